Source: an optimization exercise on an open RTL-to-GDS flow (aim: small area, a short achievable clock period and few clock cycles per item). Production flows keep margins and buffers that such runs may drop. RTL that was checked went through simulation tests only; none was proved equivalent to the original. Runs are listed by start time; runs that overlapped did not see each other's results, and the first one shown may already differ from the original design. The series may have gaps, and a smaller design here may also do less where the tests do not look. Function not checked in runs 5, 10, 12 to 15, 20, 34 and 37: the RTL went through the layout flow alone. Power and IR drop assume default switching activity.

==> design.v <==
module pow_5_seq
(
    input         clock,
    input         reset_n,
    input         run,
    input  [17:0] n,
    output        ready,
    output [17:0] n_pow_5
);
    reg [4:0] shift;
    always @(posedge clock or negedge reset_n)
        if (! reset_n)
            shift <= 0;
        else if (run)
            shift <= 5'b10000;
        else
            shift <= shift >> 1;
    assign ready = shift [0];
    reg [17:0] r_n, mul;
    always @(posedge clock)
        if (run)
        begin
            r_n <= n;
            mul <= n;
        end
        else
        begin
            mul <= mul * r_n;
        end
    assign n_pow_5 = mul;
endmodule
==> run.sh <==
#!/bin/bash
# synth_recipe.tcl (not shown) runs the flow's synth.tcl, then flattens the netlist and writes it again
# the make line also repeats each setting of config.mk as NAME=value (left out here)
make -C /OpenROAD-flow-scripts/flow DESIGN_CONFIG=/design/flow/config.mk WORK_HOME=/design/flow/orfs CLKGATE_MAP_FILE= SYNTH_SCRIPT=/design/flow/synth_recipe.tcl finish
==> config.mk <==
export PLATFORM = sky130hd
export DESIGN_NAME = pow_5_seq
export DESIGN_NICKNAME = pow_5_seq
export VERILOG_FILES = /design/flow/design.v
export SDC_FILE = /design/flow/constraint.sdc
export NUM_CORES = 4
export LEC_CHECK = 0
export CAP_MARGIN = 20
export CORE_MARGIN = 2
export CORE_UTILIZATION = 40
export SLEW_MARGIN = 20
==> constraint.sdc <==
create_clock -name core_clock -period 5.8 [get_ports {clock}]
set_input_delay 1.1600 -clock core_clock [delete_from_list [all_inputs] [get_ports {clock}]]
set_output_delay 1.1600 -clock core_clock [all_outputs]
set_load 0.01 [all_outputs]
==> flow_summary.ini, run 1 <==
[run_status]
run_status = timing/DRC/antenna clean

[floorplan]
floorplan.die_area_um2 = 16900
initial_core_utilization_pct = 40.5
rows = 46
design.portCount = 40
floorplan.core_area_um2 = 15700
fp.dieW_um = 130
die-height_um = 130

[clock_network]
clk_root_buffer_cell = clkbuf_16
clock_tree.htree_level_count = 2
holdBufCountCts = 0
tritoncts.num_buffers = 5
clk_pin_slew_ps = 60
worst_skew_pair.late_latency_ps = 280
tritoncts = yes
numClockSinks = 41
cts_max_path_buffers = 2

[setup_path]
cp_num_buf_inv = 4
startpoint_type = flop
number_of_cells_on_the_worst_reg_to_reg_path = 18
worstPathCellList = and2_2, fa_1, inv_1, fa_1, inv_1, fa_1, inv_1, fa_1, fa_1, inv_1, ha_1, a21o_1, nor3_1, a211oi_2, o21ai_1, nand2b_1, xnor2_1, o21ai_1
timing.critical_path.slowest_stage_cell = edfxtp_1
critical_path_required_ps = 5930
worst_path_dominant_cell_family = adder cells
critical_path_arrival_ps = 5660
path_max_fanout = 15
critPathMostFrequentCell = fa_1
crit_path_max_incr_delay_ps = 700
setup.worst_path.class = reg -> reg
timing.critical_path.to_type = flop
path_depth = 18

[synth]
cells_after_synthesis = 674
synth_sequential_area_ratio_pct = 16.1
yosys_register_bits = 41
postSynth.topFlopCell = edfxtp_1
edff_count_synth = 18
ys_async_sr_fraction_pct = 12.2
post-synth-top-area-cell = fa_1
ys_types = 40
yosysTopAreaCellShare_pct = 34.3
yosysWarningCount = 1
netlist_top_cells_area = fa_1, ha_1, and2_1
synth.avg_cell_area_um2 = 9.45
syn_nets = 857
synthesis.area_um2 = 6370

[layout]
area_growth_syn_to_layout_pct = 13.4
layout_commonest_cell = inv_1
antenna_diode_count = 0
design_area_um2 = 7220
ratio_of_cells_with_drive_above_1_in_the_final_layout_pct = 5.87
final_cell_mix = inv_1, fa_1, and2_1
fin_cells = 932
fin_nets = 898
fill_count = 1480

[placed_design]
place_hpwl_mm = 12.8
port-buffer-count = 39
placed_cells_incl_taps = 919
placed_area_um2 = 7010
globalplace.congestion = 0.864
dp_slack_ps = 184

[global_route]
vias_in_the_first_global_route = 4993
grt_antenna_before_repair = 0
grt_start_max_net_pins = 57
grt_pass1_wl_mm = 26.6
track_usage_pct = 20.7
overflow = 0

[timing]
setup_viol_count_final = 0
remaining_max_slew_budget_at_the_tightest_pin_pct = 31.2
final-max-slew-violation-count = 0
peak_freq_mhz = 181
final.setup_skew_ps = 4.89
layout_worst_path_cycle_share_pct = 95.3
rsz_0062_raised_after_global_routing = false
accumulated_negative_setup_slack_ps = 0
worst-slew-pin-transition_ps = 1030
timing.final.hold_violations = 0
final_setup_margin_ps = 271
timing.final.crit_period_ps = 5530

[drt]
vias = 4496
postRouteAntennaNets = 0
drt-initial-drc-count = 257
wire_per_inst_um = 17.2
detail_route.first_pass.iterations = 4
avgViaCountPerCell = 4.82
finalWirelength_mm = 16.0
drcViolationCount = 0

[flow_run]
max_cap_violations = 0

[worst_hold_path]
hp-class = reg -> reg
hold_path_depth = 1
-- logic make-up after synthesis --
logic type               share of synthesized area, %
adder cells (fa/ha/maj)                          44.7
multiplexers                                     1.04
buffers and inverters                            11.4
XOR/XNOR                                         5.92
AND/OR/NAND/NOR                                  17.4
AO/OA/AOI/OAI                                    3.48
flip-flops                                       16.1
-- sequential cells by signal, summed over array words and instances (netlist names) --
register	count
r_n	18
mul	18
shift	5
-- through the flow --
stage | util, % | hold WS [ps]
2_1_floorplan | - | 439
3_3_place_gp | 44.6 | 447
3_5_place_dp | 44.6 | 458
4_1_cts | 45.7 | 471
5_1_grt | 45.9 | 481
6_report | 45.9 | 466
-- what timing repair did --
item,CTS,global route
setup endpoints to repair,0,2
gates resized for setup,0,1
buffers inserted,0,5
-- layout make-up --
type / instances / area [um2] / area share, %
Clock buffer: 6 / 129 / 1.79
Clock inverter: 2 / 38.8 / 0.537
Inverter: 167 / 627 / 8.69
Multi-Input combinational cell: 445 / 4620 / 64.0
Sequential cell: 41 / 1030 / 14.2
Tap cell: 216 / 270 / 3.74
Timing Repair Buffer: 55 / 505 / 7.00
-- synth_stat cells, drive strengths merged (9+ instances only) --
library cell,number
o21ai,15
inv,167
dfxtp,18
and2,113
nand2,70
xnor2,28
fa,109
ha,53
xor2,9
clkbuf,18
edfxtp,18
-- path summary, 6_finish.rpt --
path / start / to / slack, ps
max in group asynchronous: reset_n / shift[4]$_DFF_PN0_ / 4530
min: shift[3]$_DFF_PN0_ / shift[2]$_DFF_PN0_ / 470
max: r_n[2]$_DFFE_PP_ / mul[15]$_DFF_P_ / 270
min in group asynchronous: reset_n / shift[2]$_DFF_PN0_ / 1090
min reg2reg: shift[3]$_DFF_PN0_ / shift[2]$_DFF_PN0_ / 470
max reg2reg: r_n[2]$_DFFE_PP_ / mul[15]$_DFF_P_ / 270
-- layer usage --
metal	share of wire [%]	track usage [%]	vias up
li1	-	-	2056
met1	43	29.6	2275
met2	47	33.3	140
met3	7.5	2.42	25
met4	2.1	5.88	0
met5	0	0	-
Testbench counts, summed over its fixed seeds: cycles 120,000, items 24,000.
Power of run 1 is left out: the tool's default activity adds up to more than one toggle a clock period on the data nets, which glitch-free logic cannot reach.
==> inputs of run 2 (changes only) <==
==> design.v (replaced) <==
module pow_5_seq
(
    input         clock,
    input         reset_n,
    input         run,
    input  [17:0] n,
    output        ready,
    output [17:0] n_pow_5
);
    reg rdy;
    always @(posedge clock or negedge reset_n)
        if (!reset_n) rdy <= 1'b0;
        else          rdy <= run;
    assign ready = rdy;
    wire w1;
    wire w2;
    wire w3;
    wire w4;
    wire w5;
    wire w6;
    wire w7;
    wire w8;
    wire w9;
    wire w10;
    wire w11;
    wire w12;
    wire w13;
    wire w14;
    wire w15;
    wire w16;
    wire w17;
    wire w18;
    wire w19;
    wire w20;
    wire w21;
    wire w22;
    wire w23;
    wire w24;
    wire w25;
    wire w26;
    wire w27;
    wire w28;
    wire w29;
    wire w30;
    wire w31;
    wire w32;
    wire w33;
    wire w34;
    wire w35;
    wire w36;
    wire w37;
    wire w38;
    wire w39;
    wire w40;
    wire w41;
    wire w42;
    wire w43;
    wire w44;
    wire w45;
    wire w46;
    wire w47;
    wire w48;
    wire w49;
    wire w50;
    wire w51;
    wire w52;
    wire w53;
    wire w54;
    wire w55;
    wire w56;
    wire w57;
    wire w58;
    wire w59;
    wire w60;
    wire w61;
    wire w62;
    wire w63;
    wire w64;
    wire w65;
    wire w66;
    wire w67;
    wire w68;
    wire w69;
    wire w70;
    wire w71;
    wire w72;
    wire w73;
    wire w74;
    wire w75;
    wire w76;
    wire w77;
    wire w78;
    wire w79;
    wire w80;
    wire w81;
    wire w82;
    wire w83;
    wire w84;
    wire w85;
    wire w86;
    wire w87;
    wire w88;
    wire w89;
    wire w90;
    wire w91;
    wire w92;
    wire w93;
    wire w94;
    wire w95;
    wire w96;
    wire w97;
    wire w98;
    wire w99;
    wire w100;
    wire w101;
    wire w102;
    wire w103;
    wire w104;
    wire w105;
    wire w106;
    wire w107;
    wire w108;
    wire w109;
    wire w110;
    wire w111;
    wire w112;
    wire w113;
    wire w114;
    wire w115;
    wire w116;
    wire w117;
    wire w118;
    wire w119;
    wire w120;
    wire w121;
    wire w122;
    wire w123;
    wire w124;
    wire w125;
    wire w126;
    wire w127;
    wire w128;
    wire w129;
    wire w130;
    wire w131;
    wire w132;
    wire w133;
    wire w134;
    wire w135;
    wire w136;
    wire w137;
    wire w138;
    wire w139;
    wire w140;
    wire w141;
    wire w142;
    wire w143;
    wire w144;
    wire w145;
    wire w146;
    wire w147;
    wire w148;
    wire w149;
    wire w150;
    wire w151;
    wire w152;
    wire w153;
    wire w154;
    wire w155;
    wire w156;
    wire w157;
    wire w158;
    wire w159;
    wire w160;
    wire w161;
    wire w162;
    wire w163;
    wire w164;
    wire w165;
    wire w166;
    wire w167;
    wire w168;
    wire w169;
    wire w170;
    wire w171;
    wire w172;
    wire w173;
    wire w174;
    wire w175;
    wire w176;
    wire w177;
    wire w178;
    wire w179;
    wire w180;
    wire w181;
    wire w182;
    wire w183;
    wire w184;
    wire w185;
    wire w186;
    wire w187;
    wire w188;
    wire w189;
    wire w190;
    wire w191;
    wire w192;
    wire w193;
    wire w194;
    wire w195;
    wire w196;
    wire w197;
    wire w198;
    wire w199;
    wire w200;
    wire w201;
    wire w202;
    wire w203;
    wire w204;
    wire w205;
    wire w206;
    wire w207;
    wire w208;
    wire w209;
    wire w210;
    wire w211;
    wire w212;
    wire w213;
    wire w214;
    wire w215;
    wire w216;
    wire w217;
    wire w218;
    wire w219;
    wire w220;
    wire w221;
    wire w222;
    wire w223;
    wire w224;
    wire w225;
    wire w226;
    wire w227;
    wire w228;
    wire w229;
    wire w230;
    wire w231;
    wire w232;
    wire w233;
    wire w234;
    wire w235;
    wire w236;
    wire w237;
    wire w238;
    wire w239;
    wire w240;
    wire w241;
    wire w242;
    wire w243;
    wire w244;
    wire w245;
    wire w246;
    wire w247;
    wire w248;
    wire w249;
    wire w250;
    wire w251;
    wire w252;
    wire w253;
    wire w254;
    wire w255;
    wire w256;
    wire w257;
    wire w258;
    wire w259;
    wire w260;
    wire w261;
    wire w262;
    wire w263;
    wire w264;
    wire w265;
    wire w266;
    wire w267;
    wire w268;
    wire w269;
    wire w270;
    wire w271;
    wire w272;
    wire w273;
    wire w274;
    wire w275;
    wire w276;
    wire w277;
    wire w278;
    wire w279;
    wire w280;
    wire w281;
    wire w282;
    wire w283;
    wire w284;
    wire w285;
    reg r_w99;
    reg r_w104;
    reg r_w101;
    reg r_w106;
    reg r_w103;
    reg r_w105;
    reg r_w107;
    reg r_w114;
    reg r_w116;
    reg r_w61;
    reg r_w83;
    reg r_w115;
    reg r_w117;
    reg r_w124;
    reg r_w126;
    reg r_w134;
    reg r_w125;
    reg r_w127;
    reg r_w136;
    reg r_w138;
    reg r_w140;
    reg r_w88;
    reg r_w135;
    reg r_w150;
    reg r_w137;
    reg r_w139;
    reg r_w141;
    reg r_w152;
    reg r_w154;
    reg r_w156;
    reg r_w157;
    reg r_w178;
    reg r_w179;
    reg r_w180;
    reg r_w181;
    reg r_w182;
    reg r_w100;
    reg r_w102;
    reg r_w197;
    reg r_w209;
    reg r_w221;
    reg r_w222;
    reg r_w207;
    reg r_w246;
    reg r_w219;
    reg r_w208;
    reg r_w255;
    reg r_w257;
    reg r_n_0;
    reg r_w1;
    reg r_w2;
    reg r_w3;
    reg r_w4;
    reg r_w5;
    reg r_w205;
    reg r_w275;
    reg r_w276;
    reg [16:0] lut_a5;
    always @(*)
        case ({n[5], n[4], n[3], n[2], n[1], n[0]})
            6'd0: lut_a5 = 17'b00000000000000000;
            6'd1: lut_a5 = 17'b00000000000000000;
            6'd2: lut_a5 = 17'b00000000000010000;
            6'd3: lut_a5 = 17'b00000000001111001;
            6'd4: lut_a5 = 17'b00000001000000000;
            6'd5: lut_a5 = 17'b00000011000011010;
            6'd6: lut_a5 = 17'b00000111100110000;
            6'd7: lut_a5 = 17'b00010000011010011;
            6'd8: lut_a5 = 17'b00100000000000000;
            6'd9: lut_a5 = 17'b00111001101010100;
            6'd10: lut_a5 = 17'b01100001101010000;
            6'd11: lut_a5 = 17'b10011101010001101;
            6'd12: lut_a5 = 17'b11110011000000000;
            6'd13: lut_a5 = 17'b01101010100101110;
            6'd14: lut_a5 = 17'b00001101001110000;
            6'd15: lut_a5 = 17'b11100101100100111;
            6'd16: lut_a5 = 17'b00000000000000000;
            6'd17: lut_a5 = 17'b01101010100101000;
            6'd18: lut_a5 = 17'b00110101010010000;
            6'd19: lut_a5 = 17'b01110010000100001;
            6'd20: lut_a5 = 17'b00110101000000000;
            6'd21: lut_a5 = 17'b10010100011000010;
            6'd22: lut_a5 = 17'b10101000110110000;
            6'd23: lut_a5 = 17'b10001101011111011;
            6'd24: lut_a5 = 17'b01100000000000000;
            6'd25: lut_a5 = 17'b01000000101111100;
            6'd26: lut_a5 = 17'b01010010111010000;
            6'd27: lut_a5 = 17'b10111100100110101;
            6'd28: lut_a5 = 17'b10100111000000000;
            6'd29: lut_a5 = 17'b00111110011010110;
            6'd30: lut_a5 = 17'b10110010011110000;
            6'd31: lut_a5 = 17'b00110110001001111;
            6'd32: lut_a5 = 17'b00000000000000000;
            6'd33: lut_a5 = 17'b01001010001010000;
            6'd34: lut_a5 = 17'b01010010100010000;
            6'd35: lut_a5 = 17'b01011010111001001;
            6'd36: lut_a5 = 17'b10101001000000000;
            6'd37: lut_a5 = 17'b10000110101101010;
            6'd38: lut_a5 = 17'b01000010000110000;
            6'd39: lut_a5 = 17'b00101101100100011;
            6'd40: lut_a5 = 17'b10100000000000000;
            6'd41: lut_a5 = 17'b11110100110100100;
            6'd42: lut_a5 = 17'b10001100001010000;
            6'd43: lut_a5 = 17'b11001010111011101;
            6'd44: lut_a5 = 17'b00011011000000000;
            6'd45: lut_a5 = 17'b11101011001111110;
            6'd46: lut_a5 = 17'b10101111101110000;
            6'd47: lut_a5 = 17'b11100001101110111;
            6'd48: lut_a5 = 17'b00000000000000000;
            6'd49: lut_a5 = 17'b10001110101111000;
            6'd50: lut_a5 = 17'b00010111110010000;
            6'd51: lut_a5 = 17'b00101010101110001;
            6'd52: lut_a5 = 17'b01011101000000000;
            6'd53: lut_a5 = 17'b01001010000010010;
            6'd54: lut_a5 = 17'b10010011010110000;
            6'd55: lut_a5 = 17'b11100000101001011;
            6'd56: lut_a5 = 17'b11100000000000000;
            6'd57: lut_a5 = 17'b01000101111001100;
            6'd58: lut_a5 = 17'b11001101011010000;
            6'd59: lut_a5 = 17'b00111000010000101;
            6'd60: lut_a5 = 17'b01001111000000000;
            6'd61: lut_a5 = 17'b11100001000100110;
            6'd62: lut_a5 = 17'b11000100111110000;
            6'd63: lut_a5 = 17'b11011000010011111;
        endcase
    assign w1 = lut_a5[0];
    assign w2 = lut_a5[1];
    assign w3 = lut_a5[2];
    assign w4 = lut_a5[3];
    assign w5 = lut_a5[4];
    assign w6 = lut_a5[5];
    assign w7 = lut_a5[6];
    assign w8 = lut_a5[7];
    assign w9 = lut_a5[8];
    assign w10 = lut_a5[9];
    assign w11 = lut_a5[10];
    assign w12 = lut_a5[11];
    assign w13 = lut_a5[12];
    assign w14 = lut_a5[13];
    assign w15 = lut_a5[14];
    assign w16 = lut_a5[15];
    assign w17 = lut_a5[16];
    reg [7:0] lut_p;
    always @(*)
        case ({n[5], n[4], n[3], n[2], n[1], n[0]})
            6'd0: lut_p = 8'b00000000;
            6'd1: lut_p = 8'b00000000;
            6'd2: lut_p = 8'b00000101;
            6'd3: lut_p = 8'b00011001;
            6'd4: lut_p = 8'b01010000;
            6'd5: lut_p = 8'b11000011;
            6'd6: lut_p = 8'b10010101;
            6'd7: lut_p = 8'b11101110;
            6'd8: lut_p = 8'b00000000;
            6'd9: lut_p = 8'b00000010;
            6'd10: lut_p = 8'b00110101;
            6'd11: lut_p = 8'b11011111;
            6'd12: lut_p = 8'b01010000;
            6'd13: lut_p = 8'b11011101;
            6'd14: lut_p = 8'b11100101;
            6'd15: lut_p = 8'b11001100;
            6'd16: lut_p = 8'b00000000;
            6'd17: lut_p = 8'b11110100;
            6'd18: lut_p = 8'b00100101;
            6'd19: lut_p = 8'b00010101;
            6'd20: lut_p = 8'b01010000;
            6'd21: lut_p = 8'b01100111;
            6'd22: lut_p = 8'b11110101;
            6'd23: lut_p = 8'b10011010;
            6'd24: lut_p = 8'b00000000;
            6'd25: lut_p = 8'b11010110;
            6'd26: lut_p = 8'b11010101;
            6'd27: lut_p = 8'b10111011;
            6'd28: lut_p = 8'b01010000;
            6'd29: lut_p = 8'b01100001;
            6'd30: lut_p = 8'b11000101;
            6'd31: lut_p = 8'b01011000;
            6'd32: lut_p = 8'b00000000;
            6'd33: lut_p = 8'b10101000;
            6'd34: lut_p = 8'b01000101;
            6'd35: lut_p = 8'b11010001;
            6'd36: lut_p = 8'b01010000;
            6'd37: lut_p = 8'b11001011;
            6'd38: lut_p = 8'b01010101;
            6'd39: lut_p = 8'b00000110;
            6'd40: lut_p = 8'b00000000;
            6'd41: lut_p = 8'b01101010;
            6'd42: lut_p = 8'b01110101;
            6'd43: lut_p = 8'b01010111;
            6'd44: lut_p = 8'b01010000;
            6'd45: lut_p = 8'b10100101;
            6'd46: lut_p = 8'b10100101;
            6'd47: lut_p = 8'b10100100;
            6'd48: lut_p = 8'b00000000;
            6'd49: lut_p = 8'b00011100;
            6'd50: lut_p = 8'b01100101;
            6'd51: lut_p = 8'b01001101;
            6'd52: lut_p = 8'b01010000;
            6'd53: lut_p = 8'b11101111;
            6'd54: lut_p = 8'b10110101;
            6'd55: lut_p = 8'b00110010;
            6'd56: lut_p = 8'b00000000;
            6'd57: lut_p = 8'b10111110;
            6'd58: lut_p = 8'b00010101;
            6'd59: lut_p = 8'b10110011;
            6'd60: lut_p = 8'b01010000;
            6'd61: lut_p = 8'b10101001;
            6'd62: lut_p = 8'b10000101;
            6'd63: lut_p = 8'b10110000;
        endcase
    assign w18 = lut_p[0];
    assign w19 = lut_p[1];
    assign w20 = lut_p[2];
    assign w21 = lut_p[3];
    assign w22 = lut_p[4];
    assign w23 = lut_p[5];
    assign w24 = lut_p[6];
    assign w25 = lut_p[7];
    reg [2:0] lut_q;
    always @(*)
        case ({n[5], n[4], n[3], n[2], n[1], n[0]})
            6'd0: lut_q = 3'b000;
            6'd1: lut_q = 3'b001;
            6'd2: lut_q = 3'b010;
            6'd3: lut_q = 3'b001;
            6'd4: lut_q = 3'b000;
            6'd5: lut_q = 3'b100;
            6'd6: lut_q = 3'b110;
            6'd7: lut_q = 3'b100;
            6'd8: lut_q = 3'b000;
            6'd9: lut_q = 3'b111;
            6'd10: lut_q = 3'b010;
            6'd11: lut_q = 3'b111;
            6'd12: lut_q = 3'b000;
            6'd13: lut_q = 3'b010;
            6'd14: lut_q = 3'b110;
            6'd15: lut_q = 3'b010;
            6'd16: lut_q = 3'b000;
            6'd17: lut_q = 3'b101;
            6'd18: lut_q = 3'b010;
            6'd19: lut_q = 3'b101;
            6'd20: lut_q = 3'b000;
            6'd21: lut_q = 3'b000;
            6'd22: lut_q = 3'b110;
            6'd23: lut_q = 3'b000;
            6'd24: lut_q = 3'b000;
            6'd25: lut_q = 3'b011;
            6'd26: lut_q = 3'b010;
            6'd27: lut_q = 3'b011;
            6'd28: lut_q = 3'b000;
            6'd29: lut_q = 3'b110;
            6'd30: lut_q = 3'b110;
            6'd31: lut_q = 3'b110;
            6'd32: lut_q = 3'b000;
            6'd33: lut_q = 3'b001;
            6'd34: lut_q = 3'b010;
            6'd35: lut_q = 3'b001;
            6'd36: lut_q = 3'b000;
            6'd37: lut_q = 3'b100;
            6'd38: lut_q = 3'b110;
            6'd39: lut_q = 3'b100;
            6'd40: lut_q = 3'b000;
            6'd41: lut_q = 3'b111;
            6'd42: lut_q = 3'b010;
            6'd43: lut_q = 3'b111;
            6'd44: lut_q = 3'b000;
            6'd45: lut_q = 3'b010;
            6'd46: lut_q = 3'b110;
            6'd47: lut_q = 3'b010;
            6'd48: lut_q = 3'b000;
            6'd49: lut_q = 3'b101;
            6'd50: lut_q = 3'b010;
            6'd51: lut_q = 3'b101;
            6'd52: lut_q = 3'b000;
            6'd53: lut_q = 3'b000;
            6'd54: lut_q = 3'b110;
            6'd55: lut_q = 3'b000;
            6'd56: lut_q = 3'b000;
            6'd57: lut_q = 3'b011;
            6'd58: lut_q = 3'b010;
            6'd59: lut_q = 3'b011;
            6'd60: lut_q = 3'b000;
            6'd61: lut_q = 3'b110;
            6'd62: lut_q = 3'b110;
            6'd63: lut_q = 3'b110;
        endcase
    assign w26 = lut_q[0];
    assign w27 = lut_q[1];
    assign w28 = lut_q[2];
    reg [2:0] lut_r;
    always @(*)
        case ({n[10], n[9], n[8], n[7], n[6]})
            5'd0: lut_r = 3'b000;
            5'd1: lut_r = 3'b000;
            5'd2: lut_r = 3'b001;
            5'd3: lut_r = 3'b010;
            5'd4: lut_r = 3'b100;
            5'd5: lut_r = 3'b110;
            5'd6: lut_r = 3'b001;
            5'd7: lut_r = 3'b100;
            5'd8: lut_r = 3'b000;
            5'd9: lut_r = 3'b100;
            5'd10: lut_r = 3'b001;
            5'd11: lut_r = 3'b110;
            5'd12: lut_r = 3'b100;
            5'd13: lut_r = 3'b010;
            5'd14: lut_r = 3'b001;
            5'd15: lut_r = 3'b000;
            5'd16: lut_r = 3'b000;
            5'd17: lut_r = 3'b000;
            5'd18: lut_r = 3'b001;
            5'd19: lut_r = 3'b010;
            5'd20: lut_r = 3'b100;
            5'd21: lut_r = 3'b110;
            5'd22: lut_r = 3'b001;
            5'd23: lut_r = 3'b100;
            5'd24: lut_r = 3'b000;
            5'd25: lut_r = 3'b100;
            5'd26: lut_r = 3'b001;
            5'd27: lut_r = 3'b110;
            5'd28: lut_r = 3'b100;
            5'd29: lut_r = 3'b010;
            5'd30: lut_r = 3'b001;
            5'd31: lut_r = 3'b000;
        endcase
    assign w29 = lut_r[0];
    assign w30 = lut_r[1];
    assign w31 = lut_r[2];
    assign w32 = n[0] & n[6];
    assign w33 = n[0] & n[7];
    assign w34 = n[0] & n[8];
    assign w35 = n[0] & n[9];
    assign w36 = n[0] & n[10];
    assign w37 = n[0] & n[11];
    assign w38 = w18 & n[6];
    assign w39 = w18 & n[7];
    assign w40 = w18 & n[8];
    assign w41 = w18 & n[9];
    assign w42 = w18 & n[10];
    assign w43 = w18 & n[11];
    assign w44 = w19 & n[6];
    assign w45 = w19 & n[7];
    assign w46 = w19 & n[8];
    assign w47 = w19 & n[9];
    assign w48 = w19 & n[10];
    assign w49 = w19 & n[11];
    assign w50 = w20 & n[6];
    assign w51 = w20 & n[7];
    assign w52 = w20 & n[8];
    assign w53 = w20 & n[9];
    assign w54 = w20 & n[10];
    assign w55 = w20 & n[11];
    assign w56 = w21 & n[6];
    assign w57 = w21 & n[7];
    assign w58 = w21 & n[8];
    assign w59 = w21 & n[9];
    assign w60 = w21 & n[10];
    assign w61 = w22 & n[6];
    assign w62 = w22 & n[7];
    assign w63 = w22 & n[8];
    assign w64 = w22 & n[9];
    assign w65 = w23 & n[6];
    assign w66 = w23 & n[7];
    assign w67 = w23 & n[8];
    assign w68 = w24 & n[6];
    assign w69 = w24 & n[7];
    assign w70 = w25 & n[6];
    assign w71 = n[0] & n[12];
    assign w72 = n[0] & n[13];
    assign w73 = n[0] & n[14];
    assign w74 = n[0] & n[15];
    assign w75 = n[0] & n[16];
    assign w76 = n[0] & n[17];
    assign w77 = w18 & n[12];
    assign w78 = w18 & n[13];
    assign w79 = w19 & n[12];
    assign w80 = n[0] & w29;
    assign w81 = n[0] & w30;
    assign w82 = n[0] & w31;
    assign w83 = w1 & n[6];
    assign w84 = w1 & w29;
    assign w85 = w1 & w30;
    assign w86 = w26 & n[6];
    assign w87 = w26 & w29;
    assign w88 = w27 & n[6];
    assign w89 = w28 & n[6];
    assign w90 = w34 ^ w32;
    assign w91 = w34 & w32;
    assign w92 = w35 ^ w33 ^ w91;
    assign w93 = (w35 & w33) | (w35 & w91) | (w33 & w91);
    assign w94 = w36 ^ w34 ^ w93;
    assign w95 = (w36 & w34) | (w36 & w93) | (w34 & w93);
    assign w96 = w10 ^ w38;
    assign w97 = w10 & w38;
    assign w98 = w37 ^ w35 ^ w11;
    assign w99 = (w37 & w35) | (w37 & w11) | (w35 & w11);
    assign w100 = w95 ^ w39 ^ w44;
    assign w101 = (w95 & w39) | (w95 & w44) | (w39 & w44);
    assign w102 = w97 ^ w98;
    assign w103 = w97 & w98;
    assign w104 = w36 ^ w71 ^ w12;
    assign w105 = (w36 & w71) | (w36 & w12) | (w71 & w12);
    assign w106 = w40 ^ w45 ^ w50;
    assign w107 = (w40 & w45) | (w40 & w50) | (w45 & w50);
    assign w108 = r_w99 ^ r_w104 ^ r_w101;
    assign w109 = (r_w99 & r_w104) | (r_w99 & r_w101) | (r_w104 & r_w101);
    assign w110 = r_w106 ^ r_w103;
    assign w111 = r_w106 & r_w103;
    assign w112 = w37 ^ w72 ^ w32;
    assign w113 = (w37 & w72) | (w37 & w32) | (w72 & w32);
    assign w114 = w112 ^ w13 ^ w41;
    assign w115 = (w112 & w13) | (w112 & w41) | (w13 & w41);
    assign w116 = w46 ^ w51 ^ w56;
    assign w117 = (w46 & w51) | (w46 & w56) | (w51 & w56);
    assign w118 = r_w105 ^ r_w107 ^ r_w114;
    assign w119 = (r_w105 & r_w107) | (r_w105 & r_w114) | (r_w107 & r_w114);
    assign w120 = r_w116 ^ w111 ^ w109;
    assign w121 = (r_w116 & w111) | (r_w116 & w109) | (w111 & w109);
    assign w122 = w73 ^ w71 ^ w113;
    assign w123 = (w73 & w71) | (w73 & w113) | (w71 & w113);
    assign w124 = w14 ^ w122 ^ w42;
    assign w125 = (w14 & w122) | (w14 & w42) | (w122 & w42);
    assign w126 = w47 ^ w52 ^ w57;
    assign w127 = (w47 & w52) | (w47 & w57) | (w52 & w57);
    assign w128 = r_w61 ^ r_w83 ^ r_w115;
    assign w129 = (r_w61 & r_w83) | (r_w61 & r_w115) | (r_w83 & r_w115);
    assign w130 = r_w117 ^ r_w124 ^ r_w126;
    assign w131 = (r_w117 & r_w124) | (r_w117 & r_w126) | (r_w124 & r_w126);
    assign w132 = w119 ^ w128 ^ w130;
    assign w133 = (w119 & w128) | (w119 & w130) | (w128 & w130);
    assign w134 = w74 ^ w72 ^ w123;
    assign w135 = (w74 & w72) | (w74 & w123) | (w72 & w123);
    assign w136 = w15 ^ w43 ^ w48;
    assign w137 = (w15 & w43) | (w15 & w48) | (w43 & w48);
    assign w138 = w53 ^ w58 ^ w62;
    assign w139 = (w53 & w58) | (w53 & w62) | (w58 & w62);
    assign w140 = w65 ^ w80 ^ w86;
    assign w141 = (w65 & w80) | (w65 & w86) | (w80 & w86);
    assign w142 = r_w134 ^ r_w125 ^ r_w127;
    assign w143 = (r_w134 & r_w125) | (r_w134 & r_w127) | (r_w125 & r_w127);
    assign w144 = r_w136 ^ r_w138 ^ r_w140;
    assign w145 = (r_w136 & r_w138) | (r_w136 & r_w140) | (r_w138 & r_w140);
    assign w146 = w129 ^ w131 ^ w142;
    assign w147 = (w129 & w131) | (w129 & w142) | (w131 & w142);
    assign w148 = w144 ^ w133;
    assign w149 = w144 & w133;
    assign w150 = w75 ^ w73 ^ w16;
    assign w151 = (w75 & w73) | (w75 & w16) | (w73 & w16);
    assign w152 = w49 ^ w54 ^ w59;
    assign w153 = (w49 & w54) | (w49 & w59) | (w54 & w59);
    assign w154 = w63 ^ w66 ^ w68;
    assign w155 = (w63 & w66) | (w63 & w68) | (w66 & w68);
    assign w156 = w77 ^ w81 ^ w84;
    assign w157 = (w77 & w81) | (w77 & w84) | (w81 & w84);
    assign w158 = r_w88 ^ r_w135 ^ r_w150;
    assign w159 = (r_w88 & r_w135) | (r_w88 & r_w150) | (r_w135 & r_w150);
    assign w160 = r_w137 ^ r_w139 ^ r_w141;
    assign w161 = (r_w137 & r_w139) | (r_w137 & r_w141) | (r_w139 & r_w141);
    assign w162 = r_w152 ^ r_w154 ^ r_w156;
    assign w163 = (r_w152 & r_w154) | (r_w152 & r_w156) | (r_w154 & r_w156);
    assign w164 = w143 ^ w158 ^ w145;
    assign w165 = (w143 & w158) | (w143 & w145) | (w158 & w145);
    assign w166 = w160 ^ w162 ^ w147;
    assign w167 = (w160 & w162) | (w160 & w147) | (w162 & w147);
    assign w168 = w164 ^ w149;
    assign w169 = w164 & w149;
    assign w170 = w76 ^ w74;
    assign w171 = w170 ^ w17;
    assign w172 = w55 ^ w60;
    assign w173 = w64 ^ w67;
    assign w174 = w69 ^ w70;
    assign w175 = w78 ^ w79;
    assign w176 = w82 ^ w85;
    assign w177 = w87 ^ w89;
    assign w178 = w171 ^ w172;
    assign w179 = w173 ^ w174;
    assign w180 = w175 ^ w176;
    assign w181 = w177 ^ w151;
    assign w182 = w153 ^ w155;
    assign w183 = r_w157 ^ r_w178;
    assign w184 = r_w179 ^ r_w180;
    assign w185 = r_w181 ^ r_w182;
    assign w186 = w183 ^ w184;
    assign w187 = w159 ^ w161;
    assign w188 = w185 ^ w163;
    assign w189 = w186 ^ w187;
    assign w190 = w188 ^ w189;
    assign w191 = w165 ^ w190;
    assign w192 = w167 ^ w191;
    assign w193 = w6 & w32;
    assign w194 = w7 & w33;
    assign w195 = w8 & w90;
    assign w196 = w9 & w92;
    assign w197 = w94 & w96;
    assign w198 = r_w100 & r_w102;
    assign w199 = w108 & w110;
    assign w200 = w118 & w120;
    assign w201 = w121 & w132;
    assign w202 = w146 & w148;
    assign w203 = w166 & w168;
    assign w204 = w169 & w192;
    assign w205 = w6 ^ w32;
    assign w206 = w7 ^ w33;
    assign w207 = w8 ^ w90;
    assign w208 = w9 ^ w92;
    assign w209 = w94 ^ w96;
    assign w210 = r_w100 ^ r_w102;
    assign w211 = w108 ^ w110;
    assign w212 = w118 ^ w120;
    assign w213 = w121 ^ w132;
    assign w214 = w146 ^ w148;
    assign w215 = w166 ^ w168;
    assign w216 = w169 ^ w192;
    assign w217 = w3 & w2;
    assign w218 = w5 & w4;
    assign w219 = w194 | (w206 & w193);
    assign w220 = w206 & w205;
    assign w221 = w196 | (w208 & w195);
    assign w222 = w208 & w207;
    assign w223 = w198 | (w210 & r_w197);
    assign w224 = w210 & r_w209;
    assign w225 = w200 | (w212 & w199);
    assign w226 = w212 & w211;
    assign w227 = w202 | (w214 & w201);
    assign w228 = w214 & w213;
    assign w229 = w204 | (w216 & w203);
    assign w230 = w216 & w215;
    assign w231 = w2 & w1;
    assign w232 = w217 & w1;
    assign w233 = w205 & w218;
    assign w234 = w220 & w218;
    assign w235 = r_w197 | (r_w209 & r_w221);
    assign w236 = r_w209 & r_w222;
    assign w237 = w223 | (w224 & r_w221);
    assign w238 = w224 & r_w222;
    assign w239 = w201 | (w213 & w225);
    assign w240 = w213 & w226;
    assign w241 = w227 | (w228 & w225);
    assign w242 = w228 & w226;
    assign w243 = w4 & w232;
    assign w244 = w218 & w232;
    assign w245 = w233 & w232;
    assign w246 = w234 & w232;
    assign w247 = w199 | (w211 & w237);
    assign w248 = w211 & w238;
    assign w249 = w225 | (w226 & w237);
    assign w250 = w226 & w238;
    assign w251 = w239 | (w240 & w237);
    assign w252 = w240 & w238;
    assign w253 = w241 | (w242 & w237);
    assign w254 = w242 & w238;
    assign w255 = w195 | (w207 & w219);
    assign w256 = r_w207 & r_w246;
    assign w257 = w221 | (w222 & w219);
    assign w258 = r_w222 & r_w246;
    assign w259 = w235 | (w236 & r_w219);
    assign w260 = w236 & r_w246;
    assign w261 = w237 | (w238 & r_w219);
    assign w262 = w238 & r_w246;
    assign w263 = w247 | (w248 & r_w219);
    assign w264 = w248 & r_w246;
    assign w265 = w249 | (w250 & r_w219);
    assign w266 = w250 & r_w246;
    assign w267 = w251 | (w252 & r_w219);
    assign w268 = w252 & r_w246;
    assign w269 = w253 | (w254 & r_w219);
    assign w270 = w254 & r_w246;
    assign w271 = w203 | (w215 & w269);
    assign w272 = w215 & w270;
    assign w273 = w229 | (w230 & w269);
    assign w274 = w230 & w270;
    assign w275 = w206 ^ w193;
    assign w276 = w207 ^ w219;
    assign w277 = r_w208 ^ r_w255;
    assign w278 = r_w209 ^ r_w257;
    assign w279 = w210 ^ w259;
    assign w280 = w211 ^ w261;
    assign w281 = w212 ^ w263;
    assign w282 = w213 ^ w265;
    assign w283 = w214 ^ w267;
    assign w284 = w215 ^ w269;
    assign w285 = w216 ^ w271;
    always @(posedge clock) begin
        r_w99 <= w99;
        r_w104 <= w104;
        r_w101 <= w101;
        r_w106 <= w106;
        r_w103 <= w103;
        r_w105 <= w105;
        r_w107 <= w107;
        r_w114 <= w114;
        r_w116 <= w116;
        r_w61 <= w61;
        r_w83 <= w83;
        r_w115 <= w115;
        r_w117 <= w117;
        r_w124 <= w124;
        r_w126 <= w126;
        r_w134 <= w134;
        r_w125 <= w125;
        r_w127 <= w127;
        r_w136 <= w136;
        r_w138 <= w138;
        r_w140 <= w140;
        r_w88 <= w88;
        r_w135 <= w135;
        r_w150 <= w150;
        r_w137 <= w137;
        r_w139 <= w139;
        r_w141 <= w141;
        r_w152 <= w152;
        r_w154 <= w154;
        r_w156 <= w156;
        r_w157 <= w157;
        r_w178 <= w178;
        r_w179 <= w179;
        r_w180 <= w180;
        r_w181 <= w181;
        r_w182 <= w182;
        r_w100 <= w100;
        r_w102 <= w102;
        r_w197 <= w197;
        r_w209 <= w209;
        r_w221 <= w221;
        r_w222 <= w222;
        r_w207 <= w207;
        r_w246 <= w246;
        r_w219 <= w219;
        r_w208 <= w208;
        r_w255 <= w255;
        r_w257 <= w257;
        r_n_0 <= n[0];
        r_w1 <= w1;
        r_w2 <= w2;
        r_w3 <= w3;
        r_w4 <= w4;
        r_w5 <= w5;
        r_w205 <= w205;
        r_w275 <= w275;
        r_w276 <= w276;
    end
    assign n_pow_5 = {w285, w284, w283, w282, w281, w280, w279, w278, w277, r_w276, r_w275, r_w205, r_w5, r_w4, r_w3, r_w2, r_w1, r_n_0};
endmodule
==> flow_summary.ini, run 2 <==
[run_status]
run_status = timing/DRC/antenna clean

[placed_design]
globalplace.congestion = 0.927
place_hpwl_mm = 9.66
placed_cells_incl_taps = 709
port-buffer-count = 39

[layout]
multi_input_area_um2 = 3190
ratio_of_cells_with_drive_above_1_in_the_final_layout_pct = 5.96
final-seq-area_um2 = 1130
antenna_diode_count = 0
fin_cells = 717
fin_nets = 654
layout_commonest_cell = nand2_1
area_growth_syn_to_layout_pct = 10.1
fill_count = 1165
final_cell_mix = nand2_1, inv_1, dfxtp_1

[synth]
post_synth_and_or_nand_nor_area_fraction_pct = 17.3
yosysWarningCount = 1
synth_sequential_area_ratio_pct = 23.2
ys_async_sr_fraction_pct = 1.79
adder_cell_share_of_the_synthesized_area_pct = 22.2
syn_nets = 654
edff_count_synth = 0
synth_top_family_by_area = adder cells
post-synth-top-area-cell = dfxtp_1
cells_after_synthesis = 569
synth_compound_area_share_pct = 17.3
yosysTopAreaCellShare_pct = 22.7
synth.avg_cell_area_um2 = 8.54
post_synth_mux_area_share_pct = 2.21
yosys_register_bits = 56
post_synth_xor_area_fraction_pct = 6.57
synthTopCellsByCount = nand2_1, inv_1, dfxtp_1, fa_1, a21oi_1
netlist_top_cells_area = dfxtp_1, fa_1, ha_1
synth_most_common_cell = nand2_1
postSynth.topFlopCell = dfxtp_1
synthesis.area_um2 = 4860
ys_types = 70

[drt]
finalWirelength_mm = 12.6
vias = 3943
avgViaCountPerCell = 5.50
drt-initial-drc-count = 401
drcViolationCount = 0
wire_per_inst_um = 17.6
postRouteAntennaNets = 0
detail_route.first_pass.iterations = 5

[timing]
rsz_0062_raised_after_global_routing = false
worst-slew-pin-transition_ps = 931
setup_viol_count_final = 0
remaining_max_slew_budget_at_the_tightest_pin_pct = 37.8
accumulated_negative_setup_slack_ps = 0
peak_freq_mhz = 194
final-max-slew-violation-count = 0
timing.final.crit_period_ps = 5160
timing.final.hold_violations = 0
layout_worst_path_cycle_share_pct = 89.0

[clock_network]
clk_pin_slew_ps = 70
cts.repair.resized = 0
clk_root_buffer_cell = clkbuf_16
post-cts-setup-buffer-count = 0
clock_tree.htree_level_count = 2
holdBufCountCts = 0
numClockSinks = 56
tritoncts.num_buffers = 5
cts_max_path_buffers = 2
tritoncts = yes

[pwr]
portion_of_total_power_attributed_to_sequential_cells_pct = 26.3
p_int_mw = 1.17
power_frac_clock_pct = 18.3
combPwrFrac_pct = 55.5
pwr_density_cell_nw_per_um2 = 337
power.switching_fraction_pct = 35.0
power.static_leakage_nw = 2.40
ir_drop_mv = 0.160
power.net_switching_uw = 632

[setup_path]
setup.worst_path.class = reg -> out
timing.critical_path.to_type = output port
critical_path_required_ps = 4640
critical_path_arrival_ps = 4000
startpoint_type = flop
path_max_fanout = 2

[global_route]
overflow = 0
grt_pass1_wl_mm = 20.6
grt_start_max_net_pins = 39
grt_antenna_before_repair = 0
track_usage_pct = 20.4
vias_in_the_first_global_route = 3990

[worst_hold_path]
hp-class = in -> async

[floorplan]
floorplan.core_area_um2 = 11900
fp.dieW_um = 114
die-height_um = 114
floorplan.die_area_um2 = 13000
initial_core_utilization_pct = 40.8
design.portCount = 40
rows = 40

[flow_run]
max_cap_violations = 0
==> run 2: changes by cell type in the layout (fill, tap and decap cells not counted), moves of 20 or more <==
cell / change
dfxtp_1: +37
and2_1: -93
a21oi_1: +22
ha_1: -26
fa_1: -72
nor2_1: +20
inv_1: -108
==> run 2: cell type report <==
type                       instances  share of cell area (%)
clock buffer                       6                    2.41
tap                              147                    3.44
clock inverter                     2                   0.655
sequential                        56                    21.0
timing repair buffer              49                    8.60
inverter                          61                    4.28
multi-input combinational        396                    59.6
==> run 2: metrics by stage <==
step / util (%) / total power [mW] / hold slack, ps / worst slack [ps] / cell area (um2)
finish: 44.9 / 1.81 / 1010 / 637 / 5350
floorplan: - / 1.26 / 864 / 1560 / 4860
global placement: 43.6 / 1.48 / 1310 / 942 / 5190
global route: 44.9 / 1.94 / 1000 / 455 / 5350
CTS: 44.9 / 1.83 / 998 / 600 / 5350
detailed placement: 43.6 / 1.49 / 1310 / 940 / 5190
==> run 2: worst max-delay path: stages (launching register included) <==
cell,delay [ps]
dfxtp_1,320
fa_1,400
inv_1,70
fa_1,400
inv_1,60
ha_1,240
or2_2,300
a21oi_1,150
a21oi_1,80
a21o_1,220
fa_1,380
xnor2_1,230
xnor2_1,160
xnor2_1,140
clkdlybuf4s50_1,560
==> run 2: kinds of logic after synthesis <==
kind of cell | Yosys count
buf+inv | 117
fa+ha+maj | 64
flops | 56
compound gates | 121
xor+xnor | 34
mux | 7
simple gates | 170
==> run 2: power by group through the flow <==
stage	Clock, mW	Sequential, mW	Combinational [mW]
final	0.330	0.474	1.00
after global routing	0.354	0.481	1.10
after CTS	0.338	0.475	1.02
after detailed placement	0	0.484	1.01
after global placement	0	0.482	0.993
after floorplan	0	0.478	0.777
==> run 2: final timing paths <==
| path | start | end | cells past startpoint |
|---|---|---|---|
| hold / removal | reset_n | rdy$_DFF_PN0_ | 1 |
| min in group core_clock | run | rdy$_DFF_PN0_ | 1 |
| setup / recovery | r_w99$_DFF_P_ | n_pow_5[17] | 14 |
| max in group asynchronous | reset_n | rdy$_DFF_PN0_ | 1 |
==> run 2: routing by layer <==
layer / vias to the layer above / share of wire [%] / global-route usage (%)
met1: 1881 / 43 / 26.9
met4: 0 / 4.4 / 10.8
met3: 34 / 5.9 / 2.91
li1: 1881 / - / -
met2: 147 / 47 / 32.3
met5: - / 0 / 0
Testbench counts for the RTL of run 2, summed over its fixed seeds: cycles 24,000, items 24,000.
==> inputs of run 3 (changes only) <==
--- a/config.mk
+++ b/config.mk
@@ -9,3 +9,4 @@
 export CORE_MARGIN = 2
 export CORE_UTILIZATION = 40
+export SETUP_SLACK_MARGIN = 1.0
 export SLEW_MARGIN = 20
==> flow_summary.ini, run 3 <==
[run_status]
run_status = timing/DRC/antenna clean

[pwr]
power.static_leakage_nw = 2.41
pwr_density_cell_nw_per_um2 = 333
post-layout-total-power_mw = 1.78
ir_drop_mv = 0.137

[drt]
detail_route.first_pass.iterations = 6
postRouteAntennaNets = 0
drcViolationCount = 0
vias = 3908
finalWirelength_mm = 12.6
drt-initial-drc-count = 406
avgViaCountPerCell = 5.45
wire_per_inst_um = 17.5

[setup_path]
timing.critical_path.slowest_stage_cell = fa_1
setup.worst_path.class = reg -> out
worstPathCellList = fa_1, inv_1, fa_1, inv_1, ha_1, or2_2, a21oi_1, a21oi_1, a21o_1, fa_2, xnor2_2, xnor2_1, xnor2_1, buf_2
crit_path_max_incr_delay_ps = 400
timing.critical_path.to_type = output port
worst_path_dominant_cell_family = adder cells
startpoint_type = flop
path_max_fanout = 2
critical_path_required_ps = 4640
cp_num_buf_inv = 3
critical_path_arrival_ps = 3510

[timing]
layout_worst_path_cycle_share_pct = 80.5
worst-slew-pin-transition_ps = 911
accumulated_negative_setup_slack_ps = 0
final-max-slew-violation-count = 0
rsz_0062_raised_after_global_routing = true
timing.final.crit_period_ps = 4670
setup_viol_count_final = 0
timing.final.hold_violations = 0
final_setup_margin_ps = 1130
peak_freq_mhz = 214
remaining_max_slew_budget_at_the_tightest_pin_pct = 39.1

[flow_run]
max_cap_violations = 0

[placed_design]
dp_slack_ps = 940
port-buffer-count = 39
place_hpwl_mm = 9.66
globalplace.congestion = 0.927

[synth]
synthTopCellsByCount = nand2_1, inv_1, dfxtp_1, fa_1, a21oi_1
syn_nets = 654
post_synth_xor_area_fraction_pct = 6.57
ys_async_sr_fraction_pct = 1.79
ys_types = 70
edff_count_synth = 0
cells_after_synthesis = 569
post-synth-top-area-cell = dfxtp_1
synth.avg_cell_area_um2 = 8.54
netlist_top_cells_area = dfxtp_1, fa_1, ha_1
synth_top_family_by_area = adder cells
synthesis.area_um2 = 4860
synth_most_common_cell = nand2_1
yosysTopAreaCellShare_pct = 22.7
adder_cell_share_of_the_synthesized_area_pct = 22.2
post_synth_mux_area_share_pct = 2.21
synth_sequential_area_ratio_pct = 23.2
post_synth_and_or_nand_nor_area_fraction_pct = 17.3
postSynth.topFlopCell = dfxtp_1
yosysWarningCount = 1
synth_compound_area_share_pct = 17.3
yosys_register_bits = 56

[layout]
fill_count = 1165
final_util_pct = 45.0
final_cell_mix = nand2_1, inv_1, dfxtp_1
area_growth_syn_to_layout_pct = 10.3
ratio_of_cells_with_drive_above_1_in_the_final_layout_pct = 6.49
fin_nets = 654
antenna_diode_count = 0
layout_commonest_cell = nand2_1

[clock_network]
numClockSinks = 56
tritoncts.num_buffers = 5
holdBufCountCts = 0
clock_tree.htree_level_count = 2
clk_pin_slew_ps = 70
cts_max_path_buffers = 2
tritoncts = yes
post-cts-setup-buffer-count = 0
clk_root_buffer_cell = clkbuf_16

[global_route]
vias_in_the_first_global_route = 3990
overflow = 0
track_usage_pct = 20.4
grt_start_max_net_pins = 39
grt_antenna_before_repair = 0
grt_pass1_wl_mm = 20.6

[floorplan]
fp.dieW_um = 114
design.portCount = 40
floorplan.core_area_um2 = 11900
die-height_um = 114
rows = 40
floorplan.die_area_um2 = 13000
initial_core_utilization_pct = 40.8

[worst_hold_path]
hp-class = in -> async
-- run 3: final timing paths --
path                          startpoint       endpoint  slack (ps)  depth (start not counted)
worst max-delay path       r_w99$_DFF_P_    n_pow_5[17]        1130                         14
worst min-delay path             reset_n  rdy$_DFF_PN0_        1010                          1
max in group asynchronous        reset_n  rdy$_DFF_PN0_        4700                          1
min in group core_clock              run  rdy$_DFF_PN0_        1310                          1
-- run 3: timing repair --
action                                  4_1_cts  5_1_grt
endpoints found under the setup margin        1        2
pin swaps                                     1        2
resized for setup                             5        2
-- run 3: power breakdown --
group | switching [mW] | leakage (nW) | internal [mW] | total, mW
clock | 0.127 | 0.0808 | 0.203 | 0.331
sequential | 0.0252 | 0.470 | 0.449 | 0.474
combinational | 0.483 | 1.86 | 0.496 | 0.979
-- run 3: cells by family (layout without fill, tap and decap cells) --
kind of cell / count (synthesis) / count (layout)
fa+ha+maj: 64 / 64
compound gates: 121 / 121
mux: 7 / 7
xor+xnor: 34 / 34
simple gates: 170 / 170
buf+inv: 117 / 118
flops: 56 / 56
-- run 3: cell type report --
type                       count  area, um2  area share (%)
multi-input combinational    396       3200            59.7
sequential                    56       1130            21.0
timing repair buffer          49        458            8.55
inverter                      61        229            4.27
tap                          147        184            3.43
clock buffer                   6        129            2.40
clock inverter                 2       35.0           0.654
-- run 3: layer usage --
metal | GRT usage, % | up-vias | routed length (um)
li1 | - | 1880 | -
met1 | 26.9 | 1843 | 5410
met2 | 32.3 | 147 | 5840
met3 | 2.91 | 38 | 772
met4 | 10.8 | 0 | 553
met5 | 0 | - | 0
-- run 3: stage by stage --
step	std cells	hold slack [ps]	instance area, um2
after CTS	717	998	5360
after floorplan	569	864	4860
after detailed placement	709	1310	5190
final	717	1010	5360
after global routing	717	1000	5360
after global placement	709	1310	5190
==> inputs of run 4 (changes only) <==
--- a/config.mk
+++ b/config.mk
@@ -9,4 +9,4 @@
 export CORE_MARGIN = 2
 export CORE_UTILIZATION = 40
-export SETUP_SLACK_MARGIN = 1.0
+export SETUP_SLACK_MARGIN = 2.0
 export SLEW_MARGIN = 20
==> flow_summary.ini, run 4 <==
[timing]
final_setup_margin_ps = 1330
timing.final.crit_period_ps = 4470
layout_worst_path_cycle_share_pct = 77.1
remaining_max_slew_budget_at_the_tightest_pin_pct = 50.7
accumulated_negative_setup_slack_ps = 0
timing.final.hold_violations = 0
rsz_0062_raised_after_global_routing = true
worst-slew-pin-transition_ps = 740
final-max-slew-violation-count = 0
setup_viol_count_final = 0
peak_freq_mhz = 224

[pwr]
pwr_density_cell_nw_per_um2 = 335
power.switching_fraction_pct = 36.4
power_frac_clock_pct = 17.7
power.static_leakage_nw = 2.61
combPwrFrac_pct = 58.2
power.net_switching_uw = 717
portion_of_total_power_attributed_to_sequential_cells_pct = 24.1
p_int_mw = 1.25
ir_drop_mv = 0.152

[placed_design]
placed_cells_incl_taps = 711
globalplace.congestion = 0.960
port-buffer-count = 39
dp_slack_ps = 1080
place_hpwl_mm = 10.4

[drt]
detail_route.first_pass.iterations = 5
wire_per_inst_um = 19.0
postRouteAntennaNets = 0
vias = 4151
drcViolationCount = 0
avgViaCountPerCell = 5.56
drt-initial-drc-count = 351
finalWirelength_mm = 14.2

[setup_path]
critical_path_arrival_ps = 3310
path_max_fanout = 2
setup.worst_path.class = reg -> out
timing.critical_path.to_type = output port
worstPathCellList = fa_1, inv_1, fa_1, inv_1, ha_4, a21oi_4, a21oi_2, a21o_1, fa_2, xnor2_2, xnor2_1, xnor2_1, buf_2
timing.critical_path.slowest_stage_cell = fa_1
critical_path_required_ps = 4640
cp_num_buf_inv = 3
worst_path_dominant_cell_family = adder cells
startpoint_type = flop
crit_path_max_incr_delay_ps = 520

[layout]
fin_nets = 684
fin_cells = 747
ratio_of_cells_with_drive_above_1_in_the_final_layout_pct = 18.2
area_growth_syn_to_layout_pct = 20.9
layout_commonest_cell = nand2_1
final_cell_mix = nand2_1, inv_1, dfxtp_1
antenna_diode_count = 0

[global_route]
grt_start_max_net_pins = 38
overflow = 0
grt_antenna_before_repair = 0
vias_in_the_first_global_route = 4133
track_usage_pct = 22.3
grt_pass1_wl_mm = 22.3

[synth]
synthesis.area_um2 = 4860
ys_async_sr_fraction_pct = 1.79
netlist_top_cells_area = dfxtp_1, fa_1, ha_1
yosysTopAreaCellShare_pct = 22.7
syn_nets = 654
synthTopCellsByCount = nand2_1, inv_1, dfxtp_1, fa_1, a21oi_1
post-synth-top-area-cell = dfxtp_1
postSynth.topFlopCell = dfxtp_1
edff_count_synth = 0
synth_most_common_cell = nand2_1
cells_after_synthesis = 569
synth.avg_cell_area_um2 = 8.54
ys_types = 70
synth_sequential_area_ratio_pct = 23.2
yosysWarningCount = 1
yosys_register_bits = 56

[clock_network]
clk_pin_slew_ps = 70
tritoncts.num_buffers = 5
clk_root_buffer_cell = clkbuf_16
tritoncts = yes
cts_max_path_buffers = 2
clock_tree.htree_level_count = 2
numClockSinks = 56

[worst_hold_path]
hp-class = in -> async

[floorplan]
rows = 40
floorplan.die_area_um2 = 13000
fp.dieW_um = 114
design.portCount = 40
floorplan.core_area_um2 = 11900
die-height_um = 114
initial_core_utilization_pct = 40.8

[run_status]
run_status = timing/DRC/antenna clean

[flow_run]
max_cap_violations = 0
[run 4: power groups by stage]
stage / sequential [mW] / clock [mW] / combinational, mW
global placement: 0.482 / 0 / 1.04
CTS: 0.475 / 0.355 / 1.08
finish: 0.475 / 0.348 / 1.15
global route: 0.481 / 0.375 / 1.27
floorplan: 0.478 / 0 / 0.810
detailed placement: 0.484 / 0 / 1.04
[run 4: cell type report]
class	count	area, um2
clock inverters	3	47.5
fillers	1173	6040
repair buffers	79	709
clock buffers	5	125
well taps	147	184
flip-flops and latches	56	1130
multi-input cells	396	3440
inverters	61	239
[run 4: layer usage]
metal  part of all wire [%]  vias up  global-route usage, %
met5                      0        -                      0
met1                     42     1987                   28.9
met4                    4.6        0                   11.3
li1                       -     1950                      -
met2                     47      175                   36.1
met3                    6.6       39                   3.34
[run 4: metrics by stage]
step | util (%) | instance area, um2 | hold WS, ps | power [mW]
after floorplan | - | 4910 | 864 | 1.29
after global placement | 44.1 | 5250 | 1310 | 1.52
after detailed placement | 44.1 | 5250 | 1310 | 1.53
after CTS | 47.6 | 5670 | 999 | 1.91
after global routing | 49.3 | 5870 | 990 | 2.12
final | 49.3 | 5870 | 1000 | 1.97
[run 4: path summary, 6_finish.rpt]
check	startpoint	end	cells after the start
max in group asynchronous	reset_n	rdy$_DFF_PN0_	1
max	r_w61$_DFF_P_	n_pow_5[17]	13
min	reset_n	rdy$_DFF_PN0_	1
min in group core_clock	run	rdy$_DFF_PN0_	1
[run 4: repair_timing]
action,in CTS,in global routing
pin swaps,8,11
hold buffers,0,0
setup endpoints to repair,32,9
setup buffers,16,12
resized for setup,51,30
[run 4: kinds of logic after synthesis]
group | count (synthesis) | synth area share [%]
AND/OR/NAND/NOR | 170 | 17.3
AO/OA/AOI/OAI | 121 | 17.3
buffers and inverters | 117 | 11.2
adder cells (fa/ha/maj) | 64 | 22.2
flip-flops | 56 | 23.2
XOR/XNOR | 34 | 6.57
multiplexers | 7 | 2.21
==> inputs of run 5 (changes only) <==
--- a/design.v
+++ b/design.v
@@ -298,52 +298,44 @@
     wire w284;
     wire w285;
-    reg r_w99;
-    reg r_w104;
-    reg r_w101;
-    reg r_w106;
-    reg r_w103;
     reg r_w105;
     reg r_w107;
     reg r_w114;
     reg r_w116;
-    reg r_w61;
-    reg r_w83;
-    reg r_w115;
+    reg r_w111;
+    reg r_w109;
     reg r_w117;
     reg r_w124;
     reg r_w126;
-    reg r_w134;
-    reg r_w125;
-    reg r_w127;
+    reg r_w119;
+    reg r_w128;
     reg r_w136;
     reg r_w138;
     reg r_w140;
-    reg r_w88;
-    reg r_w135;
-    reg r_w150;
-    reg r_w137;
-    reg r_w139;
-    reg r_w141;
+    reg r_w129;
+    reg r_w131;
+    reg r_w142;
     reg r_w152;
     reg r_w154;
     reg r_w156;
-    reg r_w157;
-    reg r_w178;
-    reg r_w179;
-    reg r_w180;
-    reg r_w181;
-    reg r_w182;
-    reg r_w100;
-    reg r_w102;
+    reg r_w143;
+    reg r_w158;
+    reg r_w145;
+    reg r_w160;
+    reg r_w159;
+    reg r_w161;
+    reg r_w185;
+    reg r_w163;
+    reg r_w186;
+    reg r_w108;
+    reg r_w110;
+    reg r_w198;
+    reg r_w210;
     reg r_w197;
     reg r_w209;
     reg r_w221;
     reg r_w222;
-    reg r_w207;
-    reg r_w246;
     reg r_w219;
-    reg r_w208;
-    reg r_w255;
-    reg r_w257;
+    reg r_w246;
+    reg r_w259;
     reg r_n_0;
     reg r_w1;
@@ -355,4 +347,6 @@
     reg r_w275;
     reg r_w276;
+    reg r_w277;
+    reg r_w278;
     reg [16:0] lut_a5;
     always @(*)
@@ -702,8 +696,8 @@
     assign w106 = w40 ^ w45 ^ w50;
     assign w107 = (w40 & w45) | (w40 & w50) | (w45 & w50);
-    assign w108 = r_w99 ^ r_w104 ^ r_w101;
-    assign w109 = (r_w99 & r_w104) | (r_w99 & r_w101) | (r_w104 & r_w101);
-    assign w110 = r_w106 ^ r_w103;
-    assign w111 = r_w106 & r_w103;
+    assign w108 = w99 ^ w104 ^ w101;
+    assign w109 = (w99 & w104) | (w99 & w101) | (w104 & w101);
+    assign w110 = w106 ^ w103;
+    assign w111 = w106 & w103;
     assign w112 = w37 ^ w72 ^ w32;
     assign w113 = (w37 & w72) | (w37 & w32) | (w72 & w32);
@@ -713,7 +707,7 @@
     assign w117 = (w46 & w51) | (w46 & w56) | (w51 & w56);
     assign w118 = r_w105 ^ r_w107 ^ r_w114;
-    assign w119 = (r_w105 & r_w107) | (r_w105 & r_w114) | (r_w107 & r_w114);
-    assign w120 = r_w116 ^ w111 ^ w109;
-    assign w121 = (r_w116 & w111) | (r_w116 & w109) | (w111 & w109);
+    assign w119 = (w105 & w107) | (w105 & w114) | (w107 & w114);
+    assign w120 = r_w116 ^ r_w111 ^ r_w109;
+    assign w121 = (r_w116 & r_w111) | (r_w116 & r_w109) | (r_w111 & r_w109);
     assign w122 = w73 ^ w71 ^ w113;
     assign w123 = (w73 & w71) | (w73 & w113) | (w71 & w113);
@@ -722,10 +716,10 @@
     assign w126 = w47 ^ w52 ^ w57;
     assign w127 = (w47 & w52) | (w47 & w57) | (w52 & w57);
-    assign w128 = r_w61 ^ r_w83 ^ r_w115;
-    assign w129 = (r_w61 & r_w83) | (r_w61 & r_w115) | (r_w83 & r_w115);
+    assign w128 = w61 ^ w83 ^ w115;
+    assign w129 = (w61 & w83) | (w61 & w115) | (w83 & w115);
     assign w130 = r_w117 ^ r_w124 ^ r_w126;
-    assign w131 = (r_w117 & r_w124) | (r_w117 & r_w126) | (r_w124 & r_w126);
-    assign w132 = w119 ^ w128 ^ w130;
-    assign w133 = (w119 & w128) | (w119 & w130) | (w128 & w130);
+    assign w131 = (w117 & w124) | (w117 & w126) | (w124 & w126);
+    assign w132 = r_w119 ^ r_w128 ^ w130;
+    assign w133 = (r_w119 & r_w128) | (r_w119 & w130) | (r_w128 & w130);
     assign w134 = w74 ^ w72 ^ w123;
     assign w135 = (w74 & w72) | (w74 & w123) | (w72 & w123);
@@ -736,10 +730,10 @@
     assign w140 = w65 ^ w80 ^ w86;
     assign w141 = (w65 & w80) | (w65 & w86) | (w80 & w86);
-    assign w142 = r_w134 ^ r_w125 ^ r_w127;
-    assign w143 = (r_w134 & r_w125) | (r_w134 & r_w127) | (r_w125 & r_w127);
+    assign w142 = w134 ^ w125 ^ w127;
+    assign w143 = (w134 & w125) | (w134 & w127) | (w125 & w127);
     assign w144 = r_w136 ^ r_w138 ^ r_w140;
-    assign w145 = (r_w136 & r_w138) | (r_w136 & r_w140) | (r_w138 & r_w140);
-    assign w146 = w129 ^ w131 ^ w142;
-    assign w147 = (w129 & w131) | (w129 & w142) | (w131 & w142);
+    assign w145 = (w136 & w138) | (w136 & w140) | (w138 & w140);
+    assign w146 = r_w129 ^ r_w131 ^ r_w142;
+    assign w147 = (r_w129 & r_w131) | (r_w129 & r_w142) | (r_w131 & r_w142);
     assign w148 = w144 ^ w133;
     assign w149 = w144 & w133;
@@ -752,14 +746,14 @@
     assign w156 = w77 ^ w81 ^ w84;
     assign w157 = (w77 & w81) | (w77 & w84) | (w81 & w84);
-    assign w158 = r_w88 ^ r_w135 ^ r_w150;
-    assign w159 = (r_w88 & r_w135) | (r_w88 & r_w150) | (r_w135 & r_w150);
-    assign w160 = r_w137 ^ r_w139 ^ r_w141;
-    assign w161 = (r_w137 & r_w139) | (r_w137 & r_w141) | (r_w139 & r_w141);
+    assign w158 = w88 ^ w135 ^ w150;
+    assign w159 = (w88 & w135) | (w88 & w150) | (w135 & w150);
+    assign w160 = w137 ^ w139 ^ w141;
+    assign w161 = (w137 & w139) | (w137 & w141) | (w139 & w141);
     assign w162 = r_w152 ^ r_w154 ^ r_w156;
-    assign w163 = (r_w152 & r_w154) | (r_w152 & r_w156) | (r_w154 & r_w156);
-    assign w164 = w143 ^ w158 ^ w145;
-    assign w165 = (w143 & w158) | (w143 & w145) | (w158 & w145);
-    assign w166 = w160 ^ w162 ^ w147;
-    assign w167 = (w160 & w162) | (w160 & w147) | (w162 & w147);
+    assign w163 = (w152 & w154) | (w152 & w156) | (w154 & w156);
+    assign w164 = r_w143 ^ r_w158 ^ r_w145;
+    assign w165 = (r_w143 & r_w158) | (r_w143 & r_w145) | (r_w158 & r_w145);
+    assign w166 = r_w160 ^ w162 ^ w147;
+    assign w167 = (r_w160 & w162) | (r_w160 & w147) | (w162 & w147);
     assign w168 = w164 ^ w149;
     assign w169 = w164 & w149;
@@ -777,11 +771,11 @@
     assign w181 = w177 ^ w151;
     assign w182 = w153 ^ w155;
-    assign w183 = r_w157 ^ r_w178;
-    assign w184 = r_w179 ^ r_w180;
-    assign w185 = r_w181 ^ r_w182;
+    assign w183 = w157 ^ w178;
+    assign w184 = w179 ^ w180;
+    assign w185 = w181 ^ w182;
     assign w186 = w183 ^ w184;
-    assign w187 = w159 ^ w161;
-    assign w188 = w185 ^ w163;
-    assign w189 = w186 ^ w187;
+    assign w187 = r_w159 ^ r_w161;
+    assign w188 = r_w185 ^ r_w163;
+    assign w189 = r_w186 ^ w187;
     assign w190 = w188 ^ w189;
     assign w191 = w165 ^ w190;
@@ -792,6 +786,6 @@
     assign w196 = w9 & w92;
     assign w197 = w94 & w96;
-    assign w198 = r_w100 & r_w102;
-    assign w199 = w108 & w110;
+    assign w198 = w100 & w102;
+    assign w199 = r_w108 & r_w110;
     assign w200 = w118 & w120;
     assign w201 = w121 & w132;
@@ -804,6 +798,6 @@
     assign w208 = w9 ^ w92;
     assign w209 = w94 ^ w96;
-    assign w210 = r_w100 ^ r_w102;
-    assign w211 = w108 ^ w110;
+    assign w210 = w100 ^ w102;
+    assign w211 = r_w108 ^ r_w110;
     assign w212 = w118 ^ w120;
     assign w213 = w121 ^ w132;
@@ -817,6 +811,6 @@
     assign w221 = w196 | (w208 & w195);
     assign w222 = w208 & w207;
-    assign w223 = w198 | (w210 & r_w197);
-    assign w224 = w210 & r_w209;
+    assign w223 = r_w198 | (r_w210 & r_w197);
+    assign w224 = r_w210 & r_w209;
     assign w225 = w200 | (w212 & w199);
     assign w226 = w212 & w211;
@@ -829,6 +823,6 @@
     assign w233 = w205 & w218;
     assign w234 = w220 & w218;
-    assign w235 = r_w197 | (r_w209 & r_w221);
-    assign w236 = r_w209 & r_w222;
+    assign w235 = w197 | (w209 & w221);
+    assign w236 = w209 & w222;
     assign w237 = w223 | (w224 & r_w221);
     assign w238 = w224 & r_w222;
@@ -850,9 +844,9 @@
     assign w254 = w242 & w238;
     assign w255 = w195 | (w207 & w219);
-    assign w256 = r_w207 & r_w246;
+    assign w256 = w207 & w246;
     assign w257 = w221 | (w222 & w219);
-    assign w258 = r_w222 & r_w246;
-    assign w259 = w235 | (w236 & r_w219);
-    assign w260 = w236 & r_w246;
+    assign w258 = w222 & w246;
+    assign w259 = w235 | (w236 & w219);
+    assign w260 = w236 & w246;
     assign w261 = w237 | (w238 & r_w219);
     assign w262 = w238 & r_w246;
@@ -871,7 +865,7 @@
     assign w275 = w206 ^ w193;
     assign w276 = w207 ^ w219;
-    assign w277 = r_w208 ^ r_w255;
-    assign w278 = r_w209 ^ r_w257;
-    assign w279 = w210 ^ w259;
+    assign w277 = w208 ^ w255;
+    assign w278 = w209 ^ w257;
+    assign w279 = r_w210 ^ r_w259;
     assign w280 = w211 ^ w261;
     assign w281 = w212 ^ w263;
@@ -881,52 +875,44 @@
     assign w285 = w216 ^ w271;
     always @(posedge clock) begin
-        r_w99 <= w99;
-        r_w104 <= w104;
-        r_w101 <= w101;
-        r_w106 <= w106;
-        r_w103 <= w103;
         r_w105 <= w105;
         r_w107 <= w107;
         r_w114 <= w114;
         r_w116 <= w116;
-        r_w61 <= w61;
-        r_w83 <= w83;
-        r_w115 <= w115;
+        r_w111 <= w111;
+        r_w109 <= w109;
         r_w117 <= w117;
         r_w124 <= w124;
         r_w126 <= w126;
-        r_w134 <= w134;
-        r_w125 <= w125;
-        r_w127 <= w127;
+        r_w119 <= w119;
+        r_w128 <= w128;
         r_w136 <= w136;
         r_w138 <= w138;
         r_w140 <= w140;
-        r_w88 <= w88;
-        r_w135 <= w135;
-        r_w150 <= w150;
-        r_w137 <= w137;
-        r_w139 <= w139;
-        r_w141 <= w141;
+        r_w129 <= w129;
+        r_w131 <= w131;
+        r_w142 <= w142;
         r_w152 <= w152;
         r_w154 <= w154;
         r_w156 <= w156;
-        r_w157 <= w157;
-        r_w178 <= w178;
-        r_w179 <= w179;
-        r_w180 <= w180;
-        r_w181 <= w181;
-        r_w182 <= w182;
-        r_w100 <= w100;
-        r_w102 <= w102;
+        r_w143 <= w143;
+        r_w158 <= w158;
+        r_w145 <= w145;
+        r_w160 <= w160;
+        r_w159 <= w159;
+        r_w161 <= w161;
+        r_w185 <= w185;
+        r_w163 <= w163;
+        r_w186 <= w186;
+        r_w108 <= w108;
+        r_w110 <= w110;
+        r_w198 <= w198;
+        r_w210 <= w210;
         r_w197 <= w197;
         r_w209 <= w209;
         r_w221 <= w221;
         r_w222 <= w222;
-        r_w207 <= w207;
-        r_w246 <= w246;
         r_w219 <= w219;
-        r_w208 <= w208;
-        r_w255 <= w255;
-        r_w257 <= w257;
+        r_w246 <= w246;
+        r_w259 <= w259;
         r_n_0 <= n[0];
         r_w1 <= w1;
@@ -938,5 +924,7 @@
         r_w275 <= w275;
         r_w276 <= w276;
+        r_w277 <= w277;
+        r_w278 <= w278;
     end
-    assign n_pow_5 = {w285, w284, w283, w282, w281, w280, w279, w278, w277, r_w276, r_w275, r_w205, r_w5, r_w4, r_w3, r_w2, r_w1, r_n_0};
+    assign n_pow_5 = {w285, w284, w283, w282, w281, w280, w279, r_w278, r_w277, r_w276, r_w275, r_w205, r_w5, r_w4, r_w3, r_w2, r_w1, r_n_0};
 endmodule
--- a/config.mk
+++ b/config.mk
@@ -9,4 +9,4 @@
 export CORE_MARGIN = 2
 export CORE_UTILIZATION = 40
-export SETUP_SLACK_MARGIN = 2.0
+export SETUP_SLACK_MARGIN = 1.0
 export SLEW_MARGIN = 20
==> flow_summary.ini, run 5 <==
[clock_network]
numClockSinks = 51
tritoncts.num_buffers = 5
clk_pin_slew_ps = 70
clk_root_buffer_cell = clkbuf_16
clock_tree.htree_level_count = 2
cts_max_path_buffers = 2
tritoncts = yes
holdBufCountCts = 0

[timing]
whs_ps = 1000
final-max-slew-violation-count = 0
timing.final.crit_period_ps = 4550
final_setup_margin_ps = 1250
worst-slew-pin-transition_ps = 771
rsz_0062_raised_after_global_routing = false
peak_freq_mhz = 220
remaining_max_slew_budget_at_the_tightest_pin_pct = 48.6
accumulated_negative_setup_slack_ps = 0
timing.final.hold_violations = 0
layout_worst_path_cycle_share_pct = 78.4
setup_viol_count_final = 0

[layout]
antenna_diode_count = 0
final-seq-area_um2 = 1030
final_cell_mix = nand2_1, inv_1, dfxtp_1
layout_commonest_cell = nand2_1
area_growth_syn_to_layout_pct = 10.6
final_util_pct = 45.8
multi_input_area_um2 = 3230
fin_nets = 660
ratio_of_cells_with_drive_above_1_in_the_final_layout_pct = 6.86
fill_count = 1134

[setup_path]
worstPathCellList = clkdlybuf4s50_1, buf_4, ha_1, buf_4, o32ai_1, nor3_1, o21ai_0, fa_1, inv_1, maj3_1
setup.worst_path.class = in -> reg
timing.critical_path.slowest_stage_cell = nor3_1
critical_path_required_ps = 5980
startpoint_type = input pin
path_max_fanout = 32
critPathMostFrequentCell = buf_4
critical_path_arrival_ps = 4730
crit_path_max_incr_delay_ps = 590
timing.critical_path.to_type = flop

[floorplan]
rows = 39
design.portCount = 40
die-height_um = 113
floorplan.die_area_um2 = 12800
initial_core_utilization_pct = 41.5
fp.dieW_um = 113
floorplan.core_area_um2 = 11500

[drt]
drcViolationCount = 0
drt-initial-drc-count = 643
wire_per_inst_um = 17.6
vias = 4075
finalWirelength_mm = 12.8
avgViaCountPerCell = 5.61
detail_route.first_pass.iterations = 17
postRouteAntennaNets = 0

[synth]
yosysWarningCount = 1
yosysTopAreaCellShare_pct = 21.0
synthTopCellsByCount = nand2_1, inv_1, dfxtp_1, o21ai_0
ys_types = 64
ys_async_sr_fraction_pct = 1.96
synth_sequential_area_ratio_pct = 21.5
netlist_top_cells_area = dfxtp_1, fa_1, ha_1
synthesis.area_um2 = 4780
synth_most_common_cell = nand2_1
syn_nets = 663
post-synth-top-area-cell = dfxtp_1
cells_after_synthesis = 585
postSynth.topFlopCell = dfxtp_1
edff_count_synth = 0
synth.avg_cell_area_um2 = 8.16
yosys_register_bits = 51

[pwr]
power_frac_clock_pct = 18.9
power.static_leakage_nw = 2.35
power.net_switching_uw = 637
combPwrFrac_pct = 55.6
power.switching_fraction_pct = 35.7
post-layout-total-power_mw = 1.78
p_int_mw = 1.15
ir_drop_mv = 0.158
portion_of_total_power_attributed_to_sequential_cells_pct = 25.5
pwr_density_cell_nw_per_um2 = 338

[worst_hold_path]
hp-class = in -> async

[flow_run]
max_cap_violations = 0

[global_route]
vias_in_the_first_global_route = 3925
grt_antenna_before_repair = 0
overflow = 0
grt_pass1_wl_mm = 20.8
grt_start_max_net_pins = 47
track_usage_pct = 20.7

[placed_design]
port-buffer-count = 39
globalplace.congestion = 0.963
dp_slack_ps = 788
place_hpwl_mm = 9.65

[run_status]
run_status = timing/DRC/antenna clean
==> run 5: cell count changes after synthesis, moves of 7 or more <==
cell,change
nand2_1,+12
xnor2_1,+7
o211ai_1,-7
buf_2,-14
clkbuf_1,+10
nor2_1,+8
o21ai_0,+16
==> run 5: final cells by class <==
cell class,instances,area share (%)
multi-input combinational,416,61.1
clock inverter,3,0.900
timing repair buffer,48,8.51
tap,143,3.39
inverter,60,4.27
sequential,51,19.4
clock buffer,5,2.37
==> run 5: cells by family (layout without fill, tap and decap cells) <==
group / Yosys count / count (layout) / share of synthesized area, %
simple gates: 171 / 171 / 16.5
compound gates: 133 / 133 / 17.9
buf+inv: 118 / 116 / 11.2
fa+ha+maj: 61 / 61 / 21.0
flops: 51 / 51 / 21.5
xor+xnor: 40 / 40 / 8.25
mux: 11 / 11 / 3.64
==> run 5: repair_timing <==
action                                 4_1_cts  5_1_grt
setup buffers                                0        0
resized for setup                            3        2
endpoints found under the hold margin        0        0
gates cloned                                 0        0
setup endpoints to repair                    1        6
==> run 5: through the flow <==
step / instance area [um2] / std cells
finish: 5280 / 726
global route: 5280 / 726
global placement: 5090 / 718
CTS: 5280 / 726
detailed placement: 5090 / 718
floorplan: 4780 / 585
==> run 5: path summary, 6_finish.rpt <==
check                      startpoint        endpoint  depth (start not counted)
max                              n[0]  r_w163$_DFF_P_                         10
min                           reset_n   rdy$_DFF_PN0_                          1
max in group asynchronous     reset_n   rdy$_DFF_PN0_                          1
min in group core_clock           run   rdy$_DFF_PN0_                          1
==> run 5: power by group through the flow <==
stage	registers [mW]	logic, mW	clock network [mW]
2_1_floorplan	0.458	0.782	0
6_report	0.456	0.991	0.336
3_5_place_dp	0.465	1.00	0
3_3_place_gp	0.464	0.981	0
5_1_grt	0.463	1.10	0.359
4_1_cts	0.457	1.00	0.347
==> run 5: critical path: cells and delay by family <==
kind                     cells  cell delay, ps
AO/OA/AOI/OAI                2             370
AND/OR/NAND/NOR              1             590
adder cells (fa/ha/maj)      3            1440
buffers and inverters        4            1150
==> run 5: layer usage <==
metal  up-vias  global-route usage, %  share of wire, %
met2       225                   32.6                46
met5         -                      0                 0
met3        39                   2.36               8.5
met4         0                   8.05               3.6
li1       1925                      -                 -
met1      1886                   29.2                42
==> inputs of run 6 (changes only) <==
--- a/design.v
+++ b/design.v
@@ -298,43 +298,34 @@
     wire w284;
     wire w285;
-    reg r_w105;
-    reg r_w107;
-    reg r_w114;
     reg r_w116;
     reg r_w111;
     reg r_w109;
-    reg r_w117;
-    reg r_w124;
-    reg r_w126;
     reg r_w119;
     reg r_w128;
-    reg r_w136;
-    reg r_w138;
-    reg r_w140;
+    reg r_w130;
     reg r_w129;
     reg r_w131;
     reg r_w142;
-    reg r_w152;
-    reg r_w154;
-    reg r_w156;
+    reg r_w144;
     reg r_w143;
     reg r_w158;
     reg r_w145;
     reg r_w160;
-    reg r_w159;
-    reg r_w161;
+    reg r_w162;
     reg r_w185;
     reg r_w163;
     reg r_w186;
+    reg r_w187;
+    reg r_w118;
     reg r_w108;
     reg r_w110;
-    reg r_w198;
-    reg r_w210;
-    reg r_w197;
-    reg r_w209;
+    reg r_w199;
+    reg r_w223;
+    reg r_w224;
     reg r_w221;
     reg r_w222;
     reg r_w219;
     reg r_w246;
+    reg r_w210;
     reg r_w259;
     reg r_n_0;
@@ -706,5 +697,5 @@
     assign w116 = w46 ^ w51 ^ w56;
     assign w117 = (w46 & w51) | (w46 & w56) | (w51 & w56);
-    assign w118 = r_w105 ^ r_w107 ^ r_w114;
+    assign w118 = w105 ^ w107 ^ w114;
     assign w119 = (w105 & w107) | (w105 & w114) | (w107 & w114);
     assign w120 = r_w116 ^ r_w111 ^ r_w109;
@@ -718,8 +709,8 @@
     assign w128 = w61 ^ w83 ^ w115;
     assign w129 = (w61 & w83) | (w61 & w115) | (w83 & w115);
-    assign w130 = r_w117 ^ r_w124 ^ r_w126;
+    assign w130 = w117 ^ w124 ^ w126;
     assign w131 = (w117 & w124) | (w117 & w126) | (w124 & w126);
-    assign w132 = r_w119 ^ r_w128 ^ w130;
-    assign w133 = (r_w119 & r_w128) | (r_w119 & w130) | (r_w128 & w130);
+    assign w132 = r_w119 ^ r_w128 ^ r_w130;
+    assign w133 = (r_w119 & r_w128) | (r_w119 & r_w130) | (r_w128 & r_w130);
     assign w134 = w74 ^ w72 ^ w123;
     assign w135 = (w74 & w72) | (w74 & w123) | (w72 & w123);
@@ -732,10 +723,10 @@
     assign w142 = w134 ^ w125 ^ w127;
     assign w143 = (w134 & w125) | (w134 & w127) | (w125 & w127);
-    assign w144 = r_w136 ^ r_w138 ^ r_w140;
+    assign w144 = w136 ^ w138 ^ w140;
     assign w145 = (w136 & w138) | (w136 & w140) | (w138 & w140);
     assign w146 = r_w129 ^ r_w131 ^ r_w142;
     assign w147 = (r_w129 & r_w131) | (r_w129 & r_w142) | (r_w131 & r_w142);
-    assign w148 = w144 ^ w133;
-    assign w149 = w144 & w133;
+    assign w148 = r_w144 ^ w133;
+    assign w149 = r_w144 & w133;
     assign w150 = w75 ^ w73 ^ w16;
     assign w151 = (w75 & w73) | (w75 & w16) | (w73 & w16);
@@ -750,10 +741,10 @@
     assign w160 = w137 ^ w139 ^ w141;
     assign w161 = (w137 & w139) | (w137 & w141) | (w139 & w141);
-    assign w162 = r_w152 ^ r_w154 ^ r_w156;
+    assign w162 = w152 ^ w154 ^ w156;
     assign w163 = (w152 & w154) | (w152 & w156) | (w154 & w156);
     assign w164 = r_w143 ^ r_w158 ^ r_w145;
     assign w165 = (r_w143 & r_w158) | (r_w143 & r_w145) | (r_w158 & r_w145);
-    assign w166 = r_w160 ^ w162 ^ w147;
-    assign w167 = (r_w160 & w162) | (r_w160 & w147) | (w162 & w147);
+    assign w166 = r_w160 ^ r_w162 ^ w147;
+    assign w167 = (r_w160 & r_w162) | (r_w160 & w147) | (r_w162 & w147);
     assign w168 = w164 ^ w149;
     assign w169 = w164 & w149;
@@ -775,7 +766,7 @@
     assign w185 = w181 ^ w182;
     assign w186 = w183 ^ w184;
-    assign w187 = r_w159 ^ r_w161;
+    assign w187 = w159 ^ w161;
     assign w188 = r_w185 ^ r_w163;
-    assign w189 = r_w186 ^ w187;
+    assign w189 = r_w186 ^ r_w187;
     assign w190 = w188 ^ w189;
     assign w191 = w165 ^ w190;
@@ -787,6 +778,6 @@
     assign w197 = w94 & w96;
     assign w198 = w100 & w102;
-    assign w199 = r_w108 & r_w110;
-    assign w200 = w118 & w120;
+    assign w199 = w108 & w110;
+    assign w200 = r_w118 & w120;
     assign w201 = w121 & w132;
     assign w202 = w146 & w148;
@@ -800,5 +791,5 @@
     assign w210 = w100 ^ w102;
     assign w211 = r_w108 ^ r_w110;
-    assign w212 = w118 ^ w120;
+    assign w212 = r_w118 ^ w120;
     assign w213 = w121 ^ w132;
     assign w214 = w146 ^ w148;
@@ -811,7 +802,7 @@
     assign w221 = w196 | (w208 & w195);
     assign w222 = w208 & w207;
-    assign w223 = r_w198 | (r_w210 & r_w197);
-    assign w224 = r_w210 & r_w209;
-    assign w225 = w200 | (w212 & w199);
+    assign w223 = w198 | (w210 & w197);
+    assign w224 = w210 & w209;
+    assign w225 = w200 | (w212 & r_w199);
     assign w226 = w212 & w211;
     assign w227 = w202 | (w214 & w201);
@@ -825,6 +816,6 @@
     assign w235 = w197 | (w209 & w221);
     assign w236 = w209 & w222;
-    assign w237 = w223 | (w224 & r_w221);
-    assign w238 = w224 & r_w222;
+    assign w237 = r_w223 | (r_w224 & r_w221);
+    assign w238 = r_w224 & r_w222;
     assign w239 = w201 | (w213 & w225);
     assign w240 = w213 & w226;
@@ -835,5 +826,5 @@
     assign w245 = w233 & w232;
     assign w246 = w234 & w232;
-    assign w247 = w199 | (w211 & w237);
+    assign w247 = r_w199 | (w211 & w237);
     assign w248 = w211 & w238;
     assign w249 = w225 | (w226 & w237);
@@ -875,43 +866,34 @@
     assign w285 = w216 ^ w271;
     always @(posedge clock) begin
-        r_w105 <= w105;
-        r_w107 <= w107;
-        r_w114 <= w114;
         r_w116 <= w116;
         r_w111 <= w111;
         r_w109 <= w109;
-        r_w117 <= w117;
-        r_w124 <= w124;
-        r_w126 <= w126;
         r_w119 <= w119;
         r_w128 <= w128;
-        r_w136 <= w136;
-        r_w138 <= w138;
-        r_w140 <= w140;
+        r_w130 <= w130;
         r_w129 <= w129;
         r_w131 <= w131;
         r_w142 <= w142;
-        r_w152 <= w152;
-        r_w154 <= w154;
-        r_w156 <= w156;
+        r_w144 <= w144;
         r_w143 <= w143;
         r_w158 <= w158;
         r_w145 <= w145;
         r_w160 <= w160;
-        r_w159 <= w159;
-        r_w161 <= w161;
+        r_w162 <= w162;
         r_w185 <= w185;
         r_w163 <= w163;
         r_w186 <= w186;
+        r_w187 <= w187;
+        r_w118 <= w118;
         r_w108 <= w108;
         r_w110 <= w110;
-        r_w198 <= w198;
-        r_w210 <= w210;
-        r_w197 <= w197;
-        r_w209 <= w209;
+        r_w199 <= w199;
+        r_w223 <= w223;
+        r_w224 <= w224;
         r_w221 <= w221;
         r_w222 <= w222;
         r_w219 <= w219;
         r_w246 <= w246;
+        r_w210 <= w210;
         r_w259 <= w259;
         r_n_0 <= n[0];
==> flow_summary.ini, run 6 <==
[flow_run]
max_cap_violations = 0

[layout]
final_cell_mix = nand2_1, nor2_1, dfxtp_1
fill_count = 1080
multi_input_area_um2 = 3160
final_util_pct = 45.1
antenna_diode_count = 0
fin_nets = 630
area_growth_syn_to_layout_pct = 9.79
ratio_of_cells_with_drive_above_1_in_the_final_layout_pct = 7.47
layout_commonest_cell = nand2_1
final-seq-area_um2 = 846
fin_cells = 689

[placed_design]
globalplace.congestion = 0.965
placed_cells_incl_taps = 679
dp_slack_ps = 825
place_hpwl_mm = 9.01
port-buffer-count = 39

[setup_path]
worstPathCellList = clkdlybuf4s50_1, buf_4, nand2b_1, nand2_1, nor2_1, a21oi_1, a21oi_1, a21oi_1, ha_1, fa_1, fa_1, xor2_1
critical_path_required_ps = 6010
path_max_fanout = 14
crit_path_max_incr_delay_ps = 800
crit_start = n[2]
worst_setup_path_endpoint = r_w277$_DFF_P_
startpoint_type = input pin
setup.worst_path.class = in -> reg
timing.critical_path.to_type = flop
critPathMostFrequentCell = a21oi_1
timing.critical_path.slowest_stage_cell = clkdlybuf4s50_1
critical_path_arrival_ps = 4650

[global_route]
grt_pass1_wl_mm = 18.9
grt_start_max_net_pins = 56
gr-usage-met2_pct = 31.0
grt_antenna_before_repair = 0
top_usage_layer = met2
overflow = 0
gr-usage-met3_pct = 3.97
vias_in_the_first_global_route = 3612
met1_usage_pct = 29.4
track_usage_pct = 20.8

[drt]
vias = 3843
avgViaCountPerCell = 5.58
wire_per_inst_um = 17.4
detail_route.first_pass.iterations = 5
drt-initial-drc-count = 445
finalWirelength_mm = 12.0
postRouteAntennaNets = 0
drcViolationCount = 0

[clock_network]
cts_max_path_buffers = 2
clk_pin_slew_ps = 100
clk_root_buffer_cell = clkbuf_8
tritoncts.num_buffers = 5
tritoncts = yes
numClockSinks = 42
clock_tree.htree_level_count = 2

[timing]
rsz_0062_raised_after_global_routing = false
setup_viol_count_final = 0
timing.final.crit_period_ps = 4440
final_setup_margin_ps = 1360
accumulated_negative_setup_slack_ps = 0
timing.final.hold_violations = 0
layout_worst_path_cycle_share_pct = 76.6
worst-slew-pin-transition_ps = 950
remaining_max_slew_budget_at_the_tightest_pin_pct = 36.7
peak_freq_mhz = 225
final-max-slew-violation-count = 0

[synth]
yosysWarningCount = 1
synth_most_common_cell = nand2_1
ys_types = 55
synthesis.area_um2 = 4470
post-synth-top-area-cell = dfxtp_1
yosysTopAreaCellShare_pct = 18.3
synthTopCellsByCount = nand2_1, nor2_1, dfxtp_1, inv_1, fa_1
ys_async_sr_fraction_pct = 2.38
edff_count_synth = 0
syn_nets = 630
netlist_top_cells_area = dfxtp_1, fa_1, nand2_1
postSynth.topFlopCell = dfxtp_1
yosys_register_bits = 42
synth_sequential_area_ratio_pct = 18.9
cells_after_synthesis = 548
synth.avg_cell_area_um2 = 8.16

[pwr]
pwr_density_cell_nw_per_um2 = 313
ir_drop_mv = 0.247
power.static_leakage_nw = 2.18

[floorplan]
fp.dieW_um = 110
floorplan.core_area_um2 = 10900
design.portCount = 40
die-height_um = 110
rows = 38
initial_core_utilization_pct = 41.1
floorplan.die_area_um2 = 12000

[worst_hold_path]
hp-class = in -> async

[run_status]
run_status = timing/DRC/antenna clean
-- run 6: cell count changes in the layout (fill, tap and decap cells not counted), sizes merged, moves of 7 or more --
cell	delta
dfxtp	-9
o211ai	+12
xnor2	-7
inv	-19
nor2	+10
o21ai	-9
-- run 6: layout make-up --
class                      count  share of cell area, %
multi-input combinational    407                   64.3
sequential                    42                   17.2
timing repair buffer          52                   9.89
tap                          140                   3.57
inverter                      40                   3.13
clock buffer                   5                   1.40
clock inverter                 3                  0.484
-- run 6: critical path: cells and delay by family --
family	cells	cell delay (ps)
AO/OA/AOI/OAI	3	320
buffers and inverters	2	1110
AND/OR/NAND/NOR	3	730
XOR/XNOR	1	150
adder cells (fa/ha/maj)	3	1170
-- run 6: logic make-up (layout without fill, tap and decap cells) --
family / Yosys count / count (layout) / share of synthesized area [%]
and+or+nand+nor: 180 / 180 / 18.3
DFF: 42 / 42 / 18.9
xor gates and xnor gates: 30 / 30 / 6.80
muxes: 10 / 10 / 4.00
AOI/OAI and AO/OA: 126 / 126 / 18.1
buffers and inverters: 99 / 100 / 10.7
adders and majority gates: 61 / 61 / 23.3
-- run 6: through the flow --
stage / power (mW) / instance area [um2] / hold slack [ps]
global placement: 1.32 / 4780 / 1310
finish: 1.54 / 4910 / 984
CTS: 1.55 / 4880 / 966
global route: 1.67 / 4910 / 972
detailed placement: 1.34 / 4780 / 1310
floorplan: 1.13 / 4470 / 864
-- run 6: repair_timing --
| item | 4_1_cts | 5_1_grt |
|---|---|---|
| endpoints found under the setup margin | 0 | 5 |
| buffers inserted | 0 | 2 |
| resized for setup | 0 | 5 |
| hold buffers | 0 | 0 |
-- run 6: worst min-delay path by stage --
stage	startpoint	end	slack, ps	cells past startpoint
after floorplan	reset_n	rdy$_DFF_PN0_	860	0
after global placement	reset_n	rdy$_DFF_PN0_	1310	1
after detailed placement	reset_n	rdy$_DFF_PN0_	1310	1
after CTS	reset_n	rdy$_DFF_PN0_	970	1
after global routing	reset_n	rdy$_DFF_PN0_	970	1
final	reset_n	rdy$_DFF_PN0_	980	1
-- run 6: power by group --
group	internal, mW	total [mW]	switching (mW)
logic	0.496	0.934	0.439
registers	0.368	0.398	0.0300
clock network	0.0862	0.204	0.118
-- run 6: layer usage --
layer	share of wire (%)	vias up
met2	45	190
met5	0	-
met3	7.5	26
li1	-	1811
met1	45	1816
met4	3.0	0
Testbench counts for the RTL of run 6, summed over its fixed seeds: cycles 24,000, items 24,000.
==> inputs of run 7 (changes only) <==
--- a/config.mk
+++ b/config.mk
@@ -8,5 +8,5 @@
 export CAP_MARGIN = 20
 export CORE_MARGIN = 2
-export CORE_UTILIZATION = 40
+export CORE_UTILIZATION = 70
 export SETUP_SLACK_MARGIN = 1.0
 export SLEW_MARGIN = 20
==> flow_summary.ini, run 7 <==
[placed_design]
globalplace.congestion = 1.02
placed_area_um2 = 4740
place_hpwl_mm = 8.69
port-buffer-count = 39

[setup_path]
crit_start = n[0]
crit_path_max_incr_delay_ps = 510
worst_setup_path_endpoint = r_w186$_DFF_P_
setup.worst_path.class = in -> reg
worstPathCellList = clkdlybuf4s50_1, inv_1, ha_1, mux2_2, and2_1, fa_1, xnor2_1, xnor2_1, xnor2_1, xnor3_1, xnor3_1
critical_path_arrival_ps = 4630
timing.critical_path.to_type = flop
critical_path_required_ps = 6000
path_max_fanout = 10
startpoint_type = input pin
critPathMostFrequentCell = xnor2_1
timing.critical_path.slowest_stage_cell = clkdlybuf4s50_1

[synth]
synthTopCellsByCount = nand2_1, nor2_1, dfxtp_1, inv_1, fa_1
netlist_top_cells_area = dfxtp_1, fa_1, nand2_1
yosysWarningCount = 1
synth_most_common_cell = nand2_1
yosysTopAreaCellShare_pct = 18.3
syn_nets = 630
edff_count_synth = 0
postSynth.topFlopCell = dfxtp_1
ys_async_sr_fraction_pct = 2.38
synth.avg_cell_area_um2 = 8.16
yosys_register_bits = 42
synthesis.area_um2 = 4470
cells_after_synthesis = 548
ys_types = 55
synth_sequential_area_ratio_pct = 18.9
post-synth-top-area-cell = dfxtp_1

[timing]
layout_worst_path_cycle_share_pct = 76.4
peak_freq_mhz = 226
remaining_max_slew_budget_at_the_tightest_pin_pct = 32.3
whs_ps = 999
worst-slew-pin-transition_ps = 1020
rsz_0062_raised_after_global_routing = false
timing.final.hold_violations = 0
accumulated_negative_setup_slack_ps = 0
final-max-slew-violation-count = 0
setup_viol_count_final = 0
timing.final.crit_period_ps = 4430

[clock_network]
tritoncts.num_buffers = 5
tritoncts = yes
holdBufCountCts = 0
cts_max_path_buffers = 2
numClockSinks = 42
cts.repair.resized = 0
clk_pin_slew_ps = 100
clk_root_buffer_cell = clkbuf_8
clock_tree.htree_level_count = 2
post-cts-setup-buffer-count = 0

[drt]
finalWirelength_mm = 11.4
avgViaCountPerCell = 6.23
drcViolationCount = 0
vias = 3910
detail_route.first_pass.iterations = 6
postRouteAntennaNets = 0
wire_per_inst_um = 18.1
drt-initial-drc-count = 528

[floorplan]
rows = 29
floorplan.core_area_um2 = 6280
fp.dieW_um = 83.9
floorplan.die_area_um2 = 7050
design.portCount = 40
die-height_um = 83.9
initial_core_utilization_pct = 71.3

[pwr]
power.static_leakage_nw = 2.17
pwr_density_cell_nw_per_um2 = 320
ir_drop_mv = 0.433

[worst_hold_path]
hp-class = in -> async

[layout]
ratio_of_cells_with_drive_above_1_in_the_final_layout_pct = 7.08
design_area_um2 = 4830
layout_commonest_cell = nand2_1
fin_nets = 632
final_util_pct = 76.9
area_growth_syn_to_layout_pct = 7.97
antenna_diode_count = 0
final_cell_mix = nand2_1, nor2_1, dfxtp_1
fill_count = 460

[global_route]
grt_start_max_net_pins = 64
grt_pass1_wl_mm = 18.9
grt_antenna_before_repair = 0
track_usage_pct = 33.8
overflow = 0
vias_in_the_first_global_route = 3796

[run_status]
run_status = timing/DRC/antenna clean

[flow_run]
max_cap_violations = 0
==> run 7: worst max-delay path: cells and delay by family <==
family,cells,cell delay [ps]
xor gates and xnor gates,5,1220
adders and majority gates,2,910
buffers and inverters,2,720
muxes,1,400
and+or+nand+nor,1,210
==> run 7: cell type report <==
| class | count | area (um2) | share of cell area, % |
|---|---|---|---|
| multi-input cells | 407 | 3150 | 65.2 |
| flip-flops and latches | 42 | 846 | 17.5 |
| repair buffers | 54 | 500 | 10.4 |
| inverters | 40 | 150 | 3.11 |
| well taps | 77 | 96.3 | 1.99 |
| clock buffers | 6 | 72.6 | 1.50 |
| clock inverters | 2 | 13.8 | 0.285 |
==> run 7: kinds of logic (layout without fill, tap and decap cells) <==
logic type / Yosys count / count (layout) / share of synthesized area, %
buffers and inverters: 99 / 102 / 10.7
and+or+nand+nor: 180 / 180 / 18.3
DFF: 42 / 42 / 18.9
AOI/OAI and AO/OA: 126 / 126 / 18.1
adders and majority gates: 61 / 61 / 23.3
muxes: 10 / 10 / 4.00
xor gates and xnor gates: 30 / 30 / 6.80
==> run 7: power by group <==
part           total [mW]  switching, mW  internal (mW)
clock               0.194          0.109         0.0852
combinational       0.954          0.465          0.489
sequential          0.399         0.0312          0.368
total                1.55          0.605          0.943
==> run 7: metal layers <==
metal	share of wire, %	track usage [%]	up-vias
li1	-	-	1812
met1	41	48.2	1818
met2	46	53.1	240
met3	9.7	5.74	40
met4	3.1	10.6	0
met5	0	0	-
==> run 7: worst min path at each step <==
stage	slack (ps)	depth (start not counted)	to
6_report	1000	1	rdy$_DFF_PN0_
2_1_floorplan	860	0	rdy$_DFF_PN0_
3_5_place_dp	1310	1	rdy$_DFF_PN0_
4_1_cts	1000	1	rdy$_DFF_PN0_
3_3_place_gp	1310	1	rdy$_DFF_PN0_
5_1_grt	990	1	rdy$_DFF_PN0_
==> run 7: through the flow <==
stage | total power [mW] | setup WS (ps) | cells
6_report | 1.55 | 1370 | 628
5_1_grt | 1.66 | 1170 | 628
4_1_cts | 1.56 | 1050 | 628
3_5_place_dp | 1.36 | 1080 | 620
3_3_place_gp | 1.30 | 1140 | 620
2_1_floorplan | 1.13 | 1700 | 548
==> inputs of run 8 (changes only) <==
--- a/config.mk
+++ b/config.mk
@@ -6,7 +6,8 @@
 export NUM_CORES = 4
 export LEC_CHECK = 0
+export ABC_AREA = 1
 export CAP_MARGIN = 20
 export CORE_MARGIN = 2
-export CORE_UTILIZATION = 70
+export CORE_UTILIZATION = 40
 export SETUP_SLACK_MARGIN = 1.0
 export SLEW_MARGIN = 20
==> flow_summary.ini, run 8 <==
[pwr]
pwr_density_cell_nw_per_um2 = 333
power.static_leakage_nw = 2.61
post-layout-total-power_mw = 1.68
ir_drop_mv = 0.368

[synth]
synthesis.area_um2 = 4580
syn_nets = 753
synth_most_common_cell = nand2_1
yosysWarningCount = 1
ys_types = 43
cells_after_synthesis = 671
postSynth.topFlopCell = dfxtp_1
synthTopCellsByCount = nand2_1, inv_1, nor2_1, nand3_1, dfxtp_1
synth.avg_cell_area_um2 = 6.82
edff_count_synth = 0
ys_async_sr_fraction_pct = 2.38
post-synth-top-area-cell = dfxtp_1
synth_sequential_area_ratio_pct = 18.5
netlist_top_cells_area = dfxtp_1, fa_1, nand2_1
yosys_register_bits = 42
yosysTopAreaCellShare_pct = 17.9

[floorplan]
floorplan.die_area_um2 = 12300
die-height_um = 111
fp.dieW_um = 111
rows = 39
design.portCount = 40
initial_core_utilization_pct = 40.6
floorplan.core_area_um2 = 11300

[setup_path]
critical_path_arrival_ps = 4790
setup.worst_path.class = in -> reg
critical_path_required_ps = 5960
timing.critical_path.to_type = flop
startpoint_type = input pin
path_max_fanout = 11

[drt]
drcViolationCount = 0
drt-initial-drc-count = 445
avgViaCountPerCell = 5.45
postRouteAntennaNets = 0
detail_route.first_pass.iterations = 6
wire_per_inst_um = 18.8
vias = 4470
finalWirelength_mm = 15.4

[timing]
setup_viol_count_final = 0
remaining_max_slew_budget_at_the_tightest_pin_pct = 55.3
timing.final.crit_period_ps = 4620
peak_freq_mhz = 216
rsz_0062_raised_after_global_routing = false
layout_worst_path_cycle_share_pct = 79.7
timing.final.hold_violations = 0
final-max-slew-violation-count = 0
accumulated_negative_setup_slack_ps = 0
worst-slew-pin-transition_ps = 666

[layout]
layout_commonest_cell = nand2_1
final_cell_mix = nand2_1, inv_1, nor2_1
antenna_diode_count = 0
fin_nets = 758
fill_count = 1181
area_growth_syn_to_layout_pct = 10.1
multi_input_area_um2 = 3060
final-seq-area_um2 = 846
ratio_of_cells_with_drive_above_1_in_the_final_layout_pct = 5.32

[clock_network]
cts.repair.resized = 0
clock_tree.htree_level_count = 2
tritoncts.num_buffers = 5
numClockSinks = 42
tritoncts = yes
clk_root_buffer_cell = clkbuf_16
clk_pin_slew_ps = 70
holdBufCountCts = 0
cts_max_path_buffers = 2
post-cts-setup-buffer-count = 0

[global_route]
vias_in_the_first_global_route = 4367
grt_antenna_before_repair = 0
overflow = 0
track_usage_pct = 25.7
grt_pass1_wl_mm = 24.4
grt_start_max_net_pins = 37

[placed_design]
port-buffer-count = 39
globalplace.congestion = 0.971
place_hpwl_mm = 12.1

[run_status]
run_status = timing/DRC/antenna clean

[flow_run]
max_cap_violations = 0

[worst_hold_path]
hp-class = in -> async
run 8: cell types whose count changed after synthesis, sizes merged, moves of 6 or more:
cell	before	now
nand3	7	53
clkbuf	22	9
xor2	7	13
a21oi	32	25
o211ai	14	4
inv	40	95
and2	14	0
nand2b	17	0
mux4	6	0
nand2	81	188
nor2	43	58
nor2b	7	0
xnor2	20	6
run 8: layer usage:
layer  GRT usage [%]  up-vias  wire length [um]
met2            39.1      230              6720
met1            36.7     2102              7030
met4            9.67        0               410
li1                -     2109                 -
met5               0        -                 0
met3            3.94       29              1240
run 8: report_power, final:
group	switching [mW]	internal, mW	leakage (nW)
registers	0.0318	0.370	0.355
clock network	0.125	0.160	0.0708
logic	0.503	0.488	2.19
total	0.660	1.02	2.61
run 8: area by class of cell:
cell class              count  area share, %
flip-flops and latches     42           16.8
repair buffers             47           8.99
inverters                  96           7.15
clock buffers               6           2.56
multi-input cells         484           60.7
well taps                 143           3.55
clock inverters             2          0.273
run 8: path summary, 6_finish.rpt:
kind,from,endpoint,cells past startpoint
max,n[0],r_w130$_DFF_P_,14
min,reset_n,rdy$_DFF_PN0_,1
max in group asynchronous,reset_n,rdy$_DFF_PN0_,1
min in group core_clock,run,rdy$_DFF_PN0_,1
run 8: cells by family after synthesis:
kind of cell / synth area share, %
compound gates: 12.2
buf+inv: 14.8
flops: 18.5
xor+xnor: 3.64
fa+ha+maj: 22.7
simple gates: 28.2
run 8: critical path: stages:
cell and delay, ps:
clkdlybuf4s50_1 590, inv_1 300, ha_1 250, inv_1 80, nand2_1 210, nand2_1 160, nor2_1 170, inv_1 60
a21oi_1 330, nor3_1 120, o22ai_1 360, fa_1 480, inv_1 80, fa_1 420
run 8: through the flow:
stage / utilization (%) / cell area (um2) / hold WS [ps] / worst slack [ps] / std cells
2_1_floorplan: - / 4580 / 864 / 2030 / 671
4_1_cts: 44.7 / 5030 / 997 / 1200 / 820
3_5_place_dp: 43.4 / 4890 / 1310 / 903 / 812
6_report: 44.7 / 5040 / 1000 / 1180 / 820
3_3_place_gp: 43.4 / 4890 / 1310 / 798 / 812
5_1_grt: 44.7 / 5040 / 999 / 1010 / 820
==> inputs of run 9 (changes only) <==
--- a/config.mk
+++ b/config.mk
@@ -6,8 +6,7 @@
 export NUM_CORES = 4
 export LEC_CHECK = 0
-export ABC_AREA = 1
 export CAP_MARGIN = 20
 export CORE_MARGIN = 2
 export CORE_UTILIZATION = 40
-export SETUP_SLACK_MARGIN = 1.0
+export SETUP_SLACK_MARGIN = 2.0
 export SLEW_MARGIN = 20
==> flow_summary.ini, run 9 <==
[synth]
synth.avg_cell_area_um2 = 8.16
postSynth.topFlopCell = dfxtp_1
yosys_register_bits = 42
netlist_top_cells_area = dfxtp_1, fa_1, nand2_1
ys_types = 55
synth_most_common_cell = nand2_1
cells_after_synthesis = 548
syn_nets = 630
synthTopCellsByCount = nand2_1, nor2_1, dfxtp_1, inv_1, fa_1
synthesis.area_um2 = 4470
edff_count_synth = 0
post-synth-top-area-cell = dfxtp_1
synth_sequential_area_ratio_pct = 18.9
yosysWarningCount = 1
ys_async_sr_fraction_pct = 2.38
yosysTopAreaCellShare_pct = 18.3

[timing]
worst-slew-pin-transition_ps = 629
timing.final.hold_violations = 0
layout_worst_path_cycle_share_pct = 70.0
remaining_max_slew_budget_at_the_tightest_pin_pct = 57.8
accumulated_negative_setup_slack_ps = 0
final-max-slew-violation-count = 0
rsz_0062_raised_after_global_routing = true
peak_freq_mhz = 246
timing.final.crit_period_ps = 4060
setup_viol_count_final = 0
whs_ps = 980

[layout]
fin_cells = 697
layout_commonest_cell = nand2_1
ratio_of_cells_with_drive_above_1_in_the_final_layout_pct = 13.8
antenna_diode_count = 0
area_growth_syn_to_layout_pct = 14.9
fill_count = 1079
fin_nets = 638
final_util_pct = 47.2
final_cell_mix = nand2_1, nor2_1, dfxtp_1

[setup_path]
crit_path_max_incr_delay_ps = 580
critical_path_arrival_ps = 2900
path_max_fanout = 2
timing.critical_path.slowest_stage_cell = fa_1
worstPathCellList = fa_1, ha_4, o21a_1, o21a_1, o21ai_1, nand2b_1, fa_2, xnor2_2, xnor2_1, xnor2_1, buf_2
setup.worst_path.class = reg -> out
timing.critical_path.to_type = output port
critical_path_required_ps = 4640
startpoint_type = flop

[clock_network]
tritoncts = yes
clk_pin_slew_ps = 100
cts_max_path_buffers = 2
tritoncts.num_buffers = 5
numClockSinks = 42
clock_tree.htree_level_count = 2
clk_root_buffer_cell = clkbuf_8

[pwr]
post-layout-total-power_mw = 1.61
pwr_density_cell_nw_per_um2 = 313
power.static_leakage_nw = 2.27
ir_drop_mv = 0.292

[floorplan]
fp.dieW_um = 110
floorplan.core_area_um2 = 10900
initial_core_utilization_pct = 41.1
die-height_um = 110
design.portCount = 40
floorplan.die_area_um2 = 12000
rows = 38

[worst_hold_path]
hp-class = in -> async

[global_route]
grt_pass1_wl_mm = 19.6
grt_antenna_before_repair = 0
vias_in_the_first_global_route = 3615
track_usage_pct = 21.4
overflow = 0
grt_start_max_net_pins = 55

[drt]
vias = 3863
drt-initial-drc-count = 308
detail_route.first_pass.iterations = 5
avgViaCountPerCell = 5.54
postRouteAntennaNets = 0
finalWirelength_mm = 12.4
wire_per_inst_um = 17.8
drcViolationCount = 0

[placed_design]
port-buffer-count = 39
placed_cells_incl_taps = 674
globalplace.congestion = 0.923
place_hpwl_mm = 9.06

[run_status]
run_status = timing/DRC/antenna clean

[flow_run]
max_cap_violations = 0
run 9: cell count changes after synthesis, sizes merged, moves of 5 or more:
| cell | change |
|---|---|
| nand4 | -5 |
| nand3 | -46 |
| clkbuf | +13 |
| nor2b | +7 |
| and2 | +14 |
| a21oi | +7 |
| inv | -55 |
| nor2 | -15 |
| mux4 | +6 |
| xnor2 | +14 |
| nand2 | -107 |
| xor2 | -6 |
| nand2b | +17 |
| o211ai | +10 |
run 9: worst max-delay path: cells and delay by family, from the launching register on:
kind / cells / cell delay [ps]
fa+ha+maj: 3 / 1150
simple gates: 1 / 110
xor+xnor: 3 / 430
flops: 1 / 330
buf+inv: 1 / 140
compound gates: 3 / 440
run 9: logic make-up after synthesis:
kind of cell,after synthesis,share of synthesized area [%]
AND/OR/NAND/NOR,180,18.3
AO/OA/AOI/OAI,126,18.1
buffers and inverters,99,10.7
XOR/XNOR,30,6.80
adder cells (fa/ha/maj),61,23.3
multiplexers,10,4.00
flip-flops,42,18.9
run 9: how the worst max path moves through the flow:
stage	endpoint	from	cells after the start
finish	n_pow_5[17]	r_w116$_DFF_P_	11
global route	n_pow_5[17]	r_w116$_DFF_P_	11
CTS	n_pow_5[17]	r_w109$_DFF_P_	11
detailed placement	r_w223$_DFF_P_	n[1]	11
global placement	r_w223$_DFF_P_	n[1]	11
floorplan	r_w130$_DFF_P_	n[0]	9
run 9: cell type report:
class                           instances  area (um2)  area share [%]
Tap cell                              140         175            3.41
Multi-Input combinational cell        407        3270            63.6
Clock buffer                            6        72.6            1.41
Sequential cell                        42         847            16.5
Inverter                               40         158            3.07
Timing Repair Buffer                   60         579            11.3
Clock inverter                          2        37.5           0.730
run 9: layer usage:
metal | vias to the layer above | global-route usage (%) | share of wire [%]
li1 | 1837 | - | -
met3 | 23 | 3.68 | 7.5
met1 | 1834 | 29.2 | 43
met2 | 169 | 34.4 | 46
met5 | - | 0 | 0
met4 | 0 | 6.96 | 2.7
run 9: what timing repair did:
item / in CTS / in global routing
buffers inserted: 7 / 7
endpoints found under the setup margin: 35 / 24
cloned: 0 / 1
hold buffers: 0 / 0
pin swaps: 3 / 2
gates resized for setup: 42 / 24
run 9: report_power, final:
group          switching [mW]  internal [mW]
Sequential             0.0326          0.368
Clock                   0.118          0.129
Combinational           0.455          0.508
run 9: stage by stage:
| step | cell area [um2] | worst slack, ps |
|---|---|---|
| global route | 5140 | 1600 |
| floorplan | 4520 | 2000 |
| detailed placement | 4780 | 882 |
| finish | 5140 | 1740 |
| CTS | 5020 | 1700 |
| global placement | 4780 | 991 |
==> inputs of run 10 (changes only) <==
--- a/design.v
+++ b/design.v
@@ -298,6 +298,11 @@
     wire w284;
     wire w285;
+    reg r_w34;
+    reg r_w32;
+    reg r_w10;
+    reg r_w38;
+    reg r_w98;
+    reg r_w106;
     reg r_w116;
-    reg r_w111;
     reg r_w109;
     reg r_w119;
@@ -317,112 +322,170 @@
     reg r_w186;
     reg r_w187;
-    reg r_w118;
+    reg r_w33;
+    reg r_w92;
+    reg r_w94;
+    reg r_w100;
     reg r_w108;
-    reg r_w110;
-    reg r_w199;
-    reg r_w223;
-    reg r_w224;
-    reg r_w221;
-    reg r_w222;
-    reg r_w219;
-    reg r_w246;
-    reg r_w210;
-    reg r_w259;
-    reg r_n_0;
+    reg r_w118;
     reg r_w1;
-    reg r_w2;
-    reg r_w3;
-    reg r_w4;
-    reg r_w5;
-    reg r_w205;
-    reg r_w275;
-    reg r_w276;
-    reg r_w277;
-    reg r_w278;
-    reg [16:0] lut_a5;
+    reg r_n_0;
+    reg r_n_1;
+    reg r_n_2;
+    reg r_n_3;
+    reg r_n_4;
+    reg r_n_5;
+    reg [8:0] lut_a5;
     always @(*)
         case ({n[5], n[4], n[3], n[2], n[1], n[0]})
-            6'd0: lut_a5 = 17'b00000000000000000;
-            6'd1: lut_a5 = 17'b00000000000000000;
-            6'd2: lut_a5 = 17'b00000000000010000;
-            6'd3: lut_a5 = 17'b00000000001111001;
-            6'd4: lut_a5 = 17'b00000001000000000;
-            6'd5: lut_a5 = 17'b00000011000011010;
-            6'd6: lut_a5 = 17'b00000111100110000;
-            6'd7: lut_a5 = 17'b00010000011010011;
-            6'd8: lut_a5 = 17'b00100000000000000;
-            6'd9: lut_a5 = 17'b00111001101010100;
-            6'd10: lut_a5 = 17'b01100001101010000;
-            6'd11: lut_a5 = 17'b10011101010001101;
-            6'd12: lut_a5 = 17'b11110011000000000;
-            6'd13: lut_a5 = 17'b01101010100101110;
-            6'd14: lut_a5 = 17'b00001101001110000;
-            6'd15: lut_a5 = 17'b11100101100100111;
-            6'd16: lut_a5 = 17'b00000000000000000;
-            6'd17: lut_a5 = 17'b01101010100101000;
-            6'd18: lut_a5 = 17'b00110101010010000;
-            6'd19: lut_a5 = 17'b01110010000100001;
-            6'd20: lut_a5 = 17'b00110101000000000;
-            6'd21: lut_a5 = 17'b10010100011000010;
-            6'd22: lut_a5 = 17'b10101000110110000;
-            6'd23: lut_a5 = 17'b10001101011111011;
-            6'd24: lut_a5 = 17'b01100000000000000;
-            6'd25: lut_a5 = 17'b01000000101111100;
-            6'd26: lut_a5 = 17'b01010010111010000;
-            6'd27: lut_a5 = 17'b10111100100110101;
-            6'd28: lut_a5 = 17'b10100111000000000;
-            6'd29: lut_a5 = 17'b00111110011010110;
-            6'd30: lut_a5 = 17'b10110010011110000;
-            6'd31: lut_a5 = 17'b00110110001001111;
-            6'd32: lut_a5 = 17'b00000000000000000;
-            6'd33: lut_a5 = 17'b01001010001010000;
-            6'd34: lut_a5 = 17'b01010010100010000;
-            6'd35: lut_a5 = 17'b01011010111001001;
-            6'd36: lut_a5 = 17'b10101001000000000;
-            6'd37: lut_a5 = 17'b10000110101101010;
-            6'd38: lut_a5 = 17'b01000010000110000;
-            6'd39: lut_a5 = 17'b00101101100100011;
-            6'd40: lut_a5 = 17'b10100000000000000;
-            6'd41: lut_a5 = 17'b11110100110100100;
-            6'd42: lut_a5 = 17'b10001100001010000;
-            6'd43: lut_a5 = 17'b11001010111011101;
-            6'd44: lut_a5 = 17'b00011011000000000;
-            6'd45: lut_a5 = 17'b11101011001111110;
-            6'd46: lut_a5 = 17'b10101111101110000;
-            6'd47: lut_a5 = 17'b11100001101110111;
-            6'd48: lut_a5 = 17'b00000000000000000;
-            6'd49: lut_a5 = 17'b10001110101111000;
-            6'd50: lut_a5 = 17'b00010111110010000;
-            6'd51: lut_a5 = 17'b00101010101110001;
-            6'd52: lut_a5 = 17'b01011101000000000;
-            6'd53: lut_a5 = 17'b01001010000010010;
-            6'd54: lut_a5 = 17'b10010011010110000;
-            6'd55: lut_a5 = 17'b11100000101001011;
-            6'd56: lut_a5 = 17'b11100000000000000;
-            6'd57: lut_a5 = 17'b01000101111001100;
-            6'd58: lut_a5 = 17'b11001101011010000;
-            6'd59: lut_a5 = 17'b00111000010000101;
-            6'd60: lut_a5 = 17'b01001111000000000;
-            6'd61: lut_a5 = 17'b11100001000100110;
-            6'd62: lut_a5 = 17'b11000100111110000;
-            6'd63: lut_a5 = 17'b11011000010011111;
+            6'd0: lut_a5 = 9'b000000000;
+            6'd1: lut_a5 = 9'b000000000;
+            6'd2: lut_a5 = 9'b000000000;
+            6'd3: lut_a5 = 9'b000000001;
+            6'd4: lut_a5 = 9'b000000010;
+            6'd5: lut_a5 = 9'b000000110;
+            6'd6: lut_a5 = 9'b000001110;
+            6'd7: lut_a5 = 9'b000100001;
+            6'd8: lut_a5 = 9'b001000000;
+            6'd9: lut_a5 = 9'b001110010;
+            6'd10: lut_a5 = 9'b011000010;
+            6'd11: lut_a5 = 9'b100111011;
+            6'd12: lut_a5 = 9'b111100110;
+            6'd13: lut_a5 = 9'b011010100;
+            6'd14: lut_a5 = 9'b000011010;
+            6'd15: lut_a5 = 9'b111001011;
+            6'd16: lut_a5 = 9'b000000000;
+            6'd17: lut_a5 = 9'b011010100;
+            6'd18: lut_a5 = 9'b001101010;
+            6'd19: lut_a5 = 9'b011100101;
+            6'd20: lut_a5 = 9'b001101010;
+            6'd21: lut_a5 = 9'b100101000;
+            6'd22: lut_a5 = 9'b101010000;
+            6'd23: lut_a5 = 9'b100011011;
+            6'd24: lut_a5 = 9'b011000000;
+            6'd25: lut_a5 = 9'b010000000;
+            6'd26: lut_a5 = 9'b010100100;
+            6'd27: lut_a5 = 9'b101111001;
+            6'd28: lut_a5 = 9'b101001110;
+            6'd29: lut_a5 = 9'b001111100;
+            6'd30: lut_a5 = 9'b101100100;
+            6'd31: lut_a5 = 9'b001101101;
+            6'd32: lut_a5 = 9'b000000000;
+            6'd33: lut_a5 = 9'b010010100;
+            6'd34: lut_a5 = 9'b010100100;
+            6'd35: lut_a5 = 9'b010110101;
+            6'd36: lut_a5 = 9'b101010010;
+            6'd37: lut_a5 = 9'b100001100;
+            6'd38: lut_a5 = 9'b010000100;
+            6'd39: lut_a5 = 9'b001011011;
+            6'd40: lut_a5 = 9'b101000000;
+            6'd41: lut_a5 = 9'b111101000;
+            6'd42: lut_a5 = 9'b100011000;
+            6'd43: lut_a5 = 9'b110010101;
+            6'd44: lut_a5 = 9'b000110110;
+            6'd45: lut_a5 = 9'b111010110;
+            6'd46: lut_a5 = 9'b101011110;
+            6'd47: lut_a5 = 9'b111000011;
+            6'd48: lut_a5 = 9'b000000000;
+            6'd49: lut_a5 = 9'b100011100;
+            6'd50: lut_a5 = 9'b000101110;
+            6'd51: lut_a5 = 9'b001010101;
+            6'd52: lut_a5 = 9'b010111010;
+            6'd53: lut_a5 = 9'b010010100;
+            6'd54: lut_a5 = 9'b100100110;
+            6'd55: lut_a5 = 9'b111000001;
+            6'd56: lut_a5 = 9'b111000000;
+            6'd57: lut_a5 = 9'b010001010;
+            6'd58: lut_a5 = 9'b110011010;
+            6'd59: lut_a5 = 9'b001110001;
+            6'd60: lut_a5 = 9'b010011110;
+            6'd61: lut_a5 = 9'b111000010;
+            6'd62: lut_a5 = 9'b110001000;
+            6'd63: lut_a5 = 9'b110110001;
         endcase
     assign w1 = lut_a5[0];
-    assign w2 = lut_a5[1];
-    assign w3 = lut_a5[2];
-    assign w4 = lut_a5[3];
-    assign w5 = lut_a5[4];
-    assign w6 = lut_a5[5];
-    assign w7 = lut_a5[6];
-    assign w8 = lut_a5[7];
-    assign w9 = lut_a5[8];
-    assign w10 = lut_a5[9];
-    assign w11 = lut_a5[10];
-    assign w12 = lut_a5[11];
-    assign w13 = lut_a5[12];
-    assign w14 = lut_a5[13];
-    assign w15 = lut_a5[14];
-    assign w16 = lut_a5[15];
-    assign w17 = lut_a5[16];
+    assign w10 = lut_a5[1];
+    assign w11 = lut_a5[2];
+    assign w12 = lut_a5[3];
+    assign w13 = lut_a5[4];
+    assign w14 = lut_a5[5];
+    assign w15 = lut_a5[6];
+    assign w16 = lut_a5[7];
+    assign w17 = lut_a5[8];
+    reg [7:0] lut_a5_2;
+    always @(*)
+        case ({r_n_5, r_n_4, r_n_3, r_n_2, r_n_1, r_n_0})
+            6'd0: lut_a5_2 = 8'b00000000;
+            6'd1: lut_a5_2 = 8'b00000000;
+            6'd2: lut_a5_2 = 8'b00001000;
+            6'd3: lut_a5_2 = 8'b00111100;
+            6'd4: lut_a5_2 = 8'b00000000;
+            6'd5: lut_a5_2 = 8'b00001101;
+            6'd6: lut_a5_2 = 8'b10011000;
+            6'd7: lut_a5_2 = 8'b01101001;
+            6'd8: lut_a5_2 = 8'b00000000;
+            6'd9: lut_a5_2 = 8'b10101010;
+            6'd10: lut_a5_2 = 8'b10101000;
+            6'd11: lut_a5_2 = 8'b01000110;
+            6'd12: lut_a5_2 = 8'b00000000;
+            6'd13: lut_a5_2 = 8'b10010111;
+            6'd14: lut_a5_2 = 8'b00111000;
+            6'd15: lut_a5_2 = 8'b10010011;
+            6'd16: lut_a5_2 = 8'b00000000;
+            6'd17: lut_a5_2 = 8'b10010100;
+            6'd18: lut_a5_2 = 8'b01001000;
+            6'd19: lut_a5_2 = 8'b00010000;
+            6'd20: lut_a5_2 = 8'b00000000;
+            6'd21: lut_a5_2 = 8'b01100001;
+            6'd22: lut_a5_2 = 8'b11011000;
+            6'd23: lut_a5_2 = 8'b01111101;
+            6'd24: lut_a5_2 = 8'b00000000;
+            6'd25: lut_a5_2 = 8'b10111110;
+            6'd26: lut_a5_2 = 8'b11101000;
+            6'd27: lut_a5_2 = 8'b10011010;
+            6'd28: lut_a5_2 = 8'b00000000;
+            6'd29: lut_a5_2 = 8'b01101011;
+            6'd30: lut_a5_2 = 8'b01111000;
+            6'd31: lut_a5_2 = 8'b00100111;
+            6'd32: lut_a5_2 = 8'b00000000;
+            6'd33: lut_a5_2 = 8'b00101000;
+            6'd34: lut_a5_2 = 8'b10001000;
+            6'd35: lut_a5_2 = 8'b11100100;
+            6'd36: lut_a5_2 = 8'b00000000;
+            6'd37: lut_a5_2 = 8'b10110101;
+            6'd38: lut_a5_2 = 8'b00011000;
+            6'd39: lut_a5_2 = 8'b10010001;
+            6'd40: lut_a5_2 = 8'b00000000;
+            6'd41: lut_a5_2 = 8'b11010010;
+            6'd42: lut_a5_2 = 8'b00101000;
+            6'd43: lut_a5_2 = 8'b11101110;
+            6'd44: lut_a5_2 = 8'b00000000;
+            6'd45: lut_a5_2 = 8'b00111111;
+            6'd46: lut_a5_2 = 8'b10111000;
+            6'd47: lut_a5_2 = 8'b10111011;
+            6'd48: lut_a5_2 = 8'b00000000;
+            6'd49: lut_a5_2 = 8'b10111100;
+            6'd50: lut_a5_2 = 8'b11001000;
+            6'd51: lut_a5_2 = 8'b10111000;
+            6'd52: lut_a5_2 = 8'b00000000;
+            6'd53: lut_a5_2 = 8'b00001001;
+            6'd54: lut_a5_2 = 8'b01011000;
+            6'd55: lut_a5_2 = 8'b10100101;
+            6'd56: lut_a5_2 = 8'b00000000;
+            6'd57: lut_a5_2 = 8'b11100110;
+            6'd58: lut_a5_2 = 8'b01101000;
+            6'd59: lut_a5_2 = 8'b01000010;
+            6'd60: lut_a5_2 = 8'b00000000;
+            6'd61: lut_a5_2 = 8'b00010011;
+            6'd62: lut_a5_2 = 8'b11111000;
+            6'd63: lut_a5_2 = 8'b01001111;
+        endcase
+    assign w2 = lut_a5_2[0];
+    assign w3 = lut_a5_2[1];
+    assign w4 = lut_a5_2[2];
+    assign w5 = lut_a5_2[3];
+    assign w6 = lut_a5_2[4];
+    assign w7 = lut_a5_2[5];
+    assign w8 = lut_a5_2[6];
+    assign w9 = lut_a5_2[7];
     reg [7:0] lut_p;
     always @(*)
@@ -669,5 +732,5 @@
     assign w88 = w27 & n[6];
     assign w89 = w28 & n[6];
-    assign w90 = w34 ^ w32;
+    assign w90 = r_w34 ^ r_w32;
     assign w91 = w34 & w32;
     assign w92 = w35 ^ w33 ^ w91;
@@ -675,12 +738,12 @@
     assign w94 = w36 ^ w34 ^ w93;
     assign w95 = (w36 & w34) | (w36 & w93) | (w34 & w93);
-    assign w96 = w10 ^ w38;
-    assign w97 = w10 & w38;
+    assign w96 = r_w10 ^ r_w38;
+    assign w97 = r_w10 & r_w38;
     assign w98 = w37 ^ w35 ^ w11;
     assign w99 = (w37 & w35) | (w37 & w11) | (w35 & w11);
     assign w100 = w95 ^ w39 ^ w44;
     assign w101 = (w95 & w39) | (w95 & w44) | (w39 & w44);
-    assign w102 = w97 ^ w98;
-    assign w103 = w97 & w98;
+    assign w102 = w97 ^ r_w98;
+    assign w103 = w97 & r_w98;
     assign w104 = w36 ^ w71 ^ w12;
     assign w105 = (w36 & w71) | (w36 & w12) | (w71 & w12);
@@ -689,6 +752,6 @@
     assign w108 = w99 ^ w104 ^ w101;
     assign w109 = (w99 & w104) | (w99 & w101) | (w104 & w101);
-    assign w110 = w106 ^ w103;
-    assign w111 = w106 & w103;
+    assign w110 = r_w106 ^ w103;
+    assign w111 = r_w106 & w103;
     assign w112 = w37 ^ w72 ^ w32;
     assign w113 = (w37 & w72) | (w37 & w32) | (w72 & w32);
@@ -699,6 +762,6 @@
     assign w118 = w105 ^ w107 ^ w114;
     assign w119 = (w105 & w107) | (w105 & w114) | (w107 & w114);
-    assign w120 = r_w116 ^ r_w111 ^ r_w109;
-    assign w121 = (r_w116 & r_w111) | (r_w116 & r_w109) | (r_w111 & r_w109);
+    assign w120 = r_w116 ^ w111 ^ r_w109;
+    assign w121 = (r_w116 & w111) | (r_w116 & r_w109) | (w111 & r_w109);
     assign w122 = w73 ^ w71 ^ w113;
     assign w123 = (w73 & w71) | (w73 & w113) | (w71 & w113);
@@ -772,11 +835,11 @@
     assign w191 = w165 ^ w190;
     assign w192 = w167 ^ w191;
-    assign w193 = w6 & w32;
-    assign w194 = w7 & w33;
+    assign w193 = w6 & r_w32;
+    assign w194 = w7 & r_w33;
     assign w195 = w8 & w90;
-    assign w196 = w9 & w92;
-    assign w197 = w94 & w96;
-    assign w198 = w100 & w102;
-    assign w199 = w108 & w110;
+    assign w196 = w9 & r_w92;
+    assign w197 = r_w94 & w96;
+    assign w198 = r_w100 & w102;
+    assign w199 = r_w108 & w110;
     assign w200 = r_w118 & w120;
     assign w201 = w121 & w132;
@@ -784,11 +847,11 @@
     assign w203 = w166 & w168;
     assign w204 = w169 & w192;
-    assign w205 = w6 ^ w32;
-    assign w206 = w7 ^ w33;
+    assign w205 = w6 ^ r_w32;
+    assign w206 = w7 ^ r_w33;
     assign w207 = w8 ^ w90;
-    assign w208 = w9 ^ w92;
-    assign w209 = w94 ^ w96;
-    assign w210 = w100 ^ w102;
-    assign w211 = r_w108 ^ r_w110;
+    assign w208 = w9 ^ r_w92;
+    assign w209 = r_w94 ^ w96;
+    assign w210 = r_w100 ^ w102;
+    assign w211 = r_w108 ^ w110;
     assign w212 = r_w118 ^ w120;
     assign w213 = w121 ^ w132;
@@ -804,5 +867,5 @@
     assign w223 = w198 | (w210 & w197);
     assign w224 = w210 & w209;
-    assign w225 = w200 | (w212 & r_w199);
+    assign w225 = w200 | (w212 & w199);
     assign w226 = w212 & w211;
     assign w227 = w202 | (w214 & w201);
@@ -810,12 +873,12 @@
     assign w229 = w204 | (w216 & w203);
     assign w230 = w216 & w215;
-    assign w231 = w2 & w1;
-    assign w232 = w217 & w1;
+    assign w231 = w2 & r_w1;
+    assign w232 = w217 & r_w1;
     assign w233 = w205 & w218;
     assign w234 = w220 & w218;
     assign w235 = w197 | (w209 & w221);
     assign w236 = w209 & w222;
-    assign w237 = r_w223 | (r_w224 & r_w221);
-    assign w238 = r_w224 & r_w222;
+    assign w237 = w223 | (w224 & w221);
+    assign w238 = w224 & w222;
     assign w239 = w201 | (w213 & w225);
     assign w240 = w213 & w226;
@@ -826,5 +889,5 @@
     assign w245 = w233 & w232;
     assign w246 = w234 & w232;
-    assign w247 = r_w199 | (w211 & w237);
+    assign w247 = w199 | (w211 & w237);
     assign w248 = w211 & w238;
     assign w249 = w225 | (w226 & w237);
@@ -840,14 +903,14 @@
     assign w259 = w235 | (w236 & w219);
     assign w260 = w236 & w246;
-    assign w261 = w237 | (w238 & r_w219);
-    assign w262 = w238 & r_w246;
-    assign w263 = w247 | (w248 & r_w219);
-    assign w264 = w248 & r_w246;
-    assign w265 = w249 | (w250 & r_w219);
-    assign w266 = w250 & r_w246;
-    assign w267 = w251 | (w252 & r_w219);
-    assign w268 = w252 & r_w246;
-    assign w269 = w253 | (w254 & r_w219);
-    assign w270 = w254 & r_w246;
+    assign w261 = w237 | (w238 & w219);
+    assign w262 = w238 & w246;
+    assign w263 = w247 | (w248 & w219);
+    assign w264 = w248 & w246;
+    assign w265 = w249 | (w250 & w219);
+    assign w266 = w250 & w246;
+    assign w267 = w251 | (w252 & w219);
+    assign w268 = w252 & w246;
+    assign w269 = w253 | (w254 & w219);
+    assign w270 = w254 & w246;
     assign w271 = w203 | (w215 & w269);
     assign w272 = w215 & w270;
@@ -858,5 +921,5 @@
     assign w277 = w208 ^ w255;
     assign w278 = w209 ^ w257;
-    assign w279 = r_w210 ^ r_w259;
+    assign w279 = w210 ^ w259;
     assign w280 = w211 ^ w261;
     assign w281 = w212 ^ w263;
@@ -866,6 +929,11 @@
     assign w285 = w216 ^ w271;
     always @(posedge clock) begin
+        r_w34 <= w34;
+        r_w32 <= w32;
+        r_w10 <= w10;
+        r_w38 <= w38;
+        r_w98 <= w98;
+        r_w106 <= w106;
         r_w116 <= w116;
-        r_w111 <= w111;
         r_w109 <= w109;
         r_w119 <= w119;
@@ -885,28 +953,18 @@
         r_w186 <= w186;
         r_w187 <= w187;
-        r_w118 <= w118;
+        r_w33 <= w33;
+        r_w92 <= w92;
+        r_w94 <= w94;
+        r_w100 <= w100;
         r_w108 <= w108;
-        r_w110 <= w110;
-        r_w199 <= w199;
-        r_w223 <= w223;
-        r_w224 <= w224;
-        r_w221 <= w221;
-        r_w222 <= w222;
-        r_w219 <= w219;
-        r_w246 <= w246;
-        r_w210 <= w210;
-        r_w259 <= w259;
-        r_n_0 <= n[0];
+        r_w118 <= w118;
         r_w1 <= w1;
-        r_w2 <= w2;
-        r_w3 <= w3;
-        r_w4 <= w4;
-        r_w5 <= w5;
-        r_w205 <= w205;
-        r_w275 <= w275;
-        r_w276 <= w276;
-        r_w277 <= w277;
-        r_w278 <= w278;
+        r_n_0 <= n[0];
+        r_n_1 <= n[1];
+        r_n_2 <= n[2];
+        r_n_3 <= n[3];
+        r_n_4 <= n[4];
+        r_n_5 <= n[5];
     end
-    assign n_pow_5 = {w285, w284, w283, w282, w281, w280, w279, r_w278, r_w277, r_w276, r_w275, r_w205, r_w5, r_w4, r_w3, r_w2, r_w1, r_n_0};
+    assign n_pow_5 = {w285, w284, w283, w282, w281, w280, w279, w278, w277, w276, w275, w205, w5, w4, w3, w2, r_w1, r_n_0};
 endmodule
--- a/config.mk
+++ b/config.mk
@@ -9,4 +9,4 @@
 export CORE_MARGIN = 2
 export CORE_UTILIZATION = 40
-export SETUP_SLACK_MARGIN = 2.0
+export SETUP_SLACK_MARGIN = 1.5
 export SLEW_MARGIN = 20
==> flow_summary.ini, run 10 <==
[run_status]
run_status = timing/DRC/antenna clean

[floorplan]
die-height_um = 111
rows = 39
initial_core_utilization_pct = 40.6
design.portCount = 40
floorplan.core_area_um2 = 11300
fp.dieW_um = 111
floorplan.die_area_um2 = 12300

[pwr]
portion_of_total_power_attributed_to_sequential_cells_pct = 21.4
power.switching_fraction_pct = 36.1
combPwrFrac_pct = 57.9
power.net_switching_uw = 633
post-layout-total-power_mw = 1.75
p_int_mw = 1.12
ir_drop_mv = 0.217
power.static_leakage_nw = 2.22
power_frac_clock_pct = 20.8
pwr_density_cell_nw_per_um2 = 332

[global_route]
grt_antenna_before_repair = 0
grt_start_max_net_pins = 58
overflow = 0
grt_pass1_wl_mm = 21.2
track_usage_pct = 21.6
vias_in_the_first_global_route = 4078

[layout]
final_cell_mix = nand2_1, inv_1, nor2_1
antenna_diode_count = 0
final_util_pct = 46.8
ratio_of_cells_with_drive_above_1_in_the_final_layout_pct = 14.0
area_growth_syn_to_layout_pct = 15.4
multi_input_area_um2 = 3320
final-seq-area_um2 = 830
layout_commonest_cell = nand2_1
fill_count = 1128
fin_nets = 655
largest_register_ffs = 8

[timing]
peak_freq_mhz = 220
timing.final.hold_violations = 0
remaining_max_slew_budget_at_the_tightest_pin_pct = 62.3
worst-slew-pin-transition_ps = 566
setup_viol_count_final = 0
rsz_0062_raised_after_global_routing = true
final_setup_margin_ps = 1250
layout_worst_path_cycle_share_pct = 78.5
accumulated_negative_setup_slack_ps = 0
final-max-slew-violation-count = 0
whs_ps = 1000
timing.final.crit_period_ps = 4550

[setup_path]
critical_path_arrival_ps = 3390
setup.worst_path.class = reg -> out
timing.critical_path.slowest_stage_cell = fa_1
worstPathCellList = ha_4, ha_4, ha_4, inv_2, fa_1, inv_2, ha_4, o21a_1, o31a_1, or2_4, fa_2, xnor2_2, xnor2_1, xnor2_1, buf_2
crit_path_max_incr_delay_ps = 420
cp_num_buf_inv = 3
critical_path_required_ps = 4640
path_max_fanout = 2
worst_path_dominant_cell_family = adder cells
timing.critical_path.to_type = output port
critPathMostFrequentCell = ha_4
startpoint_type = flop

[clock_network]
clock_tree.htree_level_count = 2
numClockSinks = 41
holdBufCountCts = 0
clk_pin_slew_ps = 70
tritoncts.num_buffers = 5
clk_root_buffer_cell = clkbuf_16
tritoncts = yes
cts_max_path_buffers = 2

[synth]
postSynth.topFlopCell = dfxtp_1
synth_most_common_cell = nand2_1
cells_after_synthesis = 564
ys_async_sr_fraction_pct = 2.44
ys_types = 69
yosysWarningCount = 1
edff_count_synth = 0
yosysTopAreaCellShare_pct = 17.5
synth_sequential_area_ratio_pct = 18.1
post-synth-top-area-cell = dfxtp_1
syn_nets = 648
synthesis.area_um2 = 4570
synthTopCellsByCount = nand2_1, inv_1, dfxtp_1, nor2_1, fa_1
netlist_top_cells_area = dfxtp_1, fa_1, ha_1
synth.avg_cell_area_um2 = 8.11
yosys_register_bits = 41

[drt]
detail_route.first_pass.iterations = 6
drt-initial-drc-count = 558
wire_per_inst_um = 18.2
finalWirelength_mm = 13.0
vias = 4084
drcViolationCount = 0
postRouteAntennaNets = 0
avgViaCountPerCell = 5.71

[placed_design]
globalplace.congestion = 0.974
dp_slack_ps = 848
port-buffer-count = 39
place_hpwl_mm = 9.40

[worst_hold_path]
hp-class = in -> async

[flow_run]
max_cap_violations = 0
run 10: timing repair:
action / 4_1_cts / 5_1_grt
buffers inserted: 4 / 2
setup endpoints to repair: 15 / 16
gates resized for setup: 34 / 13
pin swaps: 14 / 12
run 10: worst max path at each step:
stage / start / endpoint / slack [ps] / depth (start not counted)
floorplan: r_w10$_DFF_P_ / n_pow_5[17] / 1570 / 15
global placement: r_w32$_DFF_P_ / n_pow_5[17] / 910 / 15
detailed placement: r_w32$_DFF_P_ / n_pow_5[17] / 850 / 15
CTS: r_w38$_DFF_P_ / n_pow_5[17] / 1130 / 15
global route: r_w38$_DFF_P_ / n_pow_5[17] / 1130 / 15
finish: r_w38$_DFF_P_ / n_pow_5[17] / 1250 / 15
run 10: cells by family after synthesis:
group	Yosys count	share of synthesized area, %
AND/OR/NAND/NOR	172	17.4
AO/OA/AOI/OAI	132	19.2
buffers and inverters	116	12.3
adder cells (fa/ha/maj)	64	23.6
flip-flops	41	18.1
XOR/XNOR	31	6.57
multiplexers	8	2.85
run 10: final cells by class:
cell class | instances | share of cell area (%)
well taps | 143 | 3.39
inverters | 59 | 4.20
clock inverters | 3 | 1.30
multi-input cells | 407 | 62.8
repair buffers | 57 | 10.2
clock buffers | 5 | 2.37
flip-flops and latches | 41 | 15.7
run 10: power groups by stage:
stage / clock network (mW) / registers, mW / logic [mW]
after floorplan: 0 / 0.369 / 0.749
after global placement: 0 / 0.375 / 0.948
after detailed placement: 0 / 0.375 / 0.961
after CTS: 0.371 / 0.374 / 1.01
after global routing: 0.380 / 0.380 / 1.11
final: 0.364 / 0.374 / 1.01
run 10: metal layers:
| layer | global-route usage [%] | vias to the layer above | wire (um) |
|---|---|---|---|
| met2 | 33.6 | 213 | 5800 |
| met3 | 3.23 | 44 | 941 |
| met5 | 0.833 | - | 0 |
| met4 | 10.9 | 0 | 628 |
| met1 | 29.2 | 1944 | 5620 |
| li1 | - | 1883 | - |
run 10: stage by stage:
stage	cells	instance area (um2)
final	715	5280
after global routing	715	5280
after CTS	713	5200
after detailed placement	701	4880
after global placement	701	4880
after floorplan	564	4570
==> inputs of run 11 (changes only) <==
==> design.v: back to that of run 6 <==
--- a/config.mk
+++ b/config.mk
@@ -8,5 +8,5 @@
 export CAP_MARGIN = 20
 export CORE_MARGIN = 2
-export CORE_UTILIZATION = 40
+export CORE_UTILIZATION = 70
 export SETUP_SLACK_MARGIN = 1.5
 export SLEW_MARGIN = 20
==> flow_summary.ini, run 11 <==
[run_status]
run_status = timing/DRC/antenna clean

[layout]
ratio_of_cells_with_drive_above_1_in_the_final_layout_pct = 10.4
fill_count = 443
area_growth_syn_to_layout_pct = 9.76
design_area_um2 = 4910
fin_cells = 634
layout_commonest_cell = nand2_1
fin_nets = 638
final_cell_mix = nand2_1, nor2_1, dfxtp_1
antenna_diode_count = 0

[global_route]
vias_in_the_first_global_route = 3810
grt_antenna_before_repair = 0
met1_usage_pct = 47.8
grt_start_max_net_pins = 64
gr-usage-met3_pct = 5.14
gr-usage-met2_pct = 54.3
top_usage_layer = met2
grt_pass1_wl_mm = 18.9
overflow = 0
track_usage_pct = 33.9

[setup_path]
critical_path_required_ps = 4640
timing.critical_path.to_type = output port
worstPathCellList = fa_1, ha_1, o21a_1, o21a_1, o21ai_2, nand2b_1, fa_2, clkdlybuf4s50_1
timing.critical_path.slowest_stage_cell = fa_2
crit_path_max_incr_delay_ps = 530
critPathMostFrequentCell = o21a_1
setup.worst_path.class = reg -> out
worst_path_dominant_cell_family = adder cells
startpoint_type = flop
cp_num_buf_inv = 1
path_max_fanout = 3
critical_path_arrival_ps = 3030

[pwr]
power.net_switching_uw = 633
power_frac_clock_pct = 12.1
power.static_leakage_nw = 2.22
combPwrFrac_pct = 62.9
power.switching_fraction_pct = 39.5
pwr_density_cell_nw_per_um2 = 326
p_int_uw = 970
ir_drop_mv = 0.478
portion_of_total_power_attributed_to_sequential_cells_pct = 25.0

[synth]
synth_most_common_cell = nand2_1
synthTopCellsByCount = nand2_1, nor2_1, dfxtp_1, inv_1, fa_1
syn_nets = 630
synth_sequential_area_ratio_pct = 18.9
yosysWarningCount = 1
cells_after_synthesis = 548
post-synth-top-area-cell = dfxtp_1
yosys_register_bits = 42
synthesis.area_um2 = 4470
synth.avg_cell_area_um2 = 8.16
yosysTopAreaCellShare_pct = 18.3
postSynth.topFlopCell = dfxtp_1
edff_count_synth = 0
netlist_top_cells_area = dfxtp_1, fa_1, nand2_1
ys_types = 55
ys_async_sr_fraction_pct = 2.38

[drt]
postRouteAntennaNets = 0
avgViaCountPerCell = 6.28
drcViolationCount = 0
drt-initial-drc-count = 492
detail_route.first_pass.iterations = 5
finalWirelength_mm = 11.6
wire_per_inst_um = 18.4
vias = 3982

[timing]
accumulated_negative_setup_slack_ps = 0
worst-slew-pin-transition_ps = 1030
peak_freq_mhz = 238
layout_worst_path_cycle_share_pct = 72.3
final_setup_margin_ps = 1610
remaining_max_slew_budget_at_the_tightest_pin_pct = 31.5
final-max-slew-violation-count = 0
rsz_0062_raised_after_global_routing = true
timing.final.hold_violations = 0
whs_ps = 998
setup_viol_count_final = 0
timing.final.crit_period_ps = 4190

[clock_network]
clk_pin_slew_ps = 80
numClockSinks = 42
clock_tree.htree_level_count = 2
clk_root_buffer_cell = clkbuf_8
tritoncts.num_buffers = 5
cts_max_path_buffers = 2
tritoncts = yes

[floorplan]
floorplan.die_area_um2 = 7050
initial_core_utilization_pct = 71.3
design.portCount = 40
floorplan.core_area_um2 = 6280
rows = 29
fp.dieW_um = 83.9
die-height_um = 83.9

[placed_design]
placed_area_um2 = 4740
dp_slack_ps = 1080
placed_cells_incl_taps = 620
port-buffer-count = 39
place_hpwl_mm = 8.69
globalplace.congestion = 1.02

[flow_run]
max_cap_violations = 0

[worst_hold_path]
hp-class = in -> async
-- run 11: cell type report --
type | instances | area (um2) | area share, %
clock inverters | 2 | 13.8 | 0.280
clock buffers | 6 | 72.6 | 1.48
flip-flops and latches | 42 | 847 | 17.3
well taps | 77 | 96.3 | 1.96
multi-input cells | 407 | 3180 | 64.8
repair buffers | 60 | 542 | 11.0
inverters | 40 | 156 | 3.19
-- run 11: logic make-up (layout without fill, tap and decap cells) --
group | count (synthesis) | count (layout) | share of synthesized area [%]
fa+ha+maj | 61 | 61 | 23.3
flops | 42 | 42 | 18.9
buf+inv | 99 | 108 | 10.7
mux | 10 | 10 | 4.00
simple gates | 180 | 180 | 18.3
compound gates | 126 | 126 | 18.1
xor+xnor | 30 | 30 | 6.80
-- run 11: path summary, 6_finish.rpt --
path / from / end / slack (ps) / cells past startpoint
min in group core_clock: n[0] / r_n_0$_DFF_P_ / 1110 / 1
worst min-delay path: reset_n / rdy$_DFF_PN0_ / 1000 / 1
worst max-delay path: r_w116$_DFF_P_ / n_pow_5[16] / 1610 / 8
max in group asynchronous: reset_n / rdy$_DFF_PN0_ / 4710 / 1
-- run 11: per-layer routing --
layer / wire (um) / up-vias
met3: 1200 / 34
li1: - / 1832
met5: 0 / -
met2: 5470 / 255
met1: 4670 / 1861
met4: 305 / 0
-- run 11: repair_timing --
item,CTS,global route
setup buffers,3,3
hold buffers,0,0
pin swaps,1,1
resized for setup,8,15
setup endpoints to repair,8,21
-- run 11: power groups by stage --
stage | Combinational, mW | Clock [mW] | Sequential [mW]
final | 1.01 | 0.194 | 0.400
after CTS | 0.952 | 0.196 | 0.401
after detailed placement | 0.955 | 0 | 0.408
after floorplan | 0.729 | 0 | 0.398
after global placement | 0.899 | 0 | 0.404
after global routing | 1.10 | 0.206 | 0.407
-- run 11: per-stage QoR --
stage	power, mW	utilization, %
CTS	1.55	77.4
global placement	1.30	75.5
floorplan	1.13	-
detailed placement	1.36	75.5
global route	1.72	78.2
finish	1.60	78.2
Testbench counts for the RTL of run 11, summed over its fixed seeds: cycles 24,000, items 24,000.
## Run 12: large edit since run 11, in outline
design.v: 912 -> 996 lines; modules unchanged: 0
  pow_5_seq: edited, 912 -> 996 lines, shown in part
==> module pow_5_seq, changes in run 12, first 79 of 585 lines <==
@@ -298,6 +298,21 @@
     wire w284;
     wire w285;
+    wire w286;
+    wire w287;
+    wire w288;
+    wire w289;
+    wire w290;
+    wire w291;
+    wire w292;
+    wire w293;
+    wire w294;
+    wire w295;
+    reg r_w34;
+    reg r_w32;
+    reg r_w10;
+    reg r_w38;
+    reg r_w98;
+    reg r_w106;
     reg r_w116;
-    reg r_w111;
     reg r_w109;
     reg r_w119;
@@ -317,112 +332,173 @@
     reg r_w186;
     reg r_w187;
-    reg r_w118;
+    reg r_w7;
+    reg r_w33;
+    reg r_w8;
+    reg r_w9;
+    reg r_w92;
+    reg r_w94;
+    reg r_w100;
     reg r_w108;
-    reg r_w110;
-    reg r_w199;
-    reg r_w223;
-    reg r_w224;
-    reg r_w221;
-    reg r_w222;
-    reg r_w219;
-    reg r_w246;
-    reg r_w210;
-    reg r_w259;
-    reg r_n_0;
+    reg r_w118;
     reg r_w1;
-    reg r_w2;
-    reg r_w3;
-    reg r_w4;
-    reg r_w5;
-    reg r_w205;
-    reg r_w275;
-    reg r_w276;
-    reg r_w277;
-    reg r_w278;
-    reg [16:0] lut_a5;
+    reg r_n_0;
+    reg r_n_1;
+    reg r_n_2;
+    reg r_n_3;
+    reg r_n_4;
+    reg r_n_5;
+    reg [11:0] lut_a5;
     always @(*)
         case ({n[5], n[4], n[3], n[2], n[1], n[0]})
-            6'd0: lut_a5 = 17'b00000000000000000;
-            6'd1: lut_a5 = 17'b00000000000000000;
-            6'd2: lut_a5 = 17'b00000000000010000;
-            6'd3: lut_a5 = 17'b00000000001111001;
-            6'd4: lut_a5 = 17'b00000001000000000;
-            6'd5: lut_a5 = 17'b00000011000011010;
-            6'd6: lut_a5 = 17'b00000111100110000;
-            6'd7: lut_a5 = 17'b00010000011010011;
-            6'd8: lut_a5 = 17'b00100000000000000;
-            6'd9: lut_a5 = 17'b00111001101010100;
-            6'd10: lut_a5 = 17'b01100001101010000;
-            6'd11: lut_a5 = 17'b10011101010001101;
--- a/config.mk
+++ b/config.mk
@@ -8,5 +8,5 @@
 export CAP_MARGIN = 20
 export CORE_MARGIN = 2
-export CORE_UTILIZATION = 70
+export CORE_UTILIZATION = 40
 export SETUP_SLACK_MARGIN = 1.5
 export SLEW_MARGIN = 20
==> flow_summary.ini, run 12 <==
[synth]
cells_after_synthesis = 556
ys_async_sr_fraction_pct = 2.44
edff_count_synth = 0
synthTopCellsByCount = nand2_1, inv_1, nor2_1, dfxtp_1
synth.avg_cell_area_um2 = 8.40
yosys_register_bits = 41
syn_nets = 653
yosysWarningCount = 1
synth_most_common_cell = nand2_1
synthesis.area_um2 = 4670
ys_types = 63
post-synth-top-area-cell = dfxtp_1
synth_sequential_area_ratio_pct = 17.7
netlist_top_cells_area = dfxtp_1, fa_1, ha_1
postSynth.topFlopCell = dfxtp_1
yosysTopAreaCellShare_pct = 17.1

[global_route]
vias_in_the_first_global_route = 3781
track_usage_pct = 21.5
overflow = 0
grt_start_max_net_pins = 48
grt_antenna_before_repair = 0
grt_pass1_wl_mm = 21.1

[pwr]
pwr_density_cell_nw_per_um2 = 306
power.static_leakage_nw = 2.36
ir_drop_mv = 0.340

[layout]
fin_nets = 665
fill_count = 1133
antenna_diode_count = 0
final_cell_mix = inv_1, nand2_1, nor2_1
area_growth_syn_to_layout_pct = 13.5
final_util_pct = 46.4
largest_register_ffs = 5
ratio_of_cells_with_drive_above_1_in_the_final_layout_pct = 10.7

[drt]
postRouteAntennaNets = 0
avgViaCountPerCell = 5.61
vias = 3995
detail_route.first_pass.iterations = 5
finalWirelength_mm = 13.5
drt-initial-drc-count = 521
wire_per_inst_um = 18.9
drcViolationCount = 0

[timing]
setup_viol_count_final = 0
peak_freq_mhz = 238
rsz_0062_raised_after_global_routing = true
worst-slew-pin-transition_ps = 766
timing.final.hold_violations = 0
remaining_max_slew_budget_at_the_tightest_pin_pct = 48.7
final-max-slew-violation-count = 0
layout_worst_path_cycle_share_pct = 72.4
accumulated_negative_setup_slack_ps = 0
timing.final.crit_period_ps = 4200
whs_ps = 1010

[floorplan]
initial_core_utilization_pct = 40.9
rows = 39
fp.dieW_um = 112
design.portCount = 40
floorplan.core_area_um2 = 11400
die-height_um = 112
floorplan.die_area_um2 = 12600

[clock_network]
clk_root_buffer_cell = clkbuf_16
tritoncts.num_buffers = 5
tritoncts = yes
cts_max_path_buffers = 2
clk_pin_slew_ps = 60
clock_tree.htree_level_count = 2
numClockSinks = 41

[setup_path]
critical_path_arrival_ps = 3040
critical_path_required_ps = 4640
crit_start = r_w10$_DFF_P_
timing.critical_path.to_type = output port
setup.worst_path.class = reg -> out
startpoint_type = flop
path_max_fanout = 3

[run_status]
run_status = timing/DRC/antenna clean

[placed_design]
port-buffer-count = 39
globalplace.congestion = 0.977
place_hpwl_mm = 10.2

[flow_run]
max_cap_violations = 0

[worst_hold_path]
hp-class = in -> async
==> run 12: area by class of cell <==
cell class              instances  area (um2)  share of cell area, %
multi-input cells             408        3450                   65.0
clock inverters                 2        13.8                  0.260
flip-flops and latches         41         826                   15.6
well taps                     143         179                   3.37
clock buffers                   6         139                   2.62
inverters                      58         218                   4.11
repair buffers                 54         479                   9.04
==> run 12: how the worst max path moves through the flow <==
stage                endpoint  slack [ps]  depth (start not counted)
3_3_place_gp   r_w162$_DFF_P_         650                         10
5_1_grt           n_pow_5[17]        1450                         12
3_5_place_dp   r_w144$_DFF_P_         650                         10
2_1_floorplan  r_w162$_DFF_P_        1940                         11
6_report          n_pow_5[17]        1600                         12
4_1_cts           n_pow_5[17]        1400                         12
==> run 12: logic make-up (layout without fill, tap and decap cells) <==
family	count (synthesis)	in the layout	synth area share, %
flops	41	41	17.7
simple gates	170	170	17.4
xor+xnor	29	29	6.48
fa+ha+maj	77	77	26.7
mux	11	11	3.99
buf+inv	107	120	11.0
compound gates	121	121	16.7
==> run 12: repair_timing <==
| item | in CTS | in global routing |
|---|---|---|
| endpoints found under the setup margin | 25 | 21 |
| pin swaps | 2 | 5 |
| buffers inserted | 4 | 2 |
| hold buffers | 0 | 0 |
| gates resized for setup | 27 | 19 |
| cloned | 0 | 0 |
==> run 12: power breakdown <==
group,total [mW],internal (mW),switching [mW]
logic,0.960,0.468,0.492
clock network,0.286,0.171,0.115
registers,0.379,0.345,0.0341
==> run 12: worst max-delay path: stages, from the launching register on <==
cell	delay, ps
dfxtp_1	320
ha_1	200
ha_1	180
ha_1	200
fa_1	500
ha_4	300
nand4_1	90
or2_4	260
nor2_4	160
o41ai_4	90
o21bai_1	180
xnor2_1	120
buf_2	140
==> run 12: per-layer routing <==
metal  vias up  share of wire, %  global-route usage (%)
li1       1871                 -                       -
met1      1887                43                    30.0
met2       204                46                    33.8
met3        33               7.2                    2.16
met4         0               4.1                    10.2
met5         -                 0                       0
==> run 12: through the flow <==
| step | instance area (um2) | setup slack, ps | std cells | total power, mW |
|---|---|---|---|---|
| 2_1_floorplan | 4670 | 1940 | 556 | 1.16 |
| 3_3_place_gp | 5000 | 645 | 698 | 1.37 |
| 3_5_place_dp | 5000 | 655 | 698 | 1.38 |
| 4_1_cts | 5270 | 1400 | 710 | 1.64 |
| 5_1_grt | 5300 | 1450 | 712 | 1.76 |
| 6_report | 5300 | 1600 | 712 | 1.62 |
==> inputs of run 13 (changes only) <==
--- a/design.v
+++ b/design.v
@@ -308,10 +308,6 @@
     wire w294;
     wire w295;
-    reg r_w34;
-    reg r_w32;
-    reg r_w10;
-    reg r_w38;
-    reg r_w98;
     reg r_w106;
+    reg r_w103;
     reg r_w116;
     reg r_w109;
@@ -332,173 +328,109 @@
     reg r_w186;
     reg r_w187;
+    reg r_w6;
+    reg r_w32;
     reg r_w7;
     reg r_w33;
     reg r_w8;
-    reg r_w9;
-    reg r_w92;
+    reg r_w90;
     reg r_w94;
+    reg r_w96;
     reg r_w100;
+    reg r_w102;
     reg r_w108;
     reg r_w118;
+    reg r_w2;
     reg r_w1;
+    reg r_w3;
+    reg r_w4;
+    reg r_w5;
+    reg r_w208;
+    reg r_w196;
     reg r_n_0;
-    reg r_n_1;
-    reg r_n_2;
-    reg r_n_3;
-    reg r_n_4;
-    reg r_n_5;
-    reg [11:0] lut_a5;
+    reg [16:0] lut_a5;
     always @(*)
         case ({n[5], n[4], n[3], n[2], n[1], n[0]})
-            6'd0: lut_a5 = 12'b000000000000;
-            6'd1: lut_a5 = 12'b000000000000;
-            6'd2: lut_a5 = 12'b000000000000;
-            6'd3: lut_a5 = 12'b000000000011;
-            6'd4: lut_a5 = 12'b000000010000;
-            6'd5: lut_a5 = 12'b000000110000;
-            6'd6: lut_a5 = 12'b000001111000;
-            6'd7: lut_a5 = 12'b000100000111;
-            6'd8: lut_a5 = 12'b001000000000;
-            6'd9: lut_a5 = 12'b001110011010;
-            6'd10: lut_a5 = 12'b011000011010;
-            6'd11: lut_a5 = 12'b100111010101;
-            6'd12: lut_a5 = 12'b111100110000;
-            6'd13: lut_a5 = 12'b011010101000;
-            6'd14: lut_a5 = 12'b000011010010;
-            6'd15: lut_a5 = 12'b111001011001;
-            6'd16: lut_a5 = 12'b000000000000;
-            6'd17: lut_a5 = 12'b011010101000;
-            6'd18: lut_a5 = 12'b001101010100;
-            6'd19: lut_a5 = 12'b011100100001;
-            6'd20: lut_a5 = 12'b001101010000;
-            6'd21: lut_a5 = 12'b100101000110;
-            6'd22: lut_a5 = 12'b101010001100;
-            6'd23: lut_a5 = 12'b100011010111;
-            6'd24: lut_a5 = 12'b011000000000;
-            6'd25: lut_a5 = 12'b010000001010;
-            6'd26: lut_a5 = 12'b010100101110;
-            6'd27: lut_a5 = 12'b101111001001;
-            6'd28: lut_a5 = 12'b101001110000;
-            6'd29: lut_a5 = 12'b001111100110;
-            6'd30: lut_a5 = 12'b101100100110;
-            6'd31: lut_a5 = 12'b001101100011;
-            6'd32: lut_a5 = 12'b000000000000;
-            6'd33: lut_a5 = 12'b010010100010;
-            6'd34: lut_a5 = 12'b010100101000;
-            6'd35: lut_a5 = 12'b010110101111;
-            6'd36: lut_a5 = 12'b101010010000;
-            6'd37: lut_a5 = 12'b100001101010;
-            6'd38: lut_a5 = 12'b010000100000;
-            6'd39: lut_a5 = 12'b001011011001;
-            6'd40: lut_a5 = 12'b101000000000;
-            6'd41: lut_a5 = 12'b111101001100;
-            6'd42: lut_a5 = 12'b100011000010;
-            6'd43: lut_a5 = 12'b110010101111;
-            6'd44: lut_a5 = 12'b000110110000;
-            6'd45: lut_a5 = 12'b111010110010;
-            6'd46: lut_a5 = 12'b101011111010;
-            6'd47: lut_a5 = 12'b111000011011;
-            6'd48: lut_a5 = 12'b000000000000;
-            6'd49: lut_a5 = 12'b100011101010;
-            6'd50: lut_a5 = 12'b000101111100;
-            6'd51: lut_a5 = 12'b001010101011;
-            6'd52: lut_a5 = 12'b010111010000;
-            6'd53: lut_a5 = 12'b010010100000;
-            6'd54: lut_a5 = 12'b100100110100;
-            6'd55: lut_a5 = 12'b111000001011;
-            6'd56: lut_a5 = 12'b111000000000;
-            6'd57: lut_a5 = 12'b010001011110;
-            6'd58: lut_a5 = 12'b110011010110;
-            6'd59: lut_a5 = 12'b001110000101;
-            6'd60: lut_a5 = 12'b010011110000;
-            6'd61: lut_a5 = 12'b111000010000;
-            6'd62: lut_a5 = 12'b110001001110;
-            6'd63: lut_a5 = 12'b110110000101;
+            6'd0: lut_a5 = 17'b00000000000000000;
+            6'd1: lut_a5 = 17'b00000000000000000;
+            6'd2: lut_a5 = 17'b00000000000010000;
+            6'd3: lut_a5 = 17'b00000000001111001;
+            6'd4: lut_a5 = 17'b00000001000000000;
+            6'd5: lut_a5 = 17'b00000011000011010;
+            6'd6: lut_a5 = 17'b00000111100110000;
+            6'd7: lut_a5 = 17'b00010000011010011;
+            6'd8: lut_a5 = 17'b00100000000000000;
+            6'd9: lut_a5 = 17'b00111001101010100;
+            6'd10: lut_a5 = 17'b01100001101010000;
+            6'd11: lut_a5 = 17'b10011101010001101;
+            6'd12: lut_a5 = 17'b11110011000000000;
+            6'd13: lut_a5 = 17'b01101010100101110;
+            6'd14: lut_a5 = 17'b00001101001110000;
+            6'd15: lut_a5 = 17'b11100101100100111;
+            6'd16: lut_a5 = 17'b00000000000000000;
+            6'd17: lut_a5 = 17'b01101010100101000;
+            6'd18: lut_a5 = 17'b00110101010010000;
+            6'd19: lut_a5 = 17'b01110010000100001;
+            6'd20: lut_a5 = 17'b00110101000000000;
+            6'd21: lut_a5 = 17'b10010100011000010;
+            6'd22: lut_a5 = 17'b10101000110110000;
+            6'd23: lut_a5 = 17'b10001101011111011;
+            6'd24: lut_a5 = 17'b01100000000000000;
+            6'd25: lut_a5 = 17'b01000000101111100;
+            6'd26: lut_a5 = 17'b01010010111010000;
+            6'd27: lut_a5 = 17'b10111100100110101;
+            6'd28: lut_a5 = 17'b10100111000000000;
+            6'd29: lut_a5 = 17'b00111110011010110;
+            6'd30: lut_a5 = 17'b10110010011110000;
+            6'd31: lut_a5 = 17'b00110110001001111;
+            6'd32: lut_a5 = 17'b00000000000000000;
+            6'd33: lut_a5 = 17'b01001010001010000;
+            6'd34: lut_a5 = 17'b01010010100010000;
+            6'd35: lut_a5 = 17'b01011010111001001;
+            6'd36: lut_a5 = 17'b10101001000000000;
+            6'd37: lut_a5 = 17'b10000110101101010;
+            6'd38: lut_a5 = 17'b01000010000110000;
+            6'd39: lut_a5 = 17'b00101101100100011;
+            6'd40: lut_a5 = 17'b10100000000000000;
+            6'd41: lut_a5 = 17'b11110100110100100;
+            6'd42: lut_a5 = 17'b10001100001010000;
+            6'd43: lut_a5 = 17'b11001010111011101;
+            6'd44: lut_a5 = 17'b00011011000000000;
+            6'd45: lut_a5 = 17'b11101011001111110;
+            6'd46: lut_a5 = 17'b10101111101110000;
+            6'd47: lut_a5 = 17'b11100001101110111;
+            6'd48: lut_a5 = 17'b00000000000000000;
+            6'd49: lut_a5 = 17'b10001110101111000;
+            6'd50: lut_a5 = 17'b00010111110010000;
+            6'd51: lut_a5 = 17'b00101010101110001;
+            6'd52: lut_a5 = 17'b01011101000000000;
+            6'd53: lut_a5 = 17'b01001010000010010;
+            6'd54: lut_a5 = 17'b10010011010110000;
+            6'd55: lut_a5 = 17'b11100000101001011;
+            6'd56: lut_a5 = 17'b11100000000000000;
+            6'd57: lut_a5 = 17'b01000101111001100;
+            6'd58: lut_a5 = 17'b11001101011010000;
+            6'd59: lut_a5 = 17'b00111000010000101;
+            6'd60: lut_a5 = 17'b01001111000000000;
+            6'd61: lut_a5 = 17'b11100001000100110;
+            6'd62: lut_a5 = 17'b11000100111110000;
+            6'd63: lut_a5 = 17'b11011000010011111;
         endcase
     assign w1 = lut_a5[0];
-    assign w7 = lut_a5[1];
-    assign w8 = lut_a5[2];
-    assign w9 = lut_a5[3];
-    assign w10 = lut_a5[4];
-    assign w11 = lut_a5[5];
-    assign w12 = lut_a5[6];
-    assign w13 = lut_a5[7];
-    assign w14 = lut_a5[8];
-    assign w15 = lut_a5[9];
-    assign w16 = lut_a5[10];
-    assign w17 = lut_a5[11];
-    reg [4:0] lut_a5_2;
-    always @(*)
-        case ({r_n_5, r_n_4, r_n_3, r_n_2, r_n_1, r_n_0})
-            6'd0: lut_a5_2 = 5'b00000;
-            6'd1: lut_a5_2 = 5'b00000;
-            6'd2: lut_a5_2 = 5'b01000;
-            6'd3: lut_a5_2 = 5'b11100;
-            6'd4: lut_a5_2 = 5'b00000;
-            6'd5: lut_a5_2 = 5'b01101;
-            6'd6: lut_a5_2 = 5'b11000;
-            6'd7: lut_a5_2 = 5'b01001;
-            6'd8: lut_a5_2 = 5'b00000;
-            6'd9: lut_a5_2 = 5'b01010;
-            6'd10: lut_a5_2 = 5'b01000;
-            6'd11: lut_a5_2 = 5'b00110;
-            6'd12: lut_a5_2 = 5'b00000;
-            6'd13: lut_a5_2 = 5'b10111;
-            6'd14: lut_a5_2 = 5'b11000;
-            6'd15: lut_a5_2 = 5'b10011;
-            6'd16: lut_a5_2 = 5'b00000;
-            6'd17: lut_a5_2 = 5'b10100;
-            6'd18: lut_a5_2 = 5'b01000;
-            6'd19: lut_a5_2 = 5'b10000;
-            6'd20: lut_a5_2 = 5'b00000;
-            6'd21: lut_a5_2 = 5'b00001;
-            6'd22: lut_a5_2 = 5'b11000;
-            6'd23: lut_a5_2 = 5'b11101;
-            6'd24: lut_a5_2 = 5'b00000;
-            6'd25: lut_a5_2 = 5'b11110;
-            6'd26: lut_a5_2 = 5'b01000;
-            6'd27: lut_a5_2 = 5'b11010;
-            6'd28: lut_a5_2 = 5'b00000;
-            6'd29: lut_a5_2 = 5'b01011;
-            6'd30: lut_a5_2 = 5'b11000;
-            6'd31: lut_a5_2 = 5'b00111;
-            6'd32: lut_a5_2 = 5'b00000;
-            6'd33: lut_a5_2 = 5'b01000;
-            6'd34: lut_a5_2 = 5'b01000;
-            6'd35: lut_a5_2 = 5'b00100;
-            6'd36: lut_a5_2 = 5'b00000;
-            6'd37: lut_a5_2 = 5'b10101;
-            6'd38: lut_a5_2 = 5'b11000;
-            6'd39: lut_a5_2 = 5'b10001;
-            6'd40: lut_a5_2 = 5'b00000;
-            6'd41: lut_a5_2 = 5'b10010;
-            6'd42: lut_a5_2 = 5'b01000;
-            6'd43: lut_a5_2 = 5'b01110;
-            6'd44: lut_a5_2 = 5'b00000;
-            6'd45: lut_a5_2 = 5'b11111;
-            6'd46: lut_a5_2 = 5'b11000;
-            6'd47: lut_a5_2 = 5'b11011;
-            6'd48: lut_a5_2 = 5'b00000;
-            6'd49: lut_a5_2 = 5'b11100;
-            6'd50: lut_a5_2 = 5'b01000;
-            6'd51: lut_a5_2 = 5'b11000;
-            6'd52: lut_a5_2 = 5'b00000;
-            6'd53: lut_a5_2 = 5'b01001;
-            6'd54: lut_a5_2 = 5'b11000;
-            6'd55: lut_a5_2 = 5'b00101;
-            6'd56: lut_a5_2 = 5'b00000;
-            6'd57: lut_a5_2 = 5'b00110;
-            6'd58: lut_a5_2 = 5'b01000;
-            6'd59: lut_a5_2 = 5'b00010;
-            6'd60: lut_a5_2 = 5'b00000;
-            6'd61: lut_a5_2 = 5'b10011;
-            6'd62: lut_a5_2 = 5'b11000;
-            6'd63: lut_a5_2 = 5'b01111;
-        endcase
-    assign w2 = lut_a5_2[0];
-    assign w3 = lut_a5_2[1];
-    assign w4 = lut_a5_2[2];
-    assign w5 = lut_a5_2[3];
-    assign w6 = lut_a5_2[4];
+    assign w2 = lut_a5[1];
+    assign w3 = lut_a5[2];
+    assign w4 = lut_a5[3];
+    assign w5 = lut_a5[4];
+    assign w6 = lut_a5[5];
+    assign w7 = lut_a5[6];
+    assign w8 = lut_a5[7];
+    assign w9 = lut_a5[8];
+    assign w10 = lut_a5[9];
+    assign w11 = lut_a5[10];
+    assign w12 = lut_a5[11];
+    assign w13 = lut_a5[12];
+    assign w14 = lut_a5[13];
+    assign w15 = lut_a5[14];
+    assign w16 = lut_a5[15];
+    assign w17 = lut_a5[16];
     reg [7:0] lut_p;
     always @(*)
@@ -745,5 +677,5 @@
     assign w88 = w27 & n[6];
     assign w89 = w28 & n[6];
-    assign w90 = r_w34 ^ r_w32;
+    assign w90 = w34 ^ w32;
     assign w91 = w34 & w32;
     assign w92 = w35 ^ w33 ^ w91;
@@ -751,12 +683,12 @@
     assign w94 = w36 ^ w34 ^ w93;
     assign w95 = (w36 & w34) | (w36 & w93) | (w34 & w93);
-    assign w96 = r_w10 ^ r_w38;
-    assign w97 = r_w10 & r_w38;
+    assign w96 = w10 ^ w38;
+    assign w97 = w10 & w38;
     assign w98 = w37 ^ w35 ^ w11;
     assign w99 = (w37 & w35) | (w37 & w11) | (w35 & w11);
     assign w100 = w95 ^ w39 ^ w44;
     assign w101 = (w95 & w39) | (w95 & w44) | (w39 & w44);
-    assign w102 = w97 ^ r_w98;
-    assign w103 = w97 & r_w98;
+    assign w102 = w97 ^ w98;
+    assign w103 = w97 & w98;
     assign w104 = w36 ^ w71 ^ w12;
     assign w105 = (w36 & w71) | (w36 & w12) | (w71 & w12);
@@ -765,6 +697,6 @@
     assign w108 = w99 ^ w104 ^ w101;
     assign w109 = (w99 & w104) | (w99 & w101) | (w104 & w101);
-    assign w110 = r_w106 ^ w103;
-    assign w111 = r_w106 & w103;
+    assign w110 = r_w106 ^ r_w103;
+    assign w111 = r_w106 & r_w103;
     assign w112 = w37 ^ w72 ^ w32;
     assign w113 = (w37 & w72) | (w37 & w32) | (w72 & w32);
@@ -848,10 +780,10 @@
     assign w191 = w165 ^ w190;
     assign w192 = w167 ^ w191;
-    assign w193 = w6 & r_w32;
+    assign w193 = r_w6 & r_w32;
     assign w194 = r_w7 & r_w33;
-    assign w195 = r_w8 & w90;
-    assign w196 = r_w9 & r_w92;
-    assign w197 = r_w94 & w96;
-    assign w198 = r_w100 & w102;
+    assign w195 = r_w8 & r_w90;
+    assign w196 = w9 & w92;
+    assign w197 = r_w94 & r_w96;
+    assign w198 = r_w100 & r_w102;
     assign w199 = r_w108 & w110;
     assign w200 = r_w118 & w120;
@@ -860,10 +792,10 @@
     assign w203 = w166 & w168;
     assign w204 = w169 & w192;
-    assign w205 = w6 ^ r_w32;
+    assign w205 = r_w6 ^ r_w32;
     assign w206 = r_w7 ^ r_w33;
-    assign w207 = r_w8 ^ w90;
-    assign w208 = r_w9 ^ r_w92;
-    assign w209 = r_w94 ^ w96;
-    assign w210 = r_w100 ^ w102;
+    assign w207 = r_w8 ^ r_w90;
+    assign w208 = w9 ^ w92;
+    assign w209 = r_w94 ^ r_w96;
+    assign w210 = r_w100 ^ r_w102;
     assign w211 = r_w108 ^ w110;
     assign w212 = r_w118 ^ w120;
@@ -872,12 +804,12 @@
     assign w215 = w166 ^ w168;
     assign w216 = w169 ^ w192;
-    assign w217 = w2 & r_w1;
-    assign w218 = w3 & w2;
+    assign w217 = r_w2 & r_w1;
+    assign w218 = r_w3 & r_w2;
     assign w219 = w218 & r_w1;
-    assign w220 = w4 & w3;
-    assign w221 = w220 & w2;
+    assign w220 = r_w4 & r_w3;
+    assign w221 = w220 & r_w2;
     assign w222 = w221 & r_w1;
-    assign w223 = w5 & w4;
-    assign w224 = w223 & w3;
+    assign w223 = r_w5 & r_w4;
+    assign w224 = w223 & r_w3;
     assign w225 = w224 & w217;
     assign w226 = w205 & w223;
@@ -894,7 +826,7 @@
     assign w237 = w235 & w226;
     assign w238 = w237 & w219;
-    assign w239 = w208 ^ w236;
-    assign w240 = w196 | (w208 & w195);
-    assign w241 = w208 & w207;
+    assign w239 = r_w208 ^ w236;
+    assign w240 = r_w196 | (r_w208 & w195);
+    assign w241 = r_w208 & w207;
     assign w242 = w240 | (w241 & w229);
     assign w243 = w241 & w230;
@@ -952,10 +884,6 @@
     assign w295 = w216 ^ w293;
     always @(posedge clock) begin
-        r_w34 <= w34;
-        r_w32 <= w32;
-        r_w10 <= w10;
-        r_w38 <= w38;
-        r_w98 <= w98;
         r_w106 <= w106;
+        r_w103 <= w103;
         r_w116 <= w116;
         r_w109 <= w109;
@@ -976,21 +904,25 @@
         r_w186 <= w186;
         r_w187 <= w187;
+        r_w6 <= w6;
+        r_w32 <= w32;
         r_w7 <= w7;
         r_w33 <= w33;
         r_w8 <= w8;
-        r_w9 <= w9;
-        r_w92 <= w92;
+        r_w90 <= w90;
         r_w94 <= w94;
+        r_w96 <= w96;
         r_w100 <= w100;
+        r_w102 <= w102;
         r_w108 <= w108;
         r_w118 <= w118;
+        r_w2 <= w2;
         r_w1 <= w1;
+        r_w3 <= w3;
+        r_w4 <= w4;
+        r_w5 <= w5;
+        r_w208 <= w208;
+        r_w196 <= w196;
         r_n_0 <= n[0];
-        r_n_1 <= n[1];
-        r_n_2 <= n[2];
-        r_n_3 <= n[3];
-        r_n_4 <= n[4];
-        r_n_5 <= n[5];
     end
-    assign n_pow_5 = {w295, w290, w275, w270, w257, w253, w249, w245, w239, w233, w228, w205, w5, w4, w3, w2, r_w1, r_n_0};
+    assign n_pow_5 = {w295, w290, w275, w270, w257, w253, w249, w245, w239, w233, w228, w205, r_w5, r_w4, r_w3, r_w2, r_w1, r_n_0};
 endmodule
==> flow_summary.ini, run 13 <==
[run_status]
run_status = timing/DRC/antenna clean

[clock_network]
numClockSinks = 41
tritoncts.num_buffers = 5
clk_root_buffer_cell = clkbuf_16
clk_pin_slew_ps = 70
holdBufCountCts = 0
clock_tree.htree_level_count = 2
cts_max_path_buffers = 2
tritoncts = yes

[worst_hold_path]
hp-class = in -> async

[layout]
area_growth_syn_to_layout_pct = 12.0
fill_count = 1137
ratio_of_cells_with_drive_above_1_in_the_final_layout_pct = 9.59
design_area_um2 = 5320
final_cell_mix = nand2_1, inv_1, nor2_1
antenna_diode_count = 0
layout_commonest_cell = nand2_1
fin_nets = 674

[setup_path]
critical_path_arrival_ps = 4380
crit_start = n[0]
critical_path_required_ps = 5970
path_max_fanout = 14
timing.critical_path.to_type = flop
setup.worst_path.class = in -> reg
startpoint_type = input pin

[synth]
synthesis.area_um2 = 4750
edff_count_synth = 0
yosys_register_bits = 41
post_synth_mux_area_share_pct = 4.16
ys_types = 67
synth_sequential_area_ratio_pct = 17.4
ys_async_sr_fraction_pct = 2.44
yosysTopAreaCellShare_pct = 16.9
post-synth-top-area-cell = dfxtp_1
yosysWarningCount = 1
synth_top_family_by_area = adder cells
synth.avg_cell_area_um2 = 8.16
synth_most_common_cell = nand2_1
synth_compound_area_share_pct = 18.9
syn_nets = 673
netlist_top_cells_area = dfxtp_1, fa_1, ha_1
synthTopCellsByCount = nand2_1, inv_1, nor2_1, a21oi_1, dfxtp_1
post_synth_xor_area_fraction_pct = 5.93
post_synth_and_or_nand_nor_area_fraction_pct = 17.4
cells_after_synthesis = 582
postSynth.topFlopCell = dfxtp_1
adder_cell_share_of_the_synthesized_area_pct = 24.7

[global_route]
overflow = 0
grt_start_max_net_pins = 52
vias_in_the_first_global_route = 4067
grt_pass1_wl_mm = 22.5
grt_antenna_before_repair = 0
track_usage_pct = 22.6

[floorplan]
initial_core_utilization_pct = 41.2
floorplan.die_area_um2 = 12800
fp.dieW_um = 113
design.portCount = 40
die-height_um = 113
floorplan.core_area_um2 = 11500
rows = 39

[flow_run]
max_cap_violations = 0

[pwr]
portion_of_total_power_attributed_to_sequential_cells_pct = 22.6
power.net_switching_uw = 650
pwr_density_cell_nw_per_um2 = 320
combPwrFrac_pct = 60.5
ir_drop_mv = 0.215
power.switching_fraction_pct = 38.2
power_frac_clock_pct = 16.9
p_int_mw = 1.05
power.static_leakage_nw = 2.32

[timing]
rsz_0062_raised_after_global_routing = false
remaining_max_slew_budget_at_the_tightest_pin_pct = 63.1
peak_freq_mhz = 238
final_setup_margin_ps = 1600
timing.final.crit_period_ps = 4200
setup_viol_count_final = 0
layout_worst_path_cycle_share_pct = 72.4
worst-slew-pin-transition_ps = 554
timing.final.hold_violations = 0
accumulated_negative_setup_slack_ps = 0
final-max-slew-violation-count = 0

[drt]
drcViolationCount = 0
drt-initial-drc-count = 459
finalWirelength_mm = 14.0
vias = 4182
detail_route.first_pass.iterations = 16
postRouteAntennaNets = 0
wire_per_inst_um = 19.3
avgViaCountPerCell = 5.75

[placed_design]
place_hpwl_mm = 10.6
placed_area_um2 = 5050
port-buffer-count = 39
globalplace.congestion = 0.985
dp_slack_ps = 1050
==> run 13: cell type report <==
| type | instances | area, um2 | share of cell area (%) |
|---|---|---|---|
| multi-input combinational | 428 | 3460 | 65.1 |
| sequential | 41 | 826 | 15.5 |
| timing repair buffer | 53 | 495 | 9.31 |
| inverter | 54 | 206 | 3.88 |
| tap | 143 | 179 | 3.36 |
| clock buffer | 6 | 139 | 2.61 |
| clock inverter | 2 | 13.8 | 0.259 |
==> run 13: kinds of logic after synthesis <==
| logic type | after synthesis |
|---|---|
| AOI/OAI and AO/OA | 141 |
| muxes | 14 |
| adders and majority gates | 71 |
| xor gates and xnor gates | 29 |
| and+or+nand+nor | 173 |
| DFF | 41 |
| buffers and inverters | 113 |
==> run 13: through the flow <==
step                instances  hold slack [ps]  total power [mW]  util [%]
finish                    727             1010              1.70      46.2
detailed placement        717             1310              1.39      43.9
global route              727             1010              1.84      46.2
floorplan                 582              864              1.16         -
global placement          717             1310              1.39      43.9
CTS                       726             1000              1.68      45.4
==> run 13: repair_timing <==
item / 4_1_cts / 5_1_grt
pin swaps: 1 / 0
resized for setup: 7 / 20
endpoints found under the hold margin: 0 / 0
setup buffers: 1 / 1
endpoints found under the setup margin: 10 / 17
==> run 13: power groups by stage <==
stage          registers [mW]  logic, mW  clock network, mW
2_1_floorplan           0.377      0.780                  0
3_3_place_gp            0.389      0.998                  0
3_5_place_dp            0.389       1.00                  0
4_1_cts                 0.383       1.01              0.294
5_1_grt                 0.392       1.14              0.309
6_report                0.384       1.03              0.287
==> run 13: routing by layer <==
metal,up-vias,track usage (%),wire [um]
met4,0,7.48,392
met5,-,0,0
li1,1945,-,-
met3,35,4.39,1030
met2,214,34.2,6260
met1,1988,32.4,6360
==> run 13: worst paths after layout <==
path                       slack [ps]  cells after the start        endpoint
setup / recovery                 1600                     12  r_w144$_DFF_P_
min in group core_clock          1310                      1   rdy$_DFF_PN0_
hold / removal                   1010                      1   rdy$_DFF_PN0_
max in group asynchronous        4700                      1   rdy$_DFF_PN0_
==> run 13: worst max-delay path, stage by stage <==
cell,delay [ps]
clkdlybuf4s50_1,440
buf_6,180
inv_1,120
buf_4,240
ha_4,260
inv_1,100
mux4_2,510
mux2i_2,240
nand2_1,110
fa_1,500
inv_1,60
fa_1,470
==> inputs of run 14 (changes only) <==
==> design.v: back to that of run 12 <==
--- a/config.mk
+++ b/config.mk
@@ -9,4 +9,4 @@
 export CORE_MARGIN = 2
 export CORE_UTILIZATION = 40
-export SETUP_SLACK_MARGIN = 1.5
+export SETUP_SLACK_MARGIN = 1.0
 export SLEW_MARGIN = 20
==> flow_summary.ini, run 14 <==
[synth]
ys_types = 63
synth.avg_cell_area_um2 = 8.40
yosysWarningCount = 1
synth_most_common_cell = nand2_1
yosys_register_bits = 41
edff_count_synth = 0
synth_sequential_area_ratio_pct = 17.7
yosysTopAreaCellShare_pct = 17.1
ys_async_sr_fraction_pct = 2.44
cells_after_synthesis = 556
syn_nets = 653
post-synth-top-area-cell = dfxtp_1
synthTopCellsByCount = nand2_1, inv_1, nor2_1, dfxtp_1
postSynth.topFlopCell = dfxtp_1
netlist_top_cells_area = dfxtp_1, fa_1, ha_1
synthesis.area_um2 = 4670

[clock_network]
clock_tree.htree_level_count = 2
cts_max_path_buffers = 2
tritoncts.num_buffers = 5
clk_root_buffer_cell = clkbuf_16
clk_pin_slew_ps = 60
tritoncts = yes
numClockSinks = 41
post-cts-setup-buffer-count = 0

[layout]
antenna_diode_count = 0
final_cell_mix = nand2_1, inv_1, nor2_1
final-seq-area_um2 = 826
layout_commonest_cell = nand2_1
largest_register_ffs = 5
fill_count = 1149
area_growth_syn_to_layout_pct = 10.7
ratio_of_cells_with_drive_above_1_in_the_final_layout_pct = 6.22
multi_input_area_um2 = 3340
design_area_um2 = 5170
fin_nets = 659

[setup_path]
timing.critical_path.to_type = output port
critical_path_required_ps = 4640
setup.worst_path.class = reg -> out
startpoint_type = flop
worstPathCellList = ha_1, ha_1, ha_1, fa_1, ha_1, nand4_1, or2_2, nor2b_1, o21a_1, nor2_1, xnor2_1, clkdlybuf4s50_1
crit_start = r_w10$_DFF_P_
critPathMostFrequentCell = ha_1
worst_setup_path_endpoint = n_pow_5[15]
crit_path_max_incr_delay_ps = 540
path_max_fanout = 3
timing.critical_path.slowest_stage_cell = clkdlybuf4s50_1
critical_path_arrival_ps = 3500

[floorplan]
initial_core_utilization_pct = 40.9
design.portCount = 40
floorplan.core_area_um2 = 11400
die-height_um = 112
floorplan.die_area_um2 = 12600
rows = 39
fp.dieW_um = 112

[pwr]
ir_drop_mv = 0.496
power.static_leakage_nw = 2.32
pwr_density_cell_nw_per_um2 = 322
post-layout-total-power_mw = 1.67

[timing]
remaining_max_slew_budget_at_the_tightest_pin_pct = 48.9
accumulated_negative_setup_slack_ps = 0
whs_ps = 1010
setup_viol_count_final = 0
timing.final.crit_period_ps = 4660
worst-slew-pin-transition_ps = 764
layout_worst_path_cycle_share_pct = 80.4
peak_freq_mhz = 215
rsz_0062_raised_after_global_routing = true
final-max-slew-violation-count = 0
timing.final.hold_violations = 0

[global_route]
overflow = 0
vias_in_the_first_global_route = 3737
grt_pass1_wl_mm = 20.8
grt_antenna_before_repair = 0
grt_start_max_net_pins = 48
track_usage_pct = 21.2

[drt]
avgViaCountPerCell = 5.63
drt-initial-drc-count = 420
wire_per_inst_um = 18.8
detail_route.first_pass.iterations = 8
vias = 3976
finalWirelength_mm = 13.2
postRouteAntennaNets = 0
drcViolationCount = 0

[flow_run]
max_cap_violations = 0

[worst_hold_path]
hp-class = in -> async

[placed_design]
port-buffer-count = 39
place_hpwl_mm = 10.2
globalplace.congestion = 0.977
placed_area_um2 = 5000

[run_status]
run_status = timing/DRC/antenna clean
[run 14: changes by cell type in the layout (fill, tap and decap cells not counted), moves of 4 or more]
cell | previous run | this run
buf_4 | 13 | 9
ha_1 | 25 | 37
ha_4 | 5 | 0
a311oi_1 | 9 | 4
nand2b_1 | 15 | 7
inv_1 | 49 | 57
a31oi_1 | 6 | 12
and2_1 | 10 | 26
a211oi_1 | 8 | 14
o21ai_0 | 32 | 19
[run 14: worst min path at each step]
stage	slack, ps	cells past startpoint	to
2_1_floorplan	860	0	rdy$_DFF_PN0_
3_3_place_gp	1310	1	rdy$_DFF_PN0_
3_5_place_dp	1310	1	rdy$_DFF_PN0_
4_1_cts	1000	1	rdy$_DFF_PN0_
5_1_grt	1000	1	rdy$_DFF_PN0_
6_report	1010	1	rdy$_DFF_PN0_
[run 14: what timing repair did]
item / CTS / global route
gates resized for setup: 1 / 3
hold buffers: 0 / 0
setup endpoints to repair: 4 / 5
[run 14: cell type report]
type,instances,share of cell area (%)
multi-input cells,408,64.6
flip-flops and latches,41,16.0
repair buffers,48,8.81
inverters,58,4.21
well taps,143,3.46
clock buffers,6,2.69
clock inverters,2,0.266
[run 14: per-layer routing]
| layer | up-vias | GRT usage [%] | wire [um] |
|---|---|---|---|
| met5 | - | 0 | 0 |
| met4 | 0 | 10.0 | 551 |
| met3 | 35 | 2.11 | 831 |
| met2 | 172 | 32.9 | 5970 |
| met1 | 1909 | 30.0 | 5890 |
| li1 | 1860 | - | - |
[run 14: where the power goes]
part | switching [mW] | leakage (nW) | internal (mW)
combinational | 0.475 | 1.89 | 0.528
sequential | 0.0328 | 0.347 | 0.345
clock | 0.114 | 0.0768 | 0.171
total | 0.621 | 2.32 | 1.04
[run 14: kinds of logic (layout without fill, tap and decap cells)]
group                      after synthesis  in the layout  share of synthesized area (%)
and+or+nand+nor                        170            170                           17.4
AOI/OAI and AO/OA                      121            121                           16.7
buffers and inverters                  107            114                           11.0
adders and majority gates               77             77                           26.7
DFF                                     41             41                           17.7
muxes                                   11             11                           3.99
xor gates and xnor gates                29             29                           6.48
[run 14: critical path, delay by kind of cell, from the launching register on]
family | cells | cell delay [ps]
xor+xnor | 1 | 130
buf+inv | 1 | 540
flops | 1 | 320
simple gates | 4 | 670
fa+ha+maj | 5 | 1360
compound gates | 1 | 180
[run 14: per-stage QoR]
stage          cells  utilization [%]  worst slack, ps
2_1_floorplan    556                -             1940
3_3_place_gp     698             43.8              645
3_5_place_dp     698             43.8              655
4_1_cts          706             45.2             1010
5_1_grt          706             45.3              984
6_report         706             45.3             1140
==> inputs of run 15 (changes only) <==
==> design.v: back to that of run 13 <==
==> flow_summary.ini, run 15 <==
[run_status]
run_status = timing/DRC/antenna clean

[clock_network]
cts_max_path_buffers = 2
tritoncts.num_buffers = 5
tritoncts = yes
post-cts-setup-buffer-count = 0
clk_root_buffer_cell = clkbuf_16
numClockSinks = 41
clock_tree.htree_level_count = 2
cts.repair.resized = 0
holdBufCountCts = 0
clk_pin_slew_ps = 70

[pwr]
power.switching_fraction_pct = 37.8
p_int_mw = 1.04
combPwrFrac_pct = 59.9
ir_drop_mv = 0.198
power.net_switching_uw = 630
portion_of_total_power_attributed_to_sequential_cells_pct = 22.9
power_frac_clock_pct = 17.2
pwr_density_cell_nw_per_um2 = 321
power.static_leakage_nw = 2.31

[layout]
fill_count = 1148
final_util_pct = 45.2
final-seq-area_um2 = 826
multi_input_area_um2 = 3380
area_growth_syn_to_layout_pct = 9.62
ratio_of_cells_with_drive_above_1_in_the_final_layout_pct = 6.70
fin_nets = 672
final_cell_mix = nand2_1, inv_1, nor2_1
fin_cells = 725
antenna_diode_count = 0
layout_commonest_cell = nand2_1

[synth]
yosysTopAreaCellShare_pct = 16.9
edff_count_synth = 0
synth.avg_cell_area_um2 = 8.16
postSynth.topFlopCell = dfxtp_1
synthTopCellsByCount = nand2_1, inv_1, nor2_1, a21oi_1, dfxtp_1
post-synth-top-area-cell = dfxtp_1
synth_sequential_area_ratio_pct = 17.4
yosysWarningCount = 1
syn_nets = 673
cells_after_synthesis = 582
ys_types = 67
synthesis.area_um2 = 4750
synth_most_common_cell = nand2_1
yosys_register_bits = 41
ys_async_sr_fraction_pct = 2.44
netlist_top_cells_area = dfxtp_1, fa_1, ha_1

[global_route]
top_usage_layer = met2
overflow = 0
track_usage_pct = 22.5
grt_start_max_net_pins = 52
gr-usage-met2_pct = 34.0
grt_pass1_wl_mm = 22.5
grt_antenna_before_repair = 0
met1_usage_pct = 32.5
gr-usage-met3_pct = 4.23
vias_in_the_first_global_route = 4040

[worst_hold_path]
hp-class = in -> async

[drt]
postRouteAntennaNets = 0
drcViolationCount = 0
detail_route.first_pass.iterations = 16
vias = 4168
drt-initial-drc-count = 520
finalWirelength_mm = 13.9
avgViaCountPerCell = 5.75
wire_per_inst_um = 19.1

[setup_path]
timing.critical_path.slowest_stage_cell = mux4_2
path_max_fanout = 14
timing.critical_path.to_type = flop
critPathMostFrequentCell = inv_1
setup.worst_path.class = in -> reg
worstPathCellList = clkdlybuf4s50_1, buf_4, inv_1, buf_4, ha_1, inv_1, mux4_2, mux2i_1, nand2_1, fa_1, inv_1, fa_1
cp_num_buf_inv = 6
critical_path_arrival_ps = 4680
startpoint_type = input pin
crit_path_max_incr_delay_ps = 520
worst_path_dominant_cell_family = adder cells
critical_path_required_ps = 5970

[timing]
timing.final.crit_period_ps = 4510
rsz_0062_raised_after_global_routing = false
timing.final.hold_violations = 0
worst-slew-pin-transition_ps = 865
setup_viol_count_final = 0
whs_ps = 1010
peak_freq_mhz = 222
layout_worst_path_cycle_share_pct = 77.8
accumulated_negative_setup_slack_ps = 0
remaining_max_slew_budget_at_the_tightest_pin_pct = 42.4
final-max-slew-violation-count = 0

[floorplan]
rows = 39
design.portCount = 40
fp.dieW_um = 113
floorplan.core_area_um2 = 11500
initial_core_utilization_pct = 41.2
floorplan.die_area_um2 = 12800
die-height_um = 113

[placed_design]
globalplace.congestion = 0.985
place_hpwl_mm = 10.6
port-buffer-count = 39
placed_cells_incl_taps = 717

[flow_run]
max_cap_violations = 0
run 15: cell types whose count changed after synthesis, sizes merged, moves of 3 or more:
cell / change
ha: -6
and2: -16
nand2b: +7
o211ai: +3
and3: +3
nand2: +3
a311oi: +5
a31oi: -6
mux2i: +3
buf: +9
a211oi: -7
a21oi: +4
o21ai: +14
inv: -5
run 15: stage by stage:
stage                     area [um2]  setup WS (ps)  power (mW)
final                           5210           1290        1.67
after global routing            5210           1140        1.81
after CTS                       5210           1360        1.69
after detailed placement        5050           1050        1.39
after global placement          5050           1070        1.39
after floorplan                 4750           1660        1.16
run 15: power by group through the flow:
| stage | Sequential, mW | Clock [mW] | Combinational [mW] |
|---|---|---|---|
| 3_3_place_gp | 0.389 | 0 | 0.998 |
| 6_report | 0.382 | 0.287 | 1.00 |
| 4_1_cts | 0.383 | 0.294 | 1.01 |
| 3_5_place_dp | 0.389 | 0 | 1.00 |
| 2_1_floorplan | 0.377 | 0 | 0.780 |
| 5_1_grt | 0.389 | 0.309 | 1.11 |
run 15: path summary, 6_finish.rpt:
path,startpoint,cells past startpoint,slack [ps],end
max,n[0],12,1290,r_w144$_DFF_P_
min,reset_n,1,1010,rdy$_DFF_PN0_
max in group asynchronous,reset_n,1,4700,rdy$_DFF_PN0_
min in group core_clock,run,1,1310,rdy$_DFF_PN0_
run 15: cell type report:
cell class,instances,area share [%]
tap,143,3.44
multi-input combinational,428,64.8
clock buffer,6,2.67
sequential,41,15.9
timing repair buffer,51,9.04
inverter,54,3.89
clock inverter,2,0.264
run 15: kinds of logic (layout without fill, tap and decap cells):
group	Yosys count	in the layout	synth area share [%]
AOI/OAI and AO/OA	141	141	18.9
and+or+nand+nor	173	173	17.4
muxes	14	14	4.16
adders and majority gates	71	71	24.7
DFF	41	41	17.4
xor gates and xnor gates	29	29	5.93
buffers and inverters	113	113	11.5
run 15: per-layer routing:
metal	up-vias	wire length (um)
li1	1937	-
met1	1982	6300
met2	212	6120
met3	37	1040
met4	0	412
met5	-	0
==> inputs of run 16 (changes only) <==
==> design.v: back to that of run 6 <==
--- a/config.mk
+++ b/config.mk
@@ -9,4 +9,4 @@
 export CORE_MARGIN = 2
 export CORE_UTILIZATION = 40
-export SETUP_SLACK_MARGIN = 1.0
+export SETUP_SLACK_MARGIN = 1.5
 export SLEW_MARGIN = 20
==> flow_summary.ini, run 16 <==
[run_status]
run_status = timing/DRC/antenna clean

[floorplan]
fp.dieW_um = 110
floorplan.core_area_um2 = 10900
floorplan.die_area_um2 = 12000
design.portCount = 40
initial_core_utilization_pct = 41.1
die-height_um = 110
rows = 38

[drt]
avgViaCountPerCell = 5.58
vias = 3831
detail_route.first_pass.iterations = 5
drcViolationCount = 0
finalWirelength_mm = 11.9
postRouteAntennaNets = 0
drt-initial-drc-count = 457
wire_per_inst_um = 17.3

[synth]
yosysWarningCount = 1
edff_count_synth = 0
syn_nets = 630
postSynth.topFlopCell = dfxtp_1
yosysTopAreaCellShare_pct = 18.3
ys_types = 55
synth_most_common_cell = nand2_1
synthesis.area_um2 = 4470
synth_sequential_area_ratio_pct = 18.9
synth.avg_cell_area_um2 = 8.16
post-synth-top-area-cell = dfxtp_1
cells_after_synthesis = 548
synthTopCellsByCount = nand2_1, nor2_1, dfxtp_1, inv_1, fa_1
yosys_register_bits = 42
netlist_top_cells_area = dfxtp_1, fa_1, nand2_1
ys_async_sr_fraction_pct = 2.38

[clock_network]
clk_pin_slew_ps = 90
cts_max_path_buffers = 2
clk_root_buffer_cell = clkbuf_8
numClockSinks = 42
clock_tree.htree_level_count = 2
tritoncts.num_buffers = 5
tritoncts = yes
post-cts-setup-buffer-count = 0

[global_route]
overflow = 0
grt_start_max_net_pins = 56
vias_in_the_first_global_route = 3608
track_usage_pct = 20.8
grt_pass1_wl_mm = 18.9
grt_antenna_before_repair = 0

[layout]
area_growth_syn_to_layout_pct = 9.01
multi_input_area_um2 = 3160
layout_commonest_cell = nand2_1
fin_nets = 628
final_cell_mix = nand2_1, nor2_1, dfxtp_1
design_area_um2 = 4880
antenna_diode_count = 0
final_util_pct = 44.8
ratio_of_cells_with_drive_above_1_in_the_final_layout_pct = 8.04
fill_count = 1079
final-seq-area_um2 = 846

[setup_path]
timing.critical_path.to_type = flop
startpoint_type = input pin
path_max_fanout = 19
setup.worst_path.class = in -> reg
critical_path_required_ps = 6010
worstPathCellList = dlygate4sd2_1, buf_4, ha_1, a221o_1, a221oi_2, nand2_1, fa_1, fa_1, xor2_1
crit_path_max_incr_delay_ps = 530
cp_num_buf_inv = 2
worst_path_dominant_cell_family = adder cells
timing.critical_path.slowest_stage_cell = dlygate4sd2_1
critical_path_arrival_ps = 4350
critPathMostFrequentCell = fa_1

[timing]
layout_worst_path_cycle_share_pct = 71.4
timing.final.crit_period_ps = 4140
peak_freq_mhz = 242
remaining_max_slew_budget_at_the_tightest_pin_pct = 35.4
final_setup_margin_ps = 1660
timing.final.hold_violations = 0
accumulated_negative_setup_slack_ps = 0
rsz_0062_raised_after_global_routing = false
final-max-slew-violation-count = 0
setup_viol_count_final = 0
worst-slew-pin-transition_ps = 969

[pwr]
power.net_switching_uw = 587
pwr_density_cell_nw_per_um2 = 310
power_frac_clock_pct = 13.5
portion_of_total_power_attributed_to_sequential_cells_pct = 26.3
ir_drop_mv = 0.216
combPwrFrac_pct = 60.1
power.switching_fraction_pct = 38.8
power.static_leakage_nw = 2.16
p_int_uw = 924

[placed_design]
dp_slack_ps = 825
globalplace.congestion = 0.965
port-buffer-count = 39
place_hpwl_mm = 9.01
placed_area_um2 = 4780

[flow_run]
max_cap_violations = 0

[worst_hold_path]
hp-class = in -> async
[run 16: cell types whose count changed after synthesis, sizes merged, moves of 5 or more]
cell,delta
a211oi,-5
a21oi,-9
a311oi,-7
buf,-6
clkbuf,+6
ha,-8
inv,-13
mux2i,-6
nand2,+20
nor3,-5
o211ai,+8
[run 16: cell type report]
cell class,instances,area share [%]
clock inverter,3,0.488
tap,140,3.59
timing repair buffer,50,9.21
clock buffer,5,1.41
multi-input combinational,407,64.9
sequential,42,17.3
inverter,40,3.08
[run 16: logic make-up after synthesis]
| group | synth area share, % |
|---|---|
| simple gates | 18.3 |
| xor+xnor | 6.80 |
| flops | 18.9 |
| compound gates | 18.1 |
| buf+inv | 10.7 |
| fa+ha+maj | 23.3 |
| mux | 4.00 |
[run 16: what timing repair did]
action / in CTS / in global routing
resized for setup: 8 / 9
setup endpoints to repair: 23 / 18
cloned: 0 / 0
pin swaps: 1 / 2
hold buffers: 0 / 0
[run 16: path summary, 6_finish.rpt]
kind | startpoint | endpoint | slack, ps | cells past startpoint
worst max-delay path | n[2] | r_w187$_DFF_P_ | 1660 | 9
worst min-delay path | reset_n | rdy$_DFF_PN0_ | 980 | 1
max in group asynchronous | reset_n | rdy$_DFF_PN0_ | 4720 | 1
min in group core_clock | n[0] | r_n_0$_DFF_P_ | 1130 | 1
[run 16: layer usage]
layer	vias to the layer above	global-route usage [%]	share of wire, %
met4	0	8.68	2.8
met5	-	0	0
met3	21	3.97	7.4
li1	1807	-	-
met1	1813	29.4	45
met2	190	30.9	45
[run 16: power by group through the flow]
stage	clock network, mW	logic [mW]	registers (mW)
6_report	0.204	0.909	0.398
5_1_grt	0.224	1.02	0.405
4_1_cts	0.215	0.928	0.400
3_5_place_dp	0	0.930	0.407
3_3_place_gp	0	0.918	0.405
2_1_floorplan	0	0.729	0.398
[run 16: metrics by stage]
step	total power, mW	hold WS (ps)	instances
after floorplan	1.13	864	548
after global routing	1.65	974	687
after global placement	1.32	1310	679
final	1.51	984	687
after detailed placement	1.34	1310	679
after CTS	1.54	966	687
Testbench counts for the RTL of run 16, summed over its fixed seeds: cycles 24,000, items 24,000.
==> inputs of run 17 (changes only) <==
--- a/config.mk
+++ b/config.mk
@@ -9,4 +9,4 @@
 export CORE_MARGIN = 2
 export CORE_UTILIZATION = 40
-export SETUP_SLACK_MARGIN = 1.5
+export SETUP_SLACK_MARGIN = 1.7
 export SLEW_MARGIN = 20
==> flow_summary.ini, run 17 <==
[run_status]
run_status = timing/DRC/antenna clean

[synth]
synthesis.area_um2 = 4470
edff_count_synth = 0
yosysWarningCount = 1
post_synth_mux_area_share_pct = 4.00
synth_top_family_by_area = adder cells
post_synth_and_or_nand_nor_area_fraction_pct = 18.3
adder_cell_share_of_the_synthesized_area_pct = 23.3
synthTopCellsByCount = nand2_1, nor2_1, dfxtp_1, inv_1, fa_1
ys_async_sr_fraction_pct = 2.38
synth_most_common_cell = nand2_1
synth_sequential_area_ratio_pct = 18.9
yosysTopAreaCellShare_pct = 18.3
post-synth-top-area-cell = dfxtp_1
synth.avg_cell_area_um2 = 8.16
yosys_register_bits = 42
postSynth.topFlopCell = dfxtp_1
ys_types = 55
netlist_top_cells_area = dfxtp_1, fa_1, nand2_1
post_synth_xor_area_fraction_pct = 6.80
syn_nets = 630
synth_compound_area_share_pct = 18.1
cells_after_synthesis = 548

[timing]
timing.final.hold_violations = 0
setup_viol_count_final = 0
timing.final.crit_period_ps = 4140
final-max-slew-violation-count = 0
accumulated_negative_setup_slack_ps = 0
worst-slew-pin-transition_ps = 983
peak_freq_mhz = 242
rsz_0062_raised_after_global_routing = true
layout_worst_path_cycle_share_pct = 71.4
remaining_max_slew_budget_at_the_tightest_pin_pct = 34.5

[layout]
ratio_of_cells_with_drive_above_1_in_the_final_layout_pct = 10.2
multi_input_area_um2 = 3190
antenna_diode_count = 0
fill_count = 1080
final-seq-area_um2 = 846
area_growth_syn_to_layout_pct = 10.4
fin_nets = 632
final_cell_mix = nand2_1, nor2_1, dfxtp_1
layout_commonest_cell = nand2_1

[pwr]
post-layout-total-power_mw = 1.52
power_frac_clock_pct = 13.5
p_int_uw = 927
ir_drop_mv = 0.207
power.static_leakage_nw = 2.16
combPwrFrac_pct = 60.3
pwr_density_cell_nw_per_um2 = 308
portion_of_total_power_attributed_to_sequential_cells_pct = 26.3
power.switching_fraction_pct = 39.1
power.net_switching_uw = 595

[setup_path]
critical_path_required_ps = 4640
critical_path_arrival_ps = 2980
setup.worst_path.class = reg -> out
startpoint_type = flop
path_max_fanout = 3
timing.critical_path.to_type = output port

[clock_network]
tritoncts = yes
tritoncts.num_buffers = 5
clk_root_buffer_cell = clkbuf_8
numClockSinks = 42
cts_max_path_buffers = 2
clock_tree.htree_level_count = 2
clk_pin_slew_ps = 90

[placed_design]
globalplace.congestion = 0.965
place_hpwl_mm = 9.01
port-buffer-count = 39

[drt]
detail_route.first_pass.iterations = 5
avgViaCountPerCell = 5.62
drt-initial-drc-count = 510
finalWirelength_mm = 12.0
drcViolationCount = 0
vias = 3882
wire_per_inst_um = 17.4
postRouteAntennaNets = 0

[worst_hold_path]
hp-class = in -> async

[global_route]
grt_start_max_net_pins = 56
overflow = 0
grt_pass1_wl_mm = 18.9
grt_antenna_before_repair = 0
vias_in_the_first_global_route = 3612
track_usage_pct = 20.8

[floorplan]
rows = 38
die-height_um = 110
fp.dieW_um = 110
floorplan.core_area_um2 = 10900
floorplan.die_area_um2 = 12000
design.portCount = 40
initial_core_utilization_pct = 41.1

[flow_run]
max_cap_violations = 0
run 17: cell counts after synthesis:
Identical to the previous run, type by type.
run 17: per-stage QoR:
stage	std cells	hold WS, ps	area, um2	worst slack [ps]	util (%)
floorplan	548	864	4470	1700	-
finish	691	984	4940	1660	45.3
global placement	679	1310	4780	896	43.9
global route	691	974	4940	1500	45.3
detailed placement	679	1310	4780	825	43.9
CTS	688	966	4890	1600	44.9
run 17: kinds of logic after synthesis:
group	Yosys count
AND/OR/NAND/NOR	180
XOR/XNOR	30
multiplexers	10
AO/OA/AOI/OAI	126
adder cells (fa/ha/maj)	61
buffers and inverters	99
flip-flops	42
run 17: power by group through the flow:
stage	combinational (mW)	clock, mW	sequential, mW
3_3_place_gp	0.918	0	0.405
6_report	0.917	0.205	0.400
3_5_place_dp	0.930	0	0.407
4_1_cts	0.912	0.215	0.400
2_1_floorplan	0.729	0	0.398
5_1_grt	1.03	0.224	0.408
run 17: repair_timing:
item | CTS | global route
cloned | 0 | 0
setup endpoints to repair | 30 | 17
resized for setup | 18 | 16
pin swaps | 3 | 4
setup buffers | 1 | 3
hold buffers | 0 | 0
run 17: per-layer routing:
metal / track usage (%) / vias up / share of wire, %
met4: 9.31 / 0 / 3.5
met3: 3.79 / 31 / 7.8
li1: - / 1816 / -
met2: 30.6 / 209 / 44
met1: 29.5 / 1826 / 44
met5: 0 / - / 0
run 17: area by class of cell:
cell class | count | share of cell area (%)
inverter | 40 | 3.22
timing repair buffer | 54 | 9.66
multi-input combinational | 407 | 64.6
clock inverter | 3 | 0.481
tap | 140 | 3.55
clock buffer | 5 | 1.39
sequential | 42 | 17.1
run 17: worst paths after layout:
check,start,end,depth (start not counted)
min,reset_n,rdy$_DFF_PN0_,1
min in group core_clock,n[0],r_n_0$_DFF_P_,1
max in group asynchronous,reset_n,rdy$_DFF_PN0_,1
max,r_w109$_DFF_P_,n_pow_5[17],11
run 17: worst max-delay path, stage by stage (launching register included):
cell      delay, ps
dfxtp_1         320
fa_1            580
ha_4            210
o21a_1          120
o21a_1          200
o21ai_1         130
nand2b_1        120
fa_2            380
xnor2_2         150
xnor2_1         180
xnor2_1         130
buf_2           150
==> inputs of run 18 (changes only) <==
--- a/config.mk
+++ b/config.mk
@@ -9,4 +9,4 @@
 export CORE_MARGIN = 2
 export CORE_UTILIZATION = 40
-export SETUP_SLACK_MARGIN = 1.7
+export SETUP_SLACK_MARGIN = 1.6
 export SLEW_MARGIN = 20
==> flow_summary.ini, run 18 <==
[global_route]
grt_antenna_before_repair = 0
grt_pass1_wl_mm = 18.9
track_usage_pct = 20.8
met1_usage_pct = 29.4
overflow = 0
gr-usage-met2_pct = 30.9
gr-usage-met3_pct = 3.79
grt_start_max_net_pins = 56
top_usage_layer = met2
vias_in_the_first_global_route = 3607

[layout]
final_util_pct = 45.2
area_growth_syn_to_layout_pct = 10.0
final_cell_mix = nand2_1, nor2_1, dfxtp_1
fin_nets = 631
layout_commonest_cell = nand2_1
design_area_um2 = 4920
antenna_diode_count = 0
ratio_of_cells_with_drive_above_1_in_the_final_layout_pct = 9.45

[pwr]
power.static_leakage_nw = 2.16
pwr_density_cell_nw_per_um2 = 308
post-layout-total-power_mw = 1.52
ir_drop_mv = 0.207

[clock_network]
clk_root_buffer_cell = clkbuf_8
tritoncts = yes
tritoncts.num_buffers = 5
holdBufCountCts = 0
cts_max_path_buffers = 2
numClockSinks = 42
clk_pin_slew_ps = 90
clock_tree.htree_level_count = 2

[synth]
edff_count_synth = 0
ys_types = 55
synth_compound_area_share_pct = 18.1
yosysWarningCount = 1
post_synth_xor_area_fraction_pct = 6.80
synthesis.area_um2 = 4470
post_synth_mux_area_share_pct = 4.00
netlist_top_cells_area = dfxtp_1, fa_1, nand2_1
adder_cell_share_of_the_synthesized_area_pct = 23.3
synth.avg_cell_area_um2 = 8.16
yosys_register_bits = 42
ys_async_sr_fraction_pct = 2.38
post-synth-top-area-cell = dfxtp_1
synth_top_family_by_area = adder cells
post_synth_and_or_nand_nor_area_fraction_pct = 18.3
synthTopCellsByCount = nand2_1, nor2_1, dfxtp_1, inv_1, fa_1
synth_sequential_area_ratio_pct = 18.9
postSynth.topFlopCell = dfxtp_1
cells_after_synthesis = 548
yosysTopAreaCellShare_pct = 18.3
synth_most_common_cell = nand2_1
syn_nets = 630

[drt]
vias = 3833
postRouteAntennaNets = 0
avgViaCountPerCell = 5.56
drcViolationCount = 0
drt-initial-drc-count = 506
finalWirelength_mm = 11.9
detail_route.first_pass.iterations = 5
wire_per_inst_um = 17.3

[setup_path]
worstPathCellList = fa_1, ha_4, o21a_1, o21a_1, o21ai_1, nand2b_1, fa_2, xnor2_2, xnor2_1, xnor2_1, buf_2
crit_path_max_incr_delay_ps = 580
critical_path_required_ps = 4640
path_max_fanout = 3
critical_path_arrival_ps = 2980
worst_path_dominant_cell_family = adder cells
setup.worst_path.class = reg -> out
timing.critical_path.to_type = output port
cp_num_buf_inv = 1
startpoint_type = flop
timing.critical_path.slowest_stage_cell = fa_1

[floorplan]
rows = 38
initial_core_utilization_pct = 41.1
design.portCount = 40
fp.dieW_um = 110
die-height_um = 110
floorplan.die_area_um2 = 12000
floorplan.core_area_um2 = 10900

[timing]
rsz_0062_raised_after_global_routing = true
worst-slew-pin-transition_ps = 990
timing.final.crit_period_ps = 4140
remaining_max_slew_budget_at_the_tightest_pin_pct = 34.0
timing.final.hold_violations = 0
setup_viol_count_final = 0
peak_freq_mhz = 242
final-max-slew-violation-count = 0
accumulated_negative_setup_slack_ps = 0
layout_worst_path_cycle_share_pct = 71.4

[placed_design]
port-buffer-count = 39
placed_area_um2 = 4780
place_hpwl_mm = 9.01
globalplace.congestion = 0.965

[run_status]
run_status = timing/DRC/antenna clean

[flow_run]
max_cap_violations = 0

[worst_hold_path]
hp-class = in -> async
-- run 18: cell counts after synthesis --
Identical to the previous run, type by type.
-- run 18: path summary, 6_finish.rpt --
check | slack (ps) | depth (start not counted) | startpoint | to
setup / recovery | 1660 | 11 | r_w109$_DFF_P_ | n_pow_5[17]
hold / removal | 990 | 1 | reset_n | rdy$_DFF_PN0_
max in group asynchronous | 4720 | 1 | reset_n | rdy$_DFF_PN0_
min in group core_clock | 1250 | 1 | n[0] | r_n_0$_DFF_P_
-- run 18: timing repair --
item	in CTS	in global routing
cloned	0	0
pin swaps	2	4
endpoints found under the setup margin	27	14
resized for setup	16	10
buffers inserted	0	3
endpoints found under the hold margin	0	0
-- run 18: logic make-up (layout without fill, tap and decap cells) --
kind of cell,count (synthesis),count (layout)
AO/OA/AOI/OAI,126,126
adder cells (fa/ha/maj),61,61
flip-flops,42,42
multiplexers,10,10
buffers and inverters,99,101
AND/OR/NAND/NOR,180,180
XOR/XNOR,30,30
-- run 18: power by group --
part / internal, mW / switching, mW
clock: 0.0862 / 0.117
sequential: 0.368 / 0.0318
combinational: 0.471 / 0.442
total: 0.925 / 0.591
-- run 18: per-layer routing --
metal  routed length, um  vias to the layer above
met3                 917                       19
met1                5310                     1805
met4                 327                        0
met2                5380                      193
met5                   0                        -
li1                    -                     1816
-- run 18: final cells by class --
cell class | instances | area [um2]
repair buffers | 53 | 470
clock buffers | 5 | 68.8
flip-flops and latches | 42 | 846
clock inverters | 3 | 23.8
fillers | 1078 | 5970
well taps | 140 | 175
multi-input cells | 407 | 3180
inverters | 40 | 156
-- run 18: through the flow --
step           worst slack, ps  std cells  hold WS (ps)
6_report                  1660        690           985
5_1_grt                   1500        690           974
4_1_cts                   1600        687           966
3_5_place_dp               825        679          1310
3_3_place_gp               896        679          1310
2_1_floorplan             1700        548           864
==> inputs of run 19 (changes only) <==
--- a/design.v
+++ b/design.v
@@ -313,20 +313,16 @@
     reg r_w160;
     reg r_w162;
-    reg r_w185;
-    reg r_w163;
     reg r_w186;
     reg r_w187;
+    reg r_w188;
     reg r_w118;
-    reg r_w108;
-    reg r_w110;
     reg r_w199;
+    reg r_w211;
     reg r_w223;
     reg r_w224;
     reg r_w221;
-    reg r_w222;
+    reg r_w238;
     reg r_w219;
     reg r_w246;
-    reg r_w210;
-    reg r_w259;
     reg r_n_0;
     reg r_w1;
@@ -340,4 +336,5 @@
     reg r_w277;
     reg r_w278;
+    reg r_w279;
     reg [16:0] lut_a5;
     always @(*)
@@ -767,7 +764,7 @@
     assign w186 = w183 ^ w184;
     assign w187 = w159 ^ w161;
-    assign w188 = r_w185 ^ r_w163;
+    assign w188 = w185 ^ w163;
     assign w189 = r_w186 ^ r_w187;
-    assign w190 = w188 ^ w189;
+    assign w190 = r_w188 ^ w189;
     assign w191 = w165 ^ w190;
     assign w192 = w167 ^ w191;
@@ -790,5 +787,5 @@
     assign w209 = w94 ^ w96;
     assign w210 = w100 ^ w102;
-    assign w211 = r_w108 ^ r_w110;
+    assign w211 = w108 ^ w110;
     assign w212 = r_w118 ^ w120;
     assign w213 = w121 ^ w132;
@@ -805,5 +802,5 @@
     assign w224 = w210 & w209;
     assign w225 = w200 | (w212 & r_w199);
-    assign w226 = w212 & w211;
+    assign w226 = w212 & r_w211;
     assign w227 = w202 | (w214 & w201);
     assign w228 = w214 & w213;
@@ -817,5 +814,5 @@
     assign w236 = w209 & w222;
     assign w237 = r_w223 | (r_w224 & r_w221);
-    assign w238 = r_w224 & r_w222;
+    assign w238 = w224 & w222;
     assign w239 = w201 | (w213 & w225);
     assign w240 = w213 & w226;
@@ -826,12 +823,12 @@
     assign w245 = w233 & w232;
     assign w246 = w234 & w232;
-    assign w247 = r_w199 | (w211 & w237);
-    assign w248 = w211 & w238;
+    assign w247 = r_w199 | (r_w211 & w237);
+    assign w248 = r_w211 & r_w238;
     assign w249 = w225 | (w226 & w237);
-    assign w250 = w226 & w238;
+    assign w250 = w226 & r_w238;
     assign w251 = w239 | (w240 & w237);
-    assign w252 = w240 & w238;
+    assign w252 = w240 & r_w238;
     assign w253 = w241 | (w242 & w237);
-    assign w254 = w242 & w238;
+    assign w254 = w242 & r_w238;
     assign w255 = w195 | (w207 & w219);
     assign w256 = w207 & w246;
@@ -840,6 +837,6 @@
     assign w259 = w235 | (w236 & w219);
     assign w260 = w236 & w246;
-    assign w261 = w237 | (w238 & r_w219);
-    assign w262 = w238 & r_w246;
+    assign w261 = w237 | (r_w238 & r_w219);
+    assign w262 = r_w238 & r_w246;
     assign w263 = w247 | (w248 & r_w219);
     assign w264 = w248 & r_w246;
@@ -858,6 +855,6 @@
     assign w277 = w208 ^ w255;
     assign w278 = w209 ^ w257;
-    assign w279 = r_w210 ^ r_w259;
-    assign w280 = w211 ^ w261;
+    assign w279 = w210 ^ w259;
+    assign w280 = r_w211 ^ w261;
     assign w281 = w212 ^ w263;
     assign w282 = w213 ^ w265;
@@ -881,20 +878,16 @@
         r_w160 <= w160;
         r_w162 <= w162;
-        r_w185 <= w185;
-        r_w163 <= w163;
         r_w186 <= w186;
         r_w187 <= w187;
+        r_w188 <= w188;
         r_w118 <= w118;
-        r_w108 <= w108;
-        r_w110 <= w110;
         r_w199 <= w199;
+        r_w211 <= w211;
         r_w223 <= w223;
         r_w224 <= w224;
         r_w221 <= w221;
-        r_w222 <= w222;
+        r_w238 <= w238;
         r_w219 <= w219;
         r_w246 <= w246;
-        r_w210 <= w210;
-        r_w259 <= w259;
         r_n_0 <= n[0];
         r_w1 <= w1;
@@ -908,5 +901,6 @@
         r_w277 <= w277;
         r_w278 <= w278;
+        r_w279 <= w279;
     end
-    assign n_pow_5 = {w285, w284, w283, w282, w281, w280, w279, r_w278, r_w277, r_w276, r_w275, r_w205, r_w5, r_w4, r_w3, r_w2, r_w1, r_n_0};
+    assign n_pow_5 = {w285, w284, w283, w282, w281, w280, r_w279, r_w278, r_w277, r_w276, r_w275, r_w205, r_w5, r_w4, r_w3, r_w2, r_w1, r_n_0};
 endmodule
--- a/config.mk
+++ b/config.mk
@@ -9,4 +9,4 @@
 export CORE_MARGIN = 2
 export CORE_UTILIZATION = 40
-export SETUP_SLACK_MARGIN = 1.6
+export SETUP_SLACK_MARGIN = 1.9
 export SLEW_MARGIN = 20
==> flow_summary.ini, run 19 <==
[synth]
edff_count_synth = 0
post-synth-top-area-cell = dfxtp_1
yosys_register_bits = 39
synthesis.area_um2 = 4450
cells_after_synthesis = 543
synth_sequential_area_ratio_pct = 17.7
synth.avg_cell_area_um2 = 8.20
ys_types = 68
postSynth.topFlopCell = dfxtp_1
ys_async_sr_fraction_pct = 2.56
synthTopCellsByCount = nand2_1, inv_1, a21oi_1, dfxtp_1, fa_1
yosysWarningCount = 1
yosysTopAreaCellShare_pct = 17.1
netlist_top_cells_area = dfxtp_1, fa_1, ha_1
syn_nets = 626
synth_most_common_cell = nand2_1

[timing]
worst-slew-pin-transition_ps = 554
peak_freq_mhz = 259
rsz_0062_raised_after_global_routing = true
timing.final.crit_period_ps = 3870
timing.final.hold_violations = 0
final_setup_margin_ps = 1930
remaining_max_slew_budget_at_the_tightest_pin_pct = 63.1
layout_worst_path_cycle_share_pct = 66.7
setup_viol_count_final = 0
final-max-slew-violation-count = 0
accumulated_negative_setup_slack_ps = 0

[layout]
fin_nets = 634
final_cell_mix = nand2_1, inv_1, a21oi_1
antenna_diode_count = 0
design_area_um2 = 5210
area_growth_syn_to_layout_pct = 17.1
layout_commonest_cell = nand2_1
fill_count = 1060
ratio_of_cells_with_drive_above_1_in_the_final_layout_pct = 15.8

[clock_network]
holdBufCountCts = 0
numClockSinks = 39
tritoncts.num_buffers = 5
clk_root_buffer_cell = clkbuf_8
clk_pin_slew_ps = 80
cts_max_path_buffers = 2
clock_tree.htree_level_count = 2
tritoncts = yes

[placed_design]
dp_slack_ps = 635
globalplace.congestion = 0.977
port-buffer-count = 39
placed_area_um2 = 4790
place_hpwl_mm = 9.11

[setup_path]
setup.worst_path.class = reg -> out
critical_path_required_ps = 4640
startpoint_type = flop
path_max_fanout = 2
critical_path_arrival_ps = 2710
timing.critical_path.to_type = output port

[floorplan]
floorplan.die_area_um2 = 12000
rows = 38
design.portCount = 40
initial_core_utilization_pct = 41.1
floorplan.core_area_um2 = 10800
fp.dieW_um = 109
die-height_um = 109

[drt]
finalWirelength_mm = 12.5
vias = 3917
drt-initial-drc-count = 471
avgViaCountPerCell = 5.66
wire_per_inst_um = 18.1
postRouteAntennaNets = 0
drcViolationCount = 0
detail_route.first_pass.iterations = 5

[global_route]
overflow = 0
track_usage_pct = 21.7
grt_pass1_wl_mm = 20.1
grt_antenna_before_repair = 0
vias_in_the_first_global_route = 3833
grt_start_max_net_pins = 85

[pwr]
ir_drop_mv = 0.341
power.static_leakage_nw = 2.23
pwr_density_cell_nw_per_um2 = 297

[run_status]
run_status = timing/DRC/antenna clean

[flow_run]
max_cap_violations = 0

[worst_hold_path]
hp-class = in -> async
-- run 19: cell count changes in the layout (fill, tap and decap cells not counted), moves of 5 or more --
| cell | before | now |
|---|---|---|
| nand2_1 | 80 | 63 |
| a211oi_1 | 3 | 10 |
| nand2b_1 | 15 | 8 |
| nor2_1 | 43 | 36 |
| o21ai_0 | 28 | 21 |
| a21o_1 | 8 | 2 |
| a21oi_1 | 32 | 38 |
| o211ai_1 | 14 | 8 |
| and2_1 | 14 | 9 |
| buf_12 | 0 | 5 |
| ha_1 | 22 | 17 |
| ha_4 | 1 | 6 |
| nor3_1 | 4 | 9 |
-- run 19: cells by family (layout without fill, tap and decap cells) --
logic type	Yosys count	after routing	synth area share, %
mux	10	10	3.77
simple gates	167	167	17.6
xor+xnor	30	30	6.52
compound gates	130	130	19.4
flops	39	39	17.7
fa+ha+maj	62	62	23.7
buf+inv	105	114	11.4
-- run 19: what timing repair did --
item | CTS | global route
pin swaps | 5 | 5
endpoints found under the setup margin | 31 | 13
gates cloned | 1 | 0
gates resized for setup | 46 | 23
buffers inserted | 8 | 7
-- run 19: area by class of cell --
type                    instances  area (um2)  share of cell area [%]
flip-flops and latches         39         787                    15.1
inverters                      43         169                    3.24
clock buffers                   6        82.6                    1.58
multi-input cells             399        3330                    63.9
repair buffers                 63         632                    12.1
clock inverters                 2        35.0                   0.672
well taps                     140         175                    3.36
-- run 19: how the worst max path moves through the flow --
stage                         startpoint        endpoint  cells after the start
after floorplan                     n[0]  r_w188$_DFF_P_                     14
after global placement              n[1]  r_w188$_DFF_P_                     13
after detailed placement            n[1]  r_w188$_DFF_P_                     13
after CTS                           n[4]  r_w188$_DFF_P_                     11
after global routing                n[1]  r_w188$_DFF_P_                     13
final                     r_w116$_DFF_P_     n_pow_5[17]                     10
-- run 19: worst max-delay path: stages (launching register included) --
cell and delay (ps):
dfxtp_2 330, fa_1 570, ha_4 210, o21a_1 120
o21a_1 180, o21ai_1 140, nand2b_1 90, fa_2 360
xnor2_2 140, xnor2_1 140, buf_2 150
-- run 19: per-stage QoR --
step	hold slack, ps	power, mW	util [%]	std cells
finish	1010	1.55	48.1	692
global route	987	1.69	48.1	692
CTS	995	1.56	47.0	685
detailed placement	1310	1.29	44.2	668
global placement	1310	1.28	44.2	668
floorplan	864	1.09	-	543
-- run 19: metal layers --
metal,up-vias,routed length [um],track usage [%]
li1,1833,-,-
met1,1874,5380,29.8
met2,177,5860,35.4
met3,33,882,2.37
met4,0,402,7.69
met5,-,0,0
-- run 19: power breakdown --
group / switching, mW / internal [mW] / total, mW
registers: 0.0310 / 0.344 / 0.375
clock network: 0.100 / 0.139 / 0.240
logic: 0.453 / 0.480 / 0.934
Testbench counts for the RTL of run 19, summed over its fixed seeds: cycles 24,000, items 24,000.
==> inputs of run 20 (changes only) <==
--- a/design.v
+++ b/design.v
@@ -313,8 +313,8 @@
     reg r_w160;
     reg r_w162;
-    reg r_w186;
-    reg r_w187;
     reg r_w188;
+    reg r_w189;
     reg r_w118;
+    reg r_w121;
     reg r_w199;
     reg r_w211;
@@ -697,5 +697,5 @@
     assign w119 = (w105 & w107) | (w105 & w114) | (w107 & w114);
     assign w120 = r_w116 ^ r_w111 ^ r_w109;
-    assign w121 = (r_w116 & r_w111) | (r_w116 & r_w109) | (r_w111 & r_w109);
+    assign w121 = (w116 & w111) | (w116 & w109) | (w111 & w109);
     assign w122 = w73 ^ w71 ^ w113;
     assign w123 = (w73 & w71) | (w73 & w113) | (w71 & w113);
@@ -765,6 +765,6 @@
     assign w187 = w159 ^ w161;
     assign w188 = w185 ^ w163;
-    assign w189 = r_w186 ^ r_w187;
-    assign w190 = r_w188 ^ w189;
+    assign w189 = w186 ^ w187;
+    assign w190 = r_w188 ^ r_w189;
     assign w191 = w165 ^ w190;
     assign w192 = w167 ^ w191;
@@ -777,5 +777,5 @@
     assign w199 = w108 & w110;
     assign w200 = r_w118 & w120;
-    assign w201 = w121 & w132;
+    assign w201 = r_w121 & w132;
     assign w202 = w146 & w148;
     assign w203 = w166 & w168;
@@ -789,5 +789,5 @@
     assign w211 = w108 ^ w110;
     assign w212 = r_w118 ^ w120;
-    assign w213 = w121 ^ w132;
+    assign w213 = r_w121 ^ w132;
     assign w214 = w146 ^ w148;
     assign w215 = w166 ^ w168;
@@ -878,8 +878,8 @@
         r_w160 <= w160;
         r_w162 <= w162;
-        r_w186 <= w186;
-        r_w187 <= w187;
         r_w188 <= w188;
+        r_w189 <= w189;
         r_w118 <= w118;
+        r_w121 <= w121;
         r_w199 <= w199;
         r_w211 <= w211;
--- a/config.mk
+++ b/config.mk
@@ -9,4 +9,4 @@
 export CORE_MARGIN = 2
 export CORE_UTILIZATION = 40
-export SETUP_SLACK_MARGIN = 1.9
+export SETUP_SLACK_MARGIN = 1.7
 export SLEW_MARGIN = 20
==> flow_summary.ini, run 20 <==
[run_status]
run_status = timing/DRC/antenna clean

[timing]
remaining_max_slew_budget_at_the_tightest_pin_pct = 51.7
layout_worst_path_cycle_share_pct = 74.9
rsz_0062_raised_after_global_routing = true
timing.final.crit_period_ps = 4350
timing.final.hold_violations = 0
accumulated_negative_setup_slack_ps = 0
peak_freq_mhz = 230
worst-slew-pin-transition_ps = 716
final_setup_margin_ps = 1450
setup_viol_count_final = 0
final-max-slew-violation-count = 0

[synth]
ys_async_sr_fraction_pct = 2.56
post-synth-top-area-cell = dfxtp_1
ys_types = 59
synth.avg_cell_area_um2 = 8.22
yosysTopAreaCellShare_pct = 16.7
netlist_top_cells_area = dfxtp_1, fa_1, ha_1
yosysWarningCount = 1
synthTopCellsByCount = nand2_1, inv_1, dfxtp_1, nor2_1, fa_1
syn_nets = 636
edff_count_synth = 0
cells_after_synthesis = 554
synth_sequential_area_ratio_pct = 17.3
postSynth.topFlopCell = dfxtp_1
synth_most_common_cell = nand2_1
yosys_register_bits = 39
synthesis.area_um2 = 4550

[layout]
final_cell_mix = nand2_1, inv_1, dfxtp_1
layout_commonest_cell = nand2_1
ratio_of_cells_with_drive_above_1_in_the_final_layout_pct = 14.8
area_growth_syn_to_layout_pct = 17.8
antenna_diode_count = 0
fin_nets = 647
fill_count = 1065

[setup_path]
setup.worst_path.class = in -> reg
timing.critical_path.to_type = flop
critical_path_required_ps = 5970
startpoint_type = input pin
critical_path_arrival_ps = 4520
timing.critical_path.slowest_stage_cell = mux4_2
path_max_fanout = 10
crit_path_max_incr_delay_ps = 500
worstPathCellList = buf_4, buf_6, ha_1, nand2_2, o21ai_0, mux4_2, mux2i_4, nand2_1, fa_2, fa_2, xor2_2, xnor2_2, xnor2_1, xnor3_1, xor3_1, xnor3_1

[floorplan]
design.portCount = 40
floorplan.core_area_um2 = 11000
rows = 38
initial_core_utilization_pct = 41.5
die-height_um = 111
floorplan.die_area_um2 = 12300
fp.dieW_um = 111

[drt]
drt-initial-drc-count = 465
vias = 3998
wire_per_inst_um = 18.5
finalWirelength_mm = 13.1
avgViaCountPerCell = 5.66
detail_route.first_pass.iterations = 5
postRouteAntennaNets = 0
drcViolationCount = 0

[flow_run]
max_cap_violations = 0

[global_route]
grt_antenna_before_repair = 0
track_usage_pct = 21.6
grt_pass1_wl_mm = 21.3
overflow = 0
vias_in_the_first_global_route = 3992
grt_start_max_net_pins = 50

[clock_network]
clk_pin_slew_ps = 70
cts_max_path_buffers = 2
clock_tree.htree_level_count = 2
tritoncts = yes
clk_root_buffer_cell = clkbuf_16
numClockSinks = 39
tritoncts.num_buffers = 5

[pwr]
pwr_density_cell_nw_per_um2 = 306
power.switching_fraction_pct = 36.4
combPwrFrac_pct = 58.1
power.static_leakage_nw = 2.34
p_int_mw = 1.05
portion_of_total_power_attributed_to_sequential_cells_pct = 22.7
power_frac_clock_pct = 19.2
ir_drop_mv = 0.262
power.net_switching_uw = 598

[placed_design]
globalplace.congestion = 0.954
dp_slack_ps = 402
place_hpwl_mm = 10.0
port-buffer-count = 39

[worst_hold_path]
hp-class = in -> async
==> run 20: cell types whose count changed after synthesis, sizes merged, moves of 5 or more <==
cell,before,now
a21oi,40,25
nor2b,7,12
and2,12,18
o21ai,24,31
==> run 20: power groups by stage <==
| stage | Clock (mW) | Combinational (mW) | Sequential, mW |
|---|---|---|---|
| after floorplan | 0 | 0.743 | 0.372 |
| after global placement | 0 | 0.932 | 0.376 |
| after detailed placement | 0 | 0.948 | 0.379 |
| after CTS | 0.323 | 0.947 | 0.374 |
| after global routing | 0.333 | 1.07 | 0.382 |
| final | 0.315 | 0.955 | 0.373 |
==> run 20: layer usage <==
layer  share of wire, %  vias to the layer above  routed length [um]  global-route usage (%)
li1                   -                     1880                   -                       -
met1                 44                     1868                5770                    30.3
met2                 46                      216                5980                    34.4
met3                7.1                       34                 930                    2.84
met4                3.0                        0                 395                    7.33
met5                  0                        -                   0                       0
==> run 20: worst max-delay path, delay by kind of cell <==
kind	cells	cell delay, ps
AO/OA/AOI/OAI	1	80
XOR/XNOR	6	1190
adder cells (fa/ha/maj)	3	930
buffers and inverters	2	300
multiplexers	2	680
AND/OR/NAND/NOR	2	170
==> run 20: cell type report <==
class	instances	area (um2)	share of cell area (%)
flip-flops and latches	39	786	14.7
well taps	140	175	3.27
repair buffers	64	617	11.5
inverters	42	173	3.22
clock inverters	3	43.8	0.817
multi-input cells	413	3440	64.2
clock buffers	5	125	2.33
==> run 20: through the flow <==
stage                     instances  hold slack (ps)  cell area, um2  util, %  power (mW)
after floorplan                 554              864            4780        -        1.12
after global placement          692             1310            4980     45.4        1.31
after detailed placement        692             1310            4980     45.4        1.33
after CTS                       706             1020            5300     48.3        1.64
after global routing            706             1020            5360     48.8        1.78
final                           706             1020            5360     48.8        1.64
==> run 20: final timing paths <==
kind,start,to,slack [ps]
hold / removal,reset_n,rdy$_DFF_PN0_,1020
min in group core_clock,n[0],r_n_0$_DFF_P_,1270
setup / recovery,n[0],r_w189$_DFF_P_,1450
max in group asynchronous,reset_n,rdy$_DFF_PN0_,4680
==> run 20: repair_timing <==
item,4_1_cts,5_1_grt
setup endpoints to repair,22,4
setup buffers,6,0
resized for setup,40,16
hold buffers,0,0
pin swaps,5,5
==> run 20: cell families after synthesis <==
logic type / Yosys count / synth area share, %
flops: 39 / 17.3
fa+ha+maj: 62 / 22.9
simple gates: 177 / 18.1
xor+xnor: 30 / 7.20
mux: 14 / 4.67
buf+inv: 102 / 10.8
compound gates: 130 / 19.1
==> inputs of run 21 (changes only) <==
--- a/design.v
+++ b/design.v
@@ -313,8 +313,8 @@
     reg r_w160;
     reg r_w162;
+    reg r_w186;
+    reg r_w187;
     reg r_w188;
-    reg r_w189;
     reg r_w118;
-    reg r_w121;
     reg r_w199;
     reg r_w211;
@@ -697,5 +697,5 @@
     assign w119 = (w105 & w107) | (w105 & w114) | (w107 & w114);
     assign w120 = r_w116 ^ r_w111 ^ r_w109;
-    assign w121 = (w116 & w111) | (w116 & w109) | (w111 & w109);
+    assign w121 = (r_w116 & r_w111) | (r_w116 & r_w109) | (r_w111 & r_w109);
     assign w122 = w73 ^ w71 ^ w113;
     assign w123 = (w73 & w71) | (w73 & w113) | (w71 & w113);
@@ -765,6 +765,6 @@
     assign w187 = w159 ^ w161;
     assign w188 = w185 ^ w163;
-    assign w189 = w186 ^ w187;
-    assign w190 = r_w188 ^ r_w189;
+    assign w189 = r_w186 ^ r_w187;
+    assign w190 = r_w188 ^ w189;
     assign w191 = w165 ^ w190;
     assign w192 = w167 ^ w191;
@@ -777,5 +777,5 @@
     assign w199 = w108 & w110;
     assign w200 = r_w118 & w120;
-    assign w201 = r_w121 & w132;
+    assign w201 = w121 & w132;
     assign w202 = w146 & w148;
     assign w203 = w166 & w168;
@@ -789,5 +789,5 @@
     assign w211 = w108 ^ w110;
     assign w212 = r_w118 ^ w120;
-    assign w213 = r_w121 ^ w132;
+    assign w213 = w121 ^ w132;
     assign w214 = w146 ^ w148;
     assign w215 = w166 ^ w168;
@@ -878,8 +878,8 @@
         r_w160 <= w160;
         r_w162 <= w162;
+        r_w186 <= w186;
+        r_w187 <= w187;
         r_w188 <= w188;
-        r_w189 <= w189;
         r_w118 <= w118;
-        r_w121 <= w121;
         r_w199 <= w199;
         r_w211 <= w211;
--- a/config.mk
+++ b/config.mk
@@ -6,4 +6,5 @@
 export NUM_CORES = 4
 export LEC_CHECK = 0
+export ABC_CLOCK_PERIOD_IN_PS = 1200
 export CAP_MARGIN = 20
 export CORE_MARGIN = 2
==> flow_summary.ini, run 21 <==
[synth]
synth_most_common_cell = nand2_1
synth_sequential_area_ratio_pct = 17.7
yosysWarningCount = 1
ys_async_sr_fraction_pct = 2.56
yosysTopAreaCellShare_pct = 17.1
netlist_top_cells_area = dfxtp_1, fa_1, ha_1
yosys_register_bits = 39
cells_after_synthesis = 543
syn_nets = 626
edff_count_synth = 0
post-synth-top-area-cell = dfxtp_1
synthTopCellsByCount = nand2_1, inv_1, a21oi_1, dfxtp_1, fa_1
synthesis.area_um2 = 4450
ys_types = 68
postSynth.topFlopCell = dfxtp_1
synth.avg_cell_area_um2 = 8.20

[placed_design]
port-buffer-count = 39
placed_area_um2 = 4740
placed_cells_incl_taps = 669
globalplace.congestion = 0.925
place_hpwl_mm = 9.09
dp_slack_ps = 587

[global_route]
track_usage_pct = 20.8
vias_in_the_first_global_route = 3667
grt_start_max_net_pins = 85
grt_pass1_wl_mm = 19.2
overflow = 0
grt_antenna_before_repair = 0

[layout]
multi_input_area_um2 = 3230
area_growth_syn_to_layout_pct = 11.2
layout_commonest_cell = nand2_1
fin_nets = 623
fin_cells = 681
design_area_um2 = 4950
ratio_of_cells_with_drive_above_1_in_the_final_layout_pct = 11.1
final_cell_mix = nand2_1, inv_1, dfxtp_1
antenna_diode_count = 0
final-seq-area_um2 = 786
fill_count = 1118

[floorplan]
design.portCount = 40
die-height_um = 109
rows = 38
floorplan.die_area_um2 = 12000
fp.dieW_um = 109
floorplan.core_area_um2 = 10800
initial_core_utilization_pct = 41.1

[pwr]
combPwrFrac_pct = 59.3
p_int_uw = 931
pwr_density_cell_nw_per_um2 = 303
portion_of_total_power_attributed_to_sequential_cells_pct = 24.7
power.static_leakage_nw = 2.11
power.net_switching_uw = 566
power_frac_clock_pct = 16.1
ir_drop_mv = 0.306
power.switching_fraction_pct = 37.8

[timing]
final_setup_margin_ps = 1800
layout_worst_path_cycle_share_pct = 69.0
final-max-slew-violation-count = 0
setup_viol_count_final = 0
accumulated_negative_setup_slack_ps = 0
rsz_0062_raised_after_global_routing = true
worst-slew-pin-transition_ps = 801
timing.final.crit_period_ps = 4000
peak_freq_mhz = 250
remaining_max_slew_budget_at_the_tightest_pin_pct = 46.6
timing.final.hold_violations = 0

[worst_hold_path]
hp-class = in -> async

[drt]
drt-initial-drc-count = 416
drcViolationCount = 0
postRouteAntennaNets = 0
wire_per_inst_um = 17.7
finalWirelength_mm = 12.0
vias = 3851
avgViaCountPerCell = 5.65
detail_route.first_pass.iterations = 5

[clock_network]
clk_pin_slew_ps = 90
clk_root_buffer_cell = clkbuf_8
holdBufCountCts = 0
tritoncts = yes
numClockSinks = 39
tritoncts.num_buffers = 5
cts_max_path_buffers = 2
clock_tree.htree_level_count = 2

[flow_run]
max_cap_violations = 0

[setup_path]
critical_path_arrival_ps = 4190
setup.worst_path.class = in -> reg
timing.critical_path.to_type = flop
startpoint_type = input pin
path_max_fanout = 16
critical_path_required_ps = 5980

[run_status]
run_status = timing/DRC/antenna clean
-- run 21: changes by cell type in the layout (fill, tap and decap cells not counted), moves of 5 or more --
cell and delta:
clkbuf_8 +6, buf_4 -9, a21oi_1 +12, and2_1 -5
o21ai_0 -6, clkbuf_16 -5
-- run 21: cells by family after synthesis --
group | count (synthesis) | share of synthesized area [%]
simple gates | 167 | 17.6
compound gates | 130 | 19.4
buf+inv | 105 | 11.4
fa+ha+maj | 62 | 23.7
flops | 39 | 17.7
xor+xnor | 30 | 6.52
mux | 10 | 3.77
-- run 21: power by group through the flow --
stage	Clock, mW	Combinational [mW]	Sequential (mW)
after floorplan	0	0.711	0.372
after global placement	0	0.901	0.376
after detailed placement	0	0.910	0.377
after CTS	0.246	0.890	0.371
after global routing	0.259	0.994	0.377
final	0.240	0.887	0.369
-- run 21: per-layer routing --
metal	vias up	global-route usage (%)	share of wire, %
li1	1803	-	-
met1	1854	28.5	44
met2	171	34.3	47
met3	23	1.96	5.9
met4	0	7.05	2.7
met5	-	0	0
-- run 21: cell type report --
class	instances	area share [%]
multi-input combinational	399	65.3
sequential	39	15.9
timing repair buffer	52	9.51
tap	140	3.54
inverter	43	3.39
clock buffer	6	1.67
clock inverter	2	0.708
-- run 21: stage by stage --
step	hold slack, ps	power [mW]	utilization [%]
2_1_floorplan	864	1.08	-
3_3_place_gp	1310	1.28	43.7
3_5_place_dp	1310	1.29	43.7
4_1_cts	994	1.51	44.9
5_1_grt	990	1.63	45.6
6_report	1000	1.50	45.6
-- run 21: worst paths after layout --
check / end / start
max in group asynchronous: rdy$_DFF_PN0_ / reset_n
setup / recovery: r_w188$_DFF_P_ / n[1]
hold / removal: rdy$_DFF_PN0_ / reset_n
min in group core_clock: r_n_0$_DFF_P_ / n[0]
-- run 21: critical path: stages --
cell	delay [ps]
clkbuf_4	190
inv_1	240
ha_4	250
mux2i_1	90
mux4_2	490
a2bb2oi_2	310
nand2_1	130
fa_1	540
fa_2	370
xor2_1	150
xnor2_1	140
xnor2_1	120
-- run 21: repair_timing --
item,4_1_cts,5_1_grt
cloned,0,0
pin swaps,1,2
setup endpoints to repair,29,6
gates resized for setup,26,19
buffers inserted,0,4
Testbench counts for the RTL of run 21, summed over its fixed seeds: cycles 24,000, items 24,000.
==> inputs of run 22 (changes only) <==
--- a/config.mk
+++ b/config.mk
@@ -6,5 +6,5 @@
 export NUM_CORES = 4
 export LEC_CHECK = 0
-export ABC_CLOCK_PERIOD_IN_PS = 1200
+export ABC_CLOCK_PERIOD_IN_PS = 2000
 export CAP_MARGIN = 20
 export CORE_MARGIN = 2
==> flow_summary.ini, run 22 <==
[synth]
yosys_register_bits = 39
netlist_top_cells_area = dfxtp_1, fa_1, ha_1
postSynth.topFlopCell = dfxtp_1
synthesis.area_um2 = 4450
ys_async_sr_fraction_pct = 2.56
edff_count_synth = 0
synth_sequential_area_ratio_pct = 17.7
syn_nets = 626
yosysTopAreaCellShare_pct = 17.1
post-synth-top-area-cell = dfxtp_1
synthTopCellsByCount = nand2_1, inv_1, a21oi_1, dfxtp_1, fa_1
synth.avg_cell_area_um2 = 8.20
cells_after_synthesis = 543
yosysWarningCount = 1
synth_most_common_cell = nand2_1
ys_types = 68

[pwr]
portion_of_total_power_attributed_to_sequential_cells_pct = 24.7
combPwrFrac_pct = 59.3
power_frac_clock_pct = 16.1
ir_drop_mv = 0.306
power.switching_fraction_pct = 37.8
power.static_leakage_nw = 2.11
p_int_uw = 931
pwr_density_cell_nw_per_um2 = 303
power.net_switching_uw = 566

[floorplan]
initial_core_utilization_pct = 41.1
floorplan.core_area_um2 = 10800
design.portCount = 40
rows = 38
fp.dieW_um = 109
die-height_um = 109
floorplan.die_area_um2 = 12000

[timing]
accumulated_negative_setup_slack_ps = 0
timing.final.crit_period_ps = 4000
timing.final.hold_violations = 0
setup_viol_count_final = 0
remaining_max_slew_budget_at_the_tightest_pin_pct = 46.6
final-max-slew-violation-count = 0
rsz_0062_raised_after_global_routing = true
worst-slew-pin-transition_ps = 801
peak_freq_mhz = 250
layout_worst_path_cycle_share_pct = 69.0
final_setup_margin_ps = 1800
whs_ps = 1000

[layout]
ratio_of_cells_with_drive_above_1_in_the_final_layout_pct = 11.1
area_growth_syn_to_layout_pct = 11.2
fin_nets = 623
multi_input_area_um2 = 3230
final-seq-area_um2 = 786
final_cell_mix = nand2_1, inv_1, dfxtp_1
fin_cells = 681
design_area_um2 = 4950
layout_commonest_cell = nand2_1
antenna_diode_count = 0
fill_count = 1118

[global_route]
grt_pass1_wl_mm = 19.2
track_usage_pct = 20.8
grt_start_max_net_pins = 85
grt_antenna_before_repair = 0
vias_in_the_first_global_route = 3667
overflow = 0

[clock_network]
clk_root_buffer_cell = clkbuf_8
tritoncts.num_buffers = 5
cts_max_path_buffers = 2
clock_tree.htree_level_count = 2
numClockSinks = 39
tritoncts = yes
clk_pin_slew_ps = 90

[run_status]
run_status = timing/DRC/antenna clean

[placed_design]
dp_slack_ps = 587
place_hpwl_mm = 9.09
placed_cells_incl_taps = 669
placed_area_um2 = 4740
globalplace.congestion = 0.925
port-buffer-count = 39

[worst_hold_path]
hp-class = in -> async

[drt]
wire_per_inst_um = 17.7
finalWirelength_mm = 12.0
drt-initial-drc-count = 416
vias = 3851
postRouteAntennaNets = 0
detail_route.first_pass.iterations = 5
drcViolationCount = 0
avgViaCountPerCell = 5.65

[setup_path]
startpoint_type = input pin
timing.critical_path.to_type = flop
setup.worst_path.class = in -> reg
critical_path_required_ps = 5980
path_max_fanout = 16
critical_path_arrival_ps = 4190

[flow_run]
max_cap_violations = 0
## run 22: final cells by class
cell class / instances / share of cell area, %
Clock buffer: 6 / 1.67
Multi-Input combinational cell: 399 / 65.3
Timing Repair Buffer: 52 / 9.51
Sequential cell: 39 / 15.9
Clock inverter: 2 / 0.708
Inverter: 43 / 3.39
Tap cell: 140 / 3.54
## run 22: worst max-delay path, cell delays in order
cell       delay (ps)
clkbuf_4          190
inv_1             240
ha_4              250
mux2i_1            90
mux4_2            490
a2bb2oi_2         310
nand2_1           130
fa_1              540
fa_2              370
xor2_1            150
xnor2_1           140
xnor2_1           120
## run 22: power by group through the flow
stage | clock, mW | sequential [mW] | combinational [mW]
5_1_grt | 0.259 | 0.377 | 0.994
3_3_place_gp | 0 | 0.376 | 0.901
6_report | 0.240 | 0.369 | 0.887
2_1_floorplan | 0 | 0.372 | 0.711
3_5_place_dp | 0 | 0.377 | 0.910
4_1_cts | 0.246 | 0.371 | 0.890
## run 22: repair_timing
action                     in CTS  in global routing
hold buffers                    0                  0
gates resized for setup        26                 19
setup endpoints to repair      29                  6
setup buffers                   0                  4
pin swaps                       1                  2
## run 22: per-stage QoR
step | power, mW | utilization [%]
after floorplan | 1.08 | -
after detailed placement | 1.29 | 43.7
after CTS | 1.51 | 44.9
after global routing | 1.63 | 45.6
final | 1.50 | 45.6
after global placement | 1.28 | 43.7
## run 22: per-layer routing
layer  share of wire [%]  up-vias  GRT usage, %
met4                 2.7        0          7.05
met2                  47      171          34.3
met5                   0        -             0
met1                  44     1854          28.5
li1                    -     1803             -
met3                 5.9       23          1.96
## run 22: cell families (layout without fill, tap and decap cells)
family	count (synthesis)	after routing	synth area share (%)
simple gates	167	167	17.6
compound gates	130	130	19.4
buf+inv	105	103	11.4
fa+ha+maj	62	62	23.7
flops	39	39	17.7
xor+xnor	30	30	6.52
mux	10	10	3.77
## run 22: path summary, 6_finish.rpt
| path | depth (start not counted) | start | slack [ps] | endpoint |
|---|---|---|---|---|
| max in group asynchronous | 1 | reset_n | 4700 | rdy$_DFF_PN0_ |
| worst max-delay path | 12 | n[1] | 1800 | r_w188$_DFF_P_ |
| min in group core_clock | 1 | n[0] | 1120 | r_n_0$_DFF_P_ |
| worst min-delay path | 1 | reset_n | 1000 | rdy$_DFF_PN0_ |
==> inputs of run 23 (changes only) <==
--- a/config.mk
+++ b/config.mk
@@ -6,8 +6,7 @@
 export NUM_CORES = 4
 export LEC_CHECK = 0
-export ABC_CLOCK_PERIOD_IN_PS = 2000
 export CAP_MARGIN = 20
 export CORE_MARGIN = 2
-export CORE_UTILIZATION = 40
+export CORE_UTILIZATION = 60
 export SETUP_SLACK_MARGIN = 1.7
 export SLEW_MARGIN = 20
==> flow_summary.ini, run 23 <==
[run_status]
run_status = timing/DRC/antenna clean

[layout]
final_util_pct = 71.3
final_cell_mix = nand2_1, inv_1, a21oi_1
antenna_diode_count = 0
ratio_of_cells_with_drive_above_1_in_the_final_layout_pct = 14.3
fin_nets = 635
fill_count = 567
layout_commonest_cell = nand2_1
fin_cells = 652
area_growth_syn_to_layout_pct = 15.7

[timing]
worst-slew-pin-transition_ps = 819
accumulated_negative_setup_slack_ps = 0
timing.final.hold_violations = 0
final_setup_margin_ps = 1770
peak_freq_mhz = 248
setup_viol_count_final = 0
rsz_0062_raised_after_global_routing = true
timing.final.crit_period_ps = 4030
layout_worst_path_cycle_share_pct = 69.5
remaining_max_slew_budget_at_the_tightest_pin_pct = 45.4
whs_ps = 987
final-max-slew-violation-count = 0

[clock_network]
clk_root_buffer_cell = clkbuf_8
numClockSinks = 39
tritoncts.num_buffers = 5
tritoncts = yes
clock_tree.htree_level_count = 2
clk_pin_slew_ps = 90
cts_max_path_buffers = 2
holdBufCountCts = 0

[global_route]
met1_usage_pct = 43.1
vias_in_the_first_global_route = 3955
grt_antenna_before_repair = 0
gr-usage-met3_pct = 5.03
track_usage_pct = 31.6
grt_pass1_wl_mm = 20.4
top_usage_layer = met2
grt_start_max_net_pins = 85
gr-usage-met2_pct = 50.6
overflow = 0

[synth]
cells_after_synthesis = 543
synthesis.area_um2 = 4450
post-synth-top-area-cell = dfxtp_1
synth_most_common_cell = nand2_1
yosysTopAreaCellShare_pct = 17.1
ys_async_sr_fraction_pct = 2.56
yosysWarningCount = 1
synth_compound_area_share_pct = 19.4
synth_sequential_area_ratio_pct = 17.7
post_synth_mux_area_share_pct = 3.77
netlist_top_cells_area = dfxtp_1, fa_1, ha_1
postSynth.topFlopCell = dfxtp_1
synth.avg_cell_area_um2 = 8.20
synthTopCellsByCount = nand2_1, inv_1, a21oi_1, dfxtp_1, fa_1
post_synth_xor_area_fraction_pct = 6.52
adder_cell_share_of_the_synthesized_area_pct = 23.7
edff_count_synth = 0
ys_types = 68
post_synth_and_or_nand_nor_area_fraction_pct = 17.6
yosys_register_bits = 39
synth_top_family_by_area = adder cells
syn_nets = 626

[pwr]
p_int_uw = 953
portion_of_total_power_attributed_to_sequential_cells_pct = 24.2
power.static_leakage_nw = 2.23
power_frac_clock_pct = 15.8
pwr_density_cell_nw_per_um2 = 300
power.net_switching_uw = 589
combPwrFrac_pct = 59.9
power.switching_fraction_pct = 38.2
ir_drop_mv = 0.132

[drt]
vias = 4055
drcViolationCount = 0
finalWirelength_mm = 12.7
detail_route.first_pass.iterations = 5
avgViaCountPerCell = 6.22
postRouteAntennaNets = 0
wire_per_inst_um = 19.5
drt-initial-drc-count = 473

[placed_design]
place_hpwl_mm = 9.14
globalplace.congestion = 0.982
placed_cells_incl_taps = 632
dp_slack_ps = 841
port-buffer-count = 39

[floorplan]
floorplan.die_area_um2 = 8120
fp.dieW_um = 90.1
initial_core_utilization_pct = 61.7
die-height_um = 90.1
rows = 31
floorplan.core_area_um2 = 7210
design.portCount = 40

[setup_path]
setup.worst_path.class = in -> reg
path_max_fanout = 12
timing.critical_path.to_type = flop
crit_start = n[7]
critical_path_required_ps = 5980
startpoint_type = input pin
critical_path_arrival_ps = 4210

[worst_hold_path]
hp-class = in -> async

[flow_run]
max_cap_violations = 0
-- run 23: how the worst max path moves through the flow --
stage,endpoint,slack [ps],depth (start not counted)
2_1_floorplan,r_w188$_DFF_P_,1700,14
3_3_place_gp,r_w188$_DFF_P_,1010,13
3_5_place_dp,r_w188$_DFF_P_,840,13
4_1_cts,r_w188$_DFF_P_,1630,14
5_1_grt,r_w188$_DFF_P_,1660,11
6_report,r_w211$_DFF_P_,1770,10
-- run 23: area by class of cell --
class | instances | area [um2] | area share [%]
Multi-Input combinational cell | 399 | 3320 | 64.5
Tap cell | 99 | 124 | 2.41
Sequential cell | 39 | 786 | 15.3
Clock inverter | 2 | 35.0 | 0.681
Clock buffer | 6 | 82.6 | 1.60
Inverter | 43 | 168 | 3.26
Timing Repair Buffer | 64 | 631 | 12.3
-- run 23: cell families (layout without fill, tap and decap cells) --
group | count (synthesis) | after routing
adders and majority gates | 62 | 62
xor gates and xnor gates | 30 | 30
muxes | 10 | 10
and+or+nand+nor | 167 | 167
buffers and inverters | 105 | 115
AOI/OAI and AO/OA | 130 | 130
DFF | 39 | 39
-- run 23: stage by stage --
stage               power, mW  instance area, um2
floorplan                1.08                4490
finish                   1.54                5150
global placement         1.26                4720
global route             1.67                5150
CTS                      1.53                5010
detailed placement       1.29                4720
-- run 23: what timing repair did --
| action | in CTS | in global routing |
|---|---|---|
| resized for setup | 32 | 24 |
| setup endpoints to repair | 24 | 11 |
| buffers inserted | 4 | 7 |
| pin swaps | 3 | 14 |
| cloned | 1 | 0 |
-- run 23: layer usage --
layer | wire length, um | share of wire (%)
met1 | 5130 | 40
met2 | 5900 | 46
met3 | 1120 | 8.8
met4 | 557 | 4.4
met5 | 0 | 0
-- run 23: power by group through the flow --
stage | Sequential [mW] | Combinational, mW | Clock, mW
after floorplan | 0.372 | 0.711 | 0
after global placement | 0.376 | 0.885 | 0
after detailed placement | 0.379 | 0.915 | 0
after CTS | 0.372 | 0.912 | 0.246
after global routing | 0.383 | 1.03 | 0.260
final | 0.374 | 0.923 | 0.244
-- run 23: worst max-delay path, stage by stage --
cell             delay [ps]
clkdlybuf4s50_1         810
nand2_1                 230
fa_1                    430
inv_1                    90
fa_1                    170
inv_1                    50
fa_1                    400
fa_1                    560
inv_1                    40
ha_1                    260
==> inputs of run 24 (changes only) <==
--- a/config.mk
+++ b/config.mk
@@ -8,5 +8,6 @@
 export CAP_MARGIN = 20
 export CORE_MARGIN = 2
-export CORE_UTILIZATION = 60
+export CORE_UTILIZATION = 40
+export PLACE_DENSITY = 0.8
 export SETUP_SLACK_MARGIN = 1.7
 export SLEW_MARGIN = 20
==> flow_summary.ini, run 24 <==
[global_route]
track_usage_pct = 20.8
grt_pass1_wl_mm = 19.2
vias_in_the_first_global_route = 3832
grt_antenna_before_repair = 0
grt_start_max_net_pins = 85
overflow = 0

[layout]
multi_input_area_um2 = 3230
fill_count = 1069
fin_nets = 624
final_cell_mix = nand2_1, inv_1, a21oi_1
area_growth_syn_to_layout_pct = 12.4
final_util_pct = 46.1
layout_commonest_cell = nand2_1
ratio_of_cells_with_drive_above_1_in_the_final_layout_pct = 10.5
antenna_diode_count = 0
final-seq-area_um2 = 786

[clock_network]
tritoncts.num_buffers = 5
clk_pin_slew_ps = 80
holdBufCountCts = 0
numClockSinks = 39
clock_tree.htree_level_count = 2
cts_max_path_buffers = 2
clk_root_buffer_cell = clkbuf_8
tritoncts = yes

[timing]
layout_worst_path_cycle_share_pct = 69.2
remaining_max_slew_budget_at_the_tightest_pin_pct = 48.0
peak_freq_mhz = 249
whs_ps = 984
worst-slew-pin-transition_ps = 771
timing.final.crit_period_ps = 4010
final_setup_margin_ps = 1790
setup_viol_count_final = 0
timing.final.hold_violations = 0
final-max-slew-violation-count = 0
accumulated_negative_setup_slack_ps = 0
rsz_0062_raised_after_global_routing = true

[setup_path]
setup.worst_path.class = in -> reg
critical_path_required_ps = 5980
critPathMostFrequentCell = fa_1
startpoint_type = input pin
crit_start = n[7]
timing.critical_path.slowest_stage_cell = clkdlybuf4s50_1
crit_path_max_incr_delay_ps = 810
timing.critical_path.to_type = flop
path_max_fanout = 12
critical_path_arrival_ps = 4200
worstPathCellList = clkdlybuf4s50_1, nand2_1, fa_1, inv_1, fa_1, inv_1, fa_1, fa_1, inv_1, ha_1

[synth]
cells_after_synthesis = 543
ys_async_sr_fraction_pct = 2.56
syn_nets = 626
synth_most_common_cell = nand2_1
yosys_register_bits = 39
yosysTopAreaCellShare_pct = 17.1
netlist_top_cells_area = dfxtp_1, fa_1, ha_1
synth.avg_cell_area_um2 = 8.20
post-synth-top-area-cell = dfxtp_1
postSynth.topFlopCell = dfxtp_1
ys_types = 68
edff_count_synth = 0
synth_sequential_area_ratio_pct = 17.7
synthesis.area_um2 = 4450
yosysWarningCount = 1
synthTopCellsByCount = nand2_1, inv_1, a21oi_1, dfxtp_1, fa_1

[drt]
wire_per_inst_um = 17.4
vias = 3918
drt-initial-drc-count = 521
finalWirelength_mm = 11.9
postRouteAntennaNets = 0
drcViolationCount = 0
avgViaCountPerCell = 5.74
detail_route.first_pass.iterations = 5

[pwr]
combPwrFrac_pct = 59.4
portion_of_total_power_attributed_to_sequential_cells_pct = 24.8
p_int_uw = 936
power.net_switching_uw = 565
ir_drop_mv = 0.343
power_frac_clock_pct = 15.9
power.switching_fraction_pct = 37.6
power.static_leakage_nw = 2.16
post-layout-total-power_mw = 1.50
pwr_density_cell_nw_per_um2 = 300

[floorplan]
design.portCount = 40
initial_core_utilization_pct = 41.1
rows = 38
die-height_um = 109
fp.dieW_um = 109
floorplan.die_area_um2 = 12000
floorplan.core_area_um2 = 10800

[placed_design]
port-buffer-count = 39
dp_slack_ps = 747
globalplace.congestion = 0.960
place_hpwl_mm = 8.74

[run_status]
run_status = timing/DRC/antenna clean

[flow_run]
max_cap_violations = 0

[worst_hold_path]
hp-class = in -> async
## run 24: cell types whose count changed in the layout (fill, tap and decap cells not counted), moves of 2 or more
cell,change
and2b_1,+2
and2b_2,-2
buf_4,-6
buf_6,-3
dlymetal6s2s_1,-2
ha_1,+4
ha_4,-5
nand2b_1,+3
nand2b_2,-2
## run 24: worst paths after layout
| path | to | slack (ps) | cells past startpoint |
|---|---|---|---|
| max | r_w211$_DFF_P_ | 1790 | 10 |
| min | rdy$_DFF_PN0_ | 980 | 1 |
| max in group asynchronous | rdy$_DFF_PN0_ | 4720 | 1 |
| min in group core_clock | r_n_0$_DFF_P_ | 1100 | 1 |
## run 24: layer usage
layer  vias to the layer above  track usage (%)  routed length (um)  part of all wire, %
met5                         -                0                   0                    0
met4                         0             10.3                 511                  4.3
met3                        42             3.85                1060                  8.9
met2                       207             34.9                5650                   48
met1                      1854             25.5                4650                   39
li1                       1815                -                   -                    -
## run 24: cell type report
type | count | area share, %
multi-input combinational | 399 | 64.6
sequential | 39 | 15.7
timing repair buffer | 53 | 10.6
tap | 140 | 3.50
inverter | 43 | 3.28
clock buffer | 6 | 1.65
clock inverter | 2 | 0.700
## run 24: logic make-up after synthesis
kind of cell    Yosys count  share of synthesized area, %
simple gates            167                          17.6
compound gates          130                          19.4
buf+inv                 105                          11.4
fa+ha+maj                62                          23.7
flops                    39                          17.7
xor+xnor                 30                          6.52
mux                      10                          3.77
## run 24: what timing repair did
item / CTS / global route
pin swaps: 1 / 1
endpoints found under the hold margin: 0 / 0
buffers inserted: 0 / 3
resized for setup: 24 / 17
endpoints found under the setup margin: 26 / 12
gates cloned: 1 / 0
## run 24: through the flow
| step | area (um2) | cells |
|---|---|---|
| 3_3_place_gp | 4760 | 670 |
| 4_1_cts | 4940 | 679 |
| 2_1_floorplan | 4490 | 543 |
| 5_1_grt | 5000 | 682 |
| 6_report | 5000 | 682 |
| 3_5_place_dp | 4760 | 670 |
## run 24: power groups by stage
| stage | clock, mW | combinational, mW | sequential, mW |
|---|---|---|---|
| floorplan | 0 | 0.711 | 0.372 |
| global placement | 0 | 0.883 | 0.375 |
| detailed placement | 0 | 0.902 | 0.380 |
| CTS | 0.243 | 0.887 | 0.373 |
| global route | 0.257 | 1.00 | 0.379 |
| finish | 0.238 | 0.891 | 0.372 |
## run 24: worst max-delay path, delay by kind of cell
kind / cells / cell delay, ps
simple gates: 1 / 240
fa+ha+maj: 5 / 1790
buf+inv: 4 / 990
==> inputs of run 25 (changes only) <==
--- a/config.mk
+++ b/config.mk
@@ -9,5 +9,4 @@
 export CORE_MARGIN = 2
 export CORE_UTILIZATION = 40
-export PLACE_DENSITY = 0.8
 export SETUP_SLACK_MARGIN = 1.7
 export SLEW_MARGIN = 20
==> flow_summary.ini, run 25 <==
[clock_network]
holdBufCountCts = 0
tritoncts.num_buffers = 5
clk_pin_slew_ps = 90
cts_max_path_buffers = 2
clock_tree.htree_level_count = 2
clk_root_buffer_cell = clkbuf_8
tritoncts = yes
numClockSinks = 39

[synth]
syn_nets = 626
synthTopCellsByCount = nand2_1, inv_1, a21oi_1, dfxtp_1, fa_1
ys_async_sr_fraction_pct = 2.56
postSynth.topFlopCell = dfxtp_1
yosys_register_bits = 39
ys_types = 68
synth_sequential_area_ratio_pct = 17.7
cells_after_synthesis = 543
netlist_top_cells_area = dfxtp_1, fa_1, ha_1
synth_most_common_cell = nand2_1
synth.avg_cell_area_um2 = 8.20
edff_count_synth = 0
yosysWarningCount = 1
post-synth-top-area-cell = dfxtp_1
synthesis.area_um2 = 4450
yosysTopAreaCellShare_pct = 17.1

[setup_path]
startpoint_type = input pin
setup.worst_path.class = in -> reg
worst_path_dominant_cell_family = adder cells
critical_path_required_ps = 5980
path_max_fanout = 16
worstPathCellList = clkbuf_4, inv_1, ha_4, mux2i_1, mux4_2, a2bb2oi_2, nand2_1, fa_1, fa_2, xor2_1, xnor2_1, xnor2_1
critical_path_arrival_ps = 4190
crit_path_max_incr_delay_ps = 540
critPathMostFrequentCell = xnor2_1
cp_num_buf_inv = 2
timing.critical_path.slowest_stage_cell = fa_1
crit_start = n[1]
timing.critical_path.to_type = flop

[timing]
worst-slew-pin-transition_ps = 801
layout_worst_path_cycle_share_pct = 69.0
final-max-slew-violation-count = 0
accumulated_negative_setup_slack_ps = 0
timing.final.hold_violations = 0
peak_freq_mhz = 250
whs_ps = 1000
setup_viol_count_final = 0
remaining_max_slew_budget_at_the_tightest_pin_pct = 46.6
timing.final.crit_period_ps = 4000
rsz_0062_raised_after_global_routing = true

[pwr]
pwr_density_cell_nw_per_um2 = 303
power.static_leakage_nw = 2.11
ir_drop_mv = 0.306

[layout]
fin_cells = 681
layout_commonest_cell = nand2_1
antenna_diode_count = 0
fill_count = 1118
final_util_pct = 45.6
area_growth_syn_to_layout_pct = 11.2
ratio_of_cells_with_drive_above_1_in_the_final_layout_pct = 11.1
fin_nets = 623
final_cell_mix = nand2_1, inv_1, dfxtp_1
design_area_um2 = 4950

[global_route]
overflow = 0
grt_start_max_net_pins = 85
track_usage_pct = 20.8
vias_in_the_first_global_route = 3667
grt_antenna_before_repair = 0
grt_pass1_wl_mm = 19.2

[floorplan]
rows = 38
die-height_um = 109
fp.dieW_um = 109
floorplan.core_area_um2 = 10800
design.portCount = 40
floorplan.die_area_um2 = 12000
initial_core_utilization_pct = 41.1

[placed_design]
placed_area_um2 = 4740
port-buffer-count = 39
globalplace.congestion = 0.925
placed_cells_incl_taps = 669
place_hpwl_mm = 9.09

[drt]
drcViolationCount = 0
wire_per_inst_um = 17.7
postRouteAntennaNets = 0
vias = 3851
finalWirelength_mm = 12.0
drt-initial-drc-count = 416
avgViaCountPerCell = 5.65
detail_route.first_pass.iterations = 5

[flow_run]
max_cap_violations = 0

[worst_hold_path]
hp-class = in -> async

[run_status]
run_status = timing/DRC/antenna clean
[run 25: final cells by class]
type                            instances  area [um2]  share of cell area [%]
Clock buffer                            6        82.6                    1.67
Sequential cell                        39         786                    15.9
Tap cell                              140         175                    3.54
Inverter                               43         168                    3.39
Multi-Input combinational cell        399        3230                    65.3
Clock inverter                          2        35.0                   0.708
Timing Repair Buffer                   52         470                    9.51
[run 25: metrics by stage]
| step | power [mW] | setup WS, ps |
|---|---|---|
| floorplan | 1.08 | 1700 |
| global placement | 1.28 | 733 |
| detailed placement | 1.29 | 587 |
| CTS | 1.51 | 1700 |
| global route | 1.63 | 1670 |
| finish | 1.50 | 1800 |
[run 25: timing repair]
item,4_1_cts,5_1_grt
pin swaps,1,2
setup endpoints to repair,29,6
setup buffers,0,4
gates resized for setup,26,19
[run 25: cell families (layout without fill, tap and decap cells)]
logic type | count (synthesis) | in the layout | share of synthesized area [%]
adder cells (fa/ha/maj) | 62 | 62 | 23.7
multiplexers | 10 | 10 | 3.77
AND/OR/NAND/NOR | 167 | 167 | 17.6
AO/OA/AOI/OAI | 130 | 130 | 19.4
buffers and inverters | 105 | 103 | 11.4
flip-flops | 39 | 39 | 17.7
XOR/XNOR | 30 | 30 | 6.52
[run 25: path summary, 6_finish.rpt]
path / to / slack [ps] / cells after the start
min: rdy$_DFF_PN0_ / 1000 / 1
min in group core_clock: r_n_0$_DFF_P_ / 1120 / 1
max: r_w188$_DFF_P_ / 1800 / 12
max in group asynchronous: rdy$_DFF_PN0_ / 4700 / 1
[run 25: per-layer routing]
layer  vias to the layer above  global-route usage, %  share of wire, %
li1                       1803                      -                 -
met2                       171                   34.3                47
met1                      1854                   28.5                44
met3                        23                   1.96               5.9
met5                         -                      0                 0
met4                         0                   7.05               2.7
[run 25: power breakdown]
group	switching (mW)	total, mW	internal, mW	leakage [nW]
logic	0.439	0.887	0.449	1.72
clock network	0.101	0.240	0.139	0.0612
registers	0.0261	0.369	0.343	0.329
total	0.566	1.50	0.931	2.11
==> inputs of run 26 (changes only) <==
--- a/config.mk
+++ b/config.mk
@@ -9,4 +9,7 @@
 export CORE_MARGIN = 2
 export CORE_UTILIZATION = 40
+export CTS_BUF_LIST = sky130_fd_sc_hd__clkbuf_4 sky130_fd_sc_hd__clkbuf_8
+export CTS_CLUSTER_DIAMETER = 200
+export CTS_CLUSTER_SIZE = 50
 export SETUP_SLACK_MARGIN = 1.7
 export SLEW_MARGIN = 20
==> flow_summary.ini, run 26 <==
[run_status]
run_status = timing/DRC/antenna clean

[worst_hold_path]
hp-class = in -> async

[synth]
synthTopCellsByCount = nand2_1, inv_1, a21oi_1, dfxtp_1, fa_1
edff_count_synth = 0
synthesis.area_um2 = 4450
synth_sequential_area_ratio_pct = 17.7
yosys_register_bits = 39
yosysTopAreaCellShare_pct = 17.1
postSynth.topFlopCell = dfxtp_1
syn_nets = 626
synth_most_common_cell = nand2_1
ys_async_sr_fraction_pct = 2.56
yosysWarningCount = 1
synth.avg_cell_area_um2 = 8.20
netlist_top_cells_area = dfxtp_1, fa_1, ha_1
ys_types = 68
post-synth-top-area-cell = dfxtp_1
cells_after_synthesis = 543

[pwr]
pwr_density_cell_nw_per_um2 = 303
post-layout-total-power_mw = 1.50
power.static_leakage_nw = 2.11
ir_drop_mv = 0.306

[placed_design]
port-buffer-count = 39
placed_area_um2 = 4740
place_hpwl_mm = 9.09
dp_slack_ps = 587
globalplace.congestion = 0.925
placed_cells_incl_taps = 669

[clock_network]
cts_max_path_buffers = 2
clock_tree.htree_level_count = 2
tritoncts = yes
clk_root_buffer_cell = clkbuf_8
holdBufCountCts = 0
clk_pin_slew_ps = 90
numClockSinks = 39
tritoncts.num_buffers = 5

[drt]
avgViaCountPerCell = 5.65
postRouteAntennaNets = 0
wire_per_inst_um = 17.7
drt-initial-drc-count = 416
detail_route.first_pass.iterations = 5
drcViolationCount = 0
finalWirelength_mm = 12.0
vias = 3851

[setup_path]
timing.critical_path.to_type = flop
setup.worst_path.class = in -> reg
cp_num_buf_inv = 2
crit_start = n[1]
startpoint_type = input pin
critical_path_required_ps = 5980
critical_path_arrival_ps = 4190
timing.critical_path.slowest_stage_cell = fa_1
worst_path_dominant_cell_family = adder cells
worst_setup_path_endpoint = r_w188$_DFF_P_
critPathMostFrequentCell = xnor2_1
crit_path_max_incr_delay_ps = 540
path_max_fanout = 16
path_depth = 12
worstPathCellList = clkbuf_4, inv_1, ha_4, mux2i_1, mux4_2, a2bb2oi_2, nand2_1, fa_1, fa_2, xor2_1, xnor2_1, xnor2_1

[timing]
final_setup_margin_ps = 1800
timing.final.crit_period_ps = 4000
remaining_max_slew_budget_at_the_tightest_pin_pct = 46.6
whs_ps = 1000
rsz_0062_raised_after_global_routing = true
layout_worst_path_cycle_share_pct = 69.0
accumulated_negative_setup_slack_ps = 0
worst-slew-pin-transition_ps = 801
final-max-slew-violation-count = 0
peak_freq_mhz = 250
setup_viol_count_final = 0
timing.final.hold_violations = 0

[floorplan]
fp.dieW_um = 109
die-height_um = 109
design.portCount = 40
initial_core_utilization_pct = 41.1
rows = 38
floorplan.core_area_um2 = 10800
floorplan.die_area_um2 = 12000

[layout]
antenna_diode_count = 0
fin_nets = 623
ratio_of_cells_with_drive_above_1_in_the_final_layout_pct = 11.1
final_cell_mix = nand2_1, inv_1, dfxtp_1
fin_cells = 681
area_growth_syn_to_layout_pct = 11.2
final_util_pct = 45.6
layout_commonest_cell = nand2_1
fill_count = 1118
design_area_um2 = 4950

[global_route]
grt_antenna_before_repair = 0
grt_start_max_net_pins = 85
overflow = 0
grt_pass1_wl_mm = 19.2
track_usage_pct = 20.8
vias_in_the_first_global_route = 3667

[flow_run]
max_cap_violations = 0
## run 26: layout make-up
class	count	area, um2	area share [%]
multi-input cells	399	3230	65.3
flip-flops and latches	39	786	15.9
repair buffers	52	470	9.51
well taps	140	175	3.54
inverters	43	168	3.39
clock buffers	6	82.6	1.67
clock inverters	2	35.0	0.708
## run 26: how the worst min path moves through the flow
stage	start	endpoint	slack (ps)	depth (start not counted)
final	reset_n	rdy$_DFF_PN0_	1000	1
after global routing	reset_n	rdy$_DFF_PN0_	990	1
after floorplan	reset_n	rdy$_DFF_PN0_	860	0
after global placement	reset_n	rdy$_DFF_PN0_	1310	1
after detailed placement	reset_n	rdy$_DFF_PN0_	1310	1
after CTS	reset_n	rdy$_DFF_PN0_	990	1
## run 26: what timing repair did
action | in CTS | in global routing
endpoints found under the setup margin | 29 | 6
resized for setup | 26 | 19
buffers inserted | 0 | 4
pin swaps | 1 | 2
## run 26: cell families after synthesis
logic type | share of synthesized area, %
AO/OA/AOI/OAI | 19.4
XOR/XNOR | 6.52
adder cells (fa/ha/maj) | 23.7
buffers and inverters | 11.4
flip-flops | 17.7
multiplexers | 3.77
AND/OR/NAND/NOR | 17.6
## run 26: where the power goes
part           switching [mW]  internal [mW]
Combinational           0.439          0.449
Clock                   0.101          0.139
Sequential             0.0261          0.343
Total                   0.566          0.931
## run 26: metal layers
metal  up-vias  wire [um]  track usage, %
li1       1803          -               -
met1      1854       5310            28.5
met2       171       5680            34.3
met3        23        713            1.96
met4         0        324            7.05
met5         -          0               0
==> inputs of run 27 (changes only) <==
--- a/config.mk
+++ b/config.mk
@@ -9,5 +9,4 @@
 export CORE_MARGIN = 2
 export CORE_UTILIZATION = 40
-export CTS_BUF_LIST = sky130_fd_sc_hd__clkbuf_4 sky130_fd_sc_hd__clkbuf_8
 export CTS_CLUSTER_DIAMETER = 200
 export CTS_CLUSTER_SIZE = 50
==> flow_summary.ini, run 27 <==
[run_status]
run_status = timing/DRC/antenna clean

[timing]
timing.final.hold_violations = 0
final-max-slew-violation-count = 0
remaining_max_slew_budget_at_the_tightest_pin_pct = 46.6
worst-slew-pin-transition_ps = 801
rsz_0062_raised_after_global_routing = true
peak_freq_mhz = 250
accumulated_negative_setup_slack_ps = 0
setup_viol_count_final = 0
timing.final.crit_period_ps = 4000
layout_worst_path_cycle_share_pct = 69.0

[layout]
final-seq-area_um2 = 786
area_growth_syn_to_layout_pct = 11.2
fill_count = 1118
fin_nets = 623
antenna_diode_count = 0
multi_input_area_um2 = 3230
design_area_um2 = 4950
layout_commonest_cell = nand2_1
final_cell_mix = nand2_1, inv_1, dfxtp_1
ratio_of_cells_with_drive_above_1_in_the_final_layout_pct = 11.1
fin_cells = 681
final_util_pct = 45.6

[global_route]
track_usage_pct = 20.8
grt_antenna_before_repair = 0
vias_in_the_first_global_route = 3667
overflow = 0
grt_pass1_wl_mm = 19.2
grt_start_max_net_pins = 85

[drt]
finalWirelength_mm = 12.0
wire_per_inst_um = 17.7
drt-initial-drc-count = 416
avgViaCountPerCell = 5.65
postRouteAntennaNets = 0
drcViolationCount = 0
detail_route.first_pass.iterations = 5
vias = 3851

[placed_design]
port-buffer-count = 39
place_hpwl_mm = 9.09
globalplace.congestion = 0.925
placed_area_um2 = 4740
placed_cells_incl_taps = 669

[synth]
synthTopCellsByCount = nand2_1, inv_1, a21oi_1, dfxtp_1, fa_1
postSynth.topFlopCell = dfxtp_1
cells_after_synthesis = 543
synth.avg_cell_area_um2 = 8.20
synth_sequential_area_ratio_pct = 17.7
ys_types = 68
syn_nets = 626
post-synth-top-area-cell = dfxtp_1
ys_async_sr_fraction_pct = 2.56
edff_count_synth = 0
yosysWarningCount = 1
synth_most_common_cell = nand2_1
synthesis.area_um2 = 4450
netlist_top_cells_area = dfxtp_1, fa_1, ha_1
yosys_register_bits = 39
yosysTopAreaCellShare_pct = 17.1

[floorplan]
floorplan.core_area_um2 = 10800
design.portCount = 40
floorplan.die_area_um2 = 12000
initial_core_utilization_pct = 41.1
die-height_um = 109
fp.dieW_um = 109
rows = 38

[setup_path]
setup.worst_path.class = in -> reg
crit_path_max_incr_delay_ps = 540
worstPathCellList = clkbuf_4, inv_1, ha_4, mux2i_1, mux4_2, a2bb2oi_2, nand2_1, fa_1, fa_2, xor2_1, xnor2_1, xnor2_1
critical_path_required_ps = 5980
timing.critical_path.slowest_stage_cell = fa_1
critPathMostFrequentCell = xnor2_1
critical_path_arrival_ps = 4190
path_max_fanout = 16
timing.critical_path.to_type = flop
startpoint_type = input pin

[clock_network]
tritoncts = yes
holdBufCountCts = 0
numClockSinks = 39
clk_pin_slew_ps = 90
tritoncts.num_buffers = 5
clk_root_buffer_cell = clkbuf_8
cts_max_path_buffers = 2
clock_tree.htree_level_count = 2

[pwr]
ir_drop_mv = 0.306
power.static_leakage_nw = 2.11
pwr_density_cell_nw_per_um2 = 303

[flow_run]
max_cap_violations = 0

[worst_hold_path]
hp-class = in -> async
==> run 27: cell counts after synthesis <==
No cell type changed its count.
==> run 27: per-stage QoR <==
| stage | hold slack, ps | power, mW | setup WS, ps |
|---|---|---|---|
| 3_3_place_gp | 1310 | 1.28 | 733 |
| 5_1_grt | 990 | 1.63 | 1670 |
| 6_report | 1000 | 1.50 | 1800 |
| 4_1_cts | 994 | 1.51 | 1700 |
| 2_1_floorplan | 864 | 1.08 | 1700 |
| 3_5_place_dp | 1310 | 1.29 | 587 |
==> run 27: layer usage <==
layer  share of wire, %  GRT usage [%]  wire, um  vias to the layer above
met5                  0              0         0                        -
met4                2.7           7.05       324                        0
met3                5.9           1.96       713                       23
met2                 47           34.3      5680                      171
met1                 44           28.5      5310                     1854
li1                   -              -         -                     1803
==> run 27: final cells by class <==
type / instances / area share, %
inverter: 43 / 3.39
sequential: 39 / 15.9
clock inverter: 2 / 0.708
multi-input combinational: 399 / 65.3
timing repair buffer: 52 / 9.51
clock buffer: 6 / 1.67
tap: 140 / 3.54
==> run 27: logic make-up after synthesis <==
family | after synthesis | share of synthesized area, %
flops | 39 | 17.7
compound gates | 130 | 19.4
fa+ha+maj | 62 | 23.7
simple gates | 167 | 17.6
mux | 10 | 3.77
buf+inv | 105 | 11.4
xor+xnor | 30 | 6.52
==> run 27: power by group <==
part           switching [mW]  leakage [nW]  internal, mW
registers              0.0261         0.329         0.343
logic                   0.439          1.72         0.449
clock network           0.101        0.0612         0.139
total                   0.566          2.11         0.931
==> run 27: path summary, 6_finish.rpt <==
kind / depth (start not counted) / to / from / slack (ps)
max: 12 / r_w188$_DFF_P_ / n[1] / 1800
min: 1 / rdy$_DFF_PN0_ / reset_n / 1000
max in group asynchronous: 1 / rdy$_DFF_PN0_ / reset_n / 4700
min in group core_clock: 1 / r_n_0$_DFF_P_ / n[0] / 1120
==> run 27: critical path, delay by kind of cell <==
kind	cells	cell delay, ps
buffers and inverters	2	430
and+or+nand+nor	1	130
xor gates and xnor gates	3	410
muxes	2	580
AOI/OAI and AO/OA	1	310
adders and majority gates	3	1160
==> run 27: what timing repair did <==
action                                  in CTS  in global routing
endpoints found under the setup margin      29                  6
buffers inserted                             0                  4
pin swaps                                    1                  2
gates resized for setup                     26                 19
==> inputs of run 28 (changes only) <==
==> flow/run.sh (new file) <==
#!/bin/bash
# Own layout flow: the standard layout (standard.sh, unchanged synthesis and steps),
# except that the port buffers are inserted as buf_2 cells instead of the default choice.
# make's full output goes to standard_flow.log in this folder; ORFS's per-step logs stay
# under orfs/logs.
set -euo pipefail
bash standard.sh "BUFFER_PORTS_ARGS=-buffer_cell sky130_fd_sc_hd__buf_2" finish > standard_flow.log 2>&1
==> standard.sh (new file) <==
#!/bin/bash
# synth_recipe.tcl (not shown) runs the flow's synth.tcl, then flattens the netlist and writes it again
# the make line also repeats each setting of config.mk as NAME=value (left out here)
make -C /OpenROAD-flow-scripts/flow DESIGN_CONFIG=/design/flow/config.mk WORK_HOME=/design/flow/orfs CLKGATE_MAP_FILE= SYNTH_SCRIPT=/design/flow/synth_recipe.tcl "${@:-finish}"
--- a/config.mk
+++ b/config.mk
@@ -9,6 +9,4 @@
 export CORE_MARGIN = 2
 export CORE_UTILIZATION = 40
-export CTS_CLUSTER_DIAMETER = 200
-export CTS_CLUSTER_SIZE = 50
 export SETUP_SLACK_MARGIN = 1.7
 export SLEW_MARGIN = 20
removed: run.sh
==> flow_summary.ini, run 28 <==
[run_status]
run_status = timing/DRC/antenna clean

[synth]
edff_count_synth = 0
synth_most_common_cell = nand2_1
synth_sequential_area_ratio_pct = 17.7
synthTopCellsByCount = nand2_1, inv_1, a21oi_1, dfxtp_1, fa_1
ys_types = 68
post-synth-top-area-cell = dfxtp_1
yosysWarningCount = 1
yosys_register_bits = 39
postSynth.topFlopCell = dfxtp_1
cells_after_synthesis = 543
yosysTopAreaCellShare_pct = 17.1
synth_top_family_by_area = adder cells
ys_async_sr_fraction_pct = 2.56
syn_nets = 626
post_synth_and_or_nand_nor_area_fraction_pct = 17.6
post_synth_xor_area_fraction_pct = 6.52
synth_compound_area_share_pct = 19.4
post_synth_mux_area_share_pct = 3.77
synthesis.area_um2 = 4450
synth.avg_cell_area_um2 = 8.20
adder_cell_share_of_the_synthesized_area_pct = 23.7
netlist_top_cells_area = dfxtp_1, fa_1, ha_1

[timing]
remaining_max_slew_budget_at_the_tightest_pin_pct = 51.5
worst-slew-pin-transition_ps = 719
timing.final.crit_period_ps = 4050
timing.final.hold_violations = 0
accumulated_negative_setup_slack_ps = 0
peak_freq_mhz = 247
final-max-slew-violation-count = 0
rsz_0062_raised_after_global_routing = true
layout_worst_path_cycle_share_pct = 69.7
setup_viol_count_final = 0

[pwr]
power.switching_fraction_pct = 39.2
post-layout-total-power_mw = 1.47
p_int_uw = 893
power.net_switching_uw = 575
pwr_density_cell_nw_per_um2 = 307
ir_drop_mv = 0.298
portion_of_total_power_attributed_to_sequential_cells_pct = 25.2
combPwrFrac_pct = 55.6
power.static_leakage_nw = 2.09
power_frac_clock_pct = 19.2

[placed_design]
placed_cells_incl_taps = 662
place_hpwl_mm = 8.85
port-buffer-count = 39
globalplace.congestion = 0.918
placed_area_um2 = 4500

[setup_path]
critical_path_arrival_ps = 4220
startpoint_type = input pin
setup.worst_path.class = in -> reg
path_max_fanout = 16
worstPathCellList = buf_6, clkinvlp_4, ha_4, clkbuf_2, buf_4, nor2_1, a21oi_1, a21oi_1, o21ai_0, fa_1, inv_1, fa_1, inv_1, ha_1
cp_num_buf_inv = 6
critical_path_required_ps = 5980
timing.critical_path.to_type = flop
crit_path_max_incr_delay_ps = 570
timing.critical_path.slowest_stage_cell = fa_1
worst_path_dominant_cell_family = adder cells

[layout]
fin_cells = 675
area_growth_syn_to_layout_pct = 7.62
fin_nets = 617
ratio_of_cells_with_drive_above_1_in_the_final_layout_pct = 15.7
design_area_um2 = 4790
antenna_diode_count = 0
fill_count = 1080
layout_commonest_cell = nand2_1
final_util_pct = 44.2
final_cell_mix = nand2_1, inv_1, a21oi_1

[clock_network]
numClockSinks = 39
clk_pin_slew_ps = 90
tritoncts = yes
cts_max_path_buffers = 2
tritoncts.num_buffers = 5
clk_root_buffer_cell = clkbuf_8
holdBufCountCts = 0
clock_tree.htree_level_count = 2

[drt]
postRouteAntennaNets = 0
drcViolationCount = 0
vias = 3820
wire_per_inst_um = 17.8
drt-initial-drc-count = 401
detail_route.first_pass.iterations = 5
avgViaCountPerCell = 5.66
finalWirelength_mm = 12.0

[floorplan]
floorplan.die_area_um2 = 12000
rows = 38
fp.dieW_um = 109
design.portCount = 40
die-height_um = 109
floorplan.core_area_um2 = 10800
initial_core_utilization_pct = 41.1

[global_route]
track_usage_pct = 20.9
grt_pass1_wl_mm = 19.2
grt_start_max_net_pins = 85
overflow = 0
grt_antenna_before_repair = 0
vias_in_the_first_global_route = 3572

[flow_run]
max_cap_violations = 0

[worst_hold_path]
hp-class = in -> async
-- run 28: area by class of cell --
type	count	area (um2)	share of cell area (%)
clock inverters	2	60.1	1.25
clock buffers	6	72.6	1.52
well taps	140	175	3.66
inverters	43	171	3.58
flip-flops and latches	39	786	16.4
multi-input cells	399	3250	67.8
repair buffers	46	279	5.83
-- run 28: final timing paths --
path,startpoint,endpoint,slack [ps],cells past startpoint
min in group core_clock,run,rdy$_DFF_PN0_,960,1
min,reset_n,rdy$_DFF_PN0_,610,1
max,n[1],r_w211$_DFF_P_,1750,14
max in group asynchronous,reset_n,rdy$_DFF_PN0_,5110,1
-- run 28: power by group through the flow --
stage | sequential (mW) | combinational, mW | clock, mW
final | 0.370 | 0.816 | 0.282
after global routing | 0.378 | 0.923 | 0.299
after CTS | 0.372 | 0.789 | 0.286
after detailed placement | 0.378 | 0.781 | 0
after global placement | 0.376 | 0.774 | 0
after floorplan | 0.372 | 0.711 | 0
-- run 28: cells by family after synthesis --
family	count (synthesis)
XOR/XNOR	30
AO/OA/AOI/OAI	130
AND/OR/NAND/NOR	167
adder cells (fa/ha/maj)	62
buffers and inverters	105
flip-flops	39
multiplexers	10
-- run 28: metal layers --
metal	part of all wire (%)	wire [um]	track usage, %	vias to the layer above
met5	0	0	0	-
met4	2.4	290	6.60	0
met3	8.5	1010	3.56	25
met2	45	5380	32.9	196
met1	44	5300	29.1	1796
li1	-	-	-	1803
-- run 28: what timing repair did --
item	CTS	global route
setup buffers	0	5
endpoints found under the setup margin	18	4
cloned	0	0
pin swaps	0	4
resized for setup	9	20
-- run 28: through the flow --
step	hold slack, ps	setup slack, ps
finish	611	1750
floorplan	864	1700
global placement	936	982
global route	595	1700
CTS	603	1720
detailed placement	937	921
==> inputs of run 29 (changes only) <==
==> flow/run.sh (replaced) <==
#!/bin/bash
# Own layout flow: the standard layout (standard.sh, unchanged synthesis and steps),
# except that the port buffers are inserted as buf_1 cells instead of the default choice.
# make's full output goes to standard_flow.log in this folder; ORFS's per-step logs stay
# under orfs/logs.
set -euo pipefail
bash standard.sh "BUFFER_PORTS_ARGS=-buffer_cell sky130_fd_sc_hd__buf_1" finish > standard_flow.log 2>&1
==> flow_summary.ini, run 29 <==
[global_route]
grt_antenna_before_repair = 0
vias_in_the_first_global_route = 3605
grt_pass1_wl_mm = 18.8
overflow = 0
grt_start_max_net_pins = 85
track_usage_pct = 20.5

[floorplan]
initial_core_utilization_pct = 41.1
floorplan.die_area_um2 = 12000
fp.dieW_um = 109
die-height_um = 109
design.portCount = 40
rows = 38
floorplan.core_area_um2 = 10800

[pwr]
power.static_leakage_nw = 1.99
post-layout-total-power_mw = 1.39
pwr_density_cell_nw_per_um2 = 296
ir_drop_mv = 0.239

[setup_path]
worstPathCellList = clkbuf_4, inv_4, ha_2, and2b_1, or2_0, mux4_2, nand2_2, fa_1, fa_2, xor2_1, xnor2_1, xnor2_1
worst_path_dominant_cell_family = adder cells
critical_path_arrival_ps = 4290
critical_path_required_ps = 6050
crit_path_max_incr_delay_ps = 580
cp_num_buf_inv = 2
path_depth = 12
critPathMostFrequentCell = xnor2_1
path_max_fanout = 11
setup.worst_path.class = in -> reg
worst_setup_path_endpoint = r_w188$_DFF_P_
crit_start = n[0]
timing.critical_path.slowest_stage_cell = mux4_2
timing.critical_path.to_type = flop
startpoint_type = input pin

[run_status]
run_status = timing/DRC/antenna clean

[layout]
layout_commonest_cell = nand2_1
fill_count = 1116
final_util_pct = 43.2
final_cell_mix = nand2_1, inv_1, a21oi_1
fin_nets = 617
ratio_of_cells_with_drive_above_1_in_the_final_layout_pct = 9.53
antenna_diode_count = 0
design_area_um2 = 4690
fin_cells = 675
area_growth_syn_to_layout_pct = 5.29

[synth]
edff_count_synth = 0
post_synth_xor_area_fraction_pct = 6.52
synthTopCellsByCount = nand2_1, inv_1, a21oi_1, dfxtp_1, fa_1
synthesis.area_um2 = 4450
netlist_top_cells_area = dfxtp_1, fa_1, ha_1
post-synth-top-area-cell = dfxtp_1
ys_types = 68
post_synth_mux_area_share_pct = 3.77
synth_sequential_area_ratio_pct = 17.7
yosysWarningCount = 1
synth.avg_cell_area_um2 = 8.20
ys_async_sr_fraction_pct = 2.56
synth_compound_area_share_pct = 19.4
synth_most_common_cell = nand2_1
cells_after_synthesis = 543
yosysTopAreaCellShare_pct = 17.1
post_synth_and_or_nand_nor_area_fraction_pct = 17.6
postSynth.topFlopCell = dfxtp_1
synth_top_family_by_area = adder cells
yosys_register_bits = 39
adder_cell_share_of_the_synthesized_area_pct = 23.7
syn_nets = 626

[drt]
vias = 3813
wire_per_inst_um = 17.7
drt-initial-drc-count = 490
drcViolationCount = 0
finalWirelength_mm = 12.0
postRouteAntennaNets = 0
avgViaCountPerCell = 5.65
detail_route.first_pass.iterations = 6

[clock_network]
tritoncts.num_buffers = 5
clk_pin_slew_ps = 90
tritoncts = yes
numClockSinks = 39
clk_root_buffer_cell = clkbuf_8
clock_tree.htree_level_count = 2
holdBufCountCts = 0
cts_max_path_buffers = 2

[timing]
rsz_0062_raised_after_global_routing = true
setup_viol_count_final = 0
remaining_max_slew_budget_at_the_tightest_pin_pct = 48.3
final-max-slew-violation-count = 0
timing.final.crit_period_ps = 4040
timing.final.hold_violations = 0
worst-slew-pin-transition_ps = 775
accumulated_negative_setup_slack_ps = 0
whs_ps = 602
layout_worst_path_cycle_share_pct = 69.6
final_setup_margin_ps = 1760
peak_freq_mhz = 248

[placed_design]
placed_cells_incl_taps = 666
port-buffer-count = 39
place_hpwl_mm = 9.03
globalplace.congestion = 0.932
dp_slack_ps = 981
placed_area_um2 = 4490

[worst_hold_path]
hp-class = in -> async

[flow_run]
max_cap_violations = 0
run 29: changes by cell type in the layout (fill, tap and decap cells not counted), sizes merged:
cell,change
bufinv,-1
clkinvlp,-2
clkinv,+1
inv,+2
buf,-3
clkbuf,+3
run 29: what timing repair did:
item	CTS	global route
resized for setup	6	19
setup endpoints to repair	18	9
pin swaps	0	2
setup buffers	0	1
run 29: logic make-up after synthesis:
kind of cell,after synthesis
flops,39
fa+ha+maj,62
buf+inv,105
simple gates,167
xor+xnor,30
compound gates,130
mux,10
run 29: worst min-delay path by stage:
stage,start,endpoint,slack (ps),depth (start not counted)
after floorplan,reset_n,rdy$_DFF_PN0_,860,0
after CTS,reset_n,rdy$_DFF_PN0_,590,1
after global routing,reset_n,rdy$_DFF_PN0_,590,1
final,reset_n,rdy$_DFF_PN0_,600,1
after global placement,reset_n,rdy$_DFF_PN0_,920,1
after detailed placement,reset_n,rdy$_DFF_PN0_,930,1
run 29: final cells by class:
class	count	area, um2	area share [%]
tap	140	175	3.74
multi-input combinational	399	3220	68.7
clock inverter	2	35.0	0.748
sequential	39	786	16.8
timing repair buffer	46	223	4.75
clock buffer	6	82.6	1.76
inverter	43	164	3.50
run 29: power breakdown:
part / internal, mW / switching [mW] / leakage (nW)
sequential: 0.344 / 0.0265 / 0.329
combinational: 0.345 / 0.429 / 1.60
clock: 0.139 / 0.102 / 0.0612
run 29: per-layer routing:
| metal | part of all wire (%) | global-route usage, % |
|---|---|---|
| met5 | 0 | 0 |
| met4 | 2.5 | 8.86 |
| met3 | 7.1 | 3.20 |
| met2 | 47 | 32.6 |
| met1 | 43 | 27.6 |
==> inputs of run 30 (changes only) <==
==> flow/run.sh (replaced) <==
#!/bin/bash
# Own layout flow: the standard layout (standard.sh, unchanged synthesis and steps),
# except that the port buffers are inserted as buf_2 cells instead of the default choice,
# and clock tree synthesis uses clkbuf_8 buffers without dummy loads.
# make's full output goes to standard_flow.log in this folder; ORFS's per-step logs stay
# under orfs/logs.
set -euo pipefail
bash standard.sh "BUFFER_PORTS_ARGS=-buffer_cell sky130_fd_sc_hd__buf_2" \
  "CTS_ARGS=-sink_clustering_enable -repair_clock_nets -dont_use_dummy_load -root_buf sky130_fd_sc_hd__clkbuf_8 -buf_list sky130_fd_sc_hd__clkbuf_8" \
  finish > standard_flow.log 2>&1
==> flow_summary.ini, run 30 <==
[setup_path]
worstPathCellList = buf_6, clkinvlp_4, ha_4, clkbuf_2, buf_4, nor2_1, a21oi_1, a21oi_1, o21ai_0, fa_1, inv_1, fa_1, inv_1, ha_1
timing.critical_path.slowest_stage_cell = fa_1
startpoint_type = input pin
path_max_fanout = 16
timing.critical_path.to_type = flop
setup.worst_path.class = in -> reg
crit_start = n[1]
critical_path_required_ps = 5970
critical_path_arrival_ps = 4230
crit_path_max_incr_delay_ps = 570
worst_setup_path_endpoint = r_w211$_DFF_P_

[synth]
yosysTopAreaCellShare_pct = 17.1
netlist_top_cells_area = dfxtp_1, fa_1, ha_1
yosys_register_bits = 39
ys_types = 68
postSynth.topFlopCell = dfxtp_1
post-synth-top-area-cell = dfxtp_1
cells_after_synthesis = 543
synth_sequential_area_ratio_pct = 17.7
ys_async_sr_fraction_pct = 2.56
synth_most_common_cell = nand2_1
synthesis.area_um2 = 4450
synth.avg_cell_area_um2 = 8.20
yosysWarningCount = 1
synthTopCellsByCount = nand2_1, inv_1, a21oi_1, dfxtp_1, fa_1
edff_count_synth = 0
syn_nets = 626

[timing]
layout_worst_path_cycle_share_pct = 70.0
peak_freq_mhz = 246
timing.final.hold_violations = 0
worst-slew-pin-transition_ps = 682
whs_ps = 623
final_setup_margin_ps = 1740
remaining_max_slew_budget_at_the_tightest_pin_pct = 54.0
accumulated_negative_setup_slack_ps = 0
timing.final.crit_period_ps = 4060
setup_viol_count_final = 0
final-max-slew-violation-count = 0
rsz_0062_raised_after_global_routing = true

[floorplan]
floorplan.core_area_um2 = 10800
initial_core_utilization_pct = 41.1
fp.dieW_um = 109
die-height_um = 109
rows = 38
floorplan.die_area_um2 = 12000
design.portCount = 40

[worst_hold_path]
hp-class = in -> async

[clock_network]
tritoncts = yes
clock_tree.htree_level_count = 2
clk_root_buffer_cell = clkbuf_8
numClockSinks = 39
tritoncts.num_buffers = 5
cts_max_path_buffers = 2
holdBufCountCts = 0
clk_pin_slew_ps = 90

[pwr]
ir_drop_mv = 0.298
pwr_density_cell_nw_per_um2 = 288
power.static_leakage_nw = 2.06
post-layout-total-power_mw = 1.36

[drt]
detail_route.first_pass.iterations = 5
drt-met1-wl_mm = 5.24
vias = 3813
highest_layer = met4
finalWirelength_mm = 11.9
postRouteAntennaNets = 0
drt-initial-drc-count = 419
avgViaCountPerCell = 5.67
dr_wl_met3_um = 987
wire_per_inst_um = 17.7
drcViolationCount = 0
dr_wl_met2_mm = 5.42

[layout]
fill_count = 1075
area_growth_syn_to_layout_pct = 6.21
ratio_of_cells_with_drive_above_1_in_the_final_layout_pct = 15.6
antenna_diode_count = 0
fin_nets = 617
fin_cells = 672
final_cell_mix = nand2_1, inv_1, a21oi_1
layout_commonest_cell = nand2_1

[global_route]
grt_antenna_before_repair = 0
grt_start_max_net_pins = 85
vias_in_the_first_global_route = 3572
overflow = 0
grt_pass1_wl_mm = 19.2
track_usage_pct = 20.8

[placed_design]
placed_cells_incl_taps = 662
port-buffer-count = 39
place_hpwl_mm = 8.85
globalplace.congestion = 0.918
dp_slack_ps = 921

[flow_run]
max_cap_violations = 0

[run_status]
run_status = timing/DRC/antenna clean
-- run 30: cell counts after synthesis --
No cell type changed its count.
-- run 30: final cells by class --
type                    count  area (um2)  area share [%]
multi-input cells         399        3250            68.7
flip-flops and latches     39         786            16.6
repair buffers             46         279            5.90
well taps                 140         175            3.71
inverters                  43         171            3.63
clock buffers               5        68.8            1.46
-- run 30: worst min path at each step --
stage                        from            end
final                     reset_n  rdy$_DFF_PN0_
after global routing      reset_n  rdy$_DFF_PN0_
after CTS                 reset_n  rdy$_DFF_PN0_
after detailed placement  reset_n  rdy$_DFF_PN0_
after global placement    reset_n  rdy$_DFF_PN0_
after floorplan           reset_n  rdy$_DFF_PN0_
-- run 30: per-layer routing --
layer / up-vias / GRT usage (%)
met1: 1822 / 29.0
met5: - / 0
met4: 0 / 6.78
met2: 172 / 32.8
met3: 17 / 3.56
li1: 1802 / -
-- run 30: what timing repair did --
| action | CTS | global route |
|---|---|---|
| setup endpoints to repair | 18 | 4 |
| pin swaps | 0 | 4 |
| setup buffers | 0 | 5 |
| gates resized for setup | 9 | 21 |
-- run 30: report_power, final --
part | leakage (nW) | switching (mW) | internal, mW | total [mW]
Clock | 0.0359 | 0.0976 | 0.0779 | 0.176
Sequential | 0.329 | 0.0270 | 0.343 | 0.370
Combinational | 1.69 | 0.438 | 0.378 | 0.815
-- run 30: kinds of logic after synthesis --
kind of cell,count (synthesis),synth area share [%]
AND/OR/NAND/NOR,167,17.6
AO/OA/AOI/OAI,130,19.4
buffers and inverters,105,11.4
adder cells (fa/ha/maj),62,23.7
flip-flops,39,17.7
XOR/XNOR,30,6.52
multiplexers,10,3.77
-- run 30: stage by stage --
| stage | utilization [%] | area, um2 |
|---|---|---|
| floorplan | - | 4490 |
| global placement | 41.5 | 4500 |
| detailed placement | 41.5 | 4500 |
| CTS | 42.4 | 4600 |
| global route | 43.6 | 4730 |
| finish | 43.6 | 4730 |
-- run 30: worst max-delay path, delay by kind of cell --
kind / cells / cell delay, ps
AOI/OAI and AO/OA: 3 / 490
and+or+nand+nor: 1 / 140
buffers and inverters: 6 / 760
adders and majority gates: 4 / 1650
==> inputs of run 31 (changes only) <==
==> flow/run.sh (replaced) <==
#!/bin/bash
# Own layout flow: the standard layout (standard.sh, unchanged synthesis and steps),
# except that the port buffers are inserted as buf_1 cells instead of the default choice,
# and clock tree synthesis uses clkbuf_8 buffers without dummy loads.
# make's full output goes to standard_flow.log in this folder; ORFS's per-step logs stay
# under orfs/logs.
set -euo pipefail
bash standard.sh "BUFFER_PORTS_ARGS=-buffer_cell sky130_fd_sc_hd__buf_1" \
  "CTS_ARGS=-sink_clustering_enable -repair_clock_nets -dont_use_dummy_load -root_buf sky130_fd_sc_hd__clkbuf_8 -buf_list sky130_fd_sc_hd__clkbuf_8" \
  finish > standard_flow.log 2>&1
==> flow_summary.ini, run 31 <==
[timing]
worst-slew-pin-transition_ps = 752
peak_freq_mhz = 250
whs_ps = 613
timing.final.hold_violations = 0
timing.final.crit_period_ps = 4010
setup_viol_count_final = 0
rsz_0062_raised_after_global_routing = true
layout_worst_path_cycle_share_pct = 69.1
final_setup_margin_ps = 1790
final-max-slew-violation-count = 0
accumulated_negative_setup_slack_ps = 0
remaining_max_slew_budget_at_the_tightest_pin_pct = 49.3

[synth]
post-synth-top-area-cell = dfxtp_1
synth_top_family_by_area = adder cells
synthesis.area_um2 = 4450
ys_async_sr_fraction_pct = 2.56
post_synth_mux_area_share_pct = 3.77
post_synth_and_or_nand_nor_area_fraction_pct = 17.6
edff_count_synth = 0
synth_sequential_area_ratio_pct = 17.7
adder_cell_share_of_the_synthesized_area_pct = 23.7
yosysTopAreaCellShare_pct = 17.1
synth_compound_area_share_pct = 19.4
post_synth_xor_area_fraction_pct = 6.52
yosysWarningCount = 1
synth_most_common_cell = nand2_1
syn_nets = 626
ys_types = 68
postSynth.topFlopCell = dfxtp_1
yosys_register_bits = 39
synth.avg_cell_area_um2 = 8.20
netlist_top_cells_area = dfxtp_1, fa_1, ha_1
cells_after_synthesis = 543
synthTopCellsByCount = nand2_1, inv_1, a21oi_1, dfxtp_1, fa_1

[layout]
final_cell_mix = nand2_1, a21oi_1, inv_1
antenna_diode_count = 0
layout_commonest_cell = nand2_1
fin_nets = 617
fill_count = 1120
final_util_pct = 42.9
ratio_of_cells_with_drive_above_1_in_the_final_layout_pct = 8.65
area_growth_syn_to_layout_pct = 4.50
fin_cells = 672
design_area_um2 = 4650

[floorplan]
design.portCount = 40
floorplan.core_area_um2 = 10800
initial_core_utilization_pct = 41.1
rows = 38
fp.dieW_um = 109
floorplan.die_area_um2 = 12000
die-height_um = 109

[placed_design]
place_hpwl_mm = 9.03
port-buffer-count = 39
placed_cells_incl_taps = 666
dp_slack_ps = 981
placed_area_um2 = 4490
globalplace.congestion = 0.932

[setup_path]
path_max_fanout = 38
critical_path_arrival_ps = 4190
setup.worst_path.class = in -> reg
timing.critical_path.to_type = flop
startpoint_type = input pin
crit_start = n[2]
critical_path_required_ps = 5990

[pwr]
power.switching_fraction_pct = 41.5
power.net_switching_uw = 545
ir_drop_mv = 0.239
combPwrFrac_pct = 59.0
post-layout-total-power_mw = 1.31
portion_of_total_power_attributed_to_sequential_cells_pct = 28.2
power_frac_clock_pct = 12.8
pwr_density_cell_nw_per_um2 = 282
power.static_leakage_nw = 1.96
p_int_uw = 768

[global_route]
vias_in_the_first_global_route = 3584
grt_pass1_wl_mm = 18.7
track_usage_pct = 20.4
grt_antenna_before_repair = 0
overflow = 0
grt_start_max_net_pins = 85

[worst_hold_path]
hp-class = in -> async

[drt]
drt-initial-drc-count = 435
finalWirelength_mm = 11.9
detail_route.first_pass.iterations = 6
vias = 3795
wire_per_inst_um = 17.7
drcViolationCount = 0
avgViaCountPerCell = 5.65
postRouteAntennaNets = 0

[clock_network]
clk_pin_slew_ps = 60
tritoncts.num_buffers = 5
cts_max_path_buffers = 2
clock_tree.htree_level_count = 2
holdBufCountCts = 0
clk_root_buffer_cell = clkbuf_8
tritoncts = yes
numClockSinks = 39

[run_status]
run_status = timing/DRC/antenna clean

[flow_run]
max_cap_violations = 0
## run 31: final cells by class
cell class / instances / area [um2] / area share, %
Sequential cell: 39 / 786 / 16.9
Tap cell: 140 / 175 / 3.77
Clock buffer: 5 / 68.8 / 1.48
Multi-Input combinational cell: 399 / 3230 / 69.4
Timing Repair Buffer: 46 / 226 / 4.87
Inverter: 43 / 168 / 3.61
## run 31: cell families (layout without fill, tap and decap cells)
logic type	Yosys count	count (layout)
DFF	39	39
AOI/OAI and AO/OA	130	130
xor gates and xnor gates	30	30
buffers and inverters	105	94
adders and majority gates	62	62
and+or+nand+nor	167	167
muxes	10	10
## run 31: worst max-delay path, cell delays in order
cell and delay [ps]:
buf_4 330, buf_4 310, nor2b_1 140, or3b_2 480, a31oi_1 180, a21oi_1 120, fa_1 500, ha_1 310
ha_1 330, and2_1 160, and3_1 170
## run 31: worst paths after layout
path	endpoint	slack, ps
max	r_w238$_DFF_P_	1790
min	rdy$_DFF_PN0_	610
max in group asynchronous	rdy$_DFF_PN0_	5090
min in group core_clock	rdy$_DFF_PN0_	970
## run 31: layer usage
metal / part of all wire [%] / GRT usage (%) / vias up
li1: - / - / 1798
met5: 0 / 0 / -
met3: 7.8 / 3.02 / 24
met4: 2.5 / 8.50 / 0
met2: 47 / 33.0 / 194
met1: 43 / 27.4 / 1779
## run 31: timing repair
action / 4_1_cts / 5_1_grt
gates resized for setup: 6 / 21
setup endpoints to repair: 19 / 9
pin swaps: 0 / 2
buffers inserted: 0 / 1
## run 31: power by group through the flow
stage	logic, mW	clock network, mW	registers, mW
after floorplan	0.711	0	0.372
after global placement	0.745	0	0.376
after detailed placement	0.756	0	0.378
after CTS	0.762	0.176	0.372
after global routing	0.886	0.187	0.379
final	0.775	0.168	0.370
==> inputs of run 32 (changes only) <==
--- a/flow/run.sh
+++ b/flow/run.sh
@@ -6,5 +6,5 @@
 # under orfs/logs.
 set -euo pipefail
-bash standard.sh "BUFFER_PORTS_ARGS=-buffer_cell sky130_fd_sc_hd__buf_1" \
+bash standard.sh "SYNTH_ARGS=-noabc" "BUFFER_PORTS_ARGS=-buffer_cell sky130_fd_sc_hd__buf_1" \
   "CTS_ARGS=-sink_clustering_enable -repair_clock_nets -dont_use_dummy_load -root_buf sky130_fd_sc_hd__clkbuf_8 -buf_list sky130_fd_sc_hd__clkbuf_8" \
   finish > standard_flow.log 2>&1
==> flow_summary.ini, run 32 <==
[synth]
yosysWarningCount = 1
cells_after_synthesis = 499
synthesis.area_um2 = 4170
ys_async_sr_fraction_pct = 2.56
synth_sequential_area_ratio_pct = 18.8
syn_nets = 572
postSynth.topFlopCell = dfxtp_1
ys_types = 62
synthTopCellsByCount = nand2_1, o21ai_0, dfxtp_1, nor2_1, fa_1
netlist_top_cells_area = dfxtp_1, fa_1, o21ai_0
synth_most_common_cell = nand2_1
post-synth-top-area-cell = dfxtp_1
yosys_register_bits = 39
synth.avg_cell_area_um2 = 8.36
yosysTopAreaCellShare_pct = 18.2
edff_count_synth = 0

[timing]
setup_viol_count_final = 0
rsz_0062_raised_after_global_routing = true
timing.final.crit_period_ps = 4070
final-max-slew-violation-count = 0
remaining_max_slew_budget_at_the_tightest_pin_pct = 48.8
layout_worst_path_cycle_share_pct = 70.1
timing.final.hold_violations = 0
accumulated_negative_setup_slack_ps = 0
final_setup_margin_ps = 1730
worst-slew-pin-transition_ps = 767
peak_freq_mhz = 246

[layout]
fin_nets = 574
multi_input_area_um2 = 3040
ratio_of_cells_with_drive_above_1_in_the_final_layout_pct = 8.82
final_cell_mix = nand2_1, o21ai_0, nor2_1, dfxtp_1
layout_commonest_cell = nand2_1
final-seq-area_um2 = 786
final_util_pct = 42.8
area_growth_syn_to_layout_pct = 5.01
fill_count = 1068
antenna_diode_count = 0

[placed_design]
dp_slack_ps = 1440
port-buffer-count = 39
place_hpwl_mm = 8.27
globalplace.congestion = 0.962

[drt]
finalWirelength_mm = 10.9
vias = 3687
detail_route.first_pass.iterations = 7
dr_wl_met2_mm = 4.96
drt-initial-drc-count = 411
wire_per_inst_um = 17.2
avgViaCountPerCell = 5.81
postRouteAntennaNets = 0
highest_layer = met4
dr_wl_met3_um = 858
drcViolationCount = 0
drt-met1-wl_mm = 4.79

[setup_path]
critical_path_arrival_ps = 2910
critical_path_required_ps = 4640
timing.critical_path.to_type = output port
setup.worst_path.class = reg -> out
startpoint_type = flop
path_max_fanout = 2

[clock_network]
clock_tree.htree_level_count = 2
numClockSinks = 39
cts_max_path_buffers = 2
tritoncts = yes
tritoncts.num_buffers = 5
clk_pin_slew_ps = 80
clk_root_buffer_cell = clkbuf_8

[floorplan]
initial_core_utilization_pct = 40.8
floorplan.core_area_um2 = 10200
fp.dieW_um = 106
rows = 37
floorplan.die_area_um2 = 11300
die-height_um = 106
design.portCount = 40

[global_route]
vias_in_the_first_global_route = 3367
grt_pass1_wl_mm = 17.7
track_usage_pct = 19.9
overflow = 0
grt_start_max_net_pins = 48
grt_antenna_before_repair = 0

[pwr]
pwr_density_cell_nw_per_um2 = 294
ir_drop_mv = 0.143
power.static_leakage_nw = 1.85

[worst_hold_path]
hp-class = in -> async

[run_status]
run_status = timing/DRC/antenna clean

[flow_run]
max_cap_violations = 0
## run 32: cell count changes after synthesis, moves of 5 or more
cell and delta:
and2_1 +10, o21ai_0 +18, and3_1 +12, nor2b_1 +8, o22ai_1 +5, nand2_1 -26
xnor2_1 -5, inv_1 -32, ha_1 -10, a21oi_1 -8, a31oi_1 -6
## run 32: cell type report
cell class	instances	area share, %
clock buffers	5	1.57
flip-flops and latches	39	17.9
inverters	11	1.03
multi-input cells	390	69.3
well taps	136	3.88
repair buffers	54	6.34
## run 32: cells by family after synthesis
group | after synthesis | synth area share [%]
and+or+nand+nor | 173 | 21.2
AOI/OAI and AO/OA | 135 | 20.6
buffers and inverters | 70 | 9.68
adders and majority gates | 52 | 22.2
DFF | 39 | 18.8
xor gates and xnor gates | 30 | 7.46
## run 32: final timing paths
kind | slack [ps] | to | cells past startpoint | startpoint
min | 630 | rdy$_DFF_PN0_ | 1 | reset_n
max in group asynchronous | 5070 | rdy$_DFF_PN0_ | 1 | reset_n
min in group core_clock | 990 | rdy$_DFF_PN0_ | 1 | run
max | 1730 | n_pow_5[17] | 11 | r_w116$_DFF_P_
## run 32: where the power goes
group	switching, mW	internal, mW	total (mW)
combinational	0.409	0.350	0.759
clock	0.0812	0.0774	0.159
sequential	0.0290	0.342	0.371
## run 32: metal layers
metal	vias to the layer above	global-route usage, %
li1	1714	-
met4	0	7.14
met5	-	0
met1	1758	28.6
met2	186	29.8
met3	29	3.74
## run 32: worst max-delay path: stages (launching register included)
cell and delay [ps]:
dfxtp_1 320, fa_1 470, ha_1 300, o21a_1 120, o21a_1 200, o21ai_2 110, nand2b_1 90, fa_2 340
xor2_1 160, xnor2_1 240, xnor2_1 140, buf_2 140
## run 32: through the flow
step                cells  power, mW  cell area (um2)  hold WS (ps)
finish                635       1.29             4380           631
global placement      624       1.09             4240           925
global route          635       1.42             4380           614
floorplan             499       1.05             4260           864
detailed placement    624       1.10             4240           925
CTS                   632       1.30             4340           619
## run 32: what timing repair did
| action | 4_1_cts | 5_1_grt |
|---|---|---|
| gates resized for setup | 3 | 12 |
| pin swaps | 5 | 2 |
| hold buffers | 0 | 0 |
| endpoints found under the setup margin | 1 | 7 |
| buffers inserted | 3 | 3 |
==> inputs of run 33 (changes only) <==
==> flow/run.sh (replaced) <==
#!/bin/bash
set -euo pipefail
W=$PWD
PLAT=${FLOW_PLATFORM:-sky130hd}
RES=$W/orfs/results/$PLAT/pow_5_seq/base
REF=$W/ref/results/$PLAT/pow_5_seq/base

# reference: the unchanged standard synthesis, in its own work folder
sed 's#WORK_HOME=\([^ ]*\)/orfs #WORK_HOME=\1/ref #' standard.sh > ref_standard.sh
bash ref_standard.sh "$REF/1_2_yosys.v" > ref_synth.log 2>&1

# our synthesis
bash standard.sh "SYNTH_ARGS=-noabc" "$RES/1_2_yosys.v" > synth_noabc.log 2>&1
if ! python3 flow/match_regs.py "$REF/1_2_yosys.v" "$RES/1_2_yosys.v" > match_regs.log 2>&1; then
  echo "flip-flops do not pair; using the standard synthesis netlist" >> match_regs.log
  cp "$REF/1_2_yosys.v" "$RES/1_2_yosys.v"
  cp "$REF/1_2_yosys.sdc" "$RES/1_2_yosys.sdc"
fi

bash standard.sh "SYNTH_ARGS=-noabc" "BUFFER_PORTS_ARGS=-buffer_cell sky130_fd_sc_hd__buf_1" \
  "CTS_ARGS=-sink_clustering_enable -repair_clock_nets -dont_use_dummy_load -root_buf sky130_fd_sc_hd__clkbuf_8 -buf_list sky130_fd_sc_hd__clkbuf_8" \
  finish > standard_flow.log 2>&1
==> flow/match_regs.py (new file) <==
#!/usr/bin/env python3
"""Give each flip-flop of our netlist the instance name the standard synthesis gave the
flip-flop that drives the same net, so the registers pair by name with the standard
synthesis. Exits non-zero (and changes nothing) unless every flip-flop pairs one to one
with the same cell type."""
import re, sys

FF = re.compile(r'^(\s*)(sky130_fd_sc_hd__(?:df|edf|sdf|dl)\w*)\s+(\\\S+\s|\S+)\s*\((.*?)\);', re.S | re.M)

def flops(txt):
    out = []
    for m in FF.finditer(txt):
        q = re.search(r'\.Q\(\s*(\\\S+\s|[^)\s]+)\s*\)', m.group(4))
        out.append((m.group(2), m.group(3).strip(), q.group(1).strip() if q else None, m))
    return out

ref_txt = open(sys.argv[1]).read()
our_txt = open(sys.argv[2]).read()
ref = flops(ref_txt)
our = flops(our_txt)
by_q = {}
for typ, name, q, _ in ref:
    if q is None or q in by_q:
        sys.exit('reference flip-flop without a unique Q net: %s' % name)
    by_q[q] = (typ, name)
if len(ref) != len(our):
    sys.exit('flip-flop count differs: %d vs %d' % (len(ref), len(our)))
used = set()
edits = []
for typ, name, q, m in our:
    if q not in by_q:
        sys.exit('no reference flip-flop drives %s' % q)
    rtyp, rname = by_q[q]
    if rtyp != typ or rname in used:
        sys.exit('flip-flop on %s does not pair: %s %s vs %s %s' % (q, typ, name, rtyp, rname))
    used.add(rname)
    if rname != name:
        edits.append((m.start(3), m.end(3), rname + (' ' if rname.startswith('\\') else '')))
        print('rename %s -> %s' % (name, rname))
for s, e, new in sorted(edits, reverse=True):
    our_txt = our_txt[:s] + new + ' ' + our_txt[e:].lstrip() if False else our_txt[:s] + new + our_txt[e:]
open(sys.argv[2], 'w').write(our_txt)
print('paired %d flip-flops, renamed %d' % (len(our), len(edits)))
==> flow_summary.ini, run 33 <==
[clock_network]
numClockSinks = 39
tritoncts.num_buffers = 5
tritoncts = yes
clock_tree.htree_level_count = 2
cts_max_path_buffers = 2
clk_pin_slew_ps = 80
clk_root_buffer_cell = clkbuf_8

[setup_path]
path_max_fanout = 2
cp_num_buf_inv = 1
worstPathCellList = fa_1, ha_1, o21a_1, o21a_1, o21ai_2, nand2b_1, fa_2, xor2_2, xnor2_2, xnor2_1, buf_2
timing.critical_path.slowest_stage_cell = fa_1
path_depth = 11
crit_start = r_w109$_DFF_P_
setup.worst_path.class = reg -> out
critical_path_required_ps = 4640
worst_path_dominant_cell_family = adder cells
worst_setup_path_endpoint = n_pow_5[17]
timing.critical_path.to_type = output port
critical_path_arrival_ps = 2900
startpoint_type = flop
critPathMostFrequentCell = o21a_1
crit_path_max_incr_delay_ps = 470

[synth]
post-synth-top-area-cell = dfxtp_1
yosysTopAreaCellShare_pct = 18.2
edff_count_synth = 0
post_synth_xor_area_fraction_pct = 7.46
cells_after_synthesis = 499
post_synth_and_or_nand_nor_area_fraction_pct = 21.2
synthesis.area_um2 = 4170
ys_async_sr_fraction_pct = 2.56
synth_compound_area_share_pct = 20.6
yosysWarningCount = 1
netlist_top_cells_area = dfxtp_1, fa_1, o21ai_0
syn_nets = 572
synth_most_common_cell = nand2_1
post_synth_mux_area_share_pct = 0
adder_cell_share_of_the_synthesized_area_pct = 22.2
postSynth.topFlopCell = dfxtp_1
synth.avg_cell_area_um2 = 8.36
yosys_register_bits = 39
synth_top_family_by_area = adder cells
synthTopCellsByCount = nand2_1, o21ai_0, dfxtp_1, nor2_1, fa_1
ys_types = 62
synth_sequential_area_ratio_pct = 18.8

[layout]
final_cell_mix = nand2_1, o21ai_0, nor2_1
ratio_of_cells_with_drive_above_1_in_the_final_layout_pct = 8.89
design_area_um2 = 4360
area_growth_syn_to_layout_pct = 4.50
layout_commonest_cell = nand2_1
fill_count = 1045
antenna_diode_count = 0
fin_nets = 570

[timing]
layout_worst_path_cycle_share_pct = 70.0
remaining_max_slew_budget_at_the_tightest_pin_pct = 51.9
accumulated_negative_setup_slack_ps = 0
final_setup_margin_ps = 1740
timing.final.crit_period_ps = 4060
timing.final.hold_violations = 0
whs_ps = 635
setup_viol_count_final = 0
final-max-slew-violation-count = 0
peak_freq_mhz = 246
rsz_0062_raised_after_global_routing = true
worst-slew-pin-transition_ps = 722

[floorplan]
fp.dieW_um = 106
initial_core_utilization_pct = 40.8
floorplan.core_area_um2 = 10200
design.portCount = 40
rows = 37
floorplan.die_area_um2 = 11300
die-height_um = 106

[global_route]
grt_pass1_wl_mm = 17.9
overflow = 0
vias_in_the_first_global_route = 3443
grt_antenna_before_repair = 0
track_usage_pct = 19.9
grt_start_max_net_pins = 49

[drt]
finalWirelength_mm = 10.8
drcViolationCount = 0
avgViaCountPerCell = 5.68
vias = 3584
drt-initial-drc-count = 429
postRouteAntennaNets = 0
detail_route.first_pass.iterations = 5
wire_per_inst_um = 17.1

[run_status]
run_status = timing/DRC/antenna clean

[placed_design]
port-buffer-count = 39
placed_area_um2 = 4230
dp_slack_ps = 1310
place_hpwl_mm = 8.05
globalplace.congestion = 0.949

[pwr]
power.static_leakage_nw = 1.85
pwr_density_cell_nw_per_um2 = 300
ir_drop_mv = 0.163

[worst_hold_path]
hp-class = in -> async

[flow_run]
max_cap_violations = 0
## run 33: cell counts after synthesis
No cell type changed its count.
## run 33: worst min-delay path by stage
| stage | end | slack, ps | depth (start not counted) |
|---|---|---|---|
| after floorplan | rdy$_DFF_PN0_ | 860 | 0 |
| after global placement | rdy$_DFF_PN0_ | 920 | 1 |
| after global routing | rdy$_DFF_PN0_ | 610 | 1 |
| after detailed placement | rdy$_DFF_PN0_ | 930 | 1 |
| final | rdy$_DFF_PN0_ | 640 | 1 |
| after CTS | rdy$_DFF_PN0_ | 620 | 1 |
## run 33: power by group
group / internal, mW / total (mW) / switching, mW
Clock: 0.0775 / 0.161 / 0.0838
Combinational: 0.362 / 0.777 / 0.415
Sequential: 0.342 / 0.371 / 0.0288
## run 33: cell families after synthesis
group / count (synthesis)
buffers and inverters: 70
adder cells (fa/ha/maj): 52
AO/OA/AOI/OAI: 135
AND/OR/NAND/NOR: 173
XOR/XNOR: 30
flip-flops: 39
## run 33: area by class of cell
type | instances | area [um2] | area share, %
multi-input cells | 390 | 3050 | 69.8
flip-flops and latches | 39 | 788 | 18.1
repair buffers | 50 | 248 | 5.68
well taps | 136 | 170 | 3.90
clock buffers | 5 | 68.8 | 1.58
inverters | 11 | 41.3 | 0.947
## run 33: per-stage QoR
| step | utilization (%) | power, mW | std cells |
|---|---|---|---|
| 3_3_place_gp | 41.4 | 1.08 | 623 |
| 5_1_grt | 42.6 | 1.44 | 631 |
| 2_1_floorplan | - | 1.05 | 499 |
| 6_report | 42.6 | 1.31 | 631 |
| 3_5_place_dp | 41.4 | 1.09 | 623 |
| 4_1_cts | 42.4 | 1.30 | 631 |
## run 33: what timing repair did
action,in CTS,in global routing
endpoints found under the setup margin,2,6
hold buffers,0,0
setup buffers,3,0
gates resized for setup,8,6
pin swaps,5,6
## run 33: routing by layer
metal | vias to the layer above | track usage (%) | wire length (um)
met2 | 167 | 32.5 | 4980
li1 | 1701 | - | -
met5 | - | 0 | 0
met4 | 0 | 5.45 | 210
met3 | 14 | 2.08 | 668
met1 | 1702 | 28.0 | 4910
==> inputs of run 34 (changes only) <==
--- a/design.v
+++ b/design.v
@@ -322,7 +322,9 @@
     reg r_w224;
     reg r_w221;
-    reg r_w238;
+    reg r_w222;
     reg r_w219;
     reg r_w246;
+    reg r_w210;
+    reg r_w259;
     reg r_n_0;
     reg r_w1;
@@ -336,5 +338,4 @@
     reg r_w277;
     reg r_w278;
-    reg r_w279;
     reg [16:0] lut_a5;
     always @(*)
@@ -814,5 +815,5 @@
     assign w236 = w209 & w222;
     assign w237 = r_w223 | (r_w224 & r_w221);
-    assign w238 = w224 & w222;
+    assign w238 = r_w224 & r_w222;
     assign w239 = w201 | (w213 & w225);
     assign w240 = w213 & w226;
@@ -824,11 +825,11 @@
     assign w246 = w234 & w232;
     assign w247 = r_w199 | (r_w211 & w237);
-    assign w248 = r_w211 & r_w238;
+    assign w248 = r_w211 & w238;
     assign w249 = w225 | (w226 & w237);
-    assign w250 = w226 & r_w238;
+    assign w250 = w226 & w238;
     assign w251 = w239 | (w240 & w237);
-    assign w252 = w240 & r_w238;
+    assign w252 = w240 & w238;
     assign w253 = w241 | (w242 & w237);
-    assign w254 = w242 & r_w238;
+    assign w254 = w242 & w238;
     assign w255 = w195 | (w207 & w219);
     assign w256 = w207 & w246;
@@ -837,6 +838,6 @@
     assign w259 = w235 | (w236 & w219);
     assign w260 = w236 & w246;
-    assign w261 = w237 | (r_w238 & r_w219);
-    assign w262 = r_w238 & r_w246;
+    assign w261 = w237 | (w238 & r_w219);
+    assign w262 = w238 & r_w246;
     assign w263 = w247 | (w248 & r_w219);
     assign w264 = w248 & r_w246;
@@ -855,5 +856,5 @@
     assign w277 = w208 ^ w255;
     assign w278 = w209 ^ w257;
-    assign w279 = w210 ^ w259;
+    assign w279 = r_w210 ^ r_w259;
     assign w280 = r_w211 ^ w261;
     assign w281 = w212 ^ w263;
@@ -887,7 +888,9 @@
         r_w224 <= w224;
         r_w221 <= w221;
-        r_w238 <= w238;
+        r_w222 <= w222;
         r_w219 <= w219;
         r_w246 <= w246;
+        r_w210 <= w210;
+        r_w259 <= w259;
         r_n_0 <= n[0];
         r_w1 <= w1;
@@ -901,6 +904,5 @@
         r_w277 <= w277;
         r_w278 <= w278;
-        r_w279 <= w279;
     end
-    assign n_pow_5 = {w285, w284, w283, w282, w281, w280, r_w279, r_w278, r_w277, r_w276, r_w275, r_w205, r_w5, r_w4, r_w3, r_w2, r_w1, r_n_0};
+    assign n_pow_5 = {w285, w284, w283, w282, w281, w280, w279, r_w278, r_w277, r_w276, r_w275, r_w205, r_w5, r_w4, r_w3, r_w2, r_w1, r_n_0};
 endmodule
==> flow_summary.ini, run 34 <==
[run_status]
run_status = timing/DRC/antenna clean

[synth]
synthesis.area_um2 = 4190
yosysTopAreaCellShare_pct = 18.6
edff_count_synth = 0
synthTopCellsByCount = dfxtp_1, fa_1, o21ai_0, nand2_1, a21oi_1
netlist_top_cells_area = dfxtp_1, fa_1, ha_1
postSynth.topFlopCell = dfxtp_1
synth_most_common_cell = dfxtp_1
synth_sequential_area_ratio_pct = 19.2
yosysWarningCount = 1
syn_nets = 561
cells_after_synthesis = 488
ys_types = 61
synth.avg_cell_area_um2 = 8.59
post-synth-top-area-cell = dfxtp_1
yosys_register_bits = 40
ys_async_sr_fraction_pct = 2.50

[layout]
ratio_of_cells_with_drive_above_1_in_the_final_layout_pct = 8.26
final_util_pct = 42.4
layout_commonest_cell = dfxtp_1
final_cell_mix = dfxtp_1, nand2_1, o21ai_0
fin_nets = 559
area_growth_syn_to_layout_pct = 3.43
antenna_diode_count = 0

[global_route]
grt_antenna_before_repair = 0
grt_start_max_net_pins = 51
overflow = 0
grt_pass1_wl_mm = 17.7
track_usage_pct = 20.0
vias_in_the_first_global_route = 3359

[floorplan]
rows = 37
floorplan.core_area_um2 = 10200
design.portCount = 40
floorplan.die_area_um2 = 11300
fp.dieW_um = 106
initial_core_utilization_pct = 41.0
die-height_um = 106

[setup_path]
startpoint_type = flop
worstPathCellList = fa_1, ha_4, o21a_1, o21a_1, o21ai_1, nand2b_1, fa_2, xor2_1, xnor2_1, xnor2_1, buf_2
critical_path_required_ps = 4640
timing.critical_path.to_type = output port
crit_path_max_incr_delay_ps = 580
setup.worst_path.class = reg -> out
path_max_fanout = 3
critical_path_arrival_ps = 2950
timing.critical_path.slowest_stage_cell = fa_1

[clock_network]
tritoncts.num_buffers = 5
tritoncts = yes
clk_pin_slew_ps = 90
numClockSinks = 40
holdBufCountCts = 0
clk_root_buffer_cell = clkbuf_8
cts_max_path_buffers = 2
clock_tree.htree_level_count = 2

[pwr]
ir_drop_mv = 0.134
pwr_density_cell_nw_per_um2 = 297
power.static_leakage_nw = 1.82

[placed_design]
port-buffer-count = 39
dp_slack_ps = 1260
globalplace.congestion = 0.978
place_hpwl_mm = 8.11

[drt]
vias = 3541
wire_per_inst_um = 17.9
avgViaCountPerCell = 5.71
postRouteAntennaNets = 0
drt-initial-drc-count = 425
drcViolationCount = 0
finalWirelength_mm = 11.1
detail_route.first_pass.iterations = 5

[timing]
remaining_max_slew_budget_at_the_tightest_pin_pct = 51.4
rsz_0062_raised_after_global_routing = true
peak_freq_mhz = 244
final-max-slew-violation-count = 0
accumulated_negative_setup_slack_ps = 0
final_setup_margin_ps = 1690
timing.final.crit_period_ps = 4110
timing.final.hold_violations = 0
setup_viol_count_final = 0
worst-slew-pin-transition_ps = 729
layout_worst_path_cycle_share_pct = 70.8

[flow_run]
max_cap_violations = 0

[worst_hold_path]
hp-class = in -> async
run 34: cell count changes after synthesis, sizes merged, moves of 4 or more:
cell	before	now
a21o	3	7
a22oi	6	2
and2	21	25
and3	16	9
nand2	43	38
nor2	39	33
nor2b	15	22
run 34: worst max-delay path: cells and delay by family (launching register included):
family                     cells  cell delay, ps
AOI/OAI and AO/OA              3             450
xor gates and xnor gates       3             500
adders and majority gates      3            1130
buffers and inverters          1             140
DFF                            1             330
and+or+nand+nor                1             110
run 34: worst max-delay path by stage:
| stage | start | endpoint | slack [ps] | depth (start not counted) |
|---|---|---|---|---|
| floorplan | n[0] | r_w211$_DFF_P_ | 1720 | 12 |
| global placement | n[3] | r_w188$_DFF_P_ | 1330 | 10 |
| detailed placement | n[3] | r_w188$_DFF_P_ | 1260 | 10 |
| CTS | r_w116$_DFF_P_ | n_pow_5[17] | 1620 | 11 |
| global route | r_w109$_DFF_P_ | n_pow_5[17] | 1540 | 11 |
| finish | r_w109$_DFF_P_ | n_pow_5[17] | 1690 | 11 |
run 34: what timing repair did:
| item | CTS | global route |
|---|---|---|
| buffers inserted | 4 | 1 |
| pin swaps | 2 | 2 |
| setup endpoints to repair | 4 | 11 |
| resized for setup | 5 | 9 |
| hold endpoints to repair | 0 | 0 |
run 34: power by group:
group          total, mW  switching, mW  internal [mW]
clock network      0.175         0.0968         0.0778
registers          0.382         0.0314          0.350
logic              0.731          0.397          0.334
total               1.29          0.526          0.762
run 34: cell families (layout without fill, tap and decap cells):
logic type / after synthesis / after routing / synth area share [%]
AND/OR/NAND/NOR: 159 / 159 / 20.1
AO/OA/AOI/OAI: 135 / 135 / 20.3
buffers and inverters: 66 / 62 / 9.58
adder cells (fa/ha/maj): 53 / 53 / 22.4
flip-flops: 40 / 40 / 19.2
XOR/XNOR: 33 / 33 / 7.88
multiplexers: 2 / 2 / 0.477
run 34: final cells by class:
type	instances	area, um2
fill	1015	5890
multi-input combinational	382	3020
sequential	40	807
timing repair buffer	49	236
tap	136	170
clock buffer	5	68.8
inverter	8	33.8
run 34: routing by layer:
layer	vias up	track usage [%]	wire, um
met3	28	3.19	694
met1	1694	27.8	4930
li1	1650	-	-
met2	169	31.4	5120
met4	0	6.86	361
met5	-	0	0
run 34: through the flow:
stage	power, mW	std cells	hold WS, ps	area, um2
4_1_cts	1.29	619	624	4310
3_5_place_dp	1.10	610	925	4190
6_report	1.29	620	631	4340
3_3_place_gp	1.08	610	923	4190
2_1_floorplan	1.05	488	864	4220
5_1_grt	1.41	620	622	4340
==> inputs of run 35 (changes only) <==
--- a/design.v
+++ b/design.v
@@ -313,10 +313,12 @@
     reg r_w160;
     reg r_w162;
+    reg r_w185;
+    reg r_w163;
     reg r_w186;
     reg r_w187;
-    reg r_w188;
     reg r_w118;
+    reg r_w108;
+    reg r_w110;
     reg r_w199;
-    reg r_w211;
     reg r_w223;
     reg r_w224;
@@ -765,7 +767,7 @@
     assign w186 = w183 ^ w184;
     assign w187 = w159 ^ w161;
-    assign w188 = w185 ^ w163;
+    assign w188 = r_w185 ^ r_w163;
     assign w189 = r_w186 ^ r_w187;
-    assign w190 = r_w188 ^ w189;
+    assign w190 = w188 ^ w189;
     assign w191 = w165 ^ w190;
     assign w192 = w167 ^ w191;
@@ -788,5 +790,5 @@
     assign w209 = w94 ^ w96;
     assign w210 = w100 ^ w102;
-    assign w211 = w108 ^ w110;
+    assign w211 = r_w108 ^ r_w110;
     assign w212 = r_w118 ^ w120;
     assign w213 = w121 ^ w132;
@@ -803,5 +805,5 @@
     assign w224 = w210 & w209;
     assign w225 = w200 | (w212 & r_w199);
-    assign w226 = w212 & r_w211;
+    assign w226 = w212 & w211;
     assign w227 = w202 | (w214 & w201);
     assign w228 = w214 & w213;
@@ -824,6 +826,6 @@
     assign w245 = w233 & w232;
     assign w246 = w234 & w232;
-    assign w247 = r_w199 | (r_w211 & w237);
-    assign w248 = r_w211 & w238;
+    assign w247 = r_w199 | (w211 & w237);
+    assign w248 = w211 & w238;
     assign w249 = w225 | (w226 & w237);
     assign w250 = w226 & w238;
@@ -857,5 +859,5 @@
     assign w278 = w209 ^ w257;
     assign w279 = r_w210 ^ r_w259;
-    assign w280 = r_w211 ^ w261;
+    assign w280 = w211 ^ w261;
     assign w281 = w212 ^ w263;
     assign w282 = w213 ^ w265;
@@ -879,10 +881,12 @@
         r_w160 <= w160;
         r_w162 <= w162;
+        r_w185 <= w185;
+        r_w163 <= w163;
         r_w186 <= w186;
         r_w187 <= w187;
-        r_w188 <= w188;
         r_w118 <= w118;
+        r_w108 <= w108;
+        r_w110 <= w110;
         r_w199 <= w199;
-        r_w211 <= w211;
         r_w223 <= w223;
         r_w224 <= w224;
--- a/config.mk
+++ b/config.mk
@@ -9,4 +9,4 @@
 export CORE_MARGIN = 2
 export CORE_UTILIZATION = 40
-export SETUP_SLACK_MARGIN = 1.7
+export SETUP_SLACK_MARGIN = 1.9
 export SLEW_MARGIN = 20
==> flow_summary.ini, run 35 <==
[synth]
ys_types = 61
synth_most_common_cell = a21oi_1
synth_sequential_area_ratio_pct = 20.6
synthTopCellsByCount = a21oi_1, dfxtp_1, fa_1, nor2_1
yosysTopAreaCellShare_pct = 20.0
post_synth_and_or_nand_nor_area_fraction_pct = 17.6
yosysWarningCount = 1
synth_compound_area_share_pct = 22.7
synth_top_family_by_area = compound AO/OA/AOI/OAI gates
cells_after_synthesis = 478
synth.avg_cell_area_um2 = 8.60
post_synth_xor_area_fraction_pct = 7.70
netlist_top_cells_area = dfxtp_1, fa_1, a21oi_1
post-synth-top-area-cell = dfxtp_1
edff_count_synth = 0
adder_cell_share_of_the_synthesized_area_pct = 22.3
yosys_register_bits = 42
post_synth_mux_area_share_pct = 0.731
postSynth.topFlopCell = dfxtp_1
syn_nets = 550
ys_async_sr_fraction_pct = 2.38
synthesis.area_um2 = 4110

[layout]
layout_commonest_cell = a21oi_1
final_cell_mix = a21oi_1, dfxtp_1, fa_1
fin_cells = 617
antenna_diode_count = 0
area_growth_syn_to_layout_pct = 6.88
ratio_of_cells_with_drive_above_1_in_the_final_layout_pct = 11.0
fin_nets = 555
fill_count = 1014

[placed_design]
globalplace.congestion = 0.942
place_hpwl_mm = 7.67
placed_cells_incl_taps = 605
port-buffer-count = 39

[drt]
drt-initial-drc-count = 431
finalWirelength_mm = 10.7
detail_route.first_pass.iterations = 5
drcViolationCount = 0
postRouteAntennaNets = 0
avgViaCountPerCell = 5.69
vias = 3511
wire_per_inst_um = 17.3

[timing]
final-max-slew-violation-count = 0
setup_viol_count_final = 0
rsz_0062_raised_after_global_routing = true
accumulated_negative_setup_slack_ps = 0
layout_worst_path_cycle_share_pct = 71.4
remaining_max_slew_budget_at_the_tightest_pin_pct = 51.9
peak_freq_mhz = 241
timing.final.crit_period_ps = 4140
timing.final.hold_violations = 0
worst-slew-pin-transition_ps = 712

[pwr]
power_frac_clock_pct = 12.1
combPwrFrac_pct = 59.1
power.net_switching_uw = 549
ir_drop_mv = 0.200
post-layout-total-power_mw = 1.38
pwr_density_cell_nw_per_um2 = 314
power.switching_fraction_pct = 39.9
portion_of_total_power_attributed_to_sequential_cells_pct = 28.8
power.static_leakage_nw = 1.84
p_int_uw = 829

[worst_hold_path]
hp-class = in -> async

[global_route]
grt_pass1_wl_mm = 17.4
track_usage_pct = 19.7
grt_antenna_before_repair = 0
overflow = 0
grt_start_max_net_pins = 42
vias_in_the_first_global_route = 3397

[floorplan]
fp.dieW_um = 105
rows = 37
initial_core_utilization_pct = 40.5
die-height_um = 105
design.portCount = 40
floorplan.core_area_um2 = 10100
floorplan.die_area_um2 = 11100

[setup_path]
timing.critical_path.to_type = output port
path_max_fanout = 2
critical_path_required_ps = 4640
critical_path_arrival_ps = 2980
startpoint_type = flop
setup.worst_path.class = reg -> out

[clock_network]
clock_tree.htree_level_count = 2
tritoncts = yes
tritoncts.num_buffers = 5
holdBufCountCts = 0
cts_max_path_buffers = 2
clk_pin_slew_ps = 80
numClockSinks = 42
clk_root_buffer_cell = clkbuf_8

[run_status]
run_status = timing/DRC/antenna clean

[flow_run]
max_cap_violations = 0
==> run 35: cell count changes after synthesis, sizes merged, moves of 5 or more <==
cell,change
a21oi,+8
buf,-5
nand2,-6
o21ai,-11
o22ai,+5
xnor2,+6
xor2,-5
==> run 35: repair_timing <==
item | CTS | global route
setup buffers | 2 | 5
resized for setup | 6 | 14
endpoints found under the setup margin | 11 | 18
pin swaps | 3 | 6
==> run 35: kinds of logic (layout without fill, tap and decap cells) <==
| family | count (synthesis) | after routing |
|---|---|---|
| flip-flops | 42 | 42 |
| adder cells (fa/ha/maj) | 51 | 51 |
| buffers and inverters | 65 | 68 |
| AO/OA/AOI/OAI | 145 | 145 |
| XOR/XNOR | 33 | 33 |
| multiplexers | 3 | 3 |
| AND/OR/NAND/NOR | 139 | 139 |
==> run 35: layout make-up <==
class | instances | area (um2) | area share, %
repair buffers | 54 | 289 | 6.58
clock buffers | 5 | 68.8 | 1.57
inverters | 9 | 41.3 | 0.940
multi-input cells | 371 | 2980 | 67.8
flip-flops and latches | 42 | 847 | 19.3
well taps | 136 | 170 | 3.87
==> run 35: worst paths after layout <==
kind	startpoint	end	slack, ps	depth (start not counted)
min in group core_clock	run	rdy$_DFF_PN0_	1000	1
max	r_w109$_DFF_P_	n_pow_5[17]	1660	11
max in group asynchronous	reset_n	rdy$_DFF_PN0_	5070	1
min	reset_n	rdy$_DFF_PN0_	640	1
==> run 35: through the flow <==
step,cell area (um2),setup WS [ps],hold WS (ps),utilization [%]
floorplan,4160,1870,864,-
global placement,4200,1410,926,41.5
CTS,4300,1690,626,42.4
global route,4390,1500,621,43.3
detailed placement,4200,1380,926,41.5
finish,4390,1660,636,43.3
==> run 35: worst max-delay path, stage by stage (launching register included) <==
cell and delay [ps]:
dfxtp_2 330, fa_1 580, ha_4 210, o21a_1 110, o21a_1 200, o21ai_1 130
nand2b_1 110, fa_2 400, xor2_2 170, xnor2_2 190, xnor2_1 130, buf_2 140
==> run 35: layer usage <==
metal | wire [um] | global-route usage (%) | part of all wire, %
met5 | 0 | 0 | 0
met4 | 331 | 8.95 | 3.1
met3 | 787 | 2.84 | 7.4
met2 | 4900 | 29.7 | 46
met1 | 4680 | 27.8 | 44
==> run 35: power groups by stage <==
stage | sequential, mW | combinational, mW | clock [mW]
floorplan | 0.395 | 0.679 | 0
global placement | 0.401 | 0.705 | 0
detailed placement | 0.403 | 0.714 | 0
CTS | 0.396 | 0.748 | 0.172
global route | 0.404 | 0.909 | 0.187
finish | 0.396 | 0.814 | 0.167
Testbench counts for the RTL of run 35, summed over its fixed seeds: cycles 24,000, items 24,000.
==> inputs of run 36 (changes only) <==
--- a/config.mk
+++ b/config.mk
@@ -9,4 +9,4 @@
 export CORE_MARGIN = 2
 export CORE_UTILIZATION = 40
-export SETUP_SLACK_MARGIN = 1.9
+export SETUP_SLACK_MARGIN = 1.7
 export SLEW_MARGIN = 20
==> flow_summary.ini, run 36 <==
[synth]
synth_sequential_area_ratio_pct = 20.6
synth_most_common_cell = a21oi_1
cells_after_synthesis = 478
synth.avg_cell_area_um2 = 8.60
post_synth_and_or_nand_nor_area_fraction_pct = 17.6
post_synth_mux_area_share_pct = 0.731
synth_top_family_by_area = compound AO/OA/AOI/OAI gates
ys_types = 61
adder_cell_share_of_the_synthesized_area_pct = 22.3
yosys_register_bits = 42
synthTopCellsByCount = a21oi_1, dfxtp_1, fa_1, nor2_1
edff_count_synth = 0
post_synth_xor_area_fraction_pct = 7.70
netlist_top_cells_area = dfxtp_1, fa_1, a21oi_1
postSynth.topFlopCell = dfxtp_1
post-synth-top-area-cell = dfxtp_1
yosysTopAreaCellShare_pct = 20.0
synthesis.area_um2 = 4110
syn_nets = 550
synth_compound_area_share_pct = 22.7
ys_async_sr_fraction_pct = 2.38
yosysWarningCount = 1

[floorplan]
floorplan.core_area_um2 = 10100
design.portCount = 40
die-height_um = 105
initial_core_utilization_pct = 40.5
fp.dieW_um = 105
floorplan.die_area_um2 = 11100
rows = 37

[clock_network]
numClockSinks = 42
holdBufCountCts = 0
tritoncts = yes
tritoncts.num_buffers = 5
clk_root_buffer_cell = clkbuf_8
clk_pin_slew_ps = 80
clock_tree.htree_level_count = 2
cts_max_path_buffers = 2

[layout]
fill_count = 1027
final_cell_mix = a21oi_1, dfxtp_1, fa_1, buf_1, nor2_1
final-seq-area_um2 = 846
multi_input_area_um2 = 2940
antenna_diode_count = 0
area_growth_syn_to_layout_pct = 4.26
ratio_of_cells_with_drive_above_1_in_the_final_layout_pct = 7.98
layout_commonest_cell = a21oi_1
fin_nets = 550

[drt]
wire_per_inst_um = 17.5
vias = 3493
drt-initial-drc-count = 435
detail_route.first_pass.iterations = 5
drcViolationCount = 0
finalWirelength_mm = 10.7
postRouteAntennaNets = 0
avgViaCountPerCell = 5.71

[setup_path]
startpoint_type = flop
worstPathCellList = fa_1, ha_1, o21a_1, o21a_1, o21ai_1, nand2b_1, fa_2, xor2_1, xnor2_1, xnor2_1, buf_2
path_max_fanout = 3
setup.worst_path.class = reg -> out
timing.critical_path.to_type = output port
critical_path_arrival_ps = 2910
timing.critical_path.slowest_stage_cell = fa_1
critical_path_required_ps = 4640
crit_path_max_incr_delay_ps = 470

[timing]
timing.final.crit_period_ps = 4070
setup_viol_count_final = 0
peak_freq_mhz = 246
final-max-slew-violation-count = 0
worst-slew-pin-transition_ps = 878
remaining_max_slew_budget_at_the_tightest_pin_pct = 41.3
rsz_0062_raised_after_global_routing = true
accumulated_negative_setup_slack_ps = 0
timing.final.hold_violations = 0
layout_worst_path_cycle_share_pct = 70.2

[run_status]
run_status = timing/DRC/antenna clean

[pwr]
ir_drop_mv = 0.142
post-layout-total-power_mw = 1.29
power.static_leakage_nw = 1.80
pwr_density_cell_nw_per_um2 = 301

[global_route]
grt_antenna_before_repair = 0
grt_pass1_wl_mm = 17.6
overflow = 0
grt_start_max_net_pins = 47
track_usage_pct = 20.1
vias_in_the_first_global_route = 3325

[placed_design]
port-buffer-count = 39
globalplace.congestion = 0.929
place_hpwl_mm = 7.90

[worst_hold_path]
hp-class = in -> async

[flow_run]
max_cap_violations = 0
run 36: cell count changes in the layout (fill, tap and decap cells not counted), moves of 2 or more:
cell        change
buf_4           -3
buf_1           +2
clkbuf_4        -2
clkinvlp_4      -2
inv_1           +2
run 36: worst max path at each step:
stage                        start              to  cells after the start
floorplan                     n[0]  r_w199$_DFF_P_                     12
global placement              n[1]  r_w223$_DFF_P_                     10
detailed placement            n[1]  r_w223$_DFF_P_                     10
CTS                 r_w116$_DFF_P_     n_pow_5[17]                     11
global route        r_w116$_DFF_P_     n_pow_5[17]                     11
finish              r_w116$_DFF_P_     n_pow_5[17]                     11
run 36: cells by family after synthesis:
kind of cell,count (synthesis)
flip-flops,42
XOR/XNOR,33
AND/OR/NAND/NOR,139
adder cells (fa/ha/maj),51
buffers and inverters,65
multiplexers,3
AO/OA/AOI/OAI,145
run 36: power by group:
part | switching (mW) | leakage (nW) | internal [mW]
combinational | 0.396 | 1.41 | 0.335
clock | 0.0871 | 0.0359 | 0.0774
sequential | 0.0300 | 0.354 | 0.365
run 36: routing by layer:
| metal | GRT usage, % | wire (um) |
|---|---|---|
| met5 | 0 | 0 |
| met4 | 7.52 | 269 |
| met3 | 3.22 | 807 |
| met2 | 31.8 | 4920 |
| met1 | 27.8 | 4740 |
run 36: timing repair:
action	CTS	global route
pin swaps	3	0
resized for setup	4	2
setup buffers	2	0
cloned	0	0
endpoints found under the setup margin	3	3
run 36: stage by stage:
stage	std cells	setup slack (ps)	util [%]	hold WS (ps)	area [um2]
after floorplan	478	1720	-	864	4140
after global placement	605	1370	41.3	922	4190
after detailed placement	605	1360	41.3	926	4190
after CTS	612	1690	42.2	611	4280
after global routing	612	1570	42.3	613	4290
final	612	1730	42.3	623	4290
run 36: final cells by class:
class,count,share of cell area [%]
flip-flops and latches,42,19.7
multi-input cells,371,68.6
repair buffers,49,5.31
inverters,9,0.788
well taps,136,3.97
clock buffers,5,1.61
run 36: critical path: cells and delay by family, from the launching register on:
kind                       cells  cell delay (ps)
xor gates and xnor gates       3              510
and+or+nand+nor                1               90
buffers and inverters          1              140
AOI/OAI and AO/OA              3              460
DFF                            1              320
adders and majority gates      3             1110
==> inputs of run 37 (changes only) <==
--- a/design.v
+++ b/design.v
@@ -293,9 +293,4 @@
     wire w279;
     wire w280;
-    wire w281;
-    wire w282;
-    wire w283;
-    wire w284;
-    wire w285;
     reg r_w116;
     reg r_w111;
@@ -313,20 +308,20 @@
     reg r_w160;
     reg r_w162;
-    reg r_w185;
+    reg r_w172;
     reg r_w163;
-    reg r_w186;
-    reg r_w187;
+    reg r_w173;
     reg r_w118;
     reg r_w108;
     reg r_w110;
-    reg r_w199;
-    reg r_w223;
-    reg r_w224;
-    reg r_w221;
-    reg r_w222;
-    reg r_w219;
-    reg r_w246;
-    reg r_w210;
-    reg r_w259;
+    reg r_w184;
+    reg r_w206;
+    reg r_w207;
+    reg r_w204;
+    reg r_w205;
+    reg r_w202;
+    reg r_w227;
+    reg r_w194;
+    reg r_w240;
+    reg r_w277;
     reg r_n_0;
     reg r_w1;
@@ -335,9 +330,9 @@
     reg r_w4;
     reg r_w5;
-    reg r_w205;
-    reg r_w275;
-    reg r_w276;
-    reg r_w277;
-    reg r_w278;
+    reg r_w189;
+    reg r_w254;
+    reg r_w255;
+    reg r_w256;
+    reg r_w257;
     reg [16:0] lut_a5;
     always @(*)
@@ -749,120 +744,115 @@
     assign w168 = w164 ^ w149;
     assign w169 = w164 & w149;
-    assign w170 = w76 ^ w74;
-    assign w171 = w170 ^ w17;
-    assign w172 = w55 ^ w60;
-    assign w173 = w64 ^ w67;
-    assign w174 = w69 ^ w70;
-    assign w175 = w78 ^ w79;
-    assign w176 = w82 ^ w85;
-    assign w177 = w87 ^ w89;
-    assign w178 = w171 ^ w172;
-    assign w179 = w173 ^ w174;
-    assign w180 = w175 ^ w176;
-    assign w181 = w177 ^ w151;
-    assign w182 = w153 ^ w155;
-    assign w183 = w157 ^ w178;
-    assign w184 = w179 ^ w180;
-    assign w185 = w181 ^ w182;
-    assign w186 = w183 ^ w184;
-    assign w187 = w159 ^ w161;
-    assign w188 = r_w185 ^ r_w163;
-    assign w189 = r_w186 ^ r_w187;
-    assign w190 = w188 ^ w189;
-    assign w191 = w165 ^ w190;
-    assign w192 = w167 ^ w191;
-    assign w193 = w6 & w32;
-    assign w194 = w7 & w33;
-    assign w195 = w8 & w90;
-    assign w196 = w9 & w92;
-    assign w197 = w94 & w96;
-    assign w198 = w100 & w102;
-    assign w199 = w108 & w110;
-    assign w200 = r_w118 & w120;
-    assign w201 = w121 & w132;
-    assign w202 = w146 & w148;
-    assign w203 = w166 & w168;
-    assign w204 = w169 & w192;
-    assign w205 = w6 ^ w32;
-    assign w206 = w7 ^ w33;
-    assign w207 = w8 ^ w90;
-    assign w208 = w9 ^ w92;
-    assign w209 = w94 ^ w96;
-    assign w210 = w100 ^ w102;
-    assign w211 = r_w108 ^ r_w110;
-    assign w212 = r_w118 ^ w120;
-    assign w213 = w121 ^ w132;
-    assign w214 = w146 ^ w148;
-    assign w215 = w166 ^ w168;
-    assign w216 = w169 ^ w192;
-    assign w217 = w3 & w2;
-    assign w218 = w5 & w4;
-    assign w219 = w194 | (w206 & w193);
-    assign w220 = w206 & w205;
-    assign w221 = w196 | (w208 & w195);
-    assign w222 = w208 & w207;
-    assign w223 = w198 | (w210 & w197);
-    assign w224 = w210 & w209;
-    assign w225 = w200 | (w212 & r_w199);
-    assign w226 = w212 & w211;
-    assign w227 = w202 | (w214 & w201);
-    assign w228 = w214 & w213;
-    assign w229 = w204 | (w216 & w203);
-    assign w230 = w216 & w215;
-    assign w231 = w2 & w1;
-    assign w232 = w217 & w1;
-    assign w233 = w205 & w218;
-    assign w234 = w220 & w218;
-    assign w235 = w197 | (w209 & w221);
-    assign w236 = w209 & w222;
-    assign w237 = r_w223 | (r_w224 & r_w221);
-    assign w238 = r_w224 & r_w222;
-    assign w239 = w201 | (w213 & w225);
-    assign w240 = w213 & w226;
-    assign w241 = w227 | (w228 & w225);
-    assign w242 = w228 & w226;
-    assign w243 = w4 & w232;
-    assign w244 = w218 & w232;
-    assign w245 = w233 & w232;
-    assign w246 = w234 & w232;
-    assign w247 = r_w199 | (w211 & w237);
-    assign w248 = w211 & w238;
-    assign w249 = w225 | (w226 & w237);
-    assign w250 = w226 & w238;
-    assign w251 = w239 | (w240 & w237);
-    assign w252 = w240 & w238;
-    assign w253 = w241 | (w242 & w237);
-    assign w254 = w242 & w238;
-    assign w255 = w195 | (w207 & w219);
-    assign w256 = w207 & w246;
-    assign w257 = w221 | (w222 & w219);
-    assign w258 = w222 & w246;
-    assign w259 = w235 | (w236 & w219);
-    assign w260 = w236 & w246;
-    assign w261 = w237 | (w238 & r_w219);
-    assign w262 = w238 & r_w246;
-    assign w263 = w247 | (w248 & r_w219);
-    assign w264 = w248 & r_w246;
-    assign w265 = w249 | (w250 & r_w219);
-    assign w266 = w250 & r_w246;
-    assign w267 = w251 | (w252 & r_w219);
-    assign w268 = w252 & r_w246;
-    assign w269 = w253 | (w254 & r_w219);
-    assign w270 = w254 & r_w246;
-    assign w271 = w203 | (w215 & w269);
-    assign w272 = w215 & w270;
-    assign w273 = w229 | (w230 & w269);
-    assign w274 = w230 & w270;
-    assign w275 = w206 ^ w193;
-    assign w276 = w207 ^ w219;
-    assign w277 = w208 ^ w255;
-    assign w278 = w209 ^ w257;
-    assign w279 = r_w210 ^ r_w259;
-    assign w280 = w211 ^ w261;
-    assign w281 = w212 ^ w263;
-    assign w282 = w213 ^ w265;
-    assign w283 = w214 ^ w267;
-    assign w284 = w215 ^ w269;
-    assign w285 = w216 ^ w271;
+    assign w170 = w151 ^ w153;
+    assign w171 = w155 ^ w157;
+    assign w172 = w170 ^ w171;
+    assign w173 = w159 ^ w161;
+    assign w174 = r_w172 ^ r_w163;
+    assign w175 = r_w173 ^ w174;
+    assign w176 = w165 ^ w175;
+    assign w177 = w176 ^ w167;
+    assign w178 = w6 & w32;
+    assign w179 = w7 & w33;
+    assign w180 = w8 & w90;
+    assign w181 = w9 & w92;
+    assign w182 = w94 & w96;
+    assign w183 = w100 & w102;
+    assign w184 = w108 & w110;
+    assign w185 = r_w118 & w120;
+    assign w186 = w121 & w132;
+    assign w187 = w146 & w148;
+    assign w188 = w166 & w168;
+    assign w189 = w6 ^ w32;
+    assign w190 = w7 ^ w33;
+    assign w191 = w8 ^ w90;
+    assign w192 = w9 ^ w92;
+    assign w193 = w94 ^ w96;
+    assign w194 = w100 ^ w102;
+    assign w195 = r_w108 ^ r_w110;
+    assign w196 = r_w118 ^ w120;
+    assign w197 = w121 ^ w132;
+    assign w198 = w146 ^ w148;
+    assign w199 = w166 ^ w168;
+    assign w200 = w3 & w2;
+    assign w201 = w5 & w4;
+    assign w202 = w179 | (w190 & w178);
+    assign w203 = w190 & w189;
+    assign w204 = w181 | (w192 & w180);
+    assign w205 = w192 & w191;
+    assign w206 = w183 | (w194 & w182);
+    assign w207 = w194 & w193;
+    assign w208 = w185 | (w196 & r_w184);
+    assign w209 = w196 & w195;
+    assign w210 = w187 | (w198 & w186);
+    assign w211 = w198 & w197;
+    assign w212 = w2 & w1;
+    assign w213 = w200 & w1;
+    assign w214 = w189 & w201;
+    assign w215 = w203 & w201;
+    assign w216 = w182 | (w193 & w204);
+    assign w217 = w193 & w205;
+    assign w218 = r_w206 | (r_w207 & r_w204);
+    assign w219 = r_w207 & r_w205;
+    assign w220 = w186 | (w197 & w208);
+    assign w221 = w197 & w209;
+    assign w222 = w210 | (w211 & w208);
+    assign w223 = w211 & w209;
+    assign w224 = w4 & w213;
+    assign w225 = w201 & w213;
+    assign w226 = w214 & w213;
+    assign w227 = w215 & w213;
+    assign w228 = r_w184 | (w195 & w218);
+    assign w229 = w195 & w219;
+    assign w230 = w208 | (w209 & w218);
+    assign w231 = w209 & w219;
+    assign w232 = w220 | (w221 & w218);
+    assign w233 = w221 & w219;
+    assign w234 = w222 | (w223 & w218);
+    assign w235 = w223 & w219;
+    assign w236 = w180 | (w191 & w202);
+    assign w237 = w191 & w227;
+    assign w238 = w204 | (w205 & w202);
+    assign w239 = w205 & w227;
+    assign w240 = w216 | (w217 & w202);
+    assign w241 = w217 & w227;
+    assign w242 = w218 | (w219 & r_w202);
+    assign w243 = w219 & r_w227;
+    assign w244 = w228 | (w229 & r_w202);
+    assign w245 = w229 & r_w227;
+    assign w246 = w230 | (w231 & r_w202);
+    assign w247 = w231 & r_w227;
+    assign w248 = w232 | (w233 & r_w202);
+    assign w249 = w233 & r_w227;
+    assign w250 = w234 | (w235 & r_w202);
+    assign w251 = w235 & r_w227;
+    assign w252 = w188 | (w199 & w250);
+    assign w253 = w199 & w251;
+    assign w254 = w190 ^ w178;
+    assign w255 = w191 ^ w202;
+    assign w256 = w192 ^ w236;
+    assign w257 = w193 ^ w238;
+    assign w258 = r_w194 ^ r_w240;
+    assign w259 = w195 ^ w242;
+    assign w260 = w196 ^ w244;
+    assign w261 = w197 ^ w246;
+    assign w262 = w198 ^ w248;
+    assign w263 = w199 ^ w250;
+    assign w264 = w76 ^ w74;
+    assign w265 = w264 ^ w17;
+    assign w266 = w55 ^ w60;
+    assign w267 = w64 ^ w67;
+    assign w268 = w69 ^ w70;
+    assign w269 = w78 ^ w79;
+    assign w270 = w82 ^ w85;
+    assign w271 = w87 ^ w89;
+    assign w272 = w265 ^ w266;
+    assign w273 = w267 ^ w268;
+    assign w274 = w269 ^ w270;
+    assign w275 = w271 ^ w272;
+    assign w276 = w273 ^ w274;
+    assign w277 = w275 ^ w276;
+    assign w278 = r_w277 ^ w169;
+    assign w279 = w177 ^ w278;
+    assign w280 = w279 ^ w252;
     always @(posedge clock) begin
         r_w116 <= w116;
@@ -881,20 +871,20 @@
         r_w160 <= w160;
         r_w162 <= w162;
-        r_w185 <= w185;
+        r_w172 <= w172;
         r_w163 <= w163;
-        r_w186 <= w186;
-        r_w187 <= w187;
+        r_w173 <= w173;
         r_w118 <= w118;
         r_w108 <= w108;
         r_w110 <= w110;
-        r_w199 <= w199;
-        r_w223 <= w223;
-        r_w224 <= w224;
-        r_w221 <= w221;
-        r_w222 <= w222;
-        r_w219 <= w219;
-        r_w246 <= w246;
-        r_w210 <= w210;
-        r_w259 <= w259;
+        r_w184 <= w184;
+        r_w206 <= w206;
+        r_w207 <= w207;
+        r_w204 <= w204;
+        r_w205 <= w205;
+        r_w202 <= w202;
+        r_w227 <= w227;
+        r_w194 <= w194;
+        r_w240 <= w240;
+        r_w277 <= w277;
         r_n_0 <= n[0];
         r_w1 <= w1;
@@ -903,10 +893,10 @@
         r_w4 <= w4;
         r_w5 <= w5;
-        r_w205 <= w205;
-        r_w275 <= w275;
-        r_w276 <= w276;
-        r_w277 <= w277;
-        r_w278 <= w278;
+        r_w189 <= w189;
+        r_w254 <= w254;
+        r_w255 <= w255;
+        r_w256 <= w256;
+        r_w257 <= w257;
     end
-    assign n_pow_5 = {w285, w284, w283, w282, w281, w280, w279, r_w278, r_w277, r_w276, r_w275, r_w205, r_w5, r_w4, r_w3, r_w2, r_w1, r_n_0};
+    assign n_pow_5 = {w280, w263, w262, w261, w260, w259, w258, r_w257, r_w256, r_w255, r_w254, r_w189, r_w5, r_w4, r_w3, r_w2, r_w1, r_n_0};
 endmodule
==> flow_summary.ini, run 37 <==
[clock_network]
clk_root_buffer_cell = clkbuf_8
tritoncts.num_buffers = 5
tritoncts = yes
clock_tree.htree_level_count = 2
numClockSinks = 42
holdBufCountCts = 0
clk_pin_slew_ps = 80
cts_max_path_buffers = 2

[global_route]
met1_usage_pct = 28.2
grt_start_max_net_pins = 56
gr-usage-met3_pct = 2.39
top_usage_layer = met2
grt_pass1_wl_mm = 17.8
vias_in_the_first_global_route = 3462
overflow = 0
track_usage_pct = 19.9
grt_antenna_before_repair = 0
gr-usage-met2_pct = 31.6

[floorplan]
rows = 37
floorplan.die_area_um2 = 11300
design.portCount = 40
floorplan.core_area_um2 = 10200
die-height_um = 106
fp.dieW_um = 106
initial_core_utilization_pct = 41.0

[timing]
accumulated_negative_setup_slack_ps = 0
worst-slew-pin-transition_ps = 927
remaining_max_slew_budget_at_the_tightest_pin_pct = 38.2
final_setup_margin_ps = 1730
setup_viol_count_final = 0
whs_ps = 624
rsz_0062_raised_after_global_routing = true
final-max-slew-violation-count = 0
timing.final.crit_period_ps = 4070
layout_worst_path_cycle_share_pct = 70.1
timing.final.hold_violations = 0
peak_freq_mhz = 246

[layout]
final_cell_mix = nor2_1, dfxtp_1, a21oi_1
antenna_diode_count = 0
fill_count = 1024
design_area_um2 = 4330
fin_nets = 555
layout_commonest_cell = nor2_1
final_util_pct = 42.3
ratio_of_cells_with_drive_above_1_in_the_final_layout_pct = 7.07
area_growth_syn_to_layout_pct = 3.22

[synth]
yosysWarningCount = 1
postSynth.topFlopCell = dfxtp_1
ys_types = 73
synth_most_common_cell = nor2_1
ys_async_sr_fraction_pct = 2.38
edff_count_synth = 0
synthesis.area_um2 = 4190
synth_sequential_area_ratio_pct = 20.2
syn_nets = 556
cells_after_synthesis = 484
netlist_top_cells_area = dfxtp_1, fa_1, a21oi_1
yosys_register_bits = 42
synth.avg_cell_area_um2 = 8.66
post-synth-top-area-cell = dfxtp_1
yosysTopAreaCellShare_pct = 19.6
synthTopCellsByCount = nor2_1, dfxtp_1, a21oi_1, fa_1, nand2_1

[worst_hold_path]
hp-class = in -> async

[setup_path]
critical_path_required_ps = 4640
worstPathCellList = fa_1, ha_1, o21a_1, o21a_1, o21ai_1, nand2b_1, fa_2, xor2_1, xnor2_1, xnor2_1, buf_2
crit_path_max_incr_delay_ps = 470
startpoint_type = flop
setup.worst_path.class = reg -> out
path_max_fanout = 3
critical_path_arrival_ps = 2910
timing.critical_path.to_type = output port
timing.critical_path.slowest_stage_cell = fa_1
cp_num_buf_inv = 1
worst_path_dominant_cell_family = adder cells

[pwr]
pwr_density_cell_nw_per_um2 = 302
ir_drop_mv = 0.163
power.static_leakage_nw = 1.85
power.net_switching_uw = 530
power_frac_clock_pct = 13.5
combPwrFrac_pct = 56.2
power.switching_fraction_pct = 40.6
p_int_uw = 778
portion_of_total_power_attributed_to_sequential_cells_pct = 30.3

[placed_design]
dp_slack_ps = 1490
place_hpwl_mm = 8.01
placed_area_um2 = 4240
globalplace.congestion = 0.931
port-buffer-count = 39

[drt]
vias = 3554
detail_route.first_pass.iterations = 6
drcViolationCount = 0
postRouteAntennaNets = 0
drt-initial-drc-count = 487
wire_per_inst_um = 17.6
finalWirelength_mm = 10.9
avgViaCountPerCell = 5.76

[run_status]
run_status = timing/DRC/antenna clean

[flow_run]
max_cap_violations = 0
==> run 37: cell type report <==
type	count	area, um2	share of cell area (%)
tap	136	170	3.93
multi-input combinational	374	2980	68.9
timing repair buffer	47	213	4.92
clock buffer	5	68.8	1.59
sequential	42	846	19.6
inverter	13	48.8	1.13
==> run 37: worst paths after layout <==
path	startpoint	endpoint	slack, ps	depth (start not counted)
worst max-delay path	r_w116$_DFF_P_	n_pow_5[17]	1730	11
worst min-delay path	reset_n	rdy$_DFF_PN0_	620	1
max in group asynchronous	reset_n	rdy$_DFF_PN0_	5080	1
min in group core_clock	run	rdy$_DFF_PN0_	980	1
==> run 37: timing repair <==
item,CTS,global route
endpoints found under the setup margin,1,11
hold endpoints to repair,0,0
resized for setup,3,1
buffers inserted,1,0
pin swaps,3,0
==> run 37: per-stage QoR <==
stage | total power [mW] | cells
after global placement | 1.11 | 611
final | 1.31 | 617
after floorplan | 1.08 | 484
after detailed placement | 1.12 | 611
after global routing | 1.42 | 617
after CTS | 1.33 | 617
==> run 37: kinds of logic after synthesis <==
group	Yosys count	synth area share [%]
xor+xnor	32	8.33
mux	3	0.717
simple gates	151	18.4
compound gates	136	21.4
flops	42	20.2
fa+ha+maj	52	22.1
buf+inv	68	8.96
==> run 37: metal layers <==
layer | up-vias | wire length, um
li1 | 1655 | -
met1 | 1702 | 4820
met2 | 180 | 5040
met3 | 17 | 791
met4 | 0 | 219
met5 | - | 0
==> run 37: power by group through the flow <==
stage / logic (mW) / clock network, mW / registers (mW)
after floorplan: 0.683 / 0 / 0.395
after global placement: 0.708 / 0 / 0.402
after detailed placement: 0.720 / 0 / 0.404
after CTS: 0.745 / 0.184 / 0.397
after global routing: 0.821 / 0.196 / 0.406
final: 0.735 / 0.177 / 0.396
==> inputs of run 38 (changes only) <==
==> design.v: back to that of run 6 <==
--- a/config.mk
+++ b/config.mk
@@ -9,4 +9,4 @@
 export CORE_MARGIN = 2
 export CORE_UTILIZATION = 40
-export SETUP_SLACK_MARGIN = 1.7
+export SETUP_SLACK_MARGIN = 1.5
 export SLEW_MARGIN = 20
==> flow_summary.ini, run 38 <==
[global_route]
grt_start_max_net_pins = 62
grt_antenna_before_repair = 0
overflow = 0
grt_pass1_wl_mm = 18.0
track_usage_pct = 20.5
vias_in_the_first_global_route = 3337

[synth]
netlist_top_cells_area = dfxtp_1, fa_1, a21oi_1
syn_nets = 550
yosysTopAreaCellShare_pct = 20.0
synth_top_family_by_area = compound AO/OA/AOI/OAI gates
post_synth_and_or_nand_nor_area_fraction_pct = 17.6
cells_after_synthesis = 478
synthTopCellsByCount = a21oi_1, dfxtp_1, fa_1, nor2_1
synthesis.area_um2 = 4110
ys_types = 61
adder_cell_share_of_the_synthesized_area_pct = 22.3
post-synth-top-area-cell = dfxtp_1
yosysWarningCount = 1
synth_compound_area_share_pct = 22.7
synth.avg_cell_area_um2 = 8.60
post_synth_xor_area_fraction_pct = 7.70
post_synth_mux_area_share_pct = 0.731
edff_count_synth = 0
synth_sequential_area_ratio_pct = 20.6
synth_most_common_cell = a21oi_1
ys_async_sr_fraction_pct = 2.38
postSynth.topFlopCell = dfxtp_1
yosys_register_bits = 42

[setup_path]
worst_path_dominant_cell_family = adder cells
path_max_fanout = 34
setup.worst_path.class = in -> reg
crit_path_max_incr_delay_ps = 700
worstPathCellList = clkbuf_2, nor2b_1, a21oi_1, o22ai_1, a31oi_1, o21ai_0, fa_1, ha_1, ha_1, a21o_1
cp_num_buf_inv = 1
timing.critical_path.to_type = flop
timing.critical_path.slowest_stage_cell = nor2b_1
critical_path_arrival_ps = 4310
startpoint_type = input pin
critPathMostFrequentCell = ha_1
critical_path_required_ps = 5990

[clock_network]
numClockSinks = 42
tritoncts = yes
clk_pin_slew_ps = 70
cts_max_path_buffers = 2
tritoncts.num_buffers = 5
clk_root_buffer_cell = clkbuf_8
holdBufCountCts = 0
clock_tree.htree_level_count = 2

[flow_run]
max_cap_violations = 0

[layout]
final_cell_mix = a21oi_1, dfxtp_1, fa_1
ratio_of_cells_with_drive_above_1_in_the_final_layout_pct = 6.95
area_growth_syn_to_layout_pct = 3.74
design_area_um2 = 4260
fin_nets = 549
fin_cells = 611
antenna_diode_count = 0
layout_commonest_cell = a21oi_1

[drt]
wire_per_inst_um = 17.9
detail_route.first_pass.iterations = 6
vias = 3492
finalWirelength_mm = 11.0
drcViolationCount = 0
drt-initial-drc-count = 395
postRouteAntennaNets = 0
avgViaCountPerCell = 5.72

[pwr]
power.static_leakage_nw = 1.79
ir_drop_mv = 0.122
post-layout-total-power_mw = 1.29
pwr_density_cell_nw_per_um2 = 302

[worst_hold_path]
hp-class = in -> async

[floorplan]
design.portCount = 40
initial_core_utilization_pct = 40.5
die-height_um = 105
rows = 37
fp.dieW_um = 105
floorplan.core_area_um2 = 10100
floorplan.die_area_um2 = 11100

[placed_design]
placed_area_um2 = 4190
place_hpwl_mm = 8.00
dp_slack_ps = 1430
globalplace.congestion = 0.945
placed_cells_incl_taps = 606
port-buffer-count = 39

[timing]
worst-slew-pin-transition_ps = 1100
final_setup_margin_ps = 1680
layout_worst_path_cycle_share_pct = 71.1
timing.final.crit_period_ps = 4120
timing.final.hold_violations = 0
setup_viol_count_final = 0
peak_freq_mhz = 243
final-max-slew-violation-count = 0
remaining_max_slew_budget_at_the_tightest_pin_pct = 25.8
rsz_0062_raised_after_global_routing = false
accumulated_negative_setup_slack_ps = 0

[run_status]
run_status = timing/DRC/antenna clean
==> run 38: changes by cell type in the layout (fill, tap and decap cells not counted), moves of 5 or more <==
cell     previous run  this run
xnor2_1            15        21
nor2b_1             8        17
inv_1              10         5
nor2_1             46        32
o22ai_1             5        11
a21oi_1            37        43
==> run 38: power by group <==
| part | switching (mW) | internal, mW |
|---|---|---|
| combinational | 0.398 | 0.326 |
| sequential | 0.0290 | 0.365 |
| clock | 0.0930 | 0.0776 |
| total | 0.520 | 0.769 |
==> run 38: path summary, 6_finish.rpt <==
check                         from  cells past startpoint        endpoint  slack, ps
worst min-delay path       reset_n                      1   rdy$_DFF_PN0_        610
worst max-delay path          n[1]                     10  r_w223$_DFF_P_       1680
min in group core_clock        run                      1   rdy$_DFF_PN0_        960
max in group asynchronous  reset_n                      1   rdy$_DFF_PN0_       5090
==> run 38: what timing repair did <==
action	4_1_cts	5_1_grt
endpoints found under the hold margin	0	0
setup endpoints to repair	0	1
buffers inserted	0	0
resized for setup	0	5
==> run 38: per-layer routing <==
layer  vias up  routed length (um)  GRT usage (%)
met1      1665                4800           28.6
li1       1646                   -              -
met2       165                5310           33.5
met4         0                 194           6.19
met5         -                   0              0
met3        16                 650           2.16
==> run 38: cell families after synthesis <==
kind of cell	Yosys count
compound gates	145
simple gates	139
buf+inv	65
fa+ha+maj	51
flops	42
xor+xnor	33
mux	3
==> run 38: cell type report <==
type	instances	area, um2
tap	136	170
fill	1059	5870
inverter	9	33.8
clock buffer	5	68.8
timing repair buffer	48	220
sequential	42	846
multi-input combinational	371	2930
==> run 38: metrics by stage <==
step | utilization (%) | hold slack (ps)
global route | 42.1 | 610
detailed placement | 41.3 | 926
CTS | 42.0 | 605
floorplan | - | 864
global placement | 41.3 | 922
finish | 42.1 | 614
Testbench counts for the RTL of run 38, summed over its fixed seeds: cycles 24,000, items 24,000.
==> inputs of run 39 (changes only) <==
--- a/flow/run.sh
+++ b/flow/run.sh
@@ -19,4 +19,4 @@
 
 bash standard.sh "SYNTH_ARGS=-noabc" "BUFFER_PORTS_ARGS=-buffer_cell sky130_fd_sc_hd__buf_1" \
-  "CTS_ARGS=-sink_clustering_enable -repair_clock_nets -dont_use_dummy_load -root_buf sky130_fd_sc_hd__clkbuf_8 -buf_list sky130_fd_sc_hd__clkbuf_8" \
+  "CTS_ARGS=-sink_clustering_enable -repair_clock_nets -dont_use_dummy_load -root_buf sky130_fd_sc_hd__clkbuf_4 -buf_list sky130_fd_sc_hd__clkbuf_4" \
   finish > standard_flow.log 2>&1
--- a/config.mk
+++ b/config.mk
@@ -9,4 +9,4 @@
 export CORE_MARGIN = 2
 export CORE_UTILIZATION = 40
-export SETUP_SLACK_MARGIN = 1.5
+export SETUP_SLACK_MARGIN = 1.7
 export SLEW_MARGIN = 20
==> flow_summary.ini, run 39 <==
[run_status]
run_status = timing/DRC/antenna clean

[global_route]
vias_in_the_first_global_route = 3330
grt_start_max_net_pins = 47
track_usage_pct = 20.2
overflow = 0
grt_antenna_before_repair = 1
grt_pass1_wl_mm = 17.6

[drt]
drt-initial-drc-count = 363
avgViaCountPerCell = 5.74
vias = 3525
finalWirelength_mm = 10.8
detail_route.first_pass.iterations = 7
drcViolationCount = 0
postRouteAntennaNets = 0
wire_per_inst_um = 17.6

[synth]
syn_nets = 550
synth.avg_cell_area_um2 = 8.60
yosysTopAreaCellShare_pct = 20.0
synthesis.area_um2 = 4110
synth_most_common_cell = a21oi_1
netlist_top_cells_area = dfxtp_1, fa_1, a21oi_1
post-synth-top-area-cell = dfxtp_1
ys_async_sr_fraction_pct = 2.38
synthTopCellsByCount = a21oi_1, dfxtp_1, fa_1, nor2_1
yosys_register_bits = 42
ys_types = 61
edff_count_synth = 0
synth_sequential_area_ratio_pct = 20.6
postSynth.topFlopCell = dfxtp_1
cells_after_synthesis = 478
yosysWarningCount = 1

[floorplan]
die-height_um = 105
floorplan.die_area_um2 = 11100
rows = 37
design.portCount = 40
fp.dieW_um = 105
initial_core_utilization_pct = 40.5
floorplan.core_area_um2 = 10100

[setup_path]
worstPathCellList = fa_1, ha_1, o21a_1, o21a_1, o21ai_1, nand2b_1, fa_2, xor2_1, xnor2_1, xnor2_1, buf_2
timing.critical_path.to_type = output port
critical_path_required_ps = 4640
critical_path_arrival_ps = 3000
startpoint_type = flop
cp_num_buf_inv = 1
worst_path_dominant_cell_family = adder cells
timing.critical_path.slowest_stage_cell = fa_1
crit_start = r_w116$_DFF_P_
path_max_fanout = 2
setup.worst_path.class = reg -> out
crit_path_max_incr_delay_ps = 470

[timing]
worst-slew-pin-transition_ps = 859
final-max-slew-violation-count = 0
layout_worst_path_cycle_share_pct = 71.7
final_setup_margin_ps = 1640
peak_freq_mhz = 240
accumulated_negative_setup_slack_ps = 0
timing.final.crit_period_ps = 4160
rsz_0062_raised_after_global_routing = true
remaining_max_slew_budget_at_the_tightest_pin_pct = 42.6
timing.final.hold_violations = 0
setup_viol_count_final = 0

[flow_run]
max_cap_violations = 0

[clock_network]
tritoncts.num_buffers = 5
clk_pin_slew_ps = 120
numClockSinks = 42
cts_max_path_buffers = 2
clk_root_buffer_cell = clkbuf_4
clock_tree.htree_level_count = 2
tritoncts = yes

[placed_design]
globalplace.congestion = 0.929
port-buffer-count = 39
dp_slack_ps = 1360
place_hpwl_mm = 7.90

[layout]
final_cell_mix = a21oi_1, dfxtp_1, fa_1, buf_1, nor2_1
area_growth_syn_to_layout_pct = 3.71
ratio_of_cells_with_drive_above_1_in_the_final_layout_pct = 8.18
layout_commonest_cell = a21oi_1
fin_nets = 551

[worst_hold_path]
hp-class = in -> async

[pwr]
power.static_leakage_nw = 1.79
ir_drop_mv = 0.143
pwr_density_cell_nw_per_um2 = 295
post-layout-total-power_mw = 1.26
-- run 39: repair_timing --
action,in CTS,in global routing
gates resized for setup,4,2
pin swaps,5,0
hold buffers,0,0
endpoints found under the setup margin,1,9
buffers inserted,3,0
-- run 39: cells by family (layout without fill, tap and decap cells) --
group                      Yosys count  count (layout)  synth area share, %
AOI/OAI and AO/OA                  145             145                 22.7
and+or+nand+nor                    139             139                 17.6
buffers and inverters               65              64                 8.40
adders and majority gates           51              51                 22.3
DFF                                 42              42                 20.6
xor gates and xnor gates            33              33                 7.70
muxes                                3               3                0.731
other                                0               1                    0
-- run 39: final cells by class --
class / instances / area (um2)
Antenna cell: 1 / 2.50
Multi-Input combinational cell: 371 / 2940
Clock buffer: 5 / 37.5
Fill cell: 1036 / 5880
Inverter: 9 / 33.8
Tap cell: 136 / 170
Timing Repair Buffer: 50 / 235
Sequential cell: 42 / 847
-- run 39: per-layer routing --
layer / GRT usage [%] / routed length (um) / part of all wire (%)
met1: 27.9 / 4680 / 43
met2: 31.8 / 4920 / 46
met3: 3.22 / 847 / 7.8
met4: 7.52 / 345 / 3.2
met5: 0 / 0 / 0
-- run 39: how the worst max path moves through the flow --
stage / end / slack [ps] / cells after the start
global route: n_pow_5[17] / 1480 / 11
floorplan: r_w199$_DFF_P_ / 1720 / 12
global placement: r_w223$_DFF_P_ / 1370 / 10
detailed placement: r_w223$_DFF_P_ / 1360 / 10
finish: n_pow_5[17] / 1640 / 11
CTS: n_pow_5[17] / 1600 / 11
-- run 39: per-stage QoR --
stage / instances / area (um2) / util (%) / hold slack, ps
after floorplan: 478 / 4140 / - / 864
after global placement: 605 / 4190 / 41.3 / 922
after detailed placement: 605 / 4190 / 41.3 / 926
after CTS: 613 / 4250 / 41.9 / 537
after global routing: 614 / 4260 / 42.0 / 538
final: 614 / 4260 / 42.0 / 555
-- run 39: power breakdown --
group	switching (mW)	internal, mW	total [mW]
clock network	0.0852	0.0405	0.126
registers	0.0300	0.365	0.395
logic	0.397	0.341	0.739
total	0.512	0.747	1.26
==> inputs of run 40 (changes only) <==
--- a/flow/run.sh
+++ b/flow/run.sh
@@ -19,4 +19,4 @@
 
 bash standard.sh "SYNTH_ARGS=-noabc" "BUFFER_PORTS_ARGS=-buffer_cell sky130_fd_sc_hd__buf_1" \
-  "CTS_ARGS=-sink_clustering_enable -repair_clock_nets -dont_use_dummy_load -root_buf sky130_fd_sc_hd__clkbuf_4 -buf_list sky130_fd_sc_hd__clkbuf_4" \
+  "CTS_ARGS=-sink_clustering_enable -repair_clock_nets -dont_use_dummy_load -root_buf sky130_fd_sc_hd__clkbuf_8 -buf_list sky130_fd_sc_hd__clkbuf_8" \
   finish > standard_flow.log 2>&1
--- a/config.mk
+++ b/config.mk
@@ -8,5 +8,5 @@
 export CAP_MARGIN = 20
 export CORE_MARGIN = 2
-export CORE_UTILIZATION = 40
+export CORE_UTILIZATION = 60
 export SETUP_SLACK_MARGIN = 1.7
 export SLEW_MARGIN = 20
==> flow_summary.ini, run 40 <==
[run_status]
run_status = timing/DRC/antenna clean

[drt]
vias = 3477
detail_route.first_pass.iterations = 5
wire_per_inst_um = 18.5
avgViaCountPerCell = 6.24
postRouteAntennaNets = 0
finalWirelength_mm = 10.3
drt-initial-drc-count = 472
drcViolationCount = 0

[floorplan]
die-height_um = 86.8
fp.dieW_um = 86.8
design.portCount = 40
floorplan.core_area_um2 = 6720
initial_core_utilization_pct = 61.2
rows = 30
floorplan.die_area_um2 = 7530

[timing]
peak_freq_mhz = 243
whs_ps = 624
worst-slew-pin-transition_ps = 720
timing.final.hold_violations = 0
accumulated_negative_setup_slack_ps = 0
remaining_max_slew_budget_at_the_tightest_pin_pct = 52.0
setup_viol_count_final = 0
timing.final.crit_period_ps = 4110
final-max-slew-violation-count = 0
rsz_0062_raised_after_global_routing = true
layout_worst_path_cycle_share_pct = 70.8

[layout]
final_cell_mix = a21oi_1, dfxtp_1, fa_1, buf_1, nor2_1
area_growth_syn_to_layout_pct = 3.41
design_area_um2 = 4250
layout_commonest_cell = a21oi_1
final-seq-area_um2 = 847
multi_input_area_um2 = 2960
antenna_diode_count = 0
fill_count = 640
ratio_of_cells_with_drive_above_1_in_the_final_layout_pct = 9.01
fin_nets = 551

[synth]
ys_async_sr_fraction_pct = 2.38
synth.avg_cell_area_um2 = 8.60
cells_after_synthesis = 478
synth_most_common_cell = a21oi_1
yosysWarningCount = 1
postSynth.topFlopCell = dfxtp_1
yosysTopAreaCellShare_pct = 20.0
netlist_top_cells_area = dfxtp_1, fa_1, a21oi_1
synthTopCellsByCount = a21oi_1, dfxtp_1, fa_1, nor2_1
post-synth-top-area-cell = dfxtp_1
ys_types = 61
edff_count_synth = 0
yosys_register_bits = 42
synthesis.area_um2 = 4110
synth_sequential_area_ratio_pct = 20.6
syn_nets = 550

[clock_network]
numClockSinks = 42
cts_max_path_buffers = 2
clock_tree.htree_level_count = 2
clk_root_buffer_cell = clkbuf_8
clk_pin_slew_ps = 80
tritoncts = yes
tritoncts.num_buffers = 5

[pwr]
post-layout-total-power_mw = 1.36
power.static_leakage_nw = 1.80
pwr_density_cell_nw_per_um2 = 321
ir_drop_mv = 0.232

[setup_path]
critical_path_required_ps = 4640
path_max_fanout = 2
worstPathCellList = fa_1, ha_4, o21a_1, o21a_1, o21ai_1, nand2b_1, fa_2, xor2_2, xnor2_2, xnor2_1, buf_2
startpoint_type = flop
critical_path_arrival_ps = 2950
critPathMostFrequentCell = o21a_1
timing.critical_path.to_type = output port
setup.worst_path.class = reg -> out
crit_path_max_incr_delay_ps = 570
timing.critical_path.slowest_stage_cell = fa_1

[global_route]
vias_in_the_first_global_route = 3207
grt_antenna_before_repair = 0
overflow = 0
track_usage_pct = 28.9
grt_pass1_wl_mm = 16.8
grt_start_max_net_pins = 44

[placed_design]
placed_area_um2 = 4120
place_hpwl_mm = 7.45
port-buffer-count = 39
globalplace.congestion = 0.963

[worst_hold_path]
hp-class = in -> async

[flow_run]
max_cap_violations = 0
==> run 40: worst paths after layout <==
path / startpoint / to / slack, ps / depth (start not counted)
max: r_w116$_DFF_P_ / n_pow_5[17] / 1690 / 11
min: reset_n / rdy$_DFF_PN0_ / 620 / 1
max in group asynchronous: reset_n / rdy$_DFF_PN0_ / 5080 / 1
min in group core_clock: run / rdy$_DFF_PN0_ / 970 / 1
==> run 40: worst max-delay path: cells and delay by family, from the launching register on <==
kind                     cells  cell delay, ps
AND/OR/NAND/NOR              1              90
XOR/XNOR                     3             500
buffers and inverters        1             150
flip-flops                   1             330
adder cells (fa/ha/maj)      3            1140
AO/OA/AOI/OAI                3             440
==> run 40: final cells by class <==
class	count	area share, %
Clock buffer	5	1.62
Multi-Input combinational cell	371	69.6
Inverter	9	0.883
Timing Repair Buffer	50	5.59
Tap cell	80	2.36
Sequential cell	42	19.9
==> run 40: routing by layer <==
metal / share of wire (%) / track usage [%] / wire, um / up-vias
li1: - / - / - / 1651
met1: 44 / 41.9 / 4530 / 1611
met2: 45 / 45.2 / 4680 / 193
met3: 8.7 / 4.95 / 896 / 22
met4: 2.1 / 6.82 / 216 / 0
met5: 0 / 0 / 0 / -
==> run 40: report_power, final <==
group | leakage, nW | internal, mW | switching, mW
clock network | 0.0359 | 0.0778 | 0.0975
logic | 1.41 | 0.368 | 0.423
registers | 0.355 | 0.365 | 0.0316
==> run 40: kinds of logic (layout without fill, tap and decap cells) <==
| logic type | count (synthesis) | after routing | synth area share [%] |
|---|---|---|---|
| and+or+nand+nor | 139 | 139 | 17.6 |
| xor gates and xnor gates | 33 | 33 | 7.70 |
| adders and majority gates | 51 | 51 | 22.3 |
| buffers and inverters | 65 | 64 | 8.40 |
| AOI/OAI and AO/OA | 145 | 145 | 22.7 |
| muxes | 3 | 3 | 0.731 |
| DFF | 42 | 42 | 20.6 |
==> run 40: through the flow <==
stage / setup slack [ps] / std cells / utilization (%)
6_report: 1690 / 557 / 63.3
5_1_grt: 1590 / 557 / 63.3
4_1_cts: 1670 / 557 / 62.7
3_5_place_dp: 1420 / 549 / 61.2
3_3_place_gp: 1500 / 549 / 61.2
2_1_floorplan: 1720 / 478 / -
==> run 40: timing repair <==
| action | CTS | global route |
|---|---|---|
| hold endpoints to repair | 0 | 0 |
| setup buffers | 3 | 0 |
| pin swaps | 6 | 5 |
| hold buffers | 0 | 0 |
| setup endpoints to repair | 1 | 15 |
| gates resized for setup | 4 | 8 |
==> inputs of run 41 (changes only) <==
==> design.v: back to that of run 19 <==
--- a/config.mk
+++ b/config.mk
@@ -6,7 +6,8 @@
 export NUM_CORES = 4
 export LEC_CHECK = 0
+export ABC_AREA = 1
 export CAP_MARGIN = 20
 export CORE_MARGIN = 2
-export CORE_UTILIZATION = 60
+export CORE_UTILIZATION = 40
 export SETUP_SLACK_MARGIN = 1.7
 export SLEW_MARGIN = 20
==> flow_summary.ini, run 41 <==
[timing]
remaining_max_slew_budget_at_the_tightest_pin_pct = 56.9
timing.final.hold_violations = 0
accumulated_negative_setup_slack_ps = 0
whs_ps = 608
layout_worst_path_cycle_share_pct = 69.2
rsz_0062_raised_after_global_routing = true
final-max-slew-violation-count = 0
worst-slew-pin-transition_ps = 644
peak_freq_mhz = 249
setup_viol_count_final = 0
timing.final.crit_period_ps = 4010

[floorplan]
fp.dieW_um = 104
die-height_um = 104
floorplan.die_area_um2 = 10900
design.portCount = 40
floorplan.core_area_um2 = 9770
rows = 36
initial_core_utilization_pct = 41.1

[synth]
cells_after_synthesis = 582
postSynth.topFlopCell = dfxtp_1
synth_top_family_by_area = simple AND/OR/NAND/NOR gates
synth_compound_area_share_pct = 12.3
post-synth-top-area-cell = dfxtp_1
post_synth_mux_area_share_pct = 0
ys_types = 39
edff_count_synth = 0
synth.avg_cell_area_um2 = 6.90
yosys_register_bits = 39
syn_nets = 655
synth_sequential_area_ratio_pct = 19.6
post_synth_xor_area_fraction_pct = 4.15
yosysTopAreaCellShare_pct = 19.0
ys_async_sr_fraction_pct = 2.56
synth_most_common_cell = nand2_1
netlist_top_cells_area = dfxtp_1, fa_1, nand2_1
synthTopCellsByCount = nand2_1, nor2_1, inv_1, nand3_1, dfxtp_1
yosysWarningCount = 1
adder_cell_share_of_the_synthesized_area_pct = 23.1
synthesis.area_um2 = 4010
post_synth_and_or_nand_nor_area_fraction_pct = 29.6

[drt]
wire_per_inst_um = 18.3
postRouteAntennaNets = 0
finalWirelength_mm = 13.4
drcViolationCount = 0
avgViaCountPerCell = 5.49
vias = 4019
detail_route.first_pass.iterations = 5
drt-initial-drc-count = 453

[clock_network]
numClockSinks = 39
clk_root_buffer_cell = clkbuf_8
clock_tree.htree_level_count = 2
cts_max_path_buffers = 2
tritoncts.num_buffers = 5
clk_pin_slew_ps = 80
tritoncts = yes

[layout]
area_growth_syn_to_layout_pct = 7.73
fill_count = 1088
ratio_of_cells_with_drive_above_1_in_the_final_layout_pct = 7.01
layout_commonest_cell = nand2_1
fin_nets = 674
antenna_diode_count = 0
final_cell_mix = nand2_1, nor2_1, inv_1
design_area_um2 = 4320
final_util_pct = 44.2

[global_route]
vias_in_the_first_global_route = 4079
grt_pass1_wl_mm = 21.6
overflow = 0
track_usage_pct = 25.5
grt_start_max_net_pins = 34
grt_antenna_before_repair = 0

[placed_design]
place_hpwl_mm = 10.4
globalplace.congestion = 1.04
placed_area_um2 = 4170
port-buffer-count = 39

[flow_run]
max_cap_violations = 0

[worst_hold_path]
hp-class = in -> async

[pwr]
ir_drop_mv = 0.199
power.static_leakage_nw = 2.21
pwr_density_cell_nw_per_um2 = 312

[setup_path]
startpoint_type = flop
critical_path_required_ps = 4640
critical_path_arrival_ps = 2850
timing.critical_path.to_type = output port
setup.worst_path.class = reg -> out
path_max_fanout = 2

[run_status]
run_status = timing/DRC/antenna clean
[run 41: cell families (layout without fill, tap and decap cells)]
kind of cell    count (synthesis)  count (layout)
xor+xnor                       19              19
flops                          39              39
simple gates                  291             291
buf+inv                        98             115
fa+ha+maj                      52              52
compound gates                 83              83
[run 41: repair_timing]
item,4_1_cts,5_1_grt
buffers inserted,0,3
hold buffers,0,0
setup endpoints to repair,2,7
pin swaps,3,5
resized for setup,5,11
[run 41: worst max-delay path: stages, from the launching register on]
cell and delay (ps):
dfxtp_2 330, fa_1 570, ha_4 220, a21oi_4 180, o21bai_4 70, a21o_1 210
fa_2 360, xnor2_2 140, xnor2_1 190, xnor2_1 140, buf_2 150
[run 41: layout make-up]
class	count	area [um2]	area share (%)
timing repair buffer	52	248	5.73
inverter	58	218	5.03
clock buffer	5	68.8	1.59
multi-input combinational	445	2840	65.6
tap	133	166	3.85
sequential	39	787	18.2
[run 41: final timing paths]
path	startpoint	to	slack [ps]	cells after the start
setup / recovery	r_w109$_DFF_P_	n_pow_5[17]	1790	10
hold / removal	reset_n	rdy$_DFF_PN0_	610	1
max in group asynchronous	reset_n	rdy$_DFF_PN0_	5090	1
min in group core_clock	run	rdy$_DFF_PN0_	970	1
[run 41: metal layers]
layer | track usage [%] | vias up | part of all wire, %
met2 | 39.6 | 238 | 44
met1 | 33.9 | 1841 | 43
met3 | 5.45 | 53 | 8.5
li1 | - | 1887 | -
met5 | 0 | - | 0
met4 | 12.1 | 0 | 4.4
[run 41: per-stage QoR]
step / cells / worst slack (ps) / power, mW
floorplan: 582 / 1740 / 1.03
global placement: 724 / 1180 / 1.09
detailed placement: 724 / 1290 / 1.10
CTS: 729 / 1650 / 1.29
global route: 732 / 1640 / 1.47
finish: 732 / 1790 / 1.35
[run 41: where the power goes]
| part | leakage (nW) | internal, mW | switching, mW | total, mW |
|---|---|---|---|---|
| Combinational | 1.84 | 0.349 | 0.464 | 0.813 |
| Sequential | 0.330 | 0.340 | 0.0284 | 0.368 |
| Clock | 0.0359 | 0.0776 | 0.0924 | 0.170 |
| Total | 2.21 | 0.766 | 0.585 | 1.35 |
Testbench counts for the RTL of run 41, summed over its fixed seeds: cycles 24,000, items 24,000.
==> inputs of run 42 (changes only) <==
==> design.v: back to that of run 6 <==
==> flow_summary.ini, run 42 <==
[floorplan]
floorplan.die_area_um2 = 11100
fp.dieW_um = 105
die-height_um = 105
floorplan.core_area_um2 = 9860
rows = 36
design.portCount = 40
initial_core_utilization_pct = 41.6

[synth]
synth_most_common_cell = nand2_1
edff_count_synth = 0
synthesis.area_um2 = 4110
synth_sequential_area_ratio_pct = 20.6
ys_async_sr_fraction_pct = 2.38
ys_types = 38
cells_after_synthesis = 589
yosysWarningCount = 1
syn_nets = 661
yosys_register_bits = 42
synth.avg_cell_area_um2 = 6.97
postSynth.topFlopCell = dfxtp_1
synthTopCellsByCount = nand2_1, nor2_1, inv_1, nand3_1, dfxtp_1
netlist_top_cells_area = dfxtp_1, fa_1, nand2_1
post-synth-top-area-cell = dfxtp_1
yosysTopAreaCellShare_pct = 20.0

[setup_path]
path_max_fanout = 2
timing.critical_path.to_type = output port
startpoint_type = flop
critical_path_required_ps = 4640
setup.worst_path.class = reg -> out
critical_path_arrival_ps = 2890

[placed_design]
place_hpwl_mm = 11.0
placed_area_um2 = 4230
placed_cells_incl_taps = 727
port-buffer-count = 39
globalplace.congestion = 1.01
dp_slack_ps = 1370

[layout]
fin_nets = 673
antenna_diode_count = 0
area_growth_syn_to_layout_pct = 5.94
ratio_of_cells_with_drive_above_1_in_the_final_layout_pct = 4.34
final_cell_mix = nand2_1, nor2_1, inv_1, nand3_1, dfxtp_1
layout_commonest_cell = nand2_1
fin_cells = 732
design_area_um2 = 4350

[run_status]
run_status = timing/DRC/antenna clean

[drt]
detail_route.first_pass.iterations = 6
vias = 4051
drt-initial-drc-count = 415
postRouteAntennaNets = 0
avgViaCountPerCell = 5.53
finalWirelength_mm = 13.9
wire_per_inst_um = 19.0
drcViolationCount = 0

[pwr]
ir_drop_mv = 0.186
power.static_leakage_nw = 2.24
post-layout-total-power_mw = 1.33
pwr_density_cell_nw_per_um2 = 305

[global_route]
grt_antenna_before_repair = 0
vias_in_the_first_global_route = 3874
grt_start_max_net_pins = 37
grt_pass1_wl_mm = 21.5
track_usage_pct = 25.5
overflow = 0

[clock_network]
clock_tree.htree_level_count = 2
tritoncts = yes
tritoncts.num_buffers = 5
clk_root_buffer_cell = clkbuf_8
numClockSinks = 42
holdBufCountCts = 0
clk_pin_slew_ps = 80
cts_max_path_buffers = 2

[timing]
worst-slew-pin-transition_ps = 592
rsz_0062_raised_after_global_routing = true
setup_viol_count_final = 0
layout_worst_path_cycle_share_pct = 69.9
final_setup_margin_ps = 1750
timing.final.hold_violations = 0
peak_freq_mhz = 247
accumulated_negative_setup_slack_ps = 0
final-max-slew-violation-count = 0
timing.final.crit_period_ps = 4050
remaining_max_slew_budget_at_the_tightest_pin_pct = 60.4

[flow_run]
max_cap_violations = 0

[worst_hold_path]
hp-class = in -> async
## run 42: cell types whose count changed after synthesis, moves of 6 or more
cell     previous run  this run
nand3_1            51        61
inv_1              53        61
nand2_1           157       141
o21ai_0            25        35
a21oi_1            27        21
## run 42: critical path: stages (launching register included)
cell	delay, ps
dfxtp_1	320
fa_1	590
ha_4	230
a21oi_4	140
o21bai_2	90
a21o_1	180
fa_2	330
xor2_1	180
xor2_1	210
xnor2_1	140
inv_1	50
buf_1	120
## run 42: layout make-up
type                            count  area, um2
Sequential cell                    42        846
Tap cell                          133        166
Clock buffer                        5       68.8
Inverter                           66        250
Timing Repair Buffer               46        208
Multi-Input combinational cell    440       2810
Fill cell                        1037       5510
## run 42: final timing paths
kind	slack, ps	startpoint	end	cells past startpoint
setup / recovery	1750	r_w116$_DFF_P_	n_pow_5[17]	11
hold / removal	610	reset_n	rdy$_DFF_PN0_	1
max in group asynchronous	5090	reset_n	rdy$_DFF_PN0_	1
min in group core_clock	960	run	rdy$_DFF_PN0_	1
## run 42: stage by stage
step                      util [%]  hold slack, ps
after floorplan                  -             864
after global placement        42.9             923
after detailed placement      42.9             925
after CTS                     44.1             612
after global routing          44.1             611
final                         44.1             615
## run 42: repair_timing
item	CTS	global route
pin swaps	6	4
setup buffers	0	0
endpoints found under the setup margin	2	3
gates resized for setup	8	2
## run 42: cell families after synthesis
| kind of cell | synth area share, % |
|---|---|
| AND/OR/NAND/NOR | 28.1 |
| buffers and inverters | 12.0 |
| AO/OA/AOI/OAI | 12.5 |
| adder cells (fa/ha/maj) | 22.3 |
| flip-flops | 20.6 |
| XOR/XNOR | 4.48 |
## run 42: report_power, final
part / internal (mW) / switching, mW
clock: 0.0776 / 0.0938
combinational: 0.308 / 0.452
sequential: 0.364 / 0.0308
total: 0.750 / 0.577
## run 42: metal layers
| metal | up-vias | track usage, % | wire [um] |
|---|---|---|---|
| li1 | 1896 | - | - |
| met1 | 1890 | 34.2 | 6020 |
| met2 | 225 | 41.0 | 6320 |
| met3 | 40 | 5.07 | 1100 |
| met4 | 0 | 8.95 | 506 |
| met5 | - | 0 | 0 |
Testbench counts for the RTL of run 42, summed over its fixed seeds: cycles 24,000, items 24,000.
==> inputs of run 43 (changes only) <==
--- a/config.mk
+++ b/config.mk
@@ -6,8 +6,7 @@
 export NUM_CORES = 4
 export LEC_CHECK = 0
-export ABC_AREA = 1
 export CAP_MARGIN = 20
 export CORE_MARGIN = 2
 export CORE_UTILIZATION = 40
-export SETUP_SLACK_MARGIN = 1.7
+export SETUP_SLACK_MARGIN = 1.8
 export SLEW_MARGIN = 20
==> flow_summary.ini, run 43 <==
[run_status]
run_status = timing/DRC/antenna clean

[placed_design]
port-buffer-count = 39
globalplace.congestion = 0.948
placed_area_um2 = 4190
place_hpwl_mm = 8.09

[layout]
layout_commonest_cell = a21oi_1
design_area_um2 = 4330
final_cell_mix = a21oi_1, dfxtp_1, buf_1
ratio_of_cells_with_drive_above_1_in_the_final_layout_pct = 9.21
fin_nets = 552
fill_count = 1024
final_util_pct = 42.7
area_growth_syn_to_layout_pct = 5.39
antenna_diode_count = 0

[floorplan]
floorplan.core_area_um2 = 10100
rows = 37
floorplan.die_area_um2 = 11100
die-height_um = 105
design.portCount = 40
initial_core_utilization_pct = 40.5
fp.dieW_um = 105

[clock_network]
clk_root_buffer_cell = clkbuf_8
numClockSinks = 42
cts_max_path_buffers = 2
tritoncts.num_buffers = 5
clock_tree.htree_level_count = 2
clk_pin_slew_ps = 80
tritoncts = yes
holdBufCountCts = 0

[drt]
finalWirelength_mm = 11.0
detail_route.first_pass.iterations = 6
avgViaCountPerCell = 5.79
drcViolationCount = 0
postRouteAntennaNets = 0
wire_per_inst_um = 18.0
drt-initial-drc-count = 370
vias = 3558

[timing]
layout_worst_path_cycle_share_pct = 69.7
setup_viol_count_final = 0
rsz_0062_raised_after_global_routing = true
remaining_max_slew_budget_at_the_tightest_pin_pct = 52.5
timing.final.crit_period_ps = 4040
worst-slew-pin-transition_ps = 703
final-max-slew-violation-count = 0
accumulated_negative_setup_slack_ps = 0
timing.final.hold_violations = 0
peak_freq_mhz = 248

[synth]
synth_sequential_area_ratio_pct = 20.6
cells_after_synthesis = 478
yosys_register_bits = 42
postSynth.topFlopCell = dfxtp_1
synth.avg_cell_area_um2 = 8.60
ys_async_sr_fraction_pct = 2.38
synthTopCellsByCount = a21oi_1, dfxtp_1, fa_1, nor2_1
syn_nets = 550
synth_most_common_cell = a21oi_1
yosysTopAreaCellShare_pct = 20.0
synthesis.area_um2 = 4110
ys_types = 61
netlist_top_cells_area = dfxtp_1, fa_1, a21oi_1
yosysWarningCount = 1
edff_count_synth = 0
post-synth-top-area-cell = dfxtp_1

[global_route]
vias_in_the_first_global_route = 3361
track_usage_pct = 20.7
overflow = 0
grt_start_max_net_pins = 39
grt_pass1_wl_mm = 18.0
grt_antenna_before_repair = 0

[pwr]
power.static_leakage_nw = 1.81
combPwrFrac_pct = 57.5
power.net_switching_uw = 528
portion_of_total_power_attributed_to_sequential_cells_pct = 29.7
pwr_density_cell_nw_per_um2 = 305
ir_drop_mv = 0.132
power.switching_fraction_pct = 40.0
p_int_uw = 792
power_frac_clock_pct = 12.8

[flow_run]
max_cap_violations = 0

[setup_path]
setup.worst_path.class = reg -> out
critical_path_required_ps = 4640
timing.critical_path.to_type = output port
path_max_fanout = 3
startpoint_type = flop
critical_path_arrival_ps = 2880

[worst_hold_path]
hp-class = in -> async
run 43: final cells by class:
| class | count | area (um2) | area share, % |
|---|---|---|---|
| clock buffer | 5 | 68.8 | 1.59 |
| timing repair buffer | 51 | 253 | 5.83 |
| multi-input combinational | 371 | 2960 | 68.3 |
| sequential | 42 | 846 | 19.5 |
| tap | 136 | 170 | 3.93 |
| inverter | 9 | 37.5 | 0.867 |
run 43: what timing repair did:
item | CTS | global route
pin swaps | 4 | 1
endpoints found under the setup margin | 4 | 10
gates resized for setup | 5 | 7
setup buffers | 1 | 3
run 43: kinds of logic (layout without fill, tap and decap cells):
group           count (synthesis)  count (layout)  share of synthesized area [%]
compound gates                145             145                           22.7
simple gates                  139             139                           17.6
buf+inv                        65              65                           8.40
fa+ha+maj                      51              51                           22.3
flops                          42              42                           20.6
xor+xnor                       33              33                           7.70
mux                             3               3                          0.731
run 43: per-stage QoR:
| step | hold WS [ps] | setup slack, ps | std cells | total power, mW |
|---|---|---|---|---|
| final | 625 | 1760 | 614 | 1.32 |
| after floorplan | 864 | 1820 | 478 | 1.07 |
| after CTS | 616 | 1680 | 611 | 1.31 |
| after detailed placement | 926 | 1390 | 605 | 1.12 |
| after global placement | 924 | 1410 | 605 | 1.10 |
| after global routing | 608 | 1600 | 614 | 1.45 |
run 43: critical path: stages, from the launching register on:
cell,delay [ps]
dfxtp_1,320
fa_1,470
ha_1,300
o21a_1,120
o21a_1,190
o21ai_1,140
nand2b_1,90
fa_2,350
xor2_2,170
xnor2_2,160
xnor2_1,130
buf_2,140
run 43: worst max path at each step:
stage / cells past startpoint / start / end / slack [ps]
global route: 11 / r_w116$_DFF_P_ / n_pow_5[17] / 1600
CTS: 11 / r_w116$_DFF_P_ / n_pow_5[17] / 1680
detailed placement: 10 / n[0] / r_w186$_DFF_P_ / 1390
finish: 11 / r_w116$_DFF_P_ / n_pow_5[17] / 1760
global placement: 10 / n[0] / r_w186$_DFF_P_ / 1410
floorplan: 12 / n[0] / r_w199$_DFF_P_ / 1820
run 43: layer usage:
| metal | part of all wire (%) | GRT usage [%] | vias to the layer above |
|---|---|---|---|
| met1 | 43 | 29.3 | 1698 |
| met4 | 2.1 | 6.76 | 0 |
| li1 | - | - | 1657 |
| met3 | 7.7 | 2.78 | 18 |
| met5 | 0 | 0 | - |
| met2 | 47 | 32.7 | 185 |
run 43: power groups by stage:
stage / Sequential, mW / Combinational [mW] / Clock, mW
floorplan: 0.395 / 0.678 / 0
global placement: 0.401 / 0.703 / 0
detailed placement: 0.401 / 0.714 / 0
CTS: 0.394 / 0.737 / 0.176
global route: 0.402 / 0.853 / 0.191
finish: 0.393 / 0.759 / 0.169
==> inputs of run 44 (changes only) <==
--- a/config.mk
+++ b/config.mk
@@ -8,5 +8,5 @@
 export CAP_MARGIN = 20
 export CORE_MARGIN = 2
-export CORE_UTILIZATION = 40
-export SETUP_SLACK_MARGIN = 1.8
+export CORE_UTILIZATION = 50
+export SETUP_SLACK_MARGIN = 1.7
 export SLEW_MARGIN = 20
==> flow_summary.ini, run 44 <==
[pwr]
power.static_leakage_nw = 1.79
pwr_density_cell_nw_per_um2 = 312
ir_drop_mv = 0.291

[layout]
fill_count = 818
final-seq-area_um2 = 847
antenna_diode_count = 0
layout_commonest_cell = a21oi_1
fin_nets = 547
final_util_pct = 52.6
design_area_um2 = 4260
ratio_of_cells_with_drive_above_1_in_the_final_layout_pct = 8.25
final_cell_mix = a21oi_1, dfxtp_1, fa_1, buf_1, nor2_1
area_growth_syn_to_layout_pct = 3.62
multi_input_area_um2 = 2970

[timing]
layout_worst_path_cycle_share_pct = 70.8
timing.final.hold_violations = 0
worst-slew-pin-transition_ps = 882
peak_freq_mhz = 244
accumulated_negative_setup_slack_ps = 0
timing.final.crit_period_ps = 4100
final-max-slew-violation-count = 0
remaining_max_slew_budget_at_the_tightest_pin_pct = 41.0
rsz_0062_raised_after_global_routing = true
setup_viol_count_final = 0

[synth]
synth_most_common_cell = a21oi_1
yosys_register_bits = 42
yosysWarningCount = 1
synthTopCellsByCount = a21oi_1, dfxtp_1, fa_1, nor2_1
synth_compound_area_share_pct = 22.7
synth.avg_cell_area_um2 = 8.60
syn_nets = 550
synth_sequential_area_ratio_pct = 20.6
post_synth_and_or_nand_nor_area_fraction_pct = 17.6
postSynth.topFlopCell = dfxtp_1
ys_async_sr_fraction_pct = 2.38
post_synth_mux_area_share_pct = 0.731
cells_after_synthesis = 478
adder_cell_share_of_the_synthesized_area_pct = 22.3
synth_top_family_by_area = compound AO/OA/AOI/OAI gates
post-synth-top-area-cell = dfxtp_1
ys_types = 61
edff_count_synth = 0
netlist_top_cells_area = dfxtp_1, fa_1, a21oi_1
synthesis.area_um2 = 4110
yosysTopAreaCellShare_pct = 20.0
post_synth_xor_area_fraction_pct = 7.70

[floorplan]
design.portCount = 40
rows = 33
floorplan.core_area_um2 = 8090
floorplan.die_area_um2 = 8960
die-height_um = 94.7
initial_core_utilization_pct = 50.8
fp.dieW_um = 94.7

[global_route]
grt_pass1_wl_mm = 17.1
vias_in_the_first_global_route = 3256
track_usage_pct = 24.7
overflow = 0
grt_start_max_net_pins = 61
grt_antenna_before_repair = 0

[drt]
wire_per_inst_um = 18.3
postRouteAntennaNets = 0
drt-initial-drc-count = 311
avgViaCountPerCell = 5.97
finalWirelength_mm = 10.6
vias = 3448
detail_route.first_pass.iterations = 5
drcViolationCount = 0

[setup_path]
worst_path_dominant_cell_family = adder cells
startpoint_type = flop
path_max_fanout = 3
cp_num_buf_inv = 1
critical_path_arrival_ps = 2940
critical_path_required_ps = 4640
setup.worst_path.class = reg -> out
worstPathCellList = fa_1, ha_4, o21a_1, o21a_1, o21ai_2, nand2b_1, fa_2, xor2_2, xnor2_2, xnor2_1, buf_2
timing.critical_path.to_type = output port
timing.critical_path.slowest_stage_cell = fa_1
crit_path_max_incr_delay_ps = 570
critPathMostFrequentCell = o21a_1

[run_status]
run_status = timing/DRC/antenna clean

[placed_design]
globalplace.congestion = 0.943
place_hpwl_mm = 7.79
placed_area_um2 = 4130
port-buffer-count = 39

[clock_network]
numClockSinks = 42
clock_tree.htree_level_count = 2
holdBufCountCts = 0
clk_root_buffer_cell = clkbuf_8
tritoncts = yes
cts_max_path_buffers = 2
tritoncts.num_buffers = 5
clk_pin_slew_ps = 80

[flow_run]
max_cap_violations = 0

[worst_hold_path]
hp-class = in -> async
==> run 44: cell counts after synthesis <==
Identical to the previous run, type by type.
==> run 44: metal layers <==
layer  GRT usage, %  wire (um)  up-vias
met2           37.8       4770      176
met4           5.92        177        0
li1               -          -     1644
met3           3.99        787       16
met5              0          0        -
met1           36.6       4840     1612
==> run 44: final cells by class <==
type	instances	area share, %
inverters	9	0.793
flip-flops and latches	42	19.9
well taps	105	3.08
clock buffers	5	1.62
repair buffers	46	4.82
multi-input cells	371	69.8
==> run 44: how the worst max path moves through the flow <==
stage / depth (start not counted) / from / end
CTS: 11 / r_w116$_DFF_P_ / n_pow_5[17]
finish: 11 / r_w109$_DFF_P_ / n_pow_5[17]
global route: 11 / r_w109$_DFF_P_ / n_pow_5[17]
detailed placement: 10 / n[1] / r_w223$_DFF_P_
global placement: 10 / n[1] / r_w223$_DFF_P_
floorplan: 12 / n[0] / r_w199$_DFF_P_
==> run 44: timing repair <==
item,in CTS,in global routing
gates resized for setup,4,8
pin swaps,4,7
endpoints found under the setup margin,3,5
setup buffers,0,1
==> run 44: per-stage QoR <==
step           power (mW)  hold WS, ps  std cells  setup slack, ps
2_1_floorplan        1.07          864        478             1720
3_3_place_gp         1.10          924        572             1350
3_5_place_dp         1.11          925        572             1350
4_1_cts              1.30          609        577             1640
5_1_grt              1.46          604        578             1530
6_report             1.33          619        578             1700
==> run 44: kinds of logic (layout without fill, tap and decap cells) <==
family                   Yosys count  count (layout)
AND/OR/NAND/NOR                  139             139
buffers and inverters             65              60
flip-flops                        42              42
multiplexers                       3               3
adder cells (fa/ha/maj)           51              51
AO/OA/AOI/OAI                    145             145
XOR/XNOR                          33              33
==> run 44: power breakdown <==
part	internal (mW)	switching, mW
clock network	0.0776	0.0898
registers	0.365	0.0314
logic	0.354	0.413
total	0.797	0.534

-- separate check: timing with driven ports --
No port has a modelled driver above. Below, the same layouts with a new extraction and two added sets of constraints. Step 1 sets driving cells, clkbuf_16 on the clock port and buf_2 on the other inputs (assumed; they add their load-dependent delay and slew). Step 2 also shifts input and output timing later by t, the mid clock arrival at the registers, as if the neighbouring blocks saw the same clock. Slacks: ideal / step 1 / step 2; pairs: ideal / step 1.
run | shift t [ns] | setup WS [ns] | hold WS [ns] | latest minus earliest clock arrival (ns) | worst register clock-pin slew, ns
run 1 | 0.310 | 0.271 / 0.271 / 0.271 | 0.466 / 0.466 / 0.466 | 0.005 / 0.005 | 0.06 / 0.06
run 2 | 0.324 | 0.637 / 0.599 / 0.923 | 1.006 / 0.991 / 1.315 | 0.005 / 0.004 | 0.07 / 0.07
run 3 | 0.325 | 1.130 / 1.092 / 1.041 | 1.006 / 0.990 / 1.315 | 0.005 / 0.005 | 0.07 / 0.07
run 4 | 0.327 | 1.328 / 1.295 / 1.622 | 1.004 / 0.992 / 1.319 | 0.010 / 0.010 | 0.07 / 0.07
run 5 | 0.327 | 1.251 / 1.231 / 0.942 | 1.002 / 0.986 / 1.313 | 0.009 / 0.010 | 0.07 / 0.07
run 6 | 0.342 | 1.358 / 1.370 / 1.029 | 0.984 / 0.972 / 1.314 | 0.009 / 0.009 | 0.10 / 0.10
run 7 | 0.329 | 1.371 / 1.380 / 1.051 | 0.999 / 0.995 / 1.323 | 0.019 / 0.019 | 0.10 / 0.10
run 8 | 0.326 | 1.176 / 1.194 / 0.868 | 1.001 / 0.987 / 1.313 | 0.009 / 0.008 | 0.07 / 0.07
run 9 | 0.333 | 1.739 / 1.707 / 1.790 | 0.980 / 0.970 / 1.303 | 0.010 / 0.010 | 0.10 / 0.10
run 10 | 0.321 | 1.249 / 1.211 / 1.306 | 1.003 / 0.988 / 1.309 | 0.014 / 0.014 | 0.07 / 0.07
run 11 | 0.327 | 1.607 / 1.577 / 1.345 | 0.998 / 0.995 / 1.322 | 0.018 / 0.018 | 0.10 / 0.10
run 12 | 0.322 | 1.603 / 1.569 / 1.336 | 1.008 / 0.998 / 1.320 | 0.009 / 0.008 | 0.06 / 0.06
run 13 | 0.326 | 1.599 / 1.574 / 1.288 | 1.007 / 0.994 / 1.320 | 0.015 / 0.015 | 0.07 / 0.07
run 14 | 0.321 | 1.139 / 1.106 / 0.856 | 1.009 / 1.000 / 1.320 | 0.010 / 0.009 | 0.06 / 0.06
run 15 | 0.325 | 1.289 / 1.304 / 0.979 | 1.007 / 0.994 / 1.319 | 0.014 / 0.014 | 0.07 / 0.07
run 16 | 0.342 | 1.660 / 1.635 / 1.335 | 0.984 / 0.972 / 1.314 | 0.010 / 0.010 | 0.10 / 0.10
run 17 | 0.343 | 1.660 / 1.626 / 1.544 | 0.984 / 0.972 / 1.315 | 0.011 / 0.011 | 0.10 / 0.10
run 18 | 0.341 | 1.661 / 1.627 / 1.437 | 0.985 / 0.973 / 1.314 | 0.009 / 0.009 | 0.10 / 0.10
run 19 | 0.322 | 1.932 / 1.900 / 1.643 | 1.005 / 1.007 / 1.329 | 0.011 / 0.011 | 0.09 / 0.09
run 20 | 0.319 | 1.454 / 1.470 / 1.151 | 1.020 / 1.008 / 1.327 | 0.013 / 0.014 | 0.07 / 0.07
run 21 | 0.316 | 1.798 / 1.809 / 1.494 | 1.003 / 0.992 / 1.308 | 0.015 / 0.015 | 0.09 / 0.09
run 22 | 0.316 | 1.798 / 1.809 / 1.494 | 1.003 / 0.992 / 1.308 | 0.015 / 0.015 | 0.09 / 0.09
run 23 | 0.326 | 1.768 / 1.778 / 1.452 | 0.987 / 0.981 / 1.307 | 0.016 / 0.016 | 0.09 / 0.09
run 24 | 0.331 | 1.785 / 1.787 / 1.457 | 0.984 / 0.977 / 1.307 | 0.015 / 0.015 | 0.08 / 0.08
run 25 | 0.316 | 1.798 / 1.809 / 1.494 | 1.003 / 0.992 / 1.308 | 0.015 / 0.015 | 0.09 / 0.09
run 26 | 0.316 | 1.798 / 1.809 / 1.494 | 1.003 / 0.992 / 1.308 | 0.015 / 0.015 | 0.09 / 0.09
run 27 | 0.316 | 1.798 / 1.809 / 1.494 | 1.003 / 0.992 / 1.308 | 0.015 / 0.015 | 0.09 / 0.09
run 28 | 0.325 | 1.755 / 1.749 / 1.424 | 0.611 / 0.601 / 0.925 | 0.023 / 0.023 | 0.10 / 0.10
run 29 | 0.338 | 1.761 / 1.773 / 1.435 | 0.602 / 0.590 / 0.928 | 0.020 / 0.020 | 0.09 / 0.09
run 30 | 0.311 | 1.741 / 1.735 / 1.424 | 0.623 / 0.613 / 0.924 | 0.014 / 0.014 | 0.09 / 0.09
run 31 | 0.329 | 1.794 / 1.804 / 1.475 | 0.613 / 0.603 / 0.932 | 0.014 / 0.014 | 0.08 / 0.08
run 32 | 0.309 | 1.732 / 1.700 / 1.470 | 0.631 / 0.627 / 0.936 | 0.014 / 0.014 | 0.08 / 0.08
run 33 | 0.314 | 1.738 / 1.703 / 1.488 | 0.635 / 0.629 / 0.943 | 0.014 / 0.014 | 0.08 / 0.08
run 34 | 0.323 | 1.694 / 1.659 / 1.423 | 0.631 / 0.617 / 0.940 | 0.025 / 0.025 | 0.09 / 0.09
run 35 | 0.311 | 1.657 / 1.626 / 1.726 | 0.636 / 0.627 / 0.938 | 0.016 / 0.016 | 0.08 / 0.08
run 36 | 0.328 | 1.727 / 1.692 / 1.554 | 0.623 / 0.609 / 0.937 | 0.017 / 0.016 | 0.08 / 0.08
run 37 | 0.326 | 1.735 / 1.702 / 1.623 | 0.624 / 0.613 / 0.938 | 0.021 / 0.021 | 0.09 / 0.09
run 38 | 0.329 | 1.678 / 1.653 / 1.359 | 0.614 / 0.605 / 0.933 | 0.017 / 0.017 | 0.08 / 0.08
run 39 | 0.388 | 1.640 / 1.608 / 1.545 | 0.555 / 0.544 / 0.931 | 0.027 / 0.027 | 0.12 / 0.12
run 40 | 0.316 | 1.692 / 1.664 / 1.590 | 0.624 / 0.621 / 0.937 | 0.014 / 0.013 | 0.08 / 0.08
run 41 | 0.327 | 1.789 / 1.754 / 1.493 | 0.608 / 0.599 / 0.926 | 0.014 / 0.015 | 0.08 / 0.08
run 42 | 0.329 | 1.747 / 1.717 / 1.558 | 0.615 / 0.607 / 0.935 | 0.015 / 0.015 | 0.08 / 0.08
run 43 | 0.319 | 1.760 / 1.728 / 1.599 | 0.625 / 0.613 / 0.932 | 0.013 / 0.014 | 0.08 / 0.08
run 44 | 0.316 | 1.696 / 1.663 / 1.539 | 0.619 / 0.610 / 0.925 | 0.015 / 0.015 | 0.08 / 0.08
After both steps setup and hold are still met in every run listed. For run 28, which loses most, drivers alone change the setup slack by -0.006 ns; drivers and shift together by -0.331 ns.
